This is an optimization exercise on Yosys and OpenROAD, whose aim is small area and a short achievable clock period, not a production implementation.
RTL that was checked went through simulation tests only; none was proved equivalent to the original.
Order is by start time. A run may have started before the one above it ended, and the first run may already hold edits.
Some runs may be left out. An edit can pass the tests and still lose a function that they never use.
No functional check of the RTL was part of runs 4, 11 to 22, 25, 38, 41 to 45, 48, 49 and 51.
In runs 12 to 15 and 17 to 54 the design's own scripts or RTL, not TritonCTS, make the clock network.
The flow treats the clock pin as an ideal source. Dropping or thinning the clock tree relies on that and would not hold on a real chip.
Power figures rest on the tool's default switching activity, not on a simulated workload.

**constraint.sdc**
```tcl
create_clock -name core_clock -period 18.0 [get_ports {clk}]
set_input_delay 3.6000 -clock core_clock [delete_from_list [all_inputs] [get_ports {clk}]]
set_output_delay 3.6000 -clock core_clock [all_outputs]
set_load 0.01 [all_outputs]
```
**design.v**
```verilog
`timescale 1ns / 1ps
module ultrasonido(clk, trig, echo, distancia, init, done);
input init;
input clk;
input echo;
output reg trig;
output reg [8:0] distancia;
output reg done;
reg [22:0] cont;
reg [22:0] cont_t;
reg [8:0] dist_cm;
always @(posedge clk) begin
if(!init) begin
	cont = 0;
	dist_cm = 0;
	cont_t = 0;
	done = 0;
	trig = 0;
	distancia <= 0;
end
else begin
	cont = cont + 1;
	if (cont<1024)
		trig = 1'b1;
	else begin
		trig = 1'b0;
		if (echo == 1)begin
			cont_t = cont_t + 1;
			dist_cm = (cont_t*34/200_000);
			end
		else if (echo == 0)begin
			done = 1;
			cont_t = 0;
			distancia <= dist_cm;
			end
		end
end
end
endmodule
```
**run.sh**
```bash
#!/bin/bash
# synth_recipe.tcl (not shown) runs the flow's synth.tcl, then flattens the netlist and writes it again
# the make line also repeats each setting of config.mk as NAME=value (left out here)
make -C /OpenROAD-flow-scripts/flow DESIGN_CONFIG=/design/flow/config.mk WORK_HOME=/design/flow/orfs CLKGATE_MAP_FILE= SYNTH_SCRIPT=/design/flow/synth_recipe.tcl finish
```
**config.mk**
```make
export PLATFORM = sky130hd
export DESIGN_NAME = ultrasonido
export DESIGN_NICKNAME = ultrasonido
export VERILOG_FILES = /design/flow/design.v
export SDC_FILE = /design/flow/constraint.sdc
export NUM_CORES = 4
export LEC_CHECK = 0
export CAP_MARGIN = 20
export CORE_MARGIN = 2
export CORE_UTILIZATION = 40
export SLEW_MARGIN = 20
```
==> results of run 1 <==
-- state kept, by name (all words and copies together) (netlist names) --
| name | count |
|---|---|
| cont | 23 |
| cont_t | 23 |
| dist_cm | 9 |
| distancia | 9 |
| done | 1 |
| trig | 1 |
-- layout by cell type, fill, tap and decap left out, drive strengths merged, types with 23 or more instances in the layout --
cell / count
ha: 36
and3: 23
nor2: 161
xnor2: 86
o21ai: 77
nand4: 28
a211oi: 28
nand2: 146
dfxtp: 66
xor2: 35
nor3: 49
mux2i: 32
o211ai: 28
or3: 24
a21oi: 106
nand3: 80
inv: 26
-- cell type report --
type | count | area [um^2] | area share
Clock buffer | 11 | 243 | 0.0220
Timing Repair Buffer | 19 | 175 | 0.0159
Tap cell | 335 | 419 | 0.0380
Inverter | 27 | 103 | 0.00930
Sequential cell | 66 | 1320 | 0.120
Clock inverter | 3 | 65.1 | 0.00590
Multi-Input combinational cell | 1272 | 8710 | 0.789
-- final timing paths --
kind	depth (start not counted)	endpoint	slack, ns	startpoint
worst max-delay path	48	dist_cm[0]$_SDFFE_PN0P_	1.75	cont_t[0]$_SDFFE_PN0N_
worst min-delay path	2	dist_cm[8]$_SDFFE_PN0P_	0.46	dist_cm[8]$_SDFFE_PN0P_
worst max register to register	48	dist_cm[0]$_SDFFE_PN0P_	1.75	cont_t[0]$_SDFFE_PN0N_
worst min register to register	2	dist_cm[8]$_SDFFE_PN0P_	0.46	dist_cm[8]$_SDFFE_PN0P_
-- kinds of logic (layout without fill, tap and decap cells) --
family          after synthesis  after routing  share of synthesized area
simple gates                616            616                      0.299
compound gates              458            458                      0.343
xor+xnor                    121            121                      0.107
buf+inv                      90             60                     0.0402
flops                        66             66                      0.126
fa+ha+maj                    39             39                     0.0469
mux                          38             38                     0.0383
-- routing by layer --
metal	track usage	vias up	wire (um)
met5	0	-	0
met4	0.0352	0	265
met3	0.0191	19	1120
met2	0.324	249	13100
met1	0.305	5088	14800
li1	-	5359	-
-- per-stage QoR --
step	setup WS [ns]	hold slack (ns)	area (um^2)
after global placement	2.39	0.438	10700
after CTS	1.91	0.460	11000
after detailed placement	1.99	0.447	10700
after global routing	0.377	0.484	11000
final	1.75	0.457	11000
after floorplan	5.50	0.426	10400
-- worst max-delay path, delay by kind of cell (launching register included) --
family	cells	cell delay (ns)
buf+inv	1	0.23
flops	1	0.51
fa+ha+maj	3	1.11
compound gates	23	8.13
simple gates	15	4.14
mux	4	1.47
xor+xnor	2	0.49
==> results.txt, run 1 <==
- Status: no timing/DRC/antenna violations
- DP Cell Count: 1719
- Biggest cell delay along the critical path: 0.86 ns
- Clk_skew: around 0.007 ns
- Layout area overhead: 5.59%
- Synth cell types: 128
- Setup CP Type: register to register
- Max-slew headroom at the worst pin: 0.319
- Final core utilization: 0.427
- Core area: 0.0258 mm^2
- DRT iter0 DRCs: 722
- Vias in the first global route: between 9000 and 10000
- RSZ-0062 raised after global routing: no
- Final Max Slew Viols: 0
- Most frequent cells after synthesis: 156 x nor2_1, 144 x nand2_1, 99 x a21oi_1
- Crit-path max FO: 23
- CTS max path bufs: 2
- Post-synth top flop: dfxtp_1
- Final Non-Filler Cells: approximately 1700
- First drt pass iteration count: 5
- Nets@finish: 1435
- Period utilisation layout: 0.903
- Clk Latency, worst-skew pair: 0.33 ns
- Pin count of the biggest net entering global routing: 64
- Routed via count: 10700
- Global placer's final weighted congestion: 0.929
- Final hold vios: 0
- Post-synth EDFFs: 0
- Synth area leader: dfxtp_1
- PortBufs: 13
- # clock sinks: between 60 and 70
- Mapped Cells: 1428
- Max-capacitance violation count: 0
- Synth top area share: 0.126
- Final Setup Violations: 0
- Post-DP HPWL: about 23000 um
- Vias per cell: 6.18
- DIE HEIGHT: 166 um
- Post-CTS Hold Buffers: 0
- Net Count, Synth: 1468
- IO Pins: 14
- Slowest cell on crit path: a21boi_1
- Worst min path class: register to register
- Max Clk Rate: 0.0616 GHz
- Die Area: 0.0274 mm^2
- Antenna diode count: 0
- First-pass GRT wire length: 49200 um
- Fillers: 2750
- Crit. End Element: register
- Total Routing Usage GR: 0.205
- Required time of the critical path: roughly 18 ns
- Avg Cell Area, Syn: 7.32 um^2
- Total congestion overflow: 0
- Worst Tran Pin Value: about 1.0 ns
- FP Rows: 59
- Fin Setup TNS: 0 ns
- Starting Density: 0.404
- CTS Buf Count: 9
- Antenna violations before repair: 0
- Startpoint Class: register
- Post-route ant nets: 0
- Die Wd: 166 um
- Post-CTS Resized: 0
- H-tree Lvls: 3
- Final Critical Period: 16.25 ns
- Routed wire per std cell: 16.9 um
- #FFs+latches synth: 66
- Root Buffer Master: clkbuf_16
- Top-count cell post-synth: nor2_1
- DRC: 0
- WL final: 29300 um
- Clock slew at reported path FFs: 0.05 ns
- Yosys warnings: 1
- Synth async-reset ratio: 0
- Ratio of cells with drive above 1 in the final layout: 0.0916
- Synthesized area: around 0.010 mm^2
- Sequential fraction of the synthesis area: 0.126
- CP arrival: between 15 and 20 ns
- Largest cells by area after synthesis: dfxtp_1 13%, xnor2_1 6.7%, nor2_1 5.6%
- Post-CTS Setup Repair Bufs: 0
- CTS tree: built
Power of run 1 is not shown: the default activity estimate is doubtful for this run.
==> run 2: changes to the inputs <==
==> design.v (replaced) <==
`timescale 1ns / 1ps
module ultrasonido(clk, trig, echo, distancia, init, done);
input init;
input clk;
input echo;
output reg trig;
output reg [8:0] distancia;
output reg done;
reg [22:0] cont;
reg [10:0] q;
reg [16:0] r;
reg clr;
wire [22:0] cont_n = cont + 23'd1;
wire win = (cont_n[22:10] == 13'd0);
wire last = (q == 11'd1426) && (r == 17'd6319);
wire [16:0] r_add = r + 17'd17;
wire carry = (r >= 17'd99983);
wire [16:0] r_step = carry ? {12'd0, r_add[4:0]} : r_add;
wire [10:0] q_step = q + {10'd0, carry};
always @(posedge clk) begin
	if (!init) begin
		cont <= 23'd0;
		trig <= 1'b0;
		done <= 1'b0;
		distancia <= 9'd0;
		q <= 11'd0;
		r <= 17'd0;
		clr <= 1'b0;
	end else begin
		cont <= cont_n;
		trig <= win;
		if (!win) begin
			if (echo) begin
				clr <= 1'b0;
				if (clr) begin
					q <= 11'd0;
					r <= 17'd17;
				end else if (last) begin
					q <= 11'd0;
					r <= 17'd0;
				end else begin
					q <= q_step;
					r <= r_step;
				end
			end else begin
				done <= 1'b1;
				clr <= 1'b1;
				distancia <= q[8:0];
			end
		end
	end
end
endmodule
==> run 2 against run 1 <==
- flip-flop and latch count is 3 lower
- clock-buffer cell count is 2 higher
- critical path depth down 43
- first-iteration DRC count is 77% lower
- design area decreased by 65%
- worst setup slack improved by 10 ns
- maximum frequency grew to 2.8 times the previous value
- core utilization increased by 2.4 points
- final cell count shrank 69%
- critical path type is now input pin to register
- critical endpoint is now r[12]$_SDFFE_PN0P_
==> results.txt, run 2 <==
- Top-count cell post-synth: dfxtp_1
- Nets@finish: 429
- Most frequent CP cell: or3_1
- Psw: 0.0696 mW
- Max-capacitance violation count: 0
- Clock slew at reported path FFs: 0.07 ns
- H-tree Lvls: 3
- Clk Latency, worst-skew pair: between 0.3 and 0.4 ns
- Final Setup Violations: 0
- Synthesized area: between 0.003 and 0.004 mm^2
- Largest cells by area after synthesis: dfxtp_1 36%, nand2_1 4.6%, nor2_1 3.8%
- Finished Cell Area: approximately 0.004 mm^2
- First drt pass iteration count: 5
- Antenna diode count: 0
- First-pass GRT wire length: 14400 um
- Synth cell types: 66
- Buffers & Inverters on Critical Path: 2
- Leak Pwr: 1.25 nW
- CTS tree: built
- Avg Cell Area, Syn: 8.35 um^2
- Max Clk Rate: 0.173 GHz
- Final Max Slew Viols: 0
- Ratio of cells with drive above 1 in the final layout: 0.0820
- Post-synth top flop: dfxtp_1
- Global placer's final weighted congestion: 0.834
- Routed wire per std cell: 15.7 um
- Synth top area share: 0.356
- Post-synth EDFFs: 0
- FP Rows: 34
- Crit. End Element: register
- CP arrival: roughly 6.0 ns
- Layout area overhead: 10.1%
- Core area: 0.00864 mm^2
- Most frequent cells in the layout: 63 x dfxtp_1, 43 x nand2_1, 36 x nor2_1, 18 x nand4_1, 17 x nor3_1
- Biggest cell delay along the critical path: ~0.94 ns
- Vias per cell: 6.00
- DRT iter0 DRCs: 164
- Max-slew headroom at the worst pin: 0.471
- Fin Setup TNS: 0 ns
- Power Density: 78.0 mW/mm^2
- Pin count of the biggest net entering global routing: 73
- Post-route ant nets: 0
- RSZ-0062 raised after global routing: no
- Slowest cell on crit path: clkdlybuf4s50_1
- CTS max path bufs: 2
- Total Routing Usage GR: 0.179
- Internal: 0.235 mW
- Net Sw Frac: 0.229
- Final Critical Period: approximately 5.8 ns
- Synth area leader: dfxtp_1
- Most frequent cells after synthesis: 63 x dfxtp_1, 43 x nand2_1, 36 x nor2_1
- Period utilisation layout: 0.321
- Post-CTS Hold Buffers: 0
- Mapped Cells: 424
- DRC: 0
- Final Non-Filler Cells: 535
- IO Pins: 14
- Sequential Power Share: 0.488
- Critical-path cell list: clkdlybuf4s50_1 > inv_1 > or3_1 > or3_1 > o211ai_1
- Startpoint Class: input pin
- Placed cell areas: 0.00365 mm^2
- Clk_skew: 0.0171 ns
- Die Area: 0.00962 mm^2
- Total congestion overflow: 0
- Yosys warnings: 1
- Number of flip-flops in the largest register: 23
- Post-DP HPWL: 5400 um
- Final hold vios: 0
- Required time of the critical path: 18.25 ns
- Root Buffer Master: clkbuf_8
- Worst Tran Pin Value: approximately 0.8 ns
- Post-CTS Resized: 0
- Net Count, Synth: roughly 430
- Vias in the first global route: 2945
- # clock sinks: 63
- Worst VDD drop: approximately 33 uV
- DP Cell Count: a little over 500
- Worst min path class: register to register
- Sequential fraction of the synthesis area: 0.356
- Synth async-reset ratio: 0
- #FFs+latches synth: 63
- Logic pwr share: 0.051
- Status: no timing/DRC/antenna violations
- Antenna violations before repair: 0
- Routed via count: 3212
- DIE HEIGHT: 98.1 um
- Die Wd: 98.1 um
- Crit-path max FO: 20
- WL final: 8390 um
- Post-CTS Setup Repair Bufs: 0
- Clock power frac: 0.461
- Most flop-heavy register: cont
- Setup CP Type: input pin to register
- Starting Density: 0.410
- Most common cell after layout, fill and taps aside: dfxtp_1
- Delay-heaviest family, CP: buffers and inverters
- Fillers: 875
- PortBufs: 13
- CTS Buf Count: 9
## run 2: cell type report
cell class	count	area (um^2)	area share
clock inverters	3	65.1	0.0167
well taps	108	135	0.0347
repair buffers	15	160	0.0411
multi-input cells	328	2100	0.539
inverters	5	18.8	0.00481
flip-flops and latches	63	1260	0.323
clock buffers	13	159	0.0408
## run 2: worst paths after layout
kind,from,to,slack (ns),cells after the start
hold / removal,distancia[7]$_SDFFE_PN0P_,distancia[7]$_SDFFE_PN0P_,0.46,2
setup reg to reg,cont[0]$_SDFF_PN0_,r[15]$_SDFFE_PN0P_,14.85,8
hold reg to reg,distancia[7]$_SDFFE_PN0P_,distancia[7]$_SDFFE_PN0P_,0.46,2
setup / recovery,echo,r[12]$_SDFFE_PN0P_,12.22,5
## run 2: power groups by stage
| stage | registers (mW) | clock network, mW | logic [mW] |
|---|---|---|---|
| after floorplan | 0.149 | 0 | 0.0126 |
| after global placement | 0.151 | 0 | 0.0138 |
| after detailed placement | 0.151 | 0 | 0.0143 |
| after CTS | 0.148 | 0.143 | 0.0144 |
| after global routing | 0.149 | 0.149 | 0.0171 |
| final | 0.149 | 0.140 | 0.0154 |
## run 2: cell families after synthesis
logic type	Yosys count	share of synthesized area
xor gates and xnor gates	18	0.0445
muxes	14	0.0399
DFF	63	0.356
and+or+nand+nor	204	0.320
adders and majority gates	4	0.0141
AOI/OAI and AO/OA	88	0.175
buffers and inverters	33	0.0505
## run 2: metrics by stage
step	worst slack (ns)	total power, mW	hold slack [ns]	utilization
6_report	12.22	0.304	0.461	0.451
4_1_cts	12.28	0.306	0.463	0.448
2_1_floorplan	13.17	0.161	0.430	-
3_3_place_gp	12.01	0.165	0.444	0.422
3_5_place_dp	11.95	0.166	0.449	0.422
5_1_grt	12.10	0.316	0.476	0.451
## run 2: worst register-to-register path, delay by kind of cell, from the launching register on
kind                       cells  cell delay (ns)
AOI/OAI and AO/OA              3             1.36
adders and majority gates      1             0.25
DFF                            1             0.37
and+or+nand+nor                4             1.08
## run 2: per-layer routing
metal	up-vias	part of all wire	global-route usage
li1	1582	-	-
met1	1541	0.51	0.256
met2	83	0.44	0.278
met3	6	0.036	0.0286
met4	0	0.0070	0.0556
met5	-	0	0
==> run 3: changes to the inputs <==
==> design.v (replaced) <==
`timescale 1ns / 1ps
module ultrasonido(clk, trig, echo, distancia, init, done);
input init;
input clk;
input echo;
output reg trig;
output reg [8:0] distancia;
output reg done;
reg [22:0] s;
wire zero22 = (s[21:0] == 22'd0);
wire fb = s[22] ^ s[17] ^ zero22;
wire cur_z = zero22 & ~s[22];           
wire next_z = zero22 & s[22];           
wire end_w = s[22] & s[20] & s[19] & s[11] & s[10] & ~s[6];
wire in_w = trig | cur_z;               
wire win = next_z | (in_w & ~end_w);    
reg [10:0] q;
reg [16:0] R;
reg h;
localparam [16:0] ROFF = 17'd31072;
wire act = ~win & echo;
wire lowev = ~win & ~echo;
wire last = q[10] & q[8] & q[7] & q[4] & q[1]
          & R[15] & R[12] & R[9] & R[3] & R[2] & R[1] & R[0];
wire [17:0] S = {1'b0, R} + 18'd17;
wire co = S[17];
wire keep = ~lowev & ~(act & last);
wire [16:0] R_step = act ? (co ? (S[16:0] | ROFF) : S[16:0]) : R;
wire [10:0] q_step = q + {10'd0, act & co};
always @(posedge clk) begin
	s <= init ? {s[21:0], fb} : 23'd0;
	trig <= init & win;
	done <= init & (done | lowev);
	if (!init) distancia <= 9'd0;
	else if (lowev & h) distancia <= q[8:0];
	h <= init & (act | (h & ~lowev));
	if (!init || !keep) begin
		q <= 11'd0;
		R <= ROFF;
	end else begin
		q <= q_step;
		R <= R_step;
	end
end
endmodule
==> run 3 against run 2 <==
- still clean
- maximum frequency is 2.2% higher
- worst hold slack hardly changed
- sequential share of layout area is 11 points higher
- via count is 42% lower
- sequential power is 3% lower
- non-clock buffer count stayed put
- clock-buffer cell count is 2 lower
- combinational power is 5% higher
- largest cell class is now sequential cells
==> results.txt, run 3 <==
- Clk_skew: 0.00788 ns
- Slowest cell on crit path: clkdlybuf4s50_1
- Post-CTS Hold Buffers: 0
- Sequential Power Share: 0.505
- Final Max Slew Viols: 0
- Synthesized area: 0.00249 mm^2
- Mapped Cells: roughly 270
- Most frequent cells after synthesis: 63 x dfxtp_1, 24 x and2_1, 24 x nand2_1, 24 x nand3_1, 18 x o21ai_0
- Antenna diode count: 0
- Net Count, Synth: between 200 and 300
- Required time of the critical path: 18.23 ns
- # clock sinks: 63
- Core area: 0.00599 mm^2
- Synth async-reset ratio: 0
- RSZ-0062 raised after global routing: no
- WL final: 4610 um
- Critical-path cell list: clkdlybuf4s50_1 > nand4_1 > nor4_1 > ha_1 > ha_1 > nand3_1 > nor3_1 > nand3_1 > xor2_1 > nor2_1
- Clock power frac: 0.439
- Placed cell areas: 0.00268 mm^2
- Starting Density: 0.416
- Routed via count: 1856
- Total power: 0.284 mW
- CP startpoint: echo
- Period utilisation layout: 0.315
- Internal: roughly 0.22 mW
- Logic pwr share: 0.057
- Most flop-heavy register: s
- IO Pins: 14
- #FFs+latches synth: 63
- CTS max path bufs: 2
- Post-synth top flop: dfxtp_1
- Worst VDD drop: 50.3 uV
- Max-capacitance violation count: 0
- Vias in the first global route: 1755
- Power Density: between 90 and 100 mW/mm^2
- Sequential fraction of the synthesis area: 0.506
- Ratio of cells with drive above 1 in the final layout: 0.0951
- Root Buffer Master: clkbuf_8
- Die Area: 0.00688 mm^2
- Most common cell after layout, fill and taps aside: dfxtp_1
- Startpoint Class: input pin
- Net Sw Frac: 0.230
- Setup CP Type: input pin to register
- Worst Tran Pin Value: 0.821 ns
- Total congestion overflow: 0
- CP arrival: 5.89 ns
- Layout area overhead: 15.6%
- Crit-path max FO: 8
- Most frequent cells in the layout: 63 x dfxtp_1, 24 x nand2_1, 24 x nand3_1, 24 x and2_1, 18 x o21ai_0
- Top-count cell post-synth: dfxtp_1
- Global placer's final weighted congestion: ~0.74
- Max Clk Rate: 0.177 GHz
- Crit. End Element: register
- Synth cell types: 40
- CTS Buf Count: 9
- PortBufs: 13
- FP Rows: 28
- DRC: 0
- Die Wd: 83.0 um
- RR Startpoint: s[6]$_SDFF_PN0_
- Nets@finish: 286
- Final hold vios: 0
- Synth top area share: 0.506
- Post-DP HPWL: 3050 um
- Number of flip-flops in the largest register: 23
- Status: no timing/DRC/antenna violations
- Post-CTS Resized: 0
- Post-route ant nets: 0
- Clk Latency, worst-skew pair: 0.34 ns
- Finished Cell Area: 0.00289 mm^2
- Max-slew headroom at the worst pin: 0.450
- Psw: roughly 0.066 mW
- CTS tree: built
- Biggest cell delay along the critical path: 0.64 ns
- Final Critical Period: around 5.7 ns
- Synth area leader: dfxtp_1
- Antenna violations before repair: 0
- Worst Hold Launch: distancia[8]$_SDFFE_PN0P_
- Routed wire per std cell: 12.8 um
- Pin count of the biggest net entering global routing: between 40 and 50
- Hold WS: between 0.4 and 0.5 ns
- Vias per cell: 5.17
- DIE HEIGHT: 83.0 um
- Final Setup Violations: 0
- Largest cells by area after synthesis: dfxtp_1 51%, and2_1 6.0%, nand3_1 4.8%
- Leak Pwr: just over 1 nW
- Fin Setup TNS: 0 ns
- Total Routing Usage GR: 0.146
- Worst min path class: register to register
- Clock slew at reported path FFs: approximately 0.060 ns
- First-pass GRT wire length: between 8000 and 9000 um
- First drt pass iteration count: 4
- Avg Cell Area, Syn: 9.38 um^2
- Post-synth EDFFs: 0
- Yosys warnings: 1
- Post-CTS Setup Repair Bufs: 0
- DRT iter0 DRCs: 76
- H-tree Lvls: 3
-- run 3: changes by cell type in the layout (fill, tap and decap cells not counted), moves of 12 or more --
cell	delta
nor2_1	-19
and2_1	+20
nand2_1	-19
mux2i_1	-12
nor3_1	-14
nand4_1	-14
-- run 3: worst paths after layout --
path	slack, ns	cells past startpoint	to
worst min-delay path	0.46	2	distancia[8]$_SDFFE_PN0P_
worst min register to register	0.46	2	distancia[8]$_SDFFE_PN0P_
worst max-delay path	12.34	10	q[10]$_SDFF_PP0_
worst max register to register	15.31	11	q[10]$_SDFF_PP0_
-- run 3: kinds of logic after synthesis --
| family | synth area share |
|---|---|
| xor gates and xnor gates | 0.0421 |
| and+or+nand+nor | 0.276 |
| AOI/OAI and AO/OA | 0.129 |
| buffers and inverters | 0.0281 |
| DFF | 0.506 |
| muxes | 0.00401 |
| adders and majority gates | 0.0150 |
-- run 3: per-layer routing --
layer | part of all wire | GRT usage | vias to the layer above
met5 | 0 | 0 | -
met4 | 0.027 | 0.0909 | 0
met3 | 0.025 | 0.0368 | 11
met2 | 0.43 | 0.208 | 21
met1 | 0.52 | 0.196 | 862
li1 | - | - | 962
-- run 3: power by group through the flow --
stage                     clock [mW]  sequential [mW]  combinational, mW
final                          0.125            0.144             0.0161
after global routing           0.135            0.144             0.0179
after CTS                      0.129            0.144             0.0162
after detailed placement           0            0.147             0.0162
after global placement             0            0.147             0.0163
after floorplan                    0            0.147             0.0120
-- run 3: metrics by stage --
step,instances,utilization,worst slack (ns)
global route,359,0.482,12.14
detailed placement,344,0.447,12.04
global placement,344,0.447,12.08
finish,359,0.482,12.34
floorplan,266,-,12.66
CTS,359,0.482,12.37
-- run 3: final cells by class --
| class | count | area, um^2 |
|---|---|---|
| Fill cell | 565 | 3110 |
| Sequential cell | 63 | 1260 |
| Multi-Input combinational cell | 187 | 1160 |
| Clock buffer | 11 | 151 |
| Timing Repair Buffer | 15 | 145 |
| Tap cell | 75 | 93.8 |
| Clock inverter | 4 | 55.1 |
| Inverter | 4 | 15.0 |
-- run 3: critical path, delay by kind of cell --
family / cells / cell delay (ns)
xor gates and xnor gates: 1 / 0.16
adders and majority gates: 2 / 0.45
buffers and inverters: 1 / 0.64
and+or+nand+nor: 6 / 1.03
==> run 4: changes to the inputs <==
--- a/design.v
+++ b/design.v
@@ -7,5 +7,7 @@
 output reg [8:0] distancia;
 output reg done;
-reg [22:0] s;
+reg [22:0] t;
+localparam [22:0] INV = 23'h2AAAAA;
+wire [22:0] s = t ^ INV;
 wire zero22 = (s[21:0] == 22'd0);
 wire fb = s[22] ^ s[17] ^ zero22;
@@ -29,5 +31,5 @@
 wire [10:0] q_step = q + {10'd0, act & co};
 always @(posedge clk) begin
-	s <= init ? {s[21:0], fb} : 23'd0;
+	t <= (init ? {s[21:0], fb} : 23'd0) ^ INV;
 	trig <= init & win;
 	done <= init & (done | lowev);
==> flow/run.sh (new file) <==
#!/bin/bash
# Standard layout, with this folder's copies of the standard flow's helper scripts kept for reference.
cp standard.sh synth_recipe.tcl config.mk constraint.sdc flow/ 2>/dev/null
bash standard.sh > standard.log 2>&1
==> flow/synth_recipe.tcl (new file) <==
proc synth {args} { yosys synth -nofsm -noshare {*}$args }
source $::env(SCRIPTS_DIR)/synth.tcl
# left out here: clear keep_hierarchy, flatten, clean up, hide names made inside functions, write 1_2_yosys.v
==> flow/config.mk (new file) <==
export PLATFORM = sky130hd
export DESIGN_NAME = ultrasonido
export DESIGN_NICKNAME = bench
export VERILOG_FILES = /design/flow/design.v
export SDC_FILE = /design/flow/constraint.sdc
export NUM_CORES = 4
export LEC_CHECK = 0
export CAP_MARGIN = 20
export CORE_MARGIN = 2
export CORE_UTILIZATION = 40
export SLEW_MARGIN = 20
==> flow/constraint.sdc (new file) <==
create_clock -name core_clock -period 18.0 [get_ports {clk}]
set_input_delay 3.6000 -clock core_clock [delete_from_list [all_inputs] [get_ports {clk}]]
set_output_delay 3.6000 -clock core_clock [all_outputs]
set_load 0.01 [all_outputs]
==> flow/standard.sh (new file) <==
#!/bin/bash
# The standard flow's own layout of this design, on the ORFS make targets given (by default finish). After
# finish it leaves the final layout's DEF at /design/flow/out/final.def.
set -euo pipefail
make -C /OpenROAD-flow-scripts/flow DESIGN_CONFIG=/design/flow/config.mk WORK_HOME=/design/flow/orfs CLKGATE_MAP_FILE= SYNTH_SCRIPT=/design/flow/synth_recipe.tcl CAP_MARGIN=20 CORE_MARGIN=2 CORE_UTILIZATION=40 SLEW_MARGIN=20 "${@:-finish}"
if [[ -f /design/flow/orfs/results/sky130hd/ultrasonido/base/6_final.odb ]]; then
  : # left out here: write the final layout as DEF
fi
==> standard.sh (new file) <==
#!/bin/bash
# synth_recipe.tcl (not shown) runs the flow's synth.tcl, then flattens the netlist and writes it again
# the make line also repeats each setting of config.mk as NAME=value (left out here)
make -C /OpenROAD-flow-scripts/flow DESIGN_CONFIG=/design/flow/config.mk WORK_HOME=/design/flow/orfs CLKGATE_MAP_FILE= SYNTH_SCRIPT=/design/flow/synth_recipe.tcl "${@:-finish}"
removed: run.sh
==> run 4 against run 3 <==
- area after synthesis fell by 1.9%
- final cell count fell by 1.9%
- global-route usage fell by 0.17 points
- clock-buffer cell count rose by 1
- critical endpoint unchanged
- critical path type unchanged
- first-iteration DRC count rose by 78%
- power fell by 8.4%
- highest routed layer unchanged
==> results.txt, run 4 <==
- Mapped Cells: 254
- R2R Setup Slk: 14.77 ns
- PortBufs: 13
- Power Density: between 90 and 100 mW/mm^2
- Antenna violations before repair: 0
- Pin count of the biggest net entering global routing: 38
- Sequential Power Share: 0.551
- Setup CP Type: input pin to register
- Final core utilization: 0.474
- Max-capacitance violation count: 0
- Crit. End Element: register
- Most frequent cells after synthesis: 63 x dfxtp_1, 23 x nand2_1, 21 x nor2_1
- Logic pwr share: 0.060
- WL final: 4440 um
- Required time of the critical path: between 15 and 20 ns
- Post-synth EDFFs: 0
- Post-DP HPWL: between 2000 and 3000 um
- Max Clk Rate: between 0.15 and 0.2 GHz
- Avg Cell Area, Syn: ~9.6 um^2
- Post-route ant nets: 0
- Synth top area share: 0.515
- DIE HEIGHT: 82.2 um
- Global placer's final weighted congestion: 0.801
- First-pass GRT wire length: 7320 um
- Die Area: 0.00676 mm^2
- IO Pins: 14
- RSZ-0062 raised after global routing: no
- Final Setup Violations: 0
- Final Max Slew Viols: 0
- CTS max path bufs: 2
- Ratio of cells with drive above 1 in the final layout: 0.0758
- DRT iter0 DRCs: 135
- Post-synth top flop: dfxtp_1
- Starting Density: 0.413
- Critical Path Sink: q[10]$_SDFF_PP0_
- Multi-input logic area: 0.00111 mm^2
- Root Buffer Master: clkbuf_8
- Yosys warnings: 1
- H-tree Lvls: 3
- Synth async-reset ratio: 0
- Largest cells by area after synthesis: dfxtp_1 52%, nor2b_1 5.1%, mux2i_1 4.1%
- Layout area overhead: 14.7%
- Worst Tran Pin Value: 0.769 ns
- Total power: 0.260 mW
- Reg-to-reg endpoint: q[10]$_SDFF_PP0_
- Critical-path cell list: clkdlybuf4s50_1 > o211ai_1 > nor4b_1 > ha_1 > ha_1 > nand3_1 > nor3_1 > nand3_1 > xor2_1 > nor2_1
- Nets@finish: 278
- DP Cell Count: 336
- Clock power frac: 0.389
- Routed via count: 1765
- Worst min path class: register to register
- Post-CTS Setup Repair Bufs: 0
- Vias per cell: around 5.0
- Most flop-heavy register: t
- Final Critical Period: approximately 6 ns
- Most frequent cells in the layout: 63 x dfxtp_1, 23 x nand2_1, 21 x nor2_1, 20 x nor2b_1, 14 x nand3_1
- Antenna diode count: 0
- Total congestion overflow: 0
- Startpoint Class: input pin
- Final Non-Filler Cells: 352
- Total Routing Usage GR: 0.144
- Status: no timing/DRC/antenna violations
- Clock slew at reported path FFs: 0.07 ns
- First drt pass iteration count: 5
- RR Startpoint: t[6]$_SDFF_PN0_
- Routed wire per std cell: roughly 13 um
- Sequential fraction of the synthesis area: 0.515
- Most common cell after layout, fill and taps aside: dfxtp_1
- Leak Pwr: 1.05 nW
- Fillers: 573
- Vias in the first global route: 1573
- Final hold vios: 0
- Synthesized area: 0.00245 mm^2
- Worst VDD drop: 51.0 uV
- Clk Latency, worst-skew pair: 0.33 ns
- DRC: 0
- Post-CTS Resized: 0
- CP startpoint: echo
- #FFs+latches synth: 63
- Number of flip-flops in the largest register: 23
- Storage element area: 0.00126 mm^2
- CP arrival: a little over 6 ns
- Top-count cell post-synth: dfxtp_1
- Slowest cell on crit path: clkdlybuf4s50_1
- Biggest cell delay along the critical path: 0.58 ns
- Fin Setup TNS: 0 ns
- Internal: just under 0.2 mW
- # clock sinks: 63
- Period utilisation layout: 0.332
- FP Rows: 28
- Net Count, Synth: 260
- Die Wd: 82.2 um
- Synth area leader: dfxtp_1
- CTS Buf Count: 9
- Net Sw Frac: 0.242
- Synth cell types: 38
- Post-CTS Hold Buffers: 0
- Max-slew headroom at the worst pin: 0.485
- CTS tree: built
- Psw: 0.0631 mW
- Crit-path max FO: 8
- Worst R2R Path Depth: 11
- Core area: 0.00592 mm^2
- Clk_skew: roughly 0.0085 ns
-- run 4: layout make-up --
| cell class | instances | share of cell area |
|---|---|---|
| tap | 75 | 0.0334 |
| clock buffer | 12 | 0.0481 |
| inverter | 7 | 0.00936 |
| multi-input combinational | 175 | 0.397 |
| timing repair buffer | 16 | 0.0544 |
| clock inverter | 4 | 0.00802 |
| sequential | 63 | 0.449 |
-- run 4: worst min-delay path by stage --
stage | end | startpoint | depth (start not counted)
after floorplan | t[13]$_DFF_P_ | t[12]$_SDFF_PN0_ | 1
after global placement | t[9]$_DFF_P_ | t[8]$_SDFF_PN0_ | 1
after detailed placement | t[17]$_DFF_P_ | t[16]$_SDFF_PN0_ | 1
after CTS | t[17]$_DFF_P_ | t[16]$_SDFF_PN0_ | 1
after global routing | t[15]$_DFF_P_ | t[14]$_SDFF_PN0_ | 1
final | t[17]$_DFF_P_ | t[16]$_SDFF_PN0_ | 1
-- run 4: stage by stage --
stage                     setup WS (ns)  cell area, um^2  hold slack (ns)
after floorplan                   12.65             2450            0.358
after global placement            11.76             2650            0.365
after detailed placement          11.60             2650            0.366
after CTS                         11.95             2810            0.384
after global routing              11.78             2810            0.395
final                             12.02             2810            0.380
-- run 4: cells by family after synthesis --
group	synth area share
xor+xnor	0.0465
fa+ha+maj	0.0153
buf+inv	0.0291
simple gates	0.246
compound gates	0.106
flops	0.515
mux	0.0409
-- run 4: worst max-delay path: cells and delay by family --
family | cells | cell delay [ns]
simple gates | 5 | 1.12
buf+inv | 1 | 0.58
fa+ha+maj | 2 | 0.45
compound gates | 1 | 0.31
xor+xnor | 1 | 0.14
-- run 4: power groups by stage --
stage / combinational, mW / sequential, mW / clock (mW)
3_3_place_gp: 0.0156 / 0.147 / 0
5_1_grt: 0.0171 / 0.144 / 0.111
4_1_cts: 0.0159 / 0.143 / 0.106
2_1_floorplan: 0.0108 / 0.147 / 0
6_report: 0.0155 / 0.144 / 0.101
3_5_place_dp: 0.0158 / 0.147 / 0
-- run 4: metal layers --
layer  up-vias  track usage  share of wire
met5         -            0              0
met4         0       0.0817         0.0095
met3         5       0.0424          0.028
met2        24        0.210           0.44
met1       812        0.190           0.52
li1        924            -              -
==> run 5: changes to the inputs <==
==> design.v (replaced) <==
`timescale 1ns / 1ps
module ultrasonido(clk, trig, echo, distancia, init, done);
input init;
input clk;
input echo;
output reg trig;
output reg [8:0] distancia;
output reg done;
reg pr;       
reg pa;       
reg pl;       
reg [22:0] t;
localparam [22:0] INV = 23'h2AAAAA;
wire [22:0] s = t ^ INV;
wire zero22 = (s[21:0] == 22'd0);
wire fb = s[22] ^ s[17] ^ zero22;
wire cur_z = zero22 & ~s[22];           
wire next_z = zero22 & s[22];           
wire end_w = s[22] & s[20] & s[19] & s[11] & s[10] & ~s[6];
wire in_w = trig | cur_z;               
wire win = pr | next_z | (in_w & ~end_w);
wire [22:0] s_nx = pr ? 23'd1 : {s[21:0], fb};
reg [10:0] q;
reg [16:0] R;
reg h;
localparam [16:0] ROFF = 17'd31072;
wire last = q[10] & q[8] & q[7] & q[4] & q[1]
          & R[15] & R[12] & R[9] & R[3] & R[2] & R[1] & R[0];
wire [17:0] S = {1'b0, R} + 18'd17;
wire co = S[17];
wire clr = pr | pl | (pa & last);
wire [16:0] R_nx = clr ? ROFF : pa ? (co ? (S[16:0] | ROFF) : S[16:0]) : R;
wire [10:0] q_nx = clr ? 11'd0 : q + {10'd0, pa & co};
wire h_now = ~pr & (pa | (h & ~pl));    
wire act = ~win & echo;
wire lowev = ~win & ~echo;
always @(posedge clk) begin
	pr <= ~init;
	pa <= init & act;
	pl <= init & lowev;
	t <= s_nx ^ INV;
	q <= q_nx;
	R <= R_nx;
	h <= h_now;
	trig <= init & win;
	done <= init & (done | lowev);
	if (!init) distancia <= 9'd0;
	else if (lowev & h_now) distancia <= q_nx[8:0];
end
endmodule
==> run.sh (new file) <==
#!/bin/bash
# synth_recipe.tcl (not shown) runs the flow's synth.tcl, then flattens the netlist and writes it again
# the make line also repeats each setting of config.mk as NAME=value (left out here)
make -C /OpenROAD-flow-scripts/flow DESIGN_CONFIG=/design/flow/config.mk WORK_HOME=/design/flow/orfs CLKGATE_MAP_FILE= SYNTH_SCRIPT=/design/flow/synth_recipe.tcl finish
removed: flow/run.sh
removed: flow/synth_recipe.tcl
removed: flow/config.mk
removed: flow/constraint.sdc
removed: flow/standard.sh
removed: standard.sh
==> run 5 against run 4 <==
- highest routed layer unchanged
- core utilization up 0.27 points
- design area rose by 2.4%
- sequential power up 4%
- die area up 3.3%
- clock-buffer cell count is 3 lower
- worst setup slack improved by 1.1 ns
- sequential share of layout area rose by 1.1 points
- largest power group unchanged
- register-to-register slack gained 0.41 ns
- global-route usage shrank 0.11 points
- critical path type is now register to output pin
- area after synthesis grew 3.5%
- non-clock buffer count down 3
- via count decreased by 3.8%
==> results.txt, run 5 <==
- Leak Pwr: between 1 and 1.5 nW
- Finished Cell Area: roughly 0.0029 mm^2
- Antenna diode count: 0
- Crit-path max FO: 2
- CTS tree: built
- Synth top area share: 0.522
- Die Wd: 83.6 um
- DIE HEIGHT: ~84 um
- Global placer's final weighted congestion: 0.704
- Placed cell areas: 0.00269 mm^2
- Status: no timing/DRC/antenna violations
- Power Density: 95.0 mW/mm^2
- Synthesized area: 0.00253 mm^2
- Post-route ant nets: 0
- Total congestion overflow: 0
- Yosys warnings: 1
- Final Setup Violations: 0
- Ratio of cells with drive above 1 in the final layout: 0.116
- Final Critical Period: 4.85 ns
- Most flop-heavy register: t
- Worst Tran Pin Value: roughly 0.85 ns
- Storage element area: about 0.0013 mm^2
- Largest cells by area after synthesis: dfxtp_1 52%, nor2_1 6.2%, xnor2_1 5.2%
- Worst min path class: register to register
- Max-slew headroom at the worst pin: 0.433
- Starting Density: 0.420
- Biggest cell delay along the critical path: 0.55 ns
- Clk Latency, worst-skew pair: 0.34 ns
- Net Count, Synth: 261
- Nets@finish: roughly 280
- Post-CTS Setup Repair Bufs: 0
- Vias per cell: 4.85
- FP Rows: 28
- Root Buffer Master: clkbuf_8
- Antenna violations before repair: 0
- Setup CP Type: register to output pin
- Pin count of the biggest net entering global routing: 29
- Number of flip-flops in the largest register: 23
- Post-DP HPWL: about 3100 um
- Worst VDD drop: 50.9 uV
- Synth area leader: dfxtp_1
- Synth cell types: 40
- Critical-path cell list: clkdlybuf4s50_1
- Sequential fraction of the synthesis area: 0.522
- Avg Cell Area, Syn: 9.93 um^2
- Most common cell after layout, fill and taps aside: dfxtp_1
- Most frequent cells in the layout: 66 x dfxtp_1, 42 x nor2_1, 23 x nand2_1, 15 x xnor2_1, 13 x clkdlybuf4s50_1
- H-tree Lvls: 3
- Layout area overhead: 13.4%
- #FFs+latches synth: 66
- Mapped Cells: 255
- Routed wire per std cell: ~13 um
- Most frequent cells after synthesis: 66 x dfxtp_1, 42 x nor2_1, 23 x nand2_1
- First drt pass iteration count: 4
- Crit. End Element: output pin
- IO Pins: 14
- Final hold vios: 0
- Startpoint Class: register
- Required time of the critical path: 14.40 ns
- Post-synth EDFFs: 0
- First-pass GRT wire length: between 7000 and 8000 um
- # clock sinks: 66
- Top-count cell post-synth: dfxtp_1
- Multi-input logic area: 0.00112 mm^2
- Max Clk Rate: 0.206 GHz
- Fin Setup TNS: 0 ns
- Period utilisation layout: 0.269
- Max-capacitance violation count: 0
- Slowest cell on crit path: clkdlybuf4s50_1
- Clock slew at reported path FFs: 0.08 ns
- CTS Buf Count: 9
- DRC: 0
- Die Area: around 0.0070 mm^2
- Delay-heaviest family, CP: buffers and inverters
- RSZ-0062 raised after global routing: no
- Vias in the first global route: ~1700
- CP arrival: 1.25 ns
- Total Routing Usage GR: 0.143
- Synth async-reset ratio: 0
- Final Max Slew Viols: 0
- Clk_skew: 0.00839 ns
- DRT iter0 DRCs: 26
- Fillers: 584
- WL final: 4480 um
- Post-synth top flop: dfxtp_1
- Routed via count: 1698
- CTS max path bufs: 2
- Core area: 0.00603 mm^2
- Buffers & Inverters on Critical Path: 1
- Post-CTS Resized: 0
- PortBufs: 13
- Post-CTS Hold Buffers: 0
==> run 5: layer usage <==
metal,vias up,share of wire,global-route usage
li1,893,-,-
met1,776,0.52,0.183
met2,21,0.44,0.217
met3,8,0.023,0.0396
met4,0,0.021,0.0792
met5,-,0,0
==> run 5: per-stage QoR <==
step                setup slack, ns  power (mW)  std cells  hold slack [ns]  utilization
floorplan                     13.66       0.161        255            0.370            -
global placement              12.95       0.163        334            0.378        0.446
detailed placement            12.93       0.163        334            0.380        0.446
CTS                           13.12       0.277        350            0.400        0.477
global route                  13.11       0.285        350            0.409        0.477
finish                        13.15       0.273        350            0.395        0.477
==> run 5: kinds of logic (layout without fill, tap and decap cells) <==
| family | count (synthesis) | count (layout) | synth area share |
|---|---|---|---|
| flops | 66 | 66 | 0.522 |
| compound gates | 22 | 22 | 0.0865 |
| buf+inv | 15 | 35 | 0.0356 |
| xor+xnor | 25 | 25 | 0.0865 |
| mux | 3 | 3 | 0.0119 |
| simple gates | 121 | 121 | 0.243 |
| fa+ha+maj | 3 | 3 | 0.0148 |
==> run 5: cell type report <==
class                      instances  area share
clock buffer                       9      0.0431
clock inverter                     7      0.0205
inverter                           6     0.00784
multi-input combinational        174       0.391
sequential                        66       0.460
tap                               75      0.0327
timing repair buffer              13      0.0453
==> run 5: worst paths after layout <==
check                                       start  cells after the start  slack, ns                   endpoint
worst max register to register  R[2]$_SDFFE_PP0P_                      9      15.18  distancia[8]$_SDFFE_PN0P_
worst min register to register   t[16]$_SDFF_PP0_                      1       0.40              t[17]$_DFF_P_
worst max-delay path                 trig$_DFF_P_                      1      13.15                       trig
worst min-delay path             t[16]$_SDFF_PP0_                      1       0.40              t[17]$_DFF_P_
==> run 5: where the power goes <==
group / total [mW] / internal (mW) / switching (mW) / leakage [nW]
Sequential: 0.150 / 0.148 / 0.00210 / 0.534
Combinational: 0.00943 / 0.00355 / 0.00588 / 0.432
Clock: 0.114 / 0.0520 / 0.0616 / 0.0872
==> run 6: changes to the inputs <==
==> flow/run.sh (new file) <==
#!/bin/bash
# Standard layout with faster port buffers and extra setup margin for repair_timing.
bash standard.sh BUFFER_PORTS_ARGS="-buffer_cell sky130_fd_sc_hd__buf_2" SETUP_SLACK_MARGIN=13.8 finish > standard.log 2>&1
==> standard.sh (new file) <==
#!/bin/bash
# synth_recipe.tcl (not shown) runs the flow's synth.tcl, then flattens the netlist and writes it again
# the make line also repeats each setting of config.mk as NAME=value (left out here)
make -C /OpenROAD-flow-scripts/flow DESIGN_CONFIG=/design/flow/config.mk WORK_HOME=/design/flow/orfs CLKGATE_MAP_FILE= SYNTH_SCRIPT=/design/flow/synth_recipe.tcl "${@:-finish}"
removed: run.sh
==> run 6 against run 5 <==
- still clean
- combinational power rose by 4.5%
- maximum frequency rose by 10%
- sequential power barely moved
- final cell count rose by 0.57%
- register-to-register slack improved by 0.04 ns
- largest cell class unchanged
- highest routed layer unchanged
==> results.txt, run 6 <==
- Most common cell after layout, fill and taps aside: dfxtp_1
- Biggest cell delay along the critical path: approximately 0.34 ns
- Simple-Gate Fraction of Synth Area: 0.243
- Avg Cell Area, Syn: 9.93 um^2
- Sequential fraction of the synthesis area: 0.522
- Largest cells by area after synthesis: dfxtp_1 52%, nor2_1 6.2%, xnor2_1 5.2%
- Post-route ant nets: 0
- H-tree Lvls: 3
- Layout area overhead: 15.9%
- Compound-gate portion of the synthesized area: 0.0865
- WHS Path Cells: 1
- Period utilisation layout: 0.245
- Delay-heaviest family, CP: flip-flops
- Main combinational cell family by area after synthesis: simple AND/OR/NAND/NOR gates
- WL final: ~4500 um
- Post-synthesis adder-cell area fraction: 0.0148
- Total power: 0.276 mW
- Worst VDD drop: between 50 and 60 uV
- Post-synth EDFFs: 0
- Most frequent cells after synthesis: 66 x dfxtp_1, 42 x nor2_1, 23 x nand2_1
- CTS tree: built
- Die Area: about 0.0070 mm^2
- Total Routing Usage GR: 0.146
- Clk_skew: 0.0100 ns
- Required time of the critical path: 14.40 ns
- Critical-path cell list: buf_6
- Slowest cell on crit path: dfxtp_2
- CTS max path bufs: 2
- Clock power frac: 0.422
- Psw: 0.0726 mW
- Mapped Cells: roughly 260
- Worst Tran Pin Value: roughly 0.86 ns
- Met1 Resource Use GR: 0.198
- Nets@finish: 278
- Worst min path class: register to register
- CP arrival: 0.81 ns
- Power Density: about 94 mW/mm^2
- Mux cell area share after synthesis: 0.0119
- Crit. End Element: output pin
- PortBufs: 13
- Number of flip-flops in the largest register: 23
- RR Startpoint: R[2]$_SDFFE_PP0P_
- Final Setup Violations: 0
- IO Pins: 14
- Final Non-Filler Cells: 352
- Vias per cell: 4.94
- Buffers & Inverters on Critical Path: 1
- Pin count of the biggest net entering global routing: 29
- DIE HEIGHT: 83.6 um
- Clock slew at reported path FFs: 0.08 ns
- Root Buffer Master: clkbuf_8
- RSZ-0062 raised after global routing: yes
- Final Critical Period: 4.41 ns
- Reg-to-reg endpoint: distancia[8]$_SDFFE_PN0P_
- Post-synth top flop: dfxtp_1
- #FFs+latches synth: 66
- Leak Pwr: around 1.1 nW
- Crit-path max FO: 2
- Yosys warnings: 1
- Worst R2R Path Depth: 9
- Internal: 0.204 mW
- Sequential Power Share: 0.542
- Worst Hold End: t[13]$_DFF_P_
- Met2 global-route usage: 0.204
- Starting Density: 0.420
- Worst Hold Launch: t[12]$_SDFF_PP0_
- Logic pwr share: 0.036
- Die Wd: 83.6 um
- Clk Latency, worst-skew pair: 0.35 ns
- First-pass GRT wire length: roughly 8100 um
- Antenna diode count: 0
- Final Max Slew Viols: 0
- CTS Buf Count: 9
- Synth top area share: 0.522
- Top-count cell post-synth: dfxtp_1
- Vias in the first global route: ~1700
- Synth cell types: 40
- Hold WS: 0.396 ns
- Most Crowded Layer GR: met2
- # clock sinks: 66
- Final hold vios: 0
- Max-capacitance violation count: 0
- Most frequent cells in the layout: 55 x dfxtp_1, 41 x nor2_1, 23 x nand2_1, 15 x xnor2_1, 12 x nand2b_1
- Most flop-heavy register: t
- DRC: 0
- Routed via count: 1738
- Antenna violations before repair: 0
- Total congestion overflow: 0
- Synth Area in XOR/XNOR: 0.0865
- Met3 usage: 0.0534
- Synth area leader: dfxtp_1
- R2R Setup Slk: 15.22 ns
- FP Rows: 28
- Ratio of cells with drive above 1 in the final layout: 0.217
- Routed wire per std cell: 12.8 um
- Status: no timing/DRC/antenna violations
- DP Cell Count: 334
- Global placer's final weighted congestion: about 0.75
- Setup CP Type: register to output pin
- Synth async-reset ratio: 0
- Startpoint Class: register
- Synthesized area: between 0.002 and 0.003 mm^2
- Net Count, Synth: around 260
- Post-DP HPWL: 2980 um
- Core area: 0.00603 mm^2
- First drt pass iteration count: 4
- Net Sw Frac: 0.263
- Max-slew headroom at the worst pin: 0.423
- Fin Setup TNS: 0 ns
- Max Clk Rate: 0.227 GHz
- Post-CTS Hold Buffers: 0
- DRT iter0 DRCs: 84
==> run 6: logic make-up after synthesis <==
kind of cell,Yosys count
flip-flops,66
buffers and inverters,15
AO/OA/AOI/OAI,22
XOR/XNOR,25
AND/OR/NAND/NOR,121
multiplexers,3
adder cells (fa/ha/maj),3
==> run 6: timing repair <==
| item | 4_1_cts | 5_1_grt |
|---|---|---|
| pin swaps | 0 | 0 |
| gates cloned | 0 | 0 |
| buffers inserted | 1 | 1 |
| endpoints found under the setup margin | 20 | 13 |
| resized for setup | 24 | 1 |
==> run 6: area by class of cell <==
cell class,count,area (um^2)
clock buffer,9,124
clock inverter,7,61.3
fill,575,3090
inverter,6,22.5
multi-input combinational,174,1150
sequential,66,1340
tap,75,93.8
timing repair buffer,15,151
==> run 6: worst max path at each step <==
stage	startpoint	endpoint	slack [ns]	depth (start not counted)
6_report	trig$_DFF_P_	trig	13.59	1
3_5_place_dp	echo	distancia[5]$_SDFFE_PN0P_	13.32	5
2_1_floorplan	echo	distancia[2]$_SDFFE_PN0P_	13.70	5
4_1_cts	trig$_DFF_P_	trig	13.56	1
5_1_grt	trig$_DFF_P_	trig	13.56	1
3_3_place_gp	echo	distancia[6]$_SDFFE_PN0P_	13.34	5
==> run 6: routing by layer <==
metal,routed length (um),up-vias
li1,-,895
met1,2290,814
met2,1950,22
met3,208,7
met4,75,0
met5,0,-
==> run 6: metrics by stage <==
step           utilization  worst slack [ns]  cell area, um^2
2_1_floorplan            -             13.70             2550
3_3_place_gp         0.438             13.34             2640
3_5_place_dp         0.438             13.32             2640
4_1_cts              0.485             13.56             2920
5_1_grt              0.487             13.56             2930
6_report             0.487             13.59             2930
==> run 6: power groups by stage <==
stage	clock network [mW]	registers [mW]	logic (mW)
2_1_floorplan	0	0.152	0.00894
3_3_place_gp	0	0.153	0.00917
3_5_place_dp	0	0.153	0.00924
4_1_cts	0.121	0.150	0.00999
5_1_grt	0.127	0.150	0.0110
6_report	0.117	0.150	0.00985
==> run 7: changes to the inputs <==
==> flow/run.sh (replaced) <==
#!/bin/bash
# Standard layout with faster port buffers and extra setup margin for repair_timing.
bash standard.sh BUFFER_PORTS_ARGS="-buffer_cell sky130_fd_sc_hd__buf_2" SETUP_SLACK_MARGIN=13.0 finish > standard.log 2>&1
==> run 7 against run 6 <==
- flip-flop and latch count stayed put
- worst hold slack hardly changed
- clock-buffer cell count is 2 higher
- combinational power is 11% lower
- non-clock buffer count is 2 lower
- first-iteration DRC count is 57% lower
- clock skew is 0.0029 ns lower
- maximum frequency is 0.52% lower
==> results.txt, run 7 <==
- Largest cells by area after synthesis: dfxtp_1 52%, nor2_1 6.2%, xnor2_1 5.2%
- Ratio of cells with drive above 1 in the final layout: 0.160
- Routed wire per std cell: 12.8 um
- Final core utilization: 0.472
- Psw: 0.0632 mW
- Internal: 0.232 mW
- Die Area: 0.00698 mm^2
- Antenna violations before repair: 0
- Most flop-heavy register: t
- Clock power frac: 0.463
- Sequential fraction of the synthesis area: 0.522
- Crit. End Element: output pin
- Max-slew headroom at the worst pin: 0.496
- Final Max Slew Viols: 0
- Antenna diode count: 0
- Worst Tran Pin Value: 0.755 ns
- Power Density: 104 mW/mm^2
- Max Clk Rate: 0.226 GHz
- Post-synth top flop: dfxtp_1
- DRT iter0 DRCs: 36
- Synth async-reset ratio: 0
- Post-CTS Hold Buffers: 0
- Pin count of the biggest net entering global routing: 29
- Total power: roughly 0.30 mW
- Post-DP HPWL: 3050 um
- Most frequent cells after synthesis: 66 x dfxtp_1, 42 x nor2_1, 23 x nand2_1
- Total congestion overflow: 0
- Mapped Cells: around 260
- Nets@finish: 276
- Top-count cell post-synth: dfxtp_1
- Clk Latency, worst-skew pair: 0.34 ns
- Fillers: 609
- Startpoint Class: register
- Final Setup Violations: 0
- # clock sinks: 66
- Logic pwr share: 0.030
- H-tree Lvls: 3
- Setup CP Type: register to output pin
- Vias in the first global route: 1645
- #FFs+latches synth: 66
- First-pass GRT wire length: 7800 um
- WHS Path Cells: 1
- Post-CTS Resized: 0
- Synth top area share: 0.522
- Net Sw Frac: 0.214
- Global placer's final weighted congestion: 0.737
- Most common cell after layout, fill and taps aside: dfxtp_1
- Post-route ant nets: 0
- Synth cell types: 40
- Root Buffer Master: clkbuf_8
- Worst path depth: 1
- Routed via count: 1721
- Starting Density: 0.420
- Fin Setup TNS: 0 ns
- Slowest cell on crit path: dfxtp_1
- Vias per cell: 4.92
- Synth area leader: dfxtp_1
- Buffers & Inverters on Critical Path: 1
- Worst VDD drop: 57.9 uV
- CTS Buf Count: 9
- Status: no timing/DRC/antenna violations
- FP Rows: 28
- Net Count, Synth: 261
- PortBufs: 13
- Avg Cell Area, Syn: 9.93 um^2
- WL final: 4470 um
- Clk_skew: ~0.007 ns
- Most frequent cells in the layout: 66 x dfxtp_1, 42 x nor2_1, 23 x nand2_1, 15 x xnor2_1, 13 x buf_2
- Leak Pwr: 1.10 nW
- Core area: ~0.006 mm^2
- Worst R2R Path Depth: 9
- DRC: 0
- Post-synth EDFFs: 0
- Clock slew at reported path FFs: 0.07 ns
- CTS tree: built
- CP arrival: 0.83 ns
- Post-CTS Setup Repair Bufs: 0
- Yosys warnings: 1
- Required time of the critical path: 14.40 ns
- Final hold vios: 0
- Period utilisation layout: 0.246
- Die Wd: around 84 um
- First drt pass iteration count: 4
- Biggest cell delay along the critical path: 0.35 ns
- Crit-path max FO: 2
- Delay-heaviest family, CP: flip-flops
- Worst min path class: register to register
- Final Critical Period: 4.43 ns
- Critical-path cell list: buf_2
- Max-capacitance violation count: 0
- Total Routing Usage GR: 0.141
- Number of flip-flops in the largest register: 23
- Layout area overhead: 12.3%
- IO Pins: 14
- DIE HEIGHT: 83.6 um
- Sequential Power Share: 0.507
- Synthesized area: 0.00253 mm^2
- CTS max path bufs: 2
- RSZ-0062 raised after global routing: no
- Hold WS: 0.396 ns
## run 7: cell counts after synthesis
No cell type changed its count.
## run 7: final timing paths
kind,slack (ns),endpoint,from
setup / recovery,13.57,trig,trig$_DFF_P_
hold reg to reg,0.40,t[8]$_SDFF_PP0_,t[7]$_DFF_P_
setup reg to reg,15.15,distancia[8]$_SDFFE_PN0P_,R[2]$_SDFFE_PP0P_
hold / removal,0.40,t[8]$_SDFF_PP0_,t[7]$_DFF_P_
## run 7: per-layer routing
| metal | up-vias | part of all wire | GRT usage |
|---|---|---|---|
| met5 | - | 0 | 0 |
| met2 | 23 | 0.43 | 0.204 |
| met3 | 6 | 0.029 | 0.0445 |
| met4 | 0 | 0.016 | 0.0748 |
| met1 | 796 | 0.52 | 0.188 |
| li1 | 896 | - | - |
## run 7: cell type report
class | instances | area, um^2 | area share
sequential | 66 | 1320 | 0.465
timing repair buffer | 13 | 65.1 | 0.0229
clock buffer | 11 | 141 | 0.0497
tap | 75 | 93.8 | 0.0330
multi-input combinational | 174 | 1120 | 0.395
clock inverter | 5 | 77.6 | 0.0273
inverter | 6 | 22.5 | 0.00792
## run 7: cells by family (layout without fill, tap and decap cells)
kind of cell	after synthesis	after routing	share of synthesized area
DFF	66	66	0.522
adders and majority gates	3	3	0.0148
muxes	3	3	0.0119
buffers and inverters	15	35	0.0356
and+or+nand+nor	121	121	0.243
AOI/OAI and AO/OA	22	22	0.0865
xor gates and xnor gates	25	25	0.0865
## run 7: power by group through the flow
stage	registers [mW]	logic [mW]	clock network [mW]
detailed placement	0.153	0.00886	0
global placement	0.153	0.00886	0
CTS	0.150	0.00891	0.140
floorplan	0.152	0.00851	0
finish	0.150	0.00878	0.137
global route	0.150	0.00988	0.148
## run 7: metrics by stage
stage	setup WS [ns]	area [um^2]	instances
after global routing	13.52	2840	350
after detailed placement	13.24	2620	334
final	13.57	2840	350
after global placement	13.31	2620	334
after CTS	13.54	2840	350
after floorplan	13.66	2530	255
## run 7: worst reg2reg max path, delay by kind of cell, from the launching register on
kind | cells | cell delay [ns]
AND/OR/NAND/NOR | 4 | 1.23
adder cells (fa/ha/maj) | 2 | 0.42
XOR/XNOR | 1 | 0.16
AO/OA/AOI/OAI | 2 | 0.53
flip-flops | 1 | 0.43
==> run 8: changes to the inputs <==
==> flow/run.sh (replaced) <==
#!/bin/bash
# Standard ORFS layout (standard.sh) with extra make settings.
bash standard.sh BUFFER_PORTS_ARGS="-buffer_cell sky130_fd_sc_hd__buf_2" SETUP_SLACK_MARGIN=13.0 CORE_UTILIZATION=70 finish > standard.log 2>&1
==> run 8 against run 7 <==
- largest cell class unchanged
- clock-buffer cell count is 3 higher
- largest power group unchanged
- critical path type unchanged
- worst setup slack worse by 0.066 ns
- die area is 41% lower
- register-to-register slack hardly changed
==> results.txt, run 8 <==
- Finished Cell Area: 0.00272 mm^2
- Sequential fraction of the synthesis area: 0.522
- Synth cell types: 40
- H-tree Lvls: 3
- Total Routing Usage GR: 0.257
- Ratio of cells with drive above 1 in the final layout: 0.156
- Critical-path cell list: buf_2
- Die Area: just over 0.004 mm^2
- PortBufs: 13
- Max-capacitance violation count: 0
- First drt pass iteration count: 7
- WHS Path Cells: 1
- Largest cells by area after synthesis: dfxtp_1 52%, nor2_1 6.2%, xnor2_1 5.2%
- Clk Latency, worst-skew pair: approximately 0.40 ns
- Sequential Power Share: 0.607
- WL final: 4650 um
- Pre-CTS setup slack: 13.27 ns
- Total congestion overflow: 0
- Synth top area share: 0.522
- Fillers: 250
- Synthesized area: 0.00253 mm^2
- Placed cell areas: 0.00259 mm^2
- Clock slew at reported path FFs: 0.10 ns
- Post-route ant nets: 0
- Post-synth top flop: dfxtp_1
- Post-CTS Setup Repair Bufs: 0
- Worst min path class: register to register
- Worst Hold End: t[3]$_DFF_P_
- RR Startpoint: R[2]$_SDFFE_PP0P_
- Final WS setup: about 14 ns
- FP Rows: 21
- DIE HEIGHT: 64.1 um
- RSZ-0062 raised after global routing: no
- Net Count, Synth: 261
- Routed via count: 1795
- Total power: 0.247 mW
- Final Critical Period: 4.50 ns
- Starting Density: 0.741
- IO Pins: 14
- Root Buffer Master: clkbuf_4
- Logic pwr share: 0.037
- Number of flip-flops in the largest register: 23
- Power Density: 90.8 mW/mm^2
- Worst R2R Path Depth: 9
- Avg Cell Area, Syn: between 9 and 10 um^2
- Final Max Slew Viols: 0
- Slowest cell on crit path: dfxtp_1
- CTS max path bufs: 2
- Post-CTS Hold Buffers: 0
- Buffers & Inverters on Critical Path: 1
- Psw: 0.0564 mW
- Vias in the first global route: 1763
- Required time of the critical path: 14.40 ns
- Top-count cell post-synth: dfxtp_1
- Status: no timing/DRC/antenna violations
- Vias per cell: 5.59
- Worst VDD drop: 66.3 uV
- Yosys warnings: 1
- Post-CTS Resized: 0
- Mapped Cells: 255
- Reg-to-reg endpoint: distancia[8]$_SDFFE_PN0P_
- Final hold vios: 0
- Most frequent cells in the layout: 66 x dfxtp_1, 42 x nor2_1, 23 x nand2_1, 15 x xnor2_1, 13 x buf_2
- Layout area overhead: 7.21%
- Antenna diode count: 0
- # clock sinks: 66
- Most common cell after layout, fill and taps aside: dfxtp_1
- Biggest cell delay along the critical path: 0.36 ns
- Clk_skew: around 0.014 ns
- CTS tree: built
- Synth async-reset ratio: 0
- Period utilisation layout: 0.250
- First-pass GRT wire length: 8000 um
- Startpoint Class: register
- Worst Hold Launch: t[2]$_SDFF_PP0_
- Nets@finish: between 200 and 300
- Max Clk Rate: 0.222 GHz
- Pin count of the biggest net entering global routing: 29
- Setup CP Type: register to output pin
- Hold WS: 0.401 ns
- Internal: 0.190 mW
- R2R Setup Slk: 15.16 ns
- Delay-heaviest family, CP: flip-flops
- #FFs+latches synth: 66
- Leak Pwr: ~1.1 nW
- Synth area leader: dfxtp_1
- Final Setup Violations: 0
- Core area: 0.00342 mm^2
- CTS Buf Count: 9
- Crit. End Element: output pin
- DRC: 0
- Antenna violations before repair: 0
- Crit-path max FO: 2
- Worst Tran Pin Value: 0.828 ns
- Die Wd: roughly 64 um
- Clock power frac: 0.356
- CP arrival: 0.90 ns
- Post-synth EDFFs: 0
- Most flop-heavy register: t
- Fin Setup TNS: 0 ns
- DRT iter0 DRCs: 119
- Net Sw Frac: 0.229
- Global placer's final weighted congestion: 0.818
- Most frequent cells after synthesis: 66 x dfxtp_1, 42 x nor2_1, 23 x nand2_1
- Post-DP HPWL: 3110 um
- Max-slew headroom at the worst pin: 0.448
- Routed wire per std cell: between 10 and 15 um
run 8: power by group through the flow:
stage	Clock [mW]	Sequential (mW)	Combinational, mW
3_5_place_dp	0	0.153	0.00890
6_report	0.0879	0.150	0.00904
4_1_cts	0.0899	0.150	0.00904
2_1_floorplan	0	0.152	0.00851
5_1_grt	0.0948	0.150	0.0101
3_3_place_gp	0	0.153	0.00866
run 8: kinds of logic (layout without fill, tap and decap cells):
kind of cell    Yosys count  in the layout  share of synthesized area
flops                    66             66                      0.522
xor+xnor                 25             25                     0.0865
buf+inv                  15             35                     0.0356
fa+ha+maj                 3              3                     0.0148
compound gates           22             22                     0.0865
mux                       3              3                     0.0119
simple gates            121            121                      0.243
run 8: worst max-delay path by stage:
| stage | from | slack [ns] | depth (start not counted) | end |
|---|---|---|---|---|
| final | distancia[2]$_SDFFE_PN0P_ | 13.50 | 1 | distancia[2] |
| after CTS | distancia[3]$_SDFFE_PN0P_ | 13.49 | 1 | distancia[3] |
| after detailed placement | echo | 13.27 | 5 | distancia[6]$_SDFFE_PN0P_ |
| after global placement | echo | 13.35 | 5 | distancia[5]$_SDFFE_PN0P_ |
| after floorplan | echo | 13.66 | 5 | distancia[2]$_SDFFE_PN0P_ |
| after global routing | distancia[3]$_SDFFE_PN0P_ | 13.46 | 1 | distancia[3] |
run 8: metrics by stage:
stage | cells | util
after global routing | 321 | 0.795
after CTS | 321 | 0.795
after floorplan | 255 | -
after detailed placement | 305 | 0.758
final | 321 | 0.795
after global placement | 305 | 0.758
run 8: final cells by class:
class	instances	area, um^2	area share
multi-input combinational	174	1120	0.413
sequential	66	1320	0.487
tap	46	57.6	0.0212
clock inverter	2	10.0	0.00369
inverter	6	22.5	0.00829
clock buffer	14	116	0.0429
timing repair buffer	13	65.1	0.0240
run 8: per-layer routing:
layer,global-route usage,wire [um],vias to the layer above
met5,0,0,-
met4,0.106,88,0
met3,0.0827,231,8
met2,0.414,2180,38
met1,0.318,2150,856
li1,-,-,893
==> run 9: changes to the inputs <==
==> flow/run.sh (replaced) <==
#!/bin/bash
# Standard ORFS layout (standard.sh) with extra make settings.
bash standard.sh BUFFER_PORTS_ARGS="-buffer_cell sky130_fd_sc_hd__buf_2" SETUP_SLACK_MARGIN=13.0 CTS_ARGS="-sink_clustering_enable -repair_clock_nets -dont_use_dummy_load -sink_clustering_size 30" finish > standard.log 2>&1
==> run 9 against run 8 <==
- synthesized cell count stayed put
- clock power is 5.3% higher
- core utilization is 34 points lower
- die area is 70% higher
- maximum frequency is 1.6% higher
- sequential power hardly changed
- design area is 1.2% higher
- global-route usage is 12 points lower
- highest routed layer unchanged
==> results.txt, run 9 <==
- Post-CTS Hold Buffers: 0
- Post-DP HPWL: 3050 um
- Post-route ant nets: 0
- Period utilisation layout: 0.246
- DP Cell Count: 334
- Root Buffer Master: clkbuf_8
- Critical-path cell list: buf_2
- Worst Tran Pin Value: 0.761 ns
- Number of flip-flops in the largest register: 23
- H-tree Lvls: 3
- CTS tree: built
- Power Density: 91.4 mW/mm^2
- Clk_skew: 0.0170 ns
- Pin count of the biggest net entering global routing: 29
- Startpoint Class: register
- Final Max Slew Viols: 0
- Global placer's final weighted congestion: 0.737
- Pre-CTS setup slack: 13.24 ns
- Final WS setup: 13.57 ns
- Post-CTS Resized: 0
- First-pass GRT wire length: 7770 um
- Vias per cell: 4.98
- Final Setup Violations: 0
- Post-synth EDFFs: 0
- Final hold vios: 0
- Max-slew headroom at the worst pin: 0.492
- Worst min path class: register to register
- Net Count, Synth: 261
- Largest cells by area after synthesis: dfxtp_1 52%, nor2_1 6.2%, xnor2_1 5.2%
- Ratio of cells with drive above 1 in the final layout: 0.142
- Max Clk Rate: approximately 0.23 GHz
- Clock slew at reported path FFs: 0.07 ns
- Synth area leader: dfxtp_1
- Status: no timing/DRC/antenna violations
- Synth cell types: 40
- Most frequent cells after synthesis: 66 x dfxtp_1, 42 x nor2_1, 23 x nand2_1
- Reg-to-reg endpoint: distancia[8]$_SDFFE_PN0P_
- Most flop-heavy register: t
- Worst R2R Path Depth: 9
- Synthesized area: roughly 0.0025 mm^2
- Die Wd: around 84 um
- Fin Setup TNS: 0 ns
- RSZ-0062 raised after global routing: no
- Synth top area share: 0.522
- # clock sinks: 66
- Layout area overhead: 8.55%
- Worst VDD drop: 54.1 uV
- R2R Setup Slk: 15.14 ns
- WL final: 4460 um
- Nets@finish: 276
- Post-CTS Setup Repair Bufs: 0
- Total congestion overflow: 0
- DIE HEIGHT: 83.6 um
- Post-synth top flop: dfxtp_1
- Fillers: 611
- Worst Hold Launch: t[7]$_DFF_P_
- CP arrival: around 0.83 ns
- Antenna diode count: 0
- PortBufs: 13
- Crit-path max FO: 2
- FP Rows: 28
- Yosys warnings: 1
- Die Area: 0.00698 mm^2
- Buffers & Inverters on Critical Path: 1
- Mapped Cells: 255
- Leak Pwr: 1.05 nW
- Synth async-reset ratio: 0
- WHS Path Cells: 1
- Total power: 0.251 mW
- Delay-heaviest family, CP: flip-flops
- Setup CP Type: register to output pin
- Vias in the first global route: 1619
- Final Critical Period: roughly 4.4 ns
- #FFs+latches synth: 66
- Antenna violations before repair: 0
- Routed via count: ~1700
- Clk Latency, worst-skew pair: between 0.3 and 0.4 ns
- Max-capacitance violation count: 0
- DRC: 0
- Avg Cell Area, Syn: 9.93 um^2
- IO Pins: 14
- CTS max path bufs: 2
- CTS Buf Count: 9
- Most common cell after layout, fill and taps aside: dfxtp_1
- First drt pass iteration count: 6
- Routed wire per std cell: 13.0 um
- DRT iter0 DRCs: 57
- Starting Density: 0.420
- RR Startpoint: pa$_DFF_P_
- Required time of the critical path: ~14 ns
- Crit. End Element: output pin
- Core area: around 0.0060 mm^2
- Final Non-Filler Cells: 343
- Multi-input logic area: 0.00112 mm^2
- Worst Hold End: t[8]$_SDFF_PP0_
- Top-count cell post-synth: dfxtp_1
- Storage element area: 0.00132 mm^2
- Most frequent cells in the layout: 66 x dfxtp_1, 42 x nor2_1, 23 x nand2_1, 15 x xnor2_1, 13 x buf_2
- Biggest cell delay along the critical path: 0.35 ns
- Slowest cell on crit path: dfxtp_1
- Sequential fraction of the synthesis area: 0.522
- Total Routing Usage GR: 0.142
-- run 9: cell counts after synthesis --
Identical to the previous run, type by type.
-- run 9: logic make-up (layout without fill, tap and decap cells) --
group | count (synthesis) | count (layout) | share of synthesized area
and+or+nand+nor | 121 | 121 | 0.243
DFF | 66 | 66 | 0.522
AOI/OAI and AO/OA | 22 | 22 | 0.0865
adders and majority gates | 3 | 3 | 0.0148
buffers and inverters | 15 | 28 | 0.0356
xor gates and xnor gates | 25 | 25 | 0.0865
muxes | 3 | 3 | 0.0119
-- run 9: routing by layer --
layer / vias up / GRT usage / wire length [um]
met5: - / 0 / 0
met4: 0 / 0.0836 / 99
met3: 10 / 0.0445 / 134
met2: 27 / 0.200 / 1930
met1: 783 / 0.189 / 2290
li1: 888 / - / -
-- run 9: how the worst max path moves through the flow --
stage	from	endpoint	slack, ns	cells past startpoint
5_1_grt	echo	distancia[2]$_SDFFE_PN0P_	13.53	5
2_1_floorplan	echo	distancia[2]$_SDFFE_PN0P_	13.66	5
3_3_place_gp	echo	distancia[7]$_SDFFE_PN0P_	13.31	5
6_report	trig$_DFF_P_	trig	13.57	1
4_1_cts	trig$_DFF_P_	trig	13.54	1
3_5_place_dp	echo	distancia[6]$_SDFFE_PN0P_	13.24	5
-- run 9: layout make-up --
cell class                 instances  area share
sequential                        66       0.481
multi-input combinational        174       0.408
clock buffer                       9      0.0451
tap                               75      0.0341
timing repair buffer              13      0.0237
inverter                           6     0.00819
-- run 9: stage by stage --
step                      area (um^2)   util  hold WS [ns]
after global routing             2750  0.456         0.406
after CTS                        2750  0.456         0.401
after global placement           2620  0.435         0.374
after detailed placement         2620  0.435         0.380
final                            2750  0.456         0.395
after floorplan                  2530      -         0.370
-- run 9: where the power goes --
part	internal (mW)	leakage, nW	switching, mW
clock network	0.0445	0.0647	0.0481
registers	0.148	0.534	0.00200
logic	0.00298	0.454	0.00578
total	0.195	1.05	0.0559
==> run 10: changes to the inputs <==
==> flow/run.sh (replaced) <==
#!/bin/bash
# Standard ORFS layout (standard.sh) with extra make settings.
bash standard.sh BUFFER_PORTS_ARGS="-buffer_cell sky130_fd_sc_hd__buf_2" SETUP_SLACK_MARGIN=13.0 CORE_UTILIZATION=70 CTS_ARGS="-sink_clustering_enable -repair_clock_nets -dont_use_dummy_load" finish > standard.log 2>&1
==> run 10 against run 9 <==
- still clean
- power fell by 11%
- design area fell by 3.4%
- global-route usage rose by 11 points
- clock power fell by 29%
- wire length rose by 2.0%
- non-clock buffer count did not move
- synthesized cell count did not move
- flip-flop and latch count did not move
- combinational power rose by 3.0%
- sequential power barely moved
- final cell count fell by 8.5%
- area after synthesis did not move
- critical endpoint is now distancia[4]
- largest power group unchanged
==> results.txt, run 10 <==
- Most frequent cells after synthesis: 66 x dfxtp_1, 42 x nor2_1, 23 x nand2_1
- Total congestion overflow: 0
- Final Critical Period: approximately 4.5 ns
- Clock slew at reported path FFs: roughly 0.09 ns
- Die Area: 0.00411 mm^2
- CTS tree: built
- Ratio of cells with drive above 1 in the final layout: 0.142
- Routed wire per std cell: 14.5 um
- IO Pins: 14
- Number of flip-flops in the largest register: 23
- Synth top area share: 0.522
- DRT iter0 DRCs: between 100 and 150
- Most common cell after layout, fill and taps aside: dfxtp_1
- Slowest cell on crit path: dfxtp_1
- Worst VDD drop: approximately 65 uV
- Total Routing Usage GR: 0.251
- Synth cell types: 40
- Post-route ant nets: 0
- Yosys warnings: 1
- Top-count cell post-synth: dfxtp_1
- Final Max Slew Viols: 0
- Root Buffer Master: clkbuf_4
- Starting Density: 0.741
- Layout area overhead: 4.89%
- Pin count of the biggest net entering global routing: 29
- Finished Cell Area: between 0.002 and 0.003 mm^2
- Post-synth top flop: dfxtp_1
- Net Count, Synth: 261
- Antenna violations before repair: 0
- Hold WS: between 0.3 and 0.4 ns
- Post-synth EDFFs: 0
- RSZ-0062 raised after global routing: no
- R2R Setup Slk: 15.12 ns
- Crit-path max FO: 2
- Max-capacitance violation count: 0
- CTS max path bufs: 2
- Vias in the first global route: 1730
- #FFs+latches synth: 66
- Clk_skew: 0.0177 ns
- Final Non-Filler Cells: about 310
- Post-CTS Hold Buffers: 0
- Placed cell areas: 0.00259 mm^2
- # clock sinks: between 60 and 70
- Max-slew headroom at the worst pin: 0.473
- Synthesized area: 0.00253 mm^2
- DRC: 0
- Sequential fraction of the synthesis area: 0.522
- Worst Tran Pin Value: approximately 0.79 ns
- Required time of the critical path: 14.40 ns
- Core area: 0.00342 mm^2
- Power Density: between 80 and 90 mW/mm^2
- Antenna diode count: 0
- Synth area leader: dfxtp_1
- First drt pass iteration count: 4
- Avg Cell Area, Syn: 9.93 um^2
- Final Setup Violations: 0
- Delay-heaviest family, CP: flip-flops
- Fin Setup TNS: 0 ns
- Vias per cell: 5.60
- Post-CTS Setup Repair Bufs: 0
- CTS Buf Count: 9
- DP Cell Count: 305
- H-tree Lvls: 3
- Critical-path cell list: buf_2
- Most flop-heavy register: t
- Final core utilization: 0.778
- Routed via count: 1759
- Startpoint Class: register
- Fillers: 263
- Leak Pwr: 1.03 nW
- Worst min path class: register to register
- Post-DP HPWL: a little over 3000 um
- Largest cells by area after synthesis: dfxtp_1 52%, nor2_1 6.2%, xnor2_1 5.2%
- Crit. End Element: output pin
- Global placer's final weighted congestion: 0.818
- CP arrival: about 0.87 ns
- Storage element area: 0.00132 mm^2
- Max Clk Rate: 0.224 GHz
- Multi-input logic area: 0.00112 mm^2
- Mapped Cells: 255
- Clk Latency, worst-skew pair: 0.39 ns
- FP Rows: 21
- Final hold vios: 0
- Synth async-reset ratio: 0
- Setup CP Type: register to output pin
- Period utilisation layout: 0.248
- First-pass GRT wire length: slightly below 8000 um
- Status: no timing/DRC/antenna violations
- Post-CTS Resized: 0
- DIE HEIGHT: 64.1 um
- Buffers & Inverters on Critical Path: 1
- Nets@finish: 276
- Biggest cell delay along the critical path: between 0.3 and 0.4 ns
- WL final: approximately 4500 um
- Most frequent cells in the layout: 66 x dfxtp_1, 42 x nor2_1, 23 x nand2_1, 15 x xnor2_1, 13 x buf_2
- Die Wd: 64.1 um
- PortBufs: 13
## run 10: changes by cell type in the layout (fill, tap and decap cells not counted)
cell / previous run / this run
clkbuf_8: 9 / 0
clkbuf_4: 0 / 9
## run 10: cell families (layout without fill, tap and decap cells)
family          Yosys count  count (layout)  share of synthesized area
simple gates            121             121                      0.243
flops                    66              66                      0.522
xor+xnor                 25              25                     0.0865
compound gates           22              22                     0.0865
buf+inv                  15              28                     0.0356
fa+ha+maj                 3               3                     0.0148
mux                       3               3                     0.0119
## run 10: layer usage
layer  wire length, um  up-vias  global-route usage
met5                 0        -                   0
met4                66        0              0.0904
met3               240        7              0.0775
met2              2080       43               0.408
met1              2160      820               0.315
li1                  -      889                   -
## run 10: path summary, 6_finish.rpt
kind / start / end / depth (start not counted)
min reg2reg: t[2]$_SDFF_PP0_ / t[3]$_DFF_P_ / 1
max reg2reg: R[2]$_SDFFE_PP0P_ / distancia[8]$_SDFFE_PN0P_ / 9
min: t[2]$_SDFF_PP0_ / t[3]$_DFF_P_ / 1
max: distancia[4]$_SDFFE_PN0P_ / distancia[4] / 1
## run 10: through the flow
stage | power, mW | worst slack [ns]
floorplan | 0.161 | 13.66
global placement | 0.162 | 13.35
detailed placement | 0.162 | 13.27
CTS | 0.226 | 13.51
global route | 0.232 | 13.48
finish | 0.224 | 13.53
## run 10: final cells by class
| class | instances | share of cell area |
|---|---|---|
| Timing Repair Buffer | 13 | 0.0245 |
| Clock buffer | 9 | 0.0254 |
| Sequential cell | 66 | 0.497 |
| Inverter | 6 | 0.00848 |
| Multi-Input combinational cell | 174 | 0.423 |
| Tap cell | 46 | 0.0217 |
## run 10: where the power goes
part           switching (mW)  internal [mW]
registers             0.00193          0.148
logic                 0.00603        0.00299
clock network          0.0423         0.0232
total                  0.0502          0.174
==> run 11: changes to the inputs <==
--- a/design.v
+++ b/design.v
@@ -13,12 +13,13 @@
 localparam [22:0] INV = 23'h2AAAAA;
 wire [22:0] s = t ^ INV;
-wire zero22 = (s[21:0] == 22'd0);
-wire fb = s[22] ^ s[17] ^ zero22;
-wire cur_z = zero22 & ~s[22];           
-wire next_z = zero22 & s[22];           
-wire end_w = s[22] & s[20] & s[19] & s[11] & s[10] & ~s[6];
-wire in_w = trig | cur_z;               
-wire win = pr | next_z | (in_w & ~end_w);
-wire [22:0] s_nx = pr ? 23'd1 : {s[21:0], fb};
+reg W;
+wire [22:0] s_nx = pr ? 23'd1 : {s[21:0], s[22] ^ s[17] ^ (s[21:0] == 22'd0)};
+wire zero22 = (s_nx[21:0] == 22'd0);
+wire next_z = zero22 & s_nx[22];        
+wire cur_z = zero22 & ~s_nx[22];        
+wire end_w = s_nx[22] & s_nx[20] & s_nx[19] & s_nx[11] & s_nx[10] & ~s_nx[6];
+wire trig_nx = init & W;
+wire W_nx = ~init | next_z | ((trig_nx | cur_z) & ~end_w);
+wire win = W;
 reg [10:0] q;
 reg [16:0] R;
@@ -43,5 +44,6 @@
 	R <= R_nx;
 	h <= h_now;
-	trig <= init & win;
+	trig <= trig_nx;
+	W <= W_nx;
 	done <= init & (done | lowev);
 	if (!init) distancia <= 9'd0;
==> run 11 against run 10 <==
- still clean
- register-to-register slack better by 0.12 ns
- maximum frequency decreased by 2.3%
- via count down 0.85%
- core utilization grew 0.17 points
- clock skew increased by 0.0056 ns
- critical path type is now input pin to register
==> results.txt, run 11 <==
- Post-CTS Resized: 0
- CTS Buf Count: 9
- Multi-input logic area: around 0.0011 mm^2
- Routed via count: approximately 1700
- Post-synth top flop: dfxtp_1
- Pin count of the biggest net entering global routing: 20
- Die Wd: 63.5 um
- RR Startpoint: pa$_DFF_P_
- Number of flip-flops in the largest register: 23
- Clk_skew: 0.0233 ns
- Ratio of cells with drive above 1 in the final layout: 0.143
- Layout area overhead: 5.70%
- FP Rows: 21
- Power Density: around 84 mW/mm^2
- DRT iter0 DRCs: 86
- CP startpoint: echo
- Period utilisation layout: 0.254
- Synth area leader: dfxtp_1
- H-tree Lvls: 3
- Required time of the critical path: 18.34 ns
- Worst min path class: register to register
- CP arrival: 4.91 ns
- Final Max Slew Viols: 0
- # clock sinks: 67
- Nets@finish: ~270
- Final Non-Filler Cells: between 300 and 400
- Largest cells by area after synthesis: dfxtp_1 54%, xnor2_1 6.7%, nor2_1 5.8%
- Vias in the first global route: 1702
- IO Pins: 14
- Final WS setup: 13.42 ns
- Fin Setup TNS: 0 ns
- RSZ-0062 raised after global routing: no
- Antenna violations before repair: 0
- Vias per cell: approximately 5.7
- PortBufs: 13
- Die Area: about 0.004 mm^2
- DP Cell Count: 296
- Post-CTS Hold Buffers: 0
- Total Routing Usage GR: 0.258
- Post-DP HPWL: 3200 um
- DRC: 0
- Total congestion overflow: 0
- Max Clk Rate: about 0.22 GHz
- Most frequent cells after synthesis: 67 x dfxtp_1, 38 x nor2_1, 29 x nand2_1
- Max-slew headroom at the worst pin: 0.544
- Post-synth EDFFs: 0
- Avg Cell Area, Syn: 10.2 um^2
- DIE HEIGHT: roughly 64 um
- Final core utilization: 0.779
- Worst VDD drop: 59.6 uV
- Hold WS: 0.382 ns
- First-pass GRT wire length: 7800 um
- Crit. End Element: register
- Synthesized area: 0.00248 mm^2
- Clock slew at reported path FFs: 0.10 ns
- Root Buffer Master: clkbuf_4
- Mapped Cells: 244
- Finished Cell Area: 0.00262 mm^2
- Most common cell after layout, fill and taps aside: dfxtp_1
- Yosys warnings: 1
- Placed cell areas: 0.00255 mm^2
- Routed wire per std cell: about 15 um
- Net Count, Synth: 250
- Final Critical Period: 4.58 ns
- Status: no timing/DRC/antenna violations
- Synth cell types: 38
- Most flop-heavy register: t
- CTS tree: built
- Max-capacitance violation count: 0
- Total power: 0.221 mW
- Clk Latency, worst-skew pair: 0.40 ns
- Storage element area: 0.00134 mm^2
- #FFs+latches synth: between 60 and 70
- Post-CTS Setup Repair Bufs: 0
- Setup CP Type: input pin to register
- Final hold vios: 0
- Global placer's final weighted congestion: 0.791
- Fillers: 252
- Crit-path max FO: 9
- Worst Hold Launch: t[2]$_DFF_P_
- Post-route ant nets: 0
- Synth async-reset ratio: 0
- CTS max path bufs: 2
- Core area: 0.00336 mm^2
- Synth top area share: 0.541
- Pre-CTS setup slack: 12.99 ns
- Antenna diode count: 0
- Starting Density: 0.737
- Final Setup Violations: 0
- Worst Tran Pin Value: 0.684 ns
- First drt pass iteration count: 4
- Startpoint Class: input pin
- Top-count cell post-synth: dfxtp_1
- Leak Pwr: 0.956 nW
- Most frequent cells in the layout: 67 x dfxtp_1, 38 x nor2_1, 29 x nand2_1, 19 x xnor2_1, 13 x buf_2
- Sequential fraction of the synthesis area: 0.541
- WL final: between 4000 and 5000 um
run 11: area by class of cell:
cell class | count | area share
repair buffers | 13 | 0.0248
flip-flops and latches | 67 | 0.512
inverters | 5 | 0.00716
multi-input cells | 165 | 0.409
clock buffers | 9 | 0.0258
well taps | 46 | 0.0220
run 11: logic make-up (layout without fill, tap and decap cells):
logic type | after synthesis | count (layout) | share of synthesized area
multiplexers | 1 | 1 | 0.00404
AND/OR/NAND/NOR | 116 | 116 | 0.233
XOR/XNOR | 26 | 26 | 0.0918
adder cells (fa/ha/maj) | 3 | 3 | 0.0151
AO/OA/AOI/OAI | 19 | 19 | 0.0883
buffers and inverters | 12 | 27 | 0.0272
flip-flops | 67 | 67 | 0.541
run 11: worst paths after layout:
| path | to | slack (ns) | depth (start not counted) |
|---|---|---|---|
| min reg2reg | t[3]$_DFF_P_ | 0.38 | 1 |
| max | distancia[4]$_SDFFE_PN0P_ | 13.42 | 5 |
| max reg2reg | q[10]$_SDFF_PN0_ | 15.24 | 9 |
| min | t[3]$_DFF_P_ | 0.38 | 1 |
run 11: layer usage:
metal,track usage,routed length [um],up-vias
met5,0,0,-
met4,0.106,87,0
met3,0.104,185,11
met2,0.405,2140,41
met1,0.314,2080,824
li1,-,-,868
run 11: power by group:
group / internal, mW / total [mW] / switching (mW)
clock network: 0.0232 / 0.0662 / 0.0430
registers: 0.149 / 0.150 / 0.000949
logic: 0.00154 / 0.00463 / 0.00309
total: 0.174 / 0.221 / 0.0470
run 11: worst max-delay path, cell delays in order:
cell and delay [ns]:
buf_2 0.12, nor3_1 0.11, o21ai_0 0.13, or4_1 0.70
o2bb2ai_2 0.25
==> run 12: changes to the inputs <==
==> flow/run.sh (replaced) <==
#!/bin/bash
# The standard ORFS layout (standard.sh) with: faster port buffers, extra
# setup margin for repair_timing, and the clock tree replaced after CTS by a
# few clock buffers on the clock port (flow/clock_leaves.tcl).
export FLOW_FLOW_DIR=$PWD/flow
bash standard.sh BUFFER_PORTS_ARGS="-buffer_cell sky130_fd_sc_hd__buf_2" CORE_UTILIZATION=70 CTS_ARGS="-sink_clustering_enable -repair_clock_nets -dont_use_dummy_load" SETUP_SLACK_MARGIN=13.5 POST_CTS_TCL=$PWD/flow/post_cts.tcl finish > standard.log 2>&1
==> flow/clock_leaves.tcl (new file) <==
# POST_CTS hook: replace the clock tree that CTS built by a few clock buffers
# driven straight from the clock port, each driving one vertical stripe of the
# registers (registers sorted by x, cut into equal groups). All registers then
# see the same one-buffer clock path.
proc leaf_clock_tree { master_name nleaves } {
  set block [ord::get_db_block]
  set master [[ord::get_db] findMaster $master_name]
  set clk_net [[$block findBTerm clk] getNet]
  set sinks {}
  foreach inst [$block getInsts] {
    if {![[$inst getMaster] isSequential]} { continue }
    foreach it [$inst getITerms] {
      if {[[$it getMTerm] getName] == "CLK"} { lappend sinks [list [lindex [$inst getLocation] 0] [lindex [$inst getLocation] 1] $it] }
    }
  }
  # the buffers CTS made: every non-register instance whose output net carries the clock
  set dead {}
  foreach inst [$block getInsts] {
    if {[[$inst getMaster] isSequential]} { continue }
    foreach it [$inst getITerms] {
      if {[$it isInputSignal] && [$it getNet] != "NULL" && [[$it getNet] getSigType] == "CLOCK"} { lappend dead $inst; break }
    }
  }
  foreach s $sinks { [lindex $s 2] disconnect }
  foreach inst $dead {
    set nets {}
    foreach it [$inst getITerms] { if {[$it getNet] != "NULL" && [$it getNet] != $clk_net} { lappend nets [$it getNet] } }
    odb::dbInst_destroy $inst
    foreach n $nets { if {[llength [$n getITerms]] == 0 && [llength [$n getBTerms]] == 0} { odb::dbNet_destroy $n } }
  }
  set sinks [lsort -integer -index 0 $sinks]
  set n [llength $sinks]
  for {set k 0} {$k < $nleaves} {incr k} {
    set lo [expr {$k * $n / $nleaves}]; set hi [expr {($k + 1) * $n / $nleaves}]
    set buf [odb::dbInst_create $block $master clkleaf_$k]
    set net [odb::dbNet_create $block clknet_leaf_$k]
    $net setSigType CLOCK
    [$buf findITerm A] connect $clk_net
    [$buf findITerm X] connect $net
    set xs 0; set ys 0
    foreach s [lrange $sinks $lo [expr {$hi - 1}]] {
      [lindex $s 2] connect $net
      set xs [expr {$xs + [lindex $s 0]}]; set ys [expr {$ys + [lindex $s 1]}]
    }
    set m [expr {$hi - $lo}]
    $buf setLocation [expr {int($xs / $m)}] [expr {int($ys / $m)}]
    $buf setPlacementStatus PLACED
  }
  puts "leaf_clock_tree: $n registers on $nleaves x $master_name, removed [llength $dead] cells"
}
==> flow/post_cts.tcl (new file) <==
# Runs at the end of ORFS's CTS step (POST_CTS_TCL).
source $::env(FLOW_FLOW_DIR)/clock_leaves.tcl
leaf_clock_tree sky130_fd_sc_hd__clkbuf_16 3
detailed_placement
estimate_parasitics -placement
==> run 12 against run 11 <==
- worst hold slack gained 0.017 ns
- combinational power rose by 17%
- sequential share of layout area is 1.5 points lower
- die area stayed put
- clock power decreased by 2%
- critical path type unchanged
- still clean on timing, DRC and antenna
- wire length grew 8.7%
- core utilization up 2.8 points
- power fell by 0.11%
==> results.txt, run 12 <==
- Synth cell types: 38
- Worst path depth: 5
- Biggest cell delay along the critical path: 0.51 ns
- Layout area overhead: 9.43%
- Worst min path class: register to register
- Number of flip-flops in the largest register: 23
- Final Max Slew Viols: 0
- First drt pass iteration count: 4
- Post-synth EDFFs: 0
- Slowest cell on crit path: or4_4
- FP Rows: 21
- RSZ-0062 raised after global routing: yes
- Nets@finish: 266
- Synthesized area: 0.00248 mm^2
- Crit. End Element: register
- Total congestion overflow: 0
- Core area: approximately 0.0034 mm^2
- Yosys warnings: 1
- Global placer's final weighted congestion: roughly 0.76
- Vias in the first global route: 1841
- Final hold vios: 0
- Buffers & Inverters on Critical Path: 1
- DRT iter0 DRCs: 127
- Total Routing Usage GR: 0.256
- Clock slew at reported path FFs: 0.08 ns
- Max Clk Rate: 0.222 GHz
- Post-DP HPWL: 3250 um
- Crit-path max FO: 5
- Most frequent cells in the layout: 61 x dfxtp_1, 38 x nor2_1, 29 x nand2_1, 19 x xnor2_1, 11 x buf_2
- WHS Path Cells: 1
- DRC: 0
- Net Count, Synth: between 200 and 300
- Worst R2R Path Depth: 9
- Most flop-heavy register: t
- Final Non-Filler Cells: 304
- Synth async-reset ratio: 0
- Avg Cell Area, Syn: 10.2 um^2
- Max-capacitance violation count: 0
- Worst VDD drop: about 100 uV
- Final Setup Violations: 0
- Fin Setup TNS: 0 ns
- Sequential fraction of the synthesis area: 0.541
- Startpoint Class: input pin
- WL final: 4880 um
- Most common cell after layout, fill and taps aside: dfxtp_1
- Antenna violations before repair: 0
- CP arrival: between 4 and 5 ns
- First-pass GRT wire length: 8270 um
- Status: no timing/DRC/antenna violations
- Final Critical Period: 4.50 ns
- Power Density: 81.3 mW/mm^2
- Clk_skew: 0.00527 ns
- Starting Density: 0.737
- Post-synth top flop: dfxtp_1
- Critical-path cell list: buf_8 > nor3_4 > o21ai_2 > or4_4 > o2bb2ai_2
- Die Wd: ~64 um
- DIE HEIGHT: 63.5 um
- Most frequent cells after synthesis: 67 x dfxtp_1, 38 x nor2_1, 29 x nand2_1
- Setup CP Type: input pin to register
- Worst Tran Pin Value: slightly above 0.7 ns
- Pin count of the biggest net entering global routing: 24
- Antenna diode count: 0
- Largest cells by area after synthesis: dfxtp_1 54%, xnor2_1 6.7%, nor2_1 5.8%
- PortBufs: 13
- Mapped Cells: between 200 and 250
- Delay-heaviest family, CP: simple AND/OR/NAND/NOR gates
- Post-route ant nets: 0
- Clk Latency, worst-skew pair: about 0.15 ns
- Required time of the critical path: between 15 and 20 ns
- DP Cell Count: a little under 300
- #FFs+latches synth: 67
- Die Area: 0.00403 mm^2
- # clock sinks: 67
- Period utilisation layout: 0.250
- Synth area leader: dfxtp_1
- Max-slew headroom at the worst pin: 0.518
- Routed via count: around 1800
- Vias per cell: 5.76
- IO Pins: 14
- Synth top area share: 0.541
- Routed wire per std cell: 16.0 um
- Top-count cell post-synth: dfxtp_1
- Leak Pwr: 0.989 nW
- Ratio of cells with drive above 1 in the final layout: 0.182
## run 12: stage by stage
stage | hold slack (ns) | worst slack [ns] | total power, mW | utilization | instance area (um^2)
3_5_place_dp | 0.376 | 13.10 | 0.158 | 0.761 | 2560
2_1_floorplan | 0.366 | 13.49 | 0.157 | - | 2480
3_3_place_gp | 0.372 | 13.15 | 0.158 | 0.761 | 2560
5_1_grt | 0.419 | 13.47 | 0.228 | 0.807 | 2710
6_report | 0.399 | 13.50 | 0.221 | 0.807 | 2710
## run 12: path summary, 6_finish.rpt
| check | startpoint | end | slack, ns |
|---|---|---|---|
| max | echo | distancia[7]$_SDFFE_PN0P_ | 13.50 |
| min | t[2]$_DFF_P_ | t[3]$_DFF_P_ | 0.40 |
| max reg2reg | pa$_DFF_P_ | q[8]$_DFF_P_ | 15.07 |
| min reg2reg | t[2]$_DFF_P_ | t[3]$_DFF_P_ | 0.40 |
## run 12: final cells by class
class                           instances  area [um^2]
Inverter                                5         18.8
Tap cell                               46         57.6
Multi-Input combinational cell        166         1100
Timing Repair Buffer                   17          111
Buffer                                  3         75.1
Fill cell                             238          649
Sequential cell                        67         1350
## run 12: cells by family after synthesis
| family | after synthesis | share of synthesized area |
|---|---|---|
| compound gates | 19 | 0.0883 |
| flops | 67 | 0.541 |
| simple gates | 116 | 0.233 |
| xor+xnor | 26 | 0.0918 |
| buf+inv | 12 | 0.0272 |
| fa+ha+maj | 3 | 0.0151 |
| mux | 1 | 0.00404 |
## run 12: layer usage
layer / GRT usage / vias up / routed length (um)
met2: 0.439 / 23 / 2480
met1: 0.330 / 857 / 2230
met3: 0.0411 / 5 / 140
met4: 0.0788 / 0 / 32
met5: 0 / - / 0
li1: - / 865 / -
## run 12: power breakdown
part	switching [mW]	internal (mW)	total (mW)	leakage, nW
combinational	0.00350	0.00194	0.00544	0.407
clock	0.0348	0.0304	0.0651	0.0370
sequential	0.00100	0.149	0.150	0.545
total	0.0393	0.181	0.221	0.989
==> run 13: changes to the inputs <==
==> flow/run.sh (replaced) <==
#!/bin/bash
# The standard ORFS layout (standard.sh) with: faster port buffers, extra
# setup margin for repair_timing, and the clock tree replaced after CTS by a
# few clock buffers on the clock port (flow/clock_leaves.tcl).
export FLOW_FLOW_DIR=$PWD/flow
bash standard.sh BUFFER_PORTS_ARGS="-buffer_cell sky130_fd_sc_hd__buf_2" CORE_UTILIZATION=70 CTS_ARGS="-sink_clustering_enable -repair_clock_nets -dont_use_dummy_load" SETUP_SLACK_MARGIN=13.8 POST_CTS_TCL=$PWD/flow/post_cts.tcl finish > standard.log 2>&1
==> run 13 against run 12 <==
- still clean on timing, DRC and antenna
- critical path depth unchanged
- synthesized cell count is the same
- worst hold slack better by 0.00094 ns
- core utilization is 3.6 points higher
==> results.txt, run 13 <==
- Fillers: 204
- Worst VDD drop: around 90 uV
- Post-synth top flop: dfxtp_1
- Max Clk Rate: between 0.2 and 0.25 GHz
- Max-slew headroom at the worst pin: 0.539
- Final Max Slew Viols: 0
- DIE HEIGHT: 63.5 um
- Storage element area: 0.00136 mm^2
- Met2 wire len: 2770 um
- R2R Setup Slk: 14.95 ns
- Number of flip-flops in the largest register: 23
- PortBufs: 13
- Net Count, Synth: 250
- Status: no timing/DRC/antenna violations
- Critical Path Sink: distancia[1]$_SDFFE_PN0P_
- Vias per cell: ~5.9
- Clk_skew: 0.00541 ns
- Final hold vios: 0
- Total power: 0.221 mW
- Global placer's final weighted congestion: 0.758
- Routed met1 length: approximately 2300 um
- CP startpoint: echo
- Core area: between 0.003 and 0.004 mm^2
- Fin Setup TNS: 0 ns
- DRC: 0
- Synthesized area: 0.00248 mm^2
- RR Startpoint: pa$_DFF_P_
- Period utilisation layout: 0.251
- Required time of the critical path: 18.08 ns
- Synth async-reset ratio: 0
- Synth top area share: 0.541
- Multi-input logic area: 0.00110 mm^2
- Avg Cell Area, Syn: 10.2 um^2
- Worst R2R Path Depth: 9
- Most frequent cells in the layout: 57 x dfxtp_1, 38 x nor2_1, 29 x nand2_1, 19 x xnor2_1, 12 x buf_4
- Final Setup Violations: 0
- DRT iter0 DRCs: 146
- Reg-to-reg endpoint: q[8]$_DFF_P_
- IO Pins: 14
- Yosys warnings: 1
- Pin count of the biggest net entering global routing: 24
- Post-DP HPWL: 3250 um
- Post-route ant nets: 0
- Largest cells by area after synthesis: dfxtp_1 54%, xnor2_1 6.7%, nor2_1 5.8%
- Most common cell after layout, fill and taps aside: dfxtp_1
- Synth cell types: 38
- CP arrival: 4.60 ns
- Die Area: between 0.004 and 0.005 mm^2
- RSZ-0062 raised after global routing: yes
- Max-capacitance violation count: 0
- Max Used Layer: met4
- DR WL met3: 205 um
- WL final: 5380 um
- Final Critical Period: 4.52 ns
- Worst Tran Pin Value: 0.691 ns
- Routed wire per std cell: between 15 and 20 um
- Top-count cell post-synth: dfxtp_1
- Nets@finish: 274
- Synth area leader: dfxtp_1
- Post-synth EDFFs: 0
- Sequential fraction of the synthesis area: 0.541
- Crit. End Element: register
- Most flop-heavy register: t
- Antenna diode count: 0
- Mapped Cells: between 200 and 250
- Layout area overhead: 14.4%
- Die Wd: 63.5 um
- Vias in the first global route: approximately 1900
- Total congestion overflow: 0
- Crit-path max FO: 5
- Routed via count: 1840
- #FFs+latches synth: 67
- Ratio of cells with drive above 1 in the final layout: 0.218
- Setup CP Type: input pin to register
- Startpoint Class: input pin
- Clock slew at reported path FFs: roughly 0.080 ns
- Leak Pwr: a little over 1 nW
- First drt pass iteration count: 4
- Starting Density: 0.737
- # clock sinks: 67
- Total Routing Usage GR: 0.273
- FP Rows: 21
- Power Density: 77.8 mW/mm^2
- Worst min path class: register to register
- First-pass GRT wire length: ~8700 um
- Antenna violations before repair: 0
- Clk Latency, worst-skew pair: approximately 0.15 ns
- Most frequent cells after synthesis: 67 x dfxtp_1, 38 x nor2_1, 29 x nand2_1
run 13: cell families (layout without fill, tap and decap cells):
kind of cell	Yosys count	after routing	share of synthesized area
buffers and inverters	12	33	0.0272
muxes	1	1	0.00404
AOI/OAI and AO/OA	19	19	0.0883
DFF	67	67	0.541
adders and majority gates	3	3	0.0151
xor gates and xnor gates	26	26	0.0918
and+or+nand+nor	116	117	0.233
run 13: layout make-up:
cell class / instances / area share
buffer: 3 / 0.0265
inverter: 5 / 0.00662
timing repair buffer: 25 / 0.0803
sequential: 67 / 0.478
tap: 46 / 0.0203
multi-input combinational: 166 / 0.388
run 13: worst min path at each step:
stage / to / cells after the start / start / slack [ns]
finish: t[3]$_DFF_P_ / 1 / t[2]$_DFF_P_ / 0.40
floorplan: t[13]$_DFF_P_ / 1 / t[12]$_DFF_P_ / 0.37
detailed placement: t[3]$_DFF_P_ / 1 / t[2]$_DFF_P_ / 0.38
global placement: t[1]$_DFF_P_ / 1 / t[0]$_DFF_P_ / 0.37
global route: t[3]$_DFF_P_ / 1 / t[2]$_DFF_P_ / 0.42
run 13: layer usage:
metal / up-vias / GRT usage
met5: - / 0
met4: 0 / 0.0679
met3: 9 / 0.0429
met2: 60 / 0.488
met1: 889 / 0.343
li1: 882 / -
run 13: report_power, final:
group / leakage (nW) / switching, mW / total, mW / internal, mW
combinational: 0.455 / 0.00347 / 0.00538 / 0.00191
clock: 0.0370 / 0.0352 / 0.0655 / 0.0304
sequential: 0.548 / 0.00100 / 0.150 / 0.149
run 13: worst max-delay path: stages:
cell and delay, ns:
buf_8 0.10, nor3_4 0.12, o21ai_2 0.10, or4_4 0.50
o2bb2ai_2 0.17
run 13: metrics by stage:
| stage | hold WS [ns] | setup slack [ns] | util | std cells | area [um^2] |
|---|---|---|---|---|---|
| 6_report | 0.400 | 13.48 | 0.843 | 312 | 2840 |
| 5_1_grt | 0.419 | 13.44 | 0.843 | 312 | 2840 |
| 3_5_place_dp | 0.376 | 13.10 | 0.761 | 296 | 2560 |
| 3_3_place_gp | 0.372 | 13.15 | 0.761 | 296 | 2560 |
| 2_1_floorplan | 0.366 | 13.49 | - | 244 | 2480 |
==> run 14: changes to the inputs <==
--- a/design.v
+++ b/design.v
@@ -33,7 +33,9 @@
 wire [16:0] R_nx = clr ? ROFF : pa ? (co ? (S[16:0] | ROFF) : S[16:0]) : R;
 wire [10:0] q_nx = clr ? 11'd0 : q + {10'd0, pa & co};
-wire h_now = ~pr & (pa | (h & ~pl));    
 wire act = ~win & echo;
 wire lowev = ~win & ~echo;
+wire h_nx = init & (act | (h & ~lowev));
+reg G;
+wire ld = ~echo & G;
 always @(posedge clk) begin
 	pr <= ~init;
@@ -43,10 +45,11 @@
 	q <= q_nx;
 	R <= R_nx;
-	h <= h_now;
+	h <= h_nx;
+	G <= ~W_nx & h_nx;
 	trig <= trig_nx;
 	W <= W_nx;
 	done <= init & (done | lowev);
 	if (!init) distancia <= 9'd0;
-	else if (lowev & h_now) distancia <= q_nx[8:0];
+	else if (ld) distancia <= q_nx[8:0];
 end
 endmodule
==> flow/run.sh (replaced) <==
#!/bin/bash
# The standard ORFS layout (standard.sh) with: faster port buffers, extra
# setup margin for repair_timing, and the clock tree replaced after CTS by a
# few clock buffers on the clock port (flow/clock_leaves.tcl).
export FLOW_FLOW_DIR=$PWD/flow
bash standard.sh BUFFER_PORTS_ARGS="-buffer_cell sky130_fd_sc_hd__buf_2" CORE_UTILIZATION=70 CTS_ARGS="-sink_clustering_enable -repair_clock_nets -dont_use_dummy_load" SETUP_SLACK_MARGIN=13.0 POST_CTS_TCL=$PWD/flow/post_cts.tcl finish > standard.log 2>&1
==> run 14 against run 13 <==
- area after synthesis increased by 2.0%
- critical endpoint is now distancia[5]$_SDFFE_PN0P_
- via count decreased by 1.1%
- critical path type unchanged
- die area grew 1.9%
==> results.txt, run 14 <==
- Placed cell areas: 0.00262 mm^2
- Fin Setup TNS: 0 ns
- Worst R2R Path Depth: 9
- Most frequent cells in the layout: 68 x dfxtp_1, 35 x nor2_1, 30 x nand2_1, 14 x nand4_1, 14 x xor2_1
- Total congestion overflow: 0
- WL final: between 4000 and 5000 um
- Status: no timing/DRC/antenna violations
- Fillers: 250
- Clk_skew: 0.00976 ns
- Synth area leader: dfxtp_1
- Final Setup Violations: 0
- Power Density: 83.1 mW/mm^2
- First-pass GRT wire length: 7600 um
- Antenna violations before repair: 0
- Storage element area: around 0.0014 mm^2
- First drt pass iteration count: 4
- Setup CP Type: input pin to register
- Vias per cell: 5.76
- Avg Cell Area, Syn: 9.61 um^2
- Synthesized area: 0.00253 mm^2
- Die Area: 0.00411 mm^2
- Period utilisation layout: 0.262
- Post-synth EDFFs: 0
- IO Pins: 14
- Core area: ~0.0034 mm^2
- Sequential fraction of the synthesis area: 0.538
- R2R Setup Slk: 15.22 ns
- RSZ-0062 raised after global routing: no
- Die Wd: about 64 um
- Max Clk Rate: 0.212 GHz
- CP arrival: 4.77 ns
- Vias in the first global route: between 1500 and 2000
- Largest cells by area after synthesis: dfxtp_1 54%, nor2_1 5.2%, xor2_1 4.8%
- Final Max Slew Viols: 0
- Most common cell after layout, fill and taps aside: dfxtp_1
- Layout area overhead: 6.38%
- Nets@finish: 278
- Crit. End Element: register
- Most frequent cells after synthesis: 68 x dfxtp_1, 35 x nor2_1, 30 x nand2_1
- DP Cell Count: 313
- Net Count, Synth: 269
- Ratio of cells with drive above 1 in the final layout: 0.0889
- Antenna diode count: 0
- DIE HEIGHT: 64.1 um
- Mapped Cells: 263
- Max-slew headroom at the worst pin: 0.515
- Clock slew at reported path FFs: 0.09 ns
- Total Routing Usage GR: 0.229
- Crit-path max FO: 11
- Pre-CTS setup slack: 13.11 ns
- Final WS setup: 13.28 ns
- Most flop-heavy register: t
- Starting Density: 0.740
- DRC: 0
- Global placer's final weighted congestion: 0.790
- Post-route ant nets: 0
- Worst Tran Pin Value: roughly 0.73 ns
- DRT iter0 DRCs: 113
- PortBufs: 13
- Startpoint Class: input pin
- Pin count of the biggest net entering global routing: 28
- Clk Latency, worst-skew pair: 0.15 ns
- FP Rows: 21
- Top-count cell post-synth: dfxtp_1
- Leak Pwr: a little over 1 nW
- Synth top area share: 0.538
- Finished Cell Area: 0.00269 mm^2
- Worst min path class: register to register
- Final hold vios: 0
- Number of flip-flops in the largest register: 23
- Final Critical Period: 4.72 ns
- Synth cell types: 44
- Multi-input logic area: 0.00111 mm^2
- WHS Path Cells: 1
- #FFs+latches synth: 68
- Synth async-reset ratio: 0
- Yosys warnings: 1
- Routed wire per std cell: 13.9 um
- Worst VDD drop: around 100 uV
- Max-capacitance violation count: 0
- # clock sinks: 68
- Post-synth top flop: dfxtp_1
- Required time of the critical path: 18.05 ns
- Routed via count: 1820
- Final Non-Filler Cells: about 320
- Post-DP HPWL: approximately 3100 um
-- run 14: final timing paths --
check                                   from                        end
worst max-delay path                    echo  distancia[5]$_SDFFE_PN0P_
worst min-delay path            t[6]$_DFF_P_               t[7]$_DFF_P_
worst max register to register    pa$_DFF_P_  distancia[8]$_SDFFE_PN0P_
worst min register to register  t[6]$_DFF_P_               t[7]$_DFF_P_
-- run 14: logic make-up (layout without fill, tap and decap cells) --
family / after synthesis / count (layout) / share of synthesized area
AND/OR/NAND/NOR: 128 / 128 / 0.258
flip-flops: 68 / 68 / 0.538
AO/OA/AOI/OAI: 27 / 27 / 0.0802
XOR/XNOR: 21 / 21 / 0.0727
buffers and inverters: 14 / 21 / 0.0277
adder cells (fa/ha/maj): 3 / 3 / 0.0148
multiplexers: 2 / 2 / 0.00792
-- run 14: area by class of cell --
cell class	instances	share of cell area
Timing Repair Buffer	14	0.0270
Multi-Input combinational cell	181	0.412
Inverter	4	0.00558
Tap cell	46	0.0214
Sequential cell	68	0.506
Buffer	3	0.0279
-- run 14: critical path, stage by stage --
cell,delay [ns]
buf_2,0.11
nor2b_1,0.51
nand2_1,0.27
o32ai_1,0.27
-- run 14: per-stage QoR --
step / util / total power, mW / hold WS, ns
final: 0.788 / 0.224 / 0.398
after global routing: 0.788 / 0.231 / 0.407
after detailed placement: 0.766 / 0.161 / 0.379
after global placement: 0.766 / 0.161 / 0.372
after floorplan: - / 0.160 / 0.370
-- run 14: metal layers --
| metal | up-vias | routed length (um) | global-route usage |
|---|---|---|---|
| met5 | - | 0 | 0 |
| met4 | 0 | 59 | 0.0559 |
| met3 | 8 | 118 | 0.0335 |
| met2 | 28 | 2070 | 0.382 |
| met1 | 862 | 2140 | 0.314 |
| li1 | 922 | - | - |
-- run 14: power by group --
group / internal [mW] / switching (mW) / total (mW)
clock network: 0.0304 / 0.0356 / 0.0660
logic: 0.00216 / 0.00309 / 0.00525
registers: 0.151 / 0.00115 / 0.152
==> run 15: changes to the inputs <==
==> flow/run.sh (replaced) <==
#!/bin/bash
# The standard ORFS layout (standard.sh) with: faster port buffers, extra
# setup margin for repair_timing, and the clock tree replaced after CTS by a
# few clock buffers on the clock port (flow/clock_leaves.tcl).
export FLOW_FLOW_DIR=$PWD/flow
bash standard.sh BUFFER_PORTS_ARGS="-buffer_cell sky130_fd_sc_hd__buf_2" CORE_UTILIZATION=70 CTS_ARGS="-sink_clustering_enable -repair_clock_nets -dont_use_dummy_load" SETUP_SLACK_MARGIN=13.5 POST_CTS_TCL=$PWD/flow/post_cts.tcl finish > standard.log 2>&1
==> run 15 against run 14 <==
- power rose by 0.19%
- via count increased by 0.66%
- clock skew down 0.0016 ns
- design area is 0.60% higher
- die area unchanged
- core utilization is 0.48 points higher
- flip-flop and latch count stayed put
- critical path depth is 1 higher
- combinational power rose by 2%
- sequential share of layout area shrank 0.17 points
- largest cell class unchanged
- highest routed layer unchanged
==> results.txt, run 15 <==
- Status: no timing/DRC/antenna violations
- DRC: 0
- Final Non-Filler Cells: 316
- WL final: approximately 4500 um
- Synth area leader: dfxtp_1
- Critical Path Sink: G$_DFF_P_
- Fin Setup TNS: 0 ns
- Die Wd: roughly 64 um
- Final hold vios: 0
- Final Setup Violations: 0
- First-pass GRT wire length: 7670 um
- Leak Pwr: 1.04 nW
- Period utilisation layout: 0.242
- Routed wire per std cell: 14.2 um
- Max-capacitance violation count: 0
- Crit-path max FO: 14
- Nets@finish: 278
- Post-DP HPWL: between 3000 and 4000 um
- DRT iter0 DRCs: 113
- Final WS setup: roughly 14 ns
- FP Rows: 21
- CP arrival: ~4.4 ns
- PortBufs: 13
- Ratio of cells with drive above 1 in the final layout: 0.107
- Synth async-reset ratio: 0
- Pre-CTS setup slack: 13.11 ns
- RSZ-0062 raised after global routing: no
- Final Max Slew Viols: 0
- Clock slew at reported path FFs: 0.08 ns
- Most frequent cells after synthesis: 68 x dfxtp_1, 35 x nor2_1, 30 x nand2_1
- IO Pins: 14
- # clock sinks: 68
- Fillers: 243
- Post-synth top flop: dfxtp_1
- Core area: 0.00342 mm^2
- Synth cell types: 44
- Layout area overhead: 7.03%
- #FFs+latches synth: just under 70
- Post-route ant nets: 0
- Total congestion overflow: 0
- Vias per cell: ~5.8
- Antenna violations before repair: 0
- R2R Setup Slk: 15.20 ns
- Total Routing Usage GR: 0.230
- Power Density: 82.8 mW/mm^2
- Antenna diode count: 0
- Final core utilization: 0.792
- Required time of the critical path: between 15 and 20 ns
- Clk Latency, worst-skew pair: approximately 0.15 ns
- Top-count cell post-synth: dfxtp_1
- Pin count of the biggest net entering global routing: 28
- Max Clk Rate: 0.229 GHz
- Starting Density: 0.740
- Worst min path class: register to register
- Most common cell after layout, fill and taps aside: dfxtp_1
- Most flop-heavy register: t
- Most frequent cells in the layout: 65 x dfxtp_1, 35 x nor2_1, 30 x nand2_1, 14 x nand4_1, 14 x xor2_1
- Clk_skew: ~0.008 ns
- Hold WS: a little under 0.4 ns
- Sequential fraction of the synthesis area: 0.538
- CP startpoint: init
- Setup CP Type: input pin to register
- Avg Cell Area, Syn: 9.61 um^2
- Max-slew headroom at the worst pin: 0.525
- Net Count, Synth: 269
- Routed via count: around 1800
- Post-synth EDFFs: 0
- Global placer's final weighted congestion: 0.790
- Yosys warnings: 1
- RR Startpoint: pa$_DFF_P_
- Crit. End Element: register
- Die Area: approximately 0.0041 mm^2
- Synthesized area: 0.00253 mm^2
- DIE HEIGHT: roughly 64 um
- Worst Tran Pin Value: about 0.71 ns
- DP Cell Count: 313
- Mapped Cells: about 260
- Reg-to-reg endpoint: distancia[8]$_SDFFE_PN0P_
- Worst R2R Path Depth: 9
- Largest cells by area after synthesis: dfxtp_1 54%, nor2_1 5.2%, xor2_1 4.8%
- Number of flip-flops in the largest register: 23
- Vias in the first global route: 1697
- Startpoint Class: input pin
- First drt pass iteration count: 4
- Synth top area share: 0.538
- Final Critical Period: ~4.4 ns
- Worst VDD drop: 117 uV
-- run 15: cell families (layout without fill, tap and decap cells) --
family | count (synthesis) | in the layout | share of synthesized area
AO/OA/AOI/OAI | 27 | 27 | 0.0802
XOR/XNOR | 21 | 21 | 0.0727
adder cells (fa/ha/maj) | 3 | 3 | 0.0148
buffers and inverters | 14 | 21 | 0.0277
flip-flops | 68 | 68 | 0.538
multiplexers | 2 | 2 | 0.00792
AND/OR/NAND/NOR | 128 | 128 | 0.258
-- run 15: critical path: stages --
cell	delay (ns)
buf_2	0.22
inv_1	0.13
nor3b_2	0.21
a21oi_1	0.08
a211oi_1	0.17
-- run 15: where the power goes --
part           switching (mW)  internal [mW]
clock network          0.0359         0.0304
logic                 0.00320        0.00218
registers             0.00113          0.151
total                  0.0402          0.184
-- run 15: final cells by class --
cell class | instances | area (um^2) | area share
repair buffers | 14 | 72.6 | 0.0268
flip-flops and latches | 68 | 1370 | 0.504
well taps | 46 | 57.6 | 0.0213
plain buffers | 3 | 75.1 | 0.0277
inverters | 4 | 15.0 | 0.00555
multi-input cells | 181 | 1120 | 0.414
-- run 15: worst min path at each step --
stage,start,to,depth (start not counted)
after floorplan,t[12]$_DFF_P_,t[13]$_DFF_P_,1
after detailed placement,t[6]$_DFF_P_,t[7]$_DFF_P_,1
final,t[6]$_DFF_P_,t[7]$_DFF_P_,1
after global placement,t[0]$_DFF_P_,t[1]$_DFF_P_,1
after global routing,t[6]$_DFF_P_,t[7]$_DFF_P_,1
-- run 15: metal layers --
layer  vias up  share of wire  GRT usage
met2        34           0.47      0.389
li1        923              -          -
met1       870           0.49      0.316
met3         5          0.034     0.0370
met4         0         0.0096     0.0426
met5         -              0          0
-- run 15: per-stage QoR --
| step | power [mW] | area, um^2 |
|---|---|---|
| 2_1_floorplan | 0.160 | 2530 |
| 3_3_place_gp | 0.161 | 2620 |
| 3_5_place_dp | 0.161 | 2620 |
| 5_1_grt | 0.231 | 2710 |
| 6_report | 0.224 | 2710 |
==> run 16: changes to the inputs <==
==> flow/run.sh (replaced) <==
#!/bin/bash
# The standard ORFS layout (standard.sh) with: faster port buffers, extra
# setup margin for repair_timing, and the clock tree replaced after CTS by a
# few clock buffers on the clock port (flow/clock_leaves.tcl).
export FLOW_FLOW_DIR=$PWD/flow
bash standard.sh BUFFER_PORTS_ARGS="-buffer_cell sky130_fd_sc_hd__buf_2" CTS_ARGS="-sink_clustering_enable -repair_clock_nets -dont_use_dummy_load" CORE_UTILIZATION=85 SETUP_SLACK_MARGIN=13.5 POST_CTS_TCL=$PWD/flow/post_cts.tcl finish > standard.log 2>&1
==> run 16 against run 15 <==
- the flow now stops in 5_1_grt
- synthesized cell count unchanged
- area after synthesis unchanged
==> results.txt, run 16 <==
- Post-synth top flop: dfxtp_1
- Synth top area share: 0.538
- # clock sinks: just under 70
- Die Wd: roughly 59 um
- Post-synth EDFFs: 0
- Starting Density: 0.909
- #FFs+latches synth: between 60 and 70
- Global placer's final weighted congestion: 0.846
- Avg Cell Area, Syn: 9.61 um^2
- Synth async-reset ratio: 0
- Most frequent cells after synthesis: 68 x dfxtp_1, 35 x nor2_1, 30 x nand2_1
- Stage reached: 5_1_grt
- Post-DP HPWL: ~3800 um
- Stop err: [ERROR GRT-0232] Routing congestion too high. Check the congestion heatmap in the GUI.
- Mapped Cells: 263
- Top-count cell post-synth: dfxtp_1
- DIE HEIGHT: ~59 um
- PortBufs: 13
- Largest cells by area after synthesis: dfxtp_1 54%, nor2_1 5.2%, xor2_1 4.8%
- Total congestion overflow: 22
- Net Count, Synth: between 200 and 300
- Synth cell types: 44
- Yosys warnings: 1
- IO Pins: 14
- Total Routing Usage GR: 0.671
- Pin count of the biggest net entering global routing: 28
- Status: aborted with a tool error
- Synthesized area: 0.00253 mm^2
- Sequential fraction of the synthesis area: 0.538
- FP Rows: 19
- Synth area leader: dfxtp_1
## run 16: cell counts after synthesis
No cell type changed its count.
## run 16: logic make-up after synthesis
family | synth area share
mux | 0.00792
compound gates | 0.0802
simple gates | 0.258
flops | 0.538
fa+ha+maj | 0.0148
buf+inv | 0.0277
xor+xnor | 0.0727
## run 16: worst max path at each step
stage               from                         to  slack [ns]
floorplan           echo  distancia[6]$_SDFFE_PN0P_       13.64
detailed placement  echo  distancia[3]$_SDFFE_PN0P_       12.94
global placement    echo  distancia[5]$_SDFFE_PN0P_       13.17
## run 16: power by group through the flow
stage,Clock [mW],Combinational (mW),Sequential [mW]
after floorplan,0,0.00439,0.155
after global placement,0,0.00496,0.156
after detailed placement,0,0.00526,0.156
## run 16: per-layer routing
metal / GRT overflow / track usage
met4: 9 / 0.701
met2: 13 / 0.859
met1: 0 / 0.700
met5: 0 / 0.0476
met3: 0 / 0.435
## run 16: stage by stage
stage | hold slack [ns] | cell area [um^2] | std cells | setup WS (ns)
2_1_floorplan | 0.370 | 2530 | 263 | 13.64
3_3_place_gp | 0.372 | 2600 | 298 | 13.17
3_5_place_dp | 0.378 | 2600 | 298 | 12.94
==> run 17: changes to the inputs <==
==> flow/run.sh (replaced) <==
#!/bin/bash
# The standard ORFS layout (standard.sh) with: faster port buffers, extra
# setup margin for repair_timing, and the clock tree replaced after CTS by a
# few clock buffers on the clock port (flow/clock_leaves.tcl).
export FLOW_FLOW_DIR=$PWD/flow
bash standard.sh BUFFER_PORTS_ARGS="-buffer_cell sky130_fd_sc_hd__buf_2" CTS_ARGS="-sink_clustering_enable -repair_clock_nets -dont_use_dummy_load" CORE_UTILIZATION=70 SETUP_SLACK_MARGIN=13.7 POST_CTS_TCL=$PWD/flow/post_cts.tcl finish > standard.log 2>&1
==> run 17 against run 16 <==
- now clean on timing, DRC and antenna
- synthesized cell count unchanged
- area after synthesis unchanged
==> results.txt, run 17 <==
- Synth async-reset ratio: 0
- Most frequent cells after synthesis: 68 x dfxtp_1, 35 x nor2_1, 30 x nand2_1
- Period utilisation layout: 0.241
- Pin count of the biggest net entering global routing: 28
- Clk Latency, worst-skew pair: around 0.15 ns
- IO Pins: 14
- RR Startpoint: pa$_DFF_P_
- Net Count, Synth: 269
- Worst Hold Launch: t[20]$_DFF_P_
- Slowest cell on crit path: o32ai_1
- Die Wd: 64.1 um
- Final Critical Period: 4.34 ns
- Post-synth EDFFs: 0
- # clock sinks: 68
- R2R Setup Slk: 15.30 ns
- Delay-heaviest family, CP: simple AND/OR/NAND/NOR gates
- PortBufs: 13
- Mapped Cells: 263
- First-pass GRT wire length: 8030 um
- DRC: 0
- CP startpoint: echo
- DRT iter0 DRCs: roughly 150
- CP arrival: 4.38 ns
- Final Setup Violations: 0
- Clk_skew: 0.00564 ns
- Global placer's final weighted congestion: approximately 0.81
- Synth top area share: 0.538
- Synth cell types: 44
- Die Area: 0.00411 mm^2
- Vias per cell: 5.76
- Leak Pwr: 1.09 nW
- Worst min path class: register to register
- Ratio of cells with drive above 1 in the final layout: 0.166
- Vias in the first global route: 1803
- Hold WS: about 0.4 ns
- RSZ-0062 raised after global routing: no
- Nets@finish: 285
- FP Rows: 21
- Top-count cell post-synth: dfxtp_1
- DIE HEIGHT: 64.1 um
- Most common cell after layout, fill and taps aside: dfxtp_1
- WL final: 5080 um
- Power Density: 78.8 mW/mm^2
- #FFs+latches synth: 68
- Largest cells by area after synthesis: dfxtp_1 54%, nor2_1 5.2%, xor2_1 4.8%
- Max-slew headroom at the worst pin: 0.469
- Biggest cell delay along the critical path: 0.28 ns
- Routed wire per std cell: between 15 and 20 um
- Worst Tran Pin Value: 0.796 ns
- Layout area overhead: 12.5%
- Routed via count: 1861
- Final core utilization: 0.833
- Total congestion overflow: 0
- Most frequent cells in the layout: 58 x dfxtp_1, 35 x nor2_1, 29 x nand2_1, 14 x nand4_1, 14 x xor2_1
- Critical Path Sink: distancia[4]$_SDFFE_PN0P_
- Post-route ant nets: 0
- Starting Density: 0.740
- Antenna diode count: 0
- Yosys warnings: 1
- Max-capacitance violation count: 0
- Status: no timing/DRC/antenna violations
- Synthesized area: 0.00253 mm^2
- Crit. End Element: register
- Crit-path max FO: 8
- Reg-to-reg endpoint: distancia[8]$_SDFFE_PN0P_
- Post-synth top flop: dfxtp_1
- Sequential fraction of the synthesis area: 0.538
- Final hold vios: 0
- Post-DP HPWL: 3160 um
- Total power: 0.224 mW
- First drt pass iteration count: 4
- Number of flip-flops in the largest register: 23
- Required time of the critical path: 18.04 ns
- Worst path depth: 4
- Avg Cell Area, Syn: 9.61 um^2
- Fin Setup TNS: 0 ns
- Clock slew at reported path FFs: ~0.09 ns
- Synth area leader: dfxtp_1
- Critical-path cell list: buf_2 > nor2b_4 > nand2_2 > o32ai_1
- Worst R2R Path Depth: 9
- Buffers & Inverters on Critical Path: 1
- Final Max Slew Viols: 0
- Total Routing Usage GR: 0.247
- Core area: 0.00342 mm^2
- Most flop-heavy register: t
- Setup CP Type: input pin to register
- Max Clk Rate: 0.230 GHz
- Startpoint Class: input pin
- Worst VDD drop: 108 uV
- Antenna violations before repair: 0
## run 17: cells by family after synthesis
logic type                 Yosys count  synth area share
adders and majority gates            3            0.0148
xor gates and xnor gates            21            0.0727
and+or+nand+nor                    128             0.258
muxes                                2           0.00792
DFF                                 68             0.538
AOI/OAI and AO/OA                   27            0.0802
buffers and inverters               14            0.0277
## run 17: worst min path at each step
stage | slack, ns | end | cells past startpoint
2_1_floorplan | 0.37 | t[13]$_DFF_P_ | 1
3_3_place_gp | 0.37 | t[1]$_DFF_P_ | 1
3_5_place_dp | 0.38 | t[3]$_DFF_P_ | 1
5_1_grt | 0.42 | t[8]$_DFF_P_ | 1
6_report | 0.40 | t[21]$_DFF_P_ | 1
## run 17: metal layers
metal  track usage  vias up  routed length, um  part of all wire
met3        0.0352        4                203             0.040
met2         0.451       30               2570              0.51
met1         0.314      888               2260              0.45
met5             0        -                  0                 0
met4        0.0426        0                 47            0.0092
li1              -      939                  -                 -
## run 17: cell type report
type                       instances  area, um^2
buffer                             3        75.1
fill                             212         571
inverter                           4        15.0
multi-input combinational        181        1140
sequential                        68        1370
tap                               46        57.6
timing repair buffer              21         188
## run 17: worst reg2reg max path: stages, from the launching register on
cell and delay [ns]:
dfxtp_1 0.58, and4_1 0.43, nand4_1 0.24, nor2_1 0.19, ha_1 0.21, ha_1 0.21, and4_1 0.25, nand4_1 0.12
xor2_1 0.26, o22ai_1 0.10
## run 17: where the power goes
group          internal, mW  switching (mW)
Combinational       0.00234         0.00329
Sequential            0.151         0.00124
Clock                0.0304          0.0357
## run 17: stage by stage
| step | setup WS (ns) | area, um^2 | std cells |
|---|---|---|---|
| final | 13.66 | 2850 | 323 |
| after global routing | 13.62 | 2850 | 323 |
| after detailed placement | 13.07 | 2620 | 313 |
| after global placement | 13.15 | 2620 | 313 |
| after floorplan | 13.75 | 2530 | 263 |
==> run 18: changes to the inputs <==
--- a/design.v
+++ b/design.v
@@ -36,6 +36,5 @@
 wire lowev = ~win & ~echo;
 wire h_nx = init & (act | (h & ~lowev));
-reg G;
-wire ld = ~echo & G;
+wire ld = lowev & h;                    
 always @(posedge clk) begin
 	pr <= ~init;
@@ -46,5 +45,4 @@
 	R <= R_nx;
 	h <= h_nx;
-	G <= ~W_nx & h_nx;
 	trig <= trig_nx;
 	W <= W_nx;
==> flow/run.sh (replaced) <==
#!/bin/bash
# The standard ORFS layout (standard.sh) with: faster port buffers, extra
# setup margin for repair_timing, and the clock tree replaced after CTS by a
# few clock buffers on the clock port (flow/clock_leaves.tcl).
export FLOW_FLOW_DIR=$PWD/flow
bash standard.sh BUFFER_PORTS_ARGS="-buffer_cell sky130_fd_sc_hd__buf_2" CTS_ARGS="-sink_clustering_enable -repair_clock_nets -dont_use_dummy_load" CORE_UTILIZATION=70 SETUP_SLACK_MARGIN=13.5 POST_CTS_TCL=$PWD/flow/post_cts.tcl finish > standard.log 2>&1
==> run 18 against run 17 <==
- die area decreased by 2.3%
- power fell by 1.4%
- flip-flop and latch count down 1
- sequential power barely moved
- core utilization fell by 4.7 points
- register-to-register slack got worse by 0.08 ns
- worst setup slack got worse by 0.089 ns
- clock skew increased by 0.0068 ns
- wire length down 8.6%
- critical path type unchanged
- largest power group unchanged
==> results.txt, run 18 <==
- Post-route ant nets: 0
- PortBufs: 13
- #FFs+latches synth: 67
- Fin Setup TNS: 0 ns
- Global placer's final weighted congestion: 0.763
- Routed wire per std cell: 14.8 um
- Internal: 0.181 mW
- Logic pwr share: 0.024
- Setup CP Type: input pin to register
- Post-synth top flop: dfxtp_1
- Most flop-heavy register: t
- DRC: 0
- Total Routing Usage GR: 0.238
- Power Density: ~84 mW/mm^2
- Most common cell after layout, fill and taps aside: dfxtp_1
- Max-slew headroom at the worst pin: 0.612
- Leak Pwr: slightly above 1 nW
- Net Sw Frac: 0.181
- Status: no timing/DRC/antenna violations
- Period utilisation layout: 0.246
- Synth area leader: dfxtp_1
- Synth async-reset ratio: 0
- Synthesized area: 0.00247 mm^2
- Mapped Cells: 259
- Most frequent cells after synthesis: 67 x dfxtp_1, 40 x nor2_1, 29 x nand2_1
- Startpoint Class: input pin
- Clock slew at reported path FFs: 0.09 ns
- Placed cell areas: 0.00257 mm^2
- Vias in the first global route: 1754
- Final Critical Period: 4.43 ns
- Max-capacitance violation count: 0
- Worst VDD drop: 95.7 uV
- Antenna diode count: 0
- Crit-path max FO: 10
- Biggest cell delay along the critical path: approximately 0.32 ns
- Clk Latency, worst-skew pair: 0.15 ns
- Final core utilization: 0.786
- Final Max Slew Viols: 0
- Total power: 0.221 mW
- Final Setup Violations: 0
- # clock sinks: 67
- Finished Cell Area: 0.00265 mm^2
- Worst Tran Pin Value: 0.582 ns
- Final WS setup: approximately 14 ns
- Routed via count: 1854
- Psw: 0.0400 mW
- Most frequent cells in the layout: 67 x dfxtp_1, 40 x nor2_1, 29 x nand2_1, 18 x nand3_1, 13 x buf_2
- Crit. End Element: register
- Largest cells by area after synthesis: dfxtp_1 54%, nor2_1 6.1%, nand2_1 4.4%
- Pre-CTS setup slack: 13.39 ns
- Starting Density: 0.734
- Core area: 0.00336 mm^2
- Synth top area share: 0.544
- Top-count cell post-synth: dfxtp_1
- Pin count of the biggest net entering global routing: 24
- Fillers: 235
- Final Non-Filler Cells: 315
- Avg Cell Area, Syn: around 9.5 um^2
- Ratio of cells with drive above 1 in the final layout: 0.0818
- Max Clk Rate: 0.226 GHz
- Net Count, Synth: ~270
- FP Rows: 21
- IO Pins: 14
- DIE HEIGHT: around 63 um
- DRT iter0 DRCs: between 150 and 200
- Synth cell types: 39
- Clk_skew: 0.0124 ns
- Final hold vios: 0
- Sequential Power Share: 0.679
- Total congestion overflow: 0
- Clock power frac: 0.297
- Vias per cell: 5.89
- First drt pass iteration count: 4
- Die Wd: 63.4 um
- Die Area: around 0.0040 mm^2
- Layout area overhead: 7.20%
- Post-synth EDFFs: 0
- Post-DP HPWL: 3300 um
- CP arrival: 4.47 ns
- WL final: 4650 um
- Number of flip-flops in the largest register: 23
- Nets@finish: 277
- Hold WS: 0.390 ns
- First-pass GRT wire length: 7710 um
- DP Cell Count: 312
- Required time of the critical path: 18.04 ns
- Yosys warnings: 1
- Slowest cell on crit path: o41ai_1
- RSZ-0062 raised after global routing: yes
- Worst min path class: register to register
- Antenna violations before repair: 0
- Critical-path cell list: buf_2 > nor2_1 > nand2_1 > o41ai_1
- Sequential fraction of the synthesis area: 0.544
run 18: cell count changes in the layout (fill, tap and decap cells not counted), sizes merged, moves of 3 or more:
cell,before,now
xor2,14,11
xnor2,7,12
nand2b,11,1
nand3,11,18
o22ai,5,0
nand4,14,9
o41ai,1,5
nor2,35,40
a21o,3,0
buf,21,14
run 18: worst max-delay path: cells and delay by family:
kind	cells	cell delay (ns)
and+or+nand+nor	2	0.42
AOI/OAI and AO/OA	1	0.32
buffers and inverters	1	0.12
run 18: area by class of cell:
class / count / area, um^2 / area share
buffer: 3 / 75.1 / 0.0284
tap: 46 / 57.6 / 0.0218
timing repair buffer: 14 / 72.6 / 0.0274
multi-input combinational: 178 / 1070 / 0.404
inverter: 7 / 30.0 / 0.0114
sequential: 67 / 1340 / 0.507
run 18: worst paths after layout:
path / start / end / slack (ns) / cells after the start
max: echo / distancia[0]$_SDFFE_PN0P_ / 13.57 / 4
min: t[6]$_DFF_P_ / t[7]$_DFF_P_ / 0.39 / 1
max reg2reg: pa$_DFF_P_ / distancia[8]$_SDFFE_PN0P_ / 15.22 / 9
min reg2reg: t[6]$_DFF_P_ / t[7]$_DFF_P_ / 0.39 / 1
run 18: routing by layer:
metal  part of all wire  global-route usage  vias to the layer above
met3              0.041              0.0339                        8
met2               0.46               0.376                       49
li1                   -                   -                      923
met5                  0                   0                        -
met4              0.018               0.103                        0
met1               0.48               0.326                      874
run 18: logic make-up after synthesis:
kind of cell,after synthesis,synth area share
fa+ha+maj,3,0.0152
xor+xnor,23,0.0816
mux,3,0.0122
simple gates,126,0.250
flops,67,0.544
buf+inv,14,0.0279
compound gates,23,0.0695
run 18: power by group through the flow:
| stage | sequential (mW) | clock (mW) | combinational, mW |
|---|---|---|---|
| 6_report | 0.150 | 0.0657 | 0.00525 |
| 3_5_place_dp | 0.154 | 0 | 0.00505 |
| 2_1_floorplan | 0.153 | 0 | 0.00397 |
| 5_1_grt | 0.150 | 0.0714 | 0.00576 |
| 3_3_place_gp | 0.153 | 0 | 0.00495 |
==> run 19: changes to the inputs <==
==> flow/run.sh (replaced) <==
#!/bin/bash
# The standard ORFS layout (standard.sh) with: faster port buffers, extra
# setup margin for repair_timing, and the clock tree replaced after CTS by a
# few clock buffers on the clock port (flow/clock_leaves.tcl).
export FLOW_FLOW_DIR=$PWD/flow
bash standard.sh BUFFER_PORTS_ARGS="-buffer_cell sky130_fd_sc_hd__buf_2" CTS_ARGS="-sink_clustering_enable -repair_clock_nets -dont_use_dummy_load" CORE_UTILIZATION=70 SETUP_SLACK_MARGIN=13.3 POST_CTS_TCL=$PWD/flow/post_cts.tcl finish > standard.log 2>&1
==> run 19 against run 18 <==
- largest cell class unchanged
- critical path depth unchanged
- worst hold slack got worse by 0.0032 ns
- critical endpoint is now W$_DFF_P_
- still clean on timing, DRC and antenna
- combinational power decreased by 2%
- critical path type unchanged
==> results.txt, run 19 <==
- FP Rows: 21
- Final Setup Violations: 0
- Required time of the critical path: 18.00 ns
- PortBufs: 13
- Clk Latency, worst-skew pair: 0.16 ns
- First drt pass iteration count: 4
- Routed met1 length: 2210 um
- Layout area overhead: 7.05%
- Global placer's final weighted congestion: 0.763
- Starting Density: 0.734
- Post-DP HPWL: approximately 3300 um
- DRC: 0
- Fin Setup TNS: 0 ns
- Yosys warnings: 1
- RSZ-0062 raised after global routing: no
- Worst Hold Launch: t[6]$_DFF_P_
- Core area: 0.00336 mm^2
- Final Non-Filler Cells: ~320
- Most common cell after layout, fill and taps aside: dfxtp_1
- Leak Pwr: 1.01 nW
- Routed wire per std cell: roughly 15 um
- Worst Tran Pin Value: 0.565 ns
- Total power: 0.221 mW
- Total congestion overflow: 0
- Max Clk Rate: 0.226 GHz
- Final Critical Period: 4.43 ns
- Net Count, Synth: 265
- Max-slew headroom at the worst pin: 0.623
- IO Pins: 14
- Mapped Cells: 259
- Vias in the first global route: 1754
- Setup CP Type: input pin to register
- Final hold vios: 0
- Die Area: roughly 0.0040 mm^2
- Max-capacitance violation count: 0
- DRT iter0 DRCs: 172
- Worst R2R Path Depth: 9
- Worst min path class: register to register
- Vias per cell: 5.87
- Placed cell areas: around 0.0026 mm^2
- DIE HEIGHT: between 60 and 70 um
- Max Used Layer: met4
- Synth area leader: dfxtp_1
- Period utilisation layout: 0.246
- Avg Cell Area, Syn: 9.53 um^2
- Reg-to-reg endpoint: distancia[8]$_SDFFE_PN0P_
- Top-count cell post-synth: dfxtp_1
- # clock sinks: 67
- Finished Cell Area: 0.00264 mm^2
- #FFs+latches synth: between 60 and 70
- Worst VDD drop: 94.9 uV
- RR Startpoint: pa$_DFF_P_
- Routed via count: about 1800
- Crit. End Element: register
- Synth async-reset ratio: 0
- Power Density: 83.8 mW/mm^2
- First-pass GRT wire length: 7710 um
- Total Routing Usage GR: 0.238
- Die Wd: 63.4 um
- Most flop-heavy register: t
- Ratio of cells with drive above 1 in the final layout: 0.0781
- Pin count of the biggest net entering global routing: 24
- WHS Path Cells: 1
- R2R Setup Slk: 15.21 ns
- Antenna diode count: 0
- Number of flip-flops in the largest register: 23
- DP Cell Count: 312
- Largest cells by area after synthesis: dfxtp_1 54%, nor2_1 6.1%, nand2_1 4.4%
- Most frequent cells after synthesis: 67 x dfxtp_1, 40 x nor2_1, 29 x nand2_1
- Fillers: 235
- Status: no timing/DRC/antenna violations
- Synth cell types: 39
- Final Max Slew Viols: 0
- Worst Hold End: t[7]$_DFF_P_
- Synth top area share: 0.544
- Most frequent cells in the layout: 67 x dfxtp_1, 40 x nor2_1, 29 x nand2_1, 18 x nand3_1, 13 x buf_2
- Antenna violations before repair: 0
- Nets@finish: between 200 and 300
- Post-route ant nets: 0
- WL final: 4600 um
- Clock slew at reported path FFs: roughly 0.090 ns
- Sequential fraction of the synthesis area: 0.544
- Met2 wire len: 2110 um
- Post-synth top flop: dfxtp_1
- Post-synth EDFFs: 0
- Crit-path max FO: 14
- CP arrival: approximately 4.4 ns
- DR WL met3: 194 um
- Clk_skew: 0.0142 ns
- Synthesized area: 0.00247 mm^2
- Startpoint Class: input pin
-- run 19: changes by cell type in the layout (fill, tap and decap cells not counted), sizes merged --
cell	delta
clkinvlp	-1
clkinv	+1
-- run 19: cell families after synthesis --
logic type,Yosys count,share of synthesized area
buf+inv,14,0.0279
compound gates,23,0.0695
xor+xnor,23,0.0816
fa+ha+maj,3,0.0152
simple gates,126,0.250
mux,3,0.0122
flops,67,0.544
-- run 19: power breakdown --
group | total, mW | leakage (nW) | switching [mW] | internal, mW
sequential | 0.150 | 0.542 | 0.00101 | 0.149
combinational | 0.00512 | 0.433 | 0.00347 | 0.00165
clock | 0.0660 | 0.0370 | 0.0356 | 0.0304
total | 0.221 | 1.01 | 0.0401 | 0.181
-- run 19: area by class of cell --
class,instances,area (um^2),area share
plain buffers,3,75.1,0.0284
inverters,7,26.3,0.00995
multi-input cells,178,1070,0.405
flip-flops and latches,67,1340,0.508
well taps,46,57.6,0.0218
repair buffers,14,72.6,0.0275
-- run 19: how the worst max path moves through the flow --
stage	cells past startpoint	slack, ns	startpoint	to
6_report	4	13.57	init	W$_DFF_P_
3_5_place_dp	3	13.39	init	distancia[1]$_SDFFE_PN0P_
3_3_place_gp	3	13.48	init	distancia[2]$_SDFFE_PN0P_
2_1_floorplan	4	13.75	echo	distancia[3]$_SDFFE_PN0P_
5_1_grt	5	13.46	echo	distancia[7]$_SDFFE_PN0P_
-- run 19: through the flow --
stage	hold slack (ns)	setup WS [ns]	util
6_report	0.387	13.57	0.785
5_1_grt	0.399	13.46	0.785
3_5_place_dp	0.380	13.39	0.763
3_3_place_gp	0.372	13.48	0.763
2_1_floorplan	0.366	13.75	-
-- run 19: layer usage --
layer  up-vias  GRT usage
li1        924          -
met1       868      0.326
met2        48      0.376
met3         8     0.0339
met4         0      0.103
met5         -          0
-- run 19: critical path, cell delays in order --
cell and delay [ns]:
buf_2 0.22, clkinv_1 0.25, a21oi_1 0.22, o41ai_1 0.14
==> run 20: changes to the inputs <==
--- a/design.v
+++ b/design.v
@@ -19,7 +19,5 @@
 wire cur_z = zero22 & ~s_nx[22];        
 wire end_w = s_nx[22] & s_nx[20] & s_nx[19] & s_nx[11] & s_nx[10] & ~s_nx[6];
-wire trig_nx = init & W;
-wire W_nx = ~init | next_z | ((trig_nx | cur_z) & ~end_w);
-wire win = W;
+wire W_nx = next_z | ((W | cur_z) & ~end_w);
 reg [10:0] q;
 reg [16:0] R;
@@ -33,21 +31,41 @@
 wire [16:0] R_nx = clr ? ROFF : pa ? (co ? (S[16:0] | ROFF) : S[16:0]) : R;
 wire [10:0] q_nx = clr ? 11'd0 : q + {10'd0, pa & co};
-wire act = ~win & echo;
-wire lowev = ~win & ~echo;
-wire h_nx = init & (act | (h & ~lowev));
-wire ld = lowev & h;                    
+wire [8:0] dist_d;
+wire trig_d, done_d, pa_d, pl_d, h_d, W_d;
+ultrasonido_io io (
+	.init(init), .echo(echo), .W(W), .h(h), .done(done), .distancia(distancia),
+	.qn(q_nx[8:0]), .Y(W_nx),
+	.trig_d(trig_d), .done_d(done_d), .pa_d(pa_d), .pl_d(pl_d), .h_d(h_d),
+	.W_d(W_d), .dist_d(dist_d));
 always @(posedge clk) begin
 	pr <= ~init;
-	pa <= init & act;
-	pl <= init & lowev;
+	pa <= pa_d;
+	pl <= pl_d;
 	t <= s_nx ^ INV;
 	q <= q_nx;
 	R <= R_nx;
-	h <= h_nx;
-	trig <= trig_nx;
-	W <= W_nx;
-	done <= init & (done | lowev);
-	if (!init) distancia <= 9'd0;
-	else if (ld) distancia <= q_nx[8:0];
+	h <= h_d;
+	trig <= trig_d;
+	W <= W_d;
+	done <= done_d;
+	distancia <= dist_d;
 end
 endmodule
+module ultrasonido_io(init, echo, W, h, done, distancia, qn, Y,
+                      trig_d, done_d, pa_d, pl_d, h_d, W_d, dist_d);
+input init, echo, W, h, done;
+input [8:0] distancia, qn;
+input Y;
+output trig_d, done_d, pa_d, pl_d, h_d, W_d;
+output [8:0] dist_d;
+wire act = ~W & echo;                   
+wire lowev = ~W & ~echo;                
+wire ld = lowev & h;                    
+assign trig_d = init & W;
+assign done_d = init & (done | lowev);
+assign pa_d = init & act;
+assign pl_d = init & lowev;
+assign h_d = init & (act | (h & ~lowev));
+assign W_d = ~init | Y;
+assign dist_d = init ? (ld ? qn : distancia) : 9'd0;
+endmodule
==> flow/run.sh (replaced) <==
#!/bin/bash
# The standard ORFS layout (standard.sh) with: faster port buffers, extra
# setup margin for repair_timing, and the clock tree replaced after CTS by a
# few clock buffers on the clock port (flow/clock_leaves.tcl).
export FLOW_FLOW_DIR=$PWD/flow
bash standard.sh BUFFER_PORTS_ARGS="-buffer_cell sky130_fd_sc_hd__buf_2" CTS_ARGS="-sink_clustering_enable -repair_clock_nets -dont_use_dummy_load" SETUP_SLACK_MARGIN=13.3 POST_CTS_TCL=$PWD/flow/post_cts.tcl finish > standard.log 2>&1
--- a/config.mk
+++ b/config.mk
@@ -8,4 +8,5 @@
 export CAP_MARGIN = 20
 export CORE_MARGIN = 2
-export CORE_UTILIZATION = 40
+export CORE_UTILIZATION = 70
 export SLEW_MARGIN = 20
+export SYNTH_HIERARCHICAL = 1
==> run 20 against run 19 <==
- combinational power decreased by about 10%
- sequential power about the same
- worst setup slack got worse by 0.042 ns
==> results.txt, run 20 <==
- Status: no timing/DRC/antenna violations
- First drt pass iteration count: 4
- Largest cells by area after synthesis: dfxtp_1 52%, nor2_1 5.6%, xnor2_1 5.5%
- DIE HEIGHT: 64.5 um
- Most frequent cells in the layout: 67 x dfxtp_1, 38 x nor2_1, 30 x nand2_1, 16 x xnor2_1, 13 x buf_2
- Most frequent cells after synthesis: 67 x dfxtp_1, 38 x nor2_1, 30 x nand2_1
- Routed wire per std cell: approximately 14 um
- Leak Pwr: 1.03 nW
- Final Setup Violations: 0
- Storage element area: around 0.0013 mm^2
- Worst VDD drop: 106 uV
- Max-capacitance violation count: 0
- Most flop-heavy register: t
- Fin Setup TNS: 0 ns
- Required time of the critical path: 18.07 ns
- Fillers: 226
- Final core utilization: 0.792
- # clock sinks: 67
- Max-slew headroom at the worst pin: 0.527
- Ratio of cells with drive above 1 in the final layout: 0.103
- CP startpoint: echo
- Finished Cell Area: ~0.0027 mm^2
- Hold WS: between 0.3 and 0.4 ns
- PortBufs: 13
- Setup CP Type: input pin to register
- Final WS setup: approximately 14 ns
- Vias in the first global route: between 1500 and 2000
- Routed via count: 1805
- Antenna diode count: 0
- Clk_skew: about 0.0076 ns
- Die Area: 0.00416 mm^2
- Core area: 0.00342 mm^2
- Global placer's final weighted congestion: between 0.7 and 0.8
- Final Critical Period: 4.47 ns
- Post-synth top flop: dfxtp_1
- Layout area overhead: 5.62%
- Worst Hold Launch: t[6]$_DFF_P_
- Crit-path max FO: 9
- Pre-CTS setup slack: 13.20 ns
- Max Clk Rate: about 0.22 GHz
- DRC: 0
- Total Routing Usage GR: 0.235
- Post-DP HPWL: 3150 um
- Synth cell types: 42
- Starting Density: 0.750
- Period utilisation layout: 0.248
- Die Wd: between 60 and 70 um
- Mapped Cells: 265
- Clock slew at reported path FFs: 0.09 ns
- Power Density: slightly above 80 mW/mm^2
- Sequential fraction of the synthesis area: 0.524
- Pin count of the biggest net entering global routing: 26
- Synth area leader: dfxtp_1
- Post-synth EDFFs: 0
- Multi-input logic area: between 0.001 and 0.0015 mm^2
- Worst Tran Pin Value: 0.700 ns
- Nets@finish: 280
- Number of flip-flops in the largest register: 23
- WL final: 4580 um
- Vias per cell: 5.68
- Avg Cell Area, Syn: between 9 and 10 um^2
- Net Count, Synth: 271
- FP Rows: 21
- First-pass GRT wire length: 7820 um
- RSZ-0062 raised after global routing: no
- Antenna violations before repair: 0
- Crit. End Element: register
- IO Pins: 14
- Synth async-reset ratio: 0
- Final Max Slew Viols: 0
- Total congestion overflow: 0
- Post-route ant nets: 0
- #FFs+latches synth: 67
- Synth top area share: 0.524
- Placed cell areas: 0.00262 mm^2
- Startpoint Class: input pin
- CP arrival: 4.54 ns
- RR Startpoint: R[2]$_SDFFE_PN0P_
- DRT iter0 DRCs: 151
- Yosys warnings: 7
- Synthesized area: 0.00256 mm^2
- Worst min path class: register to register
- Top-count cell post-synth: dfxtp_1
- Clk Latency, worst-skew pair: 0.15 ns
- Most common cell after layout, fill and taps aside: dfxtp_1
- Final hold vios: 0
## run 20: modules after synthesis, one instance, submodules excluded
| module | flip-flops and latches | times used | cells | area [um^2] |
|---|---|---|---|---|
| ultrasonido_io | 0 | 1 | 39 | 249 |
| ultrasonido | 67 | 1 | 226 | 2310 |
## run 20: worst paths after layout
check	end	slack, ns	cells after the start
min	t[7]$_DFF_P_	0.40	1
max reg2reg	distancia[8]$_DFF_P_	15.24	12
max	distancia[1]$_DFF_P_	13.53	3
min reg2reg	t[7]$_DFF_P_	0.40	1
## run 20: report_power, final
| group | internal (mW) | total (mW) | switching, mW |
|---|---|---|---|
| registers | 0.149 | 0.150 | 0.00101 |
| logic | 0.00185 | 0.00461 | 0.00276 |
| clock network | 0.0304 | 0.0660 | 0.0356 |
| total | 0.181 | 0.221 | 0.0393 |
## run 20: cell type report
cell class,count,area share
Buffer,3,0.0278
Inverter,4,0.00555
Multi-Input combinational cell,185,0.426
Sequential cell,67,0.496
Tap cell,46,0.0213
Timing Repair Buffer,13,0.0241
## run 20: layer usage
metal,GRT usage,vias to the layer above,part of all wire,wire length (um)
met2,0.409,33,0.46,2120
met4,0.0319,0,0.0052,24
li1,-,912,-,-
met3,0.0347,5,0.029,135
met1,0.320,855,0.50,2300
met5,0,-,0,0
## run 20: cells by family (layout without fill, tap and decap cells)
kind of cell,Yosys count,in the layout,synth area share
xor+xnor,22,22,0.0752
compound gates,14,14,0.0391
mux,11,11,0.0430
flops,67,67,0.524
simple gates,135,135,0.275
buf+inv,13,20,0.0293
fa+ha+maj,3,3,0.0147
## run 20: through the flow
stage	cells	power, mW
global placement	315	0.158
detailed placement	315	0.158
floorplan	265	0.157
finish	318	0.221
global route	318	0.227
## run 20: worst max-delay path, stage by stage
cell and delay (ns):
buf_2 0.13, nor3b_4 0.52, mux2i_1 0.29
==> run 21: changes to the inputs <==
==> flow/run.sh (replaced) <==
#!/bin/bash
# The standard ORFS layout (standard.sh) with: faster port buffers, extra
# setup margin for repair_timing, and the clock tree replaced after CTS by a
# few clock buffers on the clock port (flow/clock_leaves.tcl).
export FLOW_FLOW_DIR=$PWD/flow
bash standard.sh BUFFER_PORTS_ARGS="-buffer_cell sky130_fd_sc_hd__buf_2" CTS_ARGS="-sink_clustering_enable -repair_clock_nets -dont_use_dummy_load" SETUP_SLACK_MARGIN=13.6 POST_CTS_TCL=$PWD/flow/post_cts.tcl finish > standard.log 2>&1
==> run 21 against run 20 <==
- final cell count up 0.31%
- area after synthesis did not move
- global-route usage up 1.0 points
- design area increased by 3.5%
- sequential power about the same
- register-to-register slack is essentially flat
- clock skew grew 0.0030 ns
- synthesized cell count stayed put
- maximum frequency up 3.5%
- first-iteration DRC count decreased by 8.6%
- critical path type unchanged
- critical endpoint unchanged
- largest power group unchanged
- highest routed layer unchanged
==> results.txt, run 21 <==
- First-pass GRT wire length: 8140 um
- FP Rows: 21
- Biggest cell delay along the critical path: 0.28 ns
- Pin count of the biggest net entering global routing: 26
- Placed cell areas: between 0.002 and 0.003 mm^2
- Leak Pwr: 1.04 nW
- Die Area: approximately 0.0042 mm^2
- Clk_skew: 0.0106 ns
- Most common cell after layout, fill and taps aside: dfxtp_1
- Starting Density: 0.750
- Layout area overhead: 9.33%
- Total congestion overflow: 0
- Mapped Cells: 265
- #FFs+latches synth: 67
- Avg Cell Area, Syn: roughly 9.7 um^2
- Final core utilization: 0.820
- Net Count, Synth: 271
- Top-count cell post-synth: dfxtp_1
- Finished Cell Area: 0.00280 mm^2
- Fin Setup TNS: 0 ns
- Total power: 0.222 mW
- Worst Tran Pin Value: slightly below 0.7 ns
- Power Density: 79.1 mW/mm^2
- Yosys warnings: 7
- CP arrival: 4.39 ns
- Most frequent cells after synthesis: 67 x dfxtp_1, 38 x nor2_1, 30 x nand2_1
- First drt pass iteration count: 4
- Delay-heaviest family, CP: buffers and inverters
- Antenna diode count: 0
- Clk Latency, worst-skew pair: approximately 0.15 ns
- # clock sinks: 67
- Synth top area share: 0.524
- Max-slew headroom at the worst pin: 0.535
- Vias per cell: ~5.8
- Routed wire per std cell: between 15 and 20 um
- Status: no timing/DRC/antenna violations
- Post-synth EDFFs: 0
- Crit-path max FO: 8
- WL final: 4850 um
- Final Critical Period: 4.32 ns
- Setup CP Type: input pin to register
- DIE HEIGHT: 64.5 um
- Synth cell types: 42
- Ratio of cells with drive above 1 in the final layout: 0.143
- Buffers & Inverters on Critical Path: 2
- PortBufs: 13
- Die Wd: 64.5 um
- Nets@finish: 281
- Max Clk Rate: 0.232 GHz
- DRT iter0 DRCs: roughly 140
- Max Used Layer: met4
- Startpoint Class: input pin
- Required time of the critical path: 18.07 ns
- Routed via count: approximately 1900
- Number of flip-flops in the largest register: 23
- Post-route ant nets: 0
- Final Max Slew Viols: 0
- Met2 wire len: 2320 um
- Routed met1 length: 2320 um
- Post-synth top flop: dfxtp_1
- Synth area leader: dfxtp_1
- Global placer's final weighted congestion: 0.788
- Slowest cell on crit path: nor3b_4
- Post-DP HPWL: between 3000 and 4000 um
- Final hold vios: 0
- Most flop-heavy register: t
- DR WL met3: 194 um
- Period utilisation layout: 0.240
- Crit. End Element: register
- Worst VDD drop: between 90 and 100 uV
- Vias in the first global route: 1799
- RSZ-0062 raised after global routing: no
- Max-capacitance violation count: 0
- Total Routing Usage GR: 0.245
- Antenna violations before repair: 0
- Final WS setup: 13.68 ns
- IO Pins: 14
- Worst min path class: register to register
- Clock slew at reported path FFs: 0.09 ns
- Most frequent cells in the layout: 57 x dfxtp_1, 38 x nor2_1, 30 x nand2_1, 16 x xnor2_1, 12 x nand2b_1
- Critical-path cell list: buf_2 > nor3b_4 > buf_12 > mux2i_1
- R2R Setup Slk: 15.25 ns
- Sequential fraction of the synthesis area: 0.524
- DRC: 0
- Pre-CTS setup slack: 13.20 ns
- Core area: roughly 0.0034 mm^2
- Synth async-reset ratio: 0
- Largest cells by area after synthesis: dfxtp_1 52%, nor2_1 5.6%, xnor2_1 5.5%
- Final Setup Violations: 0
- Synthesized area: 0.00256 mm^2
run 21: cell counts after synthesis:
No cell type changed its count.
run 21: per-module statistics from Yosys, one instance, submodules excluded:
module	cells inside	flops+latches	copies in the design
ultrasonido	226	67	1
ultrasonido_io	39	0	1
run 21: routing by layer:
layer | track usage | up-vias
met4 | 0.0479 | 0
met5 | 0 | -
li1 | - | 915
met2 | 0.431 | 50
met1 | 0.321 | 896
met3 | 0.0417 | 2
run 21: area by class of cell:
cell class	instances	area [um^2]
Tap cell	46	57.6
Inverter	4	15.0
Buffer	3	75.1
Sequential cell	67	1350
Fill cell	198	616
Multi-Input combinational cell	185	1150
Timing Repair Buffer	14	148
run 21: report_power, final:
part	switching, mW	leakage [nW]	internal [mW]
Combinational	0.00282	0.460	0.00186
Sequential	0.00109	0.547	0.149
Clock	0.0363	0.0370	0.0304
Total	0.0402	1.04	0.181
run 21: metrics by stage:
| step | hold slack, ns | instances |
|---|---|---|
| floorplan | 0.364 | 265 |
| global placement | 0.371 | 315 |
| detailed placement | 0.380 | 315 |
| global route | 0.418 | 319 |
| finish | 0.397 | 319 |
run 21: worst paths after layout:
path | startpoint | to | cells past startpoint
worst min-delay path | t[6]$_DFF_P_ | t[7]$_DFF_P_ | 1
worst min register to register | t[6]$_DFF_P_ | t[7]$_DFF_P_ | 1
worst max register to register | pa$_DFF_P_ | distancia[8]$_DFF_P_ | 12
worst max-delay path | echo | distancia[1]$_DFF_P_ | 4
run 21: cells by family after synthesis:
| logic type | share of synthesized area |
|---|---|
| xor gates and xnor gates | 0.0752 |
| buffers and inverters | 0.0293 |
| DFF | 0.524 |
| AOI/OAI and AO/OA | 0.0391 |
| and+or+nand+nor | 0.275 |
| adders and majority gates | 0.0147 |
| muxes | 0.0430 |
==> run 22: changes to the inputs <==
==> design.v (replaced) <==
`timescale 1ns / 1ps
module ultrasonido(clk, trig, echo, distancia, init, done);
input init;
input clk;
input echo;
output reg trig;
output reg [8:0] distancia;
output reg done;
reg pr;       
reg pa;       
reg pl;       
reg [22:0] t;
localparam [22:0] INV = 23'h2AAAAA;
wire [22:0] s = t ^ INV;
reg W;
wire [22:0] s_nx = pr ? 23'd1 : {s[21:0], s[22] ^ s[17] ^ (s[21:0] == 22'd0)};
wire zero22 = (s_nx[21:0] == 22'd0);
wire next_z = zero22 & s_nx[22];        
wire cur_z = zero22 & ~s_nx[22];        
wire end_w = s_nx[22] & s_nx[20] & s_nx[19] & s_nx[11] & s_nx[10] & ~s_nx[6];
wire trig_nx = init & W;
wire W_nx = ~init | next_z | ((trig_nx | cur_z) & ~end_w);
wire win = W;
reg [10:0] q;
reg [16:0] R;
reg h;
localparam [16:0] ROFF = 17'd31072;
wire last = q[10] & q[8] & q[7] & q[4] & q[1]
          & R[15] & R[12] & R[9] & R[3] & R[2] & R[1] & R[0];
wire [17:0] S = {1'b0, R} + 18'd17;
wire co = S[17];
wire clr = pr | pl | (pa & last);
wire [16:0] R_nx = clr ? ROFF : pa ? (co ? (S[16:0] | ROFF) : S[16:0]) : R;
wire [10:0] q_nx = clr ? 11'd0 : q + {10'd0, pa & co};
wire act = ~win & echo;
wire lowev = ~win & ~echo;
wire h_nx = init & (act | (h & ~lowev));
wire ld = lowev & h;                    
always @(posedge clk) begin
	pr <= ~init;
	pa <= init & act;
	pl <= init & lowev;
	t <= s_nx ^ INV;
	q <= q_nx;
	R <= R_nx;
	h <= h_nx;
	trig <= trig_nx;
	W <= W_nx;
	done <= init & (done | lowev);
	if (!init) distancia <= 9'd0;
	else if (ld) distancia <= q_nx[8:0];
end
endmodule
==> flow/run.sh (replaced) <==
#!/bin/bash
# The standard ORFS layout (standard.sh) with: faster port buffers, extra
# setup margin for repair_timing, and the clock tree replaced after CTS by a
# few clock buffers on the clock port (flow/clock_leaves.tcl).
export FLOW_FLOW_DIR=$PWD/flow
bash standard.sh BUFFER_PORTS_ARGS="-buffer_cell sky130_fd_sc_hd__buf_2" CTS_ARGS="-sink_clustering_enable -repair_clock_nets -dont_use_dummy_load" CORE_UTILIZATION=70 SETUP_SLACK_MARGIN=13.3 POST_CTS_TCL=$PWD/flow/post_cts.tcl finish > standard.log 2>&1
==> flow/post_cts.tcl (replaced) <==
# Runs at the end of ORFS's CTS step (POST_CTS_TCL).
source $::env(FLOW_FLOW_DIR)/clock_leaves.tcl
leaf_clock_tree sky130_fd_sc_hd__clkbuf_8 4
detailed_placement
estimate_parasitics -placement
--- a/config.mk
+++ b/config.mk
@@ -8,5 +8,4 @@
 export CAP_MARGIN = 20
 export CORE_MARGIN = 2
-export CORE_UTILIZATION = 70
+export CORE_UTILIZATION = 40
 export SLEW_MARGIN = 20
-export SYNTH_HIERARCHICAL = 1
==> run 22 against run 21 <==
- synthesized cell count decreased by 2.3%
- area after synthesis is 3.7% lower
- sequential share of layout area rose by 2.8 points
- highest routed layer unchanged
==> results.txt, run 22 <==
- Clk_skew: 0.0181 ns
- Clock slew at reported path FFs: around 0.09 ns
- Fillers: 239
- Max-slew headroom at the worst pin: 0.622
- IO Pins: 14
- FP Rows: 21
- # clock sinks: 67
- Slowest cell on crit path: clkinv_1
- Layout area overhead: 6.24%
- Buffers & Inverters on Critical Path: 2
- Post-DP HPWL: 3300 um
- Final Non-Filler Cells: 316
- Core area: between 0.003 and 0.004 mm^2
- CP startpoint: init
- Starting Density: 0.734
- Yosys warnings: 1
- Worst path depth: 4
- Final core utilization: 0.779
- Critical Path Sink: W$_DFF_P_
- Synth async-reset ratio: 0
- Die Wd: ~63 um
- Post-synth EDFFs: 0
- Most frequent cells after synthesis: 67 x dfxtp_1, 40 x nor2_1, 29 x nand2_1
- Net Count, Synth: ~270
- Vias in the first global route: approximately 1700
- Status: no timing/DRC/antenna violations
- Pin count of the biggest net entering global routing: 23
- Antenna diode count: 0
- Setup CP Type: input pin to register
- Synth cell types: 39
- WL final: 4560 um
- Total power: 0.210 mW
- Max-capacitance violation count: 0
- Synth area leader: dfxtp_1
- Final Max Slew Viols: 0
- Worst min path class: register to register
- Routed wire per std cell: 14.4 um
- Post-synth top flop: dfxtp_1
- Top-count cell post-synth: dfxtp_1
- Number of flip-flops in the largest register: 23
- DP Cell Count: roughly 310
- CP arrival: 4.46 ns
- Crit. End Element: register
- Delay-heaviest family, CP: buffers and inverters
- Clk Latency, worst-skew pair: roughly 0.16 ns
- Global placer's final weighted congestion: 0.763
- Power Density: 80.2 mW/mm^2
- Nets@finish: ~280
- Final Setup Violations: 0
- Required time of the critical path: 18.02 ns
- Vias per cell: 5.84
- Final Critical Period: 4.44 ns
- Synthesized area: 0.00247 mm^2
- Ratio of cells with drive above 1 in the final layout: 0.0815
- Worst Tran Pin Value: 0.566 ns
- Worst VDD drop: 103 uV
- Critical-path cell list: buf_2 > clkinv_1 > a21oi_1 > o41ai_1
- Biggest cell delay along the critical path: between 0.2 and 0.3 ns
- PortBufs: 13
- DIE HEIGHT: 63.4 um
- Fin Setup TNS: 0 ns
- DRT iter0 DRCs: between 150 and 200
- Hold WS: 0.399 ns
- Sequential fraction of the synthesis area: 0.544
- Mapped Cells: 259
- Startpoint Class: input pin
- Antenna violations before repair: 0
- Pre-CTS setup slack: 13.39 ns
- Post-route ant nets: 0
- Die Area: 0.00402 mm^2
- Reg-to-reg endpoint: distancia[8]$_SDFFE_PN0P_
- Leak Pwr: 1.00 nW
- R2R Setup Slk: about 15 ns
- Avg Cell Area, Syn: 9.53 um^2
- DRC: 0
- Placed cell areas: about 0.0026 mm^2
- Routed via count: 1847
- Crit-path max FO: 14
- #FFs+latches synth: 67
- Total congestion overflow: 0
- Worst R2R Path Depth: 9
- First-pass GRT wire length: 7680 um
- Period utilisation layout: 0.247
- Synth top area share: 0.544
- Max Clk Rate: 0.225 GHz
- RR Startpoint: pa$_DFF_P_
- Finished Cell Area: 0.00262 mm^2
- Most frequent cells in the layout: 67 x dfxtp_1, 40 x nor2_1, 29 x nand2_1, 18 x nand3_1, 13 x buf_2
- Largest cells by area after synthesis: dfxtp_1 54%, nor2_1 6.1%, nand2_1 4.4%
- Most common cell after layout, fill and taps aside: dfxtp_1
- RSZ-0062 raised after global routing: no
- Final WS setup: 13.56 ns
- Most flop-heavy register: t
- First drt pass iteration count: 4
- Total Routing Usage GR: 0.238
- Final hold vios: 0
[run 22: cell count changes after synthesis, sizes merged, moves of 3 or more]
| cell | delta |
|---|---|
| mux2i | -8 |
| nand2b | -11 |
| o41ai | +5 |
| and4 | +5 |
| xor2 | +5 |
| xnor2 | -4 |
| nand3 | +8 |
| a21oi | +5 |
| buf | -3 |
| and2 | -3 |
| nor4 | -3 |
[run 22: worst min-delay path by stage]
stage / from / to / slack (ns) / cells past startpoint
floorplan: t[12]$_DFF_P_ / t[13]$_DFF_P_ / 0.37 / 1
global placement: t[20]$_DFF_P_ / t[21]$_DFF_P_ / 0.37 / 1
detailed placement: t[20]$_DFF_P_ / t[21]$_DFF_P_ / 0.38 / 1
global route: t[0]$_DFF_P_ / t[1]$_DFF_P_ / 0.41 / 1
finish: t[20]$_DFF_P_ / t[21]$_DFF_P_ / 0.40 / 1
[run 22: where the power goes]
| part | internal [mW] | switching [mW] |
|---|---|---|
| Sequential | 0.149 | 0.00103 |
| Combinational | 0.00165 | 0.00351 |
| Clock | 0.0206 | 0.0345 |
[run 22: kinds of logic after synthesis]
group	synth area share
DFF	0.544
adders and majority gates	0.0152
buffers and inverters	0.0279
AOI/OAI and AO/OA	0.0695
muxes	0.0122
xor gates and xnor gates	0.0816
and+or+nand+nor	0.250
[run 22: area by class of cell]
cell class	count	area, um^2	area share
sequential	67	1340	0.512
multi-input combinational	178	1070	0.408
buffer	4	55.1	0.0210
tap	46	57.6	0.0220
timing repair buffer	14	72.6	0.0277
inverter	7	26.3	0.0100
[run 22: worst reg2reg max path, stage by stage (launching register included)]
cell     delay, ns
dfxtp_1       0.52
nand3_1       0.34
nor2_1        0.43
and3_1        0.24
ha_1          0.20
ha_1          0.22
and4_1        0.26
nand4_1       0.12
xor2_1        0.23
o21ai_0       0.12
[run 22: routing by layer]
layer	wire length, um	up-vias	global-route usage
li1	-	924	-
met1	2160	866	0.325
met2	2120	45	0.379
met3	157	12	0.0339
met4	123	0	0.0978
met5	0	-	0
==> run 23: changes to the inputs <==
--- a/design.v
+++ b/design.v
@@ -19,7 +19,5 @@
 wire cur_z = zero22 & ~s_nx[22];        
 wire end_w = s_nx[22] & s_nx[20] & s_nx[19] & s_nx[11] & s_nx[10] & ~s_nx[6];
-wire trig_nx = init & W;
-wire W_nx = ~init | next_z | ((trig_nx | cur_z) & ~end_w);
-wire win = W;
+wire W_nx = next_z | ((W | cur_z) & ~end_w);
 reg [10:0] q;
 reg [16:0] R;
@@ -33,21 +31,42 @@
 wire [16:0] R_nx = clr ? ROFF : pa ? (co ? (S[16:0] | ROFF) : S[16:0]) : R;
 wire [10:0] q_nx = clr ? 11'd0 : q + {10'd0, pa & co};
-wire act = ~win & echo;
-wire lowev = ~win & ~echo;
-wire h_nx = init & (act | (h & ~lowev));
-wire ld = lowev & h;                    
+wire [8:0] dist_d;
+wire trig_d, done_d, pa_d, pl_d, h_d, W_d;
+ultrasonido_io io (
+	.init(init), .echo(echo), .W(W), .h(h), .Kn(W | ~h), .done(done), .distancia(distancia),
+	.qn(q_nx[8:0]), .Y(W_nx),
+	.trig_d(trig_d), .done_d(done_d), .pa_d(pa_d), .pl_d(pl_d), .h_d(h_d),
+	.W_d(W_d), .dist_d(dist_d));
 always @(posedge clk) begin
 	pr <= ~init;
-	pa <= init & act;
-	pl <= init & lowev;
+	pa <= pa_d;
+	pl <= pl_d;
 	t <= s_nx ^ INV;
 	q <= q_nx;
 	R <= R_nx;
-	h <= h_nx;
-	trig <= trig_nx;
-	W <= W_nx;
-	done <= init & (done | lowev);
-	if (!init) distancia <= 9'd0;
-	else if (ld) distancia <= q_nx[8:0];
+	h <= h_d;
+	trig <= trig_d;
+	W <= W_d;
+	done <= done_d;
+	distancia <= dist_d;
 end
 endmodule
+module ultrasonido_io(init, echo, W, h, Kn, done, distancia, qn, Y,
+                      trig_d, done_d, pa_d, pl_d, h_d, W_d, dist_d);
+input init, echo, W, h, done;
+input Kn;                               
+input [8:0] distancia, qn;
+input Y;
+output trig_d, done_d, pa_d, pl_d, h_d, W_d;
+output [8:0] dist_d;
+wire act = ~W & echo;                   
+wire lowev = ~W & ~echo;                
+wire ld = ~(echo | Kn);                 
+assign trig_d = init & W;
+assign done_d = init & (done | lowev);
+assign pa_d = init & act;
+assign pl_d = init & lowev;
+assign h_d = init & (act | (h & ~lowev));
+assign W_d = ~init | Y;
+assign dist_d = ld ? (qn & {9{init}}) : (distancia & {9{init}});
+endmodule
==> flow/run.sh (replaced) <==
#!/bin/bash
# The standard ORFS layout (standard.sh) with: faster port buffers, extra
# setup margin for repair_timing, and the clock tree replaced after CTS by a
# few clock buffers on the clock port (flow/clock_leaves.tcl).
export FLOW_FLOW_DIR=$PWD/flow
bash standard.sh BUFFER_PORTS_ARGS="-buffer_cell sky130_fd_sc_hd__buf_2" CTS_ARGS="-sink_clustering_enable -repair_clock_nets -dont_use_dummy_load" SETUP_SLACK_MARGIN=13.3 POST_CTS_TCL=$PWD/flow/post_cts.tcl finish > standard.log 2>&1
==> flow/post_cts.tcl (replaced) <==
# Runs at the end of ORFS's CTS step (POST_CTS_TCL).
source $::env(FLOW_FLOW_DIR)/clock_leaves.tcl
leaf_clock_tree sky130_fd_sc_hd__clkbuf_16 3
detailed_placement
estimate_parasitics -placement
--- a/config.mk
+++ b/config.mk
@@ -8,4 +8,5 @@
 export CAP_MARGIN = 20
 export CORE_MARGIN = 2
-export CORE_UTILIZATION = 40
+export CORE_UTILIZATION = 70
 export SLEW_MARGIN = 20
+export SYNTH_HIERARCHICAL = 1
==> run 23 against run 22 <==
- area after synthesis is 5.3% higher
- worst hold slack got worse by 0.020 ns
- register-to-register slack got worse by 0.49 ns
- final cell count up 0.95%
- critical path depth decreased by 1
- clock power is 18% higher
- global-route usage increased by 0.061 points
==> results.txt, run 23 <==
- Clk Latency, worst-skew pair: ~0.16 ns
- Startpoint Class: input pin
- Clock slew at reported path FFs: 0.09 ns
- DIE HEIGHT: 64.9 um
- Fraction of area in registers: 0.492
- Final Max Slew Viols: 0
- DP Cell Count: 316
- CP startpoint: echo
- Final hold vios: 0
- Leak Pwr: 1.03 nW
- Number of flip-flops in the largest register: 23
- Required time of the critical path: 18.02 ns
- Simple-Gate Fraction of Synth Area: 0.251
- Nets@finish: 279
- Max-capacitance violation count: 0
- Tap Cells: 48
- Slowest cell on crit path: or2_1
- Critical-path cell list: buf_2 > or2_1 > o21ai_2
- Post-synth top flop: dfxtp_1
- Most common cell after layout, fill and taps aside: dfxtp_1
- Final Critical Period: 4.38 ns
- Global placer's final weighted congestion: 0.782
- First-pass GRT wire length: 8050 um
- Post-DP HPWL: 3080 um
- R2R Setup Slk: approximately 15 ns
- Die Area: 0.00422 mm^2
- Reg-to-reg endpoint: distancia[8]$_DFF_P_
- Final Non-Filler Cells: between 300 and 400
- IO Pins: 14
- Crit. End Element: register
- Main combinational cell family by area after synthesis: simple AND/OR/NAND/NOR gates
- Worst VDD drop: around 100 uV
- Yosys warnings: 7
- Synth cell types: 43
- Sequential fraction of the synthesis area: 0.516
- DRC: 0
- Antenna diode count: 0
- Fillers: ~260
- Multi-input logic area: 0.00117 mm^2
- Delay-heaviest family, CP: simple AND/OR/NAND/NOR gates
- Fin Setup TNS: 0 ns
- Critical Path Sink: distancia[1]$_DFF_P_
- Post-synth EDFFs: 0
- Multi-input gate share of total cell area: 0.430
- Max-slew headroom at the worst pin: 0.336
- Starting Density: 0.721
- Most frequent cells after synthesis: 67 x dfxtp_1, 37 x nor2_1, 21 x nand2_1
- Inverters: 3
- RR Startpoint: pa$_DFF_P_
- Mapped Cells: 266
- Storage element area: 0.00134 mm^2
- Most flop-heavy register: t
- Mux cell area share after synthesis: 0.00770
- Routed via count: 1800
- Worst min path class: register to register
- Total power: 0.220 mW
- Ratio of cells with drive above 1 in the final layout: 0.111
- Synth async-reset ratio: 0
- Largest cells by area after synthesis: dfxtp_1 52%, nor2_1 5.3%, xnor2_1 5.1%
- WL final: 4510 um
- Clk_skew: 0.0132 ns
- Buffers & Inverters on Critical Path: 1
- Pre-CTS setup slack: 13.45 ns
- Total Routing Usage GR: 0.238
- Setup CP Type: input pin to register
- Crit-path max FO: 14
- Biggest cell delay along the critical path: 0.46 ns
- Routed wire per std cell: approximately 14 um
- Period utilisation layout: 0.243
- #MultiIn Comb: 185
- Status: no timing/DRC/antenna violations
- First drt pass iteration count: 4
- Final WS setup: 13.62 ns
- Layout area overhead: 4.81%
- CP arrival: about 4.4 ns
- Worst path depth: 3
- #FFs+latches synth: 67
- Max Clk Rate: 0.228 GHz
- DRT iter0 DRCs: 108
- Worst Tran Pin Value: 0.989 ns
- Top-count cell post-synth: dfxtp_1
- PortBufs: 13
- Num sequential: 67
- Die Wd: 64.9 um
- Synth area leader: dfxtp_1
- Final Setup Violations: 0
- Top class by area: sequential cells
- Net Count, Synth: 272
- Total congestion overflow: 0
- # clock sinks: between 60 and 70
- Pin count of the biggest net entering global routing: 27
- Post-synthesis adder-cell area fraction: 0.0144
- Synth Area in XOR/XNOR: 0.0775
- RSZ-0062 raised after global routing: no
- Post-route ant nets: 0
- Hold WS: roughly 0.38 ns
- Vias in the first global route: 1747
- Most frequent cells in the layout: 67 x dfxtp_1, 37 x nor2_1, 21 x nand2_1, 15 x xnor2_1
- Vias per cell: between 5 and 6
- Avg Cell Area, Syn: 9.77 um^2
- Core area: roughly 0.0036 mm^2
- Synth top area share: 0.516
- Compound-gate portion of the synthesized area: 0.100
- FP Rows: 22
- Synthesized area: around 0.0026 mm^2
- Worst R2R Path Depth: 12
- Power Density: around 81 mW/mm^2
- Antenna violations before repair: 0
## run 23: changes by cell type in the layout (fill, tap and decap cells not counted), sizes merged, moves of 3 or more
cell | previous run | this run
nand3 | 18 | 12
or2 | 0 | 3
o21ai | 4 | 12
xor2 | 11 | 8
and4 | 5 | 0
nand2b | 1 | 13
xnor2 | 12 | 15
nand2 | 29 | 21
o211ai | 0 | 9
a21oi | 5 | 1
o41ai | 5 | 1
nor2 | 40 | 37
## run 23: logic make-up (layout without fill, tap and decap cells)
| kind of cell | count (synthesis) | in the layout |
|---|---|---|
| multiplexers | 2 | 2 |
| XOR/XNOR | 23 | 23 |
| adder cells (fa/ha/maj) | 3 | 3 |
| AND/OR/NAND/NOR | 126 | 126 |
| flip-flops | 67 | 67 |
| buffers and inverters | 14 | 19 |
| AO/OA/AOI/OAI | 31 | 31 |
## run 23: worst min path at each step
stage          cells after the start            end  slack, ns           from
2_1_floorplan                      1  t[21]$_DFF_P_       0.36  t[20]$_DFF_P_
3_3_place_gp                       1   t[1]$_DFF_P_       0.37   t[0]$_DFF_P_
3_5_place_dp                       1   t[1]$_DFF_P_       0.38   t[0]$_DFF_P_
5_1_grt                            1   t[5]$_DFF_P_       0.40   t[4]$_DFF_P_
6_report                           1  t[13]$_DFF_P_       0.38  t[12]$_DFF_P_
## run 23: modules after synthesis, one instance, submodules excluded
module / flops+latches / cells / area [um^2] / copies in the design
ultrasonido_io: 0 / 41 / 292 / 1
ultrasonido: 67 / 225 / 2310 / 1
## run 23: where the power goes
part	total, mW	switching (mW)	internal (mW)	leakage [nW]
clock network	0.0652	0.0348	0.0304	0.0370
registers	0.150	0.00110	0.149	0.542
logic	0.00449	0.00285	0.00164	0.452
total	0.220	0.0388	0.181	1.03
## run 23: metal layers
metal  global-route usage  vias up  part of all wire
li1                     -      933                 -
met1                0.332      837              0.49
met2                0.402       25              0.47
met3               0.0313        5             0.026
met4               0.0399        0            0.0069
met5                    0        -                 0
## run 23: through the flow
| stage | area [um^2] | utilization |
|---|---|---|
| 2_1_floorplan | 2600 | - |
| 3_3_place_gp | 2650 | 0.735 |
| 3_5_place_dp | 2650 | 0.735 |
| 5_1_grt | 2720 | 0.755 |
| 6_report | 2720 | 0.755 |
==> run 24: changes to the inputs <==
==> flow/post_cts.tcl (replaced) <==
# Runs at the end of ORFS's CTS step (POST_CTS_TCL).
source $::env(FLOW_FLOW_DIR)/clock_leaves.tcl
leaf_clock_tree sky130_fd_sc_hd__clkbuf_8 4
detailed_placement
estimate_parasitics -placement
==> run 24 against run 23 <==
- clock power shrank 13%
- global-route usage unchanged
- still clean
- worst setup slack improved by 0.0046 ns
- via count up 0.22%
- die area did not move
==> results.txt, run 24 <==
- Status: no timing/DRC/antenna violations
- First-pass GRT wire length: 8000 um
- Hold WS: 0.392 ns
- Final hold vios: 0
- Worst VDD drop: ~90 uV
- PortBufs: 13
- Max-capacitance violation count: 0
- Clock power frac: 0.267
- Die Area: 0.00422 mm^2
- Net Sw Frac: 0.188
- Clk Latency, worst-skew pair: 0.16 ns
- Mapped Cells: ~270
- Die Wd: 64.9 um
- Synth area leader: dfxtp_1
- Net Count, Synth: 272
- Most common cell after layout, fill and taps aside: dfxtp_1
- CP arrival: 4.41 ns
- Nets@finish: 280
- Routed via count: between 1500 and 2000
- IO Pins: 14
- Setup CP Type: input pin to register
- Power Density: 78.0 mW/mm^2
- Startpoint Class: input pin
- Avg Cell Area, Syn: 9.77 um^2
- Finished Cell Area: between 0.002 and 0.003 mm^2
- Final Max Slew Viols: 0
- Post-route ant nets: 0
- Pre-CTS setup slack: 13.45 ns
- Most flop-heavy register: t
- Ratio of cells with drive above 1 in the final layout: 0.114
- Global placer's final weighted congestion: 0.782
- Layout area overhead: 4.04%
- Synthesized area: approximately 0.0026 mm^2
- First drt pass iteration count: 4
- Number of flip-flops in the largest register: 23
- Fillers: 274
- Pin count of the biggest net entering global routing: 27
- Total Routing Usage GR: 0.238
- Synth async-reset ratio: 0
- Clock slew at reported path FFs: 0.09 ns
- DP Cell Count: 316
- Sequential fraction of the synthesis area: 0.516
- Worst Tran Pin Value: 0.956 ns
- #FFs+latches synth: 67
- Worst min path class: register to register
- Largest cells by area after synthesis: dfxtp_1 52%, nor2_1 5.3%, xnor2_1 5.1%
- Fin Setup TNS: 0 ns
- Vias in the first global route: 1769
- DIE HEIGHT: 64.9 um
- Yosys warnings: 7
- Vias per cell: between 5 and 6
- Internal: 0.171 mW
- Post-synth top flop: dfxtp_1
- DRT iter0 DRCs: 106
- Placed cell areas: between 0.002 and 0.003 mm^2
- Leak Pwr: 1.02 nW
- Most frequent cells after synthesis: 67 x dfxtp_1, 37 x nor2_1, 21 x nand2_1
- Slowest cell on crit path: or2_1
- Final Critical Period: 4.38 ns
- Psw: ~0.04 mW
- Crit-path max FO: 14
- Clk_skew: 0.0180 ns
- Total power: 0.211 mW
- Final Setup Violations: 0
- RSZ-0062 raised after global routing: no
- Total congestion overflow: 0
- Routed wire per std cell: about 14 um
- Starting Density: 0.721
- Required time of the critical path: 18.03 ns
- # clock sinks: 67
- Logic pwr share: 0.021
- Top-count cell post-synth: dfxtp_1
- Core area: 0.00361 mm^2
- Max-slew headroom at the worst pin: 0.358
- Antenna violations before repair: 0
- WL final: 4430 um
- Antenna diode count: 0
- Critical-path cell list: buf_2 > or2_1 > o21ai_2
- Final WS setup: 13.62 ns
- Synth top area share: 0.516
- Final core utilization: 0.750
- Final Non-Filler Cells: 320
- Sequential Power Share: 0.712
- Crit. End Element: register
- Biggest cell delay along the critical path: 0.46 ns
- Post-synth EDFFs: 0
- Most frequent cells in the layout: 67 x dfxtp_1, 37 x nor2_1, 21 x nand2_1, 15 x xnor2_1
- Synth cell types: 43
- Period utilisation layout: 0.243
- Max Clk Rate: 0.228 GHz
- Post-DP HPWL: 3080 um
- DRC: 0
- FP Rows: 22
run 24: modules after synthesis, one instance, submodules excluded:
module	cells	area [um^2]
ultrasonido	225	2310
ultrasonido_io	41	292
run 24: routing by layer:
layer | up-vias | wire length, um | global-route usage
met3 | 2 | 98 | 0.0451
met1 | 846 | 2220 | 0.323
met2 | 23 | 2090 | 0.401
li1 | 933 | - | -
met4 | 0 | 24 | 0.0426
met5 | - | 0 | 0
run 24: path summary, 6_finish.rpt:
kind | start | to | slack, ns | cells past startpoint
setup reg to reg | pa$_DFF_P_ | distancia[8]$_DFF_P_ | 14.69 | 12
setup / recovery | echo | distancia[1]$_DFF_P_ | 13.62 | 3
hold / removal | t[0]$_DFF_P_ | t[1]$_DFF_P_ | 0.39 | 1
hold reg to reg | t[0]$_DFF_P_ | t[1]$_DFF_P_ | 0.39 | 1
run 24: logic make-up after synthesis:
kind of cell             Yosys count  synth area share
buffers and inverters             14            0.0332
multiplexers                       2           0.00770
XOR/XNOR                          23            0.0775
AO/OA/AOI/OAI                     31             0.100
adder cells (fa/ha/maj)            3            0.0144
flip-flops                        67             0.516
AND/OR/NAND/NOR                  126             0.251
run 24: final cells by class:
type	count	area, um^2	share of cell area
inverters	3	11.3	0.00416
well taps	48	60.1	0.0222
plain buffers	4	55.1	0.0204
multi-input cells	185	1170	0.433
repair buffers	13	65.1	0.0241
flip-flops and latches	67	1340	0.496
run 24: power by group through the flow:
stage | registers [mW] | logic (mW) | clock network [mW]
finish | 0.150 | 0.00445 | 0.0564
global route | 0.150 | 0.00508 | 0.0632
detailed placement | 0.154 | 0.00447 | 0
global placement | 0.154 | 0.00435 | 0
floorplan | 0.153 | 0.00416 | 0
run 24: worst max-delay path, delay by kind of cell:
| family | cells | cell delay [ns] |
|---|---|---|
| compound gates | 1 | 0.12 |
| buf+inv | 1 | 0.22 |
| simple gates | 1 | 0.46 |
==> run 25: changes to the inputs <==
==> design.v (replaced) <==
`timescale 1ns / 1ps
module ultrasonido(clk, trig, echo, distancia, init, done);
input init;
input clk;
input echo;
output reg trig;
output reg [8:0] distancia;
output reg done;
reg pr;       
reg pa;       
reg pl;       
reg [22:0] t;
localparam [22:0] INV = 23'h2AAAAA;
wire [22:0] s = t ^ INV;
reg W;
wire [22:0] s_nx = pr ? 23'd1 : {s[21:0], s[22] ^ s[17] ^ (s[21:0] == 22'd0)};
wire zero22 = (s_nx[21:0] == 22'd0);
wire next_z = zero22 & s_nx[22];        
wire cur_z = zero22 & ~s_nx[22];        
wire end_w = s_nx[22] & s_nx[20] & s_nx[19] & s_nx[11] & s_nx[10] & ~s_nx[6];
wire trig_nx = init & W;
wire W_nx = ~init | next_z | ((trig_nx | cur_z) & ~end_w);
wire win = W;
reg [10:0] q;
reg [16:0] R;
reg h;
localparam [16:0] ROFF = 17'd31072;
wire last = q[10] & q[8] & q[7] & q[4] & q[1]
          & R[15] & R[12] & R[9] & R[3] & R[2] & R[1] & R[0];
wire [17:0] S = {1'b0, R} + 18'd17;
wire co = S[17];
wire clr = pr | pl | (pa & last);
wire [16:0] R_nx = clr ? ROFF : pa ? (co ? (S[16:0] | ROFF) : S[16:0]) : R;
wire [10:0] q_nx = clr ? 11'd0 : q + {10'd0, pa & co};
wire act = ~win & echo;
wire lowev = ~win & ~echo;
wire h_nx = init & (act | (h & ~lowev));
wire ld = lowev & h;                    
always @(posedge clk) begin
	pr <= ~init;
	pa <= init & act;
	pl <= init & lowev;
	t <= s_nx ^ INV;
	q <= q_nx;
	R <= R_nx;
	h <= h_nx;
	trig <= trig_nx;
	W <= W_nx;
	done <= init & (done | lowev);
	if (!init) distancia <= 9'd0;
	else if (ld) distancia <= q_nx[8:0];
end
endmodule
==> flow/run.sh (replaced) <==
#!/bin/bash
# The standard ORFS layout (standard.sh), in two runs of make:
#  1. synthesis to CTS, after which the clock tree is replaced by a few clock
#     buffers on the clock port (flow/post_cts.tcl, flow/clock_leaves.tcl);
#  2. global route to the end, with a larger setup margin for repair_timing.
set -e
export FLOW_FLOW_DIR=$PWD/flow
bash standard.sh BUFFER_PORTS_ARGS="-buffer_cell sky130_fd_sc_hd__buf_2" CTS_ARGS="-sink_clustering_enable -repair_clock_nets -dont_use_dummy_load" SETUP_SLACK_MARGIN=13.0 CORE_UTILIZATION=70 POST_CTS_TCL=$PWD/flow/post_cts.tcl cts > standard_to_cts.log 2>&1
bash standard.sh BUFFER_PORTS_ARGS="-buffer_cell sky130_fd_sc_hd__buf_2" CTS_ARGS="-sink_clustering_enable -repair_clock_nets -dont_use_dummy_load" SETUP_SLACK_MARGIN=13.0 CORE_UTILIZATION=70 SETUP_SLACK_MARGIN=13.8 POST_CTS_TCL=$PWD/flow/post_cts.tcl finish > standard_finish.log 2>&1
--- a/config.mk
+++ b/config.mk
@@ -8,5 +8,4 @@
 export CAP_MARGIN = 20
 export CORE_MARGIN = 2
-export CORE_UTILIZATION = 70
+export CORE_UTILIZATION = 40
 export SLEW_MARGIN = 20
-export SYNTH_HIERARCHICAL = 1
==> run 25 against run 24 <==
- via count is 12% higher
- critical path depth rose by 3
- register-to-register slack better by 0.45 ns
- sequential share of layout area is 1.6 points lower
- combinational power rose by 68%
- global-route usage shrank 0.061 points
- core utilization is 8.9 points higher
- worst setup slack worse by 0.021 ns
- critical path type unchanged
- largest cell class unchanged
==> results.txt, run 25 <==
- Period utilisation layout: 0.244
- Most frequent cells in the layout: 57 x dfxtp_1, 39 x nor2_1, 27 x nand2_1, 18 x nand3_1, 12 x xnor2_1
- Routed wire per std cell: between 15 and 20 um
- Synthesized area: 0.00247 mm^2
- Clk Latency, worst-skew pair: ~0.16 ns
- Top-count cell post-synth: dfxtp_1
- Clk_skew: 0.0150 ns
- Most frequent cells after synthesis: 67 x dfxtp_1, 40 x nor2_1, 29 x nand2_1
- Power Density: 75.9 mW/mm^2
- Setup CP Type: input pin to register
- # clock sinks: 67
- Final Max Slew Viols: 0
- Die Area: around 0.004 mm^2
- Clock power frac: 0.264
- Internal: between 0.15 and 0.2 mW
- Post-route ant nets: 0
- DRT iter0 DRCs: 181
- Startpoint Class: input pin
- RSZ-0062 raised after global routing: yes
- Largest cells by area after synthesis: dfxtp_1 54%, nor2_1 6.1%, nand2_1 4.4%
- Routed via count: between 2000 and 2500
- Yosys warnings: 1
- DRC: 0
- Die Wd: 63.4 um
- FP Rows: 21
- Final Setup Violations: 0
- Core area: 0.00336 mm^2
- Status: no timing/DRC/antenna violations
- Most flop-heavy register: t
- Synth cell types: 39
- Worst VDD drop: 76.7 uV
- DP Cell Count: 312
- Net Sw Frac: 0.193
- Sequential Power Share: 0.702
- PortBufs: 13
- RR Startpoint: pa$_DFF_P_
- Vias per cell: 6.27
- Avg Cell Area, Syn: 9.53 um^2
- Max-slew headroom at the worst pin: 0.603
- Nets@finish: 284
- IO Pins: 14
- Final hold vios: 0
- Net Count, Synth: 265
- Global placer's final weighted congestion: 0.763
- Leak Pwr: 1.07 nW
- Fillers: 195
- Sequential fraction of the synthesis area: 0.544
- Most common cell after layout, fill and taps aside: dfxtp_1
- WL final: 6090 um
- Crit. End Element: register
- Mapped Cells: 259
- Logic pwr share: 0.035
- Max-capacitance violation count: 0
- Layout area overhead: 14.4%
- Clock slew at reported path FFs: 0.10 ns
- Post-DP HPWL: about 3300 um
- Synth top area share: 0.544
- Max Clk Rate: about 0.23 GHz
- Total congestion overflow: 0
- Fin Setup TNS: 0 ns
- Post-synth EDFFs: 0
- Vias in the first global route: approximately 1700
- Final Non-Filler Cells: roughly 320
- #FFs+latches synth: 67
- Worst Tran Pin Value: 0.595 ns
- Worst Hold Launch: t[20]$_DFF_P_
- Pin count of the biggest net entering global routing: 23
- Number of flip-flops in the largest register: 23
- Psw: 0.0414 mW
- Required time of the critical path: 18.06 ns
- Crit-path max FO: 3
- First-pass GRT wire length: 7680 um
- Ratio of cells with drive above 1 in the final layout: 0.174
- Antenna violations before repair: 0
- Synth area leader: dfxtp_1
- Final Critical Period: around 4.4 ns
- CP startpoint: echo
- Multi-input logic area: 0.00112 mm^2
- Total Routing Usage GR: 0.238
- Starting Density: 0.734
- Synth async-reset ratio: 0
- DIE HEIGHT: around 63 um
- CP arrival: 4.45 ns
- Storage element area: 0.00135 mm^2
- Final core utilization: 0.839
- Antenna diode count: 0
- Total power: between 0.2 and 0.25 mW
- Worst min path class: register to register
- Post-synth top flop: dfxtp_1
- First drt pass iteration count: 4
run 25: changes by cell type after synthesis, moves of 4 or more:
cell / change
nand2b_1: -12
o211ai_1: -9
o21ai_2: -9
nand2_1: +8
nand3_1: +6
and4_1: +5
a21oi_1: +4
run 25: final timing paths:
kind,end,slack (ns),cells past startpoint
setup reg to reg,distancia[8]$_SDFFE_PN0P_,15.14,9
setup / recovery,distancia[4]$_SDFFE_PN0P_,13.60,6
hold reg to reg,t[21]$_DFF_P_,0.40,1
hold / removal,t[21]$_DFF_P_,0.40,1
run 25: worst max-delay path: stages:
cell and delay (ns):
buf_8 0.10, nor2_4 0.12, and2_4 0.17, buf_4 0.13, nand2_2 0.08, o32ai_2 0.24
run 25: final cells by class:
type	count	area share
inverters	7	0.0106
plain buffers	4	0.0195
multi-input cells	178	0.397
well taps	46	0.0204
repair buffers	20	0.0727
flip-flops and latches	67	0.480
run 25: kinds of logic (layout without fill, tap and decap cells):
| logic type | after synthesis | after routing | share of synthesized area |
|---|---|---|---|
| AO/OA/AOI/OAI | 23 | 23 | 0.0695 |
| XOR/XNOR | 23 | 23 | 0.0816 |
| adder cells (fa/ha/maj) | 3 | 3 | 0.0152 |
| buffers and inverters | 14 | 31 | 0.0279 |
| flip-flops | 67 | 67 | 0.544 |
| multiplexers | 3 | 3 | 0.0122 |
| AND/OR/NAND/NOR | 126 | 126 | 0.250 |
run 25: metal layers:
layer | track usage | share of wire | vias to the layer above
met5 | 0 | 0 | -
met4 | 0.0978 | 0.045 | 0
met3 | 0.0339 | 0.047 | 20
met2 | 0.379 | 0.51 | 93
met1 | 0.325 | 0.40 | 972
li1 | - | - | 935
run 25: stage by stage:
step	setup WS [ns]	area, um^2	hold slack [ns]
6_report	13.60	2820	0.397
5_1_grt	13.58	2820	0.421
3_5_place_dp	13.39	2570	0.380
3_3_place_gp	13.48	2570	0.372
2_1_floorplan	13.75	2470	0.366
run 25: power groups by stage:
stage	logic (mW)	clock network, mW	registers (mW)
after floorplan	0.00397	0	0.153
after global placement	0.00495	0	0.153
after detailed placement	0.00505	0	0.154
after global routing	0.00798	0.0628	0.150
final	0.00749	0.0564	0.150
==> run 26: changes to the inputs <==
--- a/design.v
+++ b/design.v
@@ -19,7 +19,5 @@
 wire cur_z = zero22 & ~s_nx[22];        
 wire end_w = s_nx[22] & s_nx[20] & s_nx[19] & s_nx[11] & s_nx[10] & ~s_nx[6];
-wire trig_nx = init & W;
-wire W_nx = ~init | next_z | ((trig_nx | cur_z) & ~end_w);
-wire win = W;
+wire W_nx = next_z | ((W | cur_z) & ~end_w);
 reg [10:0] q;
 reg [16:0] R;
@@ -33,21 +31,42 @@
 wire [16:0] R_nx = clr ? ROFF : pa ? (co ? (S[16:0] | ROFF) : S[16:0]) : R;
 wire [10:0] q_nx = clr ? 11'd0 : q + {10'd0, pa & co};
-wire act = ~win & echo;
-wire lowev = ~win & ~echo;
-wire h_nx = init & (act | (h & ~lowev));
-wire ld = lowev & h;                    
+wire [8:0] dist_d;
+wire trig_d, done_d, pa_d, pl_d, h_d, W_d;
+ultrasonido_io io (
+	.init(init), .echo(echo), .W(W), .h(h), .Kn(W | ~h), .done(done), .distancia(distancia),
+	.qn(q_nx[8:0]), .Y(W_nx),
+	.trig_d(trig_d), .done_d(done_d), .pa_d(pa_d), .pl_d(pl_d), .h_d(h_d),
+	.W_d(W_d), .dist_d(dist_d));
 always @(posedge clk) begin
 	pr <= ~init;
-	pa <= init & act;
-	pl <= init & lowev;
+	pa <= pa_d;
+	pl <= pl_d;
 	t <= s_nx ^ INV;
 	q <= q_nx;
 	R <= R_nx;
-	h <= h_nx;
-	trig <= trig_nx;
-	W <= W_nx;
-	done <= init & (done | lowev);
-	if (!init) distancia <= 9'd0;
-	else if (ld) distancia <= q_nx[8:0];
+	h <= h_d;
+	trig <= trig_d;
+	W <= W_d;
+	done <= done_d;
+	distancia <= dist_d;
 end
 endmodule
+module ultrasonido_io(init, echo, W, h, Kn, done, distancia, qn, Y,
+                      trig_d, done_d, pa_d, pl_d, h_d, W_d, dist_d);
+input init, echo, W, h, done;
+input Kn;                               
+input [8:0] distancia, qn;
+input Y;
+output trig_d, done_d, pa_d, pl_d, h_d, W_d;
+output [8:0] dist_d;
+wire act = ~W & echo;                   
+wire lowev = ~W & ~echo;                
+wire ld = ~(echo | Kn);                 
+assign trig_d = init & W;
+assign done_d = init & (done | lowev);
+assign pa_d = init & act;
+assign pl_d = init & lowev;
+assign h_d = init & (act | (h & ~lowev));
+assign W_d = ~init | Y;
+assign dist_d = ld ? (qn & {9{init}}) : (distancia & {9{init}});
+endmodule
==> flow/run.sh (replaced) <==
#!/bin/bash
# The standard ORFS layout (standard.sh), in two runs of make:
#  1. synthesis to CTS, after which the clock tree is replaced by a few clock
#     buffers on the clock port (flow/post_cts.tcl, flow/clock_leaves.tcl);
#  2. global route to the end, with a larger setup margin for repair_timing.
set -e
export FLOW_FLOW_DIR=$PWD/flow
bash standard.sh BUFFER_PORTS_ARGS="-buffer_cell sky130_fd_sc_hd__buf_2" CTS_ARGS="-sink_clustering_enable -repair_clock_nets -dont_use_dummy_load" SETUP_SLACK_MARGIN=13.0 POST_CTS_TCL=$PWD/flow/post_cts.tcl cts > standard_to_cts.log 2>&1
bash standard.sh BUFFER_PORTS_ARGS="-buffer_cell sky130_fd_sc_hd__buf_2" CTS_ARGS="-sink_clustering_enable -repair_clock_nets -dont_use_dummy_load" SETUP_SLACK_MARGIN=13.0 SETUP_SLACK_MARGIN=13.8 POST_CTS_TCL=$PWD/flow/post_cts.tcl finish > standard_finish.log 2>&1
--- a/config.mk
+++ b/config.mk
@@ -8,4 +8,5 @@
 export CAP_MARGIN = 20
 export CORE_MARGIN = 2
-export CORE_UTILIZATION = 40
+export CORE_UTILIZATION = 70
 export SLEW_MARGIN = 20
+export SYNTH_HIERARCHICAL = 1
==> run 26 against run 25 <==
- still clean on timing, DRC and antenna
- wire length decreased by 19%
- register-to-register slack worse by 0.50 ns
- critical path depth is 3 lower
- die area grew 5.0%
- sequential power about the same
- combinational power down 37%
- first-iteration DRC count is 42% lower
- via count down 8.9%
- core utilization is 6.3 points lower
- power fell by 1.4%
- area after synthesis up 5.3%
- final cell count is 0.31% lower
==> results.txt, run 26 <==
- Status: no timing/DRC/antenna violations
- WHS Path Cells: 1
- DIE HEIGHT: roughly 65 um
- DRT iter0 DRCs: 105
- Die Area: 0.00422 mm^2
- Worst R2R Path Depth: 12
- Most frequent cells in the layout: 56 x dfxtp_1, 37 x nor2_1, 21 x nand2_1, 15 x xnor2_1, 13 x nand2b_1
- Top-count cell post-synth: dfxtp_1
- PortBufs: 13
- Final hold vios: 0
- Global placer's final weighted congestion: 0.782
- Antenna violations before repair: 0
- Number of flip-flops in the largest register: 23
- Final WS setup: ~14 ns
- Net Count, Synth: 272
- Vias in the first global route: 1769
- Pin count of the biggest net entering global routing: 27
- Max-capacitance violation count: 0
- WL final: 4910 um
- Core area: 0.00361 mm^2
- Most frequent cells after synthesis: 67 x dfxtp_1, 37 x nor2_1, 21 x nand2_1
- #FFs+latches synth: 67
- Post-synth top flop: dfxtp_1
- Synth async-reset ratio: 0
- Final Non-Filler Cells: 321
- Ratio of cells with drive above 1 in the final layout: 0.161
- Worst Tran Pin Value: ~0.97 ns
- Total congestion overflow: 0
- Power Density: 75.5 mW/mm^2
- RSZ-0062 raised after global routing: yes
- Mapped Cells: 266
- # clock sinks: 67
- Required time of the critical path: 18.07 ns
- Crit. End Element: register
- First-pass GRT wire length: 8000 um
- Final Critical Period: 4.22 ns
- Largest cells by area after synthesis: dfxtp_1 52%, nor2_1 5.3%, xnor2_1 5.1%
- Clock slew at reported path FFs: 0.09 ns
- Synth area leader: dfxtp_1
- Period utilisation layout: 0.235
- Setup CP Type: input pin to register
- Post-synth EDFFs: 0
- Most flop-heavy register: t
- Synthesized area: about 0.0026 mm^2
- Routed via count: ~1800
- Die Wd: 64.9 um
- DP Cell Count: 316
- Critical Path Sink: distancia[1]$_DFF_P_
- DRC: 0
- IO Pins: 14
- Layout area overhead: 7.66%
- Vias per cell: 5.74
- Fin Setup TNS: 0 ns
- RR Startpoint: pa$_DFF_P_
- Post-route ant nets: 0
- Worst VDD drop: about 98 uV
- Max-slew headroom at the worst pin: 0.351
- Starting Density: 0.721
- Yosys warnings: 7
- Startpoint Class: input pin
- Final Setup Violations: 0
- Reg-to-reg endpoint: distancia[8]$_DFF_P_
- Clk Latency, worst-skew pair: 0.16 ns
- Finished Cell Area: 0.00280 mm^2
- Leak Pwr: 1.04 nW
- Clk_skew: 0.0157 ns
- Nets@finish: 281
- Total power: 0.211 mW
- Total Routing Usage GR: 0.238
- Placed cell areas: between 0.002 and 0.003 mm^2
- Max Clk Rate: 0.237 GHz
- Sequential fraction of the synthesis area: 0.516
- Crit-path max FO: 15
- Avg Cell Area, Syn: 9.77 um^2
- Post-DP HPWL: 3080 um
- Final core utilization: 0.776
- FP Rows: 22
- Routed wire per std cell: 15.3 um
- First drt pass iteration count: 4
- Synth cell types: between 40 and 50
- Worst min path class: register to register
- Most common cell after layout, fill and taps aside: dfxtp_1
- Final Max Slew Viols: 0
- CP startpoint: echo
- Pre-CTS setup slack: 13.45 ns
- Hold WS: just under 0.4 ns
- CP arrival: 4.29 ns
- R2R Setup Slk: 14.64 ns
- Antenna diode count: 0
- Synth top area share: 0.516
[run 26: cell type report]
class	count	area, um^2
Tap cell	48	60.1
Buffer	4	55.1
Timing Repair Buffer	13	134
Multi-Input combinational cell	186	1180
Inverter	3	11.3
Sequential cell	67	1360
Fill cell	246	808
[run 26: worst min-delay path by stage]
stage                          endpoint  slack (ns)     startpoint
after floorplan           t[21]$_DFF_P_        0.36  t[20]$_DFF_P_
after global placement     t[1]$_DFF_P_        0.37   t[0]$_DFF_P_
after detailed placement   t[1]$_DFF_P_        0.38   t[0]$_DFF_P_
after global routing      t[21]$_DFF_P_        0.41  t[20]$_DFF_P_
final                     t[21]$_DFF_P_        0.39  t[20]$_DFF_P_
[run 26: cell families after synthesis]
family | Yosys count | share of synthesized area
and+or+nand+nor | 126 | 0.251
DFF | 67 | 0.516
AOI/OAI and AO/OA | 31 | 0.100
xor gates and xnor gates | 23 | 0.0775
buffers and inverters | 14 | 0.0332
adders and majority gates | 3 | 0.0144
muxes | 2 | 0.00770
[run 26: power by group]
group	internal [mW]	switching, mW
logic	0.00177	0.00295
registers	0.149	0.00115
clock network	0.0206	0.0357
[run 26: modules after synthesis, one instance, submodules excluded]
module / flip-flops and latches / times used
ultrasonido: 67 / 1
ultrasonido_io: 0 / 1
[run 26: routing by layer]
layer	track usage	vias up	part of all wire
met3	0.0451	3	0.025
met1	0.323	869	0.46
met4	0.0426	0	0.0061
li1	-	938	-
met2	0.401	31	0.51
met5	0	-	0
[run 26: critical path, cell delays in order]
cell	delay, ns
buf_2	0.19
or2_4	0.31
o21ai_2	0.19
==> run 27: changes to the inputs <==
==> flow/run.sh (replaced) <==
#!/bin/bash
# The standard ORFS layout (standard.sh), in two runs of make:
#  1. synthesis to CTS, after which the clock tree is replaced by a few clock
#     buffers on the clock port (flow/post_cts.tcl, flow/clock_leaves.tcl);
#  2. global route to the end, with a larger setup margin for repair_timing.
set -e
export FLOW_FLOW_DIR=$PWD/flow
bash standard.sh BUFFER_PORTS_ARGS="-buffer_cell sky130_fd_sc_hd__buf_2" CTS_ARGS="-sink_clustering_enable -repair_clock_nets -dont_use_dummy_load" SETUP_SLACK_MARGIN=13.0 POST_CTS_TCL=$PWD/flow/post_cts.tcl cts > standard_to_cts.log 2>&1
bash standard.sh BUFFER_PORTS_ARGS="-buffer_cell sky130_fd_sc_hd__buf_2" CTS_ARGS="-sink_clustering_enable -repair_clock_nets -dont_use_dummy_load" SETUP_SLACK_MARGIN=13.0 SETUP_SLACK_MARGIN=13.8 TNS_END_PERCENT=0 POST_CTS_TCL=$PWD/flow/post_cts.tcl finish > standard_finish.log 2>&1
==> run 27 against run 26 <==
- first-iteration DRC count shrank 0.95%
- maximum frequency barely moved
- worst hold slack lost 0.0063 ns
- highest routed layer unchanged
==> results.txt, run 27 <==
- Routed wire per std cell: 14.6 um
- Antenna diode count: 0
- Synth area leader: dfxtp_1
- Max Clk Rate: 0.237 GHz
- Total power: 0.211 mW
- Avg Cell Area, Syn: about 9.8 um^2
- Final Critical Period: 4.22 ns
- #FFs+latches synth: 67
- Yosys warnings: 7
- Net Sw Frac: 0.188
- Pin count of the biggest net entering global routing: 27
- Sequential fraction of the synthesis area: 0.516
- Most common cell after layout, fill and taps aside: dfxtp_1
- DRT iter0 DRCs: 104
- Post-synth EDFFs: 0
- Routed via count: 1827
- Vias in the first global route: 1769
- FP Rows: 22
- Die Area: 0.00422 mm^2
- Max-capacitance violation count: 0
- DRC: 0
- Most frequent cells after synthesis: 67 x dfxtp_1, 37 x nor2_1, 21 x nand2_1
- DP Cell Count: approximately 320
- Most frequent cells in the layout: 56 x dfxtp_1, 37 x nor2_1, 21 x nand2_1, 15 x xnor2_1, 13 x nand2b_1
- Sequential Power Share: 0.711
- Hold WS: 0.386 ns
- Period utilisation layout: 0.235
- Antenna violations before repair: 0
- Mapped Cells: 266
- Setup CP Type: input pin to register
- Die Wd: 64.9 um
- Crit. End Element: register
- First-pass GRT wire length: 8000 um
- RSZ-0062 raised after global routing: yes
- Leak Pwr: around 1.0 nW
- Worst Tran Pin Value: 0.963 ns
- PortBufs: 13
- Final Non-Filler Cells: 320
- Post-route ant nets: 0
- Status: no timing/DRC/antenna violations
- Clock power frac: 0.267
- Post-synth top flop: dfxtp_1
- Largest cells by area after synthesis: dfxtp_1 52%, nor2_1 5.3%, xnor2_1 5.1%
- Startpoint Class: input pin
- Synth cell types: 43
- Clk_skew: 0.0184 ns
- Top-count cell post-synth: dfxtp_1
- Worst min path class: register to register
- DIE HEIGHT: 64.9 um
- Total Routing Usage GR: 0.238
- Storage element area: 0.00136 mm^2
- R2R Setup Slk: ~15 ns
- Final Setup Violations: 0
- Post-DP HPWL: 3080 um
- Synth async-reset ratio: 0
- Fin Setup TNS: 0 ns
- Global placer's final weighted congestion: 0.782
- Core area: about 0.0036 mm^2
- Reg-to-reg endpoint: distancia[8]$_DFF_P_
- # clock sinks: 67
- Clock slew at reported path FFs: 0.09 ns
- Worst R2R Path Depth: 12
- Synthesized area: 0.00260 mm^2
- RR Startpoint: pa$_DFF_P_
- Vias per cell: about 5.7
- Crit-path max FO: 14
- Psw: 0.0398 mW
- Clk Latency, worst-skew pair: between 0.15 and 0.2 ns
- IO Pins: 14
- Max-slew headroom at the worst pin: 0.353
- Worst Hold End: t[1]$_DFF_P_
- First drt pass iteration count: 4
- Worst VDD drop: 99.7 uV
- WHS Path Cells: 1
- Most flop-heavy register: t
- Total congestion overflow: 0
- CP arrival: 4.31 ns
- Multi-input logic area: 0.00117 mm^2
- Fillers: 256
- Nets@finish: 280
- Internal: approximately 0.17 mW
- WL final: approximately 4700 um
- Final Max Slew Viols: 0
- Number of flip-flops in the largest register: 23
- Synth top area share: 0.516
- Ratio of cells with drive above 1 in the final layout: 0.158
- Logic pwr share: 0.022
- Net Count, Synth: 272
- Layout area overhead: 5.63%
- Worst Hold Launch: t[0]$_DFF_P_
- Required time of the critical path: 18.08 ns
- Power Density: 76.9 mW/mm^2
- Starting Density: 0.721
- Final hold vios: 0
-- run 27: modules after synthesis, one instance, submodules excluded --
module / cell area [um^2] / cells
ultrasonido_io: 292 / 41
ultrasonido: 2310 / 225
-- run 27: area by class of cell --
class / instances / area share
sequential: 67 / 0.494
multi-input combinational: 185 / 0.428
timing repair buffer: 13 / 0.0328
tap: 48 / 0.0219
buffer: 4 / 0.0201
inverter: 3 / 0.00410
-- run 27: kinds of logic (layout without fill, tap and decap cells) --
kind of cell / count (synthesis) / after routing / share of synthesized area
AOI/OAI and AO/OA: 31 / 31 / 0.100
buffers and inverters: 14 / 20 / 0.0332
muxes: 2 / 2 / 0.00770
DFF: 67 / 67 / 0.516
xor gates and xnor gates: 23 / 23 / 0.0775
and+or+nand+nor: 126 / 126 / 0.251
adders and majority gates: 3 / 3 / 0.0144
-- run 27: critical path, stage by stage --
cell,delay (ns)
buf_2,0.18
or2_4,0.35
o21ai_2,0.17
-- run 27: how the worst max path moves through the flow --
stage | start | to | slack (ns) | depth (start not counted)
2_1_floorplan | echo | distancia[0]$_DFF_P_ | 13.86 | 3
3_3_place_gp | echo | distancia[6]$_DFF_P_ | 13.49 | 3
3_5_place_dp | echo | distancia[1]$_DFF_P_ | 13.45 | 3
5_1_grt | distancia[8]$_DFF_P_ | distancia[8] | 13.76 | 1
6_report | echo | distancia[7]$_DFF_P_ | 13.78 | 3
-- run 27: power by group through the flow --
stage / registers (mW) / logic, mW / clock network, mW
final: 0.150 / 0.00463 / 0.0564
after global routing: 0.150 / 0.00521 / 0.0632
after detailed placement: 0.154 / 0.00447 / 0
after global placement: 0.154 / 0.00435 / 0
after floorplan: 0.153 / 0.00416 / 0
-- run 27: metal layers --
metal / share of wire / track usage / up-vias
li1: - / - / 933
met1: 0.49 / 0.323 / 869
met2: 0.49 / 0.401 / 23
met3: 0.018 / 0.0451 / 2
met4: 0.0052 / 0.0426 / 0
met5: 0 / 0 / -
-- run 27: metrics by stage --
stage | util | setup WS [ns] | area, um^2
global placement | 0.735 | 13.49 | 2650
global route | 0.761 | 13.76 | 2750
finish | 0.761 | 13.78 | 2750
detailed placement | 0.735 | 13.45 | 2650
floorplan | - | 13.86 | 2600
==> run 28: changes to the inputs <==
==> flow/run.sh (replaced) <==
#!/bin/bash
# The standard ORFS layout (standard.sh), in two runs of make:
#  1. synthesis to CTS, after which the clock tree is replaced by a few clock
#     buffers on the clock port (flow/post_cts.tcl, flow/clock_leaves.tcl);
#  2. global route to the end, with a larger setup margin for repair_timing.
set -e
export FLOW_FLOW_DIR=$PWD/flow
bash standard.sh BUFFER_PORTS_ARGS="-buffer_cell sky130_fd_sc_hd__buf_2" CTS_ARGS="-sink_clustering_enable -repair_clock_nets -dont_use_dummy_load" SETUP_SLACK_MARGIN=13.0 POST_CTS_TCL=$PWD/flow/post_cts.tcl cts > standard_to_cts.log 2>&1
bash standard.sh BUFFER_PORTS_ARGS="-buffer_cell sky130_fd_sc_hd__buf_2" CTS_ARGS="-sink_clustering_enable -repair_clock_nets -dont_use_dummy_load" SETUP_SLACK_MARGIN=13.0 SETUP_SLACK_MARGIN=13.65 POST_CTS_TCL=$PWD/flow/post_cts.tcl finish > standard_finish.log 2>&1
==> run 28 against run 27 <==
- sequential power about the same
- combinational power decreased by 3%
- register-to-register slack improved by 0.03 ns
- clock power about the same
- design area decreased by 1.4%
- power decreased by 0.14%
- highest routed layer unchanged
- wire length decreased by 4.9%
- die area unchanged
- via count decreased by 1.0%
==> results.txt, run 28 <==
- Core area: 0.00361 mm^2
- Power Density: 77.9 mW/mm^2
- Crit. End Element: output pin
- DP Cell Count: 316
- Max Used Layer: met4
- Largest cells by area after synthesis: dfxtp_1 52%, nor2_1 5.3%, xnor2_1 5.1%
- Clock slew at reported path FFs: 0.09 ns
- Top-count cell post-synth: dfxtp_1
- Die Wd: 64.9 um
- Yosys warnings: 7
- Synth cell types: 43
- Crit-path max FO: 2
- IO Pins: 14
- Synth area leader: dfxtp_1
- Met2 wire len: 2100 um
- Max Clk Rate: 0.236 GHz
- Synthesized area: roughly 0.0026 mm^2
- Ratio of cells with drive above 1 in the final layout: 0.118
- Leak Pwr: between 1 and 1.5 nW
- Avg Cell Area, Syn: 9.77 um^2
- CP arrival: 0.64 ns
- Die Area: 0.00422 mm^2
- Finished Cell Area: 0.00271 mm^2
- Total Routing Usage GR: 0.238
- Worst R2R Path Depth: 12
- Antenna violations before repair: 0
- Total congestion overflow: 0
- Routed via count: 1808
- Final Max Slew Viols: 0
- DRC: 0
- Clk_skew: 0.0181 ns
- Most flop-heavy register: t
- Starting Density: 0.721
- Max-capacitance violation count: 0
- Sequential fraction of the synthesis area: 0.516
- WL final: about 4400 um
- Worst path depth: 1
- DRT iter0 DRCs: 100
- PortBufs: 13
- Nets@finish: 280
- Setup CP Type: register to output pin
- Layout area overhead: 4.14%
- Most frequent cells in the layout: 67 x dfxtp_1, 37 x nor2_1, 21 x nand2_1, 15 x xnor2_1
- Clk Latency, worst-skew pair: 0.16 ns
- Period utilisation layout: 0.235
- Post-synth EDFFs: 0
- First-pass GRT wire length: between 7000 and 8000 um
- Global placer's final weighted congestion: a little under 0.8
- DIE HEIGHT: 64.9 um
- Fin Setup TNS: 0 ns
- Biggest cell delay along the critical path: 0.35 ns
- Net Count, Synth: 272
- # clock sinks: 67
- Final Setup Violations: 0
- Slowest cell on crit path: dfxtp_1
- #FFs+latches synth: between 60 and 70
- Antenna diode count: 0
- Total power: around 0.21 mW
- Worst Tran Pin Value: 0.947 ns
- Status: no timing/DRC/antenna violations
- RSZ-0062 raised after global routing: no
- Final hold vios: 0
- Post-route ant nets: 0
- DR WL met3: 114 um
- Placed cell areas: 0.00265 mm^2
- Buffers & Inverters on Critical Path: 1
- Required time of the critical path: 14.40 ns
- Synth async-reset ratio: 0
- Vias in the first global route: between 1500 and 2000
- Synth top area share: 0.516
- Pin count of the biggest net entering global routing: 27
- Post-DP HPWL: 3080 um
- Most common cell after layout, fill and taps aside: dfxtp_1
- Final Critical Period: 4.24 ns
- Worst min path class: register to register
- FP Rows: 22
- First drt pass iteration count: 4
- WHS Path Cells: 1
- Startpoint Class: register
- Max-slew headroom at the worst pin: 0.364
- Most frequent cells after synthesis: 67 x dfxtp_1, 37 x nor2_1, 21 x nand2_1
- Critical-path cell list: buf_2
- Vias per cell: roughly 5.7
- Number of flip-flops in the largest register: 23
- Delay-heaviest family, CP: flip-flops
- Post-synth top flop: dfxtp_1
- Mapped Cells: 266
- Final Non-Filler Cells: 320
- Routed wire per std cell: between 10 and 15 um
- Hold WS: 0.392 ns
- Worst VDD drop: 89.0 uV
- Routed met1 length: 2180 um
## run 28: cells by family (layout without fill, tap and decap cells)
family,after synthesis,in the layout,share of synthesized area
buffers and inverters,14,20,0.0332
AO/OA/AOI/OAI,31,31,0.100
AND/OR/NAND/NOR,126,126,0.251
multiplexers,2,2,0.00770
adder cells (fa/ha/maj),3,3,0.0144
flip-flops,67,67,0.516
XOR/XNOR,23,23,0.0775
## run 28: through the flow
stage / setup WS, ns / util
floorplan: 13.86 / -
global placement: 13.49 / 0.735
detailed placement: 13.45 / 0.735
global route: 13.73 / 0.751
finish: 13.76 / 0.751
## run 28: where the power goes
part / leakage (nW) / total, mW / switching (mW) / internal (mW)
sequential: 0.542 / 0.150 / 0.00108 / 0.149
combinational: 0.454 / 0.00449 / 0.00285 / 0.00164
clock: 0.0288 / 0.0563 / 0.0357 / 0.0206
## run 28: layout make-up
type	count	area [um^2]
Tap cell	48	60.1
Multi-Input combinational cell	185	1170
Fill cell	273	900
Inverter	3	11.3
Sequential cell	67	1340
Timing Repair Buffer	13	65.1
Buffer	4	55.1
## run 28: worst paths after layout
check	endpoint	slack, ns	from
max	distancia[8]	13.76	distancia[8]$_DFF_P_
min	t[1]$_DFF_P_	0.39	t[0]$_DFF_P_
max reg2reg	distancia[8]$_DFF_P_	14.70	pa$_DFF_P_
min reg2reg	t[1]$_DFF_P_	0.39	t[0]$_DFF_P_
## run 28: Yosys stat by module (local to each module, per instance)
module | copies in the design | cells inside | area, um^2 | flops+latches
ultrasonido_io | 1 | 41 | 292 | 0
ultrasonido | 1 | 225 | 2310 | 67
## run 28: worst register-to-register path: cells and delay by family, from the launching register on
kind | cells | cell delay [ns]
simple gates | 7 | 1.94
flops | 1 | 0.53
fa+ha+maj | 2 | 0.37
xor+xnor | 1 | 0.16
compound gates | 1 | 0.14
buf+inv | 1 | 0.09
## run 28: layer usage
layer,global-route usage,vias to the layer above
met2,0.401,24
met3,0.0451,3
met5,0,-
met4,0.0426,0
li1,-,933
met1,0.323,848
==> run 29: changes to the inputs <==
==> flow/run.sh (replaced) <==
#!/bin/bash
# The standard ORFS layout (standard.sh), in two runs of make:
#  1. synthesis to CTS, after which the clock tree is replaced by a few clock
#     buffers on the clock port (flow/post_cts.tcl, flow/clock_leaves.tcl);
#  2. global route to the end, with a larger setup margin for repair_timing.
set -e
export FLOW_FLOW_DIR=$PWD/flow
bash standard.sh BUFFER_PORTS_ARGS="-buffer_cell sky130_fd_sc_hd__buf_2" CTS_ARGS="-sink_clustering_enable -repair_clock_nets -dont_use_dummy_load" SETUP_SLACK_MARGIN=13.0 POST_CTS_TCL=$PWD/flow/post_cts.tcl cts > standard_to_cts.log 2>&1
bash standard.sh BUFFER_PORTS_ARGS="-buffer_cell sky130_fd_sc_hd__buf_2" CTS_ARGS="-sink_clustering_enable -repair_clock_nets -dont_use_dummy_load" SETUP_SLACK_MARGIN=13.0 SETUP_SLACK_MARGIN=13.7 TNS_END_PERCENT=0 POST_CTS_TCL=$PWD/flow/post_cts.tcl finish > standard_finish.log 2>&1
==> run 29 against run 28 <==
- combinational power about the same
- via count unchanged
- final cell count unchanged
- die area unchanged
- largest power group unchanged
==> results.txt, run 29 <==
- Mapped Cells: about 270
- Final hold vios: 0
- Buffers & Inverters on Critical Path: 1
- Leak Pwr: 1.02 nW
- Final Setup Violations: 0
- Most frequent cells after synthesis: 67 x dfxtp_1, 37 x nor2_1, 21 x nand2_1
- R2R Setup Slk: 14.70 ns
- Startpoint Class: register
- Global placer's final weighted congestion: 0.782
- WL final: 4430 um
- Net Count, Synth: 272
- #FFs+latches synth: 67
- Most common cell after layout, fill and taps aside: dfxtp_1
- RR Startpoint: pa$_DFF_P_
- PortBufs: 13
- Power Density: 77.9 mW/mm^2
- Antenna violations before repair: 0
- Synthesized area: 0.00260 mm^2
- Required time of the critical path: 14.40 ns
- WHS Path Cells: 1
- Die Wd: about 65 um
- Synth top area share: 0.516
- Core area: between 0.003 and 0.004 mm^2
- Post-DP HPWL: 3080 um
- Number of flip-flops in the largest register: 23
- Setup CP Type: register to output pin
- Post-route ant nets: 0
- Most flop-heavy register: t
- Starting Density: 0.721
- Synth cell types: 43
- Worst Hold Launch: t[0]$_DFF_P_
- Avg Cell Area, Syn: 9.77 um^2
- Post-synthesis adder-cell area fraction: 0.0144
- Worst path depth: 1
- Clock slew at reported path FFs: 0.09 ns
- RSZ-0062 raised after global routing: no
- IO Pins: 14
- Compound-gate portion of the synthesized area: 0.100
- Storage element area: 0.00134 mm^2
- Max-capacitance violation count: 0
- Simple-Gate Fraction of Synth Area: 0.251
- Synth area leader: dfxtp_1
- Mux cell area share after synthesis: 0.00770
- DRT iter0 DRCs: 100
- Largest cells by area after synthesis: dfxtp_1 52%, nor2_1 5.3%, xnor2_1 5.1%
- Pin count of the biggest net entering global routing: 27
- Status: no timing/DRC/antenna violations
- Fillers: 273
- Synth Area in XOR/XNOR: 0.0775
- DIE HEIGHT: 64.9 um
- Routed via count: 1808
- Max Clk Rate: 0.236 GHz
- Worst R2R Path Depth: 12
- Vias per cell: 5.65
- First-pass GRT wire length: 8000 um
- Post-synth top flop: dfxtp_1
- Delay-heaviest family, CP: flip-flops
- FP Rows: 22
- # clock sinks: 67
- Nets@finish: 280
- Final Max Slew Viols: 0
- Worst VDD drop: 89.0 uV
- Reg-to-reg endpoint: distancia[8]$_DFF_P_
- Die Area: about 0.0042 mm^2
- Biggest cell delay along the critical path: 0.35 ns
- Final Critical Period: 4.24 ns
- Layout area overhead: 4.14%
- Max-slew headroom at the worst pin: 0.364
- First drt pass iteration count: 4
- Multi-input logic area: 0.00117 mm^2
- Vias in the first global route: 1769
- Yosys warnings: 7
- Most frequent cells in the layout: 67 x dfxtp_1, 37 x nor2_1, 21 x nand2_1, 15 x xnor2_1
- Main combinational cell family by area after synthesis: simple AND/OR/NAND/NOR gates
- Critical-path cell list: buf_2
- Ratio of cells with drive above 1 in the final layout: 0.118
- Period utilisation layout: 0.235
- Clk_skew: 0.0181 ns
- Routed wire per std cell: 13.8 um
- Synth async-reset ratio: 0
- Antenna diode count: 0
- Pre-CTS setup slack: 13.45 ns
- Crit. End Element: output pin
- Crit-path max FO: 2
- Slowest cell on crit path: dfxtp_1
- DRC: 0
- Post-synth EDFFs: 0
- Worst Hold End: t[1]$_DFF_P_
- Fin Setup TNS: 0 ns
- Worst min path class: register to register
- Clk Latency, worst-skew pair: about 0.16 ns
- Sequential fraction of the synthesis area: 0.516
- Total congestion overflow: 0
- Top-count cell post-synth: dfxtp_1
- Worst Tran Pin Value: between 0.9 and 1 ns
- Final WS setup: approximately 14 ns
- CP arrival: roughly 0.64 ns
- Total Routing Usage GR: 0.238
[run 29: through the flow]
step                utilization  area, um^2  hold slack [ns]  cells  power [mW]
finish                    0.751        2710            0.392    320       0.211
global route              0.751        2710            0.403    320       0.219
detailed placement        0.735        2650            0.377    316       0.158
global placement          0.735        2650            0.370    316       0.158
floorplan                     -        2600            0.364    266       0.157
[run 29: cell type report]
type                            count  area share
Sequential cell                    67       0.496
Multi-Input combinational cell    185       0.434
Timing Repair Buffer               13      0.0240
Tap cell                           48      0.0222
Buffer                              4      0.0203
Inverter                            3     0.00416
[run 29: power by group]
group	leakage [nW]	switching [mW]	internal, mW
Combinational	0.454	0.00285	0.00164
Clock	0.0288	0.0357	0.0206
Sequential	0.542	0.00108	0.149
Total	1.02	0.0396	0.171
[run 29: cells by family (layout without fill, tap and decap cells)]
family                     after synthesis  count (layout)
DFF                                     67              67
and+or+nand+nor                        126             126
muxes                                    2               2
buffers and inverters                   14              20
AOI/OAI and AO/OA                       31              31
xor gates and xnor gates                23              23
adders and majority gates                3               3
[run 29: how the worst max path moves through the flow]
stage                         start              endpoint  slack (ns)
3_3_place_gp                   echo  distancia[6]$_DFF_P_       13.49
6_report       distancia[8]$_DFF_P_          distancia[8]       13.76
2_1_floorplan                  echo  distancia[0]$_DFF_P_       13.86
5_1_grt        distancia[8]$_DFF_P_          distancia[8]       13.73
3_5_place_dp                   echo  distancia[1]$_DFF_P_       13.45
[run 29: metal layers]
layer | global-route usage | vias up | part of all wire
li1 | - | 933 | -
met1 | 0.323 | 848 | 0.49
met2 | 0.401 | 24 | 0.47
met3 | 0.0451 | 3 | 0.026
met4 | 0.0426 | 0 | 0.0068
met5 | 0 | - | 0
[run 29: per-module statistics from Yosys (local to each module, per instance)]
module	copies in the design	flip-flops and latches	cells inside	cell area, um^2
ultrasonido	1	67	225	2310
ultrasonido_io	1	0	41	292
==> run 30: changes to the inputs <==
==> flow/run.sh (replaced) <==
#!/bin/bash
# The standard ORFS layout (standard.sh), in two runs of make:
#  1. synthesis to CTS, after which the clock tree is replaced by a few clock
#     buffers on the clock port (flow/post_cts.tcl, flow/clock_leaves.tcl);
#  2. global route to the end, with a larger setup margin for repair_timing.
set -e
export FLOW_FLOW_DIR=$PWD/flow
bash standard.sh BUFFER_PORTS_ARGS="-buffer_cell sky130_fd_sc_hd__buf_2" CTS_ARGS="-sink_clustering_enable -repair_clock_nets -dont_use_dummy_load" SETUP_SLACK_MARGIN=13.0 POST_CTS_TCL=$PWD/flow/post_cts.tcl cts > standard_to_cts.log 2>&1
bash standard.sh BUFFER_PORTS_ARGS="-buffer_cell sky130_fd_sc_hd__buf_2" CTS_ARGS="-sink_clustering_enable -repair_clock_nets -dont_use_dummy_load" SETUP_SLACK_MARGIN=13.0 SETUP_SLACK_MARGIN=13.7 POST_CTS_TCL=$PWD/flow/post_cts.tcl finish > standard_finish.log 2>&1
==> run 30 against run 29 <==
- area after synthesis unchanged
- combinational power about the same
- design area unchanged
- critical path depth unchanged
- sequential power about the same
- power unchanged
- die area unchanged
- sequential share of layout area unchanged
- first-iteration DRC count unchanged
==> results.txt, run 30 <==
- Final Non-Filler Cells: 320
- Critical-path cell list: buf_2
- Synthesized area: 0.00260 mm^2
- Vias per cell: roughly 5.7
- Buffers & Inverters on Critical Path: 1
- Final WS setup: 13.76 ns
- R2R Setup Slk: 14.70 ns
- Number of flip-flops in the largest register: 23
- Layout area overhead: 4.14%
- Yosys warnings: 7
- Most flop-heavy register: t
- Clock slew at reported path FFs: 0.09 ns
- Pre-CTS setup slack: 13.45 ns
- Synth top area share: 0.516
- Largest cells by area after synthesis: dfxtp_1 52%, nor2_1 5.3%, xnor2_1 5.1%
- Startpoint Class: register
- Post-synth top flop: dfxtp_1
- Power Density: about 80 mW/mm^2
- # clock sinks: 67
- RR Startpoint: pa$_DFF_P_
- Most frequent cells in the layout: 67 x dfxtp_1, 37 x nor2_1, 21 x nand2_1, 15 x xnor2_1
- CP arrival: 0.64 ns
- First-pass GRT wire length: 8000 um
- Most common cell after layout, fill and taps aside: dfxtp_1
- Final hold vios: 0
- Vias in the first global route: 1769
- Top-count cell post-synth: dfxtp_1
- Antenna violations before repair: 0
- Clk_skew: 0.0181 ns
- Biggest cell delay along the critical path: 0.35 ns
- PortBufs: 13
- Total congestion overflow: 0
- Worst min path class: register to register
- Synth async-reset ratio: 0
- Most frequent cells after synthesis: 67 x dfxtp_1, 37 x nor2_1, 21 x nand2_1
- Fin Setup TNS: 0 ns
- Status: no timing/DRC/antenna violations
- Worst VDD drop: about 89 uV
- CP startpoint: distancia[8]$_DFF_P_
- DRT iter0 DRCs: 100
- Max Clk Rate: ~0.24 GHz
- Period utilisation layout: 0.235
- Worst Tran Pin Value: 0.947 ns
- Final Critical Period: 4.24 ns
- Die Wd: 64.9 um
- Die Area: 0.00422 mm^2
- Worst R2R Path Depth: 12
- Total Routing Usage GR: 0.238
- Leak Pwr: 1.02 nW
- RSZ-0062 raised after global routing: no
- First drt pass iteration count: 4
- Antenna diode count: 0
- Crit. End Element: output pin
- Global placer's final weighted congestion: a little under 0.8
- Nets@finish: 280
- Max-slew headroom at the worst pin: 0.364
- Setup CP Type: register to output pin
- Pin count of the biggest net entering global routing: 27
- Synth area leader: dfxtp_1
- Final Max Slew Viols: 0
- Critical Path Sink: distancia[8]
- Required time of the critical path: between 10 and 15 ns
- DP Cell Count: 316
- Ratio of cells with drive above 1 in the final layout: 0.118
- Max-capacitance violation count: 0
- Routed wire per std cell: 13.8 um
- Crit-path max FO: 2
- Final Setup Violations: 0
- Reg-to-reg endpoint: distancia[8]$_DFF_P_
- Worst path depth: 1
- Clk Latency, worst-skew pair: 0.16 ns
- Net Count, Synth: 272
- DIE HEIGHT: 64.9 um
- Sequential fraction of the synthesis area: 0.516
- FP Rows: 22
- Mapped Cells: 266
- Delay-heaviest family, CP: flip-flops
- Synth cell types: between 40 and 50
- Post-route ant nets: 0
- IO Pins: 14
- DRC: 0
- Starting Density: 0.721
- Total power: approximately 0.21 mW
- Avg Cell Area, Syn: about 9.8 um^2
- Slowest cell on crit path: dfxtp_1
- Core area: 0.00361 mm^2
- #FFs+latches synth: 67
- WL final: 4430 um
- Post-DP HPWL: roughly 3000 um
- Routed via count: 1808
- Post-synth EDFFs: 0
run 30: area by class of cell:
class | instances | area [um^2]
buffer | 4 | 55.1
fill | 273 | 900
inverter | 3 | 11.3
multi-input combinational | 185 | 1170
sequential | 67 | 1340
tap | 48 | 60.1
timing repair buffer | 13 | 65.1
run 30: kinds of logic (layout without fill, tap and decap cells):
family | after synthesis | after routing | synth area share
buffers and inverters | 14 | 20 | 0.0332
and+or+nand+nor | 126 | 126 | 0.251
xor gates and xnor gates | 23 | 23 | 0.0775
muxes | 2 | 2 | 0.00770
AOI/OAI and AO/OA | 31 | 31 | 0.100
DFF | 67 | 67 | 0.516
adders and majority gates | 3 | 3 | 0.0144
run 30: worst reg2reg max path, cell delays in order (launching register included):
cell     delay (ns)
dfxtp_1        0.53
nand3_1        0.38
or2_4          0.37
or4_4          0.58
inv_1          0.09
ha_1           0.18
ha_1           0.19
and3_1         0.24
nand4_1        0.14
xor2_1         0.16
nor2_1         0.13
nand2_1        0.10
o21ai_2        0.14
run 30: per-module statistics from Yosys, one instance, submodules excluded:
module / times used / area (um^2)
ultrasonido: 1 / 2310
ultrasonido_io: 1 / 292
run 30: per-layer routing:
layer | vias to the layer above | track usage | part of all wire
li1 | 933 | - | -
met1 | 848 | 0.323 | 0.49
met2 | 24 | 0.401 | 0.47
met3 | 3 | 0.0451 | 0.026
met4 | 0 | 0.0426 | 0.0068
met5 | - | 0 | 0
run 30: per-stage QoR:
stage / area [um^2] / hold WS, ns / util
finish: 2710 / 0.392 / 0.751
global route: 2710 / 0.403 / 0.751
detailed placement: 2650 / 0.377 / 0.735
global placement: 2650 / 0.370 / 0.735
floorplan: 2600 / 0.364 / -
run 30: where the power goes:
part,switching [mW],internal (mW)
Combinational,0.00285,0.00164
Clock,0.0357,0.0206
Sequential,0.00108,0.149
Total,0.0396,0.171
run 30: worst min path at each step:
| stage | start | endpoint | cells after the start | slack, ns |
|---|---|---|---|---|
| floorplan | t[20]$_DFF_P_ | t[21]$_DFF_P_ | 1 | 0.36 |
| global placement | t[0]$_DFF_P_ | t[1]$_DFF_P_ | 1 | 0.37 |
| detailed placement | t[0]$_DFF_P_ | t[1]$_DFF_P_ | 1 | 0.38 |
| global route | t[20]$_DFF_P_ | t[21]$_DFF_P_ | 1 | 0.40 |
| finish | t[0]$_DFF_P_ | t[1]$_DFF_P_ | 1 | 0.39 |
==> run 31: changes to the inputs <==
--- a/design.v
+++ b/design.v
@@ -20,20 +20,20 @@
 wire end_w = s_nx[22] & s_nx[20] & s_nx[19] & s_nx[11] & s_nx[10] & ~s_nx[6];
 wire W_nx = next_z | ((W | cur_z) & ~end_w);
-reg [10:0] q;
+reg [8:0] q;
 reg [16:0] R;
 reg h;
 localparam [16:0] ROFF = 17'd31072;
-wire last = q[10] & q[8] & q[7] & q[4] & q[1]
-          & R[15] & R[12] & R[9] & R[3] & R[2] & R[1] & R[0];
+wire last = ~R[16] & q[7] & q[8] & q[4] & ~R[11] & q[1] & R[12] & R[9] & R[1]
+          & ~R[5] & ~q[3] & ~R[13] & ~q[0] & ~q[2] & ~q[6] & R[0] & ~R[8] & ~R[4];
 wire [17:0] S = {1'b0, R} + 18'd17;
 wire co = S[17];
 wire clr = pr | pl | (pa & last);
 wire [16:0] R_nx = clr ? ROFF : pa ? (co ? (S[16:0] | ROFF) : S[16:0]) : R;
-wire [10:0] q_nx = clr ? 11'd0 : q + {10'd0, pa & co};
+wire [8:0] q_nx = clr ? 9'd0 : q + {8'd0, pa & co};
 wire [8:0] dist_d;
 wire trig_d, done_d, pa_d, pl_d, h_d, W_d;
 ultrasonido_io io (
 	.init(init), .echo(echo), .W(W), .h(h), .Kn(W | ~h), .done(done), .distancia(distancia),
-	.qn(q_nx[8:0]), .Y(W_nx),
+	.qn(q_nx), .Y(W_nx),
 	.trig_d(trig_d), .done_d(done_d), .pa_d(pa_d), .pl_d(pl_d), .h_d(h_d),
 	.W_d(W_d), .dist_d(dist_d));
==> run 31 against run 30 <==
- still clean
- clock skew is 0.0067 ns lower
- synthesized cell count is 3.8% lower
- power is 2.7% lower
- final cell count is 3.8% lower
- first-iteration DRC count is 30% higher
- critical endpoint is now distancia[0]
==> results.txt, run 31 <==
- Status: no timing/DRC/antenna violations
- Slowest cell on crit path: dfxtp_1
- # clock sinks: 65
- Delay-heaviest family, CP: flip-flops
- Worst Tran Pin Value: ~0.92 ns
- Max Clk Rate: 0.236 GHz
- WL final: between 4000 and 5000 um
- RR Startpoint: pa$_DFF_P_
- First-pass GRT wire length: 7600 um
- RSZ-0062 raised after global routing: no
- Vias per cell: 5.56
- Mux cell area share after synthesis: 0.00782
- Biggest cell delay along the critical path: 0.35 ns
- Clk_skew: 0.0114 ns
- Pre-CTS setup slack: between 10 and 15 ns
- Avg Cell Area, Syn: 9.99 um^2
- CP startpoint: distancia[0]$_DFF_P_
- Net Count, Synth: 262
- Met2 wire len: 1940 um
- DRT iter0 DRCs: 130
- CP arrival: 0.63 ns
- Period utilisation layout: 0.235
- Core area: ~0.0034 mm^2
- Crit. End Element: output pin
- Largest cells by area after synthesis: dfxtp_1 51%, xnor2_1 5.8%, nor2_1 4.8%
- Synth area leader: dfxtp_1
- Final Critical Period: around 4.2 ns
- Sequential fraction of the synthesis area: 0.509
- Layout area overhead: 3.91%
- DR WL met3: between 100 and 150 um
- Max-slew headroom at the worst pin: 0.390
- First drt pass iteration count: 4
- Post-DP HPWL: 2900 um
- Finished Cell Area: approximately 0.0027 mm^2
- Global placer's final weighted congestion: 0.840
- Top-count cell post-synth: dfxtp_1
- Worst path depth: 1
- Final hold vios: 0
- Post-synth top flop: dfxtp_1
- Nets@finish: 270
- Synth Area in XOR/XNOR: 0.0822
- Clock slew at reported path FFs: around 0.090 ns
- Startpoint Class: register
- Die Area: 0.00416 mm^2
- Synth top area share: 0.509
- Vias in the first global route: ~1700
- Synth cell types: 41
- Crit-path max FO: 2
- Worst min path class: register to register
- Most common cell after layout, fill and taps aside: dfxtp_1
- Yosys warnings: 7
- DIE HEIGHT: 64.5 um
- Final Setup Violations: 0
- Max Used Layer: met4
- Hold WS: 0.396 ns
- PortBufs: 13
- Pin count of the biggest net entering global routing: 28
- Simple-Gate Fraction of Synth Area: 0.261
- Max-capacitance violation count: 0
- #FFs+latches synth: 65
- Ratio of cells with drive above 1 in the final layout: 0.134
- Clk Latency, worst-skew pair: 0.16 ns
- Die Wd: 64.5 um
- Total Routing Usage GR: 0.226
- R2R Setup Slk: about 15 ns
- Routed met1 length: 2120 um
- Mapped Cells: 256
- Fin Setup TNS: 0 ns
- FP Rows: 21
- Most frequent cells in the layout: 65 x dfxtp_1, 33 x nor2_1, 23 x nand2_1, 17 x xnor2_1, 14 x nand2b_1
- Required time of the critical path: 14.40 ns
- Worst R2R Path Depth: 12
- Antenna diode count: 0
- Critical Path Sink: distancia[0]
- Placed cell areas: about 0.0026 mm^2
- IO Pins: 14
- Synthesized area: around 0.0026 mm^2
- Buffers & Inverters on Critical Path: 1
- Final WS setup: 13.77 ns
- Main combinational cell family by area after synthesis: simple AND/OR/NAND/NOR gates
- Post-synthesis adder-cell area fraction: 0.0147
- Final Max Slew Viols: 0
- Most frequent cells after synthesis: 65 x dfxtp_1, 33 x nor2_1, 23 x nand2_1
- Setup CP Type: register to output pin
- Routed via count: 1713
- Compound-gate portion of the synthesized area: 0.0870
- DRC: 0
- Total congestion overflow: 0
- Synth async-reset ratio: 0
- Antenna violations before repair: 0
- Starting Density: 0.749
- Most flop-heavy register: t
- Number of flip-flops in the largest register: 23
- Post-route ant nets: 0
- Critical-path cell list: buf_2
- Leak Pwr: 0.970 nW
- Worst VDD drop: between 100 and 150 uV
- Power Density: 77.2 mW/mm^2
- Routed wire per std cell: about 14 um
- Reg-to-reg endpoint: distancia[8]$_DFF_P_
- Post-synth EDFFs: 0
==> run 31: changes by cell type in the layout (fill, tap and decap cells not counted), sizes merged, moves of 2 or more <==
cell | previous run | this run
nand3 | 12 | 4
nand3b | 0 | 7
nor2 | 37 | 33
and2 | 4 | 1
dfxtp | 67 | 65
inv | 3 | 5
nand2 | 21 | 23
o211a | 2 | 0
or2 | 3 | 1
xnor2 | 15 | 17
==> run 31: per-layer routing <==
metal	GRT usage	vias up
li1	-	894
met1	0.309	793
met2	0.385	24
met3	0.0313	2
met4	0.0479	0
met5	0	-
==> run 31: cells by family (layout without fill, tap and decap cells) <==
group	count (synthesis)	in the layout
AO/OA/AOI/OAI	26	26
XOR/XNOR	24	24
adder cells (fa/ha/maj)	3	3
buffers and inverters	16	22
flip-flops	65	65
multiplexers	2	2
AND/OR/NAND/NOR	120	120
==> run 31: report_power, final <==
part	switching, mW	internal (mW)
Clock	0.0342	0.0206
Combinational	0.00274	0.00191
Sequential	0.00111	0.145
==> run 31: stage by stage <==
stage,power (mW),std cells,util
after floorplan,0.153,256,-
after global placement,0.154,304,0.762
after detailed placement,0.154,304,0.762
after global routing,0.212,308,0.778
final,0.205,308,0.778
==> run 31: worst min path at each step <==
stage | start | to | slack, ns | cells past startpoint
floorplan | t[20]$_DFF_P_ | t[21]$_DFF_P_ | 0.36 | 1
global placement | t[20]$_DFF_P_ | t[21]$_DFF_P_ | 0.37 | 1
detailed placement | t[4]$_DFF_P_ | t[5]$_DFF_P_ | 0.38 | 1
global route | t[2]$_DFF_P_ | t[3]$_DFF_P_ | 0.41 | 1
finish | t[0]$_DFF_P_ | t[1]$_DFF_P_ | 0.40 | 1
==> run 31: cell type report <==
cell class / instances / area (um^2)
plain buffers: 4 / 55.1
fillers: 253 / 757
inverters: 5 / 18.8
multi-input cells: 175 / 1160
flip-flops and latches: 65 / 1300
well taps: 46 / 57.6
repair buffers: 13 / 65.1
==> run 31: modules after synthesis (local to each module, per instance) <==
module          cells  flops+latches  cell area [um^2]
ultrasonido       215             65              2270
ultrasonido_io     41              0               292
==> run 32: changes to the inputs <==
==> flow/run.sh (replaced) <==
#!/bin/bash
# The standard ORFS layout (standard.sh), in two runs of make:
#  1. synthesis to CTS, after which the clock tree is replaced by a few clock
#     buffers on the clock port (flow/post_cts.tcl, flow/clock_leaves.tcl);
#  2. global route to the end, with a larger setup margin for repair_timing.
set -e
export FLOW_FLOW_DIR=$PWD/flow
export FLOW_SYNTH_TCL=$PWD/synth_recipe.tcl
export FLOW_ABC_AREA_SCRIPT=$PWD/flow/abc_area_map.script
bash standard.sh BUFFER_PORTS_ARGS="-buffer_cell sky130_fd_sc_hd__buf_2" CTS_ARGS="-sink_clustering_enable -repair_clock_nets -dont_use_dummy_load" SETUP_SLACK_MARGIN=13.0 SYNTH_SCRIPT=$PWD/flow/area_synth.tcl POST_CTS_TCL=$PWD/flow/post_cts.tcl cts > standard_to_cts.log 2>&1
bash standard.sh BUFFER_PORTS_ARGS="-buffer_cell sky130_fd_sc_hd__buf_2" CTS_ARGS="-sink_clustering_enable -repair_clock_nets -dont_use_dummy_load" SETUP_SLACK_MARGIN=13.0 SETUP_SLACK_MARGIN=13.7 SYNTH_SCRIPT=$PWD/flow/area_synth.tcl POST_CTS_TCL=$PWD/flow/post_cts.tcl finish > standard_finish.log 2>&1
==> flow/abc_area_map.script (new file) <==
strash
dch
map -a
topo
==> flow/area_synth.tcl (new file) <==
# The standard flow's synthesis (synth_recipe.tcl, which runs ORFS's synth.tcl), with one
# change: ABC maps the io block with ORFS's speed script as usual, and the
# rest of the design with an area-oriented script (flow/abc_area_map.script).
proc abc {args} {
  set i [lsearch -exact $args -script]
  set rest [lreplace $args $i [expr {$i + 1}]]
  yosys abc {*}$args ultrasonido_io
  yosys abc -script $::env(FLOW_ABC_AREA_SCRIPT) {*}$rest ultrasonido
}
source $::env(FLOW_SYNTH_TCL)
==> run 32 against run 31 <==
- still clean
- sequential power about the same
- final cell count up 13%
- core utilization up 0.55 points
- wire length up 8.7%
- global-route usage up 2.5 points
- sequential share of layout area up 0.42 points
- power up 0.37%
- synthesized cell count up 13%
- register-to-register slack worse by 0.41 ns
- critical path depth unchanged
==> results.txt, run 32 <==
- Yosys warnings: 7
- Slowest cell on crit path: dfxtp_1
- Ratio of cells with drive above 1 in the final layout: 0.109
- Most flop-heavy register: t
- Avg Cell Area, Syn: 8.55 um^2
- Crit-path max FO: 2
- Die Area: 0.00403 mm^2
- Storage element area: 0.00130 mm^2
- Nets@finish: 311
- Final Critical Period: 4.25 ns
- DIE HEIGHT: 63.5 um
- Post-DP HPWL: 3270 um
- Routed via count: around 2000
- Worst Hold Launch: t[11]$_DFF_P_
- Total congestion overflow: 0
- Synth area leader: dfxtp_1
- Most frequent cells after synthesis: 65 x dfxtp_1, 45 x nand2_1, 34 x clkinv_1
- Largest cells by area after synthesis: dfxtp_1 52%, nand2_1 6.8%, clkinv_1 5.1%
- Synth async-reset ratio: 0
- Buffers & Inverters on Critical Path: 1
- DRT iter0 DRCs: roughly 130
- DRC: 0
- Delay-heaviest family, CP: flip-flops
- Required time of the critical path: 14.40 ns
- Vias in the first global route: 1877
- Core area: around 0.0034 mm^2
- Clock slew at reported path FFs: around 0.090 ns
- Top-count cell post-synth: dfxtp_1
- Synth cell types: 31
- Fin Setup TNS: 0 ns
- Logic pwr share: 0.026
- Routed wire per std cell: 13.0 um
- Max-capacitance violation count: 0
- IO Pins: 14
- Final Setup Violations: 0
- First drt pass iteration count: 4
- # clock sinks: 65
- Number of flip-flops in the largest register: 23
- Pin count of the biggest net entering global routing: 26
- Internal: 0.167 mW
- Worst min path class: register to register
- Multi-input logic area: 0.00102 mm^2
- Worst Tran Pin Value: 0.709 ns
- Synthesized area: 0.00248 mm^2
- Status: no timing/DRC/antenna violations
- Mapped Cells: 290
- Final Non-Filler Cells: 349
- CP arrival: 0.65 ns
- PortBufs: 13
- Post-route ant nets: 0
- Sequential Power Share: 0.707
- First-pass GRT wire length: 8220 um
- Post-synth top flop: dfxtp_1
- Post-synth EDFFs: 0
- Final Max Slew Viols: 0
- Global placer's final weighted congestion: 0.778
- Starting Density: 0.737
- Clock power frac: 0.267
- Critical-path cell list: buf_2
- WL final: 4540 um
- RR Startpoint: R[0]$_SDFFE_PP0P_
- Worst VDD drop: 83.5 uV
- Psw: 0.0389 mW
- Final core utilization: 0.784
- Synth top area share: 0.525
- Clk Latency, worst-skew pair: ~0.16 ns
- #FFs+latches synth: 65
- Antenna diode count: 0
- Total Routing Usage GR: 0.251
- Startpoint Class: register
- Clk_skew: 0.0152 ns
- Crit. End Element: output pin
- Max-slew headroom at the worst pin: 0.526
- Antenna violations before repair: 0
- Max Clk Rate: 0.235 GHz
- DP Cell Count: 345
- Biggest cell delay along the critical path: around 0.36 ns
- Sequential fraction of the synthesis area: 0.525
- Vias per cell: around 5.6
- Most frequent cells in the layout: 65 x dfxtp_1, 45 x nand2_1, 34 x clkinv_1, 33 x nor2_1, 20 x nor3_1
- Most common cell after layout, fill and taps aside: dfxtp_1
- Final WS setup: 13.75 ns
- Layout area overhead: 6.36%
- Power Density: 78.1 mW/mm^2
- CP startpoint: distancia[8]$_DFF_P_
- Final hold vios: 0
- FP Rows: 21
- Die Wd: 63.5 um
- Pre-CTS setup slack: 13.47 ns
- Fillers: 252
- RSZ-0062 raised after global routing: no
- Net Count, Synth: 296
- Net Sw Frac: 0.189
- Setup CP Type: register to output pin
- Total power: 0.206 mW
- Leak Pwr: slightly above 1 nW
- Period utilisation layout: 0.236
## run 32: logic make-up after synthesis
| kind of cell | share of synthesized area |
|---|---|
| buf+inv | 0.0712 |
| mux | 0.00404 |
| simple gates | 0.246 |
| flops | 0.525 |
| fa+ha+maj | 0.0151 |
| compound gates | 0.121 |
| xor+xnor | 0.0177 |
## run 32: modules after synthesis, one instance, submodules excluded
module	flip-flops and latches	cell area [um^2]	cells inside
ultrasonido_io	0	292	41
ultrasonido	65	2190	249
## run 32: worst paths after layout
check        cells past startpoint                    to  slack, ns
max                              1          distancia[8]      13.75
min reg2reg                      1         t[12]$_DFF_P_       0.41
min                              1         t[12]$_DFF_P_       0.41
max reg2reg                     18  distancia[8]$_DFF_P_      14.63
## run 32: per-layer routing
metal	global-route usage	wire length, um	part of all wire
met1	0.336	2180	0.48
met2	0.425	2190	0.48
met3	0.0357	118	0.026
met4	0.0652	50	0.011
met5	0	0	0
## run 32: worst reg2reg max path, delay by kind of cell (launching register included)
| kind | cells | cell delay, ns |
|---|---|---|
| flops | 1 | 0.38 |
| buf+inv | 2 | 0.17 |
| simple gates | 11 | 1.88 |
| compound gates | 3 | 0.43 |
| fa+ha+maj | 2 | 0.44 |
## run 32: power by group through the flow
stage	clock network [mW]	registers (mW)	logic, mW
after floorplan	0	0.149	0.00390
after global placement	0	0.149	0.00517
after detailed placement	0	0.149	0.00522
after global routing	0.0615	0.146	0.00609
final	0.0549	0.146	0.00542
## run 32: final cells by class
cell class              count  area share
flip-flops and latches     65       0.494
multi-input cells         186       0.388
inverters                  34      0.0484
repair buffers             14      0.0275
well taps                  46      0.0218
plain buffers               4      0.0209
## run 32: metrics by stage
stage / cell area [um^2] / hold slack, ns
floorplan: 2480 / 0.376
detailed placement: 2570 / 0.394
global route: 2640 / 0.431
finish: 2640 / 0.406
global placement: 2570 / 0.391
==> run 33: changes to the inputs <==
==> flow/abc_area_map.script (replaced) <==
strash
balance
rewrite
refactor
balance
rewrite -z
refactor -z
rewrite -z
balance
&get -n
&st
&dch
&nf -a
&put
topo
==> run 33 against run 32 <==
- still clean on timing, DRC and antenna
- highest routed layer unchanged
- via count is 10% lower
- largest power group unchanged
- critical path depth did not move
- register-to-register slack gained 0.21 ns
- die area down 1.9%
- sequential power is essentially flat
- clock power is 3% lower
- wire length down 6.4%
- largest cell class unchanged
- flip-flop and latch count unchanged
- design area is 2.4% lower
- clock skew fell by 0.0050 ns
- first-iteration DRC count down 27%
==> results.txt, run 33 <==
- Top-count cell post-synth: dfxtp_1
- Post-DP HPWL: 3060 um
- Ratio of cells with drive above 1 in the final layout: 0.112
- Reg-to-reg endpoint: distancia[8]$_DFF_P_
- Yosys warnings: 7
- Routed wire per std cell: approximately 14 um
- FP Rows: 21
- Most Crowded Layer GR: met2
- Vias in the first global route: 1684
- Synth top area share: 0.536
- R2R Setup Slk: 14.84 ns
- DRT iter0 DRCs: 97
- Max Clk Rate: 0.235 GHz
- Power Density: 79.3 mW/mm^2
- #FFs+latches synth: 65
- Most frequent cells after synthesis: 65 x dfxtp_1, 28 x nor2_1, 22 x nand2_1
- Synth area leader: dfxtp_1
- Setup CP Type: register to output pin
- Compound-gate portion of the synthesized area: 0.121
- Most flop-heavy register: t
- Synthesized area: 0.00243 mm^2
- Final Critical Period: 4.25 ns
- Antenna diode count: 0
- Starting Density: 0.728
- Met3 usage: 0.0324
- Storage element area: 0.00130 mm^2
- First drt pass iteration count: 4
- Worst min path class: register to register
- Worst Hold End: t[7]$_DFF_P_
- Die Wd: 62.9 um
- Pin count of the biggest net entering global routing: 26
- Post-route ant nets: 0
- Final hold vios: 0
- Required time of the critical path: 14.40 ns
- RSZ-0062 raised after global routing: no
- First-pass GRT wire length: 7310 um
- Worst Hold Launch: t[6]$_DFF_P_
- Final core utilization: 0.771
- Number of flip-flops in the largest register: 23
- Post-synth top flop: dfxtp_1
- Buffers & Inverters on Critical Path: 1
- Met2 wire len: 2140 um
- Delay-heaviest family, CP: flip-flops
- PortBufs: 13
- Met1 Resource Use GR: 0.291
- Main combinational cell family by area after synthesis: simple AND/OR/NAND/NOR gates
- Worst Tran Pin Value: 0.693 ns
- IO Pins: 14
- WHS Path Cells: 1
- Max-slew headroom at the worst pin: 0.535
- Max-capacitance violation count: 0
- # clock sinks: 65
- WL final: 4250 um
- Worst VDD drop: 99.8 uV
- Largest cells by area after synthesis: dfxtp_1 54%, nor2_1 4.3%, nand2_1 3.4%
- Fin Setup TNS: 0 ns
- Simple-Gate Fraction of Synth Area: 0.248
- Max Used Layer: met4
- Antenna violations before repair: 0
- Net Count, Synth: 251
- Final Max Slew Viols: 0
- Final Setup Violations: 0
- Mux cell area share after synthesis: 0.00824
- Avg Cell Area, Syn: 9.91 um^2
- Layout area overhead: 5.92%
- Met2 global-route usage: 0.410
- Synth cell types: 38
- Most frequent cells in the layout: 65 x dfxtp_1, 28 x nor2_1, 22 x nand2_1, 13 x nand2b_1, 13 x buf_2
- Multi-input logic area: 0.00107 mm^2
- CP arrival: 0.65 ns
- Total Routing Usage GR: 0.226
- Fillers: 249
- Startpoint Class: register
- Leak Pwr: 0.994 nW
- Routed met1 length: roughly 2000 um
- Worst R2R Path Depth: 11
- Crit-path max FO: 2
- Period utilisation layout: 0.236
- Nets@finish: 266
- DIE HEIGHT: 62.9 um
- Synth Area in XOR/XNOR: 0.0469
- Post-synthesis adder-cell area fraction: 0.0155
- Sequential fraction of the synthesis area: 0.536
- Critical-path cell list: buf_2
- Vias per cell: 5.79
- DR WL met3: 94 um
- Synth async-reset ratio: 0
- Clk_skew: 0.0102 ns
- Biggest cell delay along the critical path: 0.36 ns
- DRC: 0
- Crit. End Element: output pin
- Clk Latency, worst-skew pair: 0.15 ns
- Die Area: 0.00396 mm^2
- Post-synth EDFFs: 0
- Most common cell after layout, fill and taps aside: dfxtp_1
- Slowest cell on crit path: dfxtp_1
- Total congestion overflow: 0
- Global placer's final weighted congestion: 0.782
- RR Startpoint: R[0]$_SDFFE_PP0P_
- Routed via count: 1759
- Clock slew at reported path FFs: 0.10 ns
- Status: no timing/DRC/antenna violations
- Mapped Cells: between 200 and 250
- Core area: about 0.0033 mm^2
==> run 33: changes by cell type in the layout (fill, tap and decap cells not counted), moves of 4 or more <==
cell | previous run | this run
nor2_1 | 33 | 28
and4_1 | 0 | 4
nor3_1 | 20 | 12
nand3_1 | 8 | 3
clkinv_1 | 34 | 3
a31oi_1 | 1 | 5
xnor2_1 | 2 | 8
and3_1 | 0 | 6
nand2b_1 | 1 | 13
nand2_1 | 45 | 22
a21oi_1 | 15 | 6
nor4_1 | 9 | 2
==> run 33: worst register-to-register path, delay by kind of cell, from the launching register on <==
| kind | cells | cell delay, ns |
|---|---|---|
| fa+ha+maj | 2 | 0.48 |
| flops | 1 | 0.42 |
| compound gates | 3 | 0.40 |
| simple gates | 6 | 1.81 |
==> run 33: worst max path at each step <==
stage | startpoint | endpoint | slack (ns) | cells past startpoint
2_1_floorplan | echo | distancia[3]$_DFF_P_ | 13.86 | 3
3_3_place_gp | echo | distancia[1]$_DFF_P_ | 13.48 | 3
3_5_place_dp | echo | distancia[8]$_DFF_P_ | 13.46 | 3
5_1_grt | distancia[0]$_DFF_P_ | distancia[0] | 13.70 | 1
6_report | distancia[0]$_DFF_P_ | distancia[0] | 13.75 | 1
==> run 33: power by group <==
| part | switching [mW] | total, mW | internal [mW] |
|---|---|---|---|
| registers | 0.00112 | 0.146 | 0.145 |
| clock network | 0.0329 | 0.0535 | 0.0205 |
| logic | 0.00290 | 0.00469 | 0.00179 |
| total | 0.0370 | 0.204 | 0.167 |
==> run 33: cell type report <==
type,count,share of cell area
Buffer,4,0.0214
Inverter,3,0.00438
Multi-Input combinational cell,172,0.418
Timing Repair Buffer,14,0.0282
Sequential cell,65,0.506
Tap cell,46,0.0224
==> run 33: logic make-up (layout without fill, tap and decap cells) <==
group | count (synthesis) | count (layout)
adders and majority gates | 3 | 3
AOI/OAI and AO/OA | 40 | 40
muxes | 2 | 2
DFF | 65 | 65
xor gates and xnor gates | 13 | 13
and+or+nand+nor | 114 | 114
buffers and inverters | 8 | 21
==> run 33: metrics by stage <==
step / worst slack [ns] / area [um^2] / total power [mW] / cells / hold WS, ns
final: 13.75 / 2570 / 0.204 / 304 / 0.385
after detailed placement: 13.46 / 2510 / 0.154 / 300 / 0.375
after global placement: 13.48 / 2510 / 0.154 / 300 / 0.375
after global routing: 13.70 / 2570 / 0.212 / 304 / 0.412
after floorplan: 13.86 / 2430 / 0.152 / 245 / 0.365
==> run 34: changes to the inputs <==
==> flow/run.sh (replaced) <==
#!/bin/bash
# The standard ORFS layout (standard.sh), in two runs of make:
#  1. synthesis to CTS, after which the clock tree is replaced by a few clock
#     buffers on the clock port (flow/post_cts.tcl, flow/clock_leaves.tcl);
#  2. global route to the end, with a larger setup margin for repair_timing.
set -e
export FLOW_FLOW_DIR=$PWD/flow
export FLOW_SYNTH_TCL=$PWD/synth_recipe.tcl
export FLOW_ABC_AREA_SCRIPT=$PWD/flow/abc_area_map.script
bash standard.sh BUFFER_PORTS_ARGS="-buffer_cell sky130_fd_sc_hd__buf_2" CTS_ARGS="-sink_clustering_enable -repair_clock_nets -dont_use_dummy_load" SETUP_SLACK_MARGIN=13.0 SYNTH_SCRIPT=$PWD/flow/area_synth_all.tcl POST_CTS_TCL=$PWD/flow/post_cts.tcl cts > standard_to_cts.log 2>&1
bash standard.sh BUFFER_PORTS_ARGS="-buffer_cell sky130_fd_sc_hd__buf_2" CTS_ARGS="-sink_clustering_enable -repair_clock_nets -dont_use_dummy_load" SETUP_SLACK_MARGIN=13.0 SETUP_SLACK_MARGIN=13.7 SYNTH_SCRIPT=$PWD/flow/area_synth_all.tcl POST_CTS_TCL=$PWD/flow/post_cts.tcl finish > standard_finish.log 2>&1
==> flow/area_synth_all.tcl (new file) <==
# The standard flow's synthesis (synth_recipe.tcl, which runs ORFS's synth.tcl), with one
# change: ABC maps the whole design with an area-oriented script
# (flow/abc_area_map.script).
proc abc {args} {
  set i [lsearch -exact $args -script]
  set rest [lreplace $args $i [expr {$i + 1}]]
  yosys abc -script $::env(FLOW_ABC_AREA_SCRIPT) {*}$rest
}
source $::env(FLOW_SYNTH_TCL)
--- a/config.mk
+++ b/config.mk
@@ -10,3 +10,2 @@
 export CORE_UTILIZATION = 70
 export SLEW_MARGIN = 20
-export SYNTH_HIERARCHICAL = 1
removed: flow/area_synth.tcl
==> run 34 against run 33 <==
- first-iteration DRC count up 70%
- wire length up 2.2%
- sequential power about the same
- largest cell class unchanged
- still clean on timing, DRC and antenna
- largest power group unchanged
- final cell count up 0.66%
- core utilization up 4.4 points
- via count up 2.5%
- worst setup slack better by 0.0017 ns
- clock skew up 0.0033 ns
- global-route usage up 0.94 points
- power about the same
==> results.txt, run 34 <==
- Status: no timing/DRC/antenna violations
- First drt pass iteration count: 4
- Starting Density: 0.745
- PortBufs: 13
- Setup CP Type: register to output pin
- Fin Setup TNS: 0 ns
- Clk_skew: ~0.014 ns
- Worst VDD drop: 81.6 uV
- Antenna diode count: 0
- Clock slew at reported path FFs: about 0.10 ns
- Slowest cell on crit path: dfxtp_1
- Layout area overhead: 9.31%
- Power Density: 80.7 mW/mm^2
- # clock sinks: 65
- Number of flip-flops in the largest register: 23
- Most flop-heavy register: t
- Total power: 0.204 mW
- WL final: 4350 um
- Pin count of the biggest net entering global routing: 25
- Largest cells by area after synthesis: dfxtp_1 56%, nor2_1 5.7%, nand2_1 3.4%
- Post-synth EDFFs: 0
- Synthesized area: 0.00231 mm^2
- RSZ-0062 raised after global routing: no
- Most frequent cells after synthesis: 65 x dfxtp_1, 35 x nor2_1, 21 x nand2_1
- Final Critical Period: 4.25 ns
- Crit-path max FO: 2
- DRC: 0
- Required time of the critical path: 14.40 ns
- Total congestion overflow: 0
- Final Max Slew Viols: 0
- Biggest cell delay along the critical path: 0.36 ns
- Synth top area share: 0.563
- Buffers & Inverters on Critical Path: 1
- Post-synth top flop: dfxtp_1
- Vias in the first global route: 1654
- DIE HEIGHT: 61.5 um
- Core area: 0.00310 mm^2
- Nets@finish: 270
- Clk Latency, worst-skew pair: around 0.15 ns
- Startpoint Class: register
- Antenna violations before repair: 0
- Yosys warnings: 1
- Fillers: 241
- Most Crowded Layer GR: met2
- Final Setup Violations: 0
- Met1 Resource Use GR: 0.266
- Net Count, Synth: 248
- First-pass GRT wire length: around 6700 um
- Max-capacitance violation count: 0
- Mapped Cells: 242
- Total Routing Usage GR: 0.236
- Met2 global-route usage: 0.453
- Max Clk Rate: ~0.24 GHz
- Avg Cell Area, Syn: ~9.6 um^2
- Max-slew headroom at the worst pin: 0.546
- Final hold vios: 0
- Die Area: 0.00378 mm^2
- Critical-path cell list: buf_2
- Met3 usage: 0.0378
- Vias per cell: 5.89
- DRT iter0 DRCs: roughly 170
- Synth area leader: dfxtp_1
- IO Pins: 14
- Routed via count: between 1500 and 2000
- Routed wire per std cell: 14.2 um
- Crit. End Element: output pin
- CP arrival: 0.65 ns
- Most common cell after layout, fill and taps aside: dfxtp_1
- Worst min path class: register to register
- Delay-heaviest family, CP: flip-flops
- #FFs+latches synth: 65
- Sequential fraction of the synthesis area: 0.563
- Top-count cell post-synth: dfxtp_1
- Post-route ant nets: 0
- Die Wd: 61.5 um
- Period utilisation layout: 0.236
- Global placer's final weighted congestion: 0.911
- FP Rows: 20
- Synth async-reset ratio: 0
- Synth cell types: 33
- Leak Pwr: 1.03 nW
- Most frequent cells in the layout: 65 x dfxtp_1, 34 x nor2_1, 21 x nand2_1, 13 x buf_2
- Post-DP HPWL: 2970 um
- Worst Tran Pin Value: 0.673 ns
- Ratio of cells with drive above 1 in the final layout: 0.0878
[run 34: path summary, 6_finish.rpt]
path                                      startpoint                    to  slack (ns)  depth (start not counted)
worst min register to register          t[4]$_DFF_P_          t[5]$_DFF_P_        0.39                          1
worst min-delay path                    t[4]$_DFF_P_          t[5]$_DFF_P_        0.39                          1
worst max-delay path            distancia[2]$_DFF_P_          distancia[2]       13.75                          1
worst max register to register            pa$_DFF_P_  distancia[8]$_DFF_P_       14.61                         11
[run 34: cells by family (layout without fill, tap and decap cells)]
logic type / Yosys count / count (layout) / share of synthesized area
XOR/XNOR: 12 / 12 / 0.0455
flip-flops: 65 / 65 / 0.563
adder cells (fa/ha/maj): 3 / 3 / 0.0162
AO/OA/AOI/OAI: 38 / 38 / 0.104
buffers and inverters: 8 / 26 / 0.0130
multiplexers: 1 / 1 / 0.00433
AND/OR/NAND/NOR: 115 / 117 / 0.254
[run 34: metal layers]
| metal | up-vias | part of all wire |
|---|---|---|
| li1 | 901 | - |
| met1 | 859 | 0.44 |
| met2 | 40 | 0.52 |
| met3 | 3 | 0.037 |
| met4 | 0 | 0.0071 |
| met5 | - | 0 |
[run 34: power by group]
group | internal [mW] | total, mW | leakage [nW] | switching, mW
Combinational | 0.00191 | 0.00460 | 0.477 | 0.00269
Sequential | 0.145 | 0.146 | 0.526 | 0.00111
Clock | 0.0205 | 0.0535 | 0.0288 | 0.0329
[run 34: metrics by stage]
step,util,area [um^2],std cells,hold slack (ns),setup slack (ns)
5_1_grt,0.815,2530,306,0.399,13.70
6_report,0.815,2530,306,0.387,13.75
3_3_place_gp,0.789,2450,300,0.372,13.16
3_5_place_dp,0.789,2450,300,0.379,13.06
2_1_floorplan,-,2310,242,0.365,13.36
[run 34: worst reg2reg max path, delay by kind of cell (launching register included)]
family	cells	cell delay, ns
compound gates	2	0.24
flops	1	0.54
simple gates	7	2.17
fa+ha+maj	2	0.38
[run 34: area by class of cell]
class                   count  area (um^2)  share of cell area
plain buffers               4         55.1              0.0218
inverters                   8         30.0              0.0119
multi-input cells         171         1010               0.401
flip-flops and latches     65         1300               0.515
well taps                  44         55.1              0.0218
repair buffers             14         72.6              0.0287
==> run 35: changes to the inputs <==
--- a/config.mk
+++ b/config.mk
@@ -10,2 +10,3 @@
 export CORE_UTILIZATION = 70
 export SLEW_MARGIN = 20
+export SYNTH_HIERARCHICAL = 1
==> run 35 against run 34 <==
- wire length increased by 2.7%
- critical path depth did not move
- worst hold slack improved by 0.014 ns
- area after synthesis rose by 1.1%
- power is 0.19% higher
==> results.txt, run 35 <==
- Delay-heaviest family, CP: flip-flops
- Critical Path Sink: done
- Layout area overhead: 8.03%
- Critical-path cell list: buf_2
- Required time of the critical path: between 10 and 15 ns
- Period utilisation layout: 0.236
- Total congestion overflow: 0
- # clock sinks: 65
- Net Count, Synth: 235
- Reg-to-reg endpoint: distancia[8]$_DFF_P_
- DRC: 0
- Final Critical Period: between 4 and 5 ns
- Global placer's final weighted congestion: approximately 0.8
- Fin Setup TNS: 0 ns
- Most flop-heavy register: t
- IO Pins: 14
- Clk_skew: 0.0146 ns
- Antenna violations before repair: 0
- Synth async-reset ratio: 0
- RR Startpoint: R[0]$_SDFFE_PP0P_
- Final Max Slew Viols: 0
- Placed cell areas: 0.00247 mm^2
- Die Area: 0.00382 mm^2
- Biggest cell delay along the critical path: 0.36 ns
- Finished Cell Area: 0.00253 mm^2
- DRT iter0 DRCs: 185
- Post-synth top flop: dfxtp_1
- Worst Hold Launch: t[20]$_DFF_P_
- Max Clk Rate: roughly 0.24 GHz
- Met2 global-route usage: 0.465
- Largest cells by area after synthesis: dfxtp_1 56%, nor2_1 4.5%, o311a_1 3.9%
- Max-slew headroom at the worst pin: 0.581
- Worst Tran Pin Value: 0.628 ns
- Vias per cell: just over 6
- Core area: between 0.003 and 0.004 mm^2
- Pre-CTS setup slack: between 10 and 15 ns
- Crit. End Element: output pin
- Pin count of the biggest net entering global routing: 26
- Status: no timing/DRC/antenna violations
- Slowest cell on crit path: dfxtp_1
- Nets@finish: 255
- Ratio of cells with drive above 1 in the final layout: 0.0769
- Synth area leader: dfxtp_1
- Synth top area share: 0.556
- CP arrival: approximately 0.65 ns
- Top-count cell post-synth: dfxtp_1
- Vias in the first global route: 1611
- Most common cell after layout, fill and taps aside: dfxtp_1
- Routed wire per std cell: 15.3 um
- PortBufs: 13
- First-pass GRT wire length: roughly 7000 um
- Leak Pwr: 0.994 nW
- Most Crowded Layer GR: met2
- DP Cell Count: 287
- CP startpoint: done$_DFF_P_
- Post-route ant nets: 0
- Antenna diode count: 0
- Met1 Resource Use GR: 0.300
- Synthesized area: 0.00234 mm^2
- Final core utilization: 0.808
- Max-capacitance violation count: 0
- Fillers: 200
- Avg Cell Area, Syn: 10.2 um^2
- Power Density: 80.8 mW/mm^2
- WL final: 4460 um
- Setup CP Type: register to output pin
- Most frequent cells after synthesis: 65 x dfxtp_1, 28 x nor2_1, 14 x nand2_1
- Number of flip-flops in the largest register: 23
- Clock slew at reported path FFs: 0.09 ns
- Worst min path class: register to register
- R2R Setup Slk: 14.79 ns
- Crit-path max FO: 2
- #FFs+latches synth: 65
- Mapped Cells: 229
- Worst path depth: 1
- Routed via count: 1763
- Startpoint Class: register
- FP Rows: 20
- Worst R2R Path Depth: 10
- RSZ-0062 raised after global routing: no
- Final Setup Violations: 0
- Final hold vios: 0
- Met3 usage: 0.0455
- Die Wd: 61.8 um
- Total Routing Usage GR: 0.249
- Final WS setup: 13.75 ns
- Yosys warnings: 7
- Synth cell types: 38
- Final Non-Filler Cells: 291
- Starting Density: 0.748
- First drt pass iteration count: 4
- DIE HEIGHT: 61.8 um
- Clk Latency, worst-skew pair: 0.16 ns
- Sequential fraction of the synthesis area: 0.556
- Worst VDD drop: 130 uV
- Post-synth EDFFs: 0
- Buffers & Inverters on Critical Path: 1
- Most frequent cells in the layout: 65 x dfxtp_1, 28 x nor2_1, 14 x nand2_1, 13 x nand2b_1, 13 x buf_2
- Post-DP HPWL: 3160 um
run 35: changes by cell type after synthesis, moves of 5 or more:
cell	previous run	this run
o21bai_1	1	9
nor3_1	7	12
nor2_1	35	28
clkinv_1	8	3
or3_1	7	1
nand2_1	21	14
o311a_1	0	9
o21ai_0	11	1
run 35: layout make-up:
cell class,instances,area [um^2],area share
Buffer,4,55.1,0.0218
Sequential cell,65,1300,0.515
Tap cell,44,55.1,0.0218
Timing Repair Buffer,14,72.6,0.0287
Multi-Input combinational cell,161,1030,0.408
Inverter,3,11.3,0.00446
run 35: worst min-delay path by stage:
stage | slack, ns | cells past startpoint | endpoint
global placement | 0.37 | 1 | t[21]$_DFF_P_
detailed placement | 0.38 | 1 | t[17]$_DFF_P_
global route | 0.42 | 1 | t[21]$_DFF_P_
finish | 0.40 | 1 | t[21]$_DFF_P_
floorplan | 0.36 | 1 | t[7]$_DFF_P_
run 35: cells by family after synthesis:
kind of cell / synth area share
muxes: 0.00428
xor gates and xnor gates: 0.0487
and+or+nand+nor: 0.235
DFF: 0.556
buffers and inverters: 0.00482
adders and majority gates: 0.0161
AOI/OAI and AO/OA: 0.134
run 35: per-stage QoR:
stage	total power, mW	hold WS (ns)
3_3_place_gp	0.153	0.372
6_report	0.204	0.401
2_1_floorplan	0.151	0.365
5_1_grt	0.210	0.416
3_5_place_dp	0.154	0.381
run 35: per-layer routing:
layer / vias up / wire [um]
met5: - / 0
li1: 874 / -
met3: 4 / 154
met1: 844 / 1980
met4: 0 / 31
met2: 41 / 2300
run 35: modules after synthesis (local to each module, per instance):
module,area (um^2),flops+latches,times used,cells inside
ultrasonido,2140,65,1,204
ultrasonido_io,201,0,1,25
run 35: report_power, final:
group | internal (mW) | leakage, nW | switching [mW]
combinational | 0.00176 | 0.439 | 0.00305
sequential | 0.145 | 0.526 | 0.00107
clock | 0.0205 | 0.0288 | 0.0332
==> run 36: changes to the inputs <==
==> flow/abc_area_map.script (replaced) <==
strash
balance
rewrite
refactor
balance
rewrite -z
refactor -z
rewrite -z
balance
&get -n
&st
&dch -f
&nf -a -R 1000
&put
topo
==> run 36 against run 35 <==
- still clean
- flip-flop and latch count unchanged
- area after synthesis fell by 2.6%
- die area shrank 2.4%
- worst setup slack got worse by 0.021 ns
- largest power group unchanged
- highest routed layer unchanged
==> results.txt, run 36 <==
- Antenna diode count: 0
- Net Count, Synth: 250
- Clk Latency, worst-skew pair: 0.16 ns
- Max-capacitance violation count: 0
- Core area: 0.00308 mm^2
- FP Rows: 20
- # clock sinks: 65
- Yosys warnings: 7
- Post-synth top flop: dfxtp_1
- Max Clk Rate: ~0.23 GHz
- Fillers: just over 200
- DP Cell Count: 302
- Most frequent CP cell: nor2_1
- DIE HEIGHT: 61.1 um
- CP arrival: about 4.3 ns
- Final Setup Violations: 0
- Startpoint Class: input pin
- DRT iter0 DRCs: 57
- Most frequent cells in the layout: 65 x dfxtp_1, 47 x nor2_1, 16 x nand2_1, 14 x nand2b_1, 13 x buf_2
- Ratio of cells with drive above 1 in the final layout: 0.0763
- Starting Density: 0.740
- Synth top area share: 0.571
- Number of flip-flops in the largest register: 23
- Max-slew headroom at the worst pin: 0.555
- Status: no timing/DRC/antenna violations
- Pre-CTS setup slack: roughly 14 ns
- First-pass GRT wire length: 6550 um
- Multi-input logic area: around 960 um^2
- IO Pins: 14
- Crit. End Element: register
- Final hold vios: 0
- Post-synth EDFFs: 0
- RSZ-0062 raised after global routing: yes
- Clock slew at reported path FFs: 0.10 ns
- Hold WS: 0.397 ns
- Largest cells by area after synthesis: dfxtp_1 57%, nor2_1 7.9%, nand2b_1 3.8%
- Delay-heaviest family, CP: simple AND/OR/NAND/NOR gates
- Required time of the critical path: roughly 18 ns
- Die Wd: roughly 61 um
- Post-DP HPWL: 2760 um
- Nets@finish: 270
- Mapped Cells: between 200 and 250
- Most common cell after layout, fill and taps aside: dfxtp_1
- Vias per cell: between 5 and 6
- Period utilisation layout: 0.237
- Clk_skew: 0.0103 ns
- Synthesized area: 0.00228 mm^2
- Placed cell areas: 0.00241 mm^2
- Synth cell types: 29
- Leak Pwr: 1.05 nW
- First drt pass iteration count: 4
- Synth async-reset ratio: 0
- Critical-path cell list: buf_2 > or2_1 > nor2_1 > nor2_1
- Finished Cell Area: 0.00247 mm^2
- Total congestion overflow: 0
- Final WS setup: 13.73 ns
- Fin Setup TNS: 0 ns
- Most flop-heavy register: t
- Buffers & Inverters on Critical Path: 1
- Storage element area: between 0.001 and 0.0015 mm^2
- Routed via count: 1669
- Routed wire per std cell: 12.8 um
- Layout area overhead: 8.35%
- Final Critical Period: 4.27 ns
- Post-route ant nets: 0
- Die Area: about 0.0037 mm^2
- Sequential fraction of the synthesis area: 0.571
- Power Density: 82.5 mW/mm^2
- Pin count of the biggest net entering global routing: 26
- Worst Tran Pin Value: between 0.6 and 0.7 ns
- Vias in the first global route: about 1500
- WL final: roughly 3900 um
- Final core utilization: 0.802
- Synth area leader: dfxtp_1
- Worst min path class: register to register
- Final Non-Filler Cells: approximately 310
- Biggest cell delay along the critical path: 0.34 ns
- Slowest cell on crit path: or2_1
- Antenna violations before repair: 0
- Top-count cell post-synth: dfxtp_1
- DRC: 0
- Final Max Slew Viols: 0
- Total Routing Usage GR: 0.235
- #FFs+latches synth: 65
- Most frequent cells after synthesis: 65 x dfxtp_1, 48 x nor2_1, 16 x nand2_1
- Global placer's final weighted congestion: between 0.8 and 0.9
- PortBufs: 13
- Avg Cell Area, Syn: 9.34 um^2
- Worst VDD drop: 76.5 uV
- Total power: about 0.20 mW
- Crit-path max FO: 9
- Setup CP Type: input pin to register
[run 36: report_power, final]
group	leakage, nW	switching, mW	internal (mW)	total (mW)
Sequential	0.526	0.00110	0.145	0.146
Clock	0.0288	0.0329	0.0205	0.0535
Combinational	0.493	0.00257	0.00178	0.00435
[run 36: path summary, 6_finish.rpt]
kind	from	end	slack, ns	depth (start not counted)
worst max-delay path	echo	distancia[0]$_DFF_P_	13.73	4
worst min-delay path	t[2]$_DFF_P_	t[3]$_DFF_P_	0.40	1
worst max register to register	pa$_DFF_P_	distancia[8]$_DFF_P_	14.64	13
worst min register to register	t[2]$_DFF_P_	t[3]$_DFF_P_	0.40	1
[run 36: per-layer routing]
| layer | GRT usage | vias up | wire [um] |
|---|---|---|---|
| met4 | 0.0497 | 0 | 51 |
| met1 | 0.313 | 771 | 1950 |
| li1 | - | 873 | - |
| met5 | 0 | - | 0 |
| met3 | 0.0462 | 5 | 95 |
| met2 | 0.401 | 20 | 1820 |
[run 36: logic make-up after synthesis]
logic type | count (synthesis) | share of synthesized area
AOI/OAI and AO/OA | 32 | 0.0807
adders and majority gates | 3 | 0.0165
muxes | 1 | 0.00439
and+or+nand+nor | 124 | 0.270
buffers and inverters | 7 | 0.0115
xor gates and xnor gates | 12 | 0.0461
DFF | 65 | 0.571
[run 36: layout make-up]
class	instances	area share
plain buffers	4	0.0223
inverters	7	0.0106
multi-input cells	172	0.388
flip-flops and latches	65	0.527
well taps	44	0.0223
repair buffers	14	0.0294
[run 36: per-module statistics from Yosys (local to each module, per instance)]
| module | cell area [um^2] | copies in the design | cells inside |
|---|---|---|---|
| ultrasonido | 2110 | 1 | 208 |
| ultrasonido_io | 165 | 1 | 36 |
==> run 37: changes to the inputs <==
==> design.v (replaced) <==
`timescale 1ns / 1ps
module ultrasonido(clk, trig, echo, distancia, init, done);
input init;
input clk;
input echo;
output reg trig;
output reg [8:0] distancia;
output reg done;
reg pr;       
reg pa;       
reg [22:0] t;
localparam [22:0] INV = 23'h2AAAAA;
wire [22:0] s = t ^ INV;
wire zero22 = (s[21:0] == 22'd0);
wire next_z = zero22 & s[22];           
wire cur_z = zero22 & ~s[22];           
wire end_w = s[22] & s[20] & s[19] & s[11] & s[10] & ~s[6];
wire win = pr | next_z | ((trig | cur_z) & ~end_w);
wire [22:0] s_nx = pr ? 23'd1 : {s[21:0], s[22] ^ s[17] ^ zero22};
reg [8:0] q;
reg [16:0] R;
reg h;
localparam [16:0] ROFF = 17'd31072;
wire last = ~R[16] & q[7] & q[8] & q[4] & ~R[11] & q[1] & R[12] & R[9] & R[1]
          & ~R[5] & ~q[3] & ~R[13] & ~q[0] & ~q[2] & ~q[6] & R[0] & ~R[8] & ~R[4];
wire [17:0] S = {1'b0, R} + 18'd17;
wire co = S[17];
wire clr = ~h | (pa & last);
wire [16:0] R_nx = clr ? ROFF : pa ? (co ? (S[16:0] | ROFF) : S[16:0]) : R;
wire [8:0] q_nx = clr ? 9'd0 : q + {8'd0, pa & co};
wire [8:0] dist_d;
wire trig_d, done_d, pa_d, h_d;
ultrasonido_io io (
	.init(init), .echo(echo), .win(win), .h(h), .Kn(win | ~h), .done(done),
	.distancia(distancia), .qn(q_nx),
	.trig_d(trig_d), .done_d(done_d), .pa_d(pa_d), .h_d(h_d), .dist_d(dist_d));
always @(posedge clk) begin
	pr <= ~init;
	pa <= pa_d;
	t <= s_nx ^ INV;
	q <= q_nx;
	R <= R_nx;
	h <= h_d;
	trig <= trig_d;
	done <= done_d;
	distancia <= dist_d;
end
endmodule
module ultrasonido_io(init, echo, win, h, Kn, done, distancia, qn,
                      trig_d, done_d, pa_d, h_d, dist_d);
input init, echo, win, h, done;
input Kn;                               
input [8:0] distancia, qn;
output trig_d, done_d, pa_d, h_d;
output [8:0] dist_d;
wire act = ~win & echo;                 
wire lowev = ~win & ~echo;              
wire ld = ~(echo | Kn);                 
assign trig_d = init & win;
assign done_d = init & (done | lowev);
assign pa_d = init & act;
assign h_d = init & (act | (h & ~lowev));
assign dist_d = ld ? (qn & {9{init}}) : (distancia & {9{init}});
endmodule
==> run 37 against run 36 <==
- via count shrank 2.6%
- power shrank 0.14%
- area after synthesis shrank 2.9%
- first-iteration DRC count grew 70%
- critical path type is now register to output pin
- global-route usage grew 0.70 points
- register-to-register slack gained 0.31 ns
- sequential share of layout area shrank 0.27 points
- combinational power grew 66%
- critical path depth shrank 3
- clock power shrank 0.7%
==> results.txt, run 37 <==
- Status: no timing/DRC/antenna violations
- Final Critical Period: ~4.2 ns
- Power Density: around 85 mW/mm^2
- DRT iter0 DRCs: 97
- Logic pwr share: 0.036
- Sequential Power Share: 0.703
- Finished Cell Area: between 0.002 and 0.0025 mm^2
- Synthesized area: approximately 0.0022 mm^2
- Most common cell after layout, fill and taps aside: dfxtp_1
- Leak Pwr: 0.974 nW
- Setup CP Type: register to output pin
- WL final: 3960 um
- First drt pass iteration count: 4
- Sequential fraction of the synthesis area: 0.570
- Worst Tran Pin Value: 0.870 ns
- Clk_skew: 0.0110 ns
- Antenna violations before repair: 0
- Max-capacitance violation count: 0
- PortBufs: 13
- Psw: just under 0.04 mW
- Most frequent cells in the layout: 63 x dfxtp_1, 48 x nor2_1, 15 x nand2_1, 13 x buf_2, 12 x nand2b_1
- Crit-path max FO: 2
- Worst VDD drop: 71.6 uV
- Final Setup Violations: 0
- Top-count cell post-synth: dfxtp_1
- Routed via count: 1626
- Core area: 0.00303 mm^2
- Post-synth top flop: dfxtp_1
- Placed cell areas: 0.00235 mm^2
- Synth async-reset ratio: 0
- Biggest cell delay along the critical path: 0.34 ns
- #FFs+latches synth: 63
- Final Max Slew Viols: 0
- Die Wd: 60.2 um
- First-pass GRT wire length: 6560 um
- Clock slew at reported path FFs: 0.09 ns
- IO Pins: 14
- DP Cell Count: between 200 and 300
- Fin Setup TNS: 0 ns
- DRC: 0
- Most flop-heavy register: t
- Nets@finish: between 200 and 300
- Vias in the first global route: ~1500
- Slowest cell on crit path: dfxtp_1
- Required time of the critical path: 14.40 ns
- # clock sinks: 63
- Total congestion overflow: 0
- DIE HEIGHT: 60.2 um
- Ratio of cells with drive above 1 in the final layout: 0.0794
- Post-DP HPWL: slightly below 3000 um
- Global placer's final weighted congestion: 0.801
- Clk Latency, worst-skew pair: 0.15 ns
- Worst path depth: 1
- RSZ-0062 raised after global routing: no
- Vias per cell: 5.49
- Net Count, Synth: 240
- Worst min path class: register to register
- Clock power frac: 0.261
- Routed wire per std cell: roughly 13 um
- Final Non-Filler Cells: 296
- Synth area leader: dfxtp_1
- Total power: between 0.2 and 0.25 mW
- Die Area: 0.00363 mm^2
- Yosys warnings: 7
- Largest cells by area after synthesis: dfxtp_1 57%, nor2_1 8.3%, nand2b_1 3.4%
- Fillers: 184
- Antenna diode count: 0
- Mapped Cells: 234
- Crit. End Element: output pin
- Pin count of the biggest net entering global routing: 26
- Startpoint Class: register
- Starting Density: 0.731
- Internal: 0.165 mW
- Delay-heaviest family, CP: flip-flops
- Synth top area share: 0.570
- Critical-path cell list: buf_2
- Net Sw Frac: 0.190
- Synth cell types: 35
- Avg Cell Area, Syn: 9.45 um^2
- Buffers & Inverters on Critical Path: 1
- Final core utilization: 0.794
- Post-synth EDFFs: 0
- WHS Path Cells: 1
- Number of flip-flops in the largest register: 23
- Post-route ant nets: 0
- Layout area overhead: 8.71%
- Final hold vios: 0
- Worst R2R Path Depth: 13
- Total Routing Usage GR: 0.242
- Max Clk Rate: approximately 0.24 GHz
- Max-slew headroom at the worst pin: 0.413
- CP arrival: 0.63 ns
- Most frequent cells after synthesis: 63 x dfxtp_1, 49 x nor2_1, 15 x nand2_1
- Period utilisation layout: 0.235
- FP Rows: 20
[run 37: path summary, 6_finish.rpt]
check             slack [ns]                 start                    to
setup / recovery       13.77  distancia[1]$_DFF_P_          distancia[1]
hold / removal          0.41       t[8]$_SDFF_PP0_          t[9]$_DFF_P_
setup reg to reg       14.95     R[0]$_SDFFE_PP0P_  distancia[8]$_DFF_P_
hold reg to reg         0.41       t[8]$_SDFF_PP0_          t[9]$_DFF_P_
[run 37: layer usage]
layer,global-route usage,share of wire
met2,0.432,0.51
met1,0.289,0.45
met4,0.0603,0.0083
met5,0,0
met3,0.0606,0.033
[run 37: metrics by stage]
| stage | worst slack (ns) | hold WS [ns] |
|---|---|---|
| floorplan | 13.80 | 0.365 |
| global placement | 13.63 | 0.377 |
| detailed placement | 13.58 | 0.382 |
| global route | 13.73 | 0.433 |
| finish | 13.77 | 0.410 |
[run 37: layout make-up]
cell class	instances	area, um^2	area share
buffer	4	55.1	0.0229
inverter	6	22.5	0.00937
multi-input combinational	165	938	0.390
sequential	63	1260	0.524
tap	44	55.1	0.0229
timing repair buffer	14	72.6	0.0302
[run 37: Yosys stat by module (local to each module, per instance)]
module	flops+latches	cells inside	times used
ultrasonido_io	0	34	1
ultrasonido	63	200	1
[run 37: power groups by stage]
stage / clock network, mW / registers, mW / logic, mW
floorplan: 0 / 0.146 / 0.00422
global placement: 0 / 0.146 / 0.00682
detailed placement: 0 / 0.146 / 0.00714
global route: 0.0590 / 0.143 / 0.00804
finish: 0.0531 / 0.143 / 0.00724
[run 37: logic make-up after synthesis]
kind of cell             count (synthesis)  synth area share
multiplexers                             1           0.00453
AND/OR/NAND/NOR                        121             0.273
buffers and inverters                    6            0.0102
XOR/XNOR                                13            0.0515
flip-flops                              63             0.570
AO/OA/AOI/OAI                           27            0.0741
adder cells (fa/ha/maj)                  3            0.0170
==> run 38: changes to the inputs <==
--- a/design.v
+++ b/design.v
@@ -7,5 +7,4 @@
 output reg [8:0] distancia;
 output reg done;
-reg pr;       
 reg pa;       
 reg [22:0] t;
@@ -16,6 +15,6 @@
 wire cur_z = zero22 & ~s[22];           
 wire end_w = s[22] & s[20] & s[19] & s[11] & s[10] & ~s[6];
-wire win = pr | next_z | ((trig | cur_z) & ~end_w);
-wire [22:0] s_nx = pr ? 23'd1 : {s[21:0], s[22] ^ s[17] ^ zero22};
+wire win = next_z | ((trig | cur_z) & ~end_w);
+wire fb = s[22] ^ s[17] ^ zero22;
 reg [8:0] q;
 reg [16:0] R;
@@ -31,12 +30,13 @@
 wire [8:0] dist_d;
 wire trig_d, done_d, pa_d, h_d;
+wire [22:0] t_d;
 ultrasonido_io io (
 	.init(init), .echo(echo), .win(win), .h(h), .Kn(win | ~h), .done(done),
-	.distancia(distancia), .qn(q_nx),
-	.trig_d(trig_d), .done_d(done_d), .pa_d(pa_d), .h_d(h_d), .dist_d(dist_d));
+	.distancia(distancia), .qn(q_nx), .t(t[21:0]), .fb(fb),
+	.trig_d(trig_d), .done_d(done_d), .pa_d(pa_d), .h_d(h_d), .dist_d(dist_d),
+	.t_d(t_d));
 always @(posedge clk) begin
-	pr <= ~init;
 	pa <= pa_d;
-	t <= s_nx ^ INV;
+	t <= t_d;
 	q <= q_nx;
 	R <= R_nx;
@@ -47,11 +47,14 @@
 end
 endmodule
-module ultrasonido_io(init, echo, win, h, Kn, done, distancia, qn,
-                      trig_d, done_d, pa_d, h_d, dist_d);
+module ultrasonido_io(init, echo, win, h, Kn, done, distancia, qn, t, fb,
+                      trig_d, done_d, pa_d, h_d, dist_d, t_d);
 input init, echo, win, h, done;
 input Kn;                               
 input [8:0] distancia, qn;
+input [21:0] t;                         
+input fb;                               
 output trig_d, done_d, pa_d, h_d;
 output [8:0] dist_d;
+output [22:0] t_d;
 wire act = ~win & echo;                 
 wire lowev = ~win & ~echo;              
@@ -61,4 +64,11 @@
 assign pa_d = init & act;
 assign h_d = init & (act | (h & ~lowev));
-assign dist_d = ld ? (qn & {9{init}}) : (distancia & {9{init}});
+wire init_n = ~init;
+ultrasonido_dbit db[8:0] (.ld(ld), .init_n(init_n), .a(qn), .b(distancia), .y(dist_d));
+assign t_d = init ? {~t, fb} : 23'h2AAAAA;
 endmodule
+module ultrasonido_dbit(ld, init_n, a, b, y);
+input ld, init_n, a, b;
+output y;
+assign y = ~init_n & (ld ? a : b);
+endmodule
==> run 38 against run 37 <==
- still clean
- sequential power about the same
- wire length up 11%
- via count up 5.2%
- design area up 0.10%
- final cell count down 4.7%
- power up 0.24%
- combinational power up 53%
- die area down 0.94%
==> results.txt, run 38 <==
- Status: no timing/DRC/antenna violations
- Clk Latency, worst-skew pair: 0.15 ns
- Crit-path max FO: 15
- #FFs+latches synth: 62
- R2R Setup Slk: 14.82 ns
- Core area: 0.00300 mm^2
- Most frequent cells in the layout: 62 x dfxtp_1, 36 x nor2_1, 27 x nand2_1, 13 x nor3_1, 12 x buf_2
- Largest cells by area after synthesis: dfxtp_1 57%, nor2_1 6.3%, nand2_1 4.6%
- Top-count cell post-synth: dfxtp_1
- Post-DP HPWL: between 2000 and 3000 um
- Die Wd: 59.9 um
- Hold WS: 0.387 ns
- Clock slew at reported path FFs: around 0.09 ns
- DIE HEIGHT: 59.9 um
- Leak Pwr: 0.920 nW
- Setup CP Type: input pin to register
- Post-route ant nets: 0
- DRC: 0
- Slowest cell on crit path: nor3b_1
- Met2 wire len: 2460 um
- Mapped Cells: roughly 230
- FP Rows: 20
- Synth cell types: 30
- Most common cell after layout, fill and taps aside: dfxtp_1
- Psw: 0.0403 mW
- Fin Setup TNS: 0 ns
- Final Critical Period: 4.26 ns
- Post-synth EDFFs: 0
- Net Sw Frac: 0.198
- Most frequent cells after synthesis: 62 x dfxtp_1, 37 x nor2_1, 27 x nand2_1
- Sequential fraction of the synthesis area: 0.567
- Final Non-Filler Cells: 282
- Layout area overhead: 9.94%
- Global placer's final weighted congestion: 0.801
- Worst VDD drop: 122 uV
- Final Setup Violations: 0
- Ratio of cells with drive above 1 in the final layout: 0.0924
- Synth async-reset ratio: 0
- Yosys warnings: 7
- IO Pins: 14
- Required time of the critical path: about 18 ns
- First-pass GRT wire length: 6830 um
- Synthesized area: roughly 0.0022 mm^2
- Startpoint Class: input pin
- Sequential Power Share: 0.690
- Number of flip-flops in the largest register: 23
- Final Max Slew Viols: 0
- CP arrival: 4.36 ns
- Vias per cell: 6.06
- RSZ-0062 raised after global routing: no
- Final core utilization: 0.802
- Starting Density: 0.729
- Power Density: 84.7 mW/mm^2
- Final hold vios: 0
- Post-synth top flop: dfxtp_1
- Routed via count: 1710
- WL final: 4400 um
- Routed met1 length: around 1800 um
- Nets@finish: between 200 and 300
- Pin count of the biggest net entering global routing: 23
- First drt pass iteration count: 4
- Crit. End Element: register
- Worst Tran Pin Value: approximately 0.67 ns
- Most flop-heavy register: t
- Die Area: approximately 0.0036 mm^2
- Critical-path cell list: clkbuf_4 > clkinvlp_4 > nor3b_1 > a21o_1
- DP Cell Count: 274
- Net Count, Synth: 234
- # clock sinks: 62
- Internal: 0.163 mW
- Max Used Layer: met4
- Synth top area share: 0.567
- Max-capacitance violation count: 0
- Total congestion overflow: 0
- Antenna violations before repair: 0
- Max Clk Rate: around 0.23 GHz
- PortBufs: 13
- Biggest cell delay along the critical path: 0.27 ns
- Synth area leader: dfxtp_1
- DRT iter0 DRCs: 161
- Avg Cell Area, Syn: ~9.6 um^2
- Total Routing Usage GR: 0.253
- Fillers: 192
- Period utilisation layout: 0.237
- Clock power frac: 0.255
- Routed wire per std cell: 15.6 um
- Vias in the first global route: 1570
- Logic pwr share: 0.055
- Worst min path class: register to register
- Max-slew headroom at the worst pin: 0.555
- Antenna diode count: 0
- Clk_skew: 0.0147 ns
- DR WL met3: 136 um
## run 38: cell types whose count changed after synthesis, moves of 4 or more
cell / previous run / this run
nor3_1: 8 / 13
nand2_1: 15 / 27
mux2i_1: 1 / 10
nor2_1: 49 / 37
nor4bb_1: 0 / 4
o21ai_0: 10 / 3
nand2b_1: 12 / 0
## run 38: layout make-up
class	count	area (um^2)	area share
Inverter	8	33.8	0.0140
Tap cell	33	41.3	0.0172
Multi-Input combinational cell	158	926	0.385
Buffer	4	55.1	0.0229
Sequential cell	62	1240	0.516
Timing Repair inverter	1	7.51	0.00312
Timing Repair Buffer	16	103	0.0426
## run 38: worst max-delay path, delay by kind of cell
kind	cells	cell delay [ns]
AOI/OAI and AO/OA	1	0.12
buffers and inverters	2	0.37
and+or+nand+nor	1	0.27
## run 38: power by group through the flow
| stage | Sequential (mW) | Combinational, mW | Clock, mW |
|---|---|---|---|
| floorplan | 0.144 | 0.00650 | 0 |
| global placement | 0.144 | 0.00944 | 0 |
| detailed placement | 0.144 | 0.00982 | 0 |
| global route | 0.141 | 0.0122 | 0.0573 |
| finish | 0.141 | 0.0111 | 0.0521 |
## run 38: final timing paths
kind                                        start                   end  depth (start not counted)
worst max-delay path                         init             h$_DFF_P_                          4
worst min register to register      t[16]$_DFF_P_         t[17]$_DFF_P_                          1
worst min-delay path                t[16]$_DFF_P_         t[17]$_DFF_P_                          1
worst max register to register  R[0]$_SDFFE_PP0P_  distancia[8]$_DFF_P_                         12
## run 38: through the flow
stage,worst slack [ns],total power [mW],area [um^2]
after floorplan,13.40,0.150,2190
after global placement,13.12,0.153,2300
after detailed placement,13.04,0.154,2300
after global routing,13.70,0.210,2410
final,13.74,0.204,2410
## run 38: layer usage
metal / vias to the layer above / GRT usage
met5: - / 0
met4: 0 / 0.0381
met3: 4 / 0.0671
met2: 39 / 0.477
met1: 836 / 0.290
li1: 831 / -
## run 38: kinds of logic (layout without fill, tap and decap cells)
group	Yosys count	count (layout)	share of synthesized area
DFF	62	62	0.567
xor gates and xnor gates	12	12	0.0480
adders and majority gates	3	3	0.0171
and+or+nand+nor	113	113	0.253
muxes	10	10	0.0457
AOI/OAI and AO/OA	20	20	0.0560
buffers and inverters	8	29	0.0137
## run 38: per-module statistics from Yosys, one instance, submodules excluded
module,flops+latches,times used,cells inside,area (um^2)
ultrasonido_dbit,0,9,2,13.8
ultrasonido,62,1,179,1940
ultrasonido_io,0,1,31,129
==> run 39: changes to the inputs <==
--- a/design.v
+++ b/design.v
@@ -64,11 +64,5 @@
 assign pa_d = init & act;
 assign h_d = init & (act | (h & ~lowev));
-wire init_n = ~init;
-ultrasonido_dbit db[8:0] (.ld(ld), .init_n(init_n), .a(qn), .b(distancia), .y(dist_d));
+assign dist_d = ld ? (qn & {9{init}}) : (distancia & {9{init}});
 assign t_d = init ? {~t, fb} : 23'h2AAAAA;
 endmodule
-module ultrasonido_dbit(ld, init_n, a, b, y);
-input ld, init_n, a, b;
-output y;
-assign y = ~init_n & (ld ? a : b);
-endmodule
--- a/config.mk
+++ b/config.mk
@@ -8,5 +8,5 @@
 export CAP_MARGIN = 20
 export CORE_MARGIN = 2
-export CORE_UTILIZATION = 70
+export CORE_UTILIZATION = 60
 export SLEW_MARGIN = 20
 export SYNTH_HIERARCHICAL = 1
==> run 39 against run 38 <==
- sequential share of layout area grew 0.30 points
- worst hold slack improved by 0.0089 ns
- die area increased by 16%
- core utilization decreased by 14 points
- first-iteration DRC count shrank 29%
==> results.txt, run 39 <==
- Status: no timing/DRC/antenna violations
- Synth cell types: 32
- Clock power frac: 0.254
- Most flop-heavy register: t
- Synth area leader: dfxtp_1
- Antenna violations before repair: 0
- Startpoint Class: input pin
- Worst Hold End: t[17]$_DFF_P_
- Clock slew at reported path FFs: approximately 0.08 ns
- PortBufs: 13
- DIE HEIGHT: about 65 um
- Final Max Slew Viols: 0
- Final Critical Period: 4.24 ns
- Required time of the critical path: between 15 and 20 ns
- Final hold vios: 0
- IO Pins: 14
- Max-slew headroom at the worst pin: 0.539
- First-pass GRT wire length: 7040 um
- Post-route ant nets: 0
- Net Count, Synth: 243
- Crit. End Element: register
- Synth async-reset ratio: 0
- Worst Hold Launch: t[16]$_DFF_P_
- Number of flip-flops in the largest register: 23
- R2R Setup Slk: 14.83 ns
- Post-synth EDFFs: 0
- Routed via count: 1649
- DRT iter0 DRCs: 114
- Reg-to-reg endpoint: distancia[8]$_DFF_P_
- Most frequent cells in the layout: 62 x dfxtp_1, 33 x nor2_1, 28 x nand2_1, 13 x nor3_1
- Pin count of the biggest net entering global routing: 36
- Routed wire per std cell: 13.2 um
- Core area: 0.00361 mm^2
- Top-count cell post-synth: dfxtp_1
- Worst VDD drop: 70.6 uV
- Post-DP HPWL: 2850 um
- Nets@finish: 262
- Most frequent cells after synthesis: 62 x dfxtp_1, 34 x nor2_1, 28 x nand2_1
- DRC: 0
- Vias in the first global route: 1632
- Logic pwr share: 0.057
- WL final: 3990 um
- Synth top area share: 0.562
- Max Clk Rate: ~0.24 GHz
- # clock sinks: 62
- First drt pass iteration count: 4
- Avg Cell Area, Syn: between 9 and 10 um^2
- WHS Path Cells: 1
- Fin Setup TNS: 0 ns
- Final Setup Violations: 0
- Max-capacitance violation count: 0
- RR Startpoint: R[0]$_SDFFE_PP0P_
- Sequential fraction of the synthesis area: 0.562
- Ratio of cells with drive above 1 in the final layout: 0.0709
- Multi-input logic area: 943 um^2
- Global placer's final weighted congestion: 0.732
- Total congestion overflow: 0
- Storage element area: 0.00124 mm^2
- #FFs+latches synth: 62
- Die Area: 0.00418 mm^2
- Worst R2R Path Depth: 12
- Worst Tran Pin Value: 0.690 ns
- Clk_skew: 0.0205 ns
- Yosys warnings: 7
- Layout area overhead: 8.39%
- Starting Density: 0.612
- Fillers: 305
- Period utilisation layout: 0.235
- Leak Pwr: 0.949 nW
- CP arrival: about 4.3 ns
- Die Wd: 64.7 um
- Crit-path max FO: 9
- Vias per cell: around 5.5
- Power Density: 85.8 mW/mm^2
- Final core utilization: 0.664
- Worst min path class: register to register
- Total Routing Usage GR: 0.211
- Hold WS: 0.396 ns
- FP Rows: 22
- Synthesized area: roughly 0.0022 mm^2
- Largest cells by area after synthesis: dfxtp_1 56%, nor2_1 5.8%, nand2_1 4.8%
- Psw: 0.0409 mW
- Mapped Cells: 237
- Internal: 0.164 mW
- Sequential Power Share: 0.690
- Post-synth top flop: dfxtp_1
- Clk Latency, worst-skew pair: 0.16 ns
- RSZ-0062 raised after global routing: no
- Most common cell after layout, fill and taps aside: dfxtp_1
- Setup CP Type: input pin to register
- Antenna diode count: 0
- Net Sw Frac: 0.199
run 39: changes by cell type after synthesis, sizes merged, moves of 3 or more:
| cell | previous run | this run |
|---|---|---|
| nor2b | 0 | 11 |
| mux2i | 10 | 1 |
| nor2 | 37 | 34 |
| o21ai | 3 | 12 |
run 39: final cells by class:
class,instances,share of cell area
flip-flops and latches,62,0.519
well taps,48,0.0251
repair buffers,13,0.0282
plain buffers,4,0.0230
inverters,7,0.0110
multi-input cells,168,0.394
run 39: routing by layer:
metal / routed length (um) / global-route usage / vias up
li1: - / - / 852
met1: 1910 / 0.265 / 770
met2: 1960 / 0.374 / 25
met3: 98 / 0.0399 / 2
met4: 21 / 0.0532 / 0
met5: 0 / 0 / -
run 39: how the worst max path moves through the flow:
stage          depth (start not counted)                   end  startpoint  slack (ns)
6_report                               4  distancia[4]$_DFF_P_        echo       13.76
5_1_grt                                4  distancia[7]$_DFF_P_        echo       13.72
3_5_place_dp                           4  distancia[7]$_DFF_P_        echo       13.61
3_3_place_gp                           4  distancia[3]$_DFF_P_        echo       13.63
2_1_floorplan                          3  distancia[0]$_DFF_P_        echo       13.82
run 39: logic make-up after synthesis:
logic type	Yosys count	synth area share
muxes	1	0.00453
AOI/OAI and AO/OA	30	0.0793
xor gates and xnor gates	12	0.0476
buffers and inverters	7	0.0119
and+or+nand+nor	122	0.278
adders and majority gates	3	0.0170
DFF	62	0.562
run 39: power by group through the flow:
| stage | clock [mW] | sequential (mW) | combinational (mW) |
|---|---|---|---|
| after floorplan | 0 | 0.145 | 0.00675 |
| after global placement | 0 | 0.145 | 0.0111 |
| after detailed placement | 0 | 0.145 | 0.0114 |
| after global routing | 0.0587 | 0.142 | 0.0131 |
| final | 0.0521 | 0.142 | 0.0116 |
run 39: modules after synthesis (local to each module, per instance):
module | times used | area (um^2)
ultrasonido | 1 | 1940
ultrasonido_io | 1 | 272
run 39: critical path, stage by stage:
cell	delay [ns]
buf_2	0.12
or2_0	0.34
nor2_1	0.16
nor2_1	0.06
run 39: stage by stage:
| step | worst slack (ns) | cells | area, um^2 | total power, mW |
|---|---|---|---|---|
| after floorplan | 13.82 | 237 | 2210 | 0.152 |
| after global placement | 13.63 | 298 | 2330 | 0.156 |
| after detailed placement | 13.61 | 298 | 2330 | 0.156 |
| final | 13.76 | 302 | 2390 | 0.205 |
| after global routing | 13.72 | 302 | 2390 | 0.214 |
==> run 40: changes to the inputs <==
--- a/config.mk
+++ b/config.mk
@@ -8,5 +8,5 @@
 export CAP_MARGIN = 20
 export CORE_MARGIN = 2
-export CORE_UTILIZATION = 60
+export CORE_UTILIZATION = 80
 export SLEW_MARGIN = 20
 export SYNTH_HIERARCHICAL = 1
==> run 40 against run 39 <==
- critical endpoint is now done
- sequential power is essentially flat
- highest routed layer unchanged
- first-iteration DRC count increased by 35%
- critical path depth fell by 3
- largest cell class unchanged
- clock skew is 0.0079 ns lower
- via count up 9.5%
- worst hold slack got worse by 0.0086 ns
- clock power fell by 2%
- core utilization increased by 22 points
- sequential share of layout area up 0.46 points
==> results.txt, run 40 <==
- Startpoint Class: register
- Avg Cell Area, Syn: 9.32 um^2
- Clock slew at reported path FFs: 0.09 ns
- Ratio of cells with drive above 1 in the final layout: 0.0709
- Met2 global-route usage: 0.561
- Post-DP HPWL: 3080 um
- Synth area leader: dfxtp_1
- Simple-Gate Fraction of Synth Area: 0.278
- Internal: between 0.15 and 0.2 mW
- Core area: between 0.002 and 0.003 mm^2
- Pin count of the biggest net entering global routing: 36
- IO Pins: 14
- Post-synth top flop: dfxtp_1
- Max-slew headroom at the worst pin: 0.556
- RSZ-0062 raised after global routing: no
- Required time of the critical path: 14.40 ns
- DRT iter0 DRCs: approximately 150
- Slowest cell on crit path: dfxtp_1
- Pre-CTS setup slack: 13.56 ns
- Antenna violations before repair: 0
- Total power: approximately 0.21 mW
- Logic pwr share: 0.062
- Global placer's final weighted congestion: 0.875
- Leak Pwr: 0.949 nW
- Crit. End Element: output pin
- Biggest cell delay along the critical path: 0.36 ns
- Fillers: 137
- Synth top area share: 0.562
- Nets@finish: between 200 and 300
- Critical-path cell list: buf_2
- Most common cell after layout, fill and taps aside: dfxtp_1
- Most Crowded Layer GR: met2
- Net Count, Synth: 243
- Period utilisation layout: 0.236
- Final Max Slew Viols: 0
- #FFs+latches synth: 62
- Status: no timing/DRC/antenna violations
- Final hold vios: 0
- Vias per cell: 6.34
- Hold WS: 0.388 ns
- Met3 usage: 0.0968
- Post-synthesis adder-cell area fraction: 0.0170
- Setup CP Type: register to output pin
- Crit-path max FO: 2
- WL final: 4630 um
- FP Rows: 19
- Die Wd: 56.5 um
- Placed cell areas: 0.00231 mm^2
- Most frequent cells in the layout: 62 x dfxtp_1, 33 x nor2_1, 28 x nand2_1, 13 x nor3_1
- DP Cell Count: 281
- Max Clk Rate: roughly 0.24 GHz
- Psw: 0.0412 mW
- Total congestion overflow: 0
- Number of flip-flops in the largest register: 23
- Storage element area: 0.00124 mm^2
- Max-capacitance violation count: 0
- Multi-input logic area: 943 um^2
- Starting Density: 0.822
- Buffers & Inverters on Critical Path: 1
- Worst VDD drop: 87.6 uV
- Die Area: 0.00320 mm^2
- Top-count cell post-synth: dfxtp_1
- Mapped Cells: 237
- Largest cells by area after synthesis: dfxtp_1 56%, nor2_1 5.8%, nand2_1 4.8%
- Sequential fraction of the synthesis area: 0.562
- Synth Area in XOR/XNOR: 0.0476
- Post-synth EDFFs: 0
- Final Non-Filler Cells: 285
- Compound-gate portion of the synthesized area: 0.0793
- PortBufs: 13
- Post-route ant nets: 0
- Fin Setup TNS: 0 ns
- Antenna diode count: 0
- Synth async-reset ratio: 0
- Main combinational cell family by area after synthesis: simple AND/OR/NAND/NOR gates
- First-pass GRT wire length: between 7000 and 8000 um
- Clk_skew: 0.0127 ns
- Yosys warnings: 7
- # clock sinks: 62
- Routed wire per std cell: 16.2 um
- Sequential Power Share: 0.691
- Clk Latency, worst-skew pair: 0.15 ns
- Total Routing Usage GR: 0.321
- Routed via count: around 1800
- First drt pass iteration count: 4
- Worst min path class: register to register
- Final WS setup: approximately 14 ns
- Clock power frac: 0.247
- Layout area overhead: 7.42%
- DRC: 0
- Synth cell types: 32
- CP arrival: 0.64 ns
- DIE HEIGHT: 56.5 um
- Final Critical Period: around 4.2 ns
- Worst Tran Pin Value: 0.664 ns
- Delay-heaviest family, CP: flip-flops
- Vias in the first global route: 1726
- Final Setup Violations: 0
- Mux cell area share after synthesis: 0.00453
- Final core utilization: 0.883
- Synthesized area: 0.00221 mm^2
- Finished Cell Area: 0.00237 mm^2
- Most flop-heavy register: t
- Met1 Resource Use GR: 0.380
- Net Sw Frac: 0.200
- Power Density: 86.7 mW/mm^2
- Most frequent cells after synthesis: 62 x dfxtp_1, 34 x nor2_1, 28 x nand2_1
run 40: cell counts after synthesis:
No cell type changed its count.
run 40: modules after synthesis (local to each module, per instance):
| module | cells | cell area (um^2) |
|---|---|---|
| ultrasonido | 179 | 1940 |
| ultrasonido_io | 58 | 272 |
run 40: cell type report:
| class | instances | share of cell area |
|---|---|---|
| plain buffers | 4 | 0.0232 |
| inverters | 7 | 0.0111 |
| multi-input cells | 168 | 0.398 |
| flip-flops and latches | 62 | 0.523 |
| well taps | 31 | 0.0164 |
| repair buffers | 13 | 0.0285 |
run 40: worst paths after layout:
path | start | to | slack [ns] | cells past startpoint
max | done$_DFF_P_ | done | 13.76 | 1
min | t[18]$_DFF_P_ | t[19]$_DFF_P_ | 0.39 | 1
max reg2reg | R[0]$_SDFFE_PP0P_ | distancia[8]$_DFF_P_ | 14.87 | 12
min reg2reg | t[18]$_DFF_P_ | t[19]$_DFF_P_ | 0.39 | 1
run 40: metal layers:
metal / vias up / part of all wire
met2: 68 / 0.51
li1: 851 / -
met1: 872 / 0.42
met5: - / 0
met3: 15 / 0.053
met4: 0 / 0.022
run 40: cells by family (layout without fill, tap and decap cells):
logic type / count (synthesis) / count (layout)
and+or+nand+nor: 122 / 122
DFF: 62 / 62
AOI/OAI and AO/OA: 30 / 30
xor gates and xnor gates: 12 / 12
buffers and inverters: 7 / 24
adders and majority gates: 3 / 3
muxes: 1 / 1
run 40: power groups by stage:
stage | sequential [mW] | clock, mW | combinational [mW]
2_1_floorplan | 0.145 | 0 | 0.00675
3_3_place_gp | 0.145 | 0 | 0.0109
3_5_place_dp | 0.145 | 0 | 0.0116
5_1_grt | 0.142 | 0.0552 | 0.0137
6_report | 0.142 | 0.0509 | 0.0128
==> run 41: changes to the inputs <==
--- a/design.v
+++ b/design.v
@@ -7,5 +7,4 @@
 output reg [8:0] distancia;
 output reg done;
-reg pa;       
 reg [22:0] t;
 localparam [22:0] INV = 23'h2AAAAA;
@@ -25,17 +24,17 @@
 wire [17:0] S = {1'b0, R} + 18'd17;
 wire co = S[17];
+wire pa = h & ~trig;                    
 wire clr = ~h | (pa & last);
 wire [16:0] R_nx = clr ? ROFF : pa ? (co ? (S[16:0] | ROFF) : S[16:0]) : R;
 wire [8:0] q_nx = clr ? 9'd0 : q + {8'd0, pa & co};
 wire [8:0] dist_d;
-wire trig_d, done_d, pa_d, h_d;
+wire trig_d, done_d, h_d;
 wire [22:0] t_d;
 ultrasonido_io io (
 	.init(init), .echo(echo), .win(win), .h(h), .Kn(win | ~h), .done(done),
 	.distancia(distancia), .qn(q_nx), .t(t[21:0]), .fb(fb),
-	.trig_d(trig_d), .done_d(done_d), .pa_d(pa_d), .h_d(h_d), .dist_d(dist_d),
+	.trig_d(trig_d), .done_d(done_d), .h_d(h_d), .dist_d(dist_d),
 	.t_d(t_d));
 always @(posedge clk) begin
-	pa <= pa_d;
 	t <= t_d;
 	q <= q_nx;
@@ -48,5 +47,5 @@
 endmodule
 module ultrasonido_io(init, echo, win, h, Kn, done, distancia, qn, t, fb,
-                      trig_d, done_d, pa_d, h_d, dist_d, t_d);
+                      trig_d, done_d, h_d, dist_d, t_d);
 input init, echo, win, h, done;
 input Kn;                               
@@ -54,5 +53,5 @@
 input [21:0] t;                         
 input fb;                               
-output trig_d, done_d, pa_d, h_d;
+output trig_d, done_d, h_d;
 output [8:0] dist_d;
 output [22:0] t_d;
@@ -62,5 +61,4 @@
 assign trig_d = init & win;
 assign done_d = init & (done | lowev);
-assign pa_d = init & act;
 assign h_d = init & (act | (h & ~lowev));
 assign dist_d = ld ? (qn & {9{init}}) : (distancia & {9{init}});
--- a/config.mk
+++ b/config.mk
@@ -8,5 +8,5 @@
 export CAP_MARGIN = 20
 export CORE_MARGIN = 2
-export CORE_UTILIZATION = 80
+export CORE_UTILIZATION = 70
 export SLEW_MARGIN = 20
 export SYNTH_HIERARCHICAL = 1
==> run 41 against run 40 <==
- design area decreased by 0.16%
- worst hold slack better by 0.011 ns
- still clean
- flip-flop and latch count decreased by 1
- combinational power up 35%
- final cell count stayed put
- die area up 12%
- wire length fell by 12%
- synthesized cell count decreased by 1.3%
==> results.txt, run 41 <==
- Worst R2R Path Depth: 13
- First-pass GRT wire length: 6420 um
- CP arrival: 0.66 ns
- Largest cells by area after synthesis: dfxtp_1 56%, nor2_1 6.7%, nand2_1 4.0%
- Final hold vios: 0
- Fin Setup TNS: 0 ns
- Antenna diode count: 0
- Routed wire per std cell: 14.3 um
- Power Density: about 90 mW/mm^2
- Layout area overhead: 8.48%
- First drt pass iteration count: 6
- Required time of the critical path: 14.40 ns
- Synth cell types: 32
- Total Routing Usage GR: 0.235
- Most flop-heavy register: t
- IO Pins: 14
- Final WS setup: 13.74 ns
- Net Count, Synth: 240
- Routed via count: around 1700
- Antenna violations before repair: 0
- # clock sinks: 61
- #FFs+latches synth: 61
- Nets@finish: 260
- Core area: 0.00300 mm^2
- Logic pwr share: 0.082
- Total congestion overflow: 0
- Worst VDD drop: 86.8 uV
- Post-synth top flop: dfxtp_1
- Sequential Power Share: 0.671
- Post-DP HPWL: 2940 um
- Total power: about 0.21 mW
- Worst Hold Launch: t[0]$_DFF_P_
- Sequential fraction of the synthesis area: 0.559
- Status: no timing/DRC/antenna violations
- Psw: ~0.045 mW
- Synth area leader: dfxtp_1
- Buffers & Inverters on Critical Path: 1
- Clk Latency, worst-skew pair: 0.15 ns
- Worst min path class: register to register
- Synthesized area: 0.00218 mm^2
- Yosys warnings: 7
- Setup CP Type: register to output pin
- PortBufs: 13
- Crit. End Element: output pin
- R2R Setup Slk: 14.66 ns
- Startpoint Class: register
- FP Rows: 20
- Die Wd: about 60 um
- Internal: 0.165 mW
- Final Critical Period: 4.26 ns
- Number of flip-flops in the largest register: 23
- Mapped Cells: about 230
- Synth async-reset ratio: 0
- Global placer's final weighted congestion: 0.846
- Period utilisation layout: 0.237
- Worst Tran Pin Value: 0.905 ns
- Max Clk Rate: between 0.2 and 0.25 GHz
- Synth top area share: 0.559
- Clock slew at reported path FFs: 0.09 ns
- Vias per cell: 5.85
- DRT iter0 DRCs: 90
- Starting Density: 0.727
- Post-route ant nets: 0
- Ratio of cells with drive above 1 in the final layout: 0.0833
- DP Cell Count: 281
- Reg-to-reg endpoint: distancia[8]$_DFF_P_
- Most common cell after layout, fill and taps aside: dfxtp_1
- Pin count of the biggest net entering global routing: 36
- Clk_skew: 0.00416 ns
- DIE HEIGHT: 59.9 um
- Critical-path cell list: buf_2
- Most frequent cells in the layout: 60 x dfxtp_1, 38 x nor2_1, 23 x nand2_1
- Delay-heaviest family, CP: flip-flops
- Biggest cell delay along the critical path: between 0.3 and 0.4 ns
- RSZ-0062 raised after global routing: no
- Fillers: 214
- Final Max Slew Viols: 0
- Max-capacitance violation count: 0
- Die Area: 0.00358 mm^2
- Net Sw Frac: 0.213
- Clock power frac: 0.246
- Avg Cell Area, Syn: 9.33 um^2
- Leak Pwr: 0.959 nW
- DRC: 0
- Final Non-Filler Cells: 285
- Top-count cell post-synth: dfxtp_1
- Slowest cell on crit path: dfxtp_4
- Post-synth EDFFs: 0
- Crit-path max FO: 5
- Final Setup Violations: 0
- WHS Path Cells: 1
- Max-slew headroom at the worst pin: 0.390
- Most frequent cells after synthesis: 61 x dfxtp_1, 39 x nor2_1, 23 x nand2_1
- Vias in the first global route: ~1500
- RR Startpoint: h$_DFF_P_
- WL final: about 4100 um
- Worst Hold End: t[1]$_DFF_P_
- Pre-CTS setup slack: 13.56 ns
## run 41: cell count changes in the layout (fill, tap and decap cells not counted), moves of 2 or more
| cell | delta |
|---|---|
| a21boi_0 | -2 |
| clkinv_1 | -3 |
| dfxtp_1 | -2 |
| nor2b_1 | +2 |
| and2_0 | +2 |
| nand2_1 | -5 |
| nor2_1 | +5 |
## run 41: logic make-up after synthesis
kind of cell             share of synthesized area
AO/OA/AOI/OAI                               0.0802
AND/OR/NAND/NOR                              0.288
flip-flops                                   0.559
XOR/XNOR                                    0.0481
buffers and inverters                      0.00687
adder cells (fa/ha/maj)                     0.0172
## run 41: worst max path at each step
stage | depth (start not counted) | to | start
global route | 1 | trig | trig$_DFF_P_
global placement | 4 | distancia[6]$_DFF_P_ | echo
detailed placement | 4 | distancia[8]$_DFF_P_ | echo
finish | 1 | trig | trig$_DFF_P_
floorplan | 3 | distancia[4]$_DFF_P_ | echo
## run 41: per-stage QoR
stage | utilization | instance area [um^2] | hold slack (ns)
floorplan | - | 2180 | 0.360
finish | 0.789 | 2370 | 0.399
global route | 0.789 | 2370 | 0.414
detailed placement | 0.768 | 2300 | 0.374
global placement | 0.768 | 2300 | 0.365
## run 41: layout make-up
cell class | count | area, um^2 | area share
flip-flops and latches | 61 | 1220 | 0.517
well taps | 33 | 41.3 | 0.0174
plain buffers | 4 | 55.1 | 0.0232
inverters | 4 | 15.0 | 0.00634
repair buffers | 14 | 75.1 | 0.0317
multi-input cells | 169 | 957 | 0.404
## run 41: per-module statistics from Yosys, one instance, submodules excluded
module,cell area [um^2],cells inside,times used
ultrasonido,1910,176,1
ultrasonido_io,269,58,1
## run 41: power by group through the flow
stage | Combinational (mW) | Clock (mW) | Sequential (mW)
after global placement | 0.0161 | 0 | 0.144
after floorplan | 0.0101 | 0 | 0.144
after detailed placement | 0.0170 | 0 | 0.144
final | 0.0173 | 0.0517 | 0.141
after global routing | 0.0191 | 0.0569 | 0.141
## run 41: worst reg2reg max path, delay by kind of cell, from the launching register on
kind,cells,cell delay (ns)
and+or+nand+nor,10,2.34
adders and majority gates,2,0.45
DFF,1,0.43
AOI/OAI and AO/OA,1,0.08
## run 41: layer usage
layer / vias to the layer above / GRT usage / part of all wire
met5: - / 0 / 0
met4: 0 / 0.0603 / 0.0076
met3: 5 / 0.0433 / 0.029
met2: 30 / 0.432 / 0.51
met1: 784 / 0.278 / 0.46
li1: 849 / - / -
==> run 42: changes to the inputs <==
--- a/flow/run.sh
+++ b/flow/run.sh
@@ -9,3 +9,3 @@
 export FLOW_ABC_AREA_SCRIPT=$PWD/flow/abc_area_map.script
 bash standard.sh BUFFER_PORTS_ARGS="-buffer_cell sky130_fd_sc_hd__buf_2" CTS_ARGS="-sink_clustering_enable -repair_clock_nets -dont_use_dummy_load" SETUP_SLACK_MARGIN=13.0 SYNTH_SCRIPT=$PWD/flow/area_synth_all.tcl POST_CTS_TCL=$PWD/flow/post_cts.tcl cts > standard_to_cts.log 2>&1
-bash standard.sh BUFFER_PORTS_ARGS="-buffer_cell sky130_fd_sc_hd__buf_2" CTS_ARGS="-sink_clustering_enable -repair_clock_nets -dont_use_dummy_load" SETUP_SLACK_MARGIN=13.0 SETUP_SLACK_MARGIN=13.7 SYNTH_SCRIPT=$PWD/flow/area_synth_all.tcl POST_CTS_TCL=$PWD/flow/post_cts.tcl finish > standard_finish.log 2>&1
+bash standard.sh BUFFER_PORTS_ARGS="-buffer_cell sky130_fd_sc_hd__buf_2" CTS_ARGS="-sink_clustering_enable -repair_clock_nets -dont_use_dummy_load" SETUP_SLACK_MARGIN=13.0 SETUP_SLACK_MARGIN=13.77 SYNTH_SCRIPT=$PWD/flow/area_synth_all.tcl POST_CTS_TCL=$PWD/flow/post_cts.tcl finish > standard_finish.log 2>&1
==> run 42 against run 41 <==
- power grew 0.56%
- die area unchanged
- register-to-register slack is essentially flat
- combinational power grew 8%
- first-iteration DRC count down 3.3%
- clock power shrank 0.8%
- critical path depth unchanged
==> results.txt, run 42 <==
- Routed wire per std cell: 14.4 um
- Reg-to-reg endpoint: distancia[8]$_DFF_P_
- Vias in the first global route: 1528
- # clock sinks: roughly 60
- Synthesized area: ~0.0022 mm^2
- Required time of the critical path: 14.40 ns
- Fin Setup TNS: 0 ns
- Multi-input logic area: 960 um^2
- Synth top area share: 0.559
- Synth async-reset ratio: 0
- Clock slew at reported path FFs: 0.09 ns
- Starting Density: 0.727
- Clk_skew: 0.00470 ns
- Delay-heaviest family, CP: flip-flops
- Period utilisation layout: 0.235
- Biggest cell delay along the critical path: between 0.3 and 0.4 ns
- Vias per cell: 5.87
- Mapped Cells: about 230
- Slowest cell on crit path: dfxtp_4
- Final hold vios: 0
- Post-DP HPWL: between 2000 and 3000 um
- Yosys warnings: 7
- Total Routing Usage GR: 0.235
- Worst min path class: register to register
- Critical Path Sink: trig
- Die Wd: 59.9 um
- Antenna violations before repair: 0
- Leak Pwr: 0.971 nW
- Most frequent cells in the layout: 54 x dfxtp_1, 38 x nor2_1, 23 x nand2_1
- Status: no timing/DRC/antenna violations
- Sequential fraction of the synthesis area: 0.559
- Total power: 0.211 mW
- Largest cells by area after synthesis: dfxtp_1 56%, nor2_1 6.7%, nand2_1 4.0%
- Avg Cell Area, Syn: 9.33 um^2
- Most common cell after layout, fill and taps aside: dfxtp_1
- Clk Latency, worst-skew pair: 0.15 ns
- DRC: 0
- Startpoint Class: register
- Global placer's final weighted congestion: 0.846
- Worst Tran Pin Value: 0.916 ns
- Max-slew headroom at the worst pin: 0.383
- Routed via count: ~1700
- Synth cell types: 32
- Max-capacitance violation count: 0
- Nets@finish: approximately 260
- CP startpoint: trig$_DFF_P_
- Pin count of the biggest net entering global routing: 36
- DRT iter0 DRCs: 87
- Critical-path cell list: buf_6
- Post-synth EDFFs: 0
- Top-count cell post-synth: dfxtp_1
- Core area: 0.00300 mm^2
- Worst R2R Path Depth: 13
- Max Clk Rate: ~0.24 GHz
- Ratio of cells with drive above 1 in the final layout: 0.115
- Buffers & Inverters on Critical Path: 1
- Antenna diode count: 0
- Most frequent cells after synthesis: 61 x dfxtp_1, 39 x nor2_1, 23 x nand2_1
- Crit. End Element: output pin
- Net Count, Synth: 240
- DIE HEIGHT: ~60 um
- Post-synth top flop: dfxtp_1
- Fillers: around 210
- PortBufs: 13
- Crit-path max FO: 4
- Synth area leader: dfxtp_1
- WL final: 4130 um
- Worst path depth: 1
- Number of flip-flops in the largest register: 23
- RSZ-0062 raised after global routing: yes
- Final Max Slew Viols: 0
- Worst VDD drop: 85.7 uV
- Power Density: 88.0 mW/mm^2
- R2R Setup Slk: 14.65 ns
- Layout area overhead: 9.86%
- Finished Cell Area: 0.00240 mm^2
- Storage element area: approximately 0.0012 mm^2
- Placed cell areas: between 0.002 and 0.0025 mm^2
- #FFs+latches synth: 61
- CP arrival: 0.63 ns
- First-pass GRT wire length: 6420 um
- Most flop-heavy register: t
- IO Pins: 14
- RR Startpoint: h$_DFF_P_
- Total congestion overflow: 0
- FP Rows: 20
- Die Area: between 0.003 and 0.004 mm^2
- Post-route ant nets: 0
- Final Critical Period: approximately 4.2 ns
- Final Setup Violations: 0
- Setup CP Type: register to output pin
- First drt pass iteration count: 4
run 42: cell counts after synthesis:
Identical to the previous run, type by type.
run 42: report_power, final:
part | leakage (nW) | switching (mW) | internal, mW
Sequential | 0.497 | 0.00266 | 0.138
Clock | 0.0288 | 0.0308 | 0.0205
Combinational | 0.446 | 0.0111 | 0.00756
Total | 0.971 | 0.0446 | 0.166
run 42: cell type report:
type	count	share of cell area
buffer	4	0.0230
inverter	4	0.00626
multi-input combinational	169	0.400
sequential	61	0.514
tap	33	0.0172
timing repair buffer	15	0.0396
run 42: Yosys stat by module (local to each module, per instance):
module          cells inside  flops+latches
ultrasonido              176             61
ultrasonido_io            58              0
run 42: logic make-up (layout without fill, tap and decap cells):
logic type	count (synthesis)	count (layout)	share of synthesized area
AND/OR/NAND/NOR	124	124	0.288
flip-flops	61	61	0.559
AO/OA/AOI/OAI	30	30	0.0802
XOR/XNOR	12	12	0.0481
buffers and inverters	4	23	0.00687
adder cells (fa/ha/maj)	3	3	0.0172
run 42: how the worst min path moves through the flow:
stage | from | to | slack [ns] | cells past startpoint
final | t[0]$_DFF_P_ | t[1]$_DFF_P_ | 0.40 | 1
after global routing | t[16]$_DFF_P_ | t[17]$_DFF_P_ | 0.41 | 1
after detailed placement | t[2]$_DFF_P_ | t[3]$_DFF_P_ | 0.37 | 1
after global placement | t[0]$_DFF_P_ | t[1]$_DFF_P_ | 0.37 | 1
after floorplan | t[0]$_DFF_P_ | t[1]$_DFF_P_ | 0.36 | 1
run 42: routing by layer:
layer | wire length, um | track usage | up-vias
met1 | 1880 | 0.278 | 796
met5 | 0 | 0 | -
met2 | 2110 | 0.432 | 27
met4 | 31 | 0.0603 | 0
li1 | - | - | 851
met3 | 109 | 0.0433 | 5
run 42: through the flow:
step                      setup slack (ns)  hold WS (ns)  instances  utilization
after floorplan                      13.81         0.360        234            -
after global placement               13.66         0.365        281        0.768
after detailed placement             13.56         0.374        281        0.768
after global routing                 13.75         0.414        286        0.799
final                                13.77         0.395        286        0.799
==> run 43: changes to the inputs <==
--- a/flow/run.sh
+++ b/flow/run.sh
@@ -9,3 +9,3 @@
 export FLOW_ABC_AREA_SCRIPT=$PWD/flow/abc_area_map.script
 bash standard.sh BUFFER_PORTS_ARGS="-buffer_cell sky130_fd_sc_hd__buf_2" CTS_ARGS="-sink_clustering_enable -repair_clock_nets -dont_use_dummy_load" SETUP_SLACK_MARGIN=13.0 SYNTH_SCRIPT=$PWD/flow/area_synth_all.tcl POST_CTS_TCL=$PWD/flow/post_cts.tcl cts > standard_to_cts.log 2>&1
-bash standard.sh BUFFER_PORTS_ARGS="-buffer_cell sky130_fd_sc_hd__buf_2" CTS_ARGS="-sink_clustering_enable -repair_clock_nets -dont_use_dummy_load" SETUP_SLACK_MARGIN=13.0 SETUP_SLACK_MARGIN=13.77 SYNTH_SCRIPT=$PWD/flow/area_synth_all.tcl POST_CTS_TCL=$PWD/flow/post_cts.tcl finish > standard_finish.log 2>&1
+bash standard.sh BUFFER_PORTS_ARGS="-buffer_cell sky130_fd_sc_hd__buf_2" CTS_ARGS="-sink_clustering_enable -repair_clock_nets -dont_use_dummy_load" SETUP_SLACK_MARGIN=13.0 SETUP_SLACK_MARGIN=13.82 SYNTH_SCRIPT=$PWD/flow/area_synth_all.tcl POST_CTS_TCL=$PWD/flow/post_cts.tcl finish > standard_finish.log 2>&1
==> run 43 against run 42 <==
- still clean on timing, DRC and antenna
- sequential power barely moved
- area after synthesis stayed put
- maximum frequency about the same
- die area unchanged
- clock skew about the same
- flip-flop and latch count unchanged
==> results.txt, run 43 <==
- Nets@finish: 261
- Fillers: 196
- DRC: 0
- DIE HEIGHT: 59.9 um
- Die Area: 0.00358 mm^2
- Final Critical Period: 4.23 ns
- Final WS setup: 13.77 ns
- Antenna violations before repair: 0
- Core area: 0.00300 mm^2
- Fin Setup TNS: 0 ns
- Final Non-Filler Cells: between 200 and 300
- Status: no timing/DRC/antenna violations
- Antenna diode count: 0
- Max-capacitance violation count: 0
- Final hold vios: 0
- Synth top area share: 0.559
- Final Max Slew Viols: 0
- Mapped Cells: 234
- Slowest cell on crit path: dfxtp_4
- Clk_skew: between 0.004 and 0.005 ns
- Crit. End Element: output pin
- Largest cells by area after synthesis: dfxtp_1 56%, nor2_1 6.7%, nand2_1 4.0%
- Synthesized area: between 0.002 and 0.0025 mm^2
- Total congestion overflow: 0
- Yosys warnings: 7
- FP Rows: 20
- Synth async-reset ratio: 0
- Multi-input logic area: 965 um^2
- Power Density: approximately 86 mW/mm^2
- Most frequent cells after synthesis: 61 x dfxtp_1, 39 x nor2_1, 23 x nand2_1
- Buffers & Inverters on Critical Path: 1
- IO Pins: 14
- Vias in the first global route: 1528
- Post-route ant nets: 0
- RSZ-0062 raised after global routing: yes
- Most frequent cells in the layout: 50 x dfxtp_1, 38 x nor2_1, 23 x nand2_1
- WL final: 4360 um
- Clock slew at reported path FFs: 0.09 ns
- Biggest cell delay along the critical path: 0.36 ns
- Number of flip-flops in the largest register: 23
- Die Wd: 59.9 um
- Max Clk Rate: 0.236 GHz
- Post-DP HPWL: 2940 um
- Avg Cell Area, Syn: 9.33 um^2
- Clk Latency, worst-skew pair: 0.15 ns
- Most common cell after layout, fill and taps aside: dfxtp_1
- Storage element area: 0.00124 mm^2
- Delay-heaviest family, CP: flip-flops
- Period utilisation layout: 0.235
- Pin count of the biggest net entering global routing: 36
- First-pass GRT wire length: ~6400 um
- Synth area leader: dfxtp_1
- Net Count, Synth: 240
- # clock sinks: between 60 and 70
- Crit-path max FO: 4
- #FFs+latches synth: between 60 and 70
- DRT iter0 DRCs: 74
- First drt pass iteration count: 4
- Hold WS: ~0.40 ns
- Layout area overhead: 12.9%
- Total Routing Usage GR: 0.235
- Top-count cell post-synth: dfxtp_1
- Final core utilization: 0.821
- Vias per cell: 5.96
- Final Setup Violations: 0
- Routed via count: roughly 1700
- Worst Tran Pin Value: 0.911 ns
- PortBufs: 13
- Worst min path class: register to register
- CP arrival: 0.63 ns
- Required time of the critical path: 14.40 ns
- Max-slew headroom at the worst pin: 0.386
- DP Cell Count: roughly 280
- Routed wire per std cell: 15.2 um
- Critical-path cell list: buf_6
- Pre-CTS setup slack: between 10 and 15 ns
- Starting Density: 0.727
- Post-synth top flop: dfxtp_1
- Global placer's final weighted congestion: between 0.8 and 0.9
- Post-synth EDFFs: 0
- Most flop-heavy register: t
- Sequential fraction of the synthesis area: 0.559
- Leak Pwr: ~1 nW
- Setup CP Type: register to output pin
- Synth cell types: 32
- Worst VDD drop: 85.9 uV
- Ratio of cells with drive above 1 in the final layout: 0.130
- Startpoint Class: register
-- run 43: cell count changes in the layout (fill, tap and decap cells not counted) --
cell	delta
buf_2	-9
dfxtp_2	+4
nor2_4	+1
dfxtp_1	-4
nor2_2	-1
buf_6	+9
-- run 43: layout make-up --
class,count,share of cell area
Inverter,4,0.00609
Timing Repair Buffer,15,0.0614
Tap cell,33,0.0168
Sequential cell,61,0.502
Buffer,4,0.0223
Multi-Input combinational cell,169,0.391
-- run 43: metrics by stage --
step	power, mW	instance area, um^2
2_1_floorplan	0.154	2180
3_3_place_gp	0.160	2300
3_5_place_dp	0.161	2300
5_1_grt	0.221	2460
6_report	0.213	2460
-- run 43: logic make-up after synthesis --
family	Yosys count	share of synthesized area
xor+xnor	12	0.0481
simple gates	124	0.288
fa+ha+maj	3	0.0172
buf+inv	4	0.00687
flops	61	0.559
compound gates	30	0.0802
-- run 43: power by group --
group	switching, mW	leakage [nW]	internal (mW)	total, mW
logic	0.0114	0.452	0.00872	0.0202
clock network	0.0308	0.0288	0.0205	0.0513
registers	0.00298	0.499	0.138	0.141
-- run 43: Yosys stat by module, one instance, submodules excluded --
module / cells inside / cell area [um^2] / flops+latches / copies in the design
ultrasonido_io: 58 / 269 / 0 / 1
ultrasonido: 176 / 1910 / 61 / 1
-- run 43: routing by layer --
| layer | wire length (um) | vias to the layer above | GRT usage |
|---|---|---|---|
| met5 | 0 | - | 0 |
| met4 | 77 | 0 | 0.0603 |
| met3 | 137 | 11 | 0.0433 |
| met2 | 2240 | 38 | 0.432 |
| met1 | 1910 | 804 | 0.278 |
| li1 | - | 852 | - |
-- run 43: path summary, 6_finish.rpt --
check	from	to	slack (ns)	cells past startpoint
setup / recovery	trig$_DFF_P_	trig	13.77	1
hold / removal	t[0]$_DFF_P_	t[1]$_DFF_P_	0.40	1
setup reg to reg	h$_DFF_P_	distancia[8]$_DFF_P_	14.64	13
hold reg to reg	t[0]$_DFF_P_	t[1]$_DFF_P_	0.40	1
==> run 44: changes to the inputs <==
--- a/flow/run.sh
+++ b/flow/run.sh
@@ -9,3 +9,3 @@
 export FLOW_ABC_AREA_SCRIPT=$PWD/flow/abc_area_map.script
 bash standard.sh BUFFER_PORTS_ARGS="-buffer_cell sky130_fd_sc_hd__buf_2" CTS_ARGS="-sink_clustering_enable -repair_clock_nets -dont_use_dummy_load" SETUP_SLACK_MARGIN=13.0 SYNTH_SCRIPT=$PWD/flow/area_synth_all.tcl POST_CTS_TCL=$PWD/flow/post_cts.tcl cts > standard_to_cts.log 2>&1
-bash standard.sh BUFFER_PORTS_ARGS="-buffer_cell sky130_fd_sc_hd__buf_2" CTS_ARGS="-sink_clustering_enable -repair_clock_nets -dont_use_dummy_load" SETUP_SLACK_MARGIN=13.0 SETUP_SLACK_MARGIN=13.82 SYNTH_SCRIPT=$PWD/flow/area_synth_all.tcl POST_CTS_TCL=$PWD/flow/post_cts.tcl finish > standard_finish.log 2>&1
+bash standard.sh BUFFER_PORTS_ARGS="-buffer_cell sky130_fd_sc_hd__buf_2" CTS_ARGS="-sink_clustering_enable -repair_clock_nets -dont_use_dummy_load" SETUP_SLACK_MARGIN=13.0 SETUP_SLACK_MARGIN=13.7 SYNTH_SCRIPT=$PWD/flow/area_synth_all.tcl POST_CTS_TCL=$PWD/flow/post_cts.tcl finish > standard_finish.log 2>&1
==> flow/post_cts.tcl (replaced) <==
# Runs at the end of ORFS's CTS step (POST_CTS_TCL).
source $::env(FLOW_FLOW_DIR)/clock_leaves.tcl
leaf_clock_tree sky130_fd_sc_hd__clkbuf_8 3
detailed_placement
estimate_parasitics -placement
==> run 44 against run 43 <==
- maximum frequency fell by 1.4%
- die area did not move
- critical endpoint unchanged
- clock power fell by 7.8%
- flip-flop and latch count did not move
- highest routed layer unchanged
- via count fell by 3.7%
- sequential share of layout area rose by 1.8 points
- synthesized cell count did not move
- sequential power barely moved
==> results.txt, run 44 <==
- PortBufs: 13
- DIE HEIGHT: 59.9 um
- #FFs+latches synth: between 60 and 70
- Synth top area share: 0.559
- Max-capacitance violation count: 0
- Most common cell after layout, fill and taps aside: dfxtp_1
- Top-count cell post-synth: dfxtp_1
- Leak Pwr: between 0.9 and 1 nW
- Slowest cell on crit path: dfxtp_4
- Die Area: 0.00358 mm^2
- Post-synth top flop: dfxtp_1
- Starting Density: 0.727
- Buffers & Inverters on Critical Path: 1
- Net Count, Synth: 240
- Synth async-reset ratio: 0
- Worst Tran Pin Value: 0.855 ns
- Crit-path max FO: 5
- Routed via count: 1642
- Number of flip-flops in the largest register: 23
- Finished Cell Area: 0.00235 mm^2
- Required time of the critical path: about 14 ns
- Ratio of cells with drive above 1 in the final layout: 0.0797
- Final Critical Period: 4.29 ns
- Routed wire per std cell: 14.4 um
- Biggest cell delay along the critical path: around 0.39 ns
- Pin count of the biggest net entering global routing: 36
- Avg Cell Area, Syn: 9.33 um^2
- Global placer's final weighted congestion: ~0.85
- Most frequent cells after synthesis: 61 x dfxtp_1, 39 x nor2_1, 23 x nand2_1
- WL final: 4100 um
- Final Setup Violations: 0
- Worst VDD drop: 117 uV
- Synth area leader: dfxtp_1
- IO Pins: 14
- Startpoint Class: register
- Vias in the first global route: 1512
- Max Clk Rate: approximately 0.23 GHz
- Clock slew at reported path FFs: around 0.12 ns
- Total congestion overflow: 0
- First drt pass iteration count: 4
- Power Density: 87.2 mW/mm^2
- DRT iter0 DRCs: 88
- Final core utilization: 0.784
- Antenna diode count: 0
- Critical-path cell list: buf_2
- Die Wd: ~60 um
- Layout area overhead: 7.85%
- Antenna violations before repair: 0
- Worst min path class: register to register
- Most flop-heavy register: t
- Total Routing Usage GR: 0.235
- Period utilisation layout: 0.238
- First-pass GRT wire length: 6440 um
- Largest cells by area after synthesis: dfxtp_1 56%, nor2_1 6.7%, nand2_1 4.0%
- Synthesized area: 0.00218 mm^2
- Mapped Cells: around 230
- CP arrival: 0.69 ns
- Clk_skew: 0.0112 ns
- Max-slew headroom at the worst pin: 0.423
- Post-DP HPWL: 2940 um
- DRC: 0
- Yosys warnings: 7
- Post-route ant nets: 0
- Nets@finish: 259
- Final hold vios: 0
- FP Rows: 20
- Placed cell areas: 0.00230 mm^2
- RSZ-0062 raised after global routing: yes
- Sequential fraction of the synthesis area: 0.559
- Clk Latency, worst-skew pair: 0.17 ns
- Status: no timing/DRC/antenna violations
- Fin Setup TNS: 0 ns
- Delay-heaviest family, CP: flip-flops
- Setup CP Type: register to output pin
- Synth cell types: 32
- # clock sinks: 61
- Final Max Slew Viols: 0
- Post-synth EDFFs: 0
- Core area: 0.00300 mm^2
- Crit. End Element: output pin
- Most frequent cells in the layout: 60 x dfxtp_1, 38 x nor2_1, 23 x nand2_1
- Vias per cell: roughly 5.8
## run 44: report_power, final
part | leakage, nW | switching [mW] | internal, mW
clock network | 0.0216 | 0.0317 | 0.0156
registers | 0.494 | 0.00257 | 0.138
logic | 0.436 | 0.0108 | 0.00645
total | 0.952 | 0.0451 | 0.160
## run 44: area by class of cell
class | instances | area, um^2
inverter | 4 | 15.0
buffer | 3 | 41.3
sequential | 61 | 1220
multi-input combinational | 169 | 957
fill | 216 | 648
timing repair buffer | 14 | 75.1
tap | 33 | 41.3
## run 44: modules after synthesis (local to each module, per instance)
module          flip-flops and latches  cells  area (um^2)  copies in the design
ultrasonido                         61    176         1910                     1
ultrasonido_io                       0     58          269                     1
## run 44: through the flow
step	total power, mW	hold WS, ns	cells	setup slack (ns)
after floorplan	0.154	0.360	234	13.81
after global placement	0.160	0.365	281	13.66
final	0.205	0.407	284	13.71
after detailed placement	0.161	0.374	281	13.56
after global routing	0.213	0.420	284	13.69
## run 44: final timing paths
kind / end / from / depth (start not counted) / slack, ns
worst min-delay path: t[17]$_DFF_P_ / t[16]$_DFF_P_ / 1 / 0.41
worst max-delay path: trig / trig$_DFF_P_ / 1 / 13.71
worst min register to register: t[17]$_DFF_P_ / t[16]$_DFF_P_ / 1 / 0.41
worst max register to register: distancia[8]$_DFF_P_ / h$_DFF_P_ / 13 / 14.66
## run 44: logic make-up after synthesis
kind of cell | Yosys count | synth area share
xor+xnor | 12 | 0.0481
fa+ha+maj | 3 | 0.0172
buf+inv | 4 | 0.00687
flops | 61 | 0.559
compound gates | 30 | 0.0802
simple gates | 124 | 0.288
## run 44: routing by layer
metal / wire (um) / global-route usage
met3: 111 / 0.0390
met5: 0 / 0
met1: 1940 / 0.289
met2: 2030 / 0.430
met4: 20 / 0.0476
==> run 45: changes to the inputs <==
==> flow/post_cts.tcl (replaced) <==
# Runs at the end of ORFS's CTS step (POST_CTS_TCL).
source $::env(FLOW_FLOW_DIR)/clock_leaves.tcl
leaf_clock_tree sky130_fd_sc_hd__clkbuf_16 2
detailed_placement
estimate_parasitics -placement
==> run 45 against run 44 <==
- largest power group unchanged
- maximum frequency about the same
- core utilization up 0.33 points
- worst setup slack better by 0.0038 ns
- wire length down 0.56%
- still clean on timing, DRC and antenna
- clock skew down 0.0024 ns
- final cell count down 0.35%
==> results.txt, run 45 <==
- Worst R2R Path Depth: 13
- Final Critical Period: 4.28 ns
- Storage element area: 0.00123 mm^2
- CP arrival: 0.68 ns
- First-pass GRT wire length: 6440 um
- Most common cell after layout, fill and taps aside: dfxtp_1
- Crit-path max FO: 5
- Most frequent cells in the layout: 59 x dfxtp_1, 38 x nor2_1, 23 x nand2_1
- Post-synthesis adder-cell area fraction: 0.0172
- Most flop-heavy register: t
- Status: no timing/DRC/antenna violations
- Ratio of cells with drive above 1 in the final layout: 0.0800
- Top-count cell post-synth: dfxtp_1
- Synth async-reset ratio: 0
- First drt pass iteration count: 4
- Leak Pwr: 0.956 nW
- Worst min path class: register to register
- Vias in the first global route: approximately 1500
- Post-route ant nets: 0
- CP startpoint: trig$_DFF_P_
- Slowest cell on crit path: dfxtp_4
- Post-DP HPWL: 2940 um
- Crit. End Element: output pin
- Yosys warnings: 7
- Mapped Cells: 234
- Routed via count: between 1500 and 2000
- Final Setup Violations: 0
- Reg-to-reg endpoint: distancia[8]$_DFF_P_
- Post-synth top flop: dfxtp_1
- Avg Cell Area, Syn: 9.33 um^2
- Nets@finish: between 200 and 300
- Worst path depth: 1
- DRT iter0 DRCs: between 90 and 100
- Final Max Slew Viols: 0
- WL final: 4080 um
- Most frequent cells after synthesis: 61 x dfxtp_1, 39 x nor2_1, 23 x nand2_1
- Synth cell types: 32
- Multi-input logic area: 957 um^2
- Layout area overhead: 8.31%
- Largest cells by area after synthesis: dfxtp_1 56%, nor2_1 6.7%, nand2_1 4.0%
- Critical-path cell list: buf_2
- Final hold vios: 0
- Period utilisation layout: 0.238
- Starting Density: 0.727
- Sequential fraction of the synthesis area: 0.559
- Clk Latency, worst-skew pair: 0.17 ns
- Worst Tran Pin Value: about 0.9 ns
- Compound-gate portion of the synthesized area: 0.0802
- DRC: 0
- Antenna diode count: 0
- Max-capacitance violation count: 0
- Buffers & Inverters on Critical Path: 1
- Synth area leader: dfxtp_1
- Global placer's final weighted congestion: 0.846
- Total congestion overflow: 0
- Simple-Gate Fraction of Synth Area: 0.288
- # clock sinks: 61
- Power Density: 89.0 mW/mm^2
- Max-slew headroom at the worst pin: 0.396
- Startpoint Class: register
- Setup CP Type: register to output pin
- Routed wire per std cell: 14.4 um
- Vias per cell: between 5 and 6
- Die Area: around 0.0036 mm^2
- Synth top area share: 0.559
- Synthesized area: 0.00218 mm^2
- FP Rows: 20
- Biggest cell delay along the critical path: around 0.4 ns
- Main combinational cell family by area after synthesis: simple AND/OR/NAND/NOR gates
- Final core utilization: 0.788
- Total Routing Usage GR: 0.233
- Delay-heaviest family, CP: flip-flops
- Antenna violations before repair: 0
- RR Startpoint: h$_DFF_P_
- #FFs+latches synth: just over 60
- Number of flip-flops in the largest register: 23
- Required time of the critical path: 14.40 ns
- Net Count, Synth: 240
- Fin Setup TNS: 0 ns
- RSZ-0062 raised after global routing: yes
- Synth Area in XOR/XNOR: 0.0481
- Critical Path Sink: trig
- PortBufs: 13
- Mux cell area share after synthesis: 0
- Pin count of the biggest net entering global routing: 36
- Fillers: 214
- Post-synth EDFFs: 0
- R2R Setup Slk: 14.63 ns
- Clock slew at reported path FFs: 0.11 ns
- Worst VDD drop: 100 uV
- IO Pins: 14
- Die Wd: 59.9 um
- Core area: ~0.0030 mm^2
- DIE HEIGHT: 59.9 um
- Clk_skew: 0.00875 ns
- Max Clk Rate: 0.233 GHz
run 45: cell counts after synthesis:
Identical to the previous run, type by type.
run 45: cell families after synthesis:
| group | count (synthesis) |
|---|---|
| AOI/OAI and AO/OA | 30 |
| buffers and inverters | 4 |
| adders and majority gates | 3 |
| DFF | 61 |
| and+or+nand+nor | 124 |
| xor gates and xnor gates | 12 |
run 45: report_power, final:
part	internal [mW]	switching, mW	total, mW
clock	0.0206	0.0317	0.0523
sequential	0.138	0.00260	0.141
combinational	0.00646	0.0109	0.0173
run 45: Yosys stat by module (local to each module, per instance):
module | cells | flip-flops and latches
ultrasonido_io | 58 | 0
ultrasonido | 176 | 61
run 45: per-stage QoR:
step	setup WS (ns)	cells	total power, mW	hold slack, ns	cell area (um^2)
after floorplan	13.81	234	0.154	0.360	2180
after global placement	13.66	281	0.160	0.365	2300
after detailed placement	13.56	281	0.161	0.374	2300
after global routing	13.69	283	0.217	0.418	2360
final	13.72	283	0.210	0.406	2360
run 45: per-layer routing:
layer	vias up	track usage	wire length, um
met4	0	0.0571	25
met3	2	0.0325	129
met2	37	0.415	2020
met5	-	0	0
met1	792	0.296	1900
li1	843	-	-
run 45: final cells by class:
| type | count | share of cell area |
|---|---|---|
| inverters | 4 | 0.00635 |
| repair buffers | 14 | 0.0317 |
| well taps | 33 | 0.0175 |
| plain buffers | 2 | 0.0212 |
| flip-flops and latches | 61 | 0.519 |
| multi-input cells | 169 | 0.405 |
run 45: worst min-delay path by stage:
stage | from | endpoint | depth (start not counted)
2_1_floorplan | t[0]$_DFF_P_ | t[1]$_DFF_P_ | 1
3_3_place_gp | t[0]$_DFF_P_ | t[1]$_DFF_P_ | 1
3_5_place_dp | t[2]$_DFF_P_ | t[3]$_DFF_P_ | 1
5_1_grt | t[16]$_DFF_P_ | t[17]$_DFF_P_ | 1
6_report | t[16]$_DFF_P_ | t[17]$_DFF_P_ | 1
==> run 46: changes to the inputs <==
--- a/design.v
+++ b/design.v
@@ -7,4 +7,5 @@
 output reg [8:0] distancia;
 output reg done;
+reg pa;       
 reg [22:0] t;
 localparam [22:0] INV = 23'h2AAAAA;
@@ -24,17 +25,17 @@
 wire [17:0] S = {1'b0, R} + 18'd17;
 wire co = S[17];
-wire pa = h & ~trig;                    
 wire clr = ~h | (pa & last);
 wire [16:0] R_nx = clr ? ROFF : pa ? (co ? (S[16:0] | ROFF) : S[16:0]) : R;
 wire [8:0] q_nx = clr ? 9'd0 : q + {8'd0, pa & co};
 wire [8:0] dist_d;
-wire trig_d, done_d, h_d;
+wire trig_d, done_d, pa_d, h_d;
 wire [22:0] t_d;
 ultrasonido_io io (
 	.init(init), .echo(echo), .win(win), .h(h), .Kn(win | ~h), .done(done),
 	.distancia(distancia), .qn(q_nx), .t(t[21:0]), .fb(fb),
-	.trig_d(trig_d), .done_d(done_d), .h_d(h_d), .dist_d(dist_d),
+	.trig_d(trig_d), .done_d(done_d), .pa_d(pa_d), .h_d(h_d), .dist_d(dist_d),
 	.t_d(t_d));
 always @(posedge clk) begin
+	pa <= pa_d;
 	t <= t_d;
 	q <= q_nx;
@@ -47,5 +48,5 @@
 endmodule
 module ultrasonido_io(init, echo, win, h, Kn, done, distancia, qn, t, fb,
-                      trig_d, done_d, h_d, dist_d, t_d);
+                      trig_d, done_d, pa_d, h_d, dist_d, t_d);
 input init, echo, win, h, done;
 input Kn;                               
@@ -53,5 +54,5 @@
 input [21:0] t;                         
 input fb;                               
-output trig_d, done_d, h_d;
+output trig_d, done_d, pa_d, h_d;
 output [8:0] dist_d;
 output [22:0] t_d;
@@ -61,4 +62,5 @@
 assign trig_d = init & win;
 assign done_d = init & (done | lowev);
+assign pa_d = init & act;
 assign h_d = init & (act | (h & ~lowev));
 assign dist_d = ld ? (qn & {9{init}}) : (distancia & {9{init}});
==> flow/post_cts.tcl (replaced) <==
# Runs at the end of ORFS's CTS step (POST_CTS_TCL).
source $::env(FLOW_FLOW_DIR)/clock_leaves.tcl
leaf_clock_tree sky130_fd_sc_hd__clkbuf_8 4
detailed_placement
estimate_parasitics -placement
==> run 46 against run 45 <==
- largest power group unchanged
- sequential share of layout area up 0.11 points
- clock skew is 0.0030 ns higher
- global-route usage is 0.91 points lower
- worst setup slack improved by 0.057 ns
- clock power about the same
- highest routed layer unchanged
- final cell count up 5.3%
- power decreased by 2.2%
- maximum frequency increased by 1.3%
==> results.txt, run 46 <==
- Mapped Cells: roughly 240
- Clock slew at reported path FFs: 0.09 ns
- Ratio of cells with drive above 1 in the final layout: 0.0709
- Post-synth EDFFs: 0
- Clk_skew: 0.0118 ns
- IO Pins: 14
- Vias in the first global route: 1486
- Total congestion overflow: 0
- Delay-heaviest family, CP: flip-flops
- Net Count, Synth: 243
- Storage element area: 0.00124 mm^2
- Max-capacitance violation count: 0
- Top-count cell post-synth: dfxtp_1
- Worst VDD drop: 111 uV
- #FFs+latches synth: a little over 60
- Vias per cell: 5.38
- Net Sw Frac: 0.201
- Worst min path class: register to register
- Crit-path max FO: 2
- First-pass GRT wire length: 6240 um
- Synth top area share: 0.562
- Power Density: 86.2 mW/mm^2
- Clock power frac: 0.256
- Max-slew headroom at the worst pin: 0.553
- Post-route ant nets: 0
- Startpoint Class: register
- Fin Setup TNS: 0 ns
- Critical-path cell list: buf_2
- Clk Latency, worst-skew pair: 0.15 ns
- Slowest cell on crit path: dfxtp_1
- Routed via count: 1602
- Period utilisation layout: 0.235
- Most flop-heavy register: t
- Required time of the critical path: 14.40 ns
- RSZ-0062 raised after global routing: no
- Layout area overhead: 8.16%
- Yosys warnings: 7
- Max Clk Rate: roughly 0.24 GHz
- Sequential fraction of the synthesis area: 0.562
- Pin count of the biggest net entering global routing: 36
- Biggest cell delay along the critical path: 0.35 ns
- DRT iter0 DRCs: 96
- Synth cell types: 32
- First drt pass iteration count: 4
- Logic pwr share: 0.057
- Synth async-reset ratio: 0
- Synthesized area: 0.00221 mm^2
- Most frequent cells after synthesis: 62 x dfxtp_1, 34 x nor2_1, 28 x nand2_1
- Internal: 0.164 mW
- Multi-input logic area: around 940 um^2
- Antenna violations before repair: 0
- CP arrival: 0.63 ns
- Die Area: ~0.0036 mm^2
- Avg Cell Area, Syn: 9.32 um^2
- Hold WS: roughly 0.40 ns
- Final Critical Period: 4.23 ns
- Synth area leader: dfxtp_1
- Routed wire per std cell: 12.1 um
- Largest cells by area after synthesis: dfxtp_1 56%, nor2_1 5.8%, nand2_1 4.8%
- Post-DP HPWL: 2490 um
- Most frequent cells in the layout: 62 x dfxtp_1, 33 x nor2_1, 28 x nand2_1, 13 x nor3_1
- Die Wd: 60.2 um
- Fillers: 214
- Post-synth top flop: dfxtp_1
- Global placer's final weighted congestion: 0.777
- # clock sinks: slightly above 60
- Setup CP Type: register to output pin
- Final hold vios: 0
- Number of flip-flops in the largest register: 23
- Most common cell after layout, fill and taps aside: dfxtp_1
- DRC: 0
- FP Rows: 20
- Final Max Slew Viols: 0
- Final Setup Violations: 0
- Worst Tran Pin Value: 0.669 ns
- DIE HEIGHT: 60.2 um
- PortBufs: 13
- Antenna diode count: 0
- WL final: 3600 um
- Total Routing Usage GR: 0.224
- Core area: between 0.003 and 0.004 mm^2
- Buffers & Inverters on Critical Path: 1
- Sequential Power Share: 0.688
- Status: no timing/DRC/antenna violations
- Nets@finish: 262
- Starting Density: 0.729
- Leak Pwr: roughly 0.95 nW
- Crit. End Element: output pin
- Psw: 0.0413 mW
-- run 46: cell count changes after synthesis, sizes merged, moves of 2 or more --
cell / change
nor2: -5
nand2: +5
clkinv: +3
nor2b: -2
and2: -2
a21boi: +2
-- run 46: logic make-up (layout without fill, tap and decap cells) --
kind of cell,count (synthesis),after routing,share of synthesized area
muxes,1,1,0.00453
AOI/OAI and AO/OA,30,30,0.0793
adders and majority gates,3,3,0.0170
DFF,62,62,0.562
and+or+nand+nor,122,122,0.278
xor gates and xnor gates,12,12,0.0476
buffers and inverters,7,24,0.0119
-- run 46: area by class of cell --
cell class                      count  share of cell area
Sequential cell                    62               0.520
Multi-Input combinational cell    168               0.395
Timing Repair Buffer               13              0.0283
Buffer                              4              0.0230
Tap cell                           44              0.0230
Inverter                            7              0.0110
-- run 46: per-module statistics from Yosys (local to each module, per instance) --
module          flops+latches  area, um^2  copies in the design
ultrasonido                62        1940                     1
ultrasonido_io              0         272                     1
-- run 46: worst paths after layout --
path | slack [ns] | from | depth (start not counted) | to
setup / recovery | 13.77 | distancia[5]$_DFF_P_ | 1 | distancia[5]
hold / removal | 0.40 | t[0]$_DFF_P_ | 1 | t[1]$_DFF_P_
setup reg to reg | 14.91 | R[0]$_SDFFE_PP0P_ | 12 | distancia[8]$_DFF_P_
hold reg to reg | 0.40 | t[0]$_DFF_P_ | 1 | t[1]$_DFF_P_
-- run 46: layer usage --
metal | share of wire | vias up | GRT usage
met4 | 0.0064 | 0 | 0.0571
met1 | 0.51 | 725 | 0.302
met2 | 0.46 | 23 | 0.370
met3 | 0.022 | 2 | 0.0411
met5 | 0 | - | 0
li1 | - | 852 | -
-- run 46: power by group through the flow --
stage                     clock, mW  sequential [mW]  combinational, mW
after global placement            0            0.145             0.0112
after floorplan                   0            0.145            0.00675
after global routing         0.0581            0.142             0.0130
final                        0.0526            0.142             0.0116
after detailed placement          0            0.145             0.0114
-- run 46: stage by stage --
step / instance area, um^2 / worst slack [ns] / cells / power, mW / util
floorplan: 2210 / 13.82 / 237 / 0.152 / -
global placement: 2330 / 13.61 / 294 / 0.156 / 0.769
detailed placement: 2330 / 13.56 / 294 / 0.156 / 0.769
global route: 2390 / 13.74 / 298 / 0.213 / 0.789
finish: 2390 / 13.77 / 298 / 0.206 / 0.789
==> run 47: changes to the inputs <==
==> flow/post_cts.tcl (replaced) <==
# Runs at the end of ORFS's CTS step (POST_CTS_TCL).
source $::env(FLOW_FLOW_DIR)/clock_leaves.tcl
leaf_clock_tree sky130_fd_sc_hd__buf_6 4
detailed_placement
estimate_parasitics -placement
==> run 47 against run 46 <==
- still clean on timing, DRC and antenna
- global-route usage did not move
- power decreased by 1.3%
- wire length down 0.14%
- maximum frequency down 0.36%
- register-to-register slack is essentially flat
- flip-flop and latch count did not move
- clock skew rose by 0.0024 ns
- sequential share of layout area rose by 0.22 points
- synthesized cell count is the same
- area after synthesis unchanged
- worst setup slack lost 0.015 ns
- highest routed layer unchanged
==> results.txt, run 47 <==
- Top-count cell post-synth: dfxtp_1
- Fin Setup TNS: 0 ns
- Largest cells by area after synthesis: dfxtp_1 56%, nor2_1 5.8%, nand2_1 4.8%
- Synth top area share: 0.562
- Nets@finish: 262
- First-pass GRT wire length: just over 6000 um
- Buffers & Inverters on Critical Path: 1
- Crit. End Element: register
- Starting Density: 0.729
- # clock sinks: 62
- Ratio of cells with drive above 1 in the final layout: 0.0709
- Final Critical Period: between 4 and 5 ns
- IO Pins: 14
- Pin count of the biggest net entering global routing: 36
- Logic pwr share: 0.057
- Max-capacitance violation count: 0
- Post-route ant nets: 0
- Core area: 0.00303 mm^2
- Post-DP HPWL: approximately 2500 um
- Mapped Cells: roughly 240
- Number of flip-flops in the largest register: 23
- Post-synth EDFFs: 0
- First drt pass iteration count: 4
- Die Wd: 60.2 um
- Synth area leader: dfxtp_1
- Worst Hold Launch: t[0]$_DFF_P_
- Period utilisation layout: 0.236
- Most flop-heavy register: t
- Routed wire per std cell: 12.1 um
- Startpoint Class: input pin
- Synth cell types: 32
- Vias in the first global route: 1486
- Slowest cell on crit path: or2_1
- Crit-path max FO: 9
- Psw: 0.0412 mW
- Total congestion overflow: 0
- CP arrival: roughly 4.3 ns
- CP startpoint: echo
- Clock slew at reported path FFs: 0.10 ns
- Fillers: between 200 and 250
- Biggest cell delay along the critical path: 0.32 ns
- #FFs+latches synth: 62
- Max Clk Rate: around 0.24 GHz
- Worst Tran Pin Value: approximately 0.65 ns
- Net Sw Frac: 0.203
- Global placer's final weighted congestion: 0.777
- Avg Cell Area, Syn: just over 9 um^2
- Net Count, Synth: 243
- Final Max Slew Viols: 0
- Clock power frac: 0.246
- RSZ-0062 raised after global routing: no
- Antenna diode count: 0
- Clk_skew: 0.0142 ns
- Layout area overhead: 7.71%
- DIE HEIGHT: 60.2 um
- Total power: 0.203 mW
- Routed via count: 1604
- Status: no timing/DRC/antenna violations
- Most frequent cells after synthesis: 62 x dfxtp_1, 34 x nor2_1, 28 x nand2_1
- DRT iter0 DRCs: 93
- FP Rows: 20
- Storage element area: 0.00124 mm^2
- Vias per cell: 5.38
- Most frequent CP cell: nor2_1
- Yosys warnings: 7
- Internal: 0.162 mW
- Synth async-reset ratio: 0
- WL final: approximately 3600 um
- Multi-input logic area: approximately 940 um^2
- Worst VDD drop: 106 uV
- DRC: 0
- Delay-heaviest family, CP: simple AND/OR/NAND/NOR gates
- Die Area: approximately 0.0036 mm^2
- Required time of the critical path: 18.01 ns
- Sequential fraction of the synthesis area: 0.562
- Post-synth top flop: dfxtp_1
- Final Setup Violations: 0
- Setup CP Type: input pin to register
- Most frequent cells in the layout: 62 x dfxtp_1, 33 x nor2_1, 28 x nand2_1, 13 x nor3_1
- Power Density: 85.4 mW/mm^2
- Sequential Power Share: 0.697
- Worst min path class: register to register
- Critical-path cell list: buf_2 > or2_1 > nor2_1 > nor2_1
- Synthesized area: 0.00221 mm^2
- Antenna violations before repair: 0
- Max-slew headroom at the worst pin: 0.563
- Leak Pwr: 0.944 nW
- Most common cell after layout, fill and taps aside: dfxtp_1
- Clk Latency, worst-skew pair: 0.13 ns
- Total Routing Usage GR: 0.224
- PortBufs: 13
- RR Startpoint: R[0]$_SDFFE_PP0P_
- Final hold vios: 0
run 47: cell counts after synthesis:
No cell type changed its count.
run 47: area by class of cell:
| cell class | count | share of cell area |
|---|---|---|
| multi-input combinational | 168 | 0.397 |
| sequential | 62 | 0.522 |
| inverter | 7 | 0.0110 |
| buffer | 4 | 0.0189 |
| timing repair buffer | 13 | 0.0284 |
| tap | 44 | 0.0231 |
run 47: power groups by stage:
stage | Sequential, mW | Combinational [mW] | Clock, mW
2_1_floorplan | 0.145 | 0.00675 | 0
6_report | 0.142 | 0.0115 | 0.0499
3_5_place_dp | 0.145 | 0.0114 | 0
3_3_place_gp | 0.145 | 0.0112 | 0
5_1_grt | 0.142 | 0.0130 | 0.0554
run 47: through the flow:
step | setup slack, ns | utilization | hold WS, ns | cells | instance area [um^2]
finish | 13.76 | 0.786 | 0.397 | 298 | 2380
global route | 13.72 | 0.786 | 0.408 | 298 | 2380
detailed placement | 13.56 | 0.769 | 0.375 | 294 | 2330
global placement | 13.61 | 0.769 | 0.369 | 294 | 2330
floorplan | 13.82 | - | 0.360 | 237 | 2210
run 47: final timing paths:
kind | to | slack [ns] | cells after the start
min | t[1]$_DFF_P_ | 0.40 | 1
min reg2reg | t[1]$_DFF_P_ | 0.40 | 1
max | distancia[8]$_DFF_P_ | 13.76 | 4
max reg2reg | distancia[8]$_DFF_P_ | 14.91 | 12
run 47: routing by layer:
layer,global-route usage,routed length [um]
met1,0.302,1790
met2,0.370,1680
met3,0.0411,88
met4,0.0571,29
met5,0,0
run 47: worst reg2reg max path, delay by kind of cell (launching register included):
kind            cells  cell delay [ns]
fa+ha+maj           2             0.50
simple gates        7             1.51
flops               1             0.43
compound gates      3             0.58
run 47: modules after synthesis (local to each module, per instance):
module | flip-flops and latches | copies in the design
ultrasonido | 62 | 1
ultrasonido_io | 0 | 1
run 47: logic make-up after synthesis:
logic type,synth area share
flip-flops,0.562
buffers and inverters,0.0119
multiplexers,0.00453
AND/OR/NAND/NOR,0.278
XOR/XNOR,0.0476
AO/OA/AOI/OAI,0.0793
adder cells (fa/ha/maj),0.0170
==> run 48: changes to the inputs <==
--- a/design.v
+++ b/design.v
@@ -7,5 +7,4 @@
 output reg [8:0] distancia;
 output reg done;
-reg pa;       
 reg [22:0] t;
 localparam [22:0] INV = 23'h2AAAAA;
@@ -25,17 +24,17 @@
 wire [17:0] S = {1'b0, R} + 18'd17;
 wire co = S[17];
+wire pa = h & ~trig;                    
 wire clr = ~h | (pa & last);
 wire [16:0] R_nx = clr ? ROFF : pa ? (co ? (S[16:0] | ROFF) : S[16:0]) : R;
 wire [8:0] q_nx = clr ? 9'd0 : q + {8'd0, pa & co};
 wire [8:0] dist_d;
-wire trig_d, done_d, pa_d, h_d;
+wire trig_d, done_d, h_d;
 wire [22:0] t_d;
 ultrasonido_io io (
 	.init(init), .echo(echo), .win(win), .h(h), .Kn(win | ~h), .done(done),
 	.distancia(distancia), .qn(q_nx), .t(t[21:0]), .fb(fb),
-	.trig_d(trig_d), .done_d(done_d), .pa_d(pa_d), .h_d(h_d), .dist_d(dist_d),
+	.trig_d(trig_d), .done_d(done_d), .h_d(h_d), .dist_d(dist_d),
 	.t_d(t_d));
 always @(posedge clk) begin
-	pa <= pa_d;
 	t <= t_d;
 	q <= q_nx;
@@ -48,5 +47,5 @@
 endmodule
 module ultrasonido_io(init, echo, win, h, Kn, done, distancia, qn, t, fb,
-                      trig_d, done_d, pa_d, h_d, dist_d, t_d);
+                      trig_d, done_d, h_d, dist_d, t_d);
 input init, echo, win, h, done;
 input Kn;                               
@@ -54,5 +53,5 @@
 input [21:0] t;                         
 input fb;                               
-output trig_d, done_d, pa_d, h_d;
+output trig_d, done_d, h_d;
 output [8:0] dist_d;
 output [22:0] t_d;
@@ -62,5 +61,4 @@
 assign trig_d = init & win;
 assign done_d = init & (done | lowev);
-assign pa_d = init & act;
 assign h_d = init & (act | (h & ~lowev));
 assign dist_d = ld ? (qn & {9{init}}) : (distancia & {9{init}});
==> run 48 against run 47 <==
- area after synthesis down 1.1%
- worst hold slack improved by 0.0017 ns
- still clean on timing, DRC and antenna
- power grew 1.7%
- largest cell class unchanged
- clock skew fell by 0.0058 ns
- wire length grew 13%
- first-iteration DRC count shrank 5.4%
- worst setup slack got worse by 0.0078 ns
- register-to-register slack got worse by 0.26 ns
- combinational power up about 50%
- global-route usage up 1.2 points
- final cell count is 4.4% lower
==> results.txt, run 48 <==
- Crit-path max FO: 5
- Sequential Power Share: 0.682
- Max Clk Rate: 0.235 GHz
- WL final: 4060 um
- Die Wd: 59.9 um
- Biggest cell delay along the critical path: 0.38 ns
- Clk_skew: 0.00839 ns
- Critical Path Sink: trig
- Final Critical Period: 4.25 ns
- Post-synth top flop: dfxtp_1
- Mapped Cells: around 230
- Global placer's final weighted congestion: 0.846
- Synth top area share: 0.559
- Met2 wire len: roughly 2000 um
- Net Count, Synth: 240
- Routed met1 length: about 1800 um
- DR WL met3: 153 um
- Worst min path class: register to register
- Max-slew headroom at the worst pin: 0.385
- Hold WS: 0.399 ns
- Core area: 0.00300 mm^2
- Crit. End Element: output pin
- Pre-CTS setup slack: approximately 14 ns
- Clk Latency, worst-skew pair: 0.13 ns
- RSZ-0062 raised after global routing: no
- CP startpoint: trig$_DFF_P_
- Buffers & Inverters on Critical Path: 1
- Final WS setup: 13.75 ns
- Net Sw Frac: 0.213
- Total congestion overflow: 0
- Sequential fraction of the synthesis area: 0.559
- Nets@finish: 260
- DIE HEIGHT: 59.9 um
- IO Pins: 14
- Synth async-reset ratio: 0
- First-pass GRT wire length: 6490 um
- Startpoint Class: register
- Synth cell types: 32
- DRC: 0
- Number of flip-flops in the largest register: 23
- Routed via count: 1672
- Final Setup Violations: 0
- Max Used Layer: met4
- Worst Tran Pin Value: 0.912 ns
- Worst R2R Path Depth: 13
- Top-count cell post-synth: dfxtp_1
- Worst Hold Launch: t[0]$_DFF_P_
- Post-synth EDFFs: 0
- Most frequent cells in the layout: 60 x dfxtp_1, 38 x nor2_1, 23 x nand2_1
- Pin count of the biggest net entering global routing: 36
- Critical-path cell list: buf_2
- RR Startpoint: h$_DFF_P_
- Most flop-heavy register: t
- Yosys warnings: 7
- Max-capacitance violation count: 0
- Power Density: 87.7 mW/mm^2
- #FFs+latches synth: 61
- First drt pass iteration count: 4
- Routed wire per std cell: 14.3 um
- FP Rows: 20
- Die Area: 0.00358 mm^2
- Ratio of cells with drive above 1 in the final layout: 0.0833
- Antenna violations before repair: 0
- Vias in the first global route: roughly 1500
- Worst path depth: 1
- Slowest cell on crit path: dfxtp_2
- Clock power frac: 0.234
- CP arrival: roughly 0.65 ns
- Logic pwr share: 0.084
- Worst VDD drop: 96.4 uV
- Reg-to-reg endpoint: distancia[8]$_DFF_P_
- Placed cell areas: 0.00230 mm^2
- Antenna diode count: 0
- R2R Setup Slk: 14.65 ns
- Finished Cell Area: about 0.0024 mm^2
- Layout area overhead: 7.91%
- # clock sinks: 61
- Required time of the critical path: 14.40 ns
- Synthesized area: 0.00218 mm^2
- Largest cells by area after synthesis: dfxtp_1 56%, nor2_1 6.7%, nand2_1 4.0%
- PortBufs: 13
- Leak Pwr: 0.954 nW
- Vias per cell: between 5 and 6
- DRT iter0 DRCs: 88
- Most common cell after layout, fill and taps aside: dfxtp_1
- Starting Density: 0.727
- Internal: roughly 0.16 mW
- Synth area leader: dfxtp_1
- Post-DP HPWL: between 2000 and 3000 um
- Final hold vios: 0
- Post-route ant nets: 0
- Setup CP Type: register to output pin
- Period utilisation layout: 0.236
- Delay-heaviest family, CP: flip-flops
- Final Max Slew Viols: 0
- Most frequent cells after synthesis: 61 x dfxtp_1, 39 x nor2_1, 23 x nand2_1
- Avg Cell Area, Syn: approximately 9.3 um^2
- Status: no timing/DRC/antenna violations
- Fin Setup TNS: 0 ns
- DP Cell Count: around 280
- Psw: 0.0441 mW
- Total Routing Usage GR: 0.236
- Final Non-Filler Cells: 285
- Clock slew at reported path FFs: 0.10 ns
-- run 48: cell count changes after synthesis, sizes merged, moves of 2 or more --
| cell | previous run | this run |
|---|---|---|
| clkinv | 7 | 4 |
| nor2b | 11 | 13 |
| nand2 | 28 | 23 |
| a21boi | 2 | 0 |
| nor2 | 34 | 39 |
| and2 | 2 | 4 |
-- run 48: through the flow --
step                total power, mW   util
finish                        0.207  0.785
floorplan                     0.154      -
global placement              0.160  0.768
global route                  0.215  0.785
detailed placement            0.161  0.768
-- run 48: layer usage --
metal | track usage | vias to the layer above
met2 | 0.424 | 36
met5 | 0 | -
li1 | - | 853
met3 | 0.0455 | 6
met1 | 0.288 | 777
met4 | 0.0603 | 0
-- run 48: power by group through the flow --
stage	Clock, mW	Combinational, mW	Sequential [mW]
floorplan	0	0.0101	0.144
global placement	0	0.0161	0.144
detailed placement	0	0.0170	0.144
global route	0.0545	0.0192	0.141
finish	0.0484	0.0173	0.141
-- run 48: layout make-up --
type | count | area (um^2)
flip-flops and latches | 61 | 1220
multi-input cells | 169 | 957
fillers | 221 | 647
repair buffers | 14 | 75.1
plain buffers | 4 | 45.0
well taps | 33 | 41.3
inverters | 4 | 15.0
-- run 48: worst min-delay path by stage --
stage | to | slack, ns | cells past startpoint
6_report | t[1]$_DFF_P_ | 0.40 | 1
5_1_grt | t[19]$_DFF_P_ | 0.42 | 1
3_5_place_dp | t[3]$_DFF_P_ | 0.37 | 1
3_3_place_gp | t[1]$_DFF_P_ | 0.37 | 1
2_1_floorplan | t[1]$_DFF_P_ | 0.36 | 1
-- run 48: kinds of logic after synthesis --
group           after synthesis  synth area share
simple gates                124             0.288
fa+ha+maj                     3            0.0172
buf+inv                       4           0.00687
flops                        61             0.559
xor+xnor                     12            0.0481
compound gates               30            0.0802
-- run 48: per-module statistics from Yosys (local to each module, per instance) --
module | area (um^2) | cells
ultrasonido_io | 269 | 58
ultrasonido | 1910 | 176
==> run 49: changes to the inputs <==
--- a/design.v
+++ b/design.v
@@ -63,4 +63,22 @@
 assign h_d = init & (act | (h & ~lowev));
 assign dist_d = ld ? (qn & {9{init}}) : (distancia & {9{init}});
-assign t_d = init ? {~t, fb} : 23'h2AAAAA;
+wire init_n = ~init;
+assign t_d[0] = init & fb;
+genvar i;
+generate
+	for (i = 1; i < 23; i = i + 1) begin : stage
+		if (i % 2) ultrasonido_nand st (.a(init), .b(t[i-1]), .y(t_d[i]));
+		else ultrasonido_nor st (.a(init_n), .b(t[i-1]), .y(t_d[i]));
+	end
+endgenerate
 endmodule
+module ultrasonido_nand(a, b, y);
+input a, b;
+output y;
+assign y = ~(a & b);
+endmodule
+module ultrasonido_nor(a, b, y);
+input a, b;
+output y;
+assign y = ~(a | b);
+endmodule
==> run 49 against run 48 <==
- combinational power increased by 3%
- critical endpoint is now h$_DFF_P_
- largest cell class unchanged
- via count up 0.66%
- global-route usage up 0.45 points
==> results.txt, run 49 <==
- Synth async-reset ratio: 0
- Clock slew at reported path FFs: roughly 0.10 ns
- Worst min path class: register to register
- Power Density: between 80 and 90 mW/mm^2
- Routed via count: around 1700
- Most common cell after layout, fill and taps aside: dfxtp_1
- Net Count, Synth: 241
- Clk Latency, worst-skew pair: between 0.1 and 0.15 ns
- WL final: 4130 um
- Number of flip-flops in the largest register: 23
- Fin Setup TNS: 0 ns
- Biggest cell delay along the critical path: about 0.26 ns
- Most frequent cells in the layout: 60 x dfxtp_1, 50 x nor2_1, 23 x nand2_1, 14 x nor3_1
- Required time of the critical path: 18.06 ns
- Sequential fraction of the synthesis area: 0.566
- Die Area: between 0.003 and 0.004 mm^2
- Largest cells by area after synthesis: dfxtp_1 57%, nor2_1 8.9%, nand2_1 4.0%
- Nets@finish: roughly 260
- Max-slew headroom at the worst pin: 0.417
- Final Critical Period: 4.29 ns
- # clock sinks: 61
- Max Clk Rate: 0.233 GHz
- CP startpoint: init
- Post-route ant nets: 0
- RR Startpoint: h$_DFF_P_
- Top-count cell post-synth: dfxtp_1
- Global placer's final weighted congestion: 0.863
- Worst Tran Pin Value: 0.865 ns
- #FFs+latches synth: 61
- PortBufs: 13
- CP arrival: 4.34 ns
- Status: no timing/DRC/antenna violations
- Final Max Slew Viols: 0
- Synth cell types: 31
- Worst Hold Launch: t[4]$_DFF_P_
- Buffers & Inverters on Critical Path: 3
- Post-synth top flop: dfxtp_1
- Vias in the first global route: 1540
- Crit. End Element: register
- Crit-path max FO: 23
- Ratio of cells with drive above 1 in the final layout: 0.0945
- Die Wd: 59.5 um
- Final hold vios: 0
- Yosys warnings: 7
- Leak Pwr: 0.960 nW
- Most frequent cells after synthesis: 61 x dfxtp_1, 51 x nor2_1, 23 x nand2_1
- Most flop-heavy register: t
- Post-DP HPWL: 2970 um
- FP Rows: 20
- Total Routing Usage GR: 0.241
- Max-capacitance violation count: 0
- Vias per cell: 5.86
- Core area: 0.00300 mm^2
- DIE HEIGHT: 59.5 um
- RSZ-0062 raised after global routing: yes
- Critical-path cell list: clkbuf_4 > clkinvlp_4 > buf_4 > nor3_1
- Mapped Cells: 235
- Pin count of the biggest net entering global routing: 24
- Starting Density: 0.719
- Startpoint Class: input pin
- Slowest cell on crit path: clkbuf_4
- Avg Cell Area, Syn: around 9 um^2
- Clk_skew: roughly 0.016 ns
- Final core utilization: 0.781
- Layout area overhead: 8.64%
- Total congestion overflow: 0
- First-pass GRT wire length: 6610 um
- DRC: 0
- Synth area leader: dfxtp_1
- Final Setup Violations: 0
- Period utilisation layout: 0.238
- Synth top area share: 0.566
- Antenna diode count: 0
- Worst VDD drop: 123 uV
- First drt pass iteration count: 4
- Synthesized area: 0.00216 mm^2
- IO Pins: 14
- Antenna violations before repair: 0
- Fillers: 209
- Delay-heaviest family, CP: buffers and inverters
- DRT iter0 DRCs: around 160
- Post-synth EDFFs: 0
- Setup CP Type: input pin to register
- Routed wire per std cell: 14.4 um
==> run 49: logic make-up (layout without fill, tap and decap cells) <==
kind of cell	count (synthesis)	count (layout)	share of synthesized area
AO/OA/AOI/OAI	28	28	0.0754
XOR/XNOR	12	12	0.0487
adder cells (fa/ha/maj)	3	3	0.0174
buffers and inverters	4	23	0.00695
flip-flops	61	61	0.566
AND/OR/NAND/NOR	127	127	0.286
==> run 49: final cells by class <==
| cell class | count | area (um^2) | area share |
|---|---|---|---|
| sequential | 61 | 1220 | 0.521 |
| multi-input combinational | 170 | 935 | 0.399 |
| timing repair buffer | 15 | 82.6 | 0.0352 |
| buffer | 4 | 45.0 | 0.0192 |
| tap | 33 | 41.3 | 0.0176 |
| inverter | 4 | 18.8 | 0.00800 |
==> run 49: Yosys stat by module (local to each module, per instance) <==
module	flops+latches	cells inside	area, um^2	copies in the design
ultrasonido	61	176	1910	1
ultrasonido_nor	0	1	3.75	11
ultrasonido_io	0	37	161	1
ultrasonido_nand	0	1	3.75	11
==> run 49: per-stage QoR <==
step / cell area, um^2 / hold slack, ns / worst slack [ns] / std cells / power [mW]
5_1_grt: 2340 / 0.407 / 13.64 / 287 / 0.215
3_3_place_gp: 2280 / 0.363 / 13.42 / 282 / 0.160
3_5_place_dp: 2280 / 0.374 / 13.36 / 282 / 0.161
6_report: 2340 / 0.390 / 13.71 / 287 / 0.207
2_1_floorplan: 2160 / 0.353 / 13.80 / 235 / 0.154
==> run 49: path summary, 6_finish.rpt <==
check                           cells after the start                   end  slack (ns)
worst min-delay path                                1          t[5]$_DFF_P_        0.39
worst min register to register                      1          t[5]$_DFF_P_        0.39
worst max register to register                     13  distancia[8]$_DFF_P_       14.56
worst max-delay path                                4             h$_DFF_P_       13.71
==> run 49: where the power goes <==
part | internal (mW) | total [mW] | leakage [nW] | switching [mW]
clock network | 0.0179 | 0.0486 | 0.0242 | 0.0307
logic | 0.00654 | 0.0178 | 0.442 | 0.0113
registers | 0.138 | 0.141 | 0.494 | 0.00266
total | 0.163 | 0.207 | 0.960 | 0.0446
==> run 49: routing by layer <==
metal,vias to the layer above,GRT usage,share of wire
met5,-,0,0
met4,0,0.0794,0.029
met3,12,0.0459,0.033
met2,43,0.429,0.50
met1,777,0.291,0.44
li1,851,-,-
==> run 50: changes to the inputs <==
--- a/design.v
+++ b/design.v
@@ -63,5 +63,6 @@
 assign h_d = init & (act | (h & ~lowev));
 assign dist_d = ld ? (qn & {9{init}}) : (distancia & {9{init}});
-wire init_n = ~init;
+wire init_n;
+ultrasonido_inv iv (.a(init), .y(init_n));
 assign t_d[0] = init & fb;
 genvar i;
@@ -83,2 +84,7 @@
 assign y = ~(a | b);
 endmodule
+module ultrasonido_inv(a, y);
+input a;
+output y;
+assign y = ~a;
+endmodule
==> run 50 against run 49 <==
- still clean on timing, DRC and antenna
- first-iteration DRC count fell by 24%
- critical path depth fell by 3
- sequential power barely moved
- clock power rose by 2%
- area after synthesis barely moved
- core utilization barely moved
- worst setup slack improved by 0.038 ns
- via count fell by 0.48%
- maximum frequency rose by 0.91%
- worst hold slack got worse by 0.016 ns
- global-route usage rose by 0.13 points
- sequential share of layout area rose by 0.079 points
==> results.txt, run 50 <==
- Status: no timing/DRC/antenna violations
- Pin count of the biggest net entering global routing: 26
- Fin Setup TNS: 0 ns
- Storage element area: 0.00122 mm^2
- DRC: 0
- Critical-path cell list: buf_2
- Most flop-heavy register: t
- Clk_skew: 0.0188 ns
- Die Area: 0.00355 mm^2
- Avg Cell Area, Syn: 9.19 um^2
- Multi-input logic area: 930 um^2
- Startpoint Class: register
- Final hold vios: 0
- Worst Hold End: t[3]$_DFF_P_
- Vias per cell: between 5 and 6
- Clock slew at reported path FFs: ~0.10 ns
- IO Pins: 14
- Layout area overhead: 8.63%
- WL final: 3990 um
- Max Clk Rate: 0.235 GHz
- Post-synth EDFFs: 0
- Max-slew headroom at the worst pin: 0.615
- Final Non-Filler Cells: 287
- WHS Path Cells: 1
- Net Count, Synth: 241
- Worst Tran Pin Value: 0.577 ns
- FP Rows: 20
- Hold WS: 0.374 ns
- Most frequent cells after synthesis: 61 x dfxtp_1, 50 x nor2_1, 23 x nand2_1
- Yosys warnings: 7
- First-pass GRT wire length: 6560 um
- Synth area leader: dfxtp_1
- Fillers: between 200 and 250
- PortBufs: 13
- Worst VDD drop: 89.8 uV
- Worst Hold Launch: t[2]$_DFF_P_
- Most common cell after layout, fill and taps aside: dfxtp_1
- Synthesized area: 0.00216 mm^2
- Number of flip-flops in the largest register: 23
- Vias in the first global route: between 1500 and 2000
- Setup CP Type: register to output pin
- DP Cell Count: 282
- Die Wd: 59.5 um
- Delay-heaviest family, CP: flip-flops
- Placed cell areas: 0.00228 mm^2
- Required time of the critical path: 14.40 ns
- Post-route ant nets: 0
- Post-DP HPWL: between 2000 and 3000 um
- RSZ-0062 raised after global routing: no
- Starting Density: 0.719
- Synth async-reset ratio: 0
- R2R Setup Slk: 14.63 ns
- CP arrival: 0.65 ns
- RR Startpoint: h$_DFF_P_
- Mapped Cells: 235
- #FFs+latches synth: 61
- Total congestion overflow: 0
- Max-capacitance violation count: 0
- Power Density: 88.4 mW/mm^2
- Most frequent cells in the layout: 60 x dfxtp_1, 49 x nor2_1, 23 x nand2_1, 13 x nor3_1, 13 x o21ai_0
- DIE HEIGHT: 59.5 um
- Antenna violations before repair: 0
- Final core utilization: 0.781
- Synth cell types: 32
- Ratio of cells with drive above 1 in the final layout: 0.0906
- First drt pass iteration count: 4
- Core area: 0.00300 mm^2
- Biggest cell delay along the critical path: ~0.4 ns
- Global placer's final weighted congestion: 0.855
- Worst min path class: register to register
- Crit. End Element: output pin
- Top-count cell post-synth: dfxtp_1
- Synth top area share: 0.565
- Final Max Slew Viols: 0
- Leak Pwr: 0.955 nW
- Total Routing Usage GR: 0.242
- Post-synth top flop: dfxtp_1
- Reg-to-reg endpoint: distancia[8]$_DFF_P_
- Clk Latency, worst-skew pair: about 0.13 ns
- Largest cells by area after synthesis: dfxtp_1 57%, nor2_1 8.7%, nand2_1 4.0%
- Slowest cell on crit path: dfxtp_4
- Routed wire per std cell: 13.9 um
- Final Setup Violations: 0
- Final Critical Period: about 4.3 ns
- Routed via count: 1675
- Worst R2R Path Depth: 13
- Finished Cell Area: roughly 0.0023 mm^2
- Total power: 0.207 mW
- Period utilisation layout: 0.236
- Buffers & Inverters on Critical Path: 1
- Nets@finish: 262
- Antenna diode count: 0
- Crit-path max FO: 5
- DRT iter0 DRCs: 118
- Pre-CTS setup slack: 13.40 ns
- # clock sinks: 61
- Final WS setup: 13.75 ns
- Sequential fraction of the synthesis area: 0.565
run 50: cell families (layout without fill, tap and decap cells):
| logic type | after synthesis | in the layout | share of synthesized area |
|---|---|---|---|
| AND/OR/NAND/NOR | 124 | 124 | 0.279 |
| flip-flops | 61 | 61 | 0.565 |
| XOR/XNOR | 12 | 12 | 0.0487 |
| AO/OA/AOI/OAI | 30 | 30 | 0.0811 |
| adder cells (fa/ha/maj) | 3 | 3 | 0.0174 |
| buffers and inverters | 5 | 24 | 0.00869 |
run 50: Yosys stat by module (local to each module, per instance):
| module | copies in the design | area (um^2) | flip-flops and latches | cells inside |
|---|---|---|---|---|
| ultrasonido_nand | 11 | 3.75 | 0 | 1 |
| ultrasonido_inv | 1 | 3.75 | 0 | 1 |
| ultrasonido_io | 1 | 159 | 0 | 36 |
| ultrasonido_nor | 11 | 3.75 | 0 | 1 |
| ultrasonido | 1 | 1910 | 61 | 176 |
run 50: worst max path at each step:
| stage | endpoint | from | cells after the start | slack, ns |
|---|---|---|---|---|
| final | trig | trig$_DFF_P_ | 1 | 13.75 |
| after global routing | distancia[4]$_DFF_P_ | echo | 4 | 13.71 |
| after detailed placement | t[14]$_DFF_P_ | init | 3 | 13.40 |
| after global placement | t[8]$_DFF_P_ | init | 3 | 13.54 |
| after floorplan | distancia[4]$_DFF_P_ | echo | 3 | 13.80 |
run 50: cell type report:
type                            count  area share
Timing Repair inverter              1     0.00320
Sequential cell                    61       0.522
Inverter                            5     0.00960
Tap cell                           33      0.0176
Timing Repair Buffer               14      0.0320
Buffer                              4      0.0192
Multi-Input combinational cell    169       0.396
run 50: routing by layer:
metal  up-vias  wire length [um]  global-route usage
li1        854                 -                   -
met1       785              1850               0.294
met2        32              1980               0.436
met3         4               122              0.0393
met4         0                34              0.0730
met5         -                 0                   0
run 50: power breakdown:
part | internal (mW) | switching [mW] | leakage [nW]
registers | 0.138 | 0.00277 | 0.494
clock network | 0.0179 | 0.0315 | 0.0242
logic | 0.00620 | 0.0107 | 0.437
==> run 51: changes to the inputs <==
--- a/design.v
+++ b/design.v
@@ -7,4 +7,5 @@
 output reg [8:0] distancia;
 output reg done;
+reg pr;       
 reg [22:0] t;
 localparam [22:0] INV = 23'h2AAAAA;
@@ -14,6 +15,17 @@
 wire cur_z = zero22 & ~s[22];           
 wire end_w = s[22] & s[20] & s[19] & s[11] & s[10] & ~s[6];
-wire win = next_z | ((trig | cur_z) & ~end_w);
+wire win = pr | next_z | ((trig | cur_z) & ~end_w);
 wire fb = s[22] ^ s[17] ^ zero22;
+wire [22:0] t_d;
+wire pr_n;
+ultrasonido_inv ivp (.a(pr), .y(pr_n));
+assign t_d[0] = pr | fb;
+genvar i;
+generate
+	for (i = 1; i < 23; i = i + 1) begin : stage
+		if (i % 2) ultrasonido_nand st (.a(pr_n), .b(t[i-1]), .y(t_d[i]));
+		else ultrasonido_nor st (.a(pr), .b(t[i-1]), .y(t_d[i]));
+	end
+endgenerate
 reg [8:0] q;
 reg [16:0] R;
@@ -30,11 +42,10 @@
 wire [8:0] dist_d;
 wire trig_d, done_d, h_d;
-wire [22:0] t_d;
 ultrasonido_io io (
 	.init(init), .echo(echo), .win(win), .h(h), .Kn(win | ~h), .done(done),
-	.distancia(distancia), .qn(q_nx), .t(t[21:0]), .fb(fb),
-	.trig_d(trig_d), .done_d(done_d), .h_d(h_d), .dist_d(dist_d),
-	.t_d(t_d));
+	.distancia(distancia), .qn(q_nx),
+	.trig_d(trig_d), .done_d(done_d), .h_d(h_d), .dist_d(dist_d));
 always @(posedge clk) begin
+	pr <= ~init;
 	t <= t_d;
 	q <= q_nx;
@@ -46,14 +57,11 @@
 end
 endmodule
-module ultrasonido_io(init, echo, win, h, Kn, done, distancia, qn, t, fb,
-                      trig_d, done_d, h_d, dist_d, t_d);
+module ultrasonido_io(init, echo, win, h, Kn, done, distancia, qn,
+                      trig_d, done_d, h_d, dist_d);
 input init, echo, win, h, done;
 input Kn;                               
 input [8:0] distancia, qn;
-input [21:0] t;                         
-input fb;                               
 output trig_d, done_d, h_d;
 output [8:0] dist_d;
-output [22:0] t_d;
 wire act = ~win & echo;                 
 wire lowev = ~win & ~echo;              
@@ -63,14 +71,4 @@
 assign h_d = init & (act | (h & ~lowev));
 assign dist_d = ld ? (qn & {9{init}}) : (distancia & {9{init}});
-wire init_n;
-ultrasonido_inv iv (.a(init), .y(init_n));
-assign t_d[0] = init & fb;
-genvar i;
-generate
-	for (i = 1; i < 23; i = i + 1) begin : stage
-		if (i % 2) ultrasonido_nand st (.a(init), .b(t[i-1]), .y(t_d[i]));
-		else ultrasonido_nor st (.a(init_n), .b(t[i-1]), .y(t_d[i]));
-	end
-endgenerate
 endmodule
 module ultrasonido_nand(a, b, y);
==> run 51 against run 50 <==
- flip-flop and latch count up 1
- sequential power is essentially flat
- largest power group unchanged
- still clean on timing, DRC and antenna
- clock power rose by 1%
- critical path type unchanged
- global-route usage is 0.30 points lower
- first-iteration DRC count grew 37%
- largest cell class unchanged
==> results.txt, run 51 <==
- Status: no timing/DRC/antenna violations
- Clk_skew: 0.0176 ns
- Reg-to-reg endpoint: distancia[8]$_DFF_P_
- Vias in the first global route: 1585
- DRC: 0
- Power Density: 85.2 mW/mm^2
- Post-synth top flop: dfxtp_1
- Placed cell areas: 0.00231 mm^2
- First-pass GRT wire length: 6680 um
- Avg Cell Area, Syn: 9.18 um^2
- Met1 Resource Use GR: 0.296
- Most common cell after layout, fill and taps aside: dfxtp_1
- Fin Setup TNS: 0 ns
- Pin count of the biggest net entering global routing: 17
- Synth async-reset ratio: 0
- Worst Tran Pin Value: approximately 0.87 ns
- Worst R2R Path Depth: 13
- Die Wd: 59.9 um
- Hold WS: 0.393 ns
- Crit-path max FO: 5
- DRT iter0 DRCs: 162
- Crit. End Element: output pin
- Worst min path class: register to register
- CP arrival: 0.66 ns
- Buffers & Inverters on Critical Path: 1
- Most flop-heavy register: t
- Yosys warnings: 7
- Clock slew at reported path FFs: 0.10 ns
- Core area: 0.00300 mm^2
- Post-route ant nets: 0
- Most Crowded Layer GR: met2
- Antenna diode count: 0
- Layout area overhead: 7.90%
- Final core utilization: 0.785
- Nets@finish: 264
- Max-slew headroom at the worst pin: 0.415
- Largest cells by area after synthesis: dfxtp_1 57%, nor2_1 8.9%, nand2_1 3.8%
- Finished Cell Area: 0.00236 mm^2
- Vias per cell: slightly below 6
- Mapped Cells: 238
- RSZ-0062 raised after global routing: yes
- Routed wire per std cell: 13.8 um
- Post-DP HPWL: 2850 um
- Clk Latency, worst-skew pair: 0.13 ns
- FP Rows: 20
- Final hold vios: 0
- Storage element area: 0.00124 mm^2
- Most frequent cells in the layout: 61 x dfxtp_1, 51 x nor2_1, 22 x nand2_1, 14 x nor3_1, 14 x o21ai_0
- Leak Pwr: roughly 0.95 nW
- RR Startpoint: h$_DFF_P_
- Fillers: 199
- Max-capacitance violation count: 0
- Max Clk Rate: 0.234 GHz
- Routed via count: around 1700
- Worst VDD drop: roughly 100 uV
- Post-synth EDFFs: 0
- Required time of the critical path: 14.40 ns
- Slowest cell on crit path: dfxtp_2
- Global placer's final weighted congestion: 0.874
- Period utilisation layout: 0.237
- Final Critical Period: 4.26 ns
- Biggest cell delay along the critical path: 0.39 ns
- Met2 global-route usage: 0.432
- Die Area: 0.00358 mm^2
- IO Pins: 14
- Synth top area share: 0.568
- Final Setup Violations: 0
- Worst Hold End: t[17]$_DFF_P_
- Most frequent cells after synthesis: 62 x dfxtp_1, 52 x nor2_1, 22 x nand2_1
- Total Routing Usage GR: 0.239
- Starting Density: 0.727
- Critical-path cell list: buf_2
- Delay-heaviest family, CP: flip-flops
- Synth area leader: dfxtp_1
- Worst Hold Launch: t[16]$_DFF_P_
- Ratio of cells with drive above 1 in the final layout: 0.0859
- Top-count cell post-synth: dfxtp_1
- First drt pass iteration count: 5
- Multi-input logic area: a little over 900 um^2
- DIE HEIGHT: roughly 60 um
- Net Count, Synth: 244
- Antenna violations before repair: 0
- Setup CP Type: register to output pin
- Synthesized area: 0.00218 mm^2
- Startpoint Class: register
- R2R Setup Slk: 14.87 ns
- Synth cell types: 31
- # clock sinks: 62
- Number of flip-flops in the largest register: 23
- Met3 usage: 0.0433
- #FFs+latches synth: between 60 and 70
- Sequential fraction of the synthesis area: 0.568
- Total congestion overflow: 0
- Final Max Slew Viols: 0
- WL final: 3980 um
- WHS Path Cells: 1
- PortBufs: 13
## run 51: final cells by class
cell class	count	area share
buffer	4	0.0191
sequential	62	0.527
inverter	7	0.0111
tap	33	0.0175
multi-input combinational	169	0.394
timing repair buffer	14	0.0308
## run 51: per-module statistics from Yosys (local to each module, per instance)
module / flip-flops and latches / cells inside / copies in the design / area, um^2
ultrasonido_nand: 0 / 1 / 11 / 3.75
ultrasonido: 62 / 180 / 1 / 1950
ultrasonido_nor: 0 / 1 / 11 / 3.75
ultrasonido_io: 0 / 35 / 1 / 153
ultrasonido_inv: 0 / 1 / 1 / 3.75
## run 51: worst max-delay path by stage
stage            startpoint                    to  slack [ns]  cells past startpoint
6_report       trig$_DFF_P_                  trig       13.74                      1
5_1_grt        trig$_DFF_P_                  trig       13.70                      1
3_5_place_dp           echo  distancia[5]$_DFF_P_       13.57                      4
3_3_place_gp           echo  distancia[5]$_DFF_P_       13.64                      4
2_1_floorplan          echo  distancia[4]$_DFF_P_       13.80                      3
## run 51: cell families (layout without fill, tap and decap cells)
logic type,count (synthesis),after routing,synth area share
fa+ha+maj,3,3,0.0172
buf+inv,7,25,0.0120
compound gates,30,30,0.0802
simple gates,124,124,0.274
xor+xnor,12,12,0.0481
flops,62,62,0.568
## run 51: where the power goes
group	switching [mW]	internal, mW	leakage, nW
clock network	0.0320	0.0179	0.0242
registers	0.00208	0.139	0.503
logic	0.00593	0.00346	0.427
## run 51: per-layer routing
metal  part of all wire  routed length (um)
met2               0.49                1930
met3              0.023                  92
met4             0.0068                  27
met1               0.48                1920
met5                  0                   0
## run 51: through the flow
step,total power [mW],setup slack [ns],instances
6_report,0.201,13.74,289
2_1_floorplan,0.150,13.80,238
3_5_place_dp,0.154,13.57,285
5_1_grt,0.207,13.70,289
3_3_place_gp,0.153,13.64,285
==> run 52: changes to the inputs <==
--- a/design.v
+++ b/design.v
@@ -7,5 +7,4 @@
 output reg [8:0] distancia;
 output reg done;
-reg pr;       
 reg [22:0] t;
 localparam [22:0] INV = 23'h2AAAAA;
@@ -15,17 +14,6 @@
 wire cur_z = zero22 & ~s[22];           
 wire end_w = s[22] & s[20] & s[19] & s[11] & s[10] & ~s[6];
-wire win = pr | next_z | ((trig | cur_z) & ~end_w);
+wire win = next_z | ((trig | cur_z) & ~end_w);
 wire fb = s[22] ^ s[17] ^ zero22;
-wire [22:0] t_d;
-wire pr_n;
-ultrasonido_inv ivp (.a(pr), .y(pr_n));
-assign t_d[0] = pr | fb;
-genvar i;
-generate
-	for (i = 1; i < 23; i = i + 1) begin : stage
-		if (i % 2) ultrasonido_nand st (.a(pr_n), .b(t[i-1]), .y(t_d[i]));
-		else ultrasonido_nor st (.a(pr), .b(t[i-1]), .y(t_d[i]));
-	end
-endgenerate
 reg [8:0] q;
 reg [16:0] R;
@@ -42,10 +30,11 @@
 wire [8:0] dist_d;
 wire trig_d, done_d, h_d;
+wire [22:0] t_d;
 ultrasonido_io io (
 	.init(init), .echo(echo), .win(win), .h(h), .Kn(win | ~h), .done(done),
-	.distancia(distancia), .qn(q_nx),
-	.trig_d(trig_d), .done_d(done_d), .h_d(h_d), .dist_d(dist_d));
+	.distancia(distancia), .qn(q_nx), .t(t[21:0]), .fb(fb),
+	.trig_d(trig_d), .done_d(done_d), .h_d(h_d), .dist_d(dist_d),
+	.t_d(t_d));
 always @(posedge clk) begin
-	pr <= ~init;
 	t <= t_d;
 	q <= q_nx;
@@ -57,11 +46,14 @@
 end
 endmodule
-module ultrasonido_io(init, echo, win, h, Kn, done, distancia, qn,
-                      trig_d, done_d, h_d, dist_d);
+module ultrasonido_io(init, echo, win, h, Kn, done, distancia, qn, t, fb,
+                      trig_d, done_d, h_d, dist_d, t_d);
 input init, echo, win, h, done;
 input Kn;                               
 input [8:0] distancia, qn;
+input [21:0] t;                         
+input fb;                               
 output trig_d, done_d, h_d;
 output [8:0] dist_d;
+output [22:0] t_d;
 wire act = ~win & echo;                 
 wire lowev = ~win & ~echo;              
@@ -71,4 +63,14 @@
 assign h_d = init & (act | (h & ~lowev));
 assign dist_d = ld ? (qn & {9{init}}) : (distancia & {9{init}});
+wire init_n;
+ultrasonido_inv iv (.a(init), .y(init_n));
+assign t_d[0] = init & fb;
+genvar i;
+generate
+	for (i = 1; i < 23; i = i + 1) begin : stage
+		if (i % 2) ultrasonido_nand st (.a(init), .b(t[i-1]), .y(t_d[i]));
+		else ultrasonido_nor st (.a(init_n), .b(t[i-1]), .y(t_d[i]));
+	end
+endgenerate
 endmodule
 module ultrasonido_nand(a, b, y);
==> flow/abc_area_map.script (replaced) <==
strash
balance
rewrite
refactor
balance
rewrite -z
refactor -z
rewrite -z
balance
&get -n
&st
&syn2
&dch -f
&nf -a -R 1000 -p
&put
topo
==> run 52 against run 51 <==
- still clean on timing, DRC and antenna
- worst setup slack improved by 0.028 ns
- clock power decreased by 4.4%
- flip-flop and latch count decreased by 1
- core utilization decreased by 0.18 points
- sequential share of layout area decreased by 0.29 points
- power increased by 2.5%
- final cell count decreased by 3.1%
==> results.txt, run 52 <==
- Max-slew headroom at the worst pin: 0.402
- Post-synth top flop: dfxtp_1
- Final Setup Violations: 0
- Number of flip-flops in the largest register: 23
- Final Critical Period: 4.24 ns
- Slowest cell on crit path: or2_4
- Routed via count: 1560
- Ratio of cells with drive above 1 in the final layout: 0.0972
- Synth async-reset ratio: 0
- R2R Setup Slk: 14.43 ns
- Vias per cell: 5.57
- Max-capacitance violation count: 0
- IO Pins: 14
- #FFs+latches synth: 61
- Worst Tran Pin Value: just under 0.9 ns
- FP Rows: 20
- Synthesized area: about 0.0021 mm^2
- Net Count, Synth: 234
- Nets@finish: 255
- Most common cell after layout, fill and taps aside: dfxtp_1
- CP arrival: 4.26 ns
- DRT iter0 DRCs: 108
- Crit. End Element: register
- Worst VDD drop: 89.3 uV
- Worst Hold Launch: t[16]$_DFF_P_
- Layout area overhead: 8.69%
- Status: no timing/DRC/antenna violations
- Clk Latency, worst-skew pair: 0.12 ns
- Worst R2R Path Depth: 15
- Avg Cell Area, Syn: 9.41 um^2
- Starting Density: 0.721
- # clock sinks: 61
- Multi-input logic area: a little over 900 um^2
- Top-count cell post-synth: dfxtp_1
- Most flop-heavy register: t
- Post-synth EDFFs: 0
- First-pass GRT wire length: 6710 um
- Fillers: 226
- Post-route ant nets: 0
- CP startpoint: echo
- Core area: just under 0.003 mm^2
- RR Startpoint: h$_DFF_P_
- Global placer's final weighted congestion: 0.831
- Final hold vios: 0
- Synth top area share: 0.569
- Yosys warnings: 7
- Total congestion overflow: 0
- Antenna violations before repair: 0
- Sequential fraction of the synthesis area: 0.569
- Period utilisation layout: 0.235
- Synth area leader: dfxtp_1
- WHS Path Cells: 1
- Pin count of the biggest net entering global routing: 26
- Clock slew at reported path FFs: 0.09 ns
- Post-DP HPWL: approximately 2900 um
- Startpoint Class: input pin
- Largest cells by area after synthesis: dfxtp_1 57%, nor2_1 9.4%, xor2_1 5.3%
- Total Routing Usage GR: 0.249
- Biggest cell delay along the critical path: 0.29 ns
- Leak Pwr: 0.898 nW
- Die Wd: between 50 and 60 um
- Antenna diode count: 0
- Most frequent cells after synthesis: 61 x dfxtp_1, 54 x nor2_1, 25 x nand2_1
- Most frequent cells in the layout: 60 x dfxtp_1, 53 x nor2_1, 25 x nand2_1, 13 x xor2_1, 12 x buf_2
- Routed wire per std cell: 13.6 um
- Storage element area: 0.00122 mm^2
- DRC: 0
- First drt pass iteration count: 4
- DIE HEIGHT: 59.4 um
- Max Clk Rate: around 0.24 GHz
- Power Density: approximately 88 mW/mm^2
- Required time of the critical path: 18.02 ns
- Setup CP Type: input pin to register
- Fin Setup TNS: 0 ns
- Synth cell types: 30
- Critical-path cell list: buf_2 > or2_4 > o21ai_0 > nor2_1
- Mapped Cells: 228
- PortBufs: 13
- Vias in the first global route: 1547
- RSZ-0062 raised after global routing: no
- Worst min path class: register to register
- Crit-path max FO: 9
- Clk_skew: 0.00681 ns
- Final core utilization: 0.783
- Die Area: 0.00352 mm^2
- WL final: about 3800 um
- Final Max Slew Viols: 0
## run 52: cell count changes after synthesis, moves of 3 or more
cell,change
nor3_1,-12
nand3_1,+7
xor2_1,+6
a21oi_1,-5
clkinv_1,-4
nand4_1,-4
xnor2_1,+4
nand2_1,+3
o21ai_0,-3
## run 52: layer usage
metal  part of all wire  global-route usage  up-vias
met1               0.45               0.313      730
met5                  0                   0        -
met2               0.50               0.414       28
met3              0.037              0.0742        5
met4              0.011              0.0714        0
li1                   -                   -      797
## run 52: cell families after synthesis
family / synth area share
AOI/OAI and AO/OA: 0.0496
xor gates and xnor gates: 0.0898
adders and majority gates: 0.0175
buffers and inverters: 0.00525
DFF: 0.569
muxes: 0.00466
and+or+nand+nor: 0.264
## run 52: final timing paths
| path | to |
|---|---|
| worst max-delay path | distancia[8]$_DFF_P_ |
| worst min-delay path | t[17]$_DFF_P_ |
| worst max register to register | distancia[8]$_DFF_P_ |
| worst min register to register | t[17]$_DFF_P_ |
## run 52: per-stage QoR
step | worst slack, ns | power (mW) | area, um^2 | hold slack (ns) | std cells
final | 13.76 | 0.206 | 2330 | 0.387 | 280
after global routing | 13.71 | 0.216 | 2330 | 0.412 | 280
after detailed placement | 13.40 | 0.160 | 2270 | 0.371 | 275
after global placement | 13.52 | 0.160 | 2270 | 0.366 | 275
after floorplan | 13.79 | 0.154 | 2150 | 0.358 | 228
## run 52: modules after synthesis (local to each module, per instance)
| module | flip-flops and latches | cells |
|---|---|---|
| ultrasonido | 61 | 169 |
| ultrasonido_io | 0 | 36 |
| ultrasonido_inv | 0 | 1 |
| ultrasonido_nand | 0 | 1 |
| ultrasonido_nor | 0 | 1 |
## run 52: critical path: cells and delay by family
family | cells | cell delay, ns
and+or+nand+nor | 2 | 0.35
AOI/OAI and AO/OA | 1 | 0.19
buffers and inverters | 1 | 0.12
## run 52: area by class of cell
cell class,instances,area share
plain buffers,4,0.0193
inverters,3,0.00644
multi-input cells,164,0.397
flip-flops and latches,61,0.524
well taps,33,0.0177
repair buffers,14,0.0322
repair inverters,1,0.00322
## run 52: where the power goes
group          internal, mW  switching [mW]
Combinational       0.00674          0.0110
Sequential            0.138         0.00213
Clock                0.0178          0.0299
==> run 53: changes to the inputs <==
--- a/config.mk
+++ b/config.mk
@@ -8,5 +8,5 @@
 export CAP_MARGIN = 20
 export CORE_MARGIN = 2
-export CORE_UTILIZATION = 70
+export CORE_UTILIZATION = 75
 export SLEW_MARGIN = 20
 export SYNTH_HIERARCHICAL = 1
==> run 53 against run 52 <==
- combinational power is essentially flat
- wire length increased by 7.2%
- global-route usage is 0.88 points higher
- flip-flop and latch count is the same
- synthesized cell count unchanged
- first-iteration DRC count is 17% lower
- area after synthesis unchanged
- design area shrank 0.11%
- die area decreased by 6.2%
- sequential share of layout area is 0.056 points higher
- register-to-register slack better by 0.04 ns
- critical path type is now register to output pin
- critical endpoint is now distancia[0]
==> results.txt, run 53 <==
- Antenna diode count: 0
- Buffers & Inverters on Critical Path: 1
- Max Clk Rate: 0.234 GHz
- Max-capacitance violation count: 0
- First drt pass iteration count: 4
- Avg Cell Area, Syn: 9.41 um^2
- Hold WS: 0.383 ns
- Post-synthesis adder-cell area fraction: 0.0175
- Routed via count: 1614
- Most frequent cells in the layout: 60 x dfxtp_1, 53 x nor2_1, 25 x nand2_1, 13 x xor2_1, 12 x buf_2
- Final Setup Violations: 0
- R2R Setup Slk: between 10 and 15 ns
- Core area: ~0.0027 mm^2
- Worst Tran Pin Value: 0.508 ns
- Reg-to-reg endpoint: distancia[8]$_DFF_P_
- Critical-path cell list: buf_2
- Clk_skew: 0.0119 ns
- Post-synth top flop: dfxtp_1
- Biggest cell delay along the critical path: 0.39 ns
- Synth area leader: dfxtp_1
- Period utilisation layout: 0.237
- Fillers: 145
- Mux cell area share after synthesis: 0.00466
- #FFs+latches synth: 61
- Global placer's final weighted congestion: between 0.8 and 0.9
- Total Routing Usage GR: 0.258
- Vias per cell: 5.81
- Worst path depth: 1
- Status: no timing/DRC/antenna violations
- Layout area overhead: 8.57%
- Crit. End Element: output pin
- Post-synth EDFFs: 0
- Number of flip-flops in the largest register: 23
- Final Non-Filler Cells: 278
- Total congestion overflow: 0
- Worst VDD drop: around 120 uV
- Starting Density: 0.785
- Most frequent cells after synthesis: 61 x dfxtp_1, 54 x nor2_1, 25 x nand2_1
- Max-slew headroom at the worst pin: 0.660
- Clock slew at reported path FFs: 0.10 ns
- Antenna violations before repair: 0
- Post-route ant nets: 0
- Delay-heaviest family, CP: flip-flops
- Top-count cell post-synth: dfxtp_1
- Synth async-reset ratio: 0
- Worst R2R Path Depth: 15
- Synth Area in XOR/XNOR: 0.0898
- Power Density: between 80 and 90 mW/mm^2
- CP startpoint: distancia[0]$_DFF_P_
- DRT iter0 DRCs: 90
- Yosys warnings: 7
- Critical Path Sink: distancia[0]
- WL final: 4070 um
- Compound-gate portion of the synthesized area: 0.0496
- Most common cell after layout, fill and taps aside: dfxtp_1
- Die Wd: 57.5 um
- DRC: 0
- Slowest cell on crit path: dfxtp_1
- Largest cells by area after synthesis: dfxtp_1 57%, nor2_1 9.4%, xor2_1 5.3%
- Pin count of the biggest net entering global routing: 26
- RR Startpoint: h$_DFF_P_
- Fin Setup TNS: 0 ns
- Ratio of cells with drive above 1 in the final layout: 0.0972
- Worst min path class: register to register
- Sequential fraction of the synthesis area: 0.569
- DP Cell Count: about 270
- Most flop-heavy register: t
- Final WS setup: 13.73 ns
- Net Count, Synth: 234
- Setup CP Type: register to output pin
- CP arrival: around 0.67 ns
- Final Critical Period: 4.27 ns
- Required time of the critical path: 14.40 ns
- DIE HEIGHT: 57.5 um
- Nets@finish: 255
- Post-DP HPWL: 3040 um
- Simple-Gate Fraction of Synth Area: 0.264
- Clk Latency, worst-skew pair: 0.13 ns
- RSZ-0062 raised after global routing: no
- PortBufs: 13
- Startpoint Class: register
- Final Max Slew Viols: 0
- # clock sinks: between 60 and 70
- Mapped Cells: 228
- Routed wire per std cell: 14.6 um
- First-pass GRT wire length: 6620 um
- Vias in the first global route: 1556
- Synth top area share: 0.569
- Pre-CTS setup slack: 13.44 ns
- Leak Pwr: 0.898 nW
- IO Pins: 14
- Final hold vios: 0
- Main combinational cell family by area after synthesis: simple AND/OR/NAND/NOR gates
- FP Rows: 19
- Synth cell types: 30
- Synthesized area: roughly 0.0021 mm^2
- Die Area: 0.00331 mm^2
- Crit-path max FO: 2
-- run 53: cell counts after synthesis --
No cell type changed its count.
-- run 53: cell type report --
type                       count  area [um^2]  share of cell area
sequential                    61         1220               0.525
multi-input combinational    164          926               0.397
timing repair buffer          14         75.1              0.0322
buffer                         4         45.0              0.0193
tap                           31         38.8              0.0166
inverter                       3         15.0             0.00644
timing repair inverter         1         7.51             0.00322
-- run 53: worst min path at each step --
stage | from | cells past startpoint | endpoint | slack [ns]
6_report | t[2]$_DFF_P_ | 1 | t[3]$_DFF_P_ | 0.38
5_1_grt | t[8]$_DFF_P_ | 1 | t[9]$_DFF_P_ | 0.41
3_5_place_dp | t[8]$_DFF_P_ | 1 | t[9]$_DFF_P_ | 0.37
3_3_place_gp | t[4]$_DFF_P_ | 1 | t[5]$_DFF_P_ | 0.37
2_1_floorplan | t[12]$_DFF_P_ | 1 | t[13]$_DFF_P_ | 0.36
-- run 53: per-layer routing --
metal  vias up  track usage  share of wire
met5         -            0              0
met4         0       0.0698         0.0056
met3         4       0.0544          0.044
met2        45        0.456           0.51
met1       761        0.319           0.44
li1        804            -              -
-- run 53: cell families after synthesis --
| kind of cell | after synthesis |
|---|---|
| AO/OA/AOI/OAI | 18 |
| XOR/XNOR | 22 |
| adder cells (fa/ha/maj) | 3 |
| buffers and inverters | 3 |
| flip-flops | 61 |
| multiplexers | 1 |
| AND/OR/NAND/NOR | 120 |
-- run 53: stage by stage --
step | power (mW) | instance area [um^2] | util
5_1_grt | 0.214 | 2330 | 0.852
3_5_place_dp | 0.161 | 2260 | 0.828
6_report | 0.207 | 2330 | 0.852
3_3_place_gp | 0.159 | 2260 | 0.828
2_1_floorplan | 0.154 | 2150 | -
-- run 53: modules after synthesis (local to each module, per instance) --
module / cells / times used
ultrasonido: 169 / 1
ultrasonido_inv: 1 / 1
ultrasonido_io: 36 / 1
ultrasonido_nand: 1 / 11
ultrasonido_nor: 1 / 11
-- run 53: report_power, final --
| part | switching, mW | total, mW | internal [mW] |
|---|---|---|---|
| logic | 0.0111 | 0.0178 | 0.00673 |
| registers | 0.00241 | 0.141 | 0.138 |
| clock network | 0.0306 | 0.0485 | 0.0179 |
| total | 0.0441 | 0.207 | 0.163 |
==> run 54: changes to the inputs <==
--- a/flow/run.sh
+++ b/flow/run.sh
@@ -9,3 +9,3 @@
 export FLOW_ABC_AREA_SCRIPT=$PWD/flow/abc_area_map.script
 bash standard.sh BUFFER_PORTS_ARGS="-buffer_cell sky130_fd_sc_hd__buf_2" CTS_ARGS="-sink_clustering_enable -repair_clock_nets -dont_use_dummy_load" SETUP_SLACK_MARGIN=13.0 SYNTH_SCRIPT=$PWD/flow/area_synth_all.tcl POST_CTS_TCL=$PWD/flow/post_cts.tcl cts > standard_to_cts.log 2>&1
-bash standard.sh BUFFER_PORTS_ARGS="-buffer_cell sky130_fd_sc_hd__buf_2" CTS_ARGS="-sink_clustering_enable -repair_clock_nets -dont_use_dummy_load" SETUP_SLACK_MARGIN=13.0 SETUP_SLACK_MARGIN=13.7 SYNTH_SCRIPT=$PWD/flow/area_synth_all.tcl POST_CTS_TCL=$PWD/flow/post_cts.tcl finish > standard_finish.log 2>&1
+bash standard.sh BUFFER_PORTS_ARGS="-buffer_cell sky130_fd_sc_hd__buf_2" CTS_ARGS="-sink_clustering_enable -repair_clock_nets -dont_use_dummy_load" SETUP_SLACK_MARGIN=13.0 SETUP_SLACK_MARGIN=13.76 SYNTH_SCRIPT=$PWD/flow/area_synth_all.tcl POST_CTS_TCL=$PWD/flow/post_cts.tcl finish > standard_finish.log 2>&1
--- a/config.mk
+++ b/config.mk
@@ -8,5 +8,5 @@
 export CAP_MARGIN = 20
 export CORE_MARGIN = 2
-export CORE_UTILIZATION = 75
+export CORE_UTILIZATION = 70
 export SLEW_MARGIN = 20
 export SYNTH_HIERARCHICAL = 1
==> run 54 against run 53 <==
- critical endpoint is now distancia[3]$_DFF_P_
- die area is 6.6% higher
- critical path depth is 3 higher
- combinational power is 4% higher
- still clean
==> results.txt, run 54 <==
- Worst VDD drop: 89.0 uV
- Most frequent cells after synthesis: 61 x dfxtp_1, 54 x nor2_1, 25 x nand2_1
- Most common cell after layout, fill and taps aside: dfxtp_1
- Pin count of the biggest net entering global routing: 26
- Setup CP Type: input pin to register
- Post-DP HPWL: 2870 um
- Worst min path class: register to register
- WL final: 3850 um
- Met1 Resource Use GR: 0.313
- Most flop-heavy register: t
- Fillers: 221
- DIE HEIGHT: 59.4 um
- Met2 global-route usage: 0.414
- DR WL met3: 123 um
- Routed via count: 1557
- Synth top area share: 0.569
- Worst Tran Pin Value: 0.905 ns
- Max-slew headroom at the worst pin: 0.390
- Met3 usage: 0.0742
- Finished Cell Area: 0.00235 mm^2
- Synthesized area: roughly 0.0021 mm^2
- Clk Latency, worst-skew pair: 0.12 ns
- Largest cells by area after synthesis: dfxtp_1 57%, nor2_1 9.4%, xor2_1 5.3%
- Total Routing Usage GR: 0.249
- Synth area leader: dfxtp_1
- Period utilisation layout: 0.234
- Layout area overhead: 9.45%
- #FFs+latches synth: 61
- R2R Setup Slk: around 14 ns
- Clk_skew: 0.00577 ns
- Nets@finish: 255
- Core area: 0.00298 mm^2
- Required time of the critical path: 18.03 ns
- Met2 wire len: 1910 um
- Worst R2R Path Depth: 15
- Critical Path Sink: distancia[3]$_DFF_P_
- Top-count cell post-synth: dfxtp_1
- DRT iter0 DRCs: about 110
- Storage element area: between 0.001 and 0.0015 mm^2
- Sequential fraction of the synthesis area: 0.569
- Max Used Layer: met4
- Crit-path max FO: 9
- Max Clk Rate: 0.238 GHz
- Clock slew at reported path FFs: about 0.090 ns
- Most frequent cells in the layout: 57 x dfxtp_1, 53 x nor2_1, 25 x nand2_1, 13 x xor2_1, 11 x buf_2
- Final Max Slew Viols: 0
- Final Critical Period: 4.21 ns
- Post-route ant nets: 0
- Leak Pwr: ~0.9 nW
- Antenna diode count: 0
- Starting Density: 0.721
- Number of flip-flops in the largest register: 23
- PortBufs: 13
- # clock sinks: 61
- Power Density: 87.9 mW/mm^2
- Crit. End Element: register
- Final hold vios: 0
- Status: no timing/DRC/antenna violations
- FP Rows: 20
- Total power: 0.206 mW
- Global placer's final weighted congestion: about 0.83
- Multi-input logic area: 930 um^2
- Net Count, Synth: about 230
- RSZ-0062 raised after global routing: no
- Avg Cell Area, Syn: 9.41 um^2
- Synth async-reset ratio: 0
- Post-synth EDFFs: 0
- Yosys warnings: 7
- First drt pass iteration count: 4
- Reg-to-reg endpoint: distancia[8]$_DFF_P_
- Most Crowded Layer GR: met2
- Ratio of cells with drive above 1 in the final layout: 0.113
- Placed cell areas: between 0.002 and 0.0025 mm^2
- Vias in the first global route: 1547
- IO Pins: 14
- Routed wire per std cell: about 14 um
- DRC: 0
- Max-capacitance violation count: 0
- Vias per cell: 5.56
- First-pass GRT wire length: 6710 um
- Fin Setup TNS: 0 ns
- Startpoint Class: input pin
- CP startpoint: echo
- Antenna violations before repair: 0
- Mapped Cells: between 200 and 250
- Routed met1 length: 1780 um
- Total congestion overflow: 0
- RR Startpoint: h$_DFF_P_
- CP arrival: ~4.2 ns
- Final Setup Violations: 0
- Die Wd: around 59 um
- Die Area: 0.00352 mm^2
- Post-synth top flop: dfxtp_1
- Synth cell types: 30
-- run 54: cell count changes in the layout (fill, tap and decap cells not counted), sizes merged --
cell	delta
buf	+1
clkbuf	-1
-- run 54: how the worst min path moves through the flow --
stage,from,endpoint,slack (ns),cells past startpoint
after floorplan,t[12]$_DFF_P_,t[13]$_DFF_P_,0.36,1
after global placement,t[18]$_DFF_P_,t[19]$_DFF_P_,0.37,1
after detailed placement,t[0]$_DFF_P_,t[1]$_DFF_P_,0.37,1
after global routing,t[14]$_DFF_P_,t[15]$_DFF_P_,0.41,1
final,t[16]$_DFF_P_,t[17]$_DFF_P_,0.39,1
-- run 54: worst max-delay path: stages --
cell and delay (ns):
buf_2 0.12, or2_4 0.30, o21ai_0 0.17, nor2_1 0.05
-- run 54: power by group --
| group | total [mW] | internal, mW | leakage (nW) | switching (mW) |
|---|---|---|---|---|
| logic | 0.0185 | 0.00722 | 0.384 | 0.0113 |
| clock network | 0.0475 | 0.0178 | 0.0242 | 0.0296 |
| registers | 0.140 | 0.138 | 0.496 | 0.00223 |
| total | 0.206 | 0.163 | 0.904 | 0.0431 |
-- run 54: per-module statistics from Yosys, one instance, submodules excluded --
| module | flops+latches | times used | area (um^2) |
|---|---|---|---|
| ultrasonido | 61 | 1 | 1900 |
| ultrasonido_io | 0 | 1 | 159 |
| ultrasonido_inv | 0 | 1 | 3.75 |
| ultrasonido_nand | 0 | 11 | 3.75 |
| ultrasonido_nor | 0 | 11 | 3.75 |
-- run 54: final cells by class --
class | instances | share of cell area
inverters | 3 | 0.00639
plain buffers | 4 | 0.0192
repair inverters | 1 | 0.00320
flip-flops and latches | 61 | 0.523
multi-input cells | 164 | 0.396
well taps | 33 | 0.0176
repair buffers | 14 | 0.0346
-- run 54: cells by family after synthesis --
kind of cell,share of synthesized area
AOI/OAI and AO/OA,0.0496
xor gates and xnor gates,0.0898
adders and majority gates,0.0175
buffers and inverters,0.00525
DFF,0.569
muxes,0.00466
and+or+nand+nor,0.264
-- run 54: through the flow --
stage / hold slack, ns / utilization / std cells / setup slack (ns)
2_1_floorplan: 0.358 / - / 228 / 13.79
3_3_place_gp: 0.366 / 0.761 / 275 / 13.52
3_5_place_dp: 0.371 / 0.761 / 275 / 13.40
5_1_grt: 0.412 / 0.789 / 280 / 13.76
6_report: 0.389 / 0.789 / 280 / 13.79

what the ideal ports hide:
No port has a modelled driver above. Below, the same layouts with a new extraction and two added sets of constraints. Step 1 (the two cells are an assumption about what drives the block):
set clk [get_ports {clk}]
set_driving_cell -lib_cell sky130_fd_sc_hd__clkbuf_16 $clk
set_driving_cell -lib_cell sky130_fd_sc_hd__buf_2 [delete_from_list [all_inputs] $clk]
Step 2 times the ports against the registers' clock, not the clock port: input delays grow and output delays shrink by t, the midpoint of the rising clock arrivals with the driver on. Slacks: no drivers / after step 1 / after step 2; pairs: no drivers / after step 1.
run	t (ns)	slack for setup (ns)	worst slew at a driven data input, ns
run 1	0.358	1.754 / 1.754 / 1.754	0.03
run 2	0.359	12.216 / 12.224 / 11.865	0.03
run 3	0.363	12.339 / 12.331 / 11.968	0.04
run 4	0.350	12.022 / 12.027 / 11.676	0.03
run 5	0.365	13.151 / 13.123 / 12.914	0.03
run 6	0.376	13.593 / 13.566 / 13.510	0.03
run 7	0.359	13.570 / 13.543 / 13.236	0.04
run 8	0.417	13.505 / 13.480 / 13.301	0.03
run 9	0.358	13.574 / 13.547 / 13.241	0.04
run 10	0.401	13.529 / 13.505 / 13.289	0.03
run 11	0.412	13.423 / 13.422 / 13.009	0.03
run 12	0.201	13.501 / 13.506 / 13.306	0.06
run 13	0.202	13.477 / 13.488 / 13.286	0.06
run 14	0.201	13.281 / 13.316 / 13.115	0.03
run 15	0.202	13.643 / 13.671 / 13.469	0.03
run 17	0.202	13.659 / 13.681 / 13.480	0.04
run 18	0.204	13.570 / 13.607 / 13.403	0.02
run 19	0.205	13.571 / 13.606 / 13.401	0.02
run 20	0.200	13.529 / 13.562 / 13.362	0.03
run 21	0.200	13.681 / 13.706 / 13.506	0.03
run 22	0.201	13.560 / 13.588 / 13.387	0.03
run 23	0.204	13.618 / 13.653 / 13.449	0.02
run 24	0.204	13.623 / 13.651 / 13.447	0.02
run 25	0.205	13.602 / 13.608 / 13.403	0.08
run 26	0.204	13.777 / 13.728 / 13.602	0.03
run 27	0.204	13.777 / 13.738 / 13.604	0.02
run 28	0.204	13.762 / 13.713 / 13.624	0.02
run 29	0.204	13.762 / 13.713 / 13.624	0.02
run 30	0.204	13.762 / 13.713 / 13.624	0.02
run 31	0.200	13.768 / 13.721 / 13.642	0.02
run 32	0.200	13.745 / 13.696 / 13.636	0.03
run 33	0.195	13.748 / 13.701 / 13.651	0.03
run 34	0.194	13.750 / 13.702 / 13.603	0.03
run 35	0.194	13.750 / 13.705 / 13.641	0.03
run 36	0.198	13.729 / 13.719 / 13.561	0.02
run 37	0.199	13.774 / 13.722 / 13.631	0.03
run 38	0.191	13.741 / 13.718 / 13.570	0.04
run 39	0.196	13.764 / 13.731 / 13.593	0.03
run 40	0.201	13.755 / 13.698 / 13.596	0.04
run 41	0.195	13.742 / 13.693 / 13.611	0.03
run 42	0.194	13.771 / 13.722 / 13.674	0.03
run 43	0.195	13.771 / 13.722 / 13.650	0.03
run 44	0.204	13.712 / 13.672 / 13.622	0.03
run 45	0.208	13.716 / 13.672 / 13.626	0.03
run 46	0.194	13.773 / 13.726 / 13.616	0.03
run 47	0.174	13.758 / 13.744 / 13.615	0.03
run 48	0.172	13.750 / 13.699 / 13.612	0.03
run 49	0.170	13.711 / 13.704 / 13.567	0.03
run 50	0.176	13.749 / 13.697 / 13.618	0.03
run 51	0.173	13.736 / 13.687 / 13.671	0.03
run 52	0.172	13.764 / 13.723 / 13.625	0.03
run 53	0.169	13.725 / 13.677 / 13.624	0.03
run 54	0.172	13.790 / 13.739 / 13.650	0.03
After both steps every run listed still meets setup and hold. For run 11, which loses most, drivers alone change the setup slack by -0.001 ns; drivers and shift together by -0.414 ns.
